This is an optimization exercise on Yosys and OpenROAD, whose aim is small area, not a production implementation. Function was checked by simulation only, so behaviour that the tests miss may differ from the original. The runs stand in the order in which they began. Some may have run side by side, so a run need not build on the results above it, and the first need not be the original design. Some runs may be left out. An edit can pass the tests and still lose a function that they never use. Power and IR drop assume default switching activity.

`config.mk`:
```
export PLATFORM = sky130hd
export DESIGN_NAME = Greedy_snake
export DESIGN_NICKNAME = Greedy_snake
export VERILOG_FILES = /design/flow/design.v
export SDC_FILE = /design/flow/constraint.sdc
export NUM_CORES = 4
export LEC_CHECK = 0
export CAP_MARGIN = 20
export CORE_MARGIN = 2
export CORE_UTILIZATION = 40
export SLEW_MARGIN = 20
export SYNTH_MEMORY_MAX_BITS = 16384
```
`constraint.sdc`:
```
create_clock -name core_clock -period 40.0 [get_ports {clk}]
set_input_delay 8.0000 -clock core_clock [delete_from_list [all_inputs] [get_ports {clk}]]
set_output_delay 8.0000 -clock core_clock [all_outputs]
set_load 0.01 [all_outputs]
```
`run.sh`:
```
#!/bin/bash
# synth_recipe.tcl (not shown) runs the flow's synth.tcl, then flattens the netlist and writes it again
# the make line also repeats each setting of config.mk as NAME=value (left out here)
make -C /OpenROAD-flow-scripts/flow DESIGN_CONFIG=/design/flow/config.mk WORK_HOME=/design/flow/orfs CLKGATE_MAP_FILE= SYNTH_SCRIPT=/design/flow/synth_recipe.tcl finish
```
`design.v`:
```
module  smg_decoder(
        input         [ 3: 0]  hex_in                   ,
        output  reg   [ 6: 0]  hex_out 
);
always  @(*) begin
            case(hex_in)   
                4'h0: hex_out     <=      7'b100_0000;                  
                4'h1: hex_out     <=      7'b111_1001;
                4'h2: hex_out     <=      7'b010_0100;
                4'h3: hex_out     <=      7'b011_0000;
                4'h4: hex_out     <=      7'b001_1001;
                4'h5: hex_out     <=      7'b001_0010;
                4'h6: hex_out     <=      7'b000_0010;
                4'h7: hex_out     <=      7'b111_1000;
                4'h8: hex_out     <=      7'b000_0000;
                4'h9: hex_out     <=      7'b001_0000;
                4'ha: hex_out     <=      7'b000_1000;
                4'hb: hex_out     <=      7'b000_0011;
                4'hc: hex_out     <=      7'b100_0110;
                4'hd: hex_out     <=      7'b010_0001;
                4'he: hex_out     <=      7'b000_0110;
                4'hf: hex_out     <=      7'b000_1110;
                default:
                      hex_out     <=      7'b100_0000;
            endcase
end
endmodule
module  smg(
        input                   clk                     ,
        input                   rst_n                   ,
        input         [ 7: 0]   snake_length            ,
        output  wire  [ 6: 0]   HEX0                    ,
        output  wire  [ 6: 0]   HEX1                    
);
reg     [ 3: 0]                 hex_in0                         ;
reg     [ 3: 0]                 hex_in1                         ;
always  @(posedge clk or negedge rst_n) begin
        if(rst_n == 1'b0)
            {hex_in1,hex_in0}   <=      'd0;
        else 
            {hex_in1,hex_in0}   <=     snake_length;
end
smg_decoder smg_decoder_inst0(
        .hex_in                 (hex_in0                ),
        .hex_out                (HEX0                   )
);
smg_decoder smg_decoder_inst1(
        .hex_in                 (hex_in1                ),
        .hex_out                (HEX1                   )
);
endmodule
module  ir_decode(
        input                   clk                     ,
        input                   rst_n                   ,
        input                   ir_din                  ,
        output  wire  [ 7: 0]   ir_data                 ,
        output  reg             ir_dout_vld 
);
parameter   MIN_9MS     =       19'd406                     ; 
parameter   MAX_9MS     =       19'd619                     ; 
parameter   MIN_4_5MS   =       19'd191                      ; 
parameter   MAX_4_5MS   =       19'd347                     ; 
parameter   MIN_560US   =       19'd25                      ; 
parameter   MAX_560US   =       19'd44                      ; 
parameter   MIN_1690US  =       19'd94                      ; 
parameter   MAX_1690US  =       19'd112                      ; 
parameter   IDLE        =       4'b0001                         ;
parameter   CHECK_T9MS  =       4'b0010                         ;
parameter   CHECK_T4_5MS=       4'b0100                         ;
parameter   DATA_DECODE =       4'b1000                         ;
reg     [31: 0]                 ir_dout                         ; 
reg     [ 3: 0]                 state_c                         ;
reg     [ 3: 0]                 state_n                         ;
reg     [ 3: 0]                 ir_din_r                        ;
wire                            ir_l2h                          ;
wire                            ir_h2l                          ; 
reg     [18: 0]                 cnt_clk                         ; 
wire                            add_cnt_clk                     ;
wire                            end_cnt_clk                     ; 
reg     [31: 0]                 cnt_data                        ;
wire                            add_cnt_data                    ;
wire                            end_cnt_data                    ;
wire                            check_9ms_start                 ;
wire                            check_4_5ms_start               ;
wire                            data_decode_start               ;
wire                            idle_start                      ; 
wire                            check_9ms_ok                    ; 
wire                            check_4_5ms_ok                  ; 
wire                            check_560us_ok                  ; 
wire                            check_1690us_ok                 ; 
assign  ir_data     =       ir_dout[23:16];
always  @(posedge clk or negedge rst_n) begin
        if(rst_n == 1'b0)
            ir_din_r    <=      'd0;
        else
            ir_din_r    <=      {ir_din_r[2:0],ir_din}; 
end
assign  ir_h2l      =       (!ir_din_r[2]) && ir_din_r[3];
assign  ir_l2h      =       ir_din_r[2] && (!ir_din_r[3]);
always @(posedge clk or negedge rst_n)begin
    if(!rst_n)begin
        cnt_clk <= 0;
    end
    else if(add_cnt_clk)begin
        if(end_cnt_clk)
            cnt_clk <= 0;
        else
            cnt_clk <= cnt_clk + 1'b1;
    end
end
assign  add_cnt_clk     =       (state_c != IDLE);  
assign  end_cnt_clk     =       add_cnt_clk && (ir_h2l || ir_l2h);   
assign  check_9ms_ok    =       (state_c == CHECK_T9MS) && (cnt_clk >= MIN_9MS) && (cnt_clk <= MAX_9MS);   
assign  check_4_5ms_ok  =       (state_c == CHECK_T4_5MS) && (cnt_clk >= MIN_4_5MS) && (cnt_clk <= MAX_4_5MS);
assign  check_560us_ok  =       (state_c == DATA_DECODE) && (cnt_clk >= MIN_560US) && (cnt_clk <= MAX_560US);
assign  check_1690us_ok =       (state_c == DATA_DECODE) && (cnt_clk >= MIN_1690US) && (cnt_clk <= MAX_1690US);
always@(posedge clk or negedge rst_n)begin
    if(!rst_n)begin
        state_c <= IDLE;
    end
    else begin
        state_c <= state_n;
    end
end
always@(*)begin
    case(state_c)
        IDLE:begin
            if(check_9ms_start)begin  
                state_n = CHECK_T9MS;
            end
            else begin
                state_n = state_c;
            end
        end
        CHECK_T9MS:begin
            if(check_4_5ms_start)begin   
                state_n = CHECK_T4_5MS;
            end
            else if(ir_l2h && (!check_9ms_ok))begin  
                state_n = IDLE;
            end
            else begin
                state_n = state_c;   
            end
        end
        CHECK_T4_5MS:begin
            if(data_decode_start)begin 
                state_n = DATA_DECODE;
            end
            else if(ir_h2l && (!check_4_5ms_ok))begin
                state_n = IDLE;
            end
            else begin
                state_n = state_c;
            end
        end
        DATA_DECODE:begin
            if(idle_start)begin
                state_n = IDLE;
            end
            else begin
                state_n = state_c;
            end
        end
        default:begin
            state_n = IDLE;
        end
    endcase
end
assign  check_9ms_start         =       (state_c == IDLE) && ir_h2l;
assign  check_4_5ms_start       =       (state_c == CHECK_T9MS) && ir_l2h && check_9ms_ok;
assign  data_decode_start       =       (state_c == CHECK_T4_5MS) && ir_h2l && check_4_5ms_ok;
assign  idle_start              =       (state_c == DATA_DECODE) && ((ir_l2h && !check_560us_ok) || (ir_h2l && !check_560us_ok && !check_1690us_ok) || ir_dout_vld);
always @(posedge clk or negedge rst_n)begin
    if(!rst_n)begin
        cnt_data <= 0;
    end
    else if(add_cnt_data)begin
        if(end_cnt_data)
            cnt_data <= 0;
        else
            cnt_data <= cnt_data + 1;
    end
end
assign add_cnt_data = (state_c == DATA_DECODE) && ir_h2l; 
assign end_cnt_data = ((state_c == DATA_DECODE) && ((ir_l2h && !check_560us_ok) || (ir_h2l && !check_560us_ok && !check_1690us_ok))) || (add_cnt_data && (cnt_data == 32-1));   
always  @(posedge clk or negedge rst_n) begin
        if(rst_n == 1'b0)
            ir_dout_vld     <=      1'b0;
        else if(add_cnt_data && (cnt_data == 32-1))
            ir_dout_vld     <=      1'b1;
        else
            ir_dout_vld     <=      1'b0;
end
always  @(posedge clk or negedge rst_n) begin
        if(rst_n == 1'b0)
            ir_dout     <=      'd0;
        else if(add_cnt_data)
            if(check_560us_ok)
                ir_dout[cnt_data]   <=      1'b0;
            else if(check_1690us_ok)
                ir_dout[cnt_data]   <=      1'b1;
end
endmodule
module  apple_generate(
        input                   clk                     ,
        input                   rst_n                   ,
        input         [ 5: 0]   head_x                  ,
        input         [ 4: 0]   head_y                  ,
        output  reg   [ 5: 0]   apple_x                 ,
        output  reg   [ 4: 0]   apple_y                 ,
        output  reg             body_add_sig 
);
parameter   TIME_5MS        =   312                             ; 
parameter   APPLE_X_MAX     =   38                              ;
parameter   APPLE_Y_MAX     =   28                              ; 
reg     [ 5: 0]                 cnt0                            ;
wire                            add_cnt0                        ;
wire                            end_cnt0                        ;
always @(posedge clk or negedge rst_n)begin
    if(!rst_n)begin
        cnt0 <= 0;
    end
    else if(add_cnt0)begin
        if(end_cnt0)
            cnt0 <= 0;
        else
            cnt0 <= cnt0 + 1'b1;
    end
end
assign add_cnt0     =       1'b1;       
assign end_cnt0     =       add_cnt0 && cnt0== APPLE_X_MAX-1;
reg     [ 4: 0]                 cnt1                            ;
wire                            add_cnt1                        ;
wire                            end_cnt1                        ;
always @(posedge clk or negedge rst_n)begin
    if(!rst_n)begin
        cnt1 <= 0;
    end
    else if(add_cnt1)begin
        if(end_cnt1)
            cnt1 <= 0;
        else
            cnt1 <= cnt1 + 1'b1;
    end
end
assign add_cnt1     =       1'b1;       
assign end_cnt1     =       add_cnt1 && cnt1== APPLE_Y_MAX-1;
reg     [16: 0]                 cnt2                            ;
wire                            add_cnt2                        ;
wire                            end_cnt2                        ;
always @(posedge clk or negedge rst_n)begin
    if(!rst_n)begin
        cnt2 <= 0;
    end
    else if(add_cnt2)begin
        if(end_cnt2)
            cnt2 <= 0;
        else
            cnt2 <= cnt2 + 1'b1;
    end
end
assign add_cnt2     =       1'b1;       
assign end_cnt2     =       add_cnt2 && cnt2== TIME_5MS;
always  @(posedge clk or negedge rst_n)begin
    if(rst_n==1'b0)begin
        apple_x     <=      6'd10; 
        apple_y     <=      5'd13;
    end
    else if(end_cnt2 && apple_x == head_x && apple_y == head_y)begin
        apple_x     <=      cnt0;
        apple_y     <=      cnt1;
    end
end
always  @(posedge clk or negedge rst_n)begin
    if(rst_n==1'b0)begin
        body_add_sig    <=      1'b0;
    end
    else if(end_cnt2 && apple_x == head_x && apple_y == head_y)begin
        body_add_sig    <=      1'b1;
    end
    else begin
        body_add_sig    <=      1'b0;
    end
end
endmodule
module  snake_ctrl(
        input                   clk                     ,
        input                   rst_n                   ,
        input         [ 7: 0]   ir_data                 ,
        input                   ir_dout_vld             ,
        input         [ 9: 0]   pixel_x                 ,
        input         [ 9: 0]   pixel_y                 ,
        input         [ 2: 0]   game_status             ,
        input                   body_add_sig            ,
        output  reg   [ 7: 0]   snake_length            ,
        output  wire  [ 5: 0]   head_x                  ,
        output  wire  [ 4: 0]   head_y                  ,
        output  reg             hit_body                ,
        output  reg             hit_wall                ,
        output  reg   [ 1: 0]   object 
);
parameter   TIME_250MS  =       15_625                          ; 
localparam  PLAY    =           3'b010                          ;
parameter   IDLE        =       3'd0                            ; 
parameter   LETF        =       3'd1                            ;
parameter   RIGHT       =       3'd2                            ;
parameter   UP          =       3'd3                            ;
parameter   DOWN        =       3'd4                            ;
reg     [ 2: 0]                 status_c                        ;
reg     [ 2: 0]                 status_n                        ;
parameter   NONE        =       2'b00                           ;
parameter   HEAD        =       2'b01                           ;
parameter   BODY        =       2'b10                           ; 
wire    [ 5: 0]                 block_x                         ;
wire    [ 5: 0]                 block_y                         ;
reg     [22: 0]                 cnt0                            ;
wire                            add_cnt0                        ;
wire                            end_cnt0                        ;
reg     [ 5: 0]                 body_x[15: 0]                   ;
reg     [ 4: 0]                 body_y[15: 0]                   ;
reg     [15: 0]                 snake_light                     ;
reg     [ 3: 0]                 body_num                        ; 
assign  head_x      =       body_x[0];
assign  head_y      =       body_y[0];
always @(posedge clk or negedge rst_n)begin
    if(!rst_n)begin
        cnt0 <= 0;
    end
    else if(add_cnt0)begin
        if(end_cnt0)
            cnt0 <= 0;
        else
            cnt0 <= cnt0 + 1'b1;
    end
end
assign add_cnt0     =       1'b1;       
assign end_cnt0     =       add_cnt0 && cnt0 == TIME_250MS;
parameter   D_RIGHT     =       3'd0                           ;
parameter   D_LEFT      =       3'd1                           ;
parameter   D_UP        =       3'd2                           ;
parameter   D_DOWN      =       3'd3                           ;
parameter   D_NONE      =       3'd4                           ;
reg     [ 2: 0]                 direct                          ; 
always  @(posedge clk or negedge rst_n)begin
    if(rst_n==1'b0)begin
        direct  <=  D_NONE;
    end
    else if(ir_dout_vld && ir_data == 8'h07)begin
        direct  <=  D_LEFT;
    end
    else if(ir_dout_vld && ir_data == 8'h09)begin
        direct  <=  D_RIGHT;
    end
    else if(ir_dout_vld && ir_data == 8'h05)begin
        direct  <=  D_UP;
    end
    else if(ir_dout_vld && ir_data == 8'h08)begin
        direct  <=  D_DOWN;
    end
    else 
        direct  <=  D_NONE;
end
always@(posedge clk or negedge rst_n)begin
    if(!rst_n)begin
        status_c <= IDLE;
    end
    else begin
        status_c <= status_n;
    end
end
always@(*)begin
    if(game_status == PLAY)
        case(status_c)
            IDLE:begin 
                if(game_status == PLAY)
                    status_n = RIGHT;
                else
                    status_n = status_c;
            end
            RIGHT:begin
                if(direct == D_UP)begin
                    status_n = UP;
                end
                else if(direct == D_DOWN)begin
                    status_n = DOWN;
                end
                else begin
                    status_n = status_c;
                end
            end
            LETF:begin
                if(direct == D_UP)begin
                    status_n = UP;
                end
                else if(direct == D_DOWN)begin
                    status_n = DOWN;
                end
                else begin
                    status_n = status_c;
                end
            end
            UP:begin
                if(direct == D_RIGHT)begin
                    status_n = RIGHT;
                end
                else if(direct == D_LEFT)begin
                    status_n = LETF;
                end
                else begin
                    status_n = status_c;
                end
            end
            DOWN:begin
                if(direct == D_RIGHT)begin
                    status_n = RIGHT;
                end
                else if(direct == D_LEFT)begin
                    status_n = LETF;
                end
                else begin
                    status_n = status_c;
                end
            end
            default:begin
                status_n = IDLE;
            end
        endcase
    else
        status_n    =       IDLE;
end
always  @(posedge clk or negedge rst_n)begin
    if(rst_n==1'b0)begin
        hit_wall    <=      1'b0;
    end
    else if(game_status == PLAY)begin
        case(status_c)
            UP:if(body_y[0] == 5'd0)
                    hit_wall    <=      1'b1;
                else
                    hit_wall    <=      1'b0;
            DOWN:if(body_y[0] == 5'd29)
                    hit_wall    <=      1'b1;
                else
                    hit_wall    <=      1'b0;
            RIGHT:if(body_x[0] == 6'd39)
                    hit_wall    <=      1'b1;
                else
                    hit_wall    <=      1'b0;
            LETF:if(body_x[0] == 6'd0)
                    hit_wall    <=      1'b1;
                else
                    hit_wall    <=      1'b0;
            default:
                hit_wall    <=      1'b0;
        endcase
    end
    else
        hit_wall    <=      1'b0;
end
always  @(posedge clk or negedge rst_n)begin
    if(rst_n==1'b0)begin
        hit_body    <=      1'b0; 
    end
    else if((body_x[0] == body_x[ 1] && body_y[0] == body_y[ 1] && snake_light[ 1] == 1'b1)|
            (body_x[0] == body_x[ 2] && body_y[0] == body_y[ 2] && snake_light[ 2] == 1'b1)|
            (body_x[0] == body_x[ 3] && body_y[0] == body_y[ 3] && snake_light[ 3] == 1'b1)|
            (body_x[0] == body_x[ 4] && body_y[0] == body_y[ 4] && snake_light[ 4] == 1'b1)|
            (body_x[0] == body_x[ 5] && body_y[0] == body_y[ 5] && snake_light[ 5] == 1'b1)|
            (body_x[0] == body_x[ 6] && body_y[0] == body_y[ 6] && snake_light[ 6] == 1'b1)|
            (body_x[0] == body_x[ 7] && body_y[0] == body_y[ 7] && snake_light[ 7] == 1'b1)|
            (body_x[0] == body_x[ 8] && body_y[0] == body_y[ 8] && snake_light[ 8] == 1'b1)|
            (body_x[0] == body_x[ 9] && body_y[0] == body_y[ 9] && snake_light[ 9] == 1'b1)|
            (body_x[0] == body_x[10] && body_y[0] == body_y[10] && snake_light[10] == 1'b1)|
            (body_x[0] == body_x[11] && body_y[0] == body_y[11] && snake_light[11] == 1'b1)|
            (body_x[0] == body_x[12] && body_y[0] == body_y[12] && snake_light[12] == 1'b1)|
            (body_x[0] == body_x[13] && body_y[0] == body_y[13] && snake_light[13] == 1'b1)|
            (body_x[0] == body_x[14] && body_y[0] == body_y[14] && snake_light[14] == 1'b1)|
            (body_x[0] == body_x[15] && body_y[0] == body_y[15] && snake_light[15] == 1'b1)
            )begin
        hit_body    <=      1'b1;
    end
    else
        hit_body    <=      1'b0;
end
always  @(posedge clk or negedge rst_n)begin
    if(rst_n==1'b0)begin
        body_x[0]    <=      'd10;
        body_y[0]    <=      'd5;
    end
    else if(game_status == PLAY)begin
        case(status_c)
            UP:     if(end_cnt0)    
                        body_y[0]   <=  body_y[0] - 1'b1;
            DOWN:   if(end_cnt0)   
                        body_y[0]   <=  body_y[0] + 1'b1;
            RIGHT:  if(end_cnt0)
                        body_x[0]   <=  body_x[0] + 1'b1;
            LETF:   if(end_cnt0)
                        body_x[0]   <=  body_x[0] - 1'b1;            
            default:begin
                body_x[0]    <=      'd10;
                body_y[0]    <=      'd5;
            end
        endcase
    end
    else begin
        body_x[0]    <=      'd10;
        body_y[0]    <=      'd5;
    end
end
always  @(posedge clk or negedge rst_n)begin
    if(rst_n==1'b0)begin
        body_x[ 1]   <=      6'd9;
        body_y[ 1]   <=      5'd5;
        body_x[ 2]   <=      6'd8;
        body_y[ 2]   <=      5'd5;
        body_x[ 3]   <=      6'd0;
        body_y[ 3]   <=      5'd0;
        body_x[ 4]   <=      6'd0;
        body_y[ 4]   <=      5'd0;
        body_x[ 5]   <=      6'd0;
        body_y[ 5]   <=      5'd0;
        body_x[ 6]   <=      6'd0;
        body_y[ 6]   <=      5'd0;
        body_x[ 7]   <=      6'd0;
        body_y[ 7]   <=      5'd0;
        body_x[ 8]   <=      6'd0;
        body_y[ 8]   <=      5'd0;
        body_x[ 9]   <=      6'd0;
        body_y[ 9]   <=      5'd0;
        body_x[10]   <=      6'd0;
        body_y[10]   <=      5'd0;
        body_x[11]   <=      6'd0;
        body_y[11]   <=      5'd0;
        body_x[12]   <=      6'd0;
        body_y[12]   <=      5'd0;
        body_x[13]   <=      6'd0;
        body_y[13]   <=      5'd0;
        body_x[14]   <=      6'd0;
        body_y[14]   <=      5'd0;
        body_x[15]   <=      6'd0;
        body_y[15]   <=      5'd0;
    end
    else if(status_c != IDLE && end_cnt0 && game_status == PLAY)begin
        body_x[ 1]   <=      body_x[ 0];   
        body_y[ 1]   <=      body_y[ 0];
        body_x[ 2]   <=      body_x[ 1];
        body_y[ 2]   <=      body_y[ 1];
        body_x[ 3]   <=      body_x[ 2];
        body_y[ 3]   <=      body_y[ 2];
        body_x[ 4]   <=      body_x[ 3];
        body_y[ 4]   <=      body_y[ 3];
        body_x[ 5]   <=      body_x[ 4];
        body_y[ 5]   <=      body_y[ 4];
        body_x[ 6]   <=      body_x[ 5];
        body_y[ 6]   <=      body_y[ 5];
        body_x[ 7]   <=      body_x[ 6];
        body_y[ 7]   <=      body_y[ 6];
        body_x[ 8]   <=      body_x[ 7];
        body_y[ 8]   <=      body_y[ 7];
        body_x[ 9]   <=      body_x[ 8];
        body_y[ 9]   <=      body_y[ 8];
        body_x[10]   <=      body_x[ 9];
        body_y[10]   <=      body_y[ 9];
        body_x[11]   <=      body_x[10];
        body_y[11]   <=      body_y[10];
        body_x[12]   <=      body_x[11];
        body_y[12]   <=      body_y[11];
        body_x[13]   <=      body_x[12];
        body_y[13]   <=      body_y[12];
        body_x[14]   <=      body_x[13];
        body_y[14]   <=      body_y[13];
        body_x[15]   <=      body_x[14];
        body_y[15]   <=      body_y[14];
    end
    else if(game_status != PLAY)begin
        body_x[ 1]   <=      6'd9;
        body_y[ 1]   <=      5'd5;
        body_x[ 2]   <=      6'd8;
        body_y[ 2]   <=      5'd5;
        body_x[ 3]   <=      6'd0;
        body_y[ 3]   <=      5'd0;
        body_x[ 4]   <=      6'd0;
        body_y[ 4]   <=      5'd0;
        body_x[ 5]   <=      6'd0;
        body_y[ 5]   <=      5'd0;
        body_x[ 6]   <=      6'd0;
        body_y[ 6]   <=      5'd0;
        body_x[ 7]   <=      6'd0;
        body_y[ 7]   <=      5'd0;
        body_x[ 8]   <=      6'd0;
        body_y[ 8]   <=      5'd0;
        body_x[ 9]   <=      6'd0;
        body_y[ 9]   <=      5'd0;
        body_x[10]   <=      6'd0;
        body_y[10]   <=      5'd0;
        body_x[11]   <=      6'd0;
        body_y[11]   <=      5'd0;
        body_x[12]   <=      6'd0;
        body_y[12]   <=      5'd0;
        body_x[13]   <=      6'd0;
        body_y[13]   <=      5'd0;
        body_x[14]   <=      6'd0;
        body_y[14]   <=      5'd0;
        body_x[15]   <=      6'd0;
        body_y[15]   <=      5'd0;
    end
end
always  @(posedge clk or negedge rst_n)begin
    if(rst_n==1'b0)begin
        snake_light             <=  16'h0007;
    end
    else if(body_add_sig && game_status == PLAY)begin
        snake_light[body_num]   <=  1'b1;
    end
    else if(game_status != PLAY)begin
        snake_light <=  16'h0007;
    end
end
always  @(posedge clk or negedge rst_n)begin
    if(rst_n==1'b0)begin
        snake_length    <=      8'd3;
    end
    else
        case(snake_light)
            16'h0007: snake_length    <=      8'h3; 
            16'h000f: snake_length    <=      8'h4;
            16'h001f: snake_length    <=      8'h5;
            16'h003f: snake_length    <=      8'h6;
            16'h007f: snake_length    <=      8'h7;
            16'h00ff: snake_length    <=      8'h8;
            16'h01ff: snake_length    <=      8'h9;
            16'h03ff: snake_length    <=      8'h10;
            16'h07ff: snake_length    <=      8'h11;
            16'h0fff: snake_length    <=      8'h12;
            16'h1fff: snake_length    <=      8'h13;
            16'h3fff: snake_length    <=      8'h14;
            16'h7fff: snake_length    <=      8'h15;
            16'hffff: snake_length    <=      8'h16;
        default:
            snake_length    <=      8'd3;
		  endcase
end
always  @(posedge clk or negedge rst_n)begin
    if(rst_n==1'b0)begin
        body_num    <=      'd3;
    end
    else if(body_add_sig && game_status == PLAY)begin
        body_num    <=      body_num + 1'b1;
    end
    else if(game_status != PLAY)begin
        body_num    <=      'd3;
    end
end
assign  block_x    =       pixel_x[9:4];
assign  block_y    =       pixel_y[9:4];
always  @(posedge clk or negedge rst_n)begin
    if(rst_n==1'b0)begin
        object  <=  NONE;
    end
    else if(block_x == body_x[0] && block_y == body_y[0] && snake_light[0] == 1'b1)begin
        object  <=  HEAD;
    end
    else if((block_x == body_x[ 1] && block_y == body_y[ 1] && snake_light[ 1] == 1'b1)|
            (block_x == body_x[ 2] && block_y == body_y[ 2] && snake_light[ 2] == 1'b1)|
            (block_x == body_x[ 3] && block_y == body_y[ 3] && snake_light[ 3] == 1'b1)|
            (block_x == body_x[ 4] && block_y == body_y[ 4] && snake_light[ 4] == 1'b1)|
            (block_x == body_x[ 5] && block_y == body_y[ 5] && snake_light[ 5] == 1'b1)|
            (block_x == body_x[ 6] && block_y == body_y[ 6] && snake_light[ 6] == 1'b1)|
            (block_x == body_x[ 7] && block_y == body_y[ 7] && snake_light[ 7] == 1'b1)|
            (block_x == body_x[ 8] && block_y == body_y[ 8] && snake_light[ 8] == 1'b1)|
            (block_x == body_x[ 9] && block_y == body_y[ 9] && snake_light[ 9] == 1'b1)|
            (block_x == body_x[10] && block_y == body_y[10] && snake_light[10] == 1'b1)|
            (block_x == body_x[11] && block_y == body_y[11] && snake_light[11] == 1'b1)|
            (block_x == body_x[12] && block_y == body_y[12] && snake_light[12] == 1'b1)|
            (block_x == body_x[13] && block_y == body_y[13] && snake_light[13] == 1'b1)|
            (block_x == body_x[14] && block_y == body_y[14] && snake_light[14] == 1'b1)|
            (block_x == body_x[15] && block_y == body_y[15] && snake_light[15] == 1'b1)
            )begin
        object  <=  BODY;
    end
    else begin
        object  <=  NONE;
    end
end
endmodule
module  vga_play(
        input                   clk                     ,
        input                   rst_n                   ,
        input         [ 1: 0]   object                  ,
        input         [ 5: 0]   apple_x                 ,
        input         [ 4: 0]   apple_y                 ,
        output  reg   [ 9: 0]   pixel_x                 ,
        output  reg   [ 9: 0]   pixel_y                 ,
        output  reg   [ 7: 0]   play_vga_r              ,
        output  reg   [ 7: 0]   play_vga_g              ,
        output  reg   [ 7: 0]   play_vga_b              ,
        output  wire            play_hs                 ,
        output  wire            play_vs 
);
parameter   LinePeriod      =       800                         ;
parameter   H_SyncPulse     =       96                          ;
parameter   H_BackPorch     =       48                          ;
parameter   H_ActivePix     =       640                         ;
parameter   H_FrontPorch    =       16                          ;
parameter   Hde_start       =       H_SyncPulse + H_BackPorch   ; 
parameter   Hde_end         =       Hde_start + H_ActivePix     ; 
parameter   FramePeriod     =       525                         ;
parameter   V_SyncPulse     =       2                           ;
parameter   V_BackPorch     =       33                          ;
parameter   V_ActivePix     =       480                         ;
parameter   V_FrontPorch    =       10                          ;
parameter   Vde_start       =       V_SyncPulse + V_BackPorch   ; 
parameter   Vde_end         =       Vde_start + V_ActivePix     ; 
parameter   Red_Wide        =       16                          ;
parameter   NONE            =       2'b00                       ;
parameter   HEAD            =       2'b01                       ;
parameter   BODY            =       2'b10                       ;
reg                             hsync                           ;
reg                             vsync                           ;
reg     [ 9: 0]                 h_cnt                           ;
wire                            add_h_cnt                       ;
wire                            end_h_cnt                       ;
reg     [ 9: 0]                 v_cnt                           ;
wire                            add_v_cnt                       ; 
wire                            end_v_cnt                       ;
wire                            valid_area                      ; 
reg     [ 3: 0]                 snake_x                         ;
reg     [ 3: 0]                 snake_y                         ; 
wire                            wall_area                       ; 
assign  play_hs      =       hsync;
assign  play_vs      =       vsync;
always @(posedge clk or negedge rst_n)begin
    if(!rst_n)begin
        h_cnt <= 0;
    end
    else if(add_h_cnt)begin
        if(end_h_cnt)
            h_cnt <= 0;
        else
            h_cnt <= h_cnt + 1'b1;
    end
end
assign add_h_cnt     =       1'b1;
assign end_h_cnt     =       add_h_cnt && h_cnt== LinePeriod-1;
always @(posedge clk or negedge rst_n)begin 
    if(!rst_n)begin
        v_cnt <= 0;
    end
    else if(add_v_cnt)begin
        if(end_v_cnt)
            v_cnt <= 0;
        else
            v_cnt <= v_cnt + 1'b1;
    end
end
assign add_v_cnt     =       end_h_cnt;
assign end_v_cnt     =       add_v_cnt && v_cnt== FramePeriod-1;
always @(posedge clk or negedge rst_n)begin
    if(!rst_n)begin
        pixel_x <= 0;
        pixel_y <= 0;
    end
    else if(valid_area)begin
            pixel_x <= h_cnt - Hde_start + 2; 
            pixel_y <= v_cnt - Vde_start; 
    end
    else begin
        pixel_x <= 0;
        pixel_y <= 0;
    end
end
always  @(posedge clk or negedge rst_n)begin
    if(rst_n==1'b0)begin
        hsync   <=      1'b0;
    end
    else if(add_h_cnt && h_cnt == H_SyncPulse-1)begin
        hsync   <=      1'b1;
    end
    else if(end_h_cnt)begin
        hsync   <=      1'b0;
    end
end
always  @(posedge clk or negedge rst_n)begin
    if(rst_n==1'b0)begin
        vsync   <=      1'b0;
    end
    else if(add_v_cnt && v_cnt == V_SyncPulse-1)begin
        vsync   <=      1'b1;
    end
    else if(end_v_cnt)begin
        vsync   <=      1'b0;
    end
end
assign  valid_area        =   (h_cnt >= Hde_start - 1 && h_cnt < Hde_end - 1 && v_cnt >= Vde_start && v_cnt < Vde_end); 
assign  wall_area    =   (h_cnt >= Hde_start -1 && h_cnt < Hde_start - 1 + Red_Wide) || (h_cnt >= Hde_end - 1 - Red_Wide && h_cnt < Hde_end - 1) || (v_cnt >= Vde_start && v_cnt < Vde_start + Red_Wide) || (v_cnt >= Vde_end - Red_Wide && v_cnt < Vde_end);
always  @(posedge clk or negedge rst_n)begin
    if(rst_n==1'b0)begin
        play_vga_r   <=      8'h0;
        play_vga_g   <=      8'h0;
        play_vga_b   <=      8'h0;
    end
    else if(valid_area)begin
        if(wall_area)begin
            play_vga_r   <=      8'hff;
            play_vga_g   <=      8'h00;
            play_vga_b   <=      8'h00;
        end
        else if(pixel_x[9:4] == apple_x && pixel_y[9:4] == apple_y)begin 
            play_vga_r   <=      8'hff;
            play_vga_g   <=      8'hff;
            play_vga_b   <=      8'h00;
        end
        else if(object == NONE)begin
                play_vga_r   <=      8'h00;
                play_vga_g   <=      8'h00;
                play_vga_b   <=      8'h00;
            end
        else if(object == HEAD || object == BODY)begin
            case({snake_x,snake_y})
                8'b0000_0000,8'b0000_1111,8'b1111_0000,8'b1111_1111:begin
                    play_vga_r   <=      8'h00;
                    play_vga_g   <=      8'h00;
                    play_vga_b   <=      8'h00;
                end    
                default:begin
                    if(object == HEAD)begin
                        play_vga_r   <=      8'h00;
                        play_vga_g   <=      8'hff;
                        play_vga_b   <=      8'h00;
                    end
                    else begin
                        play_vga_r   <=      8'h00;
                        play_vga_g   <=      8'hff;
                        play_vga_b   <=      8'hff;
                    end
                end
            endcase
        end
    end
    else begin
        play_vga_r   <=      8'h0;
        play_vga_g   <=      8'h0;
        play_vga_b   <=      8'h0;
    end
end
always  @(posedge clk or negedge rst_n)begin
    if(rst_n==1'b0)begin
        snake_x     <=      'd0;
        snake_y     <=      'd0;
    end
    else if(valid_area)begin
        snake_x     <=      pixel_x[3:0];
        snake_y     <=      pixel_y[3:0];
    end
end
endmodule
module  start_end(
        input                   clk                     ,
        input                   rst_n                   ,
        output  reg   [ 7: 0]   vga_r                   ,
        output  reg   [ 7: 0]   vga_g                   ,
        output  reg   [ 7: 0]   vga_b                   ,
        output  wire            vga_hs                  ,
        output  wire            vga_vs                  ,
        input         [ 7: 0]   rom_data                ,
        output  reg             rom_rd_en 
);
parameter   LinePeriod      =       800                         ;
parameter   H_SyncPulse     =       96                          ;
parameter   H_BackPorch     =       48                          ;
parameter   H_ActivePix     =       640                         ;
parameter   H_FrontPorch    =       16                          ;
parameter   Hde_start       =       H_SyncPulse + H_BackPorch   ; 
parameter   Hde_end         =       Hde_start + H_ActivePix     ; 
parameter   FramePeriod     =       525                         ;
parameter   V_SyncPulse     =       2                           ;
parameter   V_BackPorch     =       33                          ;
parameter   V_ActivePix     =       480                         ;
parameter   V_FrontPorch    =       10                          ;
parameter   Vde_start       =       V_SyncPulse + V_BackPorch   ; 
parameter   Vde_end         =       Vde_start + V_ActivePix     ; 
parameter   Red_Wide        =       20                          ;
parameter   Red_Length      =       30                          ; 
reg                             hsync                           ;
reg                             vsync                           ;
reg     [ 9: 0]                 h_cnt                           ;
wire                            add_h_cnt                       ;
wire                            end_h_cnt                       ;
reg     [ 9: 0]                 v_cnt                           ;
wire                            add_v_cnt                       ; 
wire                            end_v_cnt                       ;
wire							start_area	                    ;
assign  vga_hs      =       hsync;
assign  vga_vs      =       vsync;
always @(posedge clk or negedge rst_n)begin
    if(!rst_n)begin
        h_cnt <= 0;
    end
    else if(add_h_cnt)begin
        if(end_h_cnt)
            h_cnt <= 0;
        else
            h_cnt <= h_cnt + 1'b1;
    end
end
assign add_h_cnt     =       1'b1;
assign end_h_cnt     =       add_h_cnt && h_cnt== LinePeriod-1;
always @(posedge clk or negedge rst_n)begin 
    if(!rst_n)begin
        v_cnt <= 0;
    end
    else if(add_v_cnt)begin
        if(end_v_cnt)
            v_cnt <= 0;
        else
            v_cnt <= v_cnt + 1'b1;
    end
end
assign add_v_cnt     =       end_h_cnt;
assign end_v_cnt     =       add_v_cnt && v_cnt== FramePeriod-1;
always  @(posedge clk or negedge rst_n)begin
    if(rst_n==1'b0)begin
        hsync   <=      1'b0;
    end
    else if(add_h_cnt && h_cnt == H_SyncPulse-1)begin
        hsync   <=      1'b1;
    end
    else if(end_h_cnt)begin
        hsync   <=      1'b0;
    end
end
always  @(posedge clk or negedge rst_n)begin
    if(rst_n==1'b0)begin
        vsync   <=      1'b0;
    end
    else if(add_v_cnt && v_cnt == V_SyncPulse-1)begin
        vsync   <=      1'b1;
    end
    else if(end_v_cnt)begin
        vsync   <=      1'b0;
    end
end
assign  start_area        =   (h_cnt >= Hde_start - 2 + 220 && h_cnt < Hde_start - 2 + 420 && v_cnt >= Vde_start + 140 && v_cnt < Vde_start + 340); 
always  @(posedge clk or negedge rst_n)begin
    if(rst_n==1'b0)begin
        vga_r   <=      8'h0;
        vga_g   <=      8'h0;
        vga_b   <=      8'h0;
    end
    else if(rom_rd_en)begin
        vga_r   <=      {rom_data[7:5],5'h0};
        vga_g   <=      {rom_data[4:2],5'h0};
        vga_b   <=      {rom_data[1:0],6'h0};
    end
    else begin
        vga_r   <=      8'h0;
        vga_g   <=      8'h0;
        vga_b   <=      8'h0;
    end
end
always  @(posedge clk or negedge rst_n)begin
    if(rst_n==1'b0)begin
        rom_rd_en   <=      1'b0;
    end
    else if(start_area)begin
        rom_rd_en   <=      1'b1;
    end
    else begin
        rom_rd_en   <=      1'b0;
    end
end
endmodule
module  rom_start(
        input         [ 4: 0]   row                     ,
        input         [ 4: 0]   col                     ,
        input                   clock                   ,
        output  reg   [ 7: 0]   q
);
always  @(posedge clock) begin
    case({row,col})
        10'd0: q <= 8'hFE;
        10'd1: q <= 8'hFF;
        10'd2: q <= 8'hFF;
        10'd3: q <= 8'hFF;
        10'd4: q <= 8'hFF;
        10'd5: q <= 8'hFF;
        10'd6: q <= 8'hFF;
        10'd7: q <= 8'hFF;
        10'd8: q <= 8'hFF;
        10'd9: q <= 8'hFF;
        10'd10: q <= 8'hFF;
        10'd11: q <= 8'hFF;
        10'd12: q <= 8'hFF;
        10'd13: q <= 8'hFF;
        10'd14: q <= 8'hFF;
        10'd15: q <= 8'hFF;
        10'd16: q <= 8'hFF;
        10'd17: q <= 8'hFF;
        10'd18: q <= 8'hFF;
        10'd19: q <= 8'hFF;
        10'd20: q <= 8'hFF;
        10'd21: q <= 8'hFF;
        10'd22: q <= 8'hFF;
        10'd23: q <= 8'hFF;
        10'd24: q <= 8'hF4;
        10'd32: q <= 8'hFF;
        10'd33: q <= 8'hFF;
        10'd34: q <= 8'hFF;
        10'd35: q <= 8'hFF;
        10'd36: q <= 8'hFF;
        10'd37: q <= 8'hFF;
        10'd38: q <= 8'hFF;
        10'd39: q <= 8'hFF;
        10'd40: q <= 8'hFF;
        10'd41: q <= 8'hFF;
        10'd42: q <= 8'hFF;
        10'd43: q <= 8'hFF;
        10'd44: q <= 8'hFF;
        10'd45: q <= 8'hFF;
        10'd46: q <= 8'hFF;
        10'd47: q <= 8'hFF;
        10'd48: q <= 8'hFF;
        10'd49: q <= 8'hFF;
        10'd50: q <= 8'hFF;
        10'd51: q <= 8'hFF;
        10'd52: q <= 8'hFF;
        10'd53: q <= 8'hFF;
        10'd54: q <= 8'hFF;
        10'd55: q <= 8'hFF;
        10'd56: q <= 8'hFE;
        10'd64: q <= 8'hFF;
        10'd65: q <= 8'hFF;
        10'd66: q <= 8'hFF;
        10'd67: q <= 8'hFF;
        10'd68: q <= 8'hFF;
        10'd69: q <= 8'hFF;
        10'd70: q <= 8'hFF;
        10'd71: q <= 8'h1D;
        10'd72: q <= 8'h1E;
        10'd73: q <= 8'h1E;
        10'd74: q <= 8'h1D;
        10'd75: q <= 8'h00;
        10'd76: q <= 8'h00;
        10'd77: q <= 8'hFF;
        10'd78: q <= 8'hFF;
        10'd79: q <= 8'hFF;
        10'd80: q <= 8'hFF;
        10'd81: q <= 8'hFF;
        10'd82: q <= 8'hFF;
        10'd83: q <= 8'hFF;
        10'd84: q <= 8'hFF;
        10'd85: q <= 8'hFF;
        10'd86: q <= 8'hFF;
        10'd87: q <= 8'hFF;
        10'd88: q <= 8'hFE;
        10'd96: q <= 8'hFF;
        10'd97: q <= 8'hFF;
        10'd98: q <= 8'hFF;
        10'd99: q <= 8'hFF;
        10'd100: q <= 8'hFF;
        10'd101: q <= 8'hFF;
        10'd102: q <= 8'h3D;
        10'd103: q <= 8'h10;
        10'd104: q <= 8'h20;
        10'd105: q <= 8'h1E;
        10'd106: q <= 8'h1D;
        10'd107: q <= 8'h1D;
        10'd108: q <= 8'h1C;
        10'd109: q <= 8'h0C;
        10'd110: q <= 8'h00;
        10'd111: q <= 8'hFF;
        10'd112: q <= 8'hFF;
        10'd113: q <= 8'hFF;
        10'd114: q <= 8'hFF;
        10'd115: q <= 8'hFF;
        10'd116: q <= 8'hFF;
        10'd117: q <= 8'hFF;
        10'd118: q <= 8'hFF;
        10'd119: q <= 8'hFF;
        10'd120: q <= 8'hFE;
        10'd128: q <= 8'hFF;
        10'd129: q <= 8'hFF;
        10'd130: q <= 8'hFF;
        10'd131: q <= 8'h44;
        10'd132: q <= 8'h44;
        10'd133: q <= 8'h20;
        10'd134: q <= 8'h20;
        10'd135: q <= 8'h00;
        10'd136: q <= 8'h1E;
        10'd137: q <= 8'h1D;
        10'd138: q <= 8'h1D;
        10'd139: q <= 8'h1D;
        10'd140: q <= 8'h00;
        10'd141: q <= 8'h00;
        10'd142: q <= 8'h48;
        10'd143: q <= 8'hFF;
        10'd144: q <= 8'hFF;
        10'd145: q <= 8'hFF;
        10'd146: q <= 8'hFF;
        10'd147: q <= 8'hFF;
        10'd148: q <= 8'hFF;
        10'd149: q <= 8'hFF;
        10'd150: q <= 8'hFF;
        10'd151: q <= 8'hFF;
        10'd152: q <= 8'hFE;
        10'd160: q <= 8'hFF;
        10'd161: q <= 8'hFF;
        10'd162: q <= 8'hFF;
        10'd163: q <= 8'hD1;
        10'd164: q <= 8'h44;
        10'd165: q <= 8'h44;
        10'd166: q <= 8'h20;
        10'd167: q <= 8'h00;
        10'd168: q <= 8'h00;
        10'd169: q <= 8'h00;
        10'd170: q <= 8'h00;
        10'd171: q <= 8'h00;
        10'd172: q <= 8'h00;
        10'd173: q <= 8'h00;
        10'd174: q <= 8'h00;
        10'd175: q <= 8'h00;
        10'd176: q <= 8'hFF;
        10'd177: q <= 8'hFF;
        10'd178: q <= 8'hFE;
        10'd179: q <= 8'hFE;
        10'd180: q <= 8'hFE;
        10'd181: q <= 8'hFE;
        10'd182: q <= 8'hFE;
        10'd183: q <= 8'hFE;
        10'd184: q <= 8'hFD;
        10'd192: q <= 8'hFE;
        10'd193: q <= 8'hFF;
        10'd194: q <= 8'hFF;
        10'd195: q <= 8'hFF;
        10'd196: q <= 8'h40;
        10'd197: q <= 8'h44;
        10'd198: q <= 8'h20;
        10'd199: q <= 8'h00;
        10'd200: q <= 8'h3D;
        10'd201: q <= 8'h1C;
        10'd202: q <= 8'h00;
        10'd203: q <= 8'h00;
        10'd204: q <= 8'h00;
        10'd205: q <= 8'h00;
        10'd206: q <= 8'h00;
        10'd207: q <= 8'hFF;
        10'd208: q <= 8'hFE;
        10'd209: q <= 8'hFE;
        10'd210: q <= 8'hFE;
        10'd211: q <= 8'hFD;
        10'd212: q <= 8'hFE;
        10'd213: q <= 8'hFE;
        10'd214: q <= 8'hFE;
        10'd215: q <= 8'hFE;
        10'd216: q <= 8'hFD;
        10'd224: q <= 8'hFE;
        10'd225: q <= 8'hFF;
        10'd226: q <= 8'hFF;
        10'd227: q <= 8'hFE;
        10'd228: q <= 8'h40;
        10'd229: q <= 8'h20;
        10'd230: q <= 8'h08;
        10'd231: q <= 8'h3D;
        10'd232: q <= 8'h1C;
        10'd233: q <= 8'h1C;
        10'd234: q <= 8'h3D;
        10'd235: q <= 8'h00;
        10'd236: q <= 8'h00;
        10'd237: q <= 8'h00;
        10'd238: q <= 8'h00;
        10'd239: q <= 8'hF4;
        10'd240: q <= 8'hF4;
        10'd241: q <= 8'hF0;
        10'd242: q <= 8'hF4;
        10'd243: q <= 8'hF0;
        10'd244: q <= 8'hF4;
        10'd245: q <= 8'hFD;
        10'd246: q <= 8'hFD;
        10'd247: q <= 8'hFE;
        10'd248: q <= 8'hFD;
        10'd256: q <= 8'hFE;
        10'd257: q <= 8'hFE;
        10'd258: q <= 8'hFE;
        10'd259: q <= 8'hFE;
        10'd260: q <= 8'hFE;
        10'd261: q <= 8'h5C;
        10'd262: q <= 8'h1C;
        10'd263: q <= 8'h1C;
        10'd264: q <= 8'h1C;
        10'd265: q <= 8'h1C;
        10'd266: q <= 8'h1C;
        10'd267: q <= 8'h1C;
        10'd268: q <= 8'h18;
        10'd269: q <= 8'h14;
        10'd270: q <= 8'h14;
        10'd271: q <= 8'hF4;
        10'd272: q <= 8'hF4;
        10'd273: q <= 8'hF0;
        10'd274: q <= 8'hF4;
        10'd275: q <= 8'hD9;
        10'd276: q <= 8'hF4;
        10'd277: q <= 8'hF4;
        10'd278: q <= 8'hF4;
        10'd279: q <= 8'hF4;
        10'd280: q <= 8'hF8;
        10'd288: q <= 8'hFD;
        10'd289: q <= 8'hFE;
        10'd290: q <= 8'hFE;
        10'd291: q <= 8'hFE;
        10'd292: q <= 8'hFD;
        10'd293: q <= 8'h7C;
        10'd294: q <= 8'h1C;
        10'd295: q <= 8'h1C;
        10'd296: q <= 8'h1C;
        10'd297: q <= 8'h1C;
        10'd298: q <= 8'h18;
        10'd299: q <= 8'h18;
        10'd300: q <= 8'h18;
        10'd301: q <= 8'h18;
        10'd302: q <= 8'hD4;
        10'd303: q <= 8'hF0;
        10'd304: q <= 8'hF4;
        10'd305: q <= 8'hF4;
        10'd306: q <= 8'hF4;
        10'd307: q <= 8'hFF;
        10'd308: q <= 8'hF4;
        10'd309: q <= 8'hF4;
        10'd310: q <= 8'hF4;
        10'd311: q <= 8'hF4;
        10'd312: q <= 8'hF4;
        10'd320: q <= 8'hFD;
        10'd321: q <= 8'hFD;
        10'd322: q <= 8'hFD;
        10'd323: q <= 8'hFD;
        10'd324: q <= 8'hFC;
        10'd325: q <= 8'hFC;
        10'd326: q <= 8'h14;
        10'd327: q <= 8'h1C;
        10'd328: q <= 8'h18;
        10'd329: q <= 8'h18;
        10'd330: q <= 8'h18;
        10'd331: q <= 8'h18;
        10'd332: q <= 8'h1C;
        10'd333: q <= 8'hBC;
        10'd334: q <= 8'hF4;
        10'd335: q <= 8'hFF;
        10'd336: q <= 8'hDA;
        10'd337: q <= 8'hDE;
        10'd338: q <= 8'hFF;
        10'd339: q <= 8'hFF;
        10'd340: q <= 8'hFF;
        10'd341: q <= 8'hDA;
        10'd342: q <= 8'hFF;
        10'd343: q <= 8'hF4;
        10'd344: q <= 8'hF4;
        10'd352: q <= 8'hFD;
        10'd353: q <= 8'hFD;
        10'd354: q <= 8'hFC;
        10'd355: q <= 8'hF8;
        10'd356: q <= 8'hFC;
        10'd357: q <= 8'hFF;
        10'd358: q <= 8'hF8;
        10'd359: q <= 8'h58;
        10'd360: q <= 8'h1D;
        10'd361: q <= 8'h1C;
        10'd362: q <= 8'h1C;
        10'd363: q <= 8'h1C;
        10'd364: q <= 8'hF8;
        10'd365: q <= 8'hF4;
        10'd366: q <= 8'hF4;
        10'd367: q <= 8'hFF;
        10'd368: q <= 8'hFF;
        10'd369: q <= 8'hFF;
        10'd370: q <= 8'hFF;
        10'd371: q <= 8'hFF;
        10'd372: q <= 8'hFF;
        10'd373: q <= 8'hFF;
        10'd374: q <= 8'hF4;
        10'd375: q <= 8'hF4;
        10'd376: q <= 8'hF4;
        10'd384: q <= 8'hFC;
        10'd385: q <= 8'hFC;
        10'd386: q <= 8'hFC;
        10'd387: q <= 8'hF8;
        10'd388: q <= 8'hF8;
        10'd389: q <= 8'hFF;
        10'd390: q <= 8'hF8;
        10'd391: q <= 8'hFD;
        10'd392: q <= 8'hFD;
        10'd393: q <= 8'hFD;
        10'd394: q <= 8'h18;
        10'd395: q <= 8'hFF;
        10'd396: q <= 8'hFF;
        10'd397: q <= 8'hF4;
        10'd398: q <= 8'hFF;
        10'd399: q <= 8'hFF;
        10'd400: q <= 8'hFF;
        10'd401: q <= 8'hFF;
        10'd402: q <= 8'hFF;
        10'd403: q <= 8'hFF;
        10'd404: q <= 8'hFF;
        10'd405: q <= 8'hFF;
        10'd406: q <= 8'hD5;
        10'd407: q <= 8'hF4;
        10'd408: q <= 8'hF4;
        10'd416: q <= 8'hFC;
        10'd417: q <= 8'hF8;
        10'd418: q <= 8'hFC;
        10'd419: q <= 8'hFF;
        10'd420: q <= 8'hFD;
        10'd421: q <= 8'hFF;
        10'd422: q <= 8'hF8;
        10'd423: q <= 8'hFF;
        10'd424: q <= 8'hFE;
        10'd425: q <= 8'h34;
        10'd426: q <= 8'hC4;
        10'd427: q <= 8'hF8;
        10'd428: q <= 8'hFF;
        10'd429: q <= 8'hFF;
        10'd430: q <= 8'hFF;
        10'd431: q <= 8'hFF;
        10'd432: q <= 8'hFF;
        10'd433: q <= 8'hFF;
        10'd434: q <= 8'hFF;
        10'd435: q <= 8'h6D;
        10'd436: q <= 8'hFF;
        10'd437: q <= 8'hFF;
        10'd438: q <= 8'hFF;
        10'd439: q <= 8'hD5;
        10'd440: q <= 8'hF4;
        10'd448: q <= 8'hF8;
        10'd449: q <= 8'hF8;
        10'd450: q <= 8'hF8;
        10'd451: q <= 8'hFC;
        10'd452: q <= 8'hF8;
        10'd453: q <= 8'hFC;
        10'd454: q <= 8'hFF;
        10'd455: q <= 8'hDB;
        10'd456: q <= 8'hDA;
        10'd457: q <= 8'h9E;
        10'd458: q <= 8'hFA;
        10'd459: q <= 8'hFF;
        10'd460: q <= 8'hFF;
        10'd461: q <= 8'hFF;
        10'd462: q <= 8'h6D;
        10'd463: q <= 8'hFF;
        10'd464: q <= 8'h6D;
        10'd465: q <= 8'hDF;
        10'd466: q <= 8'hFF;
        10'd467: q <= 8'hFF;
        10'd468: q <= 8'hFF;
        10'd469: q <= 8'hF4;
        10'd470: q <= 8'hF4;
        10'd471: q <= 8'hF4;
        10'd472: q <= 8'hF8;
        10'd480: q <= 8'hF8;
        10'd481: q <= 8'hF8;
        10'd482: q <= 8'hF8;
        10'd483: q <= 8'hFC;
        10'd484: q <= 8'hFC;
        10'd485: q <= 8'hFD;
        10'd486: q <= 8'hFF;
        10'd487: q <= 8'hFF;
        10'd488: q <= 8'hFF;
        10'd489: q <= 8'h18;
        10'd490: q <= 8'hFF;
        10'd491: q <= 8'hFF;
        10'd492: q <= 8'hFF;
        10'd493: q <= 8'h6D;
        10'd494: q <= 8'hFF;
        10'd495: q <= 8'hFF;
        10'd496: q <= 8'hFF;
        10'd497: q <= 8'hFF;
        10'd498: q <= 8'hFF;
        10'd499: q <= 8'hFF;
        10'd500: q <= 8'hD9;
        10'd501: q <= 8'hF5;
        10'd502: q <= 8'hF4;
        10'd503: q <= 8'hF4;
        10'd504: q <= 8'hF8;
        10'd512: q <= 8'hFC;
        10'd513: q <= 8'hFC;
        10'd514: q <= 8'hFC;
        10'd515: q <= 8'hF8;
        10'd516: q <= 8'hF8;
        10'd517: q <= 8'hFE;
        10'd518: q <= 8'hFF;
        10'd519: q <= 8'hFF;
        10'd520: q <= 8'hFE;
        10'd521: q <= 8'h1C;
        10'd522: q <= 8'hFF;
        10'd523: q <= 8'hFF;
        10'd524: q <= 8'hFF;
        10'd525: q <= 8'hDA;
        10'd526: q <= 8'hFF;
        10'd527: q <= 8'hFF;
        10'd528: q <= 8'hFF;
        10'd529: q <= 8'hFF;
        10'd530: q <= 8'hDF;
        10'd531: q <= 8'hFF;
        10'd532: q <= 8'hF4;
        10'd533: q <= 8'hF4;
        10'd534: q <= 8'hF4;
        10'd535: q <= 8'hF8;
        10'd536: q <= 8'hF8;
        10'd544: q <= 8'hFC;
        10'd545: q <= 8'hFC;
        10'd546: q <= 8'hFC;
        10'd547: q <= 8'hF8;
        10'd548: q <= 8'hFC;
        10'd549: q <= 8'hFD;
        10'd550: q <= 8'hFF;
        10'd551: q <= 8'hFF;
        10'd552: q <= 8'hDE;
        10'd553: q <= 8'hBF;
        10'd554: q <= 8'hCD;
        10'd555: q <= 8'hF4;
        10'd556: q <= 8'hFF;
        10'd557: q <= 8'hFF;
        10'd558: q <= 8'hFF;
        10'd559: q <= 8'hFF;
        10'd560: q <= 8'hDA;
        10'd561: q <= 8'hDA;
        10'd562: q <= 8'hF0;
        10'd563: q <= 8'hF4;
        10'd564: q <= 8'hD5;
        10'd565: q <= 8'hF8;
        10'd566: q <= 8'hFC;
        10'd567: q <= 8'hF4;
        10'd568: q <= 8'hF8;
        10'd576: q <= 8'hFC;
        10'd577: q <= 8'hFC;
        10'd578: q <= 8'hF8;
        10'd579: q <= 8'hF8;
        10'd580: q <= 8'hF8;
        10'd581: q <= 8'hFD;
        10'd582: q <= 8'hFD;
        10'd583: q <= 8'hFD;
        10'd584: q <= 8'hFD;
        10'd585: q <= 8'h18;
        10'd586: q <= 8'h18;
        10'd587: q <= 8'hF4;
        10'd588: q <= 8'hFF;
        10'd589: q <= 8'hD5;
        10'd590: q <= 8'hDA;
        10'd591: q <= 8'hFF;
        10'd592: q <= 8'hF8;
        10'd593: q <= 8'hFC;
        10'd594: q <= 8'hF4;
        10'd595: q <= 8'hF0;
        10'd596: q <= 8'hF0;
        10'd597: q <= 8'hF0;
        10'd598: q <= 8'hF0;
        10'd599: q <= 8'hF4;
        10'd600: q <= 8'hF4;
        10'd608: q <= 8'hF8;
        10'd609: q <= 8'hF8;
        10'd610: q <= 8'hF8;
        10'd611: q <= 8'hF8;
        10'd612: q <= 8'hF8;
        10'd613: q <= 8'hF8;
        10'd614: q <= 8'hFC;
        10'd615: q <= 8'hFC;
        10'd616: q <= 8'hFC;
        10'd617: q <= 8'h18;
        10'd618: q <= 8'h18;
        10'd619: q <= 8'hD6;
        10'd620: q <= 8'hF4;
        10'd621: q <= 8'hF4;
        10'd622: q <= 8'hF4;
        10'd623: q <= 8'hF4;
        10'd624: q <= 8'hFC;
        10'd625: q <= 8'hFC;
        10'd626: q <= 8'hFC;
        10'd627: q <= 8'hF4;
        10'd628: q <= 8'hF0;
        10'd629: q <= 8'hF0;
        10'd630: q <= 8'hF4;
        10'd631: q <= 8'hF0;
        10'd632: q <= 8'hF4;
        10'd640: q <= 8'hF8;
        10'd641: q <= 8'hF4;
        10'd642: q <= 8'hF8;
        10'd643: q <= 8'hF8;
        10'd644: q <= 8'hF8;
        10'd645: q <= 8'hF4;
        10'd646: q <= 8'hFC;
        10'd647: q <= 8'hFC;
        10'd648: q <= 8'hFC;
        10'd649: q <= 8'h18;
        10'd650: q <= 8'h18;
        10'd651: q <= 8'h1C;
        10'd652: q <= 8'h74;
        10'd653: q <= 8'hE0;
        10'd654: q <= 8'h3C;
        10'd655: q <= 8'hE0;
        10'd656: q <= 8'hF4;
        10'd657: q <= 8'hFC;
        10'd658: q <= 8'hF4;
        10'd659: q <= 8'hF4;
        10'd660: q <= 8'hF4;
        10'd661: q <= 8'hF4;
        10'd662: q <= 8'hFC;
        10'd663: q <= 8'hFC;
        10'd664: q <= 8'hF4;
        10'd672: q <= 8'hF4;
        10'd673: q <= 8'hF8;
        10'd674: q <= 8'hF8;
        10'd675: q <= 8'hF8;
        10'd676: q <= 8'hF8;
        10'd677: q <= 8'hF8;
        10'd678: q <= 8'hFC;
        10'd679: q <= 8'hFC;
        10'd680: q <= 8'hFC;
        10'd681: q <= 8'hFC;
        10'd682: q <= 8'h18;
        10'd683: q <= 8'h3C;
        10'd684: q <= 8'hBC;
        10'd685: q <= 8'hBC;
        10'd686: q <= 8'h1C;
        10'd687: q <= 8'h1C;
        10'd688: q <= 8'h1C;
        10'd689: q <= 8'h18;
        10'd690: q <= 8'hE4;
        10'd691: q <= 8'h1C;
        10'd692: q <= 8'h3C;
        10'd693: q <= 8'h9D;
        10'd694: q <= 8'h9D;
        10'd695: q <= 8'hFC;
        10'd696: q <= 8'hFC;
        10'd704: q <= 8'hF8;
        10'd705: q <= 8'hF8;
        10'd706: q <= 8'hF8;
        10'd707: q <= 8'hF8;
        10'd708: q <= 8'hF4;
        10'd709: q <= 8'hFC;
        10'd710: q <= 8'hFC;
        10'd711: q <= 8'hFC;
        10'd712: q <= 8'hFC;
        10'd713: q <= 8'hFC;
        10'd714: q <= 8'hFC;
        10'd715: q <= 8'h58;
        10'd716: q <= 8'hDC;
        10'd717: q <= 8'hDC;
        10'd718: q <= 8'hB8;
        10'd719: q <= 8'hFC;
        10'd720: q <= 8'hBC;
        10'd721: q <= 8'hFC;
        10'd722: q <= 8'h9C;
        10'd723: q <= 8'hFC;
        10'd724: q <= 8'hFC;
        10'd725: q <= 8'hF4;
        10'd726: q <= 8'hFC;
        10'd727: q <= 8'hFC;
        10'd728: q <= 8'hF8;
        10'd736: q <= 8'hF8;
        10'd737: q <= 8'hF8;
        10'd738: q <= 8'hF8;
        10'd739: q <= 8'hF4;
        10'd740: q <= 8'hF4;
        10'd741: q <= 8'hFC;
        10'd742: q <= 8'hFC;
        10'd743: q <= 8'hFC;
        10'd744: q <= 8'hFC;
        10'd745: q <= 8'hF8;
        10'd746: q <= 8'hF4;
        10'd747: q <= 8'hF8;
        10'd748: q <= 8'hF8;
        10'd749: q <= 8'hF8;
        10'd750: q <= 8'hF8;
        10'd751: q <= 8'hFC;
        10'd752: q <= 8'hFC;
        10'd753: q <= 8'hFC;
        10'd754: q <= 8'hFC;
        10'd755: q <= 8'hFC;
        10'd756: q <= 8'hFC;
        10'd757: q <= 8'hFC;
        10'd758: q <= 8'hF8;
        10'd759: q <= 8'hF8;
        10'd760: q <= 8'hF8;
        10'd768: q <= 8'hF8;
        10'd769: q <= 8'hF8;
        10'd770: q <= 8'hF8;
        10'd771: q <= 8'hF4;
        10'd772: q <= 8'hF4;
        10'd773: q <= 8'hFC;
        10'd774: q <= 8'hFC;
        10'd775: q <= 8'hFC;
        10'd776: q <= 8'hFC;
        10'd777: q <= 8'hF8;
        10'd778: q <= 8'hF4;
        10'd779: q <= 8'hF4;
        10'd780: q <= 8'hF4;
        10'd781: q <= 8'hF4;
        10'd782: q <= 8'hF4;
        10'd783: q <= 8'hFC;
        10'd784: q <= 8'hFC;
        10'd785: q <= 8'hFC;
        10'd786: q <= 8'hFC;
        10'd787: q <= 8'hFC;
        10'd788: q <= 8'hFC;
        10'd789: q <= 8'hF4;
        10'd790: q <= 8'hF4;
        10'd791: q <= 8'hF4;
        10'd792: q <= 8'hF8;
        default: q <= 8'h00;
    endcase
end
endmodule
module  rom_end(
        input         [ 4: 0]   row                     ,
        input         [ 4: 0]   col                     ,
        input                   clock                   ,
        output  reg   [ 7: 0]   q
);
always  @(posedge clock) begin
    case({row,col})
        10'd0: q <= 8'hFF;
        10'd1: q <= 8'hFF;
        10'd2: q <= 8'hFF;
        10'd3: q <= 8'hFF;
        10'd4: q <= 8'hFF;
        10'd5: q <= 8'hFF;
        10'd6: q <= 8'hFF;
        10'd7: q <= 8'hFF;
        10'd8: q <= 8'hFF;
        10'd9: q <= 8'hFF;
        10'd10: q <= 8'hFF;
        10'd11: q <= 8'hFF;
        10'd12: q <= 8'hFF;
        10'd13: q <= 8'hFF;
        10'd14: q <= 8'hFF;
        10'd15: q <= 8'hFF;
        10'd16: q <= 8'hFF;
        10'd17: q <= 8'hFF;
        10'd18: q <= 8'hFF;
        10'd19: q <= 8'hFF;
        10'd20: q <= 8'hFF;
        10'd21: q <= 8'hFF;
        10'd22: q <= 8'hFF;
        10'd23: q <= 8'hFF;
        10'd24: q <= 8'hFF;
        10'd32: q <= 8'hFF;
        10'd33: q <= 8'hFF;
        10'd34: q <= 8'hFF;
        10'd35: q <= 8'hFF;
        10'd36: q <= 8'hFF;
        10'd37: q <= 8'hFF;
        10'd38: q <= 8'hFF;
        10'd39: q <= 8'hFF;
        10'd40: q <= 8'hFF;
        10'd41: q <= 8'hFF;
        10'd42: q <= 8'hFF;
        10'd43: q <= 8'hFF;
        10'd44: q <= 8'hFB;
        10'd45: q <= 8'hFF;
        10'd46: q <= 8'hFF;
        10'd47: q <= 8'hFF;
        10'd48: q <= 8'hFF;
        10'd49: q <= 8'hFF;
        10'd50: q <= 8'hFF;
        10'd51: q <= 8'hFF;
        10'd52: q <= 8'hFF;
        10'd53: q <= 8'hFF;
        10'd54: q <= 8'hFF;
        10'd55: q <= 8'hFF;
        10'd56: q <= 8'hFF;
        10'd64: q <= 8'hFF;
        10'd65: q <= 8'hFF;
        10'd66: q <= 8'hFF;
        10'd67: q <= 8'hFF;
        10'd68: q <= 8'hFF;
        10'd69: q <= 8'hFF;
        10'd70: q <= 8'hFF;
        10'd71: q <= 8'hFF;
        10'd72: q <= 8'hFF;
        10'd73: q <= 8'hFF;
        10'd74: q <= 8'hFF;
        10'd75: q <= 8'hFF;
        10'd76: q <= 8'hFA;
        10'd77: q <= 8'hFF;
        10'd78: q <= 8'hFF;
        10'd79: q <= 8'hFF;
        10'd80: q <= 8'hFF;
        10'd81: q <= 8'hFF;
        10'd82: q <= 8'hFF;
        10'd83: q <= 8'hFF;
        10'd84: q <= 8'hFF;
        10'd85: q <= 8'hFF;
        10'd86: q <= 8'hFF;
        10'd87: q <= 8'hFF;
        10'd88: q <= 8'hFF;
        10'd96: q <= 8'hFF;
        10'd97: q <= 8'hFF;
        10'd98: q <= 8'hFF;
        10'd99: q <= 8'hFF;
        10'd100: q <= 8'hFF;
        10'd101: q <= 8'hFF;
        10'd102: q <= 8'hFF;
        10'd103: q <= 8'hFF;
        10'd104: q <= 8'hFF;
        10'd105: q <= 8'hFF;
        10'd106: q <= 8'hFF;
        10'd107: q <= 8'hFB;
        10'd108: q <= 8'hF6;
        10'd109: q <= 8'hFB;
        10'd110: q <= 8'hFB;
        10'd111: q <= 8'hFF;
        10'd112: q <= 8'hFF;
        10'd113: q <= 8'hFF;
        10'd114: q <= 8'hFF;
        10'd115: q <= 8'hFF;
        10'd116: q <= 8'hFF;
        10'd117: q <= 8'hFF;
        10'd118: q <= 8'hFF;
        10'd119: q <= 8'hFF;
        10'd120: q <= 8'hFF;
        10'd128: q <= 8'hFF;
        10'd129: q <= 8'hFF;
        10'd130: q <= 8'hFF;
        10'd131: q <= 8'hFF;
        10'd132: q <= 8'hFF;
        10'd133: q <= 8'hFF;
        10'd134: q <= 8'hFF;
        10'd135: q <= 8'hFF;
        10'd136: q <= 8'hFF;
        10'd137: q <= 8'hFB;
        10'd138: q <= 8'hFA;
        10'd139: q <= 8'hFA;
        10'd140: q <= 8'hFA;
        10'd141: q <= 8'hFA;
        10'd142: q <= 8'hFA;
        10'd143: q <= 8'hFB;
        10'd144: q <= 8'hFF;
        10'd145: q <= 8'hFF;
        10'd146: q <= 8'hFF;
        10'd147: q <= 8'hFF;
        10'd148: q <= 8'hFF;
        10'd149: q <= 8'hFF;
        10'd150: q <= 8'hFF;
        10'd151: q <= 8'hFF;
        10'd152: q <= 8'hFF;
        10'd160: q <= 8'hFF;
        10'd161: q <= 8'hFF;
        10'd162: q <= 8'hFF;
        10'd163: q <= 8'hFF;
        10'd164: q <= 8'hFF;
        10'd165: q <= 8'hFF;
        10'd166: q <= 8'hFF;
        10'd167: q <= 8'hFA;
        10'd168: q <= 8'hFA;
        10'd169: q <= 8'hF6;
        10'd170: q <= 8'hF6;
        10'd171: q <= 8'hF6;
        10'd172: q <= 8'hFA;
        10'd173: q <= 8'hFB;
        10'd174: q <= 8'hF6;
        10'd175: q <= 8'hFA;
        10'd176: q <= 8'hFB;
        10'd177: q <= 8'hFF;
        10'd178: q <= 8'hFF;
        10'd179: q <= 8'hFF;
        10'd180: q <= 8'hFF;
        10'd181: q <= 8'hFF;
        10'd182: q <= 8'hFF;
        10'd183: q <= 8'hFF;
        10'd184: q <= 8'hFF;
        10'd192: q <= 8'hFF;
        10'd193: q <= 8'hFF;
        10'd194: q <= 8'hFF;
        10'd195: q <= 8'hFF;
        10'd196: q <= 8'hFF;
        10'd197: q <= 8'hFB;
        10'd198: q <= 8'hF6;
        10'd199: q <= 8'hFB;
        10'd200: q <= 8'hFB;
        10'd201: q <= 8'hE8;
        10'd202: q <= 8'hF6;
        10'd203: q <= 8'hE8;
        10'd204: q <= 8'hF1;
        10'd205: q <= 8'hF5;
        10'd206: q <= 8'hFA;
        10'd207: q <= 8'hED;
        10'd208: q <= 8'hFB;
        10'd209: q <= 8'hF6;
        10'd210: q <= 8'hFF;
        10'd211: q <= 8'hFF;
        10'd212: q <= 8'hFF;
        10'd213: q <= 8'hFF;
        10'd214: q <= 8'hFF;
        10'd215: q <= 8'hFF;
        10'd216: q <= 8'hFF;
        10'd224: q <= 8'hFF;
        10'd225: q <= 8'hFF;
        10'd226: q <= 8'hFF;
        10'd227: q <= 8'hFF;
        10'd228: q <= 8'hFF;
        10'd229: q <= 8'hFF;
        10'd230: q <= 8'hFA;
        10'd231: q <= 8'hA8;
        10'd232: q <= 8'h40;
        10'd233: q <= 8'h80;
        10'd234: q <= 8'hC0;
        10'd235: q <= 8'hE8;
        10'd236: q <= 8'h60;
        10'd237: q <= 8'hE4;
        10'd238: q <= 8'hC0;
        10'd239: q <= 8'h60;
        10'd240: q <= 8'h60;
        10'd241: q <= 8'hCC;
        10'd242: q <= 8'hFA;
        10'd243: q <= 8'hFF;
        10'd244: q <= 8'hFF;
        10'd245: q <= 8'hFF;
        10'd246: q <= 8'hFF;
        10'd247: q <= 8'hFF;
        10'd248: q <= 8'hFF;
        10'd256: q <= 8'hFF;
        10'd257: q <= 8'h60;
        10'd258: q <= 8'h20;
        10'd259: q <= 8'h89;
        10'd260: q <= 8'h89;
        10'd261: q <= 8'h40;
        10'd262: q <= 8'h20;
        10'd263: q <= 8'h40;
        10'd264: q <= 8'h40;
        10'd265: q <= 8'h40;
        10'd266: q <= 8'h20;
        10'd267: q <= 8'h60;
        10'd268: q <= 8'h60;
        10'd269: q <= 8'h60;
        10'd270: q <= 8'h40;
        10'd271: q <= 8'h40;
        10'd272: q <= 8'h40;
        10'd273: q <= 8'h20;
        10'd274: q <= 8'h20;
        10'd275: q <= 8'h20;
        10'd276: q <= 8'h89;
        10'd277: q <= 8'h88;
        10'd278: q <= 8'h20;
        10'd279: q <= 8'h60;
        10'd280: q <= 8'hFF;
        10'd288: q <= 8'h68;
        10'd289: q <= 8'h20;
        10'd290: q <= 8'h40;
        10'd291: q <= 8'h20;
        10'd292: q <= 8'h20;
        10'd293: q <= 8'h40;
        10'd294: q <= 8'h40;
        10'd295: q <= 8'h60;
        10'd296: q <= 8'h40;
        10'd297: q <= 8'h60;
        10'd298: q <= 8'h64;
        10'd299: q <= 8'h60;
        10'd300: q <= 8'h64;
        10'd301: q <= 8'h64;
        10'd302: q <= 8'h64;
        10'd303: q <= 8'h64;
        10'd304: q <= 8'h40;
        10'd305: q <= 8'h60;
        10'd306: q <= 8'h40;
        10'd307: q <= 8'h20;
        10'd308: q <= 8'h20;
        10'd309: q <= 8'h40;
        10'd310: q <= 8'h40;
        10'd311: q <= 8'h20;
        10'd312: q <= 8'hD6;
        10'd320: q <= 8'h64;
        10'd321: q <= 8'h20;
        10'd322: q <= 8'h20;
        10'd323: q <= 8'h40;
        10'd324: q <= 8'hF9;
        10'd325: q <= 8'h40;
        10'd326: q <= 8'hF9;
        10'd327: q <= 8'h40;
        10'd328: q <= 8'hF5;
        10'd329: q <= 8'h40;
        10'd330: q <= 8'hD1;
        10'd331: q <= 8'h40;
        10'd332: q <= 8'h40;
        10'd333: q <= 8'h40;
        10'd334: q <= 8'h64;
        10'd335: q <= 8'h44;
        10'd336: q <= 8'hF9;
        10'd337: q <= 8'h40;
        10'd338: q <= 8'h40;
        10'd339: q <= 8'hF9;
        10'd340: q <= 8'h20;
        10'd341: q <= 8'h20;
        10'd342: q <= 8'h40;
        10'd343: q <= 8'h20;
        10'd344: q <= 8'hA8;
        10'd352: q <= 8'h84;
        10'd353: q <= 8'h00;
        10'd354: q <= 8'h40;
        10'd355: q <= 8'h20;
        10'd356: q <= 8'h88;
        10'd357: q <= 8'h20;
        10'd358: q <= 8'h88;
        10'd359: q <= 8'h40;
        10'd360: q <= 8'h84;
        10'd361: q <= 8'h40;
        10'd362: q <= 8'h84;
        10'd363: q <= 8'h40;
        10'd364: q <= 8'h40;
        10'd365: q <= 8'h40;
        10'd366: q <= 8'h40;
        10'd367: q <= 8'hA8;
        10'd368: q <= 8'hCD;
        10'd369: q <= 8'h40;
        10'd370: q <= 8'h20;
        10'd371: q <= 8'hA8;
        10'd372: q <= 8'h20;
        10'd373: q <= 8'h20;
        10'd374: q <= 8'h20;
        10'd375: q <= 8'h20;
        10'd376: q <= 8'hE8;
        10'd384: q <= 8'hFF;
        10'd385: q <= 8'h60;
        10'd386: q <= 8'h20;
        10'd387: q <= 8'h20;
        10'd388: q <= 8'h84;
        10'd389: q <= 8'hAD;
        10'd390: q <= 8'hD1;
        10'd391: q <= 8'h20;
        10'd392: q <= 8'h20;
        10'd393: q <= 8'h40;
        10'd394: q <= 8'h40;
        10'd395: q <= 8'h64;
        10'd396: q <= 8'h64;
        10'd397: q <= 8'h40;
        10'd398: q <= 8'h40;
        10'd399: q <= 8'h40;
        10'd400: q <= 8'h40;
        10'd401: q <= 8'h20;
        10'd402: q <= 8'h20;
        10'd403: q <= 8'h88;
        10'd404: q <= 8'h20;
        10'd405: q <= 8'h20;
        10'd406: q <= 8'h20;
        10'd407: q <= 8'h60;
        10'd408: q <= 8'hFF;
        10'd416: q <= 8'hFF;
        10'd417: q <= 8'h69;
        10'd418: q <= 8'h20;
        10'd419: q <= 8'h20;
        10'd420: q <= 8'h20;
        10'd421: q <= 8'h20;
        10'd422: q <= 8'h20;
        10'd423: q <= 8'h40;
        10'd424: q <= 8'h40;
        10'd425: q <= 8'h40;
        10'd426: q <= 8'h40;
        10'd427: q <= 8'h60;
        10'd428: q <= 8'h60;
        10'd429: q <= 8'h60;
        10'd430: q <= 8'h60;
        10'd431: q <= 8'h60;
        10'd432: q <= 8'h40;
        10'd433: q <= 8'h40;
        10'd434: q <= 8'h20;
        10'd435: q <= 8'h20;
        10'd436: q <= 8'h20;
        10'd437: q <= 8'h20;
        10'd438: q <= 8'h20;
        10'd439: q <= 8'hFF;
        10'd440: q <= 8'hFF;
        10'd448: q <= 8'hFF;
        10'd449: q <= 8'hFF;
        10'd450: q <= 8'h60;
        10'd451: q <= 8'hB2;
        10'd452: q <= 8'hFF;
        10'd453: q <= 8'hFA;
        10'd454: q <= 8'hED;
        10'd455: q <= 8'hF1;
        10'd456: q <= 8'hED;
        10'd457: q <= 8'h60;
        10'd458: q <= 8'h60;
        10'd459: q <= 8'h84;
        10'd460: q <= 8'h64;
        10'd461: q <= 8'h60;
        10'd462: q <= 8'h60;
        10'd463: q <= 8'h60;
        10'd464: q <= 8'hED;
        10'd465: q <= 8'hF1;
        10'd466: q <= 8'hC8;
        10'd467: q <= 8'hFF;
        10'd468: q <= 8'hFF;
        10'd469: q <= 8'h8D;
        10'd470: q <= 8'hA4;
        10'd471: q <= 8'hFF;
        10'd472: q <= 8'hFF;
        10'd480: q <= 8'hFF;
        10'd481: q <= 8'hFF;
        10'd482: q <= 8'hFF;
        10'd483: q <= 8'hFF;
        10'd484: q <= 8'hFF;
        10'd485: q <= 8'hFF;
        10'd486: q <= 8'hFA;
        10'd487: q <= 8'h84;
        10'd488: q <= 8'h80;
        10'd489: q <= 8'hE8;
        10'd490: q <= 8'hED;
        10'd491: q <= 8'h80;
        10'd492: q <= 8'hF5;
        10'd493: q <= 8'hC8;
        10'd494: q <= 8'hE9;
        10'd495: q <= 8'hE4;
        10'd496: q <= 8'h80;
        10'd497: q <= 8'hCD;
        10'd498: q <= 8'hFF;
        10'd499: q <= 8'hFB;
        10'd500: q <= 8'hFF;
        10'd501: q <= 8'hFF;
        10'd502: q <= 8'hFF;
        10'd503: q <= 8'hFF;
        10'd504: q <= 8'hFF;
        10'd512: q <= 8'hFF;
        10'd513: q <= 8'hFF;
        10'd514: q <= 8'hFF;
        10'd515: q <= 8'hFF;
        10'd516: q <= 8'hFF;
        10'd517: q <= 8'hFF;
        10'd518: q <= 8'hFF;
        10'd519: q <= 8'hFB;
        10'd520: q <= 8'hA8;
        10'd521: q <= 8'hE8;
        10'd522: q <= 8'hF6;
        10'd523: q <= 8'hFB;
        10'd524: q <= 8'hC8;
        10'd525: q <= 8'hFB;
        10'd526: q <= 8'hFA;
        10'd527: q <= 8'hC8;
        10'd528: q <= 8'hC8;
        10'd529: q <= 8'hFF;
        10'd530: q <= 8'hFF;
        10'd531: q <= 8'hFF;
        10'd532: q <= 8'hFF;
        10'd533: q <= 8'hFF;
        10'd534: q <= 8'hFF;
        10'd535: q <= 8'hFF;
        10'd536: q <= 8'hFF;
        10'd544: q <= 8'hFF;
        10'd545: q <= 8'hFF;
        10'd546: q <= 8'hFF;
        10'd547: q <= 8'hFF;
        10'd548: q <= 8'hFF;
        10'd549: q <= 8'hFF;
        10'd550: q <= 8'hFF;
        10'd551: q <= 8'hFA;
        10'd552: q <= 8'hFA;
        10'd553: q <= 8'hFB;
        10'd554: q <= 8'hFA;
        10'd555: q <= 8'hFB;
        10'd556: q <= 8'hFB;
        10'd557: q <= 8'hFB;
        10'd558: q <= 8'hFB;
        10'd559: q <= 8'hFF;
        10'd560: q <= 8'hFA;
        10'd561: q <= 8'hFF;
        10'd562: q <= 8'hFB;
        10'd563: q <= 8'hFB;
        10'd564: q <= 8'hFF;
        10'd565: q <= 8'hFF;
        10'd566: q <= 8'hFF;
        10'd567: q <= 8'hFF;
        10'd568: q <= 8'hFF;
        10'd576: q <= 8'hFF;
        10'd577: q <= 8'hFF;
        10'd578: q <= 8'hFF;
        10'd579: q <= 8'hFF;
        10'd580: q <= 8'hFF;
        10'd581: q <= 8'hFF;
        10'd582: q <= 8'hFF;
        10'd583: q <= 8'hFF;
        10'd584: q <= 8'hFF;
        10'd585: q <= 8'hFB;
        10'd586: q <= 8'hFA;
        10'd587: q <= 8'hFB;
        10'd588: q <= 8'hFF;
        10'd589: q <= 8'hFB;
        10'd590: q <= 8'hFA;
        10'd591: q <= 8'hFF;
        10'd592: q <= 8'hFF;
        10'd593: q <= 8'hFF;
        10'd594: q <= 8'hFF;
        10'd595: q <= 8'hFF;
        10'd596: q <= 8'hFF;
        10'd597: q <= 8'hFF;
        10'd598: q <= 8'hFF;
        10'd599: q <= 8'hFF;
        10'd600: q <= 8'hFF;
        10'd608: q <= 8'hFF;
        10'd609: q <= 8'hFF;
        10'd610: q <= 8'hFF;
        10'd611: q <= 8'hFF;
        10'd612: q <= 8'hFF;
        10'd613: q <= 8'hFF;
        10'd614: q <= 8'hFF;
        10'd615: q <= 8'hFF;
        10'd616: q <= 8'hFF;
        10'd617: q <= 8'hFF;
        10'd618: q <= 8'hFB;
        10'd619: q <= 8'hFB;
        10'd620: q <= 8'hFF;
        10'd621: q <= 8'hFF;
        10'd622: q <= 8'hFF;
        10'd623: q <= 8'hFF;
        10'd624: q <= 8'hFF;
        10'd625: q <= 8'hFF;
        10'd626: q <= 8'hFF;
        10'd627: q <= 8'hFF;
        10'd628: q <= 8'hFF;
        10'd629: q <= 8'hFF;
        10'd630: q <= 8'hFF;
        10'd631: q <= 8'hFF;
        10'd632: q <= 8'hFF;
        10'd640: q <= 8'hFF;
        10'd641: q <= 8'hFF;
        10'd642: q <= 8'hFF;
        10'd643: q <= 8'hFF;
        10'd644: q <= 8'hFF;
        10'd645: q <= 8'hFF;
        10'd646: q <= 8'hFF;
        10'd647: q <= 8'hFF;
        10'd648: q <= 8'hFF;
        10'd649: q <= 8'hFF;
        10'd650: q <= 8'hFF;
        10'd651: q <= 8'hFB;
        10'd652: q <= 8'hFF;
        10'd653: q <= 8'hFB;
        10'd654: q <= 8'hFF;
        10'd655: q <= 8'hFF;
        10'd656: q <= 8'hFF;
        10'd657: q <= 8'hFF;
        10'd658: q <= 8'hFF;
        10'd659: q <= 8'hFF;
        10'd660: q <= 8'hFF;
        10'd661: q <= 8'hFF;
        10'd662: q <= 8'hFF;
        10'd663: q <= 8'hFF;
        10'd664: q <= 8'hFF;
        10'd672: q <= 8'hFF;
        10'd673: q <= 8'hFF;
        10'd674: q <= 8'hFF;
        10'd675: q <= 8'hFF;
        10'd676: q <= 8'hFF;
        10'd677: q <= 8'hFF;
        10'd678: q <= 8'hFF;
        10'd679: q <= 8'hFF;
        10'd680: q <= 8'hFF;
        10'd681: q <= 8'hFF;
        10'd682: q <= 8'hFF;
        10'd683: q <= 8'hFF;
        10'd684: q <= 8'hFF;
        10'd685: q <= 8'hFF;
        10'd686: q <= 8'hFF;
        10'd687: q <= 8'hFF;
        10'd688: q <= 8'hFF;
        10'd689: q <= 8'hFF;
        10'd690: q <= 8'hFF;
        10'd691: q <= 8'hFF;
        10'd692: q <= 8'hFF;
        10'd693: q <= 8'hFF;
        10'd694: q <= 8'hFF;
        10'd695: q <= 8'hFF;
        10'd696: q <= 8'hFF;
        10'd704: q <= 8'hFF;
        10'd705: q <= 8'hFF;
        10'd706: q <= 8'hFF;
        10'd707: q <= 8'hFF;
        10'd708: q <= 8'hFF;
        10'd709: q <= 8'hFF;
        10'd710: q <= 8'hFF;
        10'd711: q <= 8'hFF;
        10'd712: q <= 8'hFF;
        10'd713: q <= 8'hFF;
        10'd714: q <= 8'hFF;
        10'd715: q <= 8'hFF;
        10'd716: q <= 8'hFF;
        10'd717: q <= 8'hFF;
        10'd718: q <= 8'hFF;
        10'd719: q <= 8'hFF;
        10'd720: q <= 8'hFF;
        10'd721: q <= 8'hFF;
        10'd722: q <= 8'hFF;
        10'd723: q <= 8'hFF;
        10'd724: q <= 8'hFF;
        10'd725: q <= 8'hFF;
        10'd726: q <= 8'hFF;
        10'd727: q <= 8'hFF;
        10'd728: q <= 8'hFF;
        10'd736: q <= 8'hFF;
        10'd737: q <= 8'hFF;
        10'd738: q <= 8'hFF;
        10'd739: q <= 8'hFF;
        10'd740: q <= 8'hFF;
        10'd741: q <= 8'hFF;
        10'd742: q <= 8'hFF;
        10'd743: q <= 8'hFF;
        10'd744: q <= 8'hFF;
        10'd745: q <= 8'hFF;
        10'd746: q <= 8'hFF;
        10'd747: q <= 8'hFF;
        10'd748: q <= 8'hFF;
        10'd749: q <= 8'hFF;
        10'd750: q <= 8'hFF;
        10'd751: q <= 8'hFF;
        10'd752: q <= 8'hFF;
        10'd753: q <= 8'hFF;
        10'd754: q <= 8'hFF;
        10'd755: q <= 8'hFF;
        10'd756: q <= 8'hFF;
        10'd757: q <= 8'hFF;
        10'd758: q <= 8'hFF;
        10'd759: q <= 8'hFF;
        10'd760: q <= 8'hFF;
        10'd768: q <= 8'hFF;
        10'd769: q <= 8'hFF;
        10'd770: q <= 8'hFF;
        10'd771: q <= 8'hFF;
        10'd772: q <= 8'hFF;
        10'd773: q <= 8'hFF;
        10'd774: q <= 8'hFF;
        10'd775: q <= 8'hFF;
        10'd776: q <= 8'hFF;
        10'd777: q <= 8'hFF;
        10'd778: q <= 8'hFF;
        10'd779: q <= 8'hFF;
        10'd780: q <= 8'hFF;
        10'd781: q <= 8'hFF;
        10'd782: q <= 8'hFF;
        10'd783: q <= 8'hFF;
        10'd784: q <= 8'hFF;
        10'd785: q <= 8'hFF;
        10'd786: q <= 8'hFF;
        10'd787: q <= 8'hFF;
        10'd788: q <= 8'hFF;
        10'd789: q <= 8'hFF;
        10'd790: q <= 8'hFF;
        10'd791: q <= 8'hFF;
        10'd792: q <= 8'hFF;
        default: q <= 8'h00;
    endcase
end
endmodule
module  rom_start_ctrl(
        input                   clk                     ,
        input                   rst_n                   ,
        input                   start_rd_en             ,
        output  wire  [ 7: 0]   start_data 
);
localparam  IMG_SIZE    =       200                             ;
reg     [ 7: 0]                 rom_col                         ;
reg     [ 7: 0]                 rom_row                         ;
wire                            add_rom_addr                    ;
wire                            end_rom_col                     ;
wire                            end_rom_row                     ;
always @(posedge clk or negedge rst_n)begin
    if(!rst_n)begin
        rom_col <= 0;
    end
    else if(add_rom_addr)begin
        if(end_rom_col)
            rom_col <= 0;
        else
            rom_col <= rom_col + 1'b1;
    end
end
always @(posedge clk or negedge rst_n)begin
    if(!rst_n)begin
        rom_row <= 0;
    end
    else if(end_rom_col)begin
        if(end_rom_row)
            rom_row <= 0;
        else
            rom_row <= rom_row + 1'b1;
    end
end
assign add_rom_addr      =       start_rd_en;
assign end_rom_col       =       add_rom_addr && rom_col== IMG_SIZE-1;
assign end_rom_row       =       end_rom_col && rom_row== IMG_SIZE-1;
rom_start rom_start_inst(
        .row                    (rom_row[7:3]           ),
        .col                    (rom_col[7:3]           ),
        .clock                  (clk                    ),
        .q                      (start_data               )
);
endmodule
module  rom_end_ctrl(
        input                   clk                     ,
        input                   rst_n                   ,
        input                   end_rd_en               ,
        output  wire  [ 7: 0]   end_data 
);
localparam  IMG_SIZE    =       200                             ;
reg     [ 7: 0]                 rom_col                         ;
reg     [ 7: 0]                 rom_row                         ;
wire                            add_rom_addr                    ;
wire                            end_rom_col                     ;
wire                            end_rom_row                     ;
always @(posedge clk or negedge rst_n)begin
    if(!rst_n)begin
        rom_col <= 0;
    end
    else if(add_rom_addr)begin
        if(end_rom_col)
            rom_col <= 0;
        else
            rom_col <= rom_col + 1'b1;
    end
end
always @(posedge clk or negedge rst_n)begin
    if(!rst_n)begin
        rom_row <= 0;
    end
    else if(end_rom_col)begin
        if(end_rom_row)
            rom_row <= 0;
        else
            rom_row <= rom_row + 1'b1;
    end
end
assign add_rom_addr      =       end_rd_en;
assign end_rom_col       =       add_rom_addr && rom_col== IMG_SIZE-1;
assign end_rom_row       =       end_rom_col && rom_row== IMG_SIZE-1;
rom_end rom_end_inst(
        .row                    (rom_row[7:3]           ),
        .col                    (rom_col[7:3]           ),
        .clock                  (clk                    ),
        .q                      (end_data               )
);
endmodule
module  game_ctrl(
        input                   clk                     ,
        input                   rst_n                   ,
        input         [ 7: 0]   ir_data                 ,
        input                   ir_dout_vld             ,
        input                   hit_wall                ,
        input                   hit_body                ,
        input         [ 7: 0]   play_vga_r              ,
        input         [ 7: 0]   play_vga_g              ,
        input         [ 7: 0]   play_vga_b              ,
        input                   play_hs                 ,
        input                   play_vs                 ,
        output  wire  [ 2: 0]   game_status             ,
        output  reg   [ 7: 0]   vga_r                   ,
        output  reg   [ 7: 0]   vga_g                   ,
        output  reg   [ 7: 0]   vga_b                   ,
        output  reg             vga_hs                  ,
        output  reg             vga_vs                
);
localparam  START   =           3'b001                          ;
localparam  PLAY    =           3'b010                          ;
localparam  END     =           3'b100                          ;
reg     [ 2: 0]                 status_c                        ;
reg     [ 2: 0]                 status_n                        ; 
wire    [ 7: 0]                 start_vga_r                     ; 
wire    [ 7: 0]                 start_vga_g                     ;
wire    [ 7: 0]                 start_vga_b                     ;
wire                            start_hs                        ;
wire                            start_vs                        ;
wire    [ 7: 0]                 end_vga_r                       ;
wire    [ 7: 0]                 end_vga_g                       ;
wire    [ 7: 0]                 end_vga_b                       ;
wire                            end_hs                          ;
wire                            end_vs                          ;
wire    [ 7: 0]                 start_data                      ;
wire                            start_rd_en                     ;
wire    [ 7: 0]                 end_data                        ;
wire                            end_rd_en                       ; 
assign	game_status		=		status_c;
always@(posedge clk or negedge rst_n)begin
    if(!rst_n)begin
        status_c <= START;
    end
    else begin
        status_c <= status_n;
    end
end
always@(*)begin
    case(status_c)
        START:begin
            if(ir_dout_vld && ir_data == 8'h12)begin
                status_n = PLAY;
            end
            else begin
                status_n = status_c;
            end
        end
        PLAY:begin
            if(hit_body||hit_wall)begin
                status_n = END;
            end
            else begin
                status_n = status_c;
            end
        end
        END:begin
            if(ir_dout_vld && ir_data == 8'h12)begin
                status_n = START;
            end
            else begin
                status_n = status_c;
            end
        end
        default:begin
            status_n = START;
        end
    endcase
end
always  @(posedge clk or negedge rst_n)begin
    if(!rst_n)begin
        vga_r        <=     8'h0;
        vga_g        <=     8'h0;
        vga_b        <=     8'h0;
        vga_hs       <=     1'b0;
        vga_vs       <=     1'b0;
    end
    else 
        case(status_c)
            START:begin
                vga_r        <=     start_vga_r; 
                vga_g        <=     start_vga_g; 
                vga_b        <=     start_vga_b; 
                vga_hs       <=     start_hs; 
                vga_vs       <=     start_vs; 
            end
            PLAY:begin
                vga_r        <=     play_vga_r; 
                vga_g        <=     play_vga_g; 
                vga_b        <=     play_vga_b; 
                vga_hs       <=     play_hs; 
                vga_vs       <=     play_vs; 
            end
            END:begin
                vga_r        <=     end_vga_r; 
                vga_g        <=     end_vga_g; 
                vga_b        <=     end_vga_b; 
                vga_hs       <=     end_hs; 
                vga_vs       <=     end_vs; 
            end
            default:begin
                vga_r        <=     start_vga_r; 
                vga_g        <=     start_vga_g; 
                vga_b        <=     start_vga_b; 
                vga_hs       <=     start_hs; 
                vga_vs       <=     start_vs; 
            end
        endcase
end
start_end   start_inst(
        .clk                    (clk                    ),
        .rst_n                  (rst_n                  ),
        .vga_r                  (start_vga_r            ),
        .vga_g                  (start_vga_g            ),
        .vga_b                  (start_vga_b            ),
        .vga_hs                 (start_hs               ),
        .vga_vs                 (start_vs               ),
        .rom_data               (start_data             ),
        .rom_rd_en              (start_rd_en            )
);
rom_start_ctrl  rom_start_ctrl_inst(
        .clk                    (clk                    ),
        .rst_n                  (rst_n                  ),
        .start_rd_en            (start_rd_en            ),
        .start_data             (start_data             )
);
start_end   end_inst(
        .clk                    (clk                    ),
        .rst_n                  (rst_n                  ),
        .vga_r                  (end_vga_r              ),
        .vga_g                  (end_vga_g              ),
        .vga_b                  (end_vga_b              ),
        .vga_hs                 (end_hs                 ),
        .vga_vs                 (end_vs                 ),
        .rom_data               (end_data               ),
        .rom_rd_en              (end_rd_en              )
);
rom_end_ctrl    rom_end_ctrl_inst(
        .clk                    (clk                    ),
        .rst_n                  (rst_n                  ),
        .end_rd_en              (end_rd_en              ),
        .end_data               (end_data               )
);
endmodule
module  Greedy_snake(
        input                   clk                     , 
        input                   rst_n                   , 
        input                   IRDA_RXD                ,
        output  wire            VGA_SYNC_N              ,
        output  wire            VGA_BLANK_N             ,
        output  wire            VGA_HS                  ,
        output  wire            VGA_VS                  ,
        output  wire  [ 7: 0]   VGA_R                   ,
        output  wire  [ 7: 0]   VGA_G                   ,
        output  wire  [ 7: 0]   VGA_B                   ,
        output  wire  [ 6: 0]   HEX0                    ,
        output  wire  [ 6: 0]   HEX1                    
);
wire                            clk_25m                         ;
wire                            rom_rd_en                       ;
wire    [ 7: 0]                 rom_data                        ; 
wire                            hit_wall                        ;
wire                            hit_body                        ;
wire    [ 7: 0]                 play_vga_r                      ;
wire    [ 7: 0]                 play_vga_g                      ;
wire    [ 7: 0]                 play_vga_b                      ;
wire                            play_hs                         ;
wire                            play_vs                         ;
wire    [ 1: 0]                 object                          ;
wire    [ 5: 0]                 apple_x                         ;
wire    [ 4: 0]                 apple_y                         ;
wire    [ 9: 0]                 pixel_x                         ;
wire    [ 9: 0]                 pixel_y                         ;
wire    [ 5: 0]                 head_x                          ;
wire    [ 4: 0]                 head_y                          ; 
wire    [ 2: 0]                 game_status                     ; 
wire                            body_add_sig                    ;
wire    [ 7: 0]                 ir_data                         ;
wire                            ir_dout_vld                     ;
wire    [ 7: 0]                 snake_length                    ; 
assign  clk_25m     =       clk;
assign  VGA_BLANK_N =       VGA_HS && VGA_VS;
assign  VGA_SYNC_N  =       1'b0;
game_ctrl   game_ctrl_inst(
        .clk                    (clk_25m                ),
        .rst_n                  (rst_n                  ),
        .ir_data                (ir_data                ),
        .ir_dout_vld            (ir_dout_vld            ),
        .hit_wall               (hit_wall               ),
        .hit_body               (hit_body               ),
        .game_status            (game_status            ),
        .play_vga_r             (play_vga_r             ),
        .play_vga_g             (play_vga_g             ),
        .play_vga_b             (play_vga_b             ),
        .play_hs                (play_hs                ),
        .play_vs                (play_vs                ),
        .vga_r                  (VGA_R                  ),
        .vga_g                  (VGA_G                  ),
        .vga_b                  (VGA_B                  ),
        .vga_hs                 (VGA_HS                 ),
        .vga_vs                 (VGA_VS                 )
);
vga_play    vga_play_inst(
        .clk                    (clk_25m                ),
        .rst_n                  (rst_n                  ),
        .object                 (object                 ),
        .apple_x                (apple_x                ),
        .apple_y                (apple_y                ),
        .pixel_x                (pixel_x                ),
        .pixel_y                (pixel_y                ),
        .play_vga_r             (play_vga_r             ),
        .play_vga_g             (play_vga_g             ),
        .play_vga_b             (play_vga_b             ),
        .play_hs                (play_hs                ),
        .play_vs                (play_vs                )
);
ir_decode   ir_decode_inst(
        .clk                    (clk_25m                ),
        .rst_n                  (rst_n                  ),
        .ir_din                 (IRDA_RXD               ),
        .ir_data                (ir_data                ),
        .ir_dout_vld            (ir_dout_vld            )
);
snake_ctrl  snake_ctrl_inst(
        .clk                    (clk_25m                ),
        .rst_n                  (rst_n                  ),
        .ir_data                (ir_data                ),
        .ir_dout_vld            (ir_dout_vld            ),
        .pixel_x                (pixel_x                ),
        .pixel_y                (pixel_y                ),
        .game_status            (game_status            ),
        .body_add_sig           (body_add_sig           ),
        .snake_length           (snake_length           ),
        .head_x                 (head_x                 ),
        .head_y                 (head_y                 ),
        .hit_body               (hit_body               ),
        .hit_wall               (hit_wall               ),
        .object                 (object                 )
);
apple_generate  apple_generate_inst(
        .clk                    (clk_25m                ),
        .rst_n                  (rst_n                  ),
        .head_x                 (head_x                 ),
        .head_y                 (head_y                 ),
        .apple_x                (apple_x                ),
        .apple_y                (apple_y                ),
        .body_add_sig           (body_add_sig           )
);
smg smg_inst(
        .clk                    (clk_25m                ),
        .rst_n                  (rst_n                  ),
        .snake_length           (snake_length           ),
        .HEX0                   (HEX0                   ),
        .HEX1                   (HEX1                   )
);
endmodule
```
==> results of run 1 <==
layer usage:
| metal | track usage, % | up-vias | wire, um |
|---|---|---|---|
| li1 | - | 13600 | - |
| met5 | 0 | - | 0 |
| met3 | 3.56 | 228 | 7050 |
| met2 | 33.9 | 1112 | 44200 |
| met1 | 30.9 | 14200 | 45000 |
| met4 | 7.00 | 0 | 2910 |
placed cells by master, fill, tap and decap left out, types with 18 or more instances in the layout:
master | netlist | routed
o31ai_1 | 32 | 32
mux2_2 | 28 | 28
nor3b_1 | 22 | 22
clkdlybuf4s50_1 | 0 | 39
mux2i_1 | 22 | 22
nor3_1 | 97 | 96
o221ai_1 | 22 | 22
o311ai_0 | 18 | 18
nand3_1 | 125 | 125
a211oi_1 | 30 | 30
xnor2_1 | 376 | 376
nor2b_1 | 40 | 40
ha_1 | 80 | 80
inv_1 | 94 | 94
nand2_1 | 283 | 283
nor2_1 | 362 | 359
nand4_1 | 128 | 128
o22ai_1 | 24 | 24
and3_1 | 40 | 40
a31oi_1 | 42 | 42
or3_1 | 20 | 20
nand2b_1 | 33 | 33
clkbuf_16 | 0 | 58
a22o_1 | 167 | 167
and2_1 | 34 | 34
a21oi_1 | 215 | 214
o21ai_0 | 181 | 181
dfstp_2 | 26 | 26
dfrtp_1 | 484 | 476
buf_4 | 21 | 55
xor2_1 | 165 | 165
o211ai_1 | 34 | 34
nor4_1 | 52 | 50
state kept, by name, indices dropped and copies added (netlist names), 16 cells and up, named ones only:
name / count
ir_decode_inst.cnt_data: 32
snake_ctrl_inst.body_x: 96
snake_ctrl_inst.snake_light: 16
ir_decode_inst.cnt_clk: 19
apple_generate_inst.cnt2: 17
snake_ctrl_inst.body_y: 80
snake_ctrl_inst.cnt0: 23
metrics by stage:
stage | hold slack [ps] | power [mW] | cells | area [sq um]
floorplan | 331 | 0.560 | 3887 | 34400
global route | 369 | 1.21 | 4918 | 37600
global placement | 333 | 0.574 | 4809 | 35400
detailed placement | 335 | 0.574 | 4809 | 35400
CTS | 348 | 1.19 | 4918 | 37600
finish | 346 | 1.17 | 4918 | 37600
path summary, 6_finish.rpt:
kind                                                                            from  cells past startpoint                                                        end
min                                        snake_ctrl_inst.snake_length[3]$_DFF_PN0_                      0                              smg_inst.hex_in0[3]$_DFF_PN0_
max reg2reg                game_ctrl_inst.rom_start_ctrl_inst.rom_col[3]$_DFFE_PN0P_                     10                                                       flop
max in group asynchronous                                                      rst_n                      3  game_ctrl_inst.rom_start_ctrl_inst.rom_col[5]$_DFFE_PN0P_
max                                                    smg_inst.hex_in0[1]$_DFF_PN0_                      6                                                    HEX0[0]
min reg2reg                                snake_ctrl_inst.snake_length[3]$_DFF_PN0_                      0                              smg_inst.hex_in0[3]$_DFF_PN0_
min in group asynchronous                                                      rst_n                      1                  snake_ctrl_inst.body_y[11][0]$_DFFE_PN0P_
synth_stat cells (all sizes together), types with 94 or more instances:
master and count:
inv 94, nand3 125, a21oi 215, xor2 165, dfrtp 484, a22o 167, nor2 362, nor3 99
o21ai 183, clkbuf 228, nand4 128, xnor2 376, nand2 284
power by group:
part / internal, mW / switching [mW]
sequential: 0.535 / 0.00416
combinational: 0.00636 / 0.0191
clock: 0.380 / 0.228
final cells by class:
type | count | area (sq um)
Multi-Input combinational cell | 2944 | 19600
Inverter | 99 | 372
Timing Repair Buffer | 96 | 838
Tap cell | 1144 | 1430
Clock buffer | 78 | 1650
Clock inverter | 31 | 552
Sequential cell | 526 | 13100
Fill cell | 8363 | 47600
worst max-delay path, cell delays in order (launching register included):
cell and delay [ps]:
dfrtp_1 420, inv_1 130, ha_1 250, nor2b_1 80, or3b_2 470, o21ai_0 90, clkdlybuf4s50_1 560
kinds of logic after synthesis:
logic type	after synthesis	share of synthesized area, %
buffers and inverters	417	4.88
adders and majority gates	82	3.03
other	2	0.0219
AOI/OAI and AO/OA	933	18.6
and+or+nand+nor	1328	19.5
muxes	56	1.95
xor gates and xnor gates	541	13.8
DFF	526	38.2
==> flow_summary.json, run 1 <==
{
  "cts_resized": 0,
  "clkLatencyLatePin_ps": 630,
  "drive_above_1_share_pct": 7.23,
  "grt_pass1_vias": 27900,
  "synth_seq_cells": 526,
  "slew_viol_final": 0,
  "initial_utilization_pct": 40.4,
  "grt_max_degree": 162,
  "wirelength_um": 99200,
  "ys_warn_count": 14,
  "relSlewSlack_pct": 24.6,
  "synth_edf_count": 0,
  "skew_ps": 30.1,
  "grt_usage_pct": 21.8,
  "wire_per_inst_um": 20.2,
  "synth_cell_types": 94,
  "drv_cap": 0,
  "syn_area_sq_um": 34400,
  "ys.flop_type": "dfrtp_1",
  "clockRootBuffer": "clkbuf_16",
  "syn2layout_area_growth_pct": 9.38,
  "hold_viol_final": 0,
  "fin_nets": 3810,
  "ant_nets": 0,
  "ir_drop_v": 0.0000327,
  "synth.avg_cell_area_sq_um": 8.85,
  "clkSlewWorstSetupHoldPaths_ps": 60,
  "setup_viol": 0,
  "synth_cells": 3885,
  "drc_errors": 0,
  "drt-initial-drc-count": 2946,
  "h-tree-depth": 2,
  "vias_per_cell": 5.91,
  "die-area_sq_um": 88300,
  "antenna_cells": 0,
  "arrival_ps": 2620,
  "place_ws_ps": 29590,
  "r2r_slack_ps": 35150,
  "synth_top_area_share_pct": 35.2,
  "dpl.hpwl_um": 64500,
  "ys_seq_area_share_pct": 38.2,
  "rsz0062_at_grt": "no",
  "drt_pre_antenna_iters": 6,
  "synthArstFlopShare_pct": 97.0,
  "grt_overflow": 0,
  "period_needed_ps": 10620,
  "final.setup.worst_slack_ps": 29380,
  "setup_tns_ps": 0,
  "die_h_um": 297,
  "cp.required_ps": 32000,
  "cts_tree": "yes",
  "total_leakage_power_nw": 15.4,
  "postCtsSetupRepairBufs": 0,
  "p_per_area_nw_per_um2": 31.2,
  "postCtsHoldBufs": 0,
  "fin_util_pct": 44.1,
  "io_pins": 45,
  "dieWidth_um": 297,
  "status": "no timing/DRC/antenna violations",
  "core_area_sq_um": 85100,
  "crit_path_end_kind": "primary output",
  "routabilityCongestion": 0.974,
  "cts_buffers": 58,
  "synth.largest_area_cell": "dfrtp_1",
  "io_buffers": 40,
  "fmax_ghz": 0.0942,
  "worst_slew_pin_slew_ps": 1130,
  "ys_top_cells_by_area": "dfrtp_1 (35%), xnor2_1 (9.6%), a22o_1 (4.3%), xor2_1 (4.2%), nor2_1 (4.0%)",
  "finalCritPeriodShare_pct": 26.5,
  "antenna_found_initial": 2,
  "grt_pass1_wl_um": 159000,
  "worstSetupPathType": "flop to primary output",
  "worstSetupStartpointType": "flop",
  "cp_max_fo": 5,
  "std_cell_rows": 107,
  "num_vias": 29100,
  "clkSinkCount": 526,
  "clockBufferDepth": 3,
  "hp-class": "flop to flop"
}
==> inputs of run 2 (changes only) <==
==> design.v (replaced) <==
module  rom_start(
        input         [ 4: 0]   row                     ,
        input         [ 4: 0]   col                     ,
        output  reg   [ 7: 0]   q
);
always @(*) begin
    case({row,col})
        10'd0: q = 8'hFE;
        10'd1: q = 8'hFF;
        10'd2: q = 8'hFF;
        10'd3: q = 8'hFF;
        10'd4: q = 8'hFF;
        10'd5: q = 8'hFF;
        10'd6: q = 8'hFF;
        10'd7: q = 8'hFF;
        10'd8: q = 8'hFF;
        10'd9: q = 8'hFF;
        10'd10: q = 8'hFF;
        10'd11: q = 8'hFF;
        10'd12: q = 8'hFF;
        10'd13: q = 8'hFF;
        10'd14: q = 8'hFF;
        10'd15: q = 8'hFF;
        10'd16: q = 8'hFF;
        10'd17: q = 8'hFF;
        10'd18: q = 8'hFF;
        10'd19: q = 8'hFF;
        10'd20: q = 8'hFF;
        10'd21: q = 8'hFF;
        10'd22: q = 8'hFF;
        10'd23: q = 8'hFF;
        10'd24: q = 8'hF4;
        10'd32: q = 8'hFF;
        10'd33: q = 8'hFF;
        10'd34: q = 8'hFF;
        10'd35: q = 8'hFF;
        10'd36: q = 8'hFF;
        10'd37: q = 8'hFF;
        10'd38: q = 8'hFF;
        10'd39: q = 8'hFF;
        10'd40: q = 8'hFF;
        10'd41: q = 8'hFF;
        10'd42: q = 8'hFF;
        10'd43: q = 8'hFF;
        10'd44: q = 8'hFF;
        10'd45: q = 8'hFF;
        10'd46: q = 8'hFF;
        10'd47: q = 8'hFF;
        10'd48: q = 8'hFF;
        10'd49: q = 8'hFF;
        10'd50: q = 8'hFF;
        10'd51: q = 8'hFF;
        10'd52: q = 8'hFF;
        10'd53: q = 8'hFF;
        10'd54: q = 8'hFF;
        10'd55: q = 8'hFF;
        10'd56: q = 8'hFE;
        10'd64: q = 8'hFF;
        10'd65: q = 8'hFF;
        10'd66: q = 8'hFF;
        10'd67: q = 8'hFF;
        10'd68: q = 8'hFF;
        10'd69: q = 8'hFF;
        10'd70: q = 8'hFF;
        10'd71: q = 8'h1D;
        10'd72: q = 8'h1E;
        10'd73: q = 8'h1E;
        10'd74: q = 8'h1D;
        10'd75: q = 8'h00;
        10'd76: q = 8'h00;
        10'd77: q = 8'hFF;
        10'd78: q = 8'hFF;
        10'd79: q = 8'hFF;
        10'd80: q = 8'hFF;
        10'd81: q = 8'hFF;
        10'd82: q = 8'hFF;
        10'd83: q = 8'hFF;
        10'd84: q = 8'hFF;
        10'd85: q = 8'hFF;
        10'd86: q = 8'hFF;
        10'd87: q = 8'hFF;
        10'd88: q = 8'hFE;
        10'd96: q = 8'hFF;
        10'd97: q = 8'hFF;
        10'd98: q = 8'hFF;
        10'd99: q = 8'hFF;
        10'd100: q = 8'hFF;
        10'd101: q = 8'hFF;
        10'd102: q = 8'h3D;
        10'd103: q = 8'h10;
        10'd104: q = 8'h20;
        10'd105: q = 8'h1E;
        10'd106: q = 8'h1D;
        10'd107: q = 8'h1D;
        10'd108: q = 8'h1C;
        10'd109: q = 8'h0C;
        10'd110: q = 8'h00;
        10'd111: q = 8'hFF;
        10'd112: q = 8'hFF;
        10'd113: q = 8'hFF;
        10'd114: q = 8'hFF;
        10'd115: q = 8'hFF;
        10'd116: q = 8'hFF;
        10'd117: q = 8'hFF;
        10'd118: q = 8'hFF;
        10'd119: q = 8'hFF;
        10'd120: q = 8'hFE;
        10'd128: q = 8'hFF;
        10'd129: q = 8'hFF;
        10'd130: q = 8'hFF;
        10'd131: q = 8'h44;
        10'd132: q = 8'h44;
        10'd133: q = 8'h20;
        10'd134: q = 8'h20;
        10'd135: q = 8'h00;
        10'd136: q = 8'h1E;
        10'd137: q = 8'h1D;
        10'd138: q = 8'h1D;
        10'd139: q = 8'h1D;
        10'd140: q = 8'h00;
        10'd141: q = 8'h00;
        10'd142: q = 8'h48;
        10'd143: q = 8'hFF;
        10'd144: q = 8'hFF;
        10'd145: q = 8'hFF;
        10'd146: q = 8'hFF;
        10'd147: q = 8'hFF;
        10'd148: q = 8'hFF;
        10'd149: q = 8'hFF;
        10'd150: q = 8'hFF;
        10'd151: q = 8'hFF;
        10'd152: q = 8'hFE;
        10'd160: q = 8'hFF;
        10'd161: q = 8'hFF;
        10'd162: q = 8'hFF;
        10'd163: q = 8'hD1;
        10'd164: q = 8'h44;
        10'd165: q = 8'h44;
        10'd166: q = 8'h20;
        10'd167: q = 8'h00;
        10'd168: q = 8'h00;
        10'd169: q = 8'h00;
        10'd170: q = 8'h00;
        10'd171: q = 8'h00;
        10'd172: q = 8'h00;
        10'd173: q = 8'h00;
        10'd174: q = 8'h00;
        10'd175: q = 8'h00;
        10'd176: q = 8'hFF;
        10'd177: q = 8'hFF;
        10'd178: q = 8'hFE;
        10'd179: q = 8'hFE;
        10'd180: q = 8'hFE;
        10'd181: q = 8'hFE;
        10'd182: q = 8'hFE;
        10'd183: q = 8'hFE;
        10'd184: q = 8'hFD;
        10'd192: q = 8'hFE;
        10'd193: q = 8'hFF;
        10'd194: q = 8'hFF;
        10'd195: q = 8'hFF;
        10'd196: q = 8'h40;
        10'd197: q = 8'h44;
        10'd198: q = 8'h20;
        10'd199: q = 8'h00;
        10'd200: q = 8'h3D;
        10'd201: q = 8'h1C;
        10'd202: q = 8'h00;
        10'd203: q = 8'h00;
        10'd204: q = 8'h00;
        10'd205: q = 8'h00;
        10'd206: q = 8'h00;
        10'd207: q = 8'hFF;
        10'd208: q = 8'hFE;
        10'd209: q = 8'hFE;
        10'd210: q = 8'hFE;
        10'd211: q = 8'hFD;
        10'd212: q = 8'hFE;
        10'd213: q = 8'hFE;
        10'd214: q = 8'hFE;
        10'd215: q = 8'hFE;
        10'd216: q = 8'hFD;
        10'd224: q = 8'hFE;
        10'd225: q = 8'hFF;
        10'd226: q = 8'hFF;
        10'd227: q = 8'hFE;
        10'd228: q = 8'h40;
        10'd229: q = 8'h20;
        10'd230: q = 8'h08;
        10'd231: q = 8'h3D;
        10'd232: q = 8'h1C;
        10'd233: q = 8'h1C;
        10'd234: q = 8'h3D;
        10'd235: q = 8'h00;
        10'd236: q = 8'h00;
        10'd237: q = 8'h00;
        10'd238: q = 8'h00;
        10'd239: q = 8'hF4;
        10'd240: q = 8'hF4;
        10'd241: q = 8'hF0;
        10'd242: q = 8'hF4;
        10'd243: q = 8'hF0;
        10'd244: q = 8'hF4;
        10'd245: q = 8'hFD;
        10'd246: q = 8'hFD;
        10'd247: q = 8'hFE;
        10'd248: q = 8'hFD;
        10'd256: q = 8'hFE;
        10'd257: q = 8'hFE;
        10'd258: q = 8'hFE;
        10'd259: q = 8'hFE;
        10'd260: q = 8'hFE;
        10'd261: q = 8'h5C;
        10'd262: q = 8'h1C;
        10'd263: q = 8'h1C;
        10'd264: q = 8'h1C;
        10'd265: q = 8'h1C;
        10'd266: q = 8'h1C;
        10'd267: q = 8'h1C;
        10'd268: q = 8'h18;
        10'd269: q = 8'h14;
        10'd270: q = 8'h14;
        10'd271: q = 8'hF4;
        10'd272: q = 8'hF4;
        10'd273: q = 8'hF0;
        10'd274: q = 8'hF4;
        10'd275: q = 8'hD9;
        10'd276: q = 8'hF4;
        10'd277: q = 8'hF4;
        10'd278: q = 8'hF4;
        10'd279: q = 8'hF4;
        10'd280: q = 8'hF8;
        10'd288: q = 8'hFD;
        10'd289: q = 8'hFE;
        10'd290: q = 8'hFE;
        10'd291: q = 8'hFE;
        10'd292: q = 8'hFD;
        10'd293: q = 8'h7C;
        10'd294: q = 8'h1C;
        10'd295: q = 8'h1C;
        10'd296: q = 8'h1C;
        10'd297: q = 8'h1C;
        10'd298: q = 8'h18;
        10'd299: q = 8'h18;
        10'd300: q = 8'h18;
        10'd301: q = 8'h18;
        10'd302: q = 8'hD4;
        10'd303: q = 8'hF0;
        10'd304: q = 8'hF4;
        10'd305: q = 8'hF4;
        10'd306: q = 8'hF4;
        10'd307: q = 8'hFF;
        10'd308: q = 8'hF4;
        10'd309: q = 8'hF4;
        10'd310: q = 8'hF4;
        10'd311: q = 8'hF4;
        10'd312: q = 8'hF4;
        10'd320: q = 8'hFD;
        10'd321: q = 8'hFD;
        10'd322: q = 8'hFD;
        10'd323: q = 8'hFD;
        10'd324: q = 8'hFC;
        10'd325: q = 8'hFC;
        10'd326: q = 8'h14;
        10'd327: q = 8'h1C;
        10'd328: q = 8'h18;
        10'd329: q = 8'h18;
        10'd330: q = 8'h18;
        10'd331: q = 8'h18;
        10'd332: q = 8'h1C;
        10'd333: q = 8'hBC;
        10'd334: q = 8'hF4;
        10'd335: q = 8'hFF;
        10'd336: q = 8'hDA;
        10'd337: q = 8'hDE;
        10'd338: q = 8'hFF;
        10'd339: q = 8'hFF;
        10'd340: q = 8'hFF;
        10'd341: q = 8'hDA;
        10'd342: q = 8'hFF;
        10'd343: q = 8'hF4;
        10'd344: q = 8'hF4;
        10'd352: q = 8'hFD;
        10'd353: q = 8'hFD;
        10'd354: q = 8'hFC;
        10'd355: q = 8'hF8;
        10'd356: q = 8'hFC;
        10'd357: q = 8'hFF;
        10'd358: q = 8'hF8;
        10'd359: q = 8'h58;
        10'd360: q = 8'h1D;
        10'd361: q = 8'h1C;
        10'd362: q = 8'h1C;
        10'd363: q = 8'h1C;
        10'd364: q = 8'hF8;
        10'd365: q = 8'hF4;
        10'd366: q = 8'hF4;
        10'd367: q = 8'hFF;
        10'd368: q = 8'hFF;
        10'd369: q = 8'hFF;
        10'd370: q = 8'hFF;
        10'd371: q = 8'hFF;
        10'd372: q = 8'hFF;
        10'd373: q = 8'hFF;
        10'd374: q = 8'hF4;
        10'd375: q = 8'hF4;
        10'd376: q = 8'hF4;
        10'd384: q = 8'hFC;
        10'd385: q = 8'hFC;
        10'd386: q = 8'hFC;
        10'd387: q = 8'hF8;
        10'd388: q = 8'hF8;
        10'd389: q = 8'hFF;
        10'd390: q = 8'hF8;
        10'd391: q = 8'hFD;
        10'd392: q = 8'hFD;
        10'd393: q = 8'hFD;
        10'd394: q = 8'h18;
        10'd395: q = 8'hFF;
        10'd396: q = 8'hFF;
        10'd397: q = 8'hF4;
        10'd398: q = 8'hFF;
        10'd399: q = 8'hFF;
        10'd400: q = 8'hFF;
        10'd401: q = 8'hFF;
        10'd402: q = 8'hFF;
        10'd403: q = 8'hFF;
        10'd404: q = 8'hFF;
        10'd405: q = 8'hFF;
        10'd406: q = 8'hD5;
        10'd407: q = 8'hF4;
        10'd408: q = 8'hF4;
        10'd416: q = 8'hFC;
        10'd417: q = 8'hF8;
        10'd418: q = 8'hFC;
        10'd419: q = 8'hFF;
        10'd420: q = 8'hFD;
        10'd421: q = 8'hFF;
        10'd422: q = 8'hF8;
        10'd423: q = 8'hFF;
        10'd424: q = 8'hFE;
        10'd425: q = 8'h34;
        10'd426: q = 8'hC4;
        10'd427: q = 8'hF8;
        10'd428: q = 8'hFF;
        10'd429: q = 8'hFF;
        10'd430: q = 8'hFF;
        10'd431: q = 8'hFF;
        10'd432: q = 8'hFF;
        10'd433: q = 8'hFF;
        10'd434: q = 8'hFF;
        10'd435: q = 8'h6D;
        10'd436: q = 8'hFF;
        10'd437: q = 8'hFF;
        10'd438: q = 8'hFF;
        10'd439: q = 8'hD5;
        10'd440: q = 8'hF4;
        10'd448: q = 8'hF8;
        10'd449: q = 8'hF8;
        10'd450: q = 8'hF8;
        10'd451: q = 8'hFC;
        10'd452: q = 8'hF8;
        10'd453: q = 8'hFC;
        10'd454: q = 8'hFF;
        10'd455: q = 8'hDB;
        10'd456: q = 8'hDA;
        10'd457: q = 8'h9E;
        10'd458: q = 8'hFA;
        10'd459: q = 8'hFF;
        10'd460: q = 8'hFF;
        10'd461: q = 8'hFF;
        10'd462: q = 8'h6D;
        10'd463: q = 8'hFF;
        10'd464: q = 8'h6D;
        10'd465: q = 8'hDF;
        10'd466: q = 8'hFF;
        10'd467: q = 8'hFF;
        10'd468: q = 8'hFF;
        10'd469: q = 8'hF4;
        10'd470: q = 8'hF4;
        10'd471: q = 8'hF4;
        10'd472: q = 8'hF8;
        10'd480: q = 8'hF8;
        10'd481: q = 8'hF8;
        10'd482: q = 8'hF8;
        10'd483: q = 8'hFC;
        10'd484: q = 8'hFC;
        10'd485: q = 8'hFD;
        10'd486: q = 8'hFF;
        10'd487: q = 8'hFF;
        10'd488: q = 8'hFF;
        10'd489: q = 8'h18;
        10'd490: q = 8'hFF;
        10'd491: q = 8'hFF;
        10'd492: q = 8'hFF;
        10'd493: q = 8'h6D;
        10'd494: q = 8'hFF;
        10'd495: q = 8'hFF;
        10'd496: q = 8'hFF;
        10'd497: q = 8'hFF;
        10'd498: q = 8'hFF;
        10'd499: q = 8'hFF;
        10'd500: q = 8'hD9;
        10'd501: q = 8'hF5;
        10'd502: q = 8'hF4;
        10'd503: q = 8'hF4;
        10'd504: q = 8'hF8;
        10'd512: q = 8'hFC;
        10'd513: q = 8'hFC;
        10'd514: q = 8'hFC;
        10'd515: q = 8'hF8;
        10'd516: q = 8'hF8;
        10'd517: q = 8'hFE;
        10'd518: q = 8'hFF;
        10'd519: q = 8'hFF;
        10'd520: q = 8'hFE;
        10'd521: q = 8'h1C;
        10'd522: q = 8'hFF;
        10'd523: q = 8'hFF;
        10'd524: q = 8'hFF;
        10'd525: q = 8'hDA;
        10'd526: q = 8'hFF;
        10'd527: q = 8'hFF;
        10'd528: q = 8'hFF;
        10'd529: q = 8'hFF;
        10'd530: q = 8'hDF;
        10'd531: q = 8'hFF;
        10'd532: q = 8'hF4;
        10'd533: q = 8'hF4;
        10'd534: q = 8'hF4;
        10'd535: q = 8'hF8;
        10'd536: q = 8'hF8;
        10'd544: q = 8'hFC;
        10'd545: q = 8'hFC;
        10'd546: q = 8'hFC;
        10'd547: q = 8'hF8;
        10'd548: q = 8'hFC;
        10'd549: q = 8'hFD;
        10'd550: q = 8'hFF;
        10'd551: q = 8'hFF;
        10'd552: q = 8'hDE;
        10'd553: q = 8'hBF;
        10'd554: q = 8'hCD;
        10'd555: q = 8'hF4;
        10'd556: q = 8'hFF;
        10'd557: q = 8'hFF;
        10'd558: q = 8'hFF;
        10'd559: q = 8'hFF;
        10'd560: q = 8'hDA;
        10'd561: q = 8'hDA;
        10'd562: q = 8'hF0;
        10'd563: q = 8'hF4;
        10'd564: q = 8'hD5;
        10'd565: q = 8'hF8;
        10'd566: q = 8'hFC;
        10'd567: q = 8'hF4;
        10'd568: q = 8'hF8;
        10'd576: q = 8'hFC;
        10'd577: q = 8'hFC;
        10'd578: q = 8'hF8;
        10'd579: q = 8'hF8;
        10'd580: q = 8'hF8;
        10'd581: q = 8'hFD;
        10'd582: q = 8'hFD;
        10'd583: q = 8'hFD;
        10'd584: q = 8'hFD;
        10'd585: q = 8'h18;
        10'd586: q = 8'h18;
        10'd587: q = 8'hF4;
        10'd588: q = 8'hFF;
        10'd589: q = 8'hD5;
        10'd590: q = 8'hDA;
        10'd591: q = 8'hFF;
        10'd592: q = 8'hF8;
        10'd593: q = 8'hFC;
        10'd594: q = 8'hF4;
        10'd595: q = 8'hF0;
        10'd596: q = 8'hF0;
        10'd597: q = 8'hF0;
        10'd598: q = 8'hF0;
        10'd599: q = 8'hF4;
        10'd600: q = 8'hF4;
        10'd608: q = 8'hF8;
        10'd609: q = 8'hF8;
        10'd610: q = 8'hF8;
        10'd611: q = 8'hF8;
        10'd612: q = 8'hF8;
        10'd613: q = 8'hF8;
        10'd614: q = 8'hFC;
        10'd615: q = 8'hFC;
        10'd616: q = 8'hFC;
        10'd617: q = 8'h18;
        10'd618: q = 8'h18;
        10'd619: q = 8'hD6;
        10'd620: q = 8'hF4;
        10'd621: q = 8'hF4;
        10'd622: q = 8'hF4;
        10'd623: q = 8'hF4;
        10'd624: q = 8'hFC;
        10'd625: q = 8'hFC;
        10'd626: q = 8'hFC;
        10'd627: q = 8'hF4;
        10'd628: q = 8'hF0;
        10'd629: q = 8'hF0;
        10'd630: q = 8'hF4;
        10'd631: q = 8'hF0;
        10'd632: q = 8'hF4;
        10'd640: q = 8'hF8;
        10'd641: q = 8'hF4;
        10'd642: q = 8'hF8;
        10'd643: q = 8'hF8;
        10'd644: q = 8'hF8;
        10'd645: q = 8'hF4;
        10'd646: q = 8'hFC;
        10'd647: q = 8'hFC;
        10'd648: q = 8'hFC;
        10'd649: q = 8'h18;
        10'd650: q = 8'h18;
        10'd651: q = 8'h1C;
        10'd652: q = 8'h74;
        10'd653: q = 8'hE0;
        10'd654: q = 8'h3C;
        10'd655: q = 8'hE0;
        10'd656: q = 8'hF4;
        10'd657: q = 8'hFC;
        10'd658: q = 8'hF4;
        10'd659: q = 8'hF4;
        10'd660: q = 8'hF4;
        10'd661: q = 8'hF4;
        10'd662: q = 8'hFC;
        10'd663: q = 8'hFC;
        10'd664: q = 8'hF4;
        10'd672: q = 8'hF4;
        10'd673: q = 8'hF8;
        10'd674: q = 8'hF8;
        10'd675: q = 8'hF8;
        10'd676: q = 8'hF8;
        10'd677: q = 8'hF8;
        10'd678: q = 8'hFC;
        10'd679: q = 8'hFC;
        10'd680: q = 8'hFC;
        10'd681: q = 8'hFC;
        10'd682: q = 8'h18;
        10'd683: q = 8'h3C;
        10'd684: q = 8'hBC;
        10'd685: q = 8'hBC;
        10'd686: q = 8'h1C;
        10'd687: q = 8'h1C;
        10'd688: q = 8'h1C;
        10'd689: q = 8'h18;
        10'd690: q = 8'hE4;
        10'd691: q = 8'h1C;
        10'd692: q = 8'h3C;
        10'd693: q = 8'h9D;
        10'd694: q = 8'h9D;
        10'd695: q = 8'hFC;
        10'd696: q = 8'hFC;
        10'd704: q = 8'hF8;
        10'd705: q = 8'hF8;
        10'd706: q = 8'hF8;
        10'd707: q = 8'hF8;
        10'd708: q = 8'hF4;
        10'd709: q = 8'hFC;
        10'd710: q = 8'hFC;
        10'd711: q = 8'hFC;
        10'd712: q = 8'hFC;
        10'd713: q = 8'hFC;
        10'd714: q = 8'hFC;
        10'd715: q = 8'h58;
        10'd716: q = 8'hDC;
        10'd717: q = 8'hDC;
        10'd718: q = 8'hB8;
        10'd719: q = 8'hFC;
        10'd720: q = 8'hBC;
        10'd721: q = 8'hFC;
        10'd722: q = 8'h9C;
        10'd723: q = 8'hFC;
        10'd724: q = 8'hFC;
        10'd725: q = 8'hF4;
        10'd726: q = 8'hFC;
        10'd727: q = 8'hFC;
        10'd728: q = 8'hF8;
        10'd736: q = 8'hF8;
        10'd737: q = 8'hF8;
        10'd738: q = 8'hF8;
        10'd739: q = 8'hF4;
        10'd740: q = 8'hF4;
        10'd741: q = 8'hFC;
        10'd742: q = 8'hFC;
        10'd743: q = 8'hFC;
        10'd744: q = 8'hFC;
        10'd745: q = 8'hF8;
        10'd746: q = 8'hF4;
        10'd747: q = 8'hF8;
        10'd748: q = 8'hF8;
        10'd749: q = 8'hF8;
        10'd750: q = 8'hF8;
        10'd751: q = 8'hFC;
        10'd752: q = 8'hFC;
        10'd753: q = 8'hFC;
        10'd754: q = 8'hFC;
        10'd755: q = 8'hFC;
        10'd756: q = 8'hFC;
        10'd757: q = 8'hFC;
        10'd758: q = 8'hF8;
        10'd759: q = 8'hF8;
        10'd760: q = 8'hF8;
        10'd768: q = 8'hF8;
        10'd769: q = 8'hF8;
        10'd770: q = 8'hF8;
        10'd771: q = 8'hF4;
        10'd772: q = 8'hF4;
        10'd773: q = 8'hFC;
        10'd774: q = 8'hFC;
        10'd775: q = 8'hFC;
        10'd776: q = 8'hFC;
        10'd777: q = 8'hF8;
        10'd778: q = 8'hF4;
        10'd779: q = 8'hF4;
        10'd780: q = 8'hF4;
        10'd781: q = 8'hF4;
        10'd782: q = 8'hF4;
        10'd783: q = 8'hFC;
        10'd784: q = 8'hFC;
        10'd785: q = 8'hFC;
        10'd786: q = 8'hFC;
        10'd787: q = 8'hFC;
        10'd788: q = 8'hFC;
        10'd789: q = 8'hF4;
        10'd790: q = 8'hF4;
        10'd791: q = 8'hF4;
        10'd792: q = 8'hF8;
        default: q = 8'h00;
    endcase
end
endmodule
module  rom_end(
        input         [ 4: 0]   row                     ,
        input         [ 4: 0]   col                     ,
        output  reg   [ 7: 0]   q
);
always @(*) begin
    case({row,col})
        10'd0: q = 8'hFF;
        10'd1: q = 8'hFF;
        10'd2: q = 8'hFF;
        10'd3: q = 8'hFF;
        10'd4: q = 8'hFF;
        10'd5: q = 8'hFF;
        10'd6: q = 8'hFF;
        10'd7: q = 8'hFF;
        10'd8: q = 8'hFF;
        10'd9: q = 8'hFF;
        10'd10: q = 8'hFF;
        10'd11: q = 8'hFF;
        10'd12: q = 8'hFF;
        10'd13: q = 8'hFF;
        10'd14: q = 8'hFF;
        10'd15: q = 8'hFF;
        10'd16: q = 8'hFF;
        10'd17: q = 8'hFF;
        10'd18: q = 8'hFF;
        10'd19: q = 8'hFF;
        10'd20: q = 8'hFF;
        10'd21: q = 8'hFF;
        10'd22: q = 8'hFF;
        10'd23: q = 8'hFF;
        10'd24: q = 8'hFF;
        10'd32: q = 8'hFF;
        10'd33: q = 8'hFF;
        10'd34: q = 8'hFF;
        10'd35: q = 8'hFF;
        10'd36: q = 8'hFF;
        10'd37: q = 8'hFF;
        10'd38: q = 8'hFF;
        10'd39: q = 8'hFF;
        10'd40: q = 8'hFF;
        10'd41: q = 8'hFF;
        10'd42: q = 8'hFF;
        10'd43: q = 8'hFF;
        10'd44: q = 8'hFB;
        10'd45: q = 8'hFF;
        10'd46: q = 8'hFF;
        10'd47: q = 8'hFF;
        10'd48: q = 8'hFF;
        10'd49: q = 8'hFF;
        10'd50: q = 8'hFF;
        10'd51: q = 8'hFF;
        10'd52: q = 8'hFF;
        10'd53: q = 8'hFF;
        10'd54: q = 8'hFF;
        10'd55: q = 8'hFF;
        10'd56: q = 8'hFF;
        10'd64: q = 8'hFF;
        10'd65: q = 8'hFF;
        10'd66: q = 8'hFF;
        10'd67: q = 8'hFF;
        10'd68: q = 8'hFF;
        10'd69: q = 8'hFF;
        10'd70: q = 8'hFF;
        10'd71: q = 8'hFF;
        10'd72: q = 8'hFF;
        10'd73: q = 8'hFF;
        10'd74: q = 8'hFF;
        10'd75: q = 8'hFF;
        10'd76: q = 8'hFA;
        10'd77: q = 8'hFF;
        10'd78: q = 8'hFF;
        10'd79: q = 8'hFF;
        10'd80: q = 8'hFF;
        10'd81: q = 8'hFF;
        10'd82: q = 8'hFF;
        10'd83: q = 8'hFF;
        10'd84: q = 8'hFF;
        10'd85: q = 8'hFF;
        10'd86: q = 8'hFF;
        10'd87: q = 8'hFF;
        10'd88: q = 8'hFF;
        10'd96: q = 8'hFF;
        10'd97: q = 8'hFF;
        10'd98: q = 8'hFF;
        10'd99: q = 8'hFF;
        10'd100: q = 8'hFF;
        10'd101: q = 8'hFF;
        10'd102: q = 8'hFF;
        10'd103: q = 8'hFF;
        10'd104: q = 8'hFF;
        10'd105: q = 8'hFF;
        10'd106: q = 8'hFF;
        10'd107: q = 8'hFB;
        10'd108: q = 8'hF6;
        10'd109: q = 8'hFB;
        10'd110: q = 8'hFB;
        10'd111: q = 8'hFF;
        10'd112: q = 8'hFF;
        10'd113: q = 8'hFF;
        10'd114: q = 8'hFF;
        10'd115: q = 8'hFF;
        10'd116: q = 8'hFF;
        10'd117: q = 8'hFF;
        10'd118: q = 8'hFF;
        10'd119: q = 8'hFF;
        10'd120: q = 8'hFF;
        10'd128: q = 8'hFF;
        10'd129: q = 8'hFF;
        10'd130: q = 8'hFF;
        10'd131: q = 8'hFF;
        10'd132: q = 8'hFF;
        10'd133: q = 8'hFF;
        10'd134: q = 8'hFF;
        10'd135: q = 8'hFF;
        10'd136: q = 8'hFF;
        10'd137: q = 8'hFB;
        10'd138: q = 8'hFA;
        10'd139: q = 8'hFA;
        10'd140: q = 8'hFA;
        10'd141: q = 8'hFA;
        10'd142: q = 8'hFA;
        10'd143: q = 8'hFB;
        10'd144: q = 8'hFF;
        10'd145: q = 8'hFF;
        10'd146: q = 8'hFF;
        10'd147: q = 8'hFF;
        10'd148: q = 8'hFF;
        10'd149: q = 8'hFF;
        10'd150: q = 8'hFF;
        10'd151: q = 8'hFF;
        10'd152: q = 8'hFF;
        10'd160: q = 8'hFF;
        10'd161: q = 8'hFF;
        10'd162: q = 8'hFF;
        10'd163: q = 8'hFF;
        10'd164: q = 8'hFF;
        10'd165: q = 8'hFF;
        10'd166: q = 8'hFF;
        10'd167: q = 8'hFA;
        10'd168: q = 8'hFA;
        10'd169: q = 8'hF6;
        10'd170: q = 8'hF6;
        10'd171: q = 8'hF6;
        10'd172: q = 8'hFA;
        10'd173: q = 8'hFB;
        10'd174: q = 8'hF6;
        10'd175: q = 8'hFA;
        10'd176: q = 8'hFB;
        10'd177: q = 8'hFF;
        10'd178: q = 8'hFF;
        10'd179: q = 8'hFF;
        10'd180: q = 8'hFF;
        10'd181: q = 8'hFF;
        10'd182: q = 8'hFF;
        10'd183: q = 8'hFF;
        10'd184: q = 8'hFF;
        10'd192: q = 8'hFF;
        10'd193: q = 8'hFF;
        10'd194: q = 8'hFF;
        10'd195: q = 8'hFF;
        10'd196: q = 8'hFF;
        10'd197: q = 8'hFB;
        10'd198: q = 8'hF6;
        10'd199: q = 8'hFB;
        10'd200: q = 8'hFB;
        10'd201: q = 8'hE8;
        10'd202: q = 8'hF6;
        10'd203: q = 8'hE8;
        10'd204: q = 8'hF1;
        10'd205: q = 8'hF5;
        10'd206: q = 8'hFA;
        10'd207: q = 8'hED;
        10'd208: q = 8'hFB;
        10'd209: q = 8'hF6;
        10'd210: q = 8'hFF;
        10'd211: q = 8'hFF;
        10'd212: q = 8'hFF;
        10'd213: q = 8'hFF;
        10'd214: q = 8'hFF;
        10'd215: q = 8'hFF;
        10'd216: q = 8'hFF;
        10'd224: q = 8'hFF;
        10'd225: q = 8'hFF;
        10'd226: q = 8'hFF;
        10'd227: q = 8'hFF;
        10'd228: q = 8'hFF;
        10'd229: q = 8'hFF;
        10'd230: q = 8'hFA;
        10'd231: q = 8'hA8;
        10'd232: q = 8'h40;
        10'd233: q = 8'h80;
        10'd234: q = 8'hC0;
        10'd235: q = 8'hE8;
        10'd236: q = 8'h60;
        10'd237: q = 8'hE4;
        10'd238: q = 8'hC0;
        10'd239: q = 8'h60;
        10'd240: q = 8'h60;
        10'd241: q = 8'hCC;
        10'd242: q = 8'hFA;
        10'd243: q = 8'hFF;
        10'd244: q = 8'hFF;
        10'd245: q = 8'hFF;
        10'd246: q = 8'hFF;
        10'd247: q = 8'hFF;
        10'd248: q = 8'hFF;
        10'd256: q = 8'hFF;
        10'd257: q = 8'h60;
        10'd258: q = 8'h20;
        10'd259: q = 8'h89;
        10'd260: q = 8'h89;
        10'd261: q = 8'h40;
        10'd262: q = 8'h20;
        10'd263: q = 8'h40;
        10'd264: q = 8'h40;
        10'd265: q = 8'h40;
        10'd266: q = 8'h20;
        10'd267: q = 8'h60;
        10'd268: q = 8'h60;
        10'd269: q = 8'h60;
        10'd270: q = 8'h40;
        10'd271: q = 8'h40;
        10'd272: q = 8'h40;
        10'd273: q = 8'h20;
        10'd274: q = 8'h20;
        10'd275: q = 8'h20;
        10'd276: q = 8'h89;
        10'd277: q = 8'h88;
        10'd278: q = 8'h20;
        10'd279: q = 8'h60;
        10'd280: q = 8'hFF;
        10'd288: q = 8'h68;
        10'd289: q = 8'h20;
        10'd290: q = 8'h40;
        10'd291: q = 8'h20;
        10'd292: q = 8'h20;
        10'd293: q = 8'h40;
        10'd294: q = 8'h40;
        10'd295: q = 8'h60;
        10'd296: q = 8'h40;
        10'd297: q = 8'h60;
        10'd298: q = 8'h64;
        10'd299: q = 8'h60;
        10'd300: q = 8'h64;
        10'd301: q = 8'h64;
        10'd302: q = 8'h64;
        10'd303: q = 8'h64;
        10'd304: q = 8'h40;
        10'd305: q = 8'h60;
        10'd306: q = 8'h40;
        10'd307: q = 8'h20;
        10'd308: q = 8'h20;
        10'd309: q = 8'h40;
        10'd310: q = 8'h40;
        10'd311: q = 8'h20;
        10'd312: q = 8'hD6;
        10'd320: q = 8'h64;
        10'd321: q = 8'h20;
        10'd322: q = 8'h20;
        10'd323: q = 8'h40;
        10'd324: q = 8'hF9;
        10'd325: q = 8'h40;
        10'd326: q = 8'hF9;
        10'd327: q = 8'h40;
        10'd328: q = 8'hF5;
        10'd329: q = 8'h40;
        10'd330: q = 8'hD1;
        10'd331: q = 8'h40;
        10'd332: q = 8'h40;
        10'd333: q = 8'h40;
        10'd334: q = 8'h64;
        10'd335: q = 8'h44;
        10'd336: q = 8'hF9;
        10'd337: q = 8'h40;
        10'd338: q = 8'h40;
        10'd339: q = 8'hF9;
        10'd340: q = 8'h20;
        10'd341: q = 8'h20;
        10'd342: q = 8'h40;
        10'd343: q = 8'h20;
        10'd344: q = 8'hA8;
        10'd352: q = 8'h84;
        10'd353: q = 8'h00;
        10'd354: q = 8'h40;
        10'd355: q = 8'h20;
        10'd356: q = 8'h88;
        10'd357: q = 8'h20;
        10'd358: q = 8'h88;
        10'd359: q = 8'h40;
        10'd360: q = 8'h84;
        10'd361: q = 8'h40;
        10'd362: q = 8'h84;
        10'd363: q = 8'h40;
        10'd364: q = 8'h40;
        10'd365: q = 8'h40;
        10'd366: q = 8'h40;
        10'd367: q = 8'hA8;
        10'd368: q = 8'hCD;
        10'd369: q = 8'h40;
        10'd370: q = 8'h20;
        10'd371: q = 8'hA8;
        10'd372: q = 8'h20;
        10'd373: q = 8'h20;
        10'd374: q = 8'h20;
        10'd375: q = 8'h20;
        10'd376: q = 8'hE8;
        10'd384: q = 8'hFF;
        10'd385: q = 8'h60;
        10'd386: q = 8'h20;
        10'd387: q = 8'h20;
        10'd388: q = 8'h84;
        10'd389: q = 8'hAD;
        10'd390: q = 8'hD1;
        10'd391: q = 8'h20;
        10'd392: q = 8'h20;
        10'd393: q = 8'h40;
        10'd394: q = 8'h40;
        10'd395: q = 8'h64;
        10'd396: q = 8'h64;
        10'd397: q = 8'h40;
        10'd398: q = 8'h40;
        10'd399: q = 8'h40;
        10'd400: q = 8'h40;
        10'd401: q = 8'h20;
        10'd402: q = 8'h20;
        10'd403: q = 8'h88;
        10'd404: q = 8'h20;
        10'd405: q = 8'h20;
        10'd406: q = 8'h20;
        10'd407: q = 8'h60;
        10'd408: q = 8'hFF;
        10'd416: q = 8'hFF;
        10'd417: q = 8'h69;
        10'd418: q = 8'h20;
        10'd419: q = 8'h20;
        10'd420: q = 8'h20;
        10'd421: q = 8'h20;
        10'd422: q = 8'h20;
        10'd423: q = 8'h40;
        10'd424: q = 8'h40;
        10'd425: q = 8'h40;
        10'd426: q = 8'h40;
        10'd427: q = 8'h60;
        10'd428: q = 8'h60;
        10'd429: q = 8'h60;
        10'd430: q = 8'h60;
        10'd431: q = 8'h60;
        10'd432: q = 8'h40;
        10'd433: q = 8'h40;
        10'd434: q = 8'h20;
        10'd435: q = 8'h20;
        10'd436: q = 8'h20;
        10'd437: q = 8'h20;
        10'd438: q = 8'h20;
        10'd439: q = 8'hFF;
        10'd440: q = 8'hFF;
        10'd448: q = 8'hFF;
        10'd449: q = 8'hFF;
        10'd450: q = 8'h60;
        10'd451: q = 8'hB2;
        10'd452: q = 8'hFF;
        10'd453: q = 8'hFA;
        10'd454: q = 8'hED;
        10'd455: q = 8'hF1;
        10'd456: q = 8'hED;
        10'd457: q = 8'h60;
        10'd458: q = 8'h60;
        10'd459: q = 8'h84;
        10'd460: q = 8'h64;
        10'd461: q = 8'h60;
        10'd462: q = 8'h60;
        10'd463: q = 8'h60;
        10'd464: q = 8'hED;
        10'd465: q = 8'hF1;
        10'd466: q = 8'hC8;
        10'd467: q = 8'hFF;
        10'd468: q = 8'hFF;
        10'd469: q = 8'h8D;
        10'd470: q = 8'hA4;
        10'd471: q = 8'hFF;
        10'd472: q = 8'hFF;
        10'd480: q = 8'hFF;
        10'd481: q = 8'hFF;
        10'd482: q = 8'hFF;
        10'd483: q = 8'hFF;
        10'd484: q = 8'hFF;
        10'd485: q = 8'hFF;
        10'd486: q = 8'hFA;
        10'd487: q = 8'h84;
        10'd488: q = 8'h80;
        10'd489: q = 8'hE8;
        10'd490: q = 8'hED;
        10'd491: q = 8'h80;
        10'd492: q = 8'hF5;
        10'd493: q = 8'hC8;
        10'd494: q = 8'hE9;
        10'd495: q = 8'hE4;
        10'd496: q = 8'h80;
        10'd497: q = 8'hCD;
        10'd498: q = 8'hFF;
        10'd499: q = 8'hFB;
        10'd500: q = 8'hFF;
        10'd501: q = 8'hFF;
        10'd502: q = 8'hFF;
        10'd503: q = 8'hFF;
        10'd504: q = 8'hFF;
        10'd512: q = 8'hFF;
        10'd513: q = 8'hFF;
        10'd514: q = 8'hFF;
        10'd515: q = 8'hFF;
        10'd516: q = 8'hFF;
        10'd517: q = 8'hFF;
        10'd518: q = 8'hFF;
        10'd519: q = 8'hFB;
        10'd520: q = 8'hA8;
        10'd521: q = 8'hE8;
        10'd522: q = 8'hF6;
        10'd523: q = 8'hFB;
        10'd524: q = 8'hC8;
        10'd525: q = 8'hFB;
        10'd526: q = 8'hFA;
        10'd527: q = 8'hC8;
        10'd528: q = 8'hC8;
        10'd529: q = 8'hFF;
        10'd530: q = 8'hFF;
        10'd531: q = 8'hFF;
        10'd532: q = 8'hFF;
        10'd533: q = 8'hFF;
        10'd534: q = 8'hFF;
        10'd535: q = 8'hFF;
        10'd536: q = 8'hFF;
        10'd544: q = 8'hFF;
        10'd545: q = 8'hFF;
        10'd546: q = 8'hFF;
        10'd547: q = 8'hFF;
        10'd548: q = 8'hFF;
        10'd549: q = 8'hFF;
        10'd550: q = 8'hFF;
        10'd551: q = 8'hFA;
        10'd552: q = 8'hFA;
        10'd553: q = 8'hFB;
        10'd554: q = 8'hFA;
        10'd555: q = 8'hFB;
        10'd556: q = 8'hFB;
        10'd557: q = 8'hFB;
        10'd558: q = 8'hFB;
        10'd559: q = 8'hFF;
        10'd560: q = 8'hFA;
        10'd561: q = 8'hFF;
        10'd562: q = 8'hFB;
        10'd563: q = 8'hFB;
        10'd564: q = 8'hFF;
        10'd565: q = 8'hFF;
        10'd566: q = 8'hFF;
        10'd567: q = 8'hFF;
        10'd568: q = 8'hFF;
        10'd576: q = 8'hFF;
        10'd577: q = 8'hFF;
        10'd578: q = 8'hFF;
        10'd579: q = 8'hFF;
        10'd580: q = 8'hFF;
        10'd581: q = 8'hFF;
        10'd582: q = 8'hFF;
        10'd583: q = 8'hFF;
        10'd584: q = 8'hFF;
        10'd585: q = 8'hFB;
        10'd586: q = 8'hFA;
        10'd587: q = 8'hFB;
        10'd588: q = 8'hFF;
        10'd589: q = 8'hFB;
        10'd590: q = 8'hFA;
        10'd591: q = 8'hFF;
        10'd592: q = 8'hFF;
        10'd593: q = 8'hFF;
        10'd594: q = 8'hFF;
        10'd595: q = 8'hFF;
        10'd596: q = 8'hFF;
        10'd597: q = 8'hFF;
        10'd598: q = 8'hFF;
        10'd599: q = 8'hFF;
        10'd600: q = 8'hFF;
        10'd608: q = 8'hFF;
        10'd609: q = 8'hFF;
        10'd610: q = 8'hFF;
        10'd611: q = 8'hFF;
        10'd612: q = 8'hFF;
        10'd613: q = 8'hFF;
        10'd614: q = 8'hFF;
        10'd615: q = 8'hFF;
        10'd616: q = 8'hFF;
        10'd617: q = 8'hFF;
        10'd618: q = 8'hFB;
        10'd619: q = 8'hFB;
        10'd620: q = 8'hFF;
        10'd621: q = 8'hFF;
        10'd622: q = 8'hFF;
        10'd623: q = 8'hFF;
        10'd624: q = 8'hFF;
        10'd625: q = 8'hFF;
        10'd626: q = 8'hFF;
        10'd627: q = 8'hFF;
        10'd628: q = 8'hFF;
        10'd629: q = 8'hFF;
        10'd630: q = 8'hFF;
        10'd631: q = 8'hFF;
        10'd632: q = 8'hFF;
        10'd640: q = 8'hFF;
        10'd641: q = 8'hFF;
        10'd642: q = 8'hFF;
        10'd643: q = 8'hFF;
        10'd644: q = 8'hFF;
        10'd645: q = 8'hFF;
        10'd646: q = 8'hFF;
        10'd647: q = 8'hFF;
        10'd648: q = 8'hFF;
        10'd649: q = 8'hFF;
        10'd650: q = 8'hFF;
        10'd651: q = 8'hFB;
        10'd652: q = 8'hFF;
        10'd653: q = 8'hFB;
        10'd654: q = 8'hFF;
        10'd655: q = 8'hFF;
        10'd656: q = 8'hFF;
        10'd657: q = 8'hFF;
        10'd658: q = 8'hFF;
        10'd659: q = 8'hFF;
        10'd660: q = 8'hFF;
        10'd661: q = 8'hFF;
        10'd662: q = 8'hFF;
        10'd663: q = 8'hFF;
        10'd664: q = 8'hFF;
        10'd672: q = 8'hFF;
        10'd673: q = 8'hFF;
        10'd674: q = 8'hFF;
        10'd675: q = 8'hFF;
        10'd676: q = 8'hFF;
        10'd677: q = 8'hFF;
        10'd678: q = 8'hFF;
        10'd679: q = 8'hFF;
        10'd680: q = 8'hFF;
        10'd681: q = 8'hFF;
        10'd682: q = 8'hFF;
        10'd683: q = 8'hFF;
        10'd684: q = 8'hFF;
        10'd685: q = 8'hFF;
        10'd686: q = 8'hFF;
        10'd687: q = 8'hFF;
        10'd688: q = 8'hFF;
        10'd689: q = 8'hFF;
        10'd690: q = 8'hFF;
        10'd691: q = 8'hFF;
        10'd692: q = 8'hFF;
        10'd693: q = 8'hFF;
        10'd694: q = 8'hFF;
        10'd695: q = 8'hFF;
        10'd696: q = 8'hFF;
        10'd704: q = 8'hFF;
        10'd705: q = 8'hFF;
        10'd706: q = 8'hFF;
        10'd707: q = 8'hFF;
        10'd708: q = 8'hFF;
        10'd709: q = 8'hFF;
        10'd710: q = 8'hFF;
        10'd711: q = 8'hFF;
        10'd712: q = 8'hFF;
        10'd713: q = 8'hFF;
        10'd714: q = 8'hFF;
        10'd715: q = 8'hFF;
        10'd716: q = 8'hFF;
        10'd717: q = 8'hFF;
        10'd718: q = 8'hFF;
        10'd719: q = 8'hFF;
        10'd720: q = 8'hFF;
        10'd721: q = 8'hFF;
        10'd722: q = 8'hFF;
        10'd723: q = 8'hFF;
        10'd724: q = 8'hFF;
        10'd725: q = 8'hFF;
        10'd726: q = 8'hFF;
        10'd727: q = 8'hFF;
        10'd728: q = 8'hFF;
        10'd736: q = 8'hFF;
        10'd737: q = 8'hFF;
        10'd738: q = 8'hFF;
        10'd739: q = 8'hFF;
        10'd740: q = 8'hFF;
        10'd741: q = 8'hFF;
        10'd742: q = 8'hFF;
        10'd743: q = 8'hFF;
        10'd744: q = 8'hFF;
        10'd745: q = 8'hFF;
        10'd746: q = 8'hFF;
        10'd747: q = 8'hFF;
        10'd748: q = 8'hFF;
        10'd749: q = 8'hFF;
        10'd750: q = 8'hFF;
        10'd751: q = 8'hFF;
        10'd752: q = 8'hFF;
        10'd753: q = 8'hFF;
        10'd754: q = 8'hFF;
        10'd755: q = 8'hFF;
        10'd756: q = 8'hFF;
        10'd757: q = 8'hFF;
        10'd758: q = 8'hFF;
        10'd759: q = 8'hFF;
        10'd760: q = 8'hFF;
        10'd768: q = 8'hFF;
        10'd769: q = 8'hFF;
        10'd770: q = 8'hFF;
        10'd771: q = 8'hFF;
        10'd772: q = 8'hFF;
        10'd773: q = 8'hFF;
        10'd774: q = 8'hFF;
        10'd775: q = 8'hFF;
        10'd776: q = 8'hFF;
        10'd777: q = 8'hFF;
        10'd778: q = 8'hFF;
        10'd779: q = 8'hFF;
        10'd780: q = 8'hFF;
        10'd781: q = 8'hFF;
        10'd782: q = 8'hFF;
        10'd783: q = 8'hFF;
        10'd784: q = 8'hFF;
        10'd785: q = 8'hFF;
        10'd786: q = 8'hFF;
        10'd787: q = 8'hFF;
        10'd788: q = 8'hFF;
        10'd789: q = 8'hFF;
        10'd790: q = 8'hFF;
        10'd791: q = 8'hFF;
        10'd792: q = 8'hFF;
        default: q = 8'h00;
    endcase
end
endmodule
module  Greedy_snake(
        input                   clk                     ,
        input                   rst_n                   ,
        input                   IRDA_RXD                ,
        output  wire            VGA_SYNC_N              ,
        output  wire            VGA_BLANK_N             ,
        output  wire            VGA_HS                  ,
        output  wire            VGA_VS                  ,
        output  wire  [ 7: 0]   VGA_R                   ,
        output  wire  [ 7: 0]   VGA_G                   ,
        output  wire  [ 7: 0]   VGA_B                   ,
        output  wire  [ 6: 0]   HEX0                    ,
        output  wire  [ 6: 0]   HEX1
);
reg     [ 9: 0]     h_cnt;
reg     [ 9: 0]     v_cnt;
wire                end_h = (h_cnt == 10'd799);
wire                end_v = (v_cnt == 10'd524);
always @(posedge clk or negedge rst_n) begin
    if (!rst_n)
        h_cnt <= 10'd0;
    else if (end_h)
        h_cnt <= 10'd0;
    else
        h_cnt <= h_cnt + 1'b1;
end
always @(posedge clk or negedge rst_n) begin
    if (!rst_n)
        v_cnt <= 10'd0;
    else if (end_h) begin
        if (end_v)
            v_cnt <= 10'd0;
        else
            v_cnt <= v_cnt + 1'b1;
    end
end
localparam  IR_IDLE = 2'd0, IR_C9 = 2'd1, IR_C45 = 2'd2, IR_DATA = 2'd3;
reg     [ 3: 0]     ir_din_r;
reg     [ 1: 0]     ir_st;
reg     [18: 0]     cnt_clk;
reg     [ 4: 0]     cnt_data;
reg     [ 7: 0]     ir_data;
reg                 ir_vld;
wire    ir_h2l  = !ir_din_r[2] &&  ir_din_r[3];
wire    ir_l2h  =  ir_din_r[2] && !ir_din_r[3];
wire    ir_edge = ir_din_r[2] ^ ir_din_r[3];
wire    ok_9ms    = (cnt_clk >= 19'd406) && (cnt_clk <= 19'd619);
wire    ok_4_5ms  = (cnt_clk >= 19'd191) && (cnt_clk <= 19'd347);
wire    ok_560us  = (cnt_clk >= 19'd25)  && (cnt_clk <= 19'd44);
wire    ok_1690us = (cnt_clk >= 19'd94)  && (cnt_clk <= 19'd112);
wire    in_data   = (ir_st == IR_DATA);
wire    add_data  = in_data && ir_h2l;
wire    bad_data  = in_data && ((ir_l2h && !ok_560us) || (ir_h2l && !ok_560us && !ok_1690us));
wire    last_bit  = add_data && (cnt_data == 5'd31);
always @(posedge clk or negedge rst_n) begin
    if (!rst_n)
        ir_din_r <= 4'd0;
    else
        ir_din_r <= {ir_din_r[2:0], IRDA_RXD};
end
always @(posedge clk or negedge rst_n) begin
    if (!rst_n)
        cnt_clk <= 19'd0;
    else if (ir_st != IR_IDLE) begin
        if (ir_edge)
            cnt_clk <= 19'd0;
        else
            cnt_clk <= cnt_clk + 1'b1;
    end
end
always @(posedge clk or negedge rst_n) begin
    if (!rst_n)
        ir_st <= IR_IDLE;
    else case (ir_st)
        IR_IDLE: if (ir_h2l) ir_st <= IR_C9;
        IR_C9:   if (ir_l2h) ir_st <= ok_9ms ? IR_C45 : IR_IDLE;
        IR_C45:  if (ir_h2l) ir_st <= ok_4_5ms ? IR_DATA : IR_IDLE;
        IR_DATA: if (bad_data || ir_vld) ir_st <= IR_IDLE;
    endcase
end
always @(posedge clk or negedge rst_n) begin
    if (!rst_n)
        cnt_data <= 5'd0;
    else if (add_data) begin
        if (bad_data)
            cnt_data <= 5'd0;
        else
            cnt_data <= cnt_data + 1'b1;
    end
end
always @(posedge clk or negedge rst_n) begin
    if (!rst_n)
        ir_vld <= 1'b0;
    else
        ir_vld <= last_bit;
end
always @(posedge clk or negedge rst_n) begin
    if (!rst_n)
        ir_data <= 8'd0;
    else if (add_data && cnt_data[4:3] == 2'b10 && (ok_560us || ok_1690us))
        ir_data[cnt_data[2:0]] <= !ok_560us;
end
localparam  G_START = 2'd0, G_PLAY = 2'd1, G_END = 2'd2;
reg     [ 1: 0]     game_st;
reg                 hit_wall;
reg                 hit_body;
wire                play = (game_st == G_PLAY);
wire                cmd_go = ir_vld && (ir_data == 8'h12);
always @(posedge clk or negedge rst_n) begin
    if (!rst_n)
        game_st <= G_START;
    else case (game_st)
        G_PLAY:  if (hit_body || hit_wall) game_st <= G_END;
        G_END:   if (cmd_go) game_st <= G_START;
        default: if (cmd_go) game_st <= G_PLAY;
    endcase
end
reg     [13: 0]     move_cnt;
wire                move_tick = (move_cnt == 14'd15625);
always @(posedge clk or negedge rst_n) begin
    if (!rst_n)
        move_cnt <= 14'd0;
    else if (move_tick)
        move_cnt <= 14'd0;
    else
        move_cnt <= move_cnt + 1'b1;
end
localparam  D_RIGHT = 3'd0, D_LEFT = 3'd1, D_UP = 3'd2, D_DOWN = 3'd3, D_NONE = 3'd4;
reg     [ 2: 0]     direct;
always @(posedge clk or negedge rst_n) begin
    if (!rst_n)
        direct <= D_NONE;
    else if (ir_vld && ir_data == 8'h07)
        direct <= D_LEFT;
    else if (ir_vld && ir_data == 8'h09)
        direct <= D_RIGHT;
    else if (ir_vld && ir_data == 8'h05)
        direct <= D_UP;
    else if (ir_vld && ir_data == 8'h08)
        direct <= D_DOWN;
    else
        direct <= D_NONE;
end
localparam  S_IDLE = 3'd0, S_LEFT = 3'd1, S_RIGHT = 3'd2, S_UP = 3'd3, S_DOWN = 3'd4;
reg     [ 2: 0]     sdir;
always @(posedge clk or negedge rst_n) begin
    if (!rst_n)
        sdir <= S_IDLE;
    else if (!play)
        sdir <= S_IDLE;
    else case (sdir)
        S_IDLE:         sdir <= S_RIGHT;
        S_LEFT, S_RIGHT: begin
            if (direct == D_UP)         sdir <= S_UP;
            else if (direct == D_DOWN)  sdir <= S_DOWN;
        end
        S_UP, S_DOWN: begin
            if (direct == D_RIGHT)      sdir <= S_RIGHT;
            else if (direct == D_LEFT)  sdir <= S_LEFT;
        end
        default:        sdir <= S_IDLE;
    endcase
end
reg     [ 5: 0]     body_x [0:15];
reg     [ 4: 0]     body_y [0:15];
wire    [ 5: 0]     head_x = body_x[0];
wire    [ 4: 0]     head_y = body_y[0];
wire                shift  = play && (sdir != S_IDLE) && move_tick;
reg     [ 3: 0]     grow;
reg                 body_add_sig;
wire    [15: 0]     light;
genvar gi;
generate
    for (gi = 0; gi < 16; gi = gi + 1) begin : g_light
        if (gi < 3)
            assign light[gi] = 1'b1;
        else
            assign light[gi] = (grow >= gi - 1);
    end
endgenerate
always @(posedge clk or negedge rst_n) begin
    if (!rst_n)
        grow <= 4'd1;
    else if (!play)
        grow <= 4'd1;
    else if (body_add_sig && grow != 4'd14)
        grow <= grow + 1'b1;
end
always @(posedge clk or negedge rst_n) begin
    if (!rst_n) begin
        body_x[0] <= 6'd10;
        body_y[0] <= 5'd5;
    end
    else if (play && sdir != S_IDLE) begin
        if (move_tick) case (sdir)
            S_UP:    body_y[0] <= body_y[0] - 1'b1;
            S_DOWN:  body_y[0] <= body_y[0] + 1'b1;
            S_RIGHT: body_x[0] <= body_x[0] + 1'b1;
            default: body_x[0] <= body_x[0] - 1'b1;
        endcase
    end
    else begin
        body_x[0] <= 6'd10;
        body_y[0] <= 5'd5;
    end
end
integer k;
always @(posedge clk) begin
    if (!play) begin
        body_x[1] <= 6'd9;
        body_y[1] <= 5'd5;
        body_x[2] <= 6'd8;
        body_y[2] <= 5'd5;
        for (k = 3; k < 16; k = k + 1) begin
            body_x[k] <= 6'd0;
            body_y[k] <= 5'd0;
        end
    end
    else if (shift) begin
        for (k = 1; k < 16; k = k + 1) begin
            body_x[k] <= body_x[k-1];
            body_y[k] <= body_y[k-1];
        end
    end
end
always @(posedge clk or negedge rst_n) begin
    if (!rst_n)
        hit_wall <= 1'b0;
    else
        hit_wall <= play && ((sdir == S_UP    && head_y == 5'd0)  ||
                             (sdir == S_DOWN  && head_y == 5'd29) ||
                             (sdir == S_RIGHT && head_x == 6'd39) ||
                             (sdir == S_LEFT  && head_x == 6'd0));
end
reg     [15: 1]     hit_k;
always @(*) begin
    for (k = 1; k < 16; k = k + 1)
        hit_k[k] = (head_x == body_x[k]) && (head_y == body_y[k]) && light[k];
end
always @(posedge clk or negedge rst_n) begin
    if (!rst_n)
        hit_body <= 1'b0;
    else
        hit_body <= |hit_k;
end
reg     [ 5: 0]     rnd_x;
reg     [ 4: 0]     rnd_y;
reg     [ 8: 0]     eat_cnt;
reg     [ 5: 0]     apple_x;
reg     [ 4: 0]     apple_y;
wire                eat_tick = (eat_cnt == 9'd312);
wire                eat = eat_tick && (apple_x == head_x) && (apple_y == head_y);
always @(posedge clk or negedge rst_n) begin
    if (!rst_n) begin
        rnd_x   <= 6'd0;
        rnd_y   <= 5'd0;
        eat_cnt <= 9'd0;
    end
    else begin
        rnd_x   <= (rnd_x == 6'd37)    ? 6'd0 : rnd_x + 1'b1;
        rnd_y   <= (rnd_y == 5'd27)    ? 5'd0 : rnd_y + 1'b1;
        eat_cnt <= eat_tick            ? 9'd0 : eat_cnt + 1'b1;
    end
end
always @(posedge clk or negedge rst_n) begin
    if (!rst_n) begin
        apple_x      <= 6'd10;
        apple_y      <= 5'd13;
        body_add_sig <= 1'b0;
    end
    else begin
        body_add_sig <= eat;
        if (eat) begin
            apple_x <= rnd_x;
            apple_y <= rnd_y;
        end
    end
end
wire    [ 9: 0]     pix_x = h_cnt - 10'd143;
wire    [ 9: 0]     pix_y = v_cnt - 10'd35;
wire    [ 5: 0]     blk_x = pix_x[9:4];
wire    [ 5: 0]     blk_y = pix_y[9:4];
localparam  O_NONE = 2'd0, O_HEAD = 2'd1, O_BODY = 2'd2;
reg     [ 1: 0]     object;
reg     [15: 1]     on_k;
always @(*) begin
    for (k = 1; k < 16; k = k + 1)
        on_k[k] = (blk_x == body_x[k]) && (blk_y == {1'b0, body_y[k]}) && light[k];
end
always @(posedge clk or negedge rst_n) begin
    if (!rst_n)
        object <= O_NONE;
    else if (blk_x == head_x && blk_y == {1'b0, head_y})
        object <= O_HEAD;
    else if (|on_k)
        object <= O_BODY;
    else
        object <= O_NONE;
end
wire    valid = (h_cnt >= 10'd143) && (h_cnt < 10'd783) && (v_cnt >= 10'd35) && (v_cnt < 10'd515);
wire    wall  = (h_cnt < 10'd159) || (h_cnt >= 10'd767) || (v_cnt < 10'd51) || (v_cnt >= 10'd499);
wire    apple_here = (blk_x == apple_x) && (blk_y == {1'b0, apple_y});
wire    [ 3: 0] cy = pix_y[3:0];
wire    corner = (h_cnt[3:0] == 4'd0 || h_cnt[3:0] == 4'd15) && (cy == 4'd0 || cy == 4'd15);
reg                 play_r, play_g, play_b;
always @(posedge clk or negedge rst_n) begin
    if (!rst_n) begin
        play_r <= 1'b0;
        play_g <= 1'b0;
        play_b <= 1'b0;
    end
    else begin
        play_r <= valid && (wall || apple_here);
        play_g <= valid && !wall && (apple_here || (object != O_NONE && !corner));
        play_b <= valid && !wall && !apple_here && object == O_BODY && !corner;
    end
end
wire    img_area = (h_cnt >= 10'd364) && (h_cnt < 10'd564) && (v_cnt >= 10'd175) && (v_cnt < 10'd375);
wire    [ 9: 0]     img_col = (h_cnt == 10'd364) ? 10'd0 : h_cnt - 10'd365;
wire    [ 9: 0]     img_row = v_cnt - 10'd175;
wire    [ 7: 0]     start_q;
wire    [ 7: 0]     end_q;
rom_start rom_start_inst(
        .row                    (img_row[7:3]           ),
        .col                    (img_col[7:3]           ),
        .q                      (start_q                )
);
rom_end rom_end_inst(
        .row                    (img_row[7:3]           ),
        .col                    (img_col[7:3]           ),
        .q                      (end_q                  )
);
wire    [ 7: 0]     img_q = !img_area ? 8'h00 : (game_st == G_END) ? end_q : start_q;
reg     [ 2: 0]     out_r_hi;
reg     [ 2: 0]     out_g_hi;
reg     [ 1: 0]     out_b_hi;
reg                 out_r_lo, out_g_lo, out_b_lo;
reg                 out_hs, out_vs;
reg     [ 3: 0]     len_d;
reg     [ 3: 0]     len_code;
always @(posedge clk or negedge rst_n) begin
    if (!rst_n) begin
        out_r_hi <= 3'd0;
        out_g_hi <= 3'd0;
        out_b_hi <= 2'd0;
        out_r_lo <= 1'b0;
        out_g_lo <= 1'b0;
        out_b_lo <= 1'b0;
        out_hs   <= 1'b0;
        out_vs   <= 1'b0;
    end
    else begin
        out_r_hi <= play ? {3{play_r}} : img_q[7:5];
        out_g_hi <= play ? {3{play_g}} : img_q[4:2];
        out_b_hi <= play ? {2{play_b}} : img_q[1:0];
        out_r_lo <= play && play_r;
        out_g_lo <= play && play_g;
        out_b_lo <= play && play_b;
        out_hs   <= (h_cnt >= 10'd96);
        out_vs   <= (v_cnt >= 10'd2);
    end
end
always @(posedge clk or negedge rst_n) begin
    if (!rst_n) begin
        len_d    <= 4'd1;
        len_code <= 4'd0;
    end
    else begin
        len_d    <= grow;
        len_code <= len_d;
    end
end
reg     [ 6: 0]     hex_units;
always @(*) begin
    case (len_code)
        4'd0, 4'd8:  hex_units = 7'b100_0000;    
        4'd9:        hex_units = 7'b111_1001;    
        4'd10:       hex_units = 7'b010_0100;    
        4'd1, 4'd11: hex_units = 7'b011_0000;    
        4'd2, 4'd12: hex_units = 7'b001_1001;    
        4'd3, 4'd13: hex_units = 7'b001_0010;    
        4'd4, 4'd14: hex_units = 7'b000_0010;    
        4'd5:        hex_units = 7'b111_1000;    
        4'd6:        hex_units = 7'b000_0000;    
        4'd7:        hex_units = 7'b001_0000;    
        default:     hex_units = 7'b100_0000;
    endcase
end
assign  HEX0        = hex_units;
assign  HEX1        = len_code[3] ? 7'b111_1001 : 7'b100_0000;
assign  VGA_R       = {out_r_hi, {5{out_r_lo}}};
assign  VGA_G       = {out_g_hi, {5{out_g_lo}}};
assign  VGA_B       = {out_b_hi, {6{out_b_lo}}};
assign  VGA_HS      = out_hs;
assign  VGA_VS      = out_vs;
assign  VGA_BLANK_N = out_hs && out_vs;
assign  VGA_SYNC_N  = 1'b0;
endmodule
==> run 2 against run 1 <==
  * Synthesized area fell by 25%
  * Maximum frequency rose by 2.8%
  * Sequential cell count fell by 205
==> flow_summary.json, run 2 <==
{
  "fmax_ghz": 0.0968,
  "clockRootBuffer": "clkbuf_16",
  "arrival_ps": 2330,
  "io_pins": 45,
  "io_buffers": 40,
  "clkSinkCount": 321,
  "r2r_slack_ps": 33810,
  "grt_usage_pct": 34.3,
  "die_h_um": 258,
  "dieWidth_um": 258,
  "synth_seq_cells": 321,
  "min_delay_path_depth": 0,
  "die-area_sq_um": 66700,
  "grt_overflow": 0,
  "critPathBufInv": 2,
  "wirelength_um": 117000,
  "cts_buffers": 39,
  "drv_cap": 0,
  "largest-register": "body_x",
  "postCtsHoldBufs": 0,
  "status": "no timing/DRC/antenna violations",
  "fin_nets": 3250,
  "clkSlewWorstSetupHoldPaths_ps": 60,
  "rsz0062_at_grt": "no",
  "r2r_cells": 15,
  "synthArstFlopShare_pct": 48.6,
  "largest_reg_flops": 96,
  "hold_viol_final": 0,
  "grt_pass1_vias": 25000,
  "cts_resized": 0,
  "ys_warn_count": 5,
  "hp-class": "flop to flop",
  "ys_top_cells_by_count": "nand2_1 (487), nand3_1 (265), nor2_1 (233)",
  "setup_tns_ps": 0,
  "fin_util_pct": 44.3,
  "hold_ws_ps": 350,
  "period_needed_ps": 10330,
  "syn_area_sq_um": 25800,
  "syn2layout_area_growth_pct": 9.79,
  "slowest_stage": "clkdlybuf4s50_1",
  "drc_errors": 0,
  "synth.largest_area_cell": "dfrtp_1",
  "antenna_found_initial": 7,
  "path_delay_family": "buffers and inverters",
  "drt-initial-drc-count": 3474,
  "h-tree-depth": 2,
  "grt_pass1_wl_um": 172000,
  "crit_chain": "inv_1 > ha_1 > mux2i_1 > o21ai_0 > a31o_2 > clkdlybuf4s50_1",
  "drt_pre_antenna_iters": 8,
  "worstSetupStartpointType": "flop",
  "num_vias": 26400,
  "setup_viol": 0,
  "cp_max_fo": 4,
  "slew_viol_final": 0,
  "yosysMostFrequentCell": "nand2_1",
  "crit_path_end_kind": "primary output",
  "wire_per_inst_um": 28.6,
  "critPathMaxStageDelay_ps": 520,
  "synth.avg_cell_area_sq_um": 7.86,
  "finalCritPeriodShare_pct": 25.8,
  "relSlewSlack_pct": 13.8,
  "most-common-layout-cells": "nand2_1 (485), nand3_1 (264), nor2_1 (233)",
  "synth_cells": 3289,
  "min-delay-start": "ir_din_r[0]$_DFF_PN0_",
  "holdPathEnd": "ir_din_r[1]$_DFF_PN0_",
  "worst_slew_pin_slew_ps": 1280,
  "drive_above_1_share_pct": 8.76,
  "ys_top_cells_by_area": "dfrtp_1 (14%), dfxtp_1 (13%), xnor2_1 (7.3%), nand2_1 (7.1%), xor2_1 (5.7%)",
  "skew_ps": 27.6,
  "grt_max_degree": 170,
  "core_area_sq_um": 64100,
  "synth_edf_count": 0,
  "synth_top_area_share_pct": 13.9,
  "startpoint": "len_code[1]$_DFF_PN0_",
  "ys.flop_type": "dfxtp_1",
  "dpl.hpwl_um": 77700,
  "clkLatencyLatePin_ps": 580,
  "r2r-start": "h_cnt[0]$_DFF_PN0_",
  "vias_per_cell": 6.48,
  "worstSetupPathType": "flop to primary output",
  "ys_seq_area_share_pct": 27.9,
  "layout_commonest_cell": "nand2_1",
  "cp.required_ps": 32000,
  "clockBufferDepth": 3,
  "cts_tree": "yes",
  "fillers": 6491,
  "ant_nets": 0,
  "routabilityCongestion": 1.09,
  "std_cell_rows": 93,
  "synth_cell_types": 113,
  "rr_endpoint": "out_b_hi[0]$_DFF_PN0_",
  "initial_utilization_pct": 40.3,
  "postCtsSetupRepairBufs": 0,
  "top_regs": "body_x (96), body_y (80), cnt_clk (19)"
}
[run 2: changes by cell type after synthesis, sizes merged, moves of 30 or more]
cell    delta
xnor3     +38
buf       +54
nor2b     -30
nand2    +203
a21oi     -66
nor2     -126
clkbuf    -87
dfxtp    +149
dfrtp    -340
nand3    +141
xnor2    -153
nand4     -55
a22o     -166
[run 2: per-stage QoR]
stage          setup slack, ps  area (sq um)  std cells
2_1_floorplan            30710         25900       3291
3_3_place_gp             30270         27000       4003
3_5_place_dp             30250         27000       4004
4_1_cts                  29630         28300       4074
5_1_grt                  29540         28400       4075
6_report                 29670         28400       4078
[run 2: final cells by class]
type                            instances  area [sq um]  share of cell area (%)
Multi-Input combinational cell       2608         17200                    60.7
Sequential cell                       321          7220                    25.4
Clock buffer                           60          1260                    4.45
Timing Repair Buffer                  143          1180                    4.18
Tap cell                              855          1070                    3.77
Inverter                               77           289                    1.02
Clock inverter                         10           121                   0.428
Antenna cell                            4          10.0                  0.0353
[run 2: logic make-up after synthesis]
group	after synthesis	synth area share [%]
xor+xnor	436	17.4
other cells	2	0.0291
mux	18	0.794
simple gates	1337	24.5
flops	321	27.9
compound gates	756	20.4
fa+ha+maj	57	2.82
buf+inv	362	6.14
[run 2: worst max path at each step]
stage	to	cells after the start
2_1_floorplan	HEX0[3]	4
3_3_place_gp	HEX0[3]	6
3_5_place_dp	HEX0[3]	6
4_1_cts	HEX0[3]	6
5_1_grt	HEX0[3]	6
6_report	HEX0[3]	6
[run 2: per-layer routing]
metal	vias to the layer above	track usage (%)	wire length [um]
met3	545	10.3	13000
li1	11600	-	-
met1	12600	42.6	44700
met5	-	0	32
met4	6	21.4	8770
met2	1725	52.1	50300
Power of run 2 is not shown: the default activity estimate is doubtful for this run.
==> inputs of run 3 (changes only) <==
==> design.v (replaced) <==
module  rom_start(
        input         [ 4: 0]   row                     ,
        input         [ 4: 0]   col                     ,
        output  reg   [ 7: 0]   q
);
always @(*) begin
    case({row,col})
        10'd0: q = 8'hF4;
        10'd1: q = 8'hD9;
        10'd2: q = 8'hF4;
        10'd3: q = 8'hF4;
        10'd4: q = 8'hF4;
        10'd5: q = 8'hF4;
        10'd6: q = 8'hF8;
        10'd13: q = 8'hFE;
        10'd14: q = 8'hFE;
        10'd15: q = 8'hFE;
        10'd16: q = 8'hFE;
        10'd17: q = 8'hFE;
        10'd18: q = 8'hFE;
        10'd19: q = 8'h5C;
        10'd20: q = 8'h1C;
        10'd21: q = 8'h1C;
        10'd22: q = 8'h1C;
        10'd23: q = 8'h1C;
        10'd24: q = 8'h1C;
        10'd25: q = 8'h1C;
        10'd26: q = 8'h18;
        10'd27: q = 8'h14;
        10'd28: q = 8'h14;
        10'd29: q = 8'hF4;
        10'd30: q = 8'hF4;
        10'd31: q = 8'hF0;
        10'd32: q = 8'hF4;
        10'd33: q = 8'hFF;
        10'd34: q = 8'hF4;
        10'd35: q = 8'hF4;
        10'd36: q = 8'hF4;
        10'd37: q = 8'hF4;
        10'd38: q = 8'hF4;
        10'd45: q = 8'hFD;
        10'd46: q = 8'hFD;
        10'd47: q = 8'hFE;
        10'd48: q = 8'hFE;
        10'd49: q = 8'hFE;
        10'd50: q = 8'hFD;
        10'd51: q = 8'h7C;
        10'd52: q = 8'h1C;
        10'd53: q = 8'h1C;
        10'd54: q = 8'h1C;
        10'd55: q = 8'h1C;
        10'd56: q = 8'h18;
        10'd57: q = 8'h18;
        10'd58: q = 8'h18;
        10'd59: q = 8'h18;
        10'd60: q = 8'hD4;
        10'd61: q = 8'hF0;
        10'd62: q = 8'hF4;
        10'd63: q = 8'hF4;
        10'd64: q = 8'hFF;
        10'd65: q = 8'hFF;
        10'd66: q = 8'hFF;
        10'd67: q = 8'hDA;
        10'd68: q = 8'hFF;
        10'd69: q = 8'hF4;
        10'd70: q = 8'hF4;
        10'd77: q = 8'hFD;
        10'd78: q = 8'hFD;
        10'd79: q = 8'hFD;
        10'd80: q = 8'hFD;
        10'd81: q = 8'hFD;
        10'd82: q = 8'hFC;
        10'd83: q = 8'hFC;
        10'd84: q = 8'h14;
        10'd85: q = 8'h1C;
        10'd86: q = 8'h18;
        10'd87: q = 8'h18;
        10'd88: q = 8'h18;
        10'd89: q = 8'h18;
        10'd90: q = 8'h1C;
        10'd91: q = 8'hBC;
        10'd92: q = 8'hF4;
        10'd93: q = 8'hFF;
        10'd94: q = 8'hDA;
        10'd95: q = 8'hDE;
        10'd96: q = 8'hFF;
        10'd97: q = 8'hFF;
        10'd98: q = 8'hFF;
        10'd99: q = 8'hFF;
        10'd100: q = 8'hF4;
        10'd101: q = 8'hF4;
        10'd102: q = 8'hF4;
        10'd109: q = 8'hFD;
        10'd110: q = 8'hFD;
        10'd111: q = 8'hFD;
        10'd112: q = 8'hFC;
        10'd113: q = 8'hF8;
        10'd114: q = 8'hFC;
        10'd115: q = 8'hFF;
        10'd116: q = 8'hF8;
        10'd117: q = 8'h58;
        10'd118: q = 8'h1D;
        10'd119: q = 8'h1C;
        10'd120: q = 8'h1C;
        10'd121: q = 8'h1C;
        10'd122: q = 8'hF8;
        10'd123: q = 8'hF4;
        10'd124: q = 8'hF4;
        10'd125: q = 8'hFF;
        10'd126: q = 8'hFF;
        10'd127: q = 8'hFF;
        10'd128: q = 8'hFF;
        10'd129: q = 8'hFF;
        10'd130: q = 8'hFF;
        10'd131: q = 8'hFF;
        10'd132: q = 8'hD5;
        10'd133: q = 8'hF4;
        10'd134: q = 8'hF4;
        10'd141: q = 8'hFC;
        10'd142: q = 8'hFC;
        10'd143: q = 8'hFC;
        10'd144: q = 8'hFC;
        10'd145: q = 8'hF8;
        10'd146: q = 8'hF8;
        10'd147: q = 8'hFF;
        10'd148: q = 8'hF8;
        10'd149: q = 8'hFD;
        10'd150: q = 8'hFD;
        10'd151: q = 8'hFD;
        10'd152: q = 8'h18;
        10'd153: q = 8'hFF;
        10'd154: q = 8'hFF;
        10'd155: q = 8'hF4;
        10'd156: q = 8'hFF;
        10'd157: q = 8'hFF;
        10'd158: q = 8'hFF;
        10'd159: q = 8'hFF;
        10'd160: q = 8'hFF;
        10'd161: q = 8'h6D;
        10'd162: q = 8'hFF;
        10'd163: q = 8'hFF;
        10'd164: q = 8'hFF;
        10'd165: q = 8'hD5;
        10'd166: q = 8'hF4;
        10'd173: q = 8'hFC;
        10'd174: q = 8'hFC;
        10'd175: q = 8'hF8;
        10'd176: q = 8'hFC;
        10'd177: q = 8'hFF;
        10'd178: q = 8'hFD;
        10'd179: q = 8'hFF;
        10'd180: q = 8'hF8;
        10'd181: q = 8'hFF;
        10'd182: q = 8'hFE;
        10'd183: q = 8'h34;
        10'd184: q = 8'hC4;
        10'd185: q = 8'hF8;
        10'd186: q = 8'hFF;
        10'd187: q = 8'hFF;
        10'd188: q = 8'hFF;
        10'd189: q = 8'hFF;
        10'd190: q = 8'hFF;
        10'd191: q = 8'hFF;
        10'd192: q = 8'hFF;
        10'd193: q = 8'hFF;
        10'd194: q = 8'hFF;
        10'd195: q = 8'hF4;
        10'd196: q = 8'hF4;
        10'd197: q = 8'hF4;
        10'd198: q = 8'hF8;
        10'd205: q = 8'hF8;
        10'd206: q = 8'hF8;
        10'd207: q = 8'hF8;
        10'd208: q = 8'hF8;
        10'd209: q = 8'hFC;
        10'd210: q = 8'hF8;
        10'd211: q = 8'hFC;
        10'd212: q = 8'hFF;
        10'd213: q = 8'hDB;
        10'd214: q = 8'hDA;
        10'd215: q = 8'h9E;
        10'd216: q = 8'hFA;
        10'd217: q = 8'hFF;
        10'd218: q = 8'hFF;
        10'd219: q = 8'hFF;
        10'd220: q = 8'h6D;
        10'd221: q = 8'hFF;
        10'd222: q = 8'h6D;
        10'd223: q = 8'hDF;
        10'd224: q = 8'hFF;
        10'd225: q = 8'hFF;
        10'd226: q = 8'hD9;
        10'd227: q = 8'hF5;
        10'd228: q = 8'hF4;
        10'd229: q = 8'hF4;
        10'd230: q = 8'hF8;
        10'd237: q = 8'hF8;
        10'd238: q = 8'hF8;
        10'd239: q = 8'hF8;
        10'd240: q = 8'hF8;
        10'd241: q = 8'hFC;
        10'd242: q = 8'hFC;
        10'd243: q = 8'hFD;
        10'd244: q = 8'hFF;
        10'd245: q = 8'hFF;
        10'd246: q = 8'hFF;
        10'd247: q = 8'h18;
        10'd248: q = 8'hFF;
        10'd249: q = 8'hFF;
        10'd250: q = 8'hFF;
        10'd251: q = 8'h6D;
        10'd252: q = 8'hFF;
        10'd253: q = 8'hFF;
        10'd254: q = 8'hFF;
        10'd255: q = 8'hFF;
        10'd256: q = 8'hDF;
        10'd257: q = 8'hFF;
        10'd258: q = 8'hF4;
        10'd259: q = 8'hF4;
        10'd260: q = 8'hF4;
        10'd261: q = 8'hF8;
        10'd262: q = 8'hF8;
        10'd269: q = 8'hFC;
        10'd270: q = 8'hFC;
        10'd271: q = 8'hFC;
        10'd272: q = 8'hFC;
        10'd273: q = 8'hF8;
        10'd274: q = 8'hF8;
        10'd275: q = 8'hFE;
        10'd276: q = 8'hFF;
        10'd277: q = 8'hFF;
        10'd278: q = 8'hFE;
        10'd279: q = 8'h1C;
        10'd280: q = 8'hFF;
        10'd281: q = 8'hFF;
        10'd282: q = 8'hFF;
        10'd283: q = 8'hDA;
        10'd284: q = 8'hFF;
        10'd285: q = 8'hFF;
        10'd286: q = 8'hFF;
        10'd287: q = 8'hFF;
        10'd288: q = 8'hF0;
        10'd289: q = 8'hF4;
        10'd290: q = 8'hD5;
        10'd291: q = 8'hF8;
        10'd292: q = 8'hFC;
        10'd293: q = 8'hF4;
        10'd294: q = 8'hF8;
        10'd301: q = 8'hFC;
        10'd302: q = 8'hFC;
        10'd303: q = 8'hFC;
        10'd304: q = 8'hFC;
        10'd305: q = 8'hF8;
        10'd306: q = 8'hFC;
        10'd307: q = 8'hFD;
        10'd308: q = 8'hFF;
        10'd309: q = 8'hFF;
        10'd310: q = 8'hDE;
        10'd311: q = 8'hBF;
        10'd312: q = 8'hCD;
        10'd313: q = 8'hF4;
        10'd314: q = 8'hFF;
        10'd315: q = 8'hFF;
        10'd316: q = 8'hFF;
        10'd317: q = 8'hFF;
        10'd318: q = 8'hDA;
        10'd319: q = 8'hDA;
        10'd320: q = 8'hF4;
        10'd321: q = 8'hF0;
        10'd322: q = 8'hF0;
        10'd323: q = 8'hF0;
        10'd324: q = 8'hF0;
        10'd325: q = 8'hF4;
        10'd326: q = 8'hF4;
        10'd333: q = 8'hFC;
        10'd334: q = 8'hFC;
        10'd335: q = 8'hFC;
        10'd336: q = 8'hF8;
        10'd337: q = 8'hF8;
        10'd338: q = 8'hF8;
        10'd339: q = 8'hFD;
        10'd340: q = 8'hFD;
        10'd341: q = 8'hFD;
        10'd342: q = 8'hFD;
        10'd343: q = 8'h18;
        10'd344: q = 8'h18;
        10'd345: q = 8'hF4;
        10'd346: q = 8'hFF;
        10'd347: q = 8'hD5;
        10'd348: q = 8'hDA;
        10'd349: q = 8'hFF;
        10'd350: q = 8'hF8;
        10'd351: q = 8'hFC;
        10'd352: q = 8'hFC;
        10'd353: q = 8'hF4;
        10'd354: q = 8'hF0;
        10'd355: q = 8'hF0;
        10'd356: q = 8'hF4;
        10'd357: q = 8'hF0;
        10'd358: q = 8'hF4;
        10'd365: q = 8'hF8;
        10'd366: q = 8'hF8;
        10'd367: q = 8'hF8;
        10'd368: q = 8'hF8;
        10'd369: q = 8'hF8;
        10'd370: q = 8'hF8;
        10'd371: q = 8'hF8;
        10'd372: q = 8'hFC;
        10'd373: q = 8'hFC;
        10'd374: q = 8'hFC;
        10'd375: q = 8'h18;
        10'd376: q = 8'h18;
        10'd377: q = 8'hD6;
        10'd378: q = 8'hF4;
        10'd379: q = 8'hF4;
        10'd380: q = 8'hF4;
        10'd381: q = 8'hF4;
        10'd382: q = 8'hFC;
        10'd383: q = 8'hFC;
        10'd384: q = 8'hF4;
        10'd385: q = 8'hF4;
        10'd386: q = 8'hF4;
        10'd387: q = 8'hF4;
        10'd388: q = 8'hFC;
        10'd389: q = 8'hFC;
        10'd390: q = 8'hF4;
        10'd397: q = 8'hF8;
        10'd398: q = 8'hF8;
        10'd399: q = 8'hF4;
        10'd400: q = 8'hF8;
        10'd401: q = 8'hF8;
        10'd402: q = 8'hF8;
        10'd403: q = 8'hF4;
        10'd404: q = 8'hFC;
        10'd405: q = 8'hFC;
        10'd406: q = 8'hFC;
        10'd407: q = 8'h18;
        10'd408: q = 8'h18;
        10'd409: q = 8'h1C;
        10'd410: q = 8'h74;
        10'd411: q = 8'hE0;
        10'd412: q = 8'h3C;
        10'd413: q = 8'hE0;
        10'd414: q = 8'hF4;
        10'd415: q = 8'hFC;
        10'd416: q = 8'hE4;
        10'd417: q = 8'h1C;
        10'd418: q = 8'h3C;
        10'd419: q = 8'h9D;
        10'd420: q = 8'h9D;
        10'd421: q = 8'hFC;
        10'd422: q = 8'hFC;
        10'd429: q = 8'hF4;
        10'd430: q = 8'hF4;
        10'd431: q = 8'hF8;
        10'd432: q = 8'hF8;
        10'd433: q = 8'hF8;
        10'd434: q = 8'hF8;
        10'd435: q = 8'hF8;
        10'd436: q = 8'hFC;
        10'd437: q = 8'hFC;
        10'd438: q = 8'hFC;
        10'd439: q = 8'hFC;
        10'd440: q = 8'h18;
        10'd441: q = 8'h3C;
        10'd442: q = 8'hBC;
        10'd443: q = 8'hBC;
        10'd444: q = 8'h1C;
        10'd445: q = 8'h1C;
        10'd446: q = 8'h1C;
        10'd447: q = 8'h18;
        10'd448: q = 8'h9C;
        10'd449: q = 8'hFC;
        10'd450: q = 8'hFC;
        10'd451: q = 8'hF4;
        10'd452: q = 8'hFC;
        10'd453: q = 8'hFC;
        10'd454: q = 8'hF8;
        10'd461: q = 8'hF8;
        10'd462: q = 8'hF8;
        10'd463: q = 8'hF8;
        10'd464: q = 8'hF8;
        10'd465: q = 8'hF8;
        10'd466: q = 8'hF4;
        10'd467: q = 8'hFC;
        10'd468: q = 8'hFC;
        10'd469: q = 8'hFC;
        10'd470: q = 8'hFC;
        10'd471: q = 8'hFC;
        10'd472: q = 8'hFC;
        10'd473: q = 8'h58;
        10'd474: q = 8'hDC;
        10'd475: q = 8'hDC;
        10'd476: q = 8'hB8;
        10'd477: q = 8'hFC;
        10'd478: q = 8'hBC;
        10'd479: q = 8'hFC;
        10'd480: q = 8'hFC;
        10'd481: q = 8'hFC;
        10'd482: q = 8'hFC;
        10'd483: q = 8'hFC;
        10'd484: q = 8'hF8;
        10'd485: q = 8'hF8;
        10'd486: q = 8'hF8;
        10'd493: q = 8'hF8;
        10'd494: q = 8'hF8;
        10'd495: q = 8'hF8;
        10'd496: q = 8'hF8;
        10'd497: q = 8'hF4;
        10'd498: q = 8'hF4;
        10'd499: q = 8'hFC;
        10'd500: q = 8'hFC;
        10'd501: q = 8'hFC;
        10'd502: q = 8'hFC;
        10'd503: q = 8'hF8;
        10'd504: q = 8'hF4;
        10'd505: q = 8'hF8;
        10'd506: q = 8'hF8;
        10'd507: q = 8'hF8;
        10'd508: q = 8'hF8;
        10'd509: q = 8'hFC;
        10'd510: q = 8'hFC;
        10'd511: q = 8'hFC;
        10'd512: q = 8'hFC;
        10'd513: q = 8'hFC;
        10'd514: q = 8'hFC;
        10'd515: q = 8'hF4;
        10'd516: q = 8'hF4;
        10'd517: q = 8'hF4;
        10'd518: q = 8'hF8;
        10'd525: q = 8'hF8;
        10'd526: q = 8'hF8;
        10'd527: q = 8'hF8;
        10'd528: q = 8'hF8;
        10'd529: q = 8'hF4;
        10'd530: q = 8'hF4;
        10'd531: q = 8'hFC;
        10'd532: q = 8'hFC;
        10'd533: q = 8'hFC;
        10'd534: q = 8'hFC;
        10'd535: q = 8'hF8;
        10'd536: q = 8'hF4;
        10'd537: q = 8'hF4;
        10'd538: q = 8'hF4;
        10'd539: q = 8'hF4;
        10'd540: q = 8'hF4;
        10'd541: q = 8'hFC;
        10'd542: q = 8'hFC;
        10'd543: q = 8'hFC;
        10'd768: q = 8'hFF;
        10'd769: q = 8'hFF;
        10'd770: q = 8'hFF;
        10'd771: q = 8'hFF;
        10'd772: q = 8'hFF;
        10'd773: q = 8'hFF;
        10'd774: q = 8'hF4;
        10'd781: q = 8'hFE;
        10'd782: q = 8'hFE;
        10'd783: q = 8'hFF;
        10'd784: q = 8'hFF;
        10'd785: q = 8'hFF;
        10'd786: q = 8'hFF;
        10'd787: q = 8'hFF;
        10'd788: q = 8'hFF;
        10'd789: q = 8'hFF;
        10'd790: q = 8'hFF;
        10'd791: q = 8'hFF;
        10'd792: q = 8'hFF;
        10'd793: q = 8'hFF;
        10'd794: q = 8'hFF;
        10'd795: q = 8'hFF;
        10'd796: q = 8'hFF;
        10'd797: q = 8'hFF;
        10'd798: q = 8'hFF;
        10'd799: q = 8'hFF;
        10'd800: q = 8'hFF;
        10'd801: q = 8'hFF;
        10'd802: q = 8'hFF;
        10'd803: q = 8'hFF;
        10'd804: q = 8'hFF;
        10'd805: q = 8'hFF;
        10'd806: q = 8'hFE;
        10'd813: q = 8'hFF;
        10'd814: q = 8'hFF;
        10'd815: q = 8'hFF;
        10'd816: q = 8'hFF;
        10'd817: q = 8'hFF;
        10'd818: q = 8'hFF;
        10'd819: q = 8'hFF;
        10'd820: q = 8'hFF;
        10'd821: q = 8'hFF;
        10'd822: q = 8'hFF;
        10'd823: q = 8'hFF;
        10'd824: q = 8'hFF;
        10'd825: q = 8'hFF;
        10'd826: q = 8'hFF;
        10'd827: q = 8'hFF;
        10'd828: q = 8'hFF;
        10'd829: q = 8'hFF;
        10'd830: q = 8'hFF;
        10'd831: q = 8'hFF;
        10'd832: q = 8'hFF;
        10'd833: q = 8'hFF;
        10'd834: q = 8'hFF;
        10'd835: q = 8'hFF;
        10'd836: q = 8'hFF;
        10'd837: q = 8'hFF;
        10'd838: q = 8'hFE;
        10'd845: q = 8'hFF;
        10'd846: q = 8'hFF;
        10'd847: q = 8'hFF;
        10'd848: q = 8'hFF;
        10'd849: q = 8'hFF;
        10'd850: q = 8'hFF;
        10'd851: q = 8'hFF;
        10'd852: q = 8'hFF;
        10'd853: q = 8'h1D;
        10'd854: q = 8'h1E;
        10'd855: q = 8'h1E;
        10'd856: q = 8'h1D;
        10'd857: q = 8'h00;
        10'd858: q = 8'h00;
        10'd859: q = 8'hFF;
        10'd860: q = 8'hFF;
        10'd861: q = 8'hFF;
        10'd862: q = 8'hFF;
        10'd863: q = 8'hFF;
        10'd864: q = 8'hFF;
        10'd865: q = 8'hFF;
        10'd866: q = 8'hFF;
        10'd867: q = 8'hFF;
        10'd868: q = 8'hFF;
        10'd869: q = 8'hFF;
        10'd870: q = 8'hFE;
        10'd877: q = 8'hFF;
        10'd878: q = 8'hFF;
        10'd879: q = 8'hFF;
        10'd880: q = 8'hFF;
        10'd881: q = 8'hFF;
        10'd882: q = 8'hFF;
        10'd883: q = 8'hFF;
        10'd884: q = 8'h3D;
        10'd885: q = 8'h10;
        10'd886: q = 8'h20;
        10'd887: q = 8'h1E;
        10'd888: q = 8'h1D;
        10'd889: q = 8'h1D;
        10'd890: q = 8'h1C;
        10'd891: q = 8'h0C;
        10'd892: q = 8'h00;
        10'd893: q = 8'hFF;
        10'd894: q = 8'hFF;
        10'd895: q = 8'hFF;
        10'd896: q = 8'hFF;
        10'd897: q = 8'hFF;
        10'd898: q = 8'hFF;
        10'd899: q = 8'hFF;
        10'd900: q = 8'hFF;
        10'd901: q = 8'hFF;
        10'd902: q = 8'hFE;
        10'd909: q = 8'hFF;
        10'd910: q = 8'hFF;
        10'd911: q = 8'hFF;
        10'd912: q = 8'hFF;
        10'd913: q = 8'h44;
        10'd914: q = 8'h44;
        10'd915: q = 8'h20;
        10'd916: q = 8'h20;
        10'd917: q = 8'h00;
        10'd918: q = 8'h1E;
        10'd919: q = 8'h1D;
        10'd920: q = 8'h1D;
        10'd921: q = 8'h1D;
        10'd922: q = 8'h00;
        10'd923: q = 8'h00;
        10'd924: q = 8'h48;
        10'd925: q = 8'hFF;
        10'd926: q = 8'hFF;
        10'd927: q = 8'hFF;
        10'd928: q = 8'hFE;
        10'd929: q = 8'hFE;
        10'd930: q = 8'hFE;
        10'd931: q = 8'hFE;
        10'd932: q = 8'hFE;
        10'd933: q = 8'hFE;
        10'd934: q = 8'hFD;
        10'd941: q = 8'hFF;
        10'd942: q = 8'hFF;
        10'd943: q = 8'hFF;
        10'd944: q = 8'hFF;
        10'd945: q = 8'hD1;
        10'd946: q = 8'h44;
        10'd947: q = 8'h44;
        10'd948: q = 8'h20;
        10'd949: q = 8'h00;
        10'd950: q = 8'h00;
        10'd951: q = 8'h00;
        10'd952: q = 8'h00;
        10'd953: q = 8'h00;
        10'd954: q = 8'h00;
        10'd955: q = 8'h00;
        10'd956: q = 8'h00;
        10'd957: q = 8'h00;
        10'd958: q = 8'hFF;
        10'd959: q = 8'hFF;
        10'd960: q = 8'hFE;
        10'd961: q = 8'hFD;
        10'd962: q = 8'hFE;
        10'd963: q = 8'hFE;
        10'd964: q = 8'hFE;
        10'd965: q = 8'hFE;
        10'd966: q = 8'hFD;
        10'd973: q = 8'hFE;
        10'd974: q = 8'hFE;
        10'd975: q = 8'hFF;
        10'd976: q = 8'hFF;
        10'd977: q = 8'hFF;
        10'd978: q = 8'h40;
        10'd979: q = 8'h44;
        10'd980: q = 8'h20;
        10'd981: q = 8'h00;
        10'd982: q = 8'h3D;
        10'd983: q = 8'h1C;
        10'd984: q = 8'h00;
        10'd985: q = 8'h00;
        10'd986: q = 8'h00;
        10'd987: q = 8'h00;
        10'd988: q = 8'h00;
        10'd989: q = 8'hFF;
        10'd990: q = 8'hFE;
        10'd991: q = 8'hFE;
        10'd992: q = 8'hF4;
        10'd993: q = 8'hF0;
        10'd994: q = 8'hF4;
        10'd995: q = 8'hFD;
        10'd996: q = 8'hFD;
        10'd997: q = 8'hFE;
        10'd998: q = 8'hFD;
        10'd1005: q = 8'hFE;
        10'd1006: q = 8'hFE;
        10'd1007: q = 8'hFF;
        10'd1008: q = 8'hFF;
        10'd1009: q = 8'hFE;
        10'd1010: q = 8'h40;
        10'd1011: q = 8'h20;
        10'd1012: q = 8'h08;
        10'd1013: q = 8'h3D;
        10'd1014: q = 8'h1C;
        10'd1015: q = 8'h1C;
        10'd1016: q = 8'h3D;
        10'd1017: q = 8'h00;
        10'd1018: q = 8'h00;
        10'd1019: q = 8'h00;
        10'd1020: q = 8'h00;
        10'd1021: q = 8'hF4;
        10'd1022: q = 8'hF4;
        10'd1023: q = 8'hF0;
        default: q = 8'h00;
    endcase
end
endmodule
module  rom_end(
        input         [ 4: 0]   row                     ,
        input         [ 4: 0]   col                     ,
        output  reg   [ 7: 0]   q
);
always @(*) begin
    case({row,col})
        10'd0: q = 8'h20;
        10'd1: q = 8'h20;
        10'd2: q = 8'h89;
        10'd3: q = 8'h88;
        10'd4: q = 8'h20;
        10'd5: q = 8'h60;
        10'd6: q = 8'hFF;
        10'd13: q = 8'hFF;
        10'd14: q = 8'hFF;
        10'd15: q = 8'h60;
        10'd16: q = 8'h20;
        10'd17: q = 8'h89;
        10'd18: q = 8'h89;
        10'd19: q = 8'h40;
        10'd20: q = 8'h20;
        10'd21: q = 8'h40;
        10'd22: q = 8'h40;
        10'd23: q = 8'h40;
        10'd24: q = 8'h20;
        10'd25: q = 8'h60;
        10'd26: q = 8'h60;
        10'd27: q = 8'h60;
        10'd28: q = 8'h40;
        10'd29: q = 8'h40;
        10'd30: q = 8'h40;
        10'd31: q = 8'h20;
        10'd32: q = 8'h40;
        10'd33: q = 8'h20;
        10'd34: q = 8'h20;
        10'd35: q = 8'h40;
        10'd36: q = 8'h40;
        10'd37: q = 8'h20;
        10'd38: q = 8'hD6;
        10'd45: q = 8'h68;
        10'd46: q = 8'h68;
        10'd47: q = 8'h20;
        10'd48: q = 8'h40;
        10'd49: q = 8'h20;
        10'd50: q = 8'h20;
        10'd51: q = 8'h40;
        10'd52: q = 8'h40;
        10'd53: q = 8'h60;
        10'd54: q = 8'h40;
        10'd55: q = 8'h60;
        10'd56: q = 8'h64;
        10'd57: q = 8'h60;
        10'd58: q = 8'h64;
        10'd59: q = 8'h64;
        10'd60: q = 8'h64;
        10'd61: q = 8'h64;
        10'd62: q = 8'h40;
        10'd63: q = 8'h60;
        10'd64: q = 8'h40;
        10'd65: q = 8'hF9;
        10'd66: q = 8'h20;
        10'd67: q = 8'h20;
        10'd68: q = 8'h40;
        10'd69: q = 8'h20;
        10'd70: q = 8'hA8;
        10'd77: q = 8'h64;
        10'd78: q = 8'h64;
        10'd79: q = 8'h20;
        10'd80: q = 8'h20;
        10'd81: q = 8'h40;
        10'd82: q = 8'hF9;
        10'd83: q = 8'h40;
        10'd84: q = 8'hF9;
        10'd85: q = 8'h40;
        10'd86: q = 8'hF5;
        10'd87: q = 8'h40;
        10'd88: q = 8'hD1;
        10'd89: q = 8'h40;
        10'd90: q = 8'h40;
        10'd91: q = 8'h40;
        10'd92: q = 8'h64;
        10'd93: q = 8'h44;
        10'd94: q = 8'hF9;
        10'd95: q = 8'h40;
        10'd96: q = 8'h20;
        10'd97: q = 8'hA8;
        10'd98: q = 8'h20;
        10'd99: q = 8'h20;
        10'd100: q = 8'h20;
        10'd101: q = 8'h20;
        10'd102: q = 8'hE8;
        10'd109: q = 8'h84;
        10'd110: q = 8'h84;
        10'd111: q = 8'h00;
        10'd112: q = 8'h40;
        10'd113: q = 8'h20;
        10'd114: q = 8'h88;
        10'd115: q = 8'h20;
        10'd116: q = 8'h88;
        10'd117: q = 8'h40;
        10'd118: q = 8'h84;
        10'd119: q = 8'h40;
        10'd120: q = 8'h84;
        10'd121: q = 8'h40;
        10'd122: q = 8'h40;
        10'd123: q = 8'h40;
        10'd124: q = 8'h40;
        10'd125: q = 8'hA8;
        10'd126: q = 8'hCD;
        10'd127: q = 8'h40;
        10'd128: q = 8'h20;
        10'd129: q = 8'h88;
        10'd130: q = 8'h20;
        10'd131: q = 8'h20;
        10'd132: q = 8'h20;
        10'd133: q = 8'h60;
        10'd134: q = 8'hFF;
        10'd141: q = 8'hFF;
        10'd142: q = 8'hFF;
        10'd143: q = 8'h60;
        10'd144: q = 8'h20;
        10'd145: q = 8'h20;
        10'd146: q = 8'h84;
        10'd147: q = 8'hAD;
        10'd148: q = 8'hD1;
        10'd149: q = 8'h20;
        10'd150: q = 8'h20;
        10'd151: q = 8'h40;
        10'd152: q = 8'h40;
        10'd153: q = 8'h64;
        10'd154: q = 8'h64;
        10'd155: q = 8'h40;
        10'd156: q = 8'h40;
        10'd157: q = 8'h40;
        10'd158: q = 8'h40;
        10'd159: q = 8'h20;
        10'd160: q = 8'h20;
        10'd161: q = 8'h20;
        10'd162: q = 8'h20;
        10'd163: q = 8'h20;
        10'd164: q = 8'h20;
        10'd165: q = 8'hFF;
        10'd166: q = 8'hFF;
        10'd173: q = 8'hFF;
        10'd174: q = 8'hFF;
        10'd175: q = 8'h69;
        10'd176: q = 8'h20;
        10'd177: q = 8'h20;
        10'd178: q = 8'h20;
        10'd179: q = 8'h20;
        10'd180: q = 8'h20;
        10'd181: q = 8'h40;
        10'd182: q = 8'h40;
        10'd183: q = 8'h40;
        10'd184: q = 8'h40;
        10'd185: q = 8'h60;
        10'd186: q = 8'h60;
        10'd187: q = 8'h60;
        10'd188: q = 8'h60;
        10'd189: q = 8'h60;
        10'd190: q = 8'h40;
        10'd191: q = 8'h40;
        10'd192: q = 8'hC8;
        10'd193: q = 8'hFF;
        10'd194: q = 8'hFF;
        10'd195: q = 8'h8D;
        10'd196: q = 8'hA4;
        10'd197: q = 8'hFF;
        10'd198: q = 8'hFF;
        10'd205: q = 8'hFF;
        10'd206: q = 8'hFF;
        10'd207: q = 8'hFF;
        10'd208: q = 8'h60;
        10'd209: q = 8'hB2;
        10'd210: q = 8'hFF;
        10'd211: q = 8'hFA;
        10'd212: q = 8'hED;
        10'd213: q = 8'hF1;
        10'd214: q = 8'hED;
        10'd215: q = 8'h60;
        10'd216: q = 8'h60;
        10'd217: q = 8'h84;
        10'd218: q = 8'h64;
        10'd219: q = 8'h60;
        10'd220: q = 8'h60;
        10'd221: q = 8'h60;
        10'd222: q = 8'hED;
        10'd223: q = 8'hF1;
        10'd224: q = 8'hFF;
        10'd225: q = 8'hFB;
        10'd226: q = 8'hFF;
        10'd227: q = 8'hFF;
        10'd228: q = 8'hFF;
        10'd229: q = 8'hFF;
        10'd230: q = 8'hFF;
        10'd237: q = 8'hFF;
        10'd238: q = 8'hFF;
        10'd239: q = 8'hFF;
        10'd240: q = 8'hFF;
        10'd241: q = 8'hFF;
        10'd242: q = 8'hFF;
        10'd243: q = 8'hFF;
        10'd244: q = 8'hFA;
        10'd245: q = 8'h84;
        10'd246: q = 8'h80;
        10'd247: q = 8'hE8;
        10'd248: q = 8'hED;
        10'd249: q = 8'h80;
        10'd250: q = 8'hF5;
        10'd251: q = 8'hC8;
        10'd252: q = 8'hE9;
        10'd253: q = 8'hE4;
        10'd254: q = 8'h80;
        10'd255: q = 8'hCD;
        10'd256: q = 8'hFF;
        10'd257: q = 8'hFF;
        10'd258: q = 8'hFF;
        10'd259: q = 8'hFF;
        10'd260: q = 8'hFF;
        10'd261: q = 8'hFF;
        10'd262: q = 8'hFF;
        10'd269: q = 8'hFF;
        10'd270: q = 8'hFF;
        10'd271: q = 8'hFF;
        10'd272: q = 8'hFF;
        10'd273: q = 8'hFF;
        10'd274: q = 8'hFF;
        10'd275: q = 8'hFF;
        10'd276: q = 8'hFF;
        10'd277: q = 8'hFB;
        10'd278: q = 8'hA8;
        10'd279: q = 8'hE8;
        10'd280: q = 8'hF6;
        10'd281: q = 8'hFB;
        10'd282: q = 8'hC8;
        10'd283: q = 8'hFB;
        10'd284: q = 8'hFA;
        10'd285: q = 8'hC8;
        10'd286: q = 8'hC8;
        10'd287: q = 8'hFF;
        10'd288: q = 8'hFB;
        10'd289: q = 8'hFB;
        10'd290: q = 8'hFF;
        10'd291: q = 8'hFF;
        10'd292: q = 8'hFF;
        10'd293: q = 8'hFF;
        10'd294: q = 8'hFF;
        10'd301: q = 8'hFF;
        10'd302: q = 8'hFF;
        10'd303: q = 8'hFF;
        10'd304: q = 8'hFF;
        10'd305: q = 8'hFF;
        10'd306: q = 8'hFF;
        10'd307: q = 8'hFF;
        10'd308: q = 8'hFF;
        10'd309: q = 8'hFA;
        10'd310: q = 8'hFA;
        10'd311: q = 8'hFB;
        10'd312: q = 8'hFA;
        10'd313: q = 8'hFB;
        10'd314: q = 8'hFB;
        10'd315: q = 8'hFB;
        10'd316: q = 8'hFB;
        10'd317: q = 8'hFF;
        10'd318: q = 8'hFA;
        10'd319: q = 8'hFF;
        10'd320: q = 8'hFF;
        10'd321: q = 8'hFF;
        10'd322: q = 8'hFF;
        10'd323: q = 8'hFF;
        10'd324: q = 8'hFF;
        10'd325: q = 8'hFF;
        10'd326: q = 8'hFF;
        10'd333: q = 8'hFF;
        10'd334: q = 8'hFF;
        10'd335: q = 8'hFF;
        10'd336: q = 8'hFF;
        10'd337: q = 8'hFF;
        10'd338: q = 8'hFF;
        10'd339: q = 8'hFF;
        10'd340: q = 8'hFF;
        10'd341: q = 8'hFF;
        10'd342: q = 8'hFF;
        10'd343: q = 8'hFB;
        10'd344: q = 8'hFA;
        10'd345: q = 8'hFB;
        10'd346: q = 8'hFF;
        10'd347: q = 8'hFB;
        10'd348: q = 8'hFA;
        10'd349: q = 8'hFF;
        10'd350: q = 8'hFF;
        10'd351: q = 8'hFF;
        10'd352: q = 8'hFF;
        10'd353: q = 8'hFF;
        10'd354: q = 8'hFF;
        10'd355: q = 8'hFF;
        10'd356: q = 8'hFF;
        10'd357: q = 8'hFF;
        10'd358: q = 8'hFF;
        10'd365: q = 8'hFF;
        10'd366: q = 8'hFF;
        10'd367: q = 8'hFF;
        10'd368: q = 8'hFF;
        10'd369: q = 8'hFF;
        10'd370: q = 8'hFF;
        10'd371: q = 8'hFF;
        10'd372: q = 8'hFF;
        10'd373: q = 8'hFF;
        10'd374: q = 8'hFF;
        10'd375: q = 8'hFF;
        10'd376: q = 8'hFB;
        10'd377: q = 8'hFB;
        10'd378: q = 8'hFF;
        10'd379: q = 8'hFF;
        10'd380: q = 8'hFF;
        10'd381: q = 8'hFF;
        10'd382: q = 8'hFF;
        10'd383: q = 8'hFF;
        10'd384: q = 8'hFF;
        10'd385: q = 8'hFF;
        10'd386: q = 8'hFF;
        10'd387: q = 8'hFF;
        10'd388: q = 8'hFF;
        10'd389: q = 8'hFF;
        10'd390: q = 8'hFF;
        10'd397: q = 8'hFF;
        10'd398: q = 8'hFF;
        10'd399: q = 8'hFF;
        10'd400: q = 8'hFF;
        10'd401: q = 8'hFF;
        10'd402: q = 8'hFF;
        10'd403: q = 8'hFF;
        10'd404: q = 8'hFF;
        10'd405: q = 8'hFF;
        10'd406: q = 8'hFF;
        10'd407: q = 8'hFF;
        10'd408: q = 8'hFF;
        10'd409: q = 8'hFB;
        10'd410: q = 8'hFF;
        10'd411: q = 8'hFB;
        10'd412: q = 8'hFF;
        10'd413: q = 8'hFF;
        10'd414: q = 8'hFF;
        10'd415: q = 8'hFF;
        10'd416: q = 8'hFF;
        10'd417: q = 8'hFF;
        10'd418: q = 8'hFF;
        10'd419: q = 8'hFF;
        10'd420: q = 8'hFF;
        10'd421: q = 8'hFF;
        10'd422: q = 8'hFF;
        10'd429: q = 8'hFF;
        10'd430: q = 8'hFF;
        10'd431: q = 8'hFF;
        10'd432: q = 8'hFF;
        10'd433: q = 8'hFF;
        10'd434: q = 8'hFF;
        10'd435: q = 8'hFF;
        10'd436: q = 8'hFF;
        10'd437: q = 8'hFF;
        10'd438: q = 8'hFF;
        10'd439: q = 8'hFF;
        10'd440: q = 8'hFF;
        10'd441: q = 8'hFF;
        10'd442: q = 8'hFF;
        10'd443: q = 8'hFF;
        10'd444: q = 8'hFF;
        10'd445: q = 8'hFF;
        10'd446: q = 8'hFF;
        10'd447: q = 8'hFF;
        10'd448: q = 8'hFF;
        10'd449: q = 8'hFF;
        10'd450: q = 8'hFF;
        10'd451: q = 8'hFF;
        10'd452: q = 8'hFF;
        10'd453: q = 8'hFF;
        10'd454: q = 8'hFF;
        10'd461: q = 8'hFF;
        10'd462: q = 8'hFF;
        10'd463: q = 8'hFF;
        10'd464: q = 8'hFF;
        10'd465: q = 8'hFF;
        10'd466: q = 8'hFF;
        10'd467: q = 8'hFF;
        10'd468: q = 8'hFF;
        10'd469: q = 8'hFF;
        10'd470: q = 8'hFF;
        10'd471: q = 8'hFF;
        10'd472: q = 8'hFF;
        10'd473: q = 8'hFF;
        10'd474: q = 8'hFF;
        10'd475: q = 8'hFF;
        10'd476: q = 8'hFF;
        10'd477: q = 8'hFF;
        10'd478: q = 8'hFF;
        10'd479: q = 8'hFF;
        10'd480: q = 8'hFF;
        10'd481: q = 8'hFF;
        10'd482: q = 8'hFF;
        10'd483: q = 8'hFF;
        10'd484: q = 8'hFF;
        10'd485: q = 8'hFF;
        10'd486: q = 8'hFF;
        10'd493: q = 8'hFF;
        10'd494: q = 8'hFF;
        10'd495: q = 8'hFF;
        10'd496: q = 8'hFF;
        10'd497: q = 8'hFF;
        10'd498: q = 8'hFF;
        10'd499: q = 8'hFF;
        10'd500: q = 8'hFF;
        10'd501: q = 8'hFF;
        10'd502: q = 8'hFF;
        10'd503: q = 8'hFF;
        10'd504: q = 8'hFF;
        10'd505: q = 8'hFF;
        10'd506: q = 8'hFF;
        10'd507: q = 8'hFF;
        10'd508: q = 8'hFF;
        10'd509: q = 8'hFF;
        10'd510: q = 8'hFF;
        10'd511: q = 8'hFF;
        10'd512: q = 8'hFF;
        10'd513: q = 8'hFF;
        10'd514: q = 8'hFF;
        10'd515: q = 8'hFF;
        10'd516: q = 8'hFF;
        10'd517: q = 8'hFF;
        10'd518: q = 8'hFF;
        10'd525: q = 8'hFF;
        10'd526: q = 8'hFF;
        10'd527: q = 8'hFF;
        10'd528: q = 8'hFF;
        10'd529: q = 8'hFF;
        10'd530: q = 8'hFF;
        10'd531: q = 8'hFF;
        10'd532: q = 8'hFF;
        10'd533: q = 8'hFF;
        10'd534: q = 8'hFF;
        10'd535: q = 8'hFF;
        10'd536: q = 8'hFF;
        10'd537: q = 8'hFF;
        10'd538: q = 8'hFF;
        10'd539: q = 8'hFF;
        10'd540: q = 8'hFF;
        10'd541: q = 8'hFF;
        10'd542: q = 8'hFF;
        10'd543: q = 8'hFF;
        10'd768: q = 8'hFF;
        10'd769: q = 8'hFF;
        10'd770: q = 8'hFF;
        10'd771: q = 8'hFF;
        10'd772: q = 8'hFF;
        10'd773: q = 8'hFF;
        10'd774: q = 8'hFF;
        10'd781: q = 8'hFF;
        10'd782: q = 8'hFF;
        10'd783: q = 8'hFF;
        10'd784: q = 8'hFF;
        10'd785: q = 8'hFF;
        10'd786: q = 8'hFF;
        10'd787: q = 8'hFF;
        10'd788: q = 8'hFF;
        10'd789: q = 8'hFF;
        10'd790: q = 8'hFF;
        10'd791: q = 8'hFF;
        10'd792: q = 8'hFF;
        10'd793: q = 8'hFF;
        10'd794: q = 8'hFF;
        10'd795: q = 8'hFF;
        10'd796: q = 8'hFF;
        10'd797: q = 8'hFF;
        10'd798: q = 8'hFF;
        10'd799: q = 8'hFF;
        10'd800: q = 8'hFF;
        10'd801: q = 8'hFF;
        10'd802: q = 8'hFF;
        10'd803: q = 8'hFF;
        10'd804: q = 8'hFF;
        10'd805: q = 8'hFF;
        10'd806: q = 8'hFF;
        10'd813: q = 8'hFF;
        10'd814: q = 8'hFF;
        10'd815: q = 8'hFF;
        10'd816: q = 8'hFF;
        10'd817: q = 8'hFF;
        10'd818: q = 8'hFF;
        10'd819: q = 8'hFF;
        10'd820: q = 8'hFF;
        10'd821: q = 8'hFF;
        10'd822: q = 8'hFF;
        10'd823: q = 8'hFF;
        10'd824: q = 8'hFF;
        10'd825: q = 8'hFF;
        10'd826: q = 8'hFB;
        10'd827: q = 8'hFF;
        10'd828: q = 8'hFF;
        10'd829: q = 8'hFF;
        10'd830: q = 8'hFF;
        10'd831: q = 8'hFF;
        10'd832: q = 8'hFF;
        10'd833: q = 8'hFF;
        10'd834: q = 8'hFF;
        10'd835: q = 8'hFF;
        10'd836: q = 8'hFF;
        10'd837: q = 8'hFF;
        10'd838: q = 8'hFF;
        10'd845: q = 8'hFF;
        10'd846: q = 8'hFF;
        10'd847: q = 8'hFF;
        10'd848: q = 8'hFF;
        10'd849: q = 8'hFF;
        10'd850: q = 8'hFF;
        10'd851: q = 8'hFF;
        10'd852: q = 8'hFF;
        10'd853: q = 8'hFF;
        10'd854: q = 8'hFF;
        10'd855: q = 8'hFF;
        10'd856: q = 8'hFF;
        10'd857: q = 8'hFF;
        10'd858: q = 8'hFA;
        10'd859: q = 8'hFF;
        10'd860: q = 8'hFF;
        10'd861: q = 8'hFF;
        10'd862: q = 8'hFF;
        10'd863: q = 8'hFF;
        10'd864: q = 8'hFF;
        10'd865: q = 8'hFF;
        10'd866: q = 8'hFF;
        10'd867: q = 8'hFF;
        10'd868: q = 8'hFF;
        10'd869: q = 8'hFF;
        10'd870: q = 8'hFF;
        10'd877: q = 8'hFF;
        10'd878: q = 8'hFF;
        10'd879: q = 8'hFF;
        10'd880: q = 8'hFF;
        10'd881: q = 8'hFF;
        10'd882: q = 8'hFF;
        10'd883: q = 8'hFF;
        10'd884: q = 8'hFF;
        10'd885: q = 8'hFF;
        10'd886: q = 8'hFF;
        10'd887: q = 8'hFF;
        10'd888: q = 8'hFF;
        10'd889: q = 8'hFB;
        10'd890: q = 8'hF6;
        10'd891: q = 8'hFB;
        10'd892: q = 8'hFB;
        10'd893: q = 8'hFF;
        10'd894: q = 8'hFF;
        10'd895: q = 8'hFF;
        10'd896: q = 8'hFF;
        10'd897: q = 8'hFF;
        10'd898: q = 8'hFF;
        10'd899: q = 8'hFF;
        10'd900: q = 8'hFF;
        10'd901: q = 8'hFF;
        10'd902: q = 8'hFF;
        10'd909: q = 8'hFF;
        10'd910: q = 8'hFF;
        10'd911: q = 8'hFF;
        10'd912: q = 8'hFF;
        10'd913: q = 8'hFF;
        10'd914: q = 8'hFF;
        10'd915: q = 8'hFF;
        10'd916: q = 8'hFF;
        10'd917: q = 8'hFF;
        10'd918: q = 8'hFF;
        10'd919: q = 8'hFB;
        10'd920: q = 8'hFA;
        10'd921: q = 8'hFA;
        10'd922: q = 8'hFA;
        10'd923: q = 8'hFA;
        10'd924: q = 8'hFA;
        10'd925: q = 8'hFB;
        10'd926: q = 8'hFF;
        10'd927: q = 8'hFF;
        10'd928: q = 8'hFF;
        10'd929: q = 8'hFF;
        10'd930: q = 8'hFF;
        10'd931: q = 8'hFF;
        10'd932: q = 8'hFF;
        10'd933: q = 8'hFF;
        10'd934: q = 8'hFF;
        10'd941: q = 8'hFF;
        10'd942: q = 8'hFF;
        10'd943: q = 8'hFF;
        10'd944: q = 8'hFF;
        10'd945: q = 8'hFF;
        10'd946: q = 8'hFF;
        10'd947: q = 8'hFF;
        10'd948: q = 8'hFF;
        10'd949: q = 8'hFA;
        10'd950: q = 8'hFA;
        10'd951: q = 8'hF6;
        10'd952: q = 8'hF6;
        10'd953: q = 8'hF6;
        10'd954: q = 8'hFA;
        10'd955: q = 8'hFB;
        10'd956: q = 8'hF6;
        10'd957: q = 8'hFA;
        10'd958: q = 8'hFB;
        10'd959: q = 8'hFF;
        10'd960: q = 8'hFF;
        10'd961: q = 8'hFF;
        10'd962: q = 8'hFF;
        10'd963: q = 8'hFF;
        10'd964: q = 8'hFF;
        10'd965: q = 8'hFF;
        10'd966: q = 8'hFF;
        10'd973: q = 8'hFF;
        10'd974: q = 8'hFF;
        10'd975: q = 8'hFF;
        10'd976: q = 8'hFF;
        10'd977: q = 8'hFF;
        10'd978: q = 8'hFF;
        10'd979: q = 8'hFB;
        10'd980: q = 8'hF6;
        10'd981: q = 8'hFB;
        10'd982: q = 8'hFB;
        10'd983: q = 8'hE8;
        10'd984: q = 8'hF6;
        10'd985: q = 8'hE8;
        10'd986: q = 8'hF1;
        10'd987: q = 8'hF5;
        10'd988: q = 8'hFA;
        10'd989: q = 8'hED;
        10'd990: q = 8'hFB;
        10'd991: q = 8'hF6;
        10'd992: q = 8'hFA;
        10'd993: q = 8'hFF;
        10'd994: q = 8'hFF;
        10'd995: q = 8'hFF;
        10'd996: q = 8'hFF;
        10'd997: q = 8'hFF;
        10'd998: q = 8'hFF;
        10'd1005: q = 8'hFF;
        10'd1006: q = 8'hFF;
        10'd1007: q = 8'hFF;
        10'd1008: q = 8'hFF;
        10'd1009: q = 8'hFF;
        10'd1010: q = 8'hFF;
        10'd1011: q = 8'hFF;
        10'd1012: q = 8'hFA;
        10'd1013: q = 8'hA8;
        10'd1014: q = 8'h40;
        10'd1015: q = 8'h80;
        10'd1016: q = 8'hC0;
        10'd1017: q = 8'hE8;
        10'd1018: q = 8'h60;
        10'd1019: q = 8'hE4;
        10'd1020: q = 8'hC0;
        10'd1021: q = 8'h60;
        10'd1022: q = 8'h60;
        10'd1023: q = 8'hCC;
        default: q = 8'h00;
    endcase
end
endmodule
module  Greedy_snake(
        input                   clk                     ,
        input                   rst_n                   ,
        input                   IRDA_RXD                ,
        output  wire            VGA_SYNC_N              ,
        output  wire            VGA_BLANK_N             ,
        output  wire            VGA_HS                  ,
        output  wire            VGA_VS                  ,
        output  wire  [ 7: 0]   VGA_R                   ,
        output  wire  [ 7: 0]   VGA_G                   ,
        output  wire  [ 7: 0]   VGA_B                   ,
        output  wire  [ 6: 0]   HEX0                    ,
        output  wire  [ 6: 0]   HEX1
);
reg     [ 9: 0]     hc;
reg     [ 9: 0]     vc;
wire                end_h = (hc == 10'd800);
wire                end_v = (vc == 10'd537);
always @(posedge clk or negedge rst_n) begin
    if (!rst_n)
        hc <= 10'd1;
    else if (end_h)
        hc <= 10'd1;
    else
        hc <= hc + 1'b1;
end
always @(posedge clk or negedge rst_n) begin
    if (!rst_n)
        vc <= 10'd13;
    else if (end_h) begin
        if (end_v)
            vc <= 10'd13;
        else
            vc <= vc + 1'b1;
    end
end
localparam  IR_IDLE = 2'd0, IR_C9 = 2'd1, IR_C45 = 2'd2, IR_DATA = 2'd3;
reg     [ 3: 0]     ir_din_r;
reg     [ 1: 0]     ir_st;
reg     [18: 0]     cnt_clk;
reg     [ 4: 0]     cnt_data;
reg     [ 7: 0]     ir_data;
reg                 ir_vld;
wire    ir_h2l  = !ir_din_r[2] &&  ir_din_r[3];
wire    ir_l2h  =  ir_din_r[2] && !ir_din_r[3];
wire    ir_edge = ir_din_r[2] ^ ir_din_r[3];
wire    ok_9ms    = (cnt_clk >= 19'd406) && (cnt_clk <= 19'd619);
wire    ok_4_5ms  = (cnt_clk >= 19'd191) && (cnt_clk <= 19'd347);
wire    ok_560us  = (cnt_clk >= 19'd25)  && (cnt_clk <= 19'd44);
wire    ok_1690us = (cnt_clk >= 19'd94)  && (cnt_clk <= 19'd112);
wire    in_data   = (ir_st == IR_DATA);
wire    add_data  = in_data && ir_h2l;
wire    bad_data  = in_data && ((ir_l2h && !ok_560us) || (ir_h2l && !ok_560us && !ok_1690us));
wire    last_bit  = add_data && (cnt_data == 5'd31);
always @(posedge clk or negedge rst_n) begin
    if (!rst_n)
        ir_din_r <= 4'd0;
    else
        ir_din_r <= {ir_din_r[2:0], IRDA_RXD};
end
always @(posedge clk or negedge rst_n) begin
    if (!rst_n)
        cnt_clk <= 19'd0;
    else if (ir_st != IR_IDLE) begin
        if (ir_edge)
            cnt_clk <= 19'd0;
        else
            cnt_clk <= cnt_clk + 1'b1;
    end
end
always @(posedge clk or negedge rst_n) begin
    if (!rst_n)
        ir_st <= IR_IDLE;
    else case (ir_st)
        IR_IDLE: if (ir_h2l) ir_st <= IR_C9;
        IR_C9:   if (ir_l2h) ir_st <= ok_9ms ? IR_C45 : IR_IDLE;
        IR_C45:  if (ir_h2l) ir_st <= ok_4_5ms ? IR_DATA : IR_IDLE;
        IR_DATA: if (bad_data || ir_vld) ir_st <= IR_IDLE;
    endcase
end
always @(posedge clk or negedge rst_n) begin
    if (!rst_n)
        cnt_data <= 5'd0;
    else if (add_data) begin
        if (bad_data)
            cnt_data <= 5'd0;
        else
            cnt_data <= cnt_data + 1'b1;
    end
end
always @(posedge clk or negedge rst_n) begin
    if (!rst_n)
        ir_vld <= 1'b0;
    else
        ir_vld <= last_bit;
end
always @(posedge clk) begin
    if (add_data && cnt_data[4:3] == 2'b10 && (ok_560us || ok_1690us))
        ir_data[cnt_data[2:0]] <= !ok_560us;
end
localparam  G_START = 2'd0, G_PLAY = 2'd1, G_END = 2'd2;
reg     [ 1: 0]     game_st;
reg                 hit_wall;
reg                 hit_body;
wire                play = (game_st == G_PLAY);
wire                cmd_go = ir_vld && (ir_data == 8'h12);
always @(posedge clk or negedge rst_n) begin
    if (!rst_n)
        game_st <= G_START;
    else case (game_st)
        G_PLAY:  if (hit_body || hit_wall) game_st <= G_END;
        G_END:   if (cmd_go) game_st <= G_START;
        default: if (cmd_go) game_st <= G_PLAY;
    endcase
end
reg     [13: 0]     move_cnt;
wire                move_tick = (move_cnt == 14'd15625);
always @(posedge clk or negedge rst_n) begin
    if (!rst_n)
        move_cnt <= 14'd0;
    else if (move_tick)
        move_cnt <= 14'd0;
    else
        move_cnt <= move_cnt + 1'b1;
end
localparam  D_RIGHT = 3'd0, D_LEFT = 3'd1, D_UP = 3'd2, D_DOWN = 3'd3, D_NONE = 3'd4;
reg     [ 2: 0]     direct;
always @(posedge clk) begin
    if (ir_vld && ir_data == 8'h07)
        direct <= D_LEFT;
    else if (ir_vld && ir_data == 8'h09)
        direct <= D_RIGHT;
    else if (ir_vld && ir_data == 8'h05)
        direct <= D_UP;
    else if (ir_vld && ir_data == 8'h08)
        direct <= D_DOWN;
    else
        direct <= D_NONE;
end
localparam  S_IDLE = 3'd0, S_LEFT = 3'd1, S_RIGHT = 3'd2, S_UP = 3'd3, S_DOWN = 3'd4;
reg     [ 2: 0]     sdir;
always @(posedge clk) begin
    if (!play)
        sdir <= S_IDLE;
    else case (sdir)
        S_IDLE:         sdir <= S_RIGHT;
        S_LEFT, S_RIGHT: begin
            if (direct == D_UP)         sdir <= S_UP;
            else if (direct == D_DOWN)  sdir <= S_DOWN;
        end
        S_UP, S_DOWN: begin
            if (direct == D_RIGHT)      sdir <= S_RIGHT;
            else if (direct == D_LEFT)  sdir <= S_LEFT;
        end
        default:        sdir <= S_IDLE;
    endcase
end
localparam  [ 5: 0] HOME_X = 6'd19;      
localparam  [ 4: 0] HOME_Y = 5'd8;       
reg     [ 5: 0]     head_x;
reg     [ 4: 0]     head_y;
always @(posedge clk) begin
    if (play && sdir != S_IDLE) begin
        if (move_tick) case (sdir)
            S_UP:    head_y <= head_y - 1'b1;
            S_DOWN:  head_y <= head_y + 1'b1;
            S_RIGHT: head_x <= head_x + 1'b1;
            default: head_x <= head_x - 1'b1;
        endcase
    end
    else begin
        head_x <= HOME_X;
        head_y <= HOME_Y;
    end
end
wire                shift    = play && (sdir != S_IDLE) && move_tick;
wire                body_en  = shift || !play;
reg     [ 1: 0]     dcode [1:15];
reg     [ 3: 0]     moves;           
integer k;
always @(posedge clk) begin
    if (body_en) begin
        if (!play)
            dcode[1] <= 2'b00;
        else case (sdir)
            S_RIGHT: dcode[1] <= 2'b00;
            S_LEFT:  dcode[1] <= 2'b01;
            S_DOWN:  dcode[1] <= 2'b10;
            default: dcode[1] <= 2'b11;      
        endcase
        for (k = 2; k < 16; k = k + 1)
            dcode[k] <= dcode[k-1];
    end
end
always @(posedge clk) begin
    if (!play)
        moves <= 4'd0;
    else if (shift && moves != 4'd13)
        moves <= moves + 1'b1;
end
wire    signed [ 4: 0]  sx [0:15];
wire    signed [ 4: 0]  sy [0:15];
assign sx[0] = 5'sd0;
assign sy[0] = 5'sd0;
function [4:0] unit_step(input [4:0] a, input en, input up);
    integer i;
    reg t;
    begin
        t = en;
        for (i = 0; i < 5; i = i + 1) begin
            unit_step[i] = a[i] ^ t;
            t = t && (up ? a[i] : !a[i]);
        end
    end
endfunction
genvar gi;
generate
    for (gi = 1; gi < 16; gi = gi + 1) begin : g_off
        localparam integer W = (gi < 2) ? 2 : (gi < 4) ? 3 : (gi < 8) ? 4 : 5;
        wire [ 4: 0] nx = unit_step(sx[gi-1], !dcode[gi][1], dcode[gi][0]);
        wire [ 4: 0] ny = unit_step(sy[gi-1],  dcode[gi][1], dcode[gi][0]);
        assign sx[gi] = {{(6-W){nx[W-1]}}, nx[W-2:0]};
        assign sy[gi] = {{(6-W){ny[W-1]}}, ny[W-2:0]};
    end
endgenerate
wire    [15: 0]     origin;
generate
    for (gi = 0; gi < 16; gi = gi + 1) begin : g_origin
        if (gi < 3)
            assign origin[gi] = 1'b0;
        else
            assign origin[gi] = (moves <= gi - 3);
    end
endgenerate
reg     [ 3: 0]     grow;
reg                 body_add_sig;
wire    [15: 0]     light;
generate
    for (gi = 0; gi < 16; gi = gi + 1) begin : g_light
        if (gi < 3)
            assign light[gi] = 1'b1;
        else
            assign light[gi] = (grow >= gi - 1);
    end
endgenerate
always @(posedge clk or negedge rst_n) begin
    if (!rst_n)
        grow <= 4'd1;
    else if (!play)
        grow <= 4'd1;
    else if (body_add_sig && grow != 4'd14)
        grow <= grow + 1'b1;
end
always @(posedge clk) begin
    hit_wall <= play && ((sdir == S_UP    && head_y == 5'd3)  ||      
                             (sdir == S_DOWN  && head_y == 5'd0)  ||      
                             (sdir == S_RIGHT && head_x == 6'd48) ||      
                             (sdir == S_LEFT  && head_x == 6'd9));        
end
wire                head_origin = (head_x == 6'd9) && (head_y == 5'd3);
reg     [15: 1]     hit_k;
always @(*) begin
    for (k = 1; k < 16; k = k + 1)
        hit_k[k] = light[k] && (origin[k] ? head_origin : (sx[k] == 5'sd0 && sy[k] == 5'sd0));
end
always @(posedge clk) begin
    hit_body <= |hit_k;
end
reg     [ 5: 0]     rnd_x;       
reg     [ 4: 0]     rnd_y;       
reg     [ 8: 0]     eat_cnt;
reg     [ 5: 0]     apple_x;
reg     [ 4: 0]     apple_y;
wire                eat_tick = (eat_cnt == 9'd312);
wire                eat = eat_tick && (apple_x == head_x) && (apple_y == head_y);
always @(posedge clk or negedge rst_n) begin
    if (!rst_n) begin
        rnd_x   <= 6'd9;
        rnd_y   <= 5'd3;
        eat_cnt <= 9'd0;
    end
    else begin
        rnd_x   <= (rnd_x == 6'd46)    ? 6'd9 : rnd_x + 1'b1;
        rnd_y   <= (rnd_y == 5'd30)    ? 5'd3 : rnd_y + 1'b1;
        eat_cnt <= eat_tick            ? 9'd0 : eat_cnt + 1'b1;
    end
end
always @(posedge clk) begin
    body_add_sig <= eat;
end
always @(posedge clk or negedge rst_n) begin
    if (!rst_n) begin
        apple_x      <= 6'd19;       
        apple_y      <= 5'd16;
    end
    else begin
        if (eat) begin
            apple_x <= rnd_x;
            apple_y <= rnd_y;
        end
    end
end
wire    [ 5: 0]     blk_x = hc[9:4];
wire    [ 4: 0]     blk_y = vc[8:4];
localparam  O_NONE = 2'd0, O_HEAD = 2'd1, O_BODY = 2'd2;
wire    [ 5: 0]     rel_x = blk_x - head_x;
wire    [ 4: 0]     rel_y = blk_y - head_y;
reg     [ 1: 0]     object;
reg     [15: 1]     on_k;
always @(*) begin
    for (k = 1; k < 16; k = k + 1)
        on_k[k] = light[k] && !origin[k] &&
                  (rel_x == {sx[k][4], sx[k]}) && (rel_y == sy[k]);
end
always @(posedge clk) begin
    if (rel_x == 6'd0 && rel_y == 5'd0)
        object <= O_HEAD;
    else if (|on_k)
        object <= O_BODY;
    else
        object <= O_NONE;
end
wire    valid = (hc >= 10'd144) && (hc < 10'd784) && (vc >= 10'd48) && (vc < 10'd528);
wire    wall  = (hc < 10'd160) || (hc >= 10'd768) || (vc < 10'd64) || (vc >= 10'd512);
wire    apple_here = (blk_x == apple_x) && (blk_y == apple_y);
wire    corner = (hc[3:1] == 3'd0) && (vc[3:0] == 4'd0 || vc[3:0] == 4'd15);
reg                 play_r, play_g, play_b;
always @(posedge clk) begin
    play_r <= valid && (wall || apple_here);
    play_g <= valid && !wall && (apple_here || (object != O_NONE && !corner));
    play_b <= valid && !wall && !apple_here && object == O_BODY && !corner;
end
wire    img_area = (hc >= 10'd365) && (hc < 10'd565) && (vc >= 10'd188) && (vc < 10'd388);
wire    [ 4: 0]     img_col = hc[7:3] + (hc[2:1] == 2'b11);
wire    [ 4: 0]     img_row = vc[7:3] + vc[2];
wire    [ 7: 0]     start_q;
wire    [ 7: 0]     end_q;
rom_start rom_start_inst(
        .row                    (img_row                ),
        .col                    (img_col                ),
        .q                      (start_q                )
);
rom_end rom_end_inst(
        .row                    (img_row                ),
        .col                    (img_col                ),
        .q                      (end_q                  )
);
wire    [ 7: 0]     img_q = !img_area ? 8'h00 : (game_st == G_END) ? end_q : start_q;
reg     [ 2: 0]     out_r_hi;
reg     [ 2: 0]     out_g_hi;
reg     [ 1: 0]     out_b_hi;
reg                 out_r_lo, out_g_lo, out_b_lo;
reg                 out_hs, out_vs;
reg     [ 3: 0]     len_d;
reg     [ 3: 0]     len_code;
always @(posedge clk or negedge rst_n) begin
    if (!rst_n) begin
        out_r_hi <= 3'd0;
        out_g_hi <= 3'd0;
        out_b_hi <= 2'd0;
        out_r_lo <= 1'b0;
        out_g_lo <= 1'b0;
        out_b_lo <= 1'b0;
        out_hs   <= 1'b0;
        out_vs   <= 1'b0;
    end
    else begin
        out_r_hi <= play ? {3{play_r}} : img_q[7:5];
        out_g_hi <= play ? {3{play_g}} : img_q[4:2];
        out_b_hi <= play ? {2{play_b}} : img_q[1:0];
        out_r_lo <= play && play_r;
        out_g_lo <= play && play_g;
        out_b_lo <= play && play_b;
        out_hs   <= (hc >= 10'd97);
        out_vs   <= (vc >= 10'd15);
    end
end
always @(posedge clk or negedge rst_n) begin
    if (!rst_n) begin
        len_d    <= 4'd1;
        len_code <= 4'd0;
    end
    else begin
        len_d    <= grow;
        len_code <= len_d;
    end
end
reg     [ 6: 0]     hex_units;
always @(*) begin
    case (len_code)
        4'd0, 4'd8:  hex_units = 7'b100_0000;    
        4'd9:        hex_units = 7'b111_1001;    
        4'd10:       hex_units = 7'b010_0100;    
        4'd1, 4'd11: hex_units = 7'b011_0000;    
        4'd2, 4'd12: hex_units = 7'b001_1001;    
        4'd3, 4'd13: hex_units = 7'b001_0010;    
        4'd4, 4'd14: hex_units = 7'b000_0010;    
        4'd5:        hex_units = 7'b111_1000;    
        4'd6:        hex_units = 7'b000_0000;    
        4'd7:        hex_units = 7'b001_0000;    
        default:     hex_units = 7'b100_0000;
    endcase
end
assign  HEX0        = hex_units;
assign  HEX1        = len_code[3] ? 7'b111_1001 : 7'b100_0000;
assign  VGA_R       = {out_r_hi, {5{out_r_lo}}};
assign  VGA_G       = {out_g_hi, {5{out_g_lo}}};
assign  VGA_B       = {out_b_hi, {6{out_b_lo}}};
assign  VGA_HS      = out_hs;
assign  VGA_VS      = out_vs;
assign  VGA_BLANK_N = out_hs && out_vs;
assign  VGA_SYNC_N  = 1'b0;
endmodule
==> flow/run.sh (new file) <==
#!/bin/bash
# Own layout flow: the standard flow (standard.sh), with
#  - clock tree synthesis without dummy loads, with larger sink clusters;
#  - the smallest buffer on the ports.
# Each ORFS step writes its full log under orfs/logs/; make's own output goes
# to make_synth.log and make_finish.log here.
set -euo pipefail
W=$PWD
rm -rf "$W/scripts_mod"
cp -r "$FLOW_HOME/scripts" "$W/scripts_mod"
cp "$W/flow/abc_area.script" "$W/scripts_mod/abc_area.script"
export SCRIPTS_DIR="$W/scripts_mod"
export CTS_ARGS="-sink_clustering_enable -repair_clock_nets -dont_use_dummy_load -sink_clustering_size 16 -sink_clustering_max_diameter 60 -buf_list {sky130_fd_sc_hd__clkbuf_8 sky130_fd_sc_hd__clkbuf_16}"
export BUFFER_PORTS_ARGS="-inputs -outputs -buffer_cell sky130_fd_sc_hd__buf_1"
bash standard.sh synth > "$W/make_synth.log" 2>&1
bash standard.sh > "$W/make_finish.log" 2>&1
==> flow/abc_area.script (new file) <==
strash
&get -n
&deepsyn -T 120
&put
dch -f
map -a
topo
==> standard.sh (new file) <==
#!/bin/bash
# synth_recipe.tcl (not shown) runs the flow's synth.tcl, then flattens the netlist and writes it again
# the make line also repeats each setting of config.mk as NAME=value (left out here)
make -C /OpenROAD-flow-scripts/flow DESIGN_CONFIG=/design/flow/config.mk WORK_HOME=/design/flow/orfs CLKGATE_MAP_FILE= SYNTH_SCRIPT=/design/flow/synth_recipe.tcl "${@:-finish}"
--- a/config.mk
+++ b/config.mk
@@ -7,2 +7,3 @@
 export LEC_CHECK = 0
+export ABC_AREA = 1
 export CAP_MARGIN = 20
@@ -10,2 +11,3 @@
 export CORE_UTILIZATION = 40
+export GPL_TIMING_DRIVEN = 0
 export SLEW_MARGIN = 20
removed: run.sh
==> run 3 against run 2 <==
  * Still clean on timing, DRC and antenna
  * Wire length is 26% lower
  * Die area is 30% lower
  * Cell count is 17% lower
  * Sequential share of layout area is 0.90 points lower
  * Sequential cell count is 131 lower
  * Setup slack better by 370 ps
  * Via count is 21% lower
  * Clock-buffer cell count is 43 lower
  * Largest cell class unchanged
==> flow_summary.json, run 3 <==
{
  "arrival_ps": 1960,
  "h-tree-depth": 4,
  "wl_met1_um": 33000,
  "ir_drop_v": 0.0000215,
  "fillers": 4668,
  "hold_viol_final": 0,
  "min-delay-start": "len_d[2]$_DFF_PN0_",
  "finalCritPeriodShare_pct": 24.9,
  "top_layer_used": "met5",
  "clockRootBuffer": "clkbuf_16",
  "crit_path_end_kind": "primary output",
  "drv_cap": 0,
  "clockBufferDepth": 2,
  "synthArstFlopShare_pct": 64.7,
  "io_pins": 45,
  "placedCellCount": 3381,
  "ys_seq_area_share_pct": 26.7,
  "yosysMostFrequentCell": "nor2_1",
  "top_regs": "dcode (30), cnt_clk (19), move_cnt (14)",
  "synth_edf_count": 38,
  "slew_viol_final": 0,
  "worstSetupStartpointType": "flop",
  "pwr-share-seq_pct": 56.1,
  "grt_usage_pct": 36.6,
  "clkPwrFrac_pct": 39.9,
  "cp_max_fo": 9,
  "grt_max_degree": 36,
  "core_area_sq_um": 44300,
  "drt-initial-drc-count": 2328,
  "cp.required_ps": 32000,
  "largest-register": "dcode",
  "hp-class": "flop to flop",
  "die-area_sq_um": 46800,
  "ys_warn_count": 4,
  "min_delay_path_depth": 0,
  "grt_overflow": 0,
  "die_h_um": 216,
  "grt_pass1_wl_um": 127000,
  "setup_tns_ps": 0,
  "setup_viol": 0,
  "r2r-start": "dcode[1][1]$_SDFFCE_PN0P_",
  "fmax_ghz": 0.100,
  "stdcell_count": 3399,
  "total_leakage_power_nw": 7.43,
  "clkSinkCount": 190,
  "ys_top_cells_by_count": "nor2_1 (471), clkinv_1 (436), nand2_1 (388)",
  "synth_seq_cells": 190,
  "largest_reg_flops": 30,
  "skew_ps": 24.6,
  "synth.avg_cell_area_sq_um": 6.59,
  "p_int_mw": 0.276,
  "dpl.hpwl_um": 66100,
  "synth.largest_area_cell": "dfrtp_1",
  "r2r_slack_ps": 31310,
  "drt_pre_antenna_iters": 9,
  "synth_top_area_share_pct": 15.1,
  "worst_slew_pin_slew_ps": 1300,
  "cts_tree": "yes",
  "holdPathEnd": "len_code[2]$_DFF_PN0_",
  "synth_cells": 2735,
  "period_needed_ps": 9960,
  "std_cell_rows": 77,
  "switching_share_pct": 22.9,
  "vias_per_cell": 6.16,
  "clkLatencyLatePin_ps": 490,
  "worstSetupPathType": "flop to primary output",
  "wire_per_inst_um": 25.3,
  "postCtsHoldBufs": 0,
  "multi_input_area_sq_um": 11500,
  "fin_nets": 2903,
  "p_sw_mw": 0.0821,
  "drive_above_1_share_pct": 4.60,
  "postCtsSetupRepairBufs": 0,
  "wl_met3_um": 8180,
  "comb_power_share_pct": 4.1,
  "rsz0062_at_grt": "no",
  "most-common-layout-cells": "nor2_1 (457), clkinv_1 (434), nand2_1 (385)",
  "clkSlewWorstSetupHoldPaths_ps": 70,
  "routabilityCongestion": 1.09,
  "relSlewSlack_pct": 12.8,
  "p_per_area_nw_per_um2": 18.3,
  "initial_utilization_pct": 40.7,
  "cts_buffers": 17,
  "drc_errors": 0,
  "syn_area_sq_um": 18000,
  "ys.flop_type": "dfrtp_1",
  "layout_commonest_cell": "nor2_1",
  "grt_pass1_vias": 20100,
  "rr_endpoint": "object[1]$_SDFF_PP0_",
  "status": "no timing/DRC/antenna violations",
  "wirelength_um": 85900,
  "num_vias": 20900,
  "cts_resized": 0,
  "ys_top_cells_by_area": "dfrtp_1 (15%), nor2_1 (9.8%), clkinv_1 (9.1%), nand2_1 (8.1%), edfxtp_1 (6.3%)",
  "antenna_found_initial": 1,
  "ant_nets": 0,
  "dieWidth_um": 216,
  "io_buffers": 40,
  "synth_cell_types": 52,
  "syn2layout_area_growth_pct": 8.81,
  "wl_met2_um": 37800,
  "antenna_cells": 0,
  "area.sequential_sq_um": 4820,
  "r2r_cells": 45
}
[run 3: cell types whose count changed after synthesis, moves of 133 or more]
cell      before  now
xnor2_1      214   35
nand3_1      265  132
clkinv_1       1  436
nor2_1       233  471
dfxtp_1      165   29
clkbuf_1     141    0
[run 3: kinds of logic (layout without fill, tap and decap cells)]
group	after synthesis	count (layout)	synth area share [%]
xor+xnor	118	118	5.73
flops	190	190	26.7
mux	1	1	0.0624
other cells	2	4	0.0416
compound gates	676	676	22.7
buf+inv	460	530	10.1
simple gates	1197	1197	28.2
fa+ha+maj	91	91	6.48
[run 3: metrics by stage]
stage          setup slack (ps)  cell area (sq um)  utilization, %  power [mW]  hold WS, ps
5_1_grt                   29880              19600            44.3       0.373          356
3_5_place_dp              30560              19200            43.3       0.219          337
2_1_floorplan             30860              18000               -       0.213          331
3_3_place_gp              25230              18900            42.7       0.218          334
4_1_cts                   30000              19600            44.2       0.363          354
6_report                  30040              19600            44.3       0.359          351
[run 3: power groups by stage]
| stage | clock, mW | sequential, mW | combinational (mW) |
|---|---|---|---|
| after floorplan | 0 | 0.204 | 0.00856 |
| after global placement | 0 | 0.205 | 0.0133 |
| after detailed placement | 0 | 0.205 | 0.0145 |
| after CTS | 0.148 | 0.201 | 0.0146 |
| after global routing | 0.155 | 0.201 | 0.0166 |
| final | 0.143 | 0.201 | 0.0146 |
[run 3: final cells by class]
| cell class | count | area share, % |
|---|---|---|
| Multi-Input combinational cell | 2087 | 58.5 |
| Sequential cell | 190 | 24.6 |
| Inverter | 436 | 8.35 |
| Tap cell | 592 | 3.78 |
| Clock buffer | 17 | 2.17 |
| Timing Repair Buffer | 53 | 1.77 |
| Buffer | 24 | 0.918 |
[run 3: how the worst max path moves through the flow]
stage | from | cells after the start | slack (ps) | to
global placement | rst_n | 1 | 25230 | out_g_hi[0]$_DFF_PN0_
global route | len_code[3]$_DFF_PN0_ | 6 | 29880 | HEX0[4]
CTS | len_code[3]$_DFF_PN0_ | 6 | 30000 | HEX0[4]
detailed placement | len_code[3]$_DFF_PN0_ | 6 | 30560 | HEX0[4]
finish | len_code[3]$_DFF_PN0_ | 6 | 30040 | HEX0[4]
floorplan | len_code[3]$_DFF_PN0_ | 4 | 30860 | HEX0[4]
[run 3: critical path, cell delays in order (launching register included)]
cell      delay, ps
dfrtp_1         500
clkinv_1        200
nor2_1          300
nor2_1           70
a211oi_1        200
a21oi_1          70
buf_1           140
[run 3: layer usage]
layer	global-route usage (%)	vias to the layer above
li1	-	9561
met2	57.6	1199
met1	44.0	9808
met3	9.19	377
met4	25.1	2
met5	0	-
==> inputs of run 4 (changes only) <==
--- a/flow/run.sh
+++ b/flow/run.sh
@@ -12,3 +12,3 @@
 export SCRIPTS_DIR="$W/scripts_mod"
-export CTS_ARGS="-sink_clustering_enable -repair_clock_nets -dont_use_dummy_load -sink_clustering_size 16 -sink_clustering_max_diameter 60 -buf_list {sky130_fd_sc_hd__clkbuf_8 sky130_fd_sc_hd__clkbuf_16}"
+export CTS_ARGS="-sink_clustering_enable -repair_clock_nets -dont_use_dummy_load -sink_clustering_size 12 -sink_clustering_max_diameter 50 -buf_list {sky130_fd_sc_hd__clkbuf_4 sky130_fd_sc_hd__clkbuf_8}"
 export BUFFER_PORTS_ARGS="-inputs -outputs -buffer_cell sky130_fd_sc_hd__buf_1"
==> run 4 against run 3 <==
  * Maximum frequency fell by 0.75%
  * Critical path type unchanged
  * Register-to-register slack barely moved
  * Still clean
  * Utilization fell by 0.44 points
==> flow_summary.json, run 4 <==
{
  "clkLatencyLatePin_ps": 560,
  "ys_warn_count": 4,
  "status": "no timing/DRC/antenna violations",
  "clkSinkCount": 190,
  "vias_per_cell": 6.17,
  "ant_nets": 0,
  "ys.flop_type": "dfrtp_1",
  "die-area_sq_um": 46800,
  "initial_utilization_pct": 40.7,
  "synth_top_area_share_pct": 15.1,
  "synth_edf_count": 38,
  "period_needed_ps": 10040,
  "cts_tree": "yes",
  "r2r_slack_ps": 31310,
  "largest_reg_flops": 30,
  "routabilityCongestion": 1.09,
  "clkSlewWorstSetupHoldPaths_ps": 100,
  "skew_ps": 38.0,
  "postCtsSetupRepairBufs": 0,
  "p_per_area_nw_per_um2": 16.3,
  "dpl.hpwl_um": 66100,
  "place_ws_ps": 30560,
  "worst_slew_pin_slew_ps": 1230,
  "grt_usage_pct": 36.5,
  "fin_nets": 2902,
  "clockRootBuffer": "clkbuf_8",
  "worstSetupStartpointType": "flop",
  "cp_max_fo": 9,
  "wirelength_um": 85900,
  "drc_errors": 0,
  "top_regs": "dcode (30), cnt_clk (19), move_cnt (14)",
  "grt_pass1_vias": 20100,
  "min-delay-start": "ir_din_r[1]$_DFF_PN0_",
  "cts_buffers": 17,
  "r2r-start": "dcode[1][1]$_SDFFCE_PN0P_",
  "most-common-layout-cells": "nor2_1 (457), clkinv_1 (434), nand2_1 (385)",
  "ys_top_cells_by_count": "nor2_1 (471), clkinv_1 (436), nand2_1 (388)",
  "postCtsHoldBufs": 0,
  "largest-register": "dcode",
  "holdPathEnd": "ir_din_r[2]$_DFF_PN0_",
  "r2r_cells": 45,
  "rsz0062_at_grt": "no",
  "hold_viol_final": 0,
  "hold_ws_ps": 357,
  "fin_util_pct": 43.8,
  "synth.largest_area_cell": "dfrtp_1",
  "die_h_um": 216,
  "drive_above_1_share_pct": 4.56,
  "finalCritPeriodShare_pct": 25.1,
  "drt_pre_antenna_iters": 8,
  "total_leakage_power_nw": 7.34,
  "min_delay_path_depth": 0,
  "crit_path_end_kind": "primary output",
  "syn2layout_area_growth_pct": 7.72,
  "hp-class": "flop to flop",
  "rr_endpoint": "object[1]$_SDFF_PP0_",
  "drv_cap": 0,
  "arrival_ps": 2040,
  "setup_viol": 0,
  "synth_seq_cells": 190,
  "ir_drop_v": 0.0000207,
  "cts_resized": 0,
  "yosysMostFrequentCell": "nor2_1",
  "grt_overflow": 0,
  "grt_max_degree": 36,
  "h-tree-depth": 4,
  "wire_per_inst_um": 25.3,
  "relSlewSlack_pct": 17.8,
  "core_area_sq_um": 44300,
  "dieWidth_um": 216,
  "ys_seq_area_share_pct": 26.7,
  "cp.required_ps": 32000,
  "worstSetupPathType": "flop to primary output",
  "io_pins": 45,
  "num_vias": 21000,
  "clockBufferDepth": 2,
  "synth_cells": 2735,
  "synthArstFlopShare_pct": 64.7,
  "drt-initial-drc-count": 2437,
  "fmax_ghz": 0.0996,
  "setup_tns_ps": 0,
  "synth_cell_types": 52,
  "ys_top_cells_by_area": "dfrtp_1 (15%), nor2_1 (9.8%), clkinv_1 (9.1%), nand2_1 (8.1%), edfxtp_1 (6.3%)",
  "syn_area_sq_um": 18000,
  "synth.avg_cell_area_sq_um": 6.59,
  "std_cell_rows": 77,
  "layout_commonest_cell": "nor2_1",
  "slew_viol_final": 0,
  "io_buffers": 40,
  "startpoint": "len_code[3]$_DFF_PN0_",
  "antenna_found_initial": 2,
  "grt_pass1_wl_um": 126000,
  "final.setup.worst_slack_ps": 29960
}
-- run 4: cell counts after synthesis --
No cell type changed its count.
-- run 4: metrics by stage --
stage          std cells  cell area, sq um  power (mW)
2_1_floorplan       2737             18000       0.213
3_3_place_gp        3369             18900       0.218
3_5_place_dp        3381             19200       0.219
4_1_cts             3398             19400       0.321
5_1_grt             3398             19400       0.331
6_report            3399             19400       0.317
-- run 4: metal layers --
layer  vias to the layer above  track usage, %  wire length (um)
met2                      1175            57.0             37800
met4                         2            26.2              6960
met3                       410            9.15              8270
li1                       9562               -                 -
met5                         -               0                13
met1                      9831            43.7             32800
-- run 4: how the worst max path moves through the flow --
stage	depth (start not counted)	slack, ps	to
after global placement	1	25230	out_g_hi[0]$_DFF_PN0_
final	6	29960	HEX0[4]
after CTS	6	29910	HEX0[4]
after detailed placement	6	30560	HEX0[4]
after global routing	6	29790	HEX0[4]
after floorplan	4	30860	HEX0[4]
-- run 4: final cells by class --
type | count | area, sq um
fillers | 4692 | 24900
multi-input cells | 2087 | 11500
flip-flops and latches | 190 | 4820
inverters | 436 | 1640
well taps | 592 | 741
repair buffers | 52 | 340
clock buffers | 17 | 234
plain buffers | 24 | 180
diodes | 1 | 2.50
-- run 4: report_power, final --
| group | switching (mW) | internal [mW] | total (mW) |
|---|---|---|---|
| Combinational | 0.0102 | 0.00441 | 0.0146 |
| Sequential | 0.00264 | 0.198 | 0.201 |
| Clock | 0.0640 | 0.0375 | 0.101 |
-- run 4: kinds of logic (layout without fill, tap and decap cells) --
family / count (synthesis) / count (layout) / share of synthesized area [%]
fa+ha+maj: 91 / 91 / 6.48
other cells: 2 / 5 / 0.0416
compound gates: 676 / 676 / 22.7
mux: 1 / 1 / 0.0624
xor+xnor: 118 / 118 / 5.73
buf+inv: 460 / 529 / 10.1
flops: 190 / 190 / 26.7
simple gates: 1197 / 1197 / 28.2
-- run 4: worst max-delay path, cell delays in order, from the launching register on --
cell and delay (ps):
dfrtp_1 510, clkinv_1 200, nor2_1 300, nor2_1 70
a211oi_1 200, a21oi_1 80, buf_1 140
--- run 5: outline of the changes from run 4 ---
design.v: 1735 -> 1638 lines; modules unchanged: 0
  img_rom: new, 1234 lines, shown in part
  Greedy_snake: edited, 413 -> 404 lines
  removed: rom_start, rom_end
==> module img_rom as of run 5, first 41 of 1234 lines <==
module img_rom(
        input         [ 9: 0]   hc                      ,
        input         [ 9: 0]   vc                      ,
        input                   is_end                  ,
        output        [ 7: 0]   img_q
);
  wire hc_0 = hc[0];
  wire hc_1 = hc[1];
  wire hc_2 = hc[2];
  wire hc_3 = hc[3];
  wire hc_4 = hc[4];
  wire hc_5 = hc[5];
  wire hc_6 = hc[6];
  wire hc_7 = hc[7];
  wire hc_8 = hc[8];
  wire hc_9 = hc[9];
  wire vc_0 = vc[0];
  wire vc_1 = vc[1];
  wire vc_2 = vc[2];
  wire vc_3 = vc[3];
  wire vc_4 = vc[4];
  wire vc_5 = vc[5];
  wire vc_6 = vc[6];
  wire vc_7 = vc[7];
  wire vc_8 = vc[8];
  wire vc_9 = vc[9];
  wire img_q_0, img_q_1, img_q_2, img_q_3, img_q_4, img_q_5, img_q_6, img_q_7;
  wire new_n30, new_n31, new_n32, new_n33, new_n34, new_n35, new_n36,
    new_n37, new_n38, new_n39, new_n40, new_n41, new_n42, new_n43, new_n44,
    new_n45, new_n46, new_n47, new_n48, new_n49, new_n50, new_n51, new_n52,
    new_n53, new_n54, new_n55, new_n56, new_n57, new_n58, new_n59, new_n60,
    new_n61, new_n62, new_n63, new_n64, new_n65, new_n66, new_n67, new_n68,
    new_n69, new_n70, new_n71, new_n72, new_n73, new_n74, new_n75, new_n76,
    new_n77, new_n78, new_n79, new_n80, new_n81, new_n82, new_n83, new_n84,
    new_n85, new_n86, new_n87, new_n88, new_n89, new_n90, new_n91, new_n92,
    new_n93, new_n94, new_n95, new_n96, new_n97, new_n98, new_n99,
    new_n100, new_n101, new_n102, new_n103, new_n104, new_n105, new_n106,
    new_n107, new_n108, new_n109, new_n110, new_n111, new_n112, new_n113,
    new_n114, new_n115, new_n116, new_n117, new_n118, new_n119, new_n120,
    new_n121, new_n122, new_n123, new_n124, new_n125, new_n126, new_n127,
    new_n128, new_n129, new_n130, new_n131, new_n132, new_n133, new_n134,
==> module Greedy_snake, changes in run 5 <==
@@ -116,3 +116,3 @@
 reg     [13: 0]     move_cnt;
-wire                move_tick = (move_cnt == 14'd15625);
+wire                move_tick = (move_cnt == 14'd12053);
 always @(posedge clk or negedge rst_n) begin
@@ -123,3 +123,3 @@
     else
-        move_cnt <= move_cnt + 1'b1;
+        move_cnt <= {move_cnt[12:0], ~(move_cnt[13] ^ move_cnt[12] ^ move_cnt[11] ^ move_cnt[1])};
 end
@@ -273,3 +273,3 @@
 reg     [ 4: 0]     apple_y;
-wire                eat_tick = (eat_cnt == 9'd312);
+wire                eat_tick = (eat_cnt == 9'd333);
 wire                eat = eat_tick && (apple_x == head_x) && (apple_y == head_y);
@@ -284,3 +284,3 @@
         rnd_y   <= (rnd_y == 5'd30)    ? 5'd3 : rnd_y + 1'b1;
-        eat_cnt <= eat_tick            ? 9'd0 : eat_cnt + 1'b1;
+        eat_cnt <= eat_tick            ? 9'd0 : {eat_cnt[7:0], ~(eat_cnt[8] ^ eat_cnt[4])};
     end
@@ -332,18 +332,9 @@
 end
-wire    img_area = (hc >= 10'd365) && (hc < 10'd565) && (vc >= 10'd188) && (vc < 10'd388);
-wire    [ 4: 0]     img_col = hc[7:3] + (hc[2:1] == 2'b11);
-wire    [ 4: 0]     img_row = vc[7:3] + vc[2];
-wire    [ 7: 0]     start_q;
-wire    [ 7: 0]     end_q;
-rom_start rom_start_inst(
-        .row                    (img_row                ),
-        .col                    (img_col                ),
-        .q                      (start_q                )
+wire    [ 7: 0]     img_q;       
+img_rom img_rom_inst(
+        .hc                     (hc                     ),
+        .vc                     (vc                     ),
+        .is_end                 (game_st == G_END       ),
+        .img_q                  (img_q                  )
 );
-rom_end rom_end_inst(
-        .row                    (img_row                ),
-        .col                    (img_col                ),
-        .q                      (end_q                  )
-);
-wire    [ 7: 0]     img_q = !img_area ? 8'h00 : (game_st == G_END) ? end_q : start_q;
 reg     [ 2: 0]     out_r_hi;
==> flow/abc_area.script (replaced) <==
strash
&get -n
&deepsyn -T 300
&dch -f
&nf -p -R 1000 -F 16 -A 8 -C 32
&put
topo
==> run 5 against run 4 <==
  * Sequential power about the same
  * Largest power group unchanged
  * Global-route usage decreased by 4.0 points
  * Sequential share of layout area increased by 2.8 points
  * Die area decreased by 10%
==> flow_summary.json, run 5 <==
{
  "min-delay-start": "len_d[2]$_DFF_PN0_",
  "vias_per_cell": 6.39,
  "syn_area_sq_um": 16200,
  "drive_above_1_share_pct": 3.84,
  "fin_nets": 2199,
  "placedCellCount": 2620,
  "top_regs": "dcode (30), cnt_clk (19), move_cnt (14)",
  "yosysMostFrequentCell": "nand2_1",
  "synth_cells": 2043,
  "ant_nets": 0,
  "total_power_mw": 0.315,
  "synth_compound_area_share_pct": 23.5,
  "worstSetupStartpointType": "flop",
  "critPathMaxStageDelay_ps": 490,
  "largest_reg_flops": 30,
  "arrival_ps": 1990,
  "cp_max_fo": 5,
  "ys_top_cells_by_area": "dfrtp_1 (17%), edfxtp_1 (7.0%), ha_1 (6.0%), nand2_1 (5.7%), a21oi_1 (5.4%)",
  "dpl.hpwl_um": 50500,
  "layout_commonest_cell": "nand2_1",
  "fillers": 4085,
  "core_area_sq_um": 39800,
  "worst_slew_pin_slew_ps": 1200,
  "ys_warn_count": 2,
  "drv_cap": 0,
  "hp-class": "flop to flop",
  "cts_buffers": 17,
  "io_pins": 45,
  "clkLatencyLatePin_ps": 550,
  "place_ws_ps": 30600,
  "skew_ps": 30.3,
  "relSlewSlack_pct": 19.8,
  "setup_viol": 0,
  "fmax_ghz": 0.100,
  "synth.largest_area_cell": "dfrtp_1",
  "clkSlewWorstSetupHoldPaths_ps": 80,
  "largest-register": "dcode",
  "antenna_found_initial": 0,
  "stdcell_count": 2638,
  "cts_resized": 0,
  "die_h_um": 205,
  "cts_tree": "yes",
  "grt_pass1_wl_um": 101000,
  "io_buffers": 40,
  "wire_per_inst_um": 25.5,
  "syn2layout_area_growth_pct": 8.01,
  "hold_ws_ps": 354,
  "die-area_sq_um": 42100,
  "r2r_slack_ps": 30690,
  "ir_drop_v": 0.0000217,
  "synth_top_family_by_area": "simple AND/OR/NAND/NOR gates",
  "h-tree-depth": 4,
  "grt_pass1_vias": 16100,
  "grt_usage_pct": 32.5,
  "ys.flop_type": "dfrtp_1",
  "synth_cell_types": 75,
  "drt_pre_antenna_iters": 7,
  "synth_top_area_share_pct": 16.8,
  "postCtsHoldBufs": 0,
  "p_per_area_nw_per_um2": 18.0,
  "routabilityCongestion": 1.05,
  "crit_path_end_kind": "primary output",
  "r2r-start": "dcode[1][1]$_SDFFCE_PN0P_",
  "rsz0062_at_grt": "no",
  "period_needed_ps": 9990,
  "wirelength_um": 67300,
  "worstSetupPathType": "flop to primary output",
  "total_leakage_power_nw": 6.66,
  "num_vias": 16900,
  "postCtsSetupRepairBufs": 0,
  "ys_top_cells_by_count": "nand2_1 (245), nor2_1 (215), a21oi_1 (176)",
  "dieWidth_um": 205,
  "synth-xor-area-share_pct": 9.30,
  "slew_viol_final": 0,
  "status": "no timing/DRC/antenna violations",
  "yosys.area_share.simple_pct": 25.2,
  "initial_utilization_pct": 40.7,
  "hold_viol_final": 0,
  "drc_errors": 0,
  "synth_edf_count": 38,
  "finalCritPeriodShare_pct": 25.0,
  "final.setup.worst_slack_ps": 30010,
  "synthArstFlopShare_pct": 64.7,
  "slowest_stage": "mux4_2",
  "grt_overflow": 0,
  "setup_tns_ps": 0,
  "most-common-layout-cells": "nand2_1 (245), nor2_1 (212), a21oi_1 (175)",
  "clockRootBuffer": "clkbuf_8",
  "cp.required_ps": 32000,
  "grt_max_degree": 30,
  "startpoint": "len_code[0]$_DFF_PN0_",
  "synthMuxAreaShare_pct": 2.36,
  "synth.avg_cell_area_sq_um": 7.93,
  "crit_chain": "clkinv_1 > ha_1 > mux4_2 > buf_1",
  "std_cell_rows": 73,
  "clockBufferDepth": 2,
  "synth_fa_ha_area_share_pct": 6.58,
  "clkSinkCount": 190,
  "ys_seq_area_share_pct": 29.7,
  "synth_seq_cells": 190,
  "drt-initial-drc-count": 1856
}
## run 5: cell types whose count changed in the layout (fill, tap and decap cells not counted), sizes merged, moves of 25 or more
cell | before | now
a21oi | 213 | 176
and2 | 4 | 29
nand3 | 132 | 73
nor2b | 0 | 40
nand2b | 0 | 45
clkinv | 436 | 84
nor2 | 471 | 215
o21ai | 195 | 136
nand2 | 388 | 245
o22ai | 41 | 16
xnor2 | 35 | 90
nor3 | 100 | 65
## run 5: per-layer routing
layer	share of wire (%)	vias up	GRT usage [%]
li1	-	7682	-
met1	42	8152	41.2
met2	45	794	51.7
met3	7.6	229	6.75
met4	5.7	0	17.9
met5	0	-	0
## run 5: metrics by stage
step                      util [%]  instance area, sq um
final                         43.9                 17500
after floorplan                  -                 16200
after global routing          43.9                 17500
after detailed placement      43.3                 17300
after global placement        42.7                 17000
after CTS                     43.9                 17500
## run 5: worst max-delay path: cells and delay by family, from the launching register on
family | cells | cell delay, ps
adders and majority gates | 1 | 270
buffers and inverters | 2 | 270
muxes | 1 | 490
DFF | 1 | 420
## run 5: final timing paths
kind | endpoint | cells after the start
setup reg to reg | object[1]$_SDFF_PP0_ | 23
setup / recovery | HEX0[6] | 4
hold / removal | len_code[2]$_DFF_PN0_ | 0
max in group asynchronous | grow[0]$_DFFE_PN1P_ | 4
min in group asynchronous | cnt_clk[13]$_DFFE_PN0N_ | 1
hold reg to reg | len_code[2]$_DFF_PN0_ | 0
## run 5: kinds of logic (layout without fill, tap and decap cells)
kind of cell               Yosys count  count (layout)
xor gates and xnor gates           172             172
AOI/OAI and AO/OA                  594             594
muxes                               35              35
buffers and inverters              117             184
and+or+nand+nor                    850             850
adders and majority gates           83              83
DFF                                190             190
other                                2               5
## run 5: power breakdown
part	internal, mW	switching [mW]	leakage, nW
Clock	0.0375	0.0653	0.122
Combinational	0.00399	0.00703	4.31
Sequential	0.198	0.00299	2.22
## run 5: cell type report
class	count	area [sq um]	share of cell area (%)
antenna	1	2.50	0.0143
buffer	33	214	1.22
clock buffer	17	234	1.34
inverter	84	315	1.80
multi-input combinational	1738	10900	62.4
sequential	190	4820	27.6
tap	525	657	3.75
timing repair buffer	50	334	1.91
==> inputs of run 6 (changes only) <==
--- a/config.mk
+++ b/config.mk
@@ -8,3 +8,3 @@
 export ABC_AREA = 1
-export CAP_MARGIN = 20
+export CAP_MARGIN = 10
 export CORE_MARGIN = 2
@@ -12,3 +12,3 @@
 export GPL_TIMING_DRIVEN = 0
-export SLEW_MARGIN = 20
+export SLEW_MARGIN = 10
 export SYNTH_MEMORY_MAX_BITS = 16384
==> run 6 against run 5 <==
  * Highest routed layer unchanged
  * Critical endpoint unchanged
  * Still clean on timing, DRC and antenna
  * Synthesized area unchanged
  * Critical path depth unchanged
  * Critical path type unchanged
  * Worst hold slack worse by 1.1 ps
  * Cell count unchanged
  * Synthesized cell count unchanged
  * Wire length down 0.73%
==> flow_summary.json, run 6 <==
{
  "critPathMaxStageDelay_ps": 490,
  "fillers": 4096,
  "die-area_sq_um": 42100,
  "hp-class": "flop to flop",
  "clkSinkCount": 190,
  "ys_top_cells_by_area": "dfrtp_1 (17%), edfxtp_1 (7.0%), ha_1 (6.0%), nand2_1 (5.7%), a21oi_1 (5.4%)",
  "yosysMostFrequentCell": "nand2_1",
  "wire_per_inst_um": 25.3,
  "fin_nets": 2199,
  "status": "no timing/DRC/antenna violations",
  "synth-xor-area-share_pct": 9.30,
  "setup_tns_ps": 0,
  "grt_pass1_wl_um": 101000,
  "h-tree-depth": 4,
  "io_buffers": 40,
  "drc_errors": 0,
  "ys_top_cells_by_count": "nand2_1 (245), nor2_1 (215), a21oi_1 (176)",
  "fmax_ghz": 0.100,
  "worstSetupPathType": "flop to primary output",
  "synth_top_family_by_area": "simple AND/OR/NAND/NOR gates",
  "die_h_um": 205,
  "syn2layout_area_growth_pct": 7.68,
  "worstSetupStartpointType": "flop",
  "synthArstFlopShare_pct": 64.7,
  "cts_buffers": 17,
  "worst_slew_pin_slew_ps": 1340,
  "postCtsHoldBufs": 0,
  "io_pins": 45,
  "grt_max_degree": 38,
  "clkLatencyLatePin_ps": 540,
  "synth_compound_area_share_pct": 23.5,
  "dpl.hpwl_um": 50400,
  "grt_pass1_vias": 16100,
  "arrival_ps": 1970,
  "cp.required_ps": 32000,
  "cp_max_fo": 5,
  "drive_above_1_share_pct": 3.50,
  "vias_per_cell": 6.32,
  "postCtsSetupRepairBufs": 0,
  "synth.largest_area_cell": "dfrtp_1",
  "slowest_stage": "mux4_2",
  "synth_cell_types": 75,
  "ant_nets": 0,
  "yosys.area_share.simple_pct": 25.2,
  "crit_path_end_kind": "primary output",
  "synth.avg_cell_area_sq_um": 7.93,
  "synth_cells": 2043,
  "ys_seq_area_share_pct": 29.7,
  "grt_overflow": 0,
  "syn_area_sq_um": 16200,
  "finalCritPeriodShare_pct": 24.9,
  "cts_resized": 0,
  "synth_edf_count": 38,
  "crit_chain": "clkinv_1 > ha_1 > mux4_2 > buf_1",
  "num_vias": 16700,
  "setup_viol": 0,
  "relSlewSlack_pct": 10.9,
  "dieWidth_um": 205,
  "top_regs": "dcode (30), cnt_clk (19), move_cnt (14)",
  "largest-register": "dcode",
  "drv_cap": 0,
  "rsz0062_at_grt": "no",
  "antenna_found_initial": 1,
  "cts_tree": "yes",
  "core_area_sq_um": 39800,
  "ys_warn_count": 2,
  "period_needed_ps": 9970,
  "clockRootBuffer": "clkbuf_8",
  "routabilityCongestion": 1.05,
  "most-common-layout-cells": "nand2_1 (245), nor2_1 (213), a21oi_1 (175)",
  "synth_seq_cells": 190,
  "postPlaceCellArea_sq_um": 17200,
  "clkSlewWorstSetupHoldPaths_ps": 80,
  "hold_viol_final": 0,
  "drt_pre_antenna_iters": 8,
  "initial_utilization_pct": 40.7,
  "clockBufferDepth": 2,
  "layout_commonest_cell": "nand2_1",
  "grt_usage_pct": 32.2,
  "largest_reg_flops": 30,
  "drt-initial-drc-count": 1991,
  "synth_fa_ha_area_share_pct": 6.58,
  "ys.flop_type": "dfrtp_1",
  "std_cell_rows": 73,
  "final_area_sq_um": 17400,
  "slew_viol_final": 0,
  "synthMuxAreaShare_pct": 2.36,
  "synth_top_area_share_pct": 16.8,
  "skew_ps": 27.7,
  "wirelength_um": 66800
}
==> run 6: final timing paths <==
| path | to | slack [ps] | depth (start not counted) | start |
|---|---|---|---|---|
| setup / recovery | HEX0[6] | 30030 | 4 | len_code[1]$_DFF_PN0_ |
| min in group asynchronous | cnt_clk[4]$_DFFE_PN0N_ | 7540 | 1 | rst_n |
| max in group asynchronous | grow[0]$_DFFE_PN1P_ | 31470 | 3 | rst_n |
| hold reg to reg | len_code[1]$_DFF_PN0_ | 350 | 0 | len_d[1]$_DFF_PN0_ |
| hold / removal | len_code[1]$_DFF_PN0_ | 350 | 0 | len_d[1]$_DFF_PN0_ |
| setup reg to reg | object[1]$_SDFF_PP0_ | 30690 | 23 | dcode[1][1]$_SDFFCE_PN0P_ |
==> run 6: logic make-up after synthesis <==
kind of cell               after synthesis
buffers and inverters                  117
other                                    2
xor gates and xnor gates               172
AOI/OAI and AO/OA                      594
adders and majority gates               83
and+or+nand+nor                        850
DFF                                    190
muxes                                   35
==> run 6: per-layer routing <==
layer	part of all wire [%]	track usage, %	wire length, um
met1	42	40.8	27900
met2	45	50.7	29900
met3	7.6	6.67	5060
met4	6.0	18.5	4020
met5	0	0	0
==> run 6: layout make-up <==
| class | count | area, sq um | area share (%) |
|---|---|---|---|
| Antenna cell | 1 | 2.50 | 0.0143 |
| Buffer | 33 | 214 | 1.23 |
| Clock buffer | 17 | 234 | 1.34 |
| Inverter | 84 | 315 | 1.81 |
| Multi-Input combinational cell | 1738 | 10900 | 62.4 |
| Sequential cell | 190 | 4820 | 27.6 |
| Tap cell | 525 | 657 | 3.76 |
| Timing Repair Buffer | 50 | 313 | 1.79 |
==> run 6: through the flow <==
stage / instances / util, % / hold slack (ps) / setup slack, ps
2_1_floorplan: 2045 / - / 331 / 30790
6_report: 2638 / 43.8 / 353 / 30030
3_5_place_dp: 2620 / 43.2 / 337 / 30620
3_3_place_gp: 2610 / 42.7 / 333 / 25260
4_1_cts: 2637 / 43.8 / 356 / 29990
5_1_grt: 2637 / 43.8 / 372 / 29780
==> run 6: worst max-delay path, delay by kind of cell (launching register included) <==
kind                     cells  cell delay [ps]
adder cells (fa/ha/maj)      1              270
flip-flops                   1              390
multiplexers                 1              490
buffers and inverters        2              290
Power of run 6 is not shown: the default activity estimate is doubtful for this run.
==> inputs of run 7 (changes only) <==
--- a/design.v
+++ b/design.v
@@ -1360,14 +1360,18 @@
 localparam  D_RIGHT = 3'd0, D_LEFT = 3'd1, D_UP = 3'd2, D_DOWN = 3'd3, D_NONE = 3'd4;
-reg     [ 2: 0]     direct;
+reg                 ir_vld_d;
 always @(posedge clk) begin
-    if (ir_vld && ir_data == 8'h07)
-        direct <= D_LEFT;
-    else if (ir_vld && ir_data == 8'h09)
-        direct <= D_RIGHT;
-    else if (ir_vld && ir_data == 8'h05)
-        direct <= D_UP;
-    else if (ir_vld && ir_data == 8'h08)
-        direct <= D_DOWN;
+    ir_vld_d <= ir_vld;
+end
+reg     [ 2: 0]     direct;
+always @(*) begin
+    if (ir_vld_d && ir_data == 8'h07)
+        direct = D_LEFT;
+    else if (ir_vld_d && ir_data == 8'h09)
+        direct = D_RIGHT;
+    else if (ir_vld_d && ir_data == 8'h05)
+        direct = D_UP;
+    else if (ir_vld_d && ir_data == 8'h08)
+        direct = D_DOWN;
     else
-        direct <= D_NONE;
+        direct = D_NONE;
 end
==> flow/abc_area.script (replaced) <==
strash
&get -n
&deepsyn -T 600
&dch -f
&nf -p -R 1000 -F 16 -A 8 -C 32
&put
topo
--- a/config.mk
+++ b/config.mk
@@ -10,3 +10,3 @@
 export CORE_MARGIN = 2
-export CORE_UTILIZATION = 40
+export CORE_UTILIZATION = 50
 export GPL_TIMING_DRIVEN = 0
==> run 7 against run 6 <==
  * Via count is 1.5% higher
  * First-iteration DRC count up 12%
  * Worst hold slack lost 2.1 ps
  * Highest routed layer is now met5
==> flow_summary.json, run 7 <==
{
  "status": "no timing/DRC/antenna violations",
  "most-common-layout-cells": "nand2_1 (234), nor2_1 (225), a21oi_1 (181)",
  "clockRootBuffer": "clkbuf_8",
  "final.setup.worst_slack_ps": 30160,
  "stdcell_count": 2512,
  "fmax_ghz": 0.102,
  "ir_drop_v": 0.0000334,
  "fillers": 3043,
  "arrival_ps": 1840,
  "io_pins": 45,
  "crit_path_end_kind": "primary output",
  "clkLatencyLatePin_ps": 480,
  "synth.avg_cell_area_sq_um": 7.85,
  "ys.flop_type": "dfrtp_1",
  "skew_ps": 33.2,
  "io_buffers": 40,
  "clkSlewWorstSetupHoldPaths_ps": 80,
  "syn2layout_area_growth_pct": 7.16,
  "synth_compound_area_share_pct": 24.2,
  "ys_top_cells_by_area": "dfrtp_1 (17%), edfxtp_1 (7.1%), ha_1 (6.1%), a21oi_1 (5.7%), nand2_1 (5.5%)",
  "cp_max_fo": 5,
  "ys_top_cells_by_count": "nand2_1 (234), nor2_1 (225), a21oi_1 (182)",
  "hp-class": "flop to flop",
  "synth-xor-area-share_pct": 9.00,
  "place_ws_ps": 30640,
  "setup_viol": 0,
  "yosysMostFrequentCell": "nand2_1",
  "synth_top_family_by_area": "simple AND/OR/NAND/NOR gates",
  "setup_tns_ps": 0,
  "total_leakage_power_nw": 6.44,
  "hold_ws_ps": 350,
  "layout_commonest_cell": "nand2_1",
  "synth.largest_area_cell": "dfrtp_1",
  "ant_nets": 0,
  "clockBufferDepth": 2,
  "placedCellCount": 2491,
  "die_h_um": 183,
  "wire_per_inst_um": 23.9,
  "drv_cap": 0,
  "dpl.hpwl_um": 44100,
  "slowest_stage": "dfrtp_1",
  "clkSinkCount": 188,
  "initial_utilization_pct": 50.7,
  "worstSetupPathType": "flop to primary output",
  "fin_nets": 2194,
  "antenna_found_initial": 2,
  "synthMuxAreaShare_pct": 1.57,
  "worst_slew_pin_slew_ps": 1390,
  "yosys.area_share.simple_pct": 25.2,
  "grt_max_degree": 43,
  "synth_seq_cells": 188,
  "core_area_sq_um": 31500,
  "hold_viol_final": 0,
  "cts_buffers": 17,
  "std_cell_rows": 65,
  "top_regs": "dcode (30), cnt_clk (19), move_cnt (14)",
  "drt-initial-drc-count": 2239,
  "drive_above_1_share_pct": 3.70,
  "grt_pass1_wl_um": 92500,
  "fin_util_pct": 54.3,
  "ys_seq_area_share_pct": 29.9,
  "worstSetupStartpointType": "flop",
  "cts_resized": 0,
  "synth_cells": 2034,
  "largest-register": "dcode",
  "critPathMaxStageDelay_ps": 430,
  "syn_area_sq_um": 16000,
  "postCtsSetupRepairBufs": 0,
  "synth_edf_count": 38,
  "synth_fa_ha_area_share_pct": 6.74,
  "relSlewSlack_pct": 7.14,
  "p_per_area_nw_per_um2": 18.2,
  "dieWidth_um": 183,
  "vias_per_cell": 6.74,
  "crit_chain": "clkinv_1 > ha_1 > clkinv_1 > o21ai_0 > a21oi_1 > a211oi_1 > buf_1",
  "routabilityCongestion": 1.15,
  "die-area_sq_um": 33400,
  "synthArstFlopShare_pct": 65.4,
  "grt_overflow": 0,
  "synth_top_area_share_pct": 17.1,
  "slew_viol_final": 0,
  "finalCritPeriodShare_pct": 24.6,
  "num_vias": 16900,
  "cts_tree": "yes",
  "grt_usage_pct": 36.1,
  "postPlaceCellArea_sq_um": 16900,
  "cpMostUsedCell": "clkinv_1",
  "grt_pass1_vias": 16200,
  "wirelength_um": 60100,
  "cp.required_ps": 32000,
  "largest_reg_flops": 30,
  "period_needed_ps": 9840,
  "drc_errors": 0,
  "h-tree-depth": 4,
  "final_area_sq_um": 17100,
  "total_power_mw": 0.311,
  "postCtsHoldBufs": 0,
  "ys_warn_count": 2,
  "drt_pre_antenna_iters": 9,
  "rsz0062_at_grt": "no",
  "synth_cell_types": 72
}
-- run 7: cell families (layout without fill, tap and decap cells) --
logic type      Yosys count  in the layout
simple gates            842            842
compound gates          613            613
flops                   188            188
xor+xnor                164            164
buf+inv                 117            188
fa+ha+maj                84             84
mux                      24             24
other cells               2              7
-- run 7: critical path: cells and delay by family, from the launching register on --
family | cells | cell delay [ps]
AOI/OAI and AO/OA | 3 | 400
adders and majority gates | 1 | 190
buffers and inverters | 3 | 350
DFF | 1 | 430
-- run 7: power breakdown --
part           switching [mW]  leakage (nW)  internal [mW]
Combinational         0.00732          4.11        0.00424
Sequential            0.00436          2.21          0.196
Clock                  0.0608         0.122         0.0377
Total                  0.0724          6.44          0.238
-- run 7: worst paths after layout --
| check | from | end | slack [ps] | cells after the start |
|---|---|---|---|---|
| worst max-delay path | len_code[1]$_DFF_PN0_ | HEX0[6] | 30160 | 7 |
| worst min-delay path | ir_din_r[1]$_DFF_PN0_ | ir_din_r[2]$_DFF_PN0_ | 350 | 0 |
| worst max register to register | hc[4]$_DFF_PN0_ | out_b_hi[1]$_DFF_PN0_ | 31060 | 18 |
| worst min register to register | ir_din_r[1]$_DFF_PN0_ | ir_din_r[2]$_DFF_PN0_ | 350 | 0 |
| max in group asynchronous | rst_n | len_d[0]$_DFF_PN1_ | 31510 | 3 |
| min in group asynchronous | rst_n | cnt_clk[16]$_DFFE_PN0N_ | 7540 | 1 |
-- run 7: final cells by class --
class	count	area (sq um)	share of cell area (%)
Inverter	84	315	1.84
Sequential cell	188	4780	27.9
Multi-Input combinational cell	1731	10700	62.5
Timing Repair Buffer	54	354	2.07
Tap cell	402	503	2.94
Buffer	33	214	1.25
Clock buffer	17	234	1.37
Antenna cell	3	7.51	0.0439
-- run 7: metal layers --
metal / global-route usage, % / vias to the layer above / share of wire [%]
met5: 0.444 / - / 0.070
met4: 18.1 / 2 / 5.9
met3: 11.3 / 311 / 11
met2: 57.1 / 1009 / 44
met1: 44.5 / 7985 / 39
li1: - / 7630 / -
==> run 8: too many edits to list; what changed since run 7 <==
design.v: 1642 -> 1537 lines; modules unchanged: 1
  img_rom: edited, 1234 -> 1129 lines, shown in part
==> module img_rom, changes in run 8, first 25 of 2113 lines <==
@@ -78,11 +78,11 @@
     new_n387, new_n388, new_n389, new_n390, new_n391, new_n392, new_n393,
-    new_n394, new_n396, new_n397, new_n398, new_n399, new_n400, new_n401,
-    new_n402, new_n403, new_n404, new_n405, new_n406, new_n407, new_n408,
-    new_n409, new_n410, new_n411, new_n412, new_n413, new_n414, new_n415,
-    new_n416, new_n417, new_n418, new_n419, new_n420, new_n421, new_n422,
-    new_n423, new_n424, new_n425, new_n426, new_n427, new_n428, new_n429,
-    new_n430, new_n431, new_n432, new_n433, new_n434, new_n435, new_n436,
-    new_n437, new_n438, new_n439, new_n440, new_n441, new_n442, new_n443,
-    new_n444, new_n445, new_n446, new_n447, new_n448, new_n449, new_n450,
-    new_n451, new_n452, new_n453, new_n454, new_n455, new_n456, new_n457,
+    new_n394, new_n395, new_n396, new_n397, new_n398, new_n399, new_n400,
+    new_n401, new_n402, new_n403, new_n404, new_n405, new_n406, new_n407,
+    new_n408, new_n409, new_n410, new_n411, new_n412, new_n413, new_n414,
+    new_n415, new_n416, new_n417, new_n418, new_n419, new_n420, new_n421,
+    new_n422, new_n423, new_n424, new_n425, new_n426, new_n427, new_n428,
+    new_n429, new_n430, new_n431, new_n432, new_n433, new_n434, new_n435,
+    new_n436, new_n437, new_n438, new_n439, new_n440, new_n441, new_n442,
+    new_n443, new_n444, new_n445, new_n446, new_n447, new_n448, new_n449,
+    new_n450, new_n451, new_n453, new_n454, new_n455, new_n456, new_n457,
     new_n458, new_n459, new_n460, new_n461, new_n462, new_n463, new_n464,
@@ -95,11 +95,11 @@
     new_n507, new_n508, new_n509, new_n510, new_n511, new_n512, new_n513,
-    new_n514, new_n515, new_n516, new_n518, new_n519, new_n520, new_n521,
-    new_n522, new_n523, new_n524, new_n525, new_n526, new_n527, new_n528,
==> flow/abc_area.script (replaced) <==
strash
&get -n
&deepsyn -T 900
&dch -f
&nf -p -R 1000 -F 16 -A 8 -C 32
&put
topo
==> run 8 against run 7 <==
  * Die area fell by 2.6%
  * Largest cell class unchanged
  * Power rose by 0.89%
  * Setup slack got worse by 1600 ps
  * Critical path depth rose by 23
  * Sequential power barely moved
  * Maximum frequency fell by 14%
  * First-iteration DRC count fell by 20%
  * Synthesized area fell by 2.7%
  * Critical path type is now flop to flop
  * Sequential share of layout area rose by 0.92 points
  * Largest power group unchanged
  * Still clean on timing, DRC and antenna
==> flow_summary.json, run 8 <==
{
  "clkLatencyLatePin_ps": 490,
  "status": "no timing/DRC/antenna violations",
  "r2r_slack_ps": 28580,
  "yosysMostFrequentCell": "nand2_1",
  "hp-class": "flop to flop",
  "synth.avg_cell_area_sq_um": 7.94,
  "dpl.hpwl_um": 44000,
  "std_cell_rows": 64,
  "die-area_sq_um": 32500,
  "r2r-start": "hc[5]$_DFF_PN0_",
  "slowest_stage": "a21oi_1",
  "grt_overflow": 0,
  "slew_viol_final": 0,
  "die_h_um": 180,
  "rsz0062_at_grt": "no",
  "clkSinkCount": 188,
  "most-common-layout-cells": "nand2_1 (216), nor2_1 (211), a21oi_1 (178)",
  "grt_pass1_vias": 15600,
  "grt_max_degree": 37,
  "startpoint": "hc[5]$_DFF_PN0_",
  "largest_reg_flops": 30,
  "h-tree-depth": 4,
  "num_vias": 16500,
  "cp.required_ps": 40340,
  "synth.largest_area_cell": "dfrtp_1",
  "p_per_area_nw_per_um2": 18.9,
  "total_power_mw": 0.313,
  "ys_top_cells_by_area": "dfrtp_1 (18%), edfxtp_1 (7.3%), ha_1 (6.3%), a21oi_1 (5.8%), nand2_1 (5.2%)",
  "hold_viol_final": 0,
  "synth_seq_cells": 188,
  "drc_errors": 0,
  "layout_commonest_cell": "nand2_1",
  "synth_cell_types": 72,
  "grt_pass1_wl_um": 91800,
  "r2r_cells": 30,
  "ir_drop_v": 0.0000304,
  "cp_max_fo": 33,
  "postCtsHoldBufs": 0,
  "switching_share_pct": 23.9,
  "crit_path_end_kind": "flop",
  "dieWidth_um": 180,
  "initial_utilization_pct": 50.8,
  "worstSetupStartpointType": "flop",
  "ant_nets": 0,
  "postCtsSetupRepairBufs": 0,
  "ys_warn_count": 2,
  "grt_usage_pct": 36.3,
  "pwr-share-seq_pct": 64.0,
  "drv_cap": 0,
  "place_ws_ps": 29410,
  "drt_pre_antenna_iters": 8,
  "worst_slew_pin_slew_ps": 1370,
  "drt-initial-drc-count": 1800,
  "io_pins": 45,
  "critPathMaxStageDelay_ps": 1160,
  "cpMostUsedCell": "nand2_1",
  "clkPwrFrac_pct": 31.9,
  "wirelength_um": 59700,
  "syn2layout_area_growth_pct": 6.61,
  "synthArstFlopShare_pct": 65.4,
  "setup_tns_ps": 0,
  "clockRootBuffer": "clkbuf_8",
  "arrival_ps": 11770,
  "core_area_sq_um": 30600,
  "antenna_cells": 0,
  "synth_top_area_share_pct": 17.6,
  "antenna_found_initial": 0,
  "fin_nets": 2111,
  "io_buffers": 40,
  "relSlewSlack_pct": 8.49,
  "top_regs": "dcode (30), cnt_clk (19), move_cnt (14)",
  "crit_end": "out_g_hi[2]$_DFF_PN0_",
  "largest-register": "dcode",
  "cts_buffers": 17,
  "cts_resized": 0,
  "skew_ps": 44.8,
  "syn_area_sq_um": 15500,
  "ys.flop_type": "dfrtp_1",
  "cts_tree": "yes",
  "p_int_mw": 0.238,
  "synth_cells": 1956,
  "wire_per_inst_um": 24.7,
  "synth_edf_count": 38,
  "worstSetupPathType": "flop to flop",
  "ys_top_cells_by_count": "nand2_1 (217), nor2_1 (211), a21oi_1 (179)",
  "rr_endpoint": "out_g_hi[2]$_DFF_PN0_",
  "period_needed_ps": 11420,
  "clockBufferDepth": 2,
  "vias_per_cell": 6.81,
  "final.setup.worst_slack_ps": 28580,
  "clkSlewWorstSetupHoldPaths_ps": 90,
  "drive_above_1_share_pct": 3.51,
  "setup_viol": 0,
  "total_leakage_power_nw": 6.31,
  "fmax_ghz": 0.0875,
  "p_sw_mw": 0.0750,
  "comb_power_share_pct": 4.1,
  "ys_seq_area_share_pct": 30.8,
  "finalCritPeriodShare_pct": 28.6,
  "routabilityCongestion": 1.05
}
==> run 8: cell types whose count changed in the layout (fill, tap and decap cells not counted), sizes merged, moves of 7 or more <==
cell,previous run,this run
o21ai,160,129
xnor2,100,76
nand2,234,217
nor2,225,211
and2,31,22
mux2,8,16
mux2i,16,8
nor3,76,83
==> run 8: layer usage <==
metal / global-route usage (%) / up-vias / share of wire [%]
met5: 0 / - / 0
li1: - / 7363 / -
met3: 8.81 / 289 / 9.4
met1: 44.8 / 7841 / 38
met2: 58.7 / 976 / 46
met4: 19.7 / 0 / 6.6
==> run 8: cell type report <==
type	count	area, sq um
buffer	33	214
clock buffer	17	234
fill	2875	14000
inverter	89	334
multi-input combinational	1648	10200
sequential	188	4780
tap	396	495
timing repair buffer	49	272
==> run 8: worst min-delay path by stage <==
stage / start / to / slack [ps] / depth (start not counted)
after floorplan: ir_din_r[0]$_DFF_PN0_ / ir_din_r[1]$_DFF_PN0_ / 330 / 0
after global placement: ir_din_r[1]$_DFF_PN0_ / ir_din_r[2]$_DFF_PN0_ / 330 / 0
after detailed placement: len_d[1]$_DFF_PN0_ / len_code[1]$_DFF_PN0_ / 340 / 0
after CTS: len_d[2]$_DFF_PN0_ / len_code[2]$_DFF_PN0_ / 360 / 0
after global routing: len_d[2]$_DFF_PN0_ / len_code[2]$_DFF_PN0_ / 360 / 0
final: len_d[2]$_DFF_PN0_ / len_code[2]$_DFF_PN0_ / 360 / 0
==> run 8: worst max-delay path, delay by kind of cell (launching register included) <==
kind	cells	cell delay, ps
flops	1	890
buf+inv	4	1600
fa+ha+maj	1	1070
simple gates	13	3220
compound gates	12	4480
==> run 8: logic make-up after synthesis <==
kind of cell	share of synthesized area, %
other	0.0484
flip-flops	30.8
buffers and inverters	3.53
adder cells (fa/ha/maj)	6.80
XOR/XNOR	8.12
AND/OR/NAND/NOR	25.1
AO/OA/AOI/OAI	24.0
multiplexers	1.68
==> run 8: metrics by stage <==
stage | instances | util [%] | hold slack (ps) | instance area [sq um]
floorplan | 1958 | - | 331 | 15500
global placement | 2394 | 52.9 | 333 | 16200
detailed placement | 2402 | 53.3 | 337 | 16300
CTS | 2419 | 54.1 | 361 | 16600
global route | 2420 | 54.1 | 362 | 16600
finish | 2420 | 54.1 | 359 | 16600
==> run 8: power groups by stage <==
| stage | registers (mW) | clock network, mW | logic [mW] |
|---|---|---|---|
| CTS | 0.200 | 0.103 | 0.0129 |
| global placement | 0.204 | 0 | 0.0119 |
| detailed placement | 0.204 | 0 | 0.0128 |
| floorplan | 0.203 | 0 | 0.00775 |
| global route | 0.201 | 0.109 | 0.0146 |
| finish | 0.201 | 0.100 | 0.0127 |
==> inputs of run 9 (changes only) <==
--- a/design.v
+++ b/design.v
@@ -1 +1,1195 @@
+module body_cmp(
+        input         [29: 0]   dcode                   ,
+        input         [ 3: 0]   moves                   ,
+        input         [ 3: 0]   grow                    ,
+        input         [ 5: 0]   rel_x                   ,
+        input         [ 4: 0]   rel_y                   ,
+        input                   head_origin             ,
+        output                  any_on                  ,
+        output                  any_hit
+);
+  wire dcode_0 = dcode[0];
+  wire dcode_1 = dcode[1];
+  wire dcode_2 = dcode[2];
+  wire dcode_3 = dcode[3];
+  wire dcode_4 = dcode[4];
+  wire dcode_5 = dcode[5];
+  wire dcode_6 = dcode[6];
+  wire dcode_7 = dcode[7];
+  wire dcode_8 = dcode[8];
+  wire dcode_9 = dcode[9];
+  wire dcode_10 = dcode[10];
+  wire dcode_11 = dcode[11];
+  wire dcode_12 = dcode[12];
+  wire dcode_13 = dcode[13];
+  wire dcode_14 = dcode[14];
+  wire dcode_15 = dcode[15];
+  wire dcode_16 = dcode[16];
+  wire dcode_17 = dcode[17];
+  wire dcode_18 = dcode[18];
+  wire dcode_19 = dcode[19];
+  wire dcode_20 = dcode[20];
+  wire dcode_21 = dcode[21];
+  wire dcode_22 = dcode[22];
+  wire dcode_23 = dcode[23];
+  wire dcode_24 = dcode[24];
+  wire dcode_25 = dcode[25];
+  wire dcode_26 = dcode[26];
+  wire dcode_27 = dcode[27];
+  wire dcode_28 = dcode[28];
+  wire dcode_29 = dcode[29];
+  wire moves_0 = moves[0];
+  wire moves_1 = moves[1];
+  wire moves_2 = moves[2];
+  wire moves_3 = moves[3];
+  wire grow_0 = grow[0];
+  wire grow_1 = grow[1];
+  wire grow_2 = grow[2];
+  wire grow_3 = grow[3];
+  wire rel_x_0 = rel_x[0];
+  wire rel_x_1 = rel_x[1];
+  wire rel_x_2 = rel_x[2];
+  wire rel_x_3 = rel_x[3];
+  wire rel_x_4 = rel_x[4];
+  wire rel_x_5 = rel_x[5];
+  wire rel_y_0 = rel_y[0];
+  wire rel_y_1 = rel_y[1];
+  wire rel_y_2 = rel_y[2];
+  wire rel_y_3 = rel_y[3];
+  wire rel_y_4 = rel_y[4];
+  wire new_n53, new_n54, new_n55, new_n56, new_n57, new_n58, new_n59,
+    new_n60, new_n61, new_n62, new_n63, new_n64, new_n65, new_n66, new_n67,
+    new_n68, new_n69, new_n70, new_n71, new_n72, new_n73, new_n74, new_n75,
+    new_n76, new_n77, new_n78, new_n79, new_n80, new_n81, new_n82, new_n83,
+    new_n84, new_n85, new_n86, new_n87, new_n88, new_n89, new_n90, new_n91,
+    new_n92, new_n93, new_n94, new_n95, new_n96, new_n97, new_n98, new_n99,
+    new_n100, new_n101, new_n102, new_n103, new_n104, new_n105, new_n106,
+    new_n107, new_n108, new_n109, new_n110, new_n111, new_n112, new_n113,
+    new_n114, new_n115, new_n116, new_n117, new_n118, new_n119, new_n120,
+    new_n121, new_n122, new_n123, new_n124, new_n125, new_n126, new_n127,
+    new_n128, new_n129, new_n130, new_n131, new_n132, new_n133, new_n134,
+    new_n135, new_n136, new_n137, new_n138, new_n139, new_n140, new_n141,
+    new_n142, new_n143, new_n144, new_n145, new_n146, new_n147, new_n148,
+    new_n149, new_n150, new_n151, new_n152, new_n153, new_n154, new_n155,
+    new_n156, new_n157, new_n158, new_n159, new_n160, new_n161, new_n162,
+    new_n163, new_n164, new_n165, new_n166, new_n167, new_n168, new_n169,
+    new_n170, new_n171, new_n172, new_n173, new_n174, new_n175, new_n176,
+    new_n177, new_n178, new_n179, new_n180, new_n181, new_n182, new_n183,
+    new_n184, new_n185, new_n186, new_n187, new_n188, new_n189, new_n190,
+    new_n191, new_n192, new_n193, new_n194, new_n195, new_n196, new_n197,
+    new_n198, new_n199, new_n200, new_n201, new_n202, new_n203, new_n204,
+    new_n205, new_n206, new_n207, new_n208, new_n209, new_n210, new_n211,
+    new_n212, new_n213, new_n214, new_n215, new_n216, new_n217, new_n218,
+    new_n219, new_n220, new_n221, new_n222, new_n223, new_n224, new_n225,
+    new_n226, new_n227, new_n228, new_n229, new_n230, new_n231, new_n232,
+    new_n233, new_n234, new_n235, new_n236, new_n237, new_n238, new_n239,
+    new_n240, new_n241, new_n242, new_n243, new_n244, new_n245, new_n246,
+    new_n247, new_n248, new_n249, new_n250, new_n251, new_n252, new_n253,
+    new_n254, new_n255, new_n256, new_n257, new_n258, new_n259, new_n260,
+    new_n261, new_n262, new_n263, new_n264, new_n265, new_n266, new_n267,
+    new_n268, new_n269, new_n270, new_n271, new_n272, new_n273, new_n274,
+    new_n275, new_n276, new_n277, new_n278, new_n279, new_n280, new_n281,
+    new_n282, new_n283, new_n284, new_n285, new_n286, new_n287, new_n288,
+    new_n289, new_n290, new_n291, new_n292, new_n293, new_n294, new_n295,
+    new_n296, new_n297, new_n298, new_n299, new_n300, new_n301, new_n302,
+    new_n303, new_n304, new_n305, new_n306, new_n307, new_n308, new_n309,
+    new_n310, new_n311, new_n312, new_n313, new_n314, new_n315, new_n316,
+    new_n317, new_n318, new_n319, new_n320, new_n321, new_n322, new_n323,
+    new_n324, new_n325, new_n326, new_n327, new_n328, new_n329, new_n330,
+    new_n331, new_n332, new_n333, new_n334, new_n335, new_n336, new_n337,
+    new_n338, new_n339, new_n340, new_n341, new_n342, new_n343, new_n344,
+    new_n345, new_n346, new_n347, new_n348, new_n349, new_n350, new_n351,
+    new_n352, new_n353, new_n354, new_n355, new_n356, new_n357, new_n358,
+    new_n359, new_n360, new_n361, new_n362, new_n363, new_n364, new_n365,
+    new_n366, new_n367, new_n368, new_n369, new_n370, new_n371, new_n372,
+    new_n373, new_n374, new_n375, new_n376, new_n377, new_n378, new_n379,
+    new_n380, new_n381, new_n382, new_n383, new_n384, new_n385, new_n386,
+    new_n387, new_n388, new_n389, new_n390, new_n391, new_n392, new_n393,
+    new_n394, new_n395, new_n396, new_n397, new_n398, new_n399, new_n400,
+    new_n401, new_n402, new_n403, new_n404, new_n405, new_n406, new_n407,
+    new_n408, new_n409, new_n410, new_n411, new_n412, new_n413, new_n414,
+    new_n415, new_n416, new_n417, new_n418, new_n419, new_n420, new_n421,
+    new_n422, new_n423, new_n424, new_n425, new_n426, new_n427, new_n428,
+    new_n429, new_n430, new_n431, new_n432, new_n433, new_n434, new_n435,
+    new_n436, new_n437, new_n438, new_n439, new_n440, new_n441, new_n442,
+    new_n443, new_n444, new_n445, new_n446, new_n447, new_n448, new_n449,
+    new_n450, new_n451, new_n452, new_n453, new_n454, new_n455, new_n456,
+    new_n457, new_n458, new_n459, new_n460, new_n461, new_n462, new_n463,
+    new_n464, new_n465, new_n466, new_n467, new_n468, new_n469, new_n470,
+    new_n471, new_n472, new_n473, new_n474, new_n475, new_n476, new_n477,
+    new_n478, new_n479, new_n480, new_n481, new_n482, new_n483, new_n484,
+    new_n485, new_n486, new_n487, new_n488, new_n489, new_n490, new_n491,
+    new_n492, new_n493, new_n494, new_n495, new_n496, new_n497, new_n498,
+    new_n499, new_n500, new_n501, new_n502, new_n503, new_n504, new_n505,
+    new_n506, new_n507, new_n508, new_n509, new_n510, new_n511, new_n512,
+    new_n513, new_n514, new_n515, new_n516, new_n517, new_n518, new_n519,
+    new_n520, new_n521, new_n522, new_n523, new_n524, new_n525, new_n526,
+    new_n527, new_n528, new_n529, new_n530, new_n531, new_n532, new_n533,
+    new_n534, new_n535, new_n536, new_n537, new_n538, new_n539, new_n540,
+    new_n541, new_n542, new_n543, new_n544, new_n545, new_n546, new_n547,
+    new_n548, new_n549, new_n550, new_n551, new_n552, new_n553, new_n554,
+    new_n555, new_n556, new_n557, new_n558, new_n559, new_n560, new_n561,
+    new_n562, new_n563, new_n564, new_n565, new_n566, new_n567, new_n568,
+    new_n569, new_n570, new_n571, new_n572, new_n573, new_n574, new_n575,
+    new_n576, new_n577, new_n578, new_n579, new_n580, new_n581, new_n582,
+    new_n583, new_n584, new_n585, new_n586, new_n587, new_n588, new_n589,
+    new_n590, new_n591, new_n592, new_n593, new_n594, new_n595, new_n596,
+    new_n597, new_n598, new_n599, new_n600, new_n601, new_n602, new_n603,
+    new_n604, new_n605, new_n606, new_n607, new_n608, new_n609, new_n610,
+    new_n611, new_n612, new_n613, new_n614, new_n615, new_n616, new_n617,
+    new_n618, new_n619, new_n620, new_n621, new_n622, new_n623, new_n624,
+    new_n625, new_n626, new_n627, new_n628, new_n629, new_n630, new_n631,
+    new_n632, new_n633, new_n634, new_n635, new_n636, new_n637, new_n638,
+    new_n639, new_n640, new_n641, new_n642, new_n643, new_n644, new_n645,
+    new_n646, new_n647, new_n648, new_n649, new_n650, new_n651, new_n652,
+    new_n653, new_n654, new_n655, new_n656, new_n657, new_n658, new_n659,
+    new_n660, new_n661, new_n662, new_n663, new_n664, new_n665, new_n666,
+    new_n667, new_n668, new_n669, new_n670, new_n671, new_n672, new_n673,
+    new_n674, new_n675, new_n676, new_n677, new_n678, new_n679, new_n680,
+    new_n681, new_n682, new_n683, new_n684, new_n685, new_n686, new_n687,
+    new_n688, new_n689, new_n690, new_n691, new_n692, new_n693, new_n694,
+    new_n695, new_n696, new_n697, new_n698, new_n699, new_n700, new_n701,
+    new_n702, new_n703, new_n704, new_n705, new_n706, new_n707, new_n708,
+    new_n709, new_n710, new_n711, new_n712, new_n713, new_n714, new_n715,
+    new_n716, new_n717, new_n718, new_n719, new_n720, new_n721, new_n722,
+    new_n723, new_n724, new_n725, new_n726, new_n727, new_n728, new_n729,
+    new_n730, new_n731, new_n732, new_n733, new_n734, new_n735, new_n736,
+    new_n737, new_n738, new_n739, new_n740, new_n741, new_n742, new_n743,
+    new_n744, new_n745, new_n746, new_n747, new_n748, new_n749, new_n750,
+    new_n751, new_n752, new_n753, new_n754, new_n755, new_n756, new_n757,
+    new_n758, new_n759, new_n760, new_n761, new_n762, new_n763, new_n764,
+    new_n765, new_n766, new_n767, new_n768, new_n769, new_n770, new_n771,
+    new_n772, new_n773, new_n774, new_n775, new_n776, new_n777, new_n778,
+    new_n779, new_n780, new_n781, new_n782, new_n783, new_n784, new_n785,
+    new_n786, new_n787, new_n788, new_n789, new_n790, new_n791, new_n792,
+    new_n793, new_n794, new_n795, new_n796, new_n797, new_n798, new_n799,
+    new_n800, new_n801, new_n802, new_n803, new_n804, new_n805, new_n806,
+    new_n807, new_n808, new_n809, new_n810, new_n811, new_n812, new_n813,
+    new_n814, new_n815, new_n816, new_n817, new_n818, new_n819, new_n820,
+    new_n821, new_n822, new_n823, new_n824, new_n825, new_n826, new_n827,
+    new_n828, new_n829, new_n830, new_n831, new_n832, new_n833, new_n834,
+    new_n835, new_n836, new_n837, new_n838, new_n839, new_n840, new_n841,
+    new_n842, new_n843, new_n844, new_n845, new_n846, new_n847, new_n848,
+    new_n849, new_n850, new_n851, new_n852, new_n853, new_n854, new_n855,
+    new_n856, new_n857, new_n858, new_n859, new_n860, new_n861, new_n862,
+    new_n863, new_n864, new_n865, new_n866, new_n867, new_n868, new_n869,
+    new_n870, new_n871, new_n872, new_n873, new_n874, new_n875, new_n876,
+    new_n877, new_n878, new_n879, new_n880, new_n881, new_n882, new_n883,
+    new_n884, new_n885, new_n886, new_n887, new_n888, new_n889, new_n890,
+    new_n891, new_n892, new_n893, new_n894, new_n895, new_n896, new_n897,
+    new_n898, new_n899, new_n900, new_n901, new_n902, new_n903, new_n904,
+    new_n905, new_n906, new_n907, new_n908, new_n909, new_n910, new_n911,
+    new_n912, new_n913, new_n914, new_n915, new_n916, new_n917, new_n918,
+    new_n919, new_n920, new_n921, new_n922, new_n923, new_n924, new_n925,
+    new_n926, new_n927, new_n928, new_n929, new_n930, new_n931, new_n932,
+    new_n933, new_n934, new_n935, new_n936, new_n937, new_n938, new_n939,
+    new_n940, new_n941, new_n942, new_n943, new_n944, new_n945, new_n946,
+    new_n947, new_n948, new_n949, new_n950, new_n951, new_n952, new_n953,
+    new_n954, new_n955, new_n956, new_n957, new_n958, new_n959, new_n960,
+    new_n961, new_n962, new_n963, new_n964, new_n965, new_n966, new_n967,
+    new_n968, new_n969, new_n970, new_n971, new_n972, new_n973, new_n975,
+    new_n976, new_n977, new_n978, new_n979, new_n980, new_n981, new_n982,
+    new_n983, new_n984, new_n985, new_n986, new_n987, new_n988, new_n989,
+    new_n990, new_n991, new_n992, new_n993, new_n994, new_n995, new_n996,
+    new_n997, new_n998, new_n999, new_n1000, new_n1001, new_n1002,
+    new_n1003, new_n1004, new_n1005, new_n1006, new_n1007, new_n1008,
+    new_n1009, new_n1010, new_n1011, new_n1012, new_n1013, new_n1014,
+    new_n1015, new_n1016, new_n1017, new_n1018, new_n1019, new_n1020,
+    new_n1021, new_n1022, new_n1023, new_n1024, new_n1025, new_n1026,
+    new_n1027, new_n1028, new_n1029, new_n1030, new_n1031, new_n1032,
+    new_n1033, new_n1034, new_n1035, new_n1036, new_n1037, new_n1038,
+    new_n1039, new_n1040, new_n1041, new_n1042, new_n1043;
+  assign new_n53 = ~dcode_1  & ~dcode_3 ;
+  assign new_n54 = dcode_1  & dcode_3 ;
+  assign new_n55 = ~new_n53 & ~new_n54;
+  assign new_n56 = ~dcode_5  & ~new_n55;
+  assign new_n57 = dcode_5  & new_n55;
+  assign new_n58 = ~new_n56 & ~new_n57;
+  assign new_n59 = dcode_7  & ~new_n58;
+  assign new_n60 = ~dcode_7  & new_n58;
+  assign new_n61 = ~new_n59 & ~new_n60;
+  assign new_n62 = dcode_9  & ~new_n61;
+  assign new_n63 = ~dcode_9  & new_n61;
+  assign new_n64 = ~new_n62 & ~new_n63;
+  assign new_n65 = ~dcode_11  & ~new_n64;
+  assign new_n66 = dcode_11  & new_n64;
+  assign new_n67 = ~new_n65 & ~new_n66;
+  assign new_n68 = dcode_13  & new_n67;
+  assign new_n69 = ~dcode_13  & ~new_n67;
+  assign new_n70 = ~new_n68 & ~new_n69;
+  assign new_n71 = dcode_15  & ~new_n70;
+  assign new_n72 = ~dcode_15  & new_n70;
+  assign new_n73 = ~new_n71 & ~new_n72;
+  assign new_n74 = ~dcode_17  & dcode_19 ;
+  assign new_n75 = dcode_17  & ~dcode_19 ;
+  assign new_n76 = ~new_n74 & ~new_n75;
+  assign new_n77 = ~new_n73 & new_n76;
+  assign new_n78 = new_n73 & ~new_n76;
+  assign new_n79 = ~new_n77 & ~new_n78;
+  assign new_n80 = ~dcode_21  & new_n79;
+  assign new_n81 = dcode_21  & ~new_n79;
+  assign new_n82 = ~new_n80 & ~new_n81;
+  assign new_n83 = dcode_23  & ~new_n82;
+  assign new_n84 = ~dcode_22  & new_n83;
+  assign new_n85 = ~dcode_0  & ~dcode_1 ;
+  assign new_n86 = dcode_1  & ~new_n58;
+  assign new_n87 = ~new_n85 & ~new_n86;
+  assign new_n88 = ~dcode_0  & ~new_n87;
+  assign new_n89 = dcode_0  & ~new_n86;
+  assign new_n90 = ~new_n88 & ~new_n89;
+  assign new_n91 = dcode_2  & dcode_3 ;
+  assign new_n92 = dcode_4  & dcode_5 ;
+  assign new_n93 = ~new_n91 & new_n92;
+  assign new_n94 = ~dcode_3  & ~dcode_5 ;
+  assign new_n95 = ~new_n91 & ~new_n94;
+  assign new_n96 = ~new_n92 & ~new_n95;
+  assign new_n97 = ~new_n93 & ~new_n96;
+  assign new_n98 = new_n90 & ~new_n97;
+  assign new_n99 = ~new_n90 & new_n97;
+  assign new_n100 = ~new_n98 & ~new_n99;
+  assign new_n101 = dcode_6  & new_n58;
+  assign new_n102 = ~dcode_6  & ~new_n58;
+  assign new_n103 = ~new_n101 & ~new_n102;
+  assign new_n104 = dcode_7  & ~new_n103;
+  assign new_n105 = new_n100 & new_n104;
+  assign new_n106 = ~new_n100 & ~new_n104;
+  assign new_n107 = ~new_n105 & ~new_n106;
+  assign new_n108 = dcode_10  & dcode_11 ;
+  assign new_n109 = ~new_n65 & ~new_n108;
+  assign new_n110 = ~dcode_8  & dcode_9 ;
+  assign new_n111 = ~new_n63 & ~new_n110;
+  assign new_n112 = ~new_n109 & new_n111;
+  assign new_n113 = new_n109 & ~new_n111;
+  assign new_n114 = ~new_n112 & ~new_n113;
+  assign new_n115 = new_n107 & new_n114;
+  assign new_n116 = ~new_n107 & ~new_n114;
+  assign new_n117 = ~new_n115 & ~new_n116;
+  assign new_n118 = dcode_14  & ~new_n67;
+  assign new_n119 = ~dcode_14  & new_n67;
+  assign new_n120 = ~dcode_13  & dcode_15 ;
+  assign new_n121 = ~new_n119 & new_n120;
+  assign new_n122 = ~new_n118 & new_n121;
+  assign new_n123 = ~dcode_15  & ~new_n67;
+  assign new_n124 = ~dcode_14  & dcode_15 ;
+  assign new_n125 = ~new_n123 & ~new_n124;
+  assign new_n126 = dcode_12  & dcode_13 ;
+  assign new_n127 = new_n125 & new_n126;
+  assign new_n128 = ~new_n122 & ~new_n127;
+  assign new_n129 = ~dcode_12  & dcode_13 ;
+  assign new_n130 = ~new_n125 & new_n129;
+  assign new_n131 = new_n128 & ~new_n130;
+  assign new_n132 = new_n117 & new_n131;
+  assign new_n133 = ~new_n117 & ~new_n131;
+  assign new_n134 = ~new_n132 & ~new_n133;
+  assign new_n135 = ~dcode_18  & dcode_19 ;
+  assign new_n136 = new_n78 & new_n135;
+  assign new_n137 = ~dcode_19  & new_n73;
+  assign new_n138 = ~new_n135 & ~new_n137;
+  assign new_n139 = ~dcode_16  & dcode_17 ;
+  assign new_n140 = ~new_n138 & new_n139;
+  assign new_n141 = ~new_n136 & ~new_n140;
+  assign new_n142 = dcode_18  & new_n74;
+  assign new_n143 = ~new_n73 & new_n142;
+  assign new_n144 = dcode_16  & dcode_17 ;
+  assign new_n145 = new_n138 & new_n144;
+  assign new_n146 = ~new_n143 & ~new_n145;
+  assign new_n147 = new_n141 & new_n146;
+  assign new_n148 = ~new_n134 & new_n147;
+  assign new_n149 = new_n134 & ~new_n147;
+  assign new_n150 = ~new_n148 & ~new_n149;
+  assign new_n151 = dcode_22  & dcode_23 ;
+  assign new_n152 = ~dcode_23  & ~new_n79;
+  assign new_n153 = ~new_n151 & ~new_n152;
+  assign new_n154 = dcode_20  & ~new_n153;
+  assign new_n155 = ~dcode_20  & new_n153;
+  assign new_n156 = dcode_21  & ~new_n155;
+  assign new_n157 = ~new_n154 & new_n156;
+  assign new_n158 = new_n82 & new_n151;
+  assign new_n159 = ~dcode_21  & ~new_n158;
+  assign new_n160 = ~new_n84 & new_n159;
+  assign new_n161 = ~new_n157 & ~new_n160;
+  assign new_n162 = new_n150 & new_n161;
+  assign new_n163 = ~new_n150 & ~new_n161;
+  assign new_n164 = ~new_n162 & ~new_n163;
+  assign new_n165 = ~new_n84 & ~new_n164;
+  assign new_n166 = ~new_n158 & new_n164;
+  assign new_n167 = ~new_n165 & ~new_n166;
+  assign new_n168 = ~new_n107 & new_n112;
+  assign new_n169 = new_n107 & new_n113;
+  assign new_n170 = ~new_n168 & ~new_n169;
+  assign new_n171 = ~dcode_4  & dcode_5 ;
+  assign new_n172 = ~dcode_2  & dcode_3 ;
+  assign new_n173 = ~new_n94 & ~new_n172;
+  assign new_n174 = ~new_n171 & new_n173;
+  assign new_n175 = dcode_7  & new_n101;
+  assign new_n176 = ~new_n100 & new_n175;
+  assign new_n177 = new_n174 & new_n176;
+  assign new_n178 = ~dcode_0  & dcode_1 ;
+  assign new_n179 = new_n100 & ~new_n178;
+  assign new_n180 = ~new_n174 & ~new_n179;
+  assign new_n181 = ~new_n176 & new_n180;
+  assign new_n182 = ~new_n58 & new_n105;
+  assign new_n183 = ~new_n181 & ~new_n182;
+  assign new_n184 = ~new_n177 & new_n183;
+  assign new_n185 = new_n170 & new_n184;
+  assign new_n186 = ~new_n170 & ~new_n184;
+  assign new_n187 = ~new_n185 & ~new_n186;
+  assign new_n188 = new_n125 & ~new_n128;
+  assign new_n189 = ~new_n132 & ~new_n188;
+  assign new_n190 = ~new_n187 & new_n189;
+  assign new_n191 = new_n187 & ~new_n189;
+  assign new_n192 = ~new_n190 & ~new_n191;
+  assign new_n193 = new_n141 & ~new_n148;
+  assign new_n194 = new_n192 & ~new_n193;
+  assign new_n195 = ~new_n192 & new_n193;
+  assign new_n196 = ~new_n194 & ~new_n195;
+  assign new_n197 = ~dcode_20  & new_n79;
+  assign new_n198 = new_n150 & ~new_n197;
+  assign new_n199 = dcode_20  & ~new_n79;
+  assign new_n200 = ~new_n150 & ~new_n199;
+  assign new_n201 = dcode_21  & ~new_n200;
+  assign new_n202 = ~new_n198 & new_n201;
+  assign new_n203 = new_n196 & new_n202;
+  assign new_n204 = ~new_n196 & ~new_n202;
+  assign new_n205 = ~new_n203 & ~new_n204;
+  assign new_n206 = rel_y_2  & ~new_n205;
+  assign new_n207 = ~rel_y_2  & new_n205;
+  assign new_n208 = ~new_n206 & ~new_n207;
+  assign new_n209 = ~new_n167 & new_n208;
+  assign new_n210 = new_n167 & ~new_n208;
+  assign new_n211 = ~new_n209 & ~new_n210;
+  assign new_n212 = ~dcode_23  & new_n82;
+  assign new_n213 = ~new_n83 & ~new_n212;
+  assign new_n214 = dcode_24  & ~new_n213;
+  assign new_n215 = new_n164 & ~new_n214;
+  assign new_n216 = ~dcode_24  & new_n213;
+  assign new_n217 = ~new_n164 & ~new_n216;
+  assign new_n218 = ~new_n215 & ~new_n217;
+  assign new_n219 = dcode_25  & new_n218;
+  assign new_n220 = new_n211 & new_n219;
+  assign new_n221 = ~new_n84 & ~new_n166;
+  assign new_n222 = ~new_n205 & new_n221;
+  assign new_n223 = new_n205 & ~new_n221;
+  assign new_n224 = ~rel_y_2  & ~new_n223;
+  assign new_n225 = ~new_n222 & ~new_n224;
+  assign new_n226 = ~new_n168 & ~new_n177;
+  assign new_n227 = ~new_n185 & new_n226;
+  assign new_n228 = ~rel_y_3  & ~new_n227;
+  assign new_n229 = rel_y_3  & new_n227;
+  assign new_n230 = ~new_n228 & ~new_n229;
+  assign new_n231 = ~new_n190 & ~new_n194;
+  assign new_n232 = dcode_20  & ~new_n196;
+  assign new_n233 = ~dcode_20  & new_n196;
+  assign new_n234 = ~new_n232 & ~new_n233;
+  assign new_n235 = new_n202 & ~new_n234;
+  assign new_n236 = new_n231 & ~new_n235;
+  assign new_n237 = ~new_n231 & new_n235;
+  assign new_n238 = ~new_n236 & ~new_n237;
+  assign new_n239 = ~new_n230 & new_n238;
+  assign new_n240 = new_n230 & ~new_n238;
+  assign new_n241 = ~new_n239 & ~new_n240;
+  assign new_n242 = new_n225 & new_n241;
+  assign new_n243 = ~new_n225 & ~new_n241;
+  assign new_n244 = ~new_n242 & ~new_n243;
+  assign new_n245 = new_n220 & new_n244;
+  assign new_n246 = ~new_n220 & ~new_n244;
+  assign new_n247 = ~new_n245 & ~new_n246;
+  assign new_n248 = ~dcode_25  & ~new_n213;
+  assign new_n249 = dcode_25  & new_n213;
+  assign new_n250 = ~new_n248 & ~new_n249;
+  assign new_n251 = dcode_28  & new_n250;
+  assign new_n252 = ~dcode_28  & ~new_n250;
+  assign new_n253 = ~new_n251 & ~new_n252;
+  assign new_n254 = dcode_27  & dcode_29 ;
+  assign new_n255 = ~new_n253 & new_n254;
+  assign new_n256 = dcode_24  & dcode_25 ;
+  assign new_n257 = ~new_n248 & ~new_n256;
+  assign new_n258 = new_n164 & new_n257;
+  assign new_n259 = ~new_n164 & ~new_n257;
+  assign new_n260 = ~new_n258 & ~new_n259;
+  assign new_n261 = rel_y_1  & ~new_n134;
+  assign new_n262 = ~rel_y_1  & new_n134;
+  assign new_n263 = ~new_n261 & ~new_n262;
+  assign new_n264 = new_n147 & new_n263;
+  assign new_n265 = ~new_n147 & ~new_n263;
+  assign new_n266 = ~new_n264 & ~new_n265;
+  assign new_n267 = new_n161 & new_n266;
+  assign new_n268 = ~new_n161 & ~new_n266;
+  assign new_n269 = ~new_n267 & ~new_n268;
+  assign new_n270 = ~new_n260 & ~new_n269;
+  assign new_n271 = new_n211 & ~new_n270;
+  assign new_n272 = ~new_n211 & new_n270;
+  assign new_n273 = ~new_n271 & ~new_n272;
+  assign new_n274 = new_n255 & new_n273;
+  assign new_n275 = ~new_n214 & ~new_n216;
+  assign new_n276 = ~dcode_25  & ~new_n275;
+  assign new_n277 = ~dcode_22  & ~dcode_23 ;
+  assign new_n278 = ~new_n83 & ~new_n277;
+  assign new_n279 = dcode_20  & ~dcode_21 ;
+  assign new_n280 = ~new_n81 & ~new_n279;
+  assign new_n281 = ~new_n278 & new_n280;
+  assign new_n282 = new_n278 & ~new_n280;
+  assign new_n283 = ~new_n281 & ~new_n282;
+  assign new_n284 = dcode_8  & ~dcode_9 ;
+  assign new_n285 = ~new_n62 & ~new_n284;
+  assign new_n286 = dcode_10  & new_n285;
+  assign new_n287 = ~dcode_10  & ~new_n285;
+  assign new_n288 = ~dcode_11  & ~new_n287;
+  assign new_n289 = ~new_n286 & new_n288;
+  assign new_n290 = dcode_8  & ~new_n61;
+  assign new_n291 = ~dcode_8  & new_n61;
+  assign new_n292 = ~new_n290 & ~new_n291;
+  assign new_n293 = ~dcode_9  & dcode_11 ;
+  assign new_n294 = ~new_n292 & new_n293;
+  assign new_n295 = ~new_n289 & ~new_n294;
+  assign new_n296 = ~dcode_7  & new_n103;
+  assign new_n297 = ~dcode_2  & ~dcode_3 ;
+  assign new_n298 = ~dcode_4  & ~dcode_5 ;
+  assign new_n299 = new_n297 & new_n298;
+  assign new_n300 = dcode_3  & dcode_5 ;
+  assign new_n301 = ~new_n297 & ~new_n298;
+  assign new_n302 = ~new_n300 & new_n301;
+  assign new_n303 = ~new_n299 & ~new_n302;
+  assign new_n304 = new_n87 & ~new_n303;
+  assign new_n305 = ~new_n87 & new_n303;
+  assign new_n306 = ~new_n304 & ~new_n305;
+  assign new_n307 = rel_x_1  & new_n306;
+  assign new_n308 = ~rel_x_1  & ~new_n306;
+  assign new_n309 = ~new_n307 & ~new_n308;
+  assign new_n310 = new_n296 & ~new_n309;
+  assign new_n311 = ~new_n296 & new_n309;
+  assign new_n312 = ~new_n310 & ~new_n311;
+  assign new_n313 = new_n295 & new_n312;
+  assign new_n314 = ~new_n295 & ~new_n312;
+  assign new_n315 = ~new_n313 & ~new_n314;
+  assign new_n316 = dcode_14  & ~dcode_15 ;
+  assign new_n317 = new_n68 & new_n316;
+  assign new_n318 = dcode_15  & new_n67;
+  assign new_n319 = ~new_n316 & ~new_n318;
+  assign new_n320 = dcode_12  & ~dcode_13 ;
+  assign new_n321 = ~new_n319 & new_n320;
+  assign new_n322 = ~new_n317 & ~new_n321;
+  assign new_n323 = dcode_13  & ~dcode_14 ;
+  assign new_n324 = new_n123 & new_n323;
+  assign new_n325 = ~dcode_12  & ~dcode_13 ;
+  assign new_n326 = new_n319 & new_n325;
+  assign new_n327 = ~new_n324 & ~new_n326;
+  assign new_n328 = new_n322 & new_n327;
+  assign new_n329 = ~new_n315 & new_n328;
+  assign new_n330 = new_n315 & ~new_n328;
+  assign new_n331 = ~new_n329 & ~new_n330;
+  assign new_n332 = ~dcode_16  & ~dcode_17 ;
+  assign new_n333 = dcode_17  & new_n73;
+  assign new_n334 = ~new_n332 & ~new_n333;
+  assign new_n335 = dcode_19  & new_n79;
+  assign new_n336 = dcode_18  & ~dcode_19 ;
+  assign new_n337 = ~new_n335 & ~new_n336;
+  assign new_n338 = ~new_n334 & new_n337;
+  assign new_n339 = new_n334 & ~new_n337;
+  assign new_n340 = ~new_n338 & ~new_n339;
+  assign new_n341 = new_n331 & new_n340;
+  assign new_n342 = ~new_n331 & ~new_n340;
+  assign new_n343 = ~new_n341 & ~new_n342;
+  assign new_n344 = new_n283 & new_n343;
+  assign new_n345 = ~new_n283 & ~new_n343;
+  assign new_n346 = ~new_n344 & ~new_n345;
+  assign new_n347 = new_n276 & ~new_n346;
+  assign new_n348 = ~new_n276 & new_n346;
+  assign new_n349 = ~new_n347 & ~new_n348;
+  assign new_n350 = dcode_26  & ~dcode_28 ;
+  assign new_n351 = ~dcode_26  & dcode_28 ;
+  assign new_n352 = ~new_n350 & ~new_n351;
+  assign new_n353 = new_n349 & new_n352;
+  assign new_n354 = ~new_n349 & ~new_n352;
+  assign new_n355 = ~new_n353 & ~new_n354;
+  assign new_n356 = dcode_25  & ~new_n275;
+  assign new_n357 = new_n269 & ~new_n356;
+  assign new_n358 = ~new_n269 & new_n356;
+  assign new_n359 = ~new_n357 & ~new_n358;
+  assign new_n360 = ~new_n355 & new_n359;
+  assign new_n361 = rel_x_0  & ~rel_y_0 ;
+  assign new_n362 = ~dcode_26  & new_n250;
+  assign new_n363 = ~new_n361 & ~new_n362;
+  assign new_n364 = ~rel_x_0  & rel_y_0 ;
+  assign new_n365 = dcode_26  & ~new_n250;
+  assign new_n366 = ~new_n364 & ~new_n365;
+  assign new_n367 = ~new_n363 & ~new_n366;
+  assign new_n368 = ~dcode_29  & ~new_n367;
+  assign new_n369 = new_n359 & ~new_n368;
+  assign new_n370 = new_n355 & ~new_n369;
+  assign new_n371 = ~dcode_27  & ~new_n367;
+  assign new_n372 = ~new_n349 & new_n371;
+  assign new_n373 = new_n250 & ~new_n361;
+  assign new_n374 = ~new_n250 & ~new_n364;
+  assign new_n375 = ~new_n373 & ~new_n374;
+  assign new_n376 = ~dcode_27  & ~dcode_29 ;
+  assign new_n377 = ~new_n254 & ~new_n376;
+  assign new_n378 = ~new_n375 & ~new_n377;
+  assign new_n379 = moves_3  & grow_3 ;
+  assign new_n380 = grow_2  & new_n379;
+  assign new_n381 = moves_2  & new_n380;
+  assign new_n382 = ~moves_0  & ~moves_1 ;
+  assign new_n383 = grow_1  & ~new_n382;
+  assign new_n384 = new_n381 & new_n383;
+  assign new_n385 = ~new_n378 & new_n384;
+  assign new_n386 = ~new_n372 & new_n385;
+  assign new_n387 = ~new_n370 & new_n386;
+  assign new_n388 = ~new_n360 & new_n387;
+  assign new_n389 = new_n296 & ~new_n306;
+  assign new_n390 = ~new_n296 & new_n306;
+  assign new_n391 = ~new_n389 & ~new_n390;
+  assign new_n392 = new_n295 & new_n391;
+  assign new_n393 = ~new_n295 & ~new_n391;
+  assign new_n394 = ~new_n392 & ~new_n393;
+  assign new_n395 = new_n328 & ~new_n394;
+  assign new_n396 = ~new_n328 & new_n394;
+  assign new_n397 = ~new_n395 & ~new_n396;
+  assign new_n398 = new_n340 & ~new_n397;
+  assign new_n399 = ~new_n340 & new_n397;
+  assign new_n400 = ~new_n398 & ~new_n399;
+  assign new_n401 = ~new_n283 & ~new_n400;
+  assign new_n402 = new_n283 & new_n400;
+  assign new_n403 = ~new_n401 & ~new_n402;
+  assign new_n404 = ~dcode_24  & ~dcode_25 ;
+  assign new_n405 = ~new_n249 & ~new_n404;
+  assign new_n406 = new_n403 & ~new_n405;
+  assign new_n407 = ~new_n403 & new_n405;
+  assign new_n408 = ~new_n406 & ~new_n407;
+  assign new_n409 = dcode_27  & ~new_n253;
+  assign new_n410 = new_n408 & ~new_n409;
+  assign new_n411 = ~dcode_27  & new_n253;
+  assign new_n412 = ~new_n408 & ~new_n411;
+  assign new_n413 = ~dcode_29  & ~new_n412;
+  assign new_n414 = ~new_n410 & new_n413;
+  assign new_n415 = ~dcode_26  & ~dcode_27 ;
+  assign new_n416 = dcode_27  & new_n250;
+  assign new_n417 = ~new_n415 & ~new_n416;
+  assign new_n418 = ~new_n407 & ~new_n417;
+  assign new_n419 = ~new_n406 & ~new_n418;
+  assign new_n420 = ~new_n281 & ~new_n402;
+  assign new_n421 = dcode_10  & new_n65;
+  assign new_n422 = new_n394 & new_n421;
+  assign new_n423 = ~dcode_10  & ~dcode_11 ;
+  assign new_n424 = new_n64 & new_n423;
+  assign new_n425 = ~new_n394 & new_n424;
+  assign new_n426 = ~new_n422 & ~new_n425;
+  assign new_n427 = dcode_6  & new_n389;
+  assign new_n428 = new_n302 & new_n427;
+  assign new_n429 = ~new_n299 & ~new_n305;
+  assign new_n430 = ~new_n427 & ~new_n429;
+  assign new_n431 = ~dcode_6  & new_n60;
+  assign new_n432 = new_n306 & new_n431;
+  assign new_n433 = ~new_n430 & ~new_n432;
+  assign new_n434 = ~new_n428 & new_n433;
+  assign new_n435 = ~dcode_9  & new_n290;
+  assign new_n436 = new_n391 & new_n435;
+  assign new_n437 = ~dcode_8  & new_n63;
+  assign new_n438 = ~new_n391 & new_n437;
+  assign new_n439 = ~new_n436 & ~new_n438;
+  assign new_n440 = new_n434 & new_n439;
+  assign new_n441 = ~new_n434 & ~new_n439;
+  assign new_n442 = ~new_n440 & ~new_n441;
+  assign new_n443 = ~rel_x_2  & ~new_n442;
+  assign new_n444 = rel_x_2  & new_n442;
+  assign new_n445 = ~new_n443 & ~new_n444;
+  assign new_n446 = ~new_n426 & ~new_n445;
+  assign new_n447 = new_n426 & new_n445;
+  assign new_n448 = ~new_n446 & ~new_n447;
+  assign new_n449 = new_n322 & ~new_n394;
+  assign new_n450 = new_n327 & new_n394;
+  assign new_n451 = ~new_n449 & ~new_n450;
+  assign new_n452 = ~new_n448 & new_n451;
+  assign new_n453 = new_n448 & ~new_n451;
+  assign new_n454 = ~new_n452 & ~new_n453;
+  assign new_n455 = new_n338 & new_n397;
+  assign new_n456 = new_n339 & ~new_n397;
+  assign new_n457 = ~new_n455 & ~new_n456;
+  assign new_n458 = ~new_n454 & ~new_n457;
+  assign new_n459 = new_n454 & new_n457;
+  assign new_n460 = ~new_n458 & ~new_n459;
+  assign new_n461 = new_n420 & new_n460;
+  assign new_n462 = ~new_n420 & ~new_n460;
+  assign new_n463 = ~new_n461 & ~new_n462;
+  assign new_n464 = new_n419 & ~new_n463;
+  assign new_n465 = ~new_n419 & new_n463;
+  assign new_n466 = ~new_n464 & ~new_n465;
+  assign new_n467 = ~new_n414 & ~new_n466;
+  assign new_n468 = dcode_27  & ~new_n359;
+  assign new_n469 = ~dcode_29  & ~new_n468;
+  assign new_n470 = ~new_n349 & ~new_n468;
+  assign new_n471 = ~dcode_26  & ~new_n250;
+  assign new_n472 = new_n361 & new_n471;
+  assign new_n473 = dcode_26  & new_n364;
+  assign new_n474 = new_n250 & new_n473;
+  assign new_n475 = ~new_n472 & ~new_n474;
+  assign new_n476 = ~new_n470 & new_n475;
+  assign new_n477 = ~new_n469 & new_n476;
+  assign new_n478 = ~new_n467 & ~new_n477;
+  assign new_n479 = new_n388 & new_n478;
+  assign new_n480 = ~new_n274 & new_n479;
+  assign new_n481 = ~new_n426 & ~new_n442;
+  assign new_n482 = new_n426 & new_n442;
+  assign new_n483 = ~new_n481 & ~new_n482;
+  assign new_n484 = ~new_n394 & ~new_n483;
+  assign new_n485 = ~new_n428 & new_n484;
+  assign new_n486 = ~new_n433 & new_n451;
+  assign new_n487 = new_n433 & ~new_n451;
+  assign new_n488 = ~new_n486 & ~new_n487;
+  assign new_n489 = new_n394 & new_n488;
+  assign new_n490 = new_n483 & ~new_n488;
+  assign new_n491 = ~new_n489 & ~new_n490;
+  assign new_n492 = ~new_n485 & new_n491;
+  assign new_n493 = ~rel_x_3  & ~new_n492;
+  assign new_n494 = rel_x_3  & new_n492;
+  assign new_n495 = ~new_n493 & ~new_n494;
+  assign new_n496 = ~new_n451 & ~new_n483;
+  assign new_n497 = new_n451 & new_n483;
+  assign new_n498 = ~new_n496 & ~new_n497;
+  assign new_n499 = new_n457 & ~new_n498;
+  assign new_n500 = ~new_n455 & ~new_n499;
+  assign new_n501 = ~new_n457 & new_n498;
+  assign new_n502 = ~new_n499 & ~new_n501;
+  assign new_n503 = new_n420 & ~new_n502;
+  assign new_n504 = ~new_n420 & new_n502;
+  assign new_n505 = ~new_n503 & ~new_n504;
+  assign new_n506 = ~new_n460 & ~new_n505;
+  assign new_n507 = new_n500 & ~new_n506;
+  assign new_n508 = ~new_n500 & new_n506;
+  assign new_n509 = ~new_n507 & ~new_n508;
+  assign new_n510 = new_n495 & new_n509;
+  assign new_n511 = ~new_n495 & ~new_n509;
+  assign new_n512 = ~new_n510 & ~new_n511;
+  assign new_n513 = ~dcode_28  & new_n465;
+  assign new_n514 = dcode_28  & new_n464;
+  assign new_n515 = ~new_n513 & ~new_n514;
+  assign new_n516 = ~new_n466 & new_n515;
+  assign new_n517 = new_n414 & ~new_n516;
+  assign new_n518 = ~new_n512 & new_n517;
+  assign new_n519 = ~new_n255 & ~new_n273;
+  assign new_n520 = ~new_n518 & ~new_n519;
+  assign new_n521 = new_n480 & new_n520;
+  assign new_n522 = ~new_n247 & new_n521;
+  assign new_n523 = ~new_n79 & ~new_n400;
+  assign new_n524 = new_n79 & new_n400;
+  assign new_n525 = ~new_n523 & ~new_n524;
+  assign new_n526 = new_n343 & ~new_n525;
+  assign new_n527 = new_n460 & new_n526;
+  assign new_n528 = new_n266 & ~new_n343;
+  assign new_n529 = ~new_n197 & ~new_n199;
+  assign new_n530 = new_n528 & ~new_n529;
+  assign new_n531 = ~new_n528 & new_n529;
+  assign new_n532 = dcode_21  & new_n343;
+  assign new_n533 = ~new_n82 & ~new_n361;
+  assign new_n534 = ~grow_1  & ~grow_2 ;
+  assign new_n535 = ~moves_1  & ~moves_2 ;
+  assign new_n536 = ~moves_0  & new_n535;
+  assign new_n537 = ~new_n534 & ~new_n536;
+  assign new_n538 = new_n82 & ~new_n364;
+  assign new_n539 = new_n537 & ~new_n538;
+  assign new_n540 = ~new_n533 & new_n539;
+  assign new_n541 = ~new_n532 & new_n540;
+  assign new_n542 = ~new_n531 & new_n541;
+  assign new_n543 = ~new_n530 & new_n542;
+  assign new_n544 = ~new_n527 & new_n543;
+  assign new_n545 = new_n208 & new_n544;
+  assign new_n546 = rel_y_2  & new_n196;
+  assign new_n547 = ~rel_y_2  & ~new_n196;
+  assign new_n548 = ~new_n546 & ~new_n547;
+  assign new_n549 = ~rel_x_0  & ~rel_y_0 ;
+  assign new_n550 = new_n79 & ~new_n549;
+  assign new_n551 = rel_x_0  & rel_y_0 ;
+  assign new_n552 = ~new_n79 & ~new_n551;
+  assign new_n553 = ~grow_0  & ~grow_1 ;
+  assign new_n554 = ~grow_2  & new_n553;
+  assign new_n555 = ~new_n552 & ~new_n554;
+  assign new_n556 = ~new_n550 & new_n555;
+  assign new_n557 = new_n528 & new_n556;
+  assign new_n558 = ~new_n548 & new_n557;
+  assign new_n559 = ~new_n545 & ~new_n558;
+  assign new_n560 = ~new_n460 & ~new_n526;
+  assign new_n561 = ~dcode_21  & ~new_n266;
+  assign new_n562 = new_n379 & ~new_n561;
+  assign new_n563 = ~new_n560 & new_n562;
+  assign new_n564 = ~new_n559 & new_n563;
+  assign new_n565 = ~new_n362 & ~new_n365;
+  assign new_n566 = new_n470 & new_n565;
+  assign new_n567 = ~new_n470 & ~new_n565;
+  assign new_n568 = dcode_27  & new_n349;
+  assign new_n569 = ~dcode_27  & new_n359;
+  assign new_n570 = ~dcode_27  & ~new_n250;
+  assign new_n571 = ~new_n416 & ~new_n570;
+  assign new_n572 = ~new_n551 & ~new_n571;
+  assign new_n573 = new_n381 & ~new_n553;
+  assign new_n574 = ~new_n549 & new_n571;
+  assign new_n575 = new_n573 & ~new_n574;
+  assign new_n576 = ~new_n572 & new_n575;
+  assign new_n577 = ~new_n569 & new_n576;
+  assign new_n578 = ~new_n568 & new_n577;
+  assign new_n579 = ~new_n567 & new_n578;
+  assign new_n580 = ~new_n566 & new_n579;
+  assign new_n581 = moves_0  & moves_1 ;
+  assign new_n582 = ~moves_2  & ~new_n581;
+  assign new_n583 = new_n380 & ~new_n582;
+  assign new_n584 = new_n375 & new_n583;
+  assign new_n585 = ~new_n349 & new_n584;
+  assign new_n586 = ~new_n359 & new_n585;
+  assign new_n587 = ~new_n213 & ~new_n551;
+  assign new_n588 = new_n213 & ~new_n549;
+  assign new_n589 = grow_0  & grow_1 ;
+  assign new_n590 = ~grow_2  & ~new_n589;
+  assign new_n591 = new_n379 & ~new_n535;
+  assign new_n592 = ~new_n590 & new_n591;
+  assign new_n593 = ~new_n588 & new_n592;
+  assign new_n594 = ~new_n587 & new_n593;
+  assign new_n595 = new_n269 & new_n594;
+  assign new_n596 = new_n346 & new_n595;
+  assign new_n597 = ~new_n586 & ~new_n596;
+  assign new_n598 = ~new_n580 & new_n597;
+  assign new_n599 = ~rel_x_1  & ~new_n406;
+  assign new_n600 = ~new_n407 & ~new_n599;
+  assign new_n601 = ~new_n463 & ~new_n600;
+  assign new_n602 = new_n463 & new_n600;
+  assign new_n603 = ~new_n601 & ~new_n602;
+  assign new_n604 = new_n273 & new_n603;
+  assign new_n605 = ~new_n598 & new_n604;
+  assign new_n606 = ~new_n564 & ~new_n605;
+  assign new_n607 = ~new_n244 & ~new_n512;
+  assign new_n608 = ~new_n606 & new_n607;
+  assign new_n609 = ~new_n522 & ~new_n608;
+  assign new_n610 = ~new_n133 & ~new_n188;
+  assign new_n611 = ~new_n117 & new_n125;
+  assign new_n612 = ~new_n610 & ~new_n611;
+  assign new_n613 = ~dcode_16  & new_n73;
+  assign new_n614 = new_n134 & ~new_n613;
+  assign new_n615 = dcode_16  & ~new_n73;
+  assign new_n616 = ~new_n134 & ~new_n615;
+  assign new_n617 = ~new_n614 & ~new_n616;
+  assign new_n618 = dcode_17  & new_n617;
+  assign new_n619 = ~new_n612 & new_n618;
+  assign new_n620 = new_n612 & ~new_n618;
+  assign new_n621 = ~new_n619 & ~new_n620;
+  assign new_n622 = ~new_n192 & ~new_n621;
+  assign new_n623 = new_n227 & ~new_n622;
+  assign new_n624 = new_n190 & ~new_n621;
+  assign new_n625 = ~new_n623 & ~new_n624;
+  assign new_n626 = rel_y_4  & ~new_n625;
+  assign new_n627 = ~rel_y_4  & new_n625;
+  assign new_n628 = ~new_n626 & ~new_n627;
+  assign new_n629 = new_n230 & ~new_n622;
+  assign new_n630 = ~new_n230 & new_n622;
+  assign new_n631 = ~new_n629 & ~new_n630;
+  assign new_n632 = new_n227 & new_n238;
+  assign new_n633 = ~new_n227 & ~new_n238;
+  assign new_n634 = ~new_n632 & ~new_n633;
+  assign new_n635 = ~new_n631 & new_n634;
+  assign new_n636 = ~new_n628 & new_n635;
+  assign new_n637 = rel_x_4  & rel_x_5 ;
+  assign new_n638 = rel_x_3  & new_n637;
+  assign new_n639 = ~rel_x_4  & ~rel_x_5 ;
+  assign new_n640 = ~rel_x_3  & new_n639;
+  assign new_n641 = ~new_n638 & ~new_n640;
+  assign new_n642 = new_n279 & new_n523;
+  assign new_n643 = ~dcode_20  & new_n80;
+  assign new_n644 = new_n400 & new_n643;
+  assign new_n645 = ~new_n502 & ~new_n644;
+  assign new_n646 = ~new_n642 & ~new_n645;
+  assign new_n647 = new_n500 & ~new_n646;
+  assign new_n648 = ~new_n500 & new_n646;
+  assign new_n649 = ~new_n647 & ~new_n648;
+  assign new_n650 = new_n492 & new_n649;
+  assign new_n651 = ~new_n492 & ~new_n649;
+  assign new_n652 = ~new_n650 & ~new_n651;
+  assign new_n653 = new_n641 & new_n652;
+  assign new_n654 = ~dcode_17  & new_n615;
+  assign new_n655 = ~new_n397 & new_n654;
+  assign new_n656 = ~new_n498 & ~new_n655;
+  assign new_n657 = new_n73 & new_n397;
+  assign new_n658 = new_n332 & new_n657;
+  assign new_n659 = ~new_n656 & ~new_n658;
+  assign new_n660 = ~new_n492 & ~new_n659;
+  assign new_n661 = ~new_n433 & new_n492;
+  assign new_n662 = ~new_n660 & ~new_n661;
+  assign new_n663 = new_n637 & ~new_n662;
+  assign new_n664 = new_n639 & new_n662;
+  assign new_n665 = ~new_n663 & ~new_n664;
+  assign new_n666 = ~new_n652 & new_n665;
+  assign new_n667 = ~new_n653 & ~new_n666;
+  assign new_n668 = ~new_n636 & new_n667;
+  assign new_n669 = new_n512 & new_n515;
+  assign new_n670 = new_n628 & ~new_n635;
+  assign new_n671 = ~new_n669 & ~new_n670;
+  assign new_n672 = new_n668 & new_n671;
+  assign new_n673 = ~new_n609 & new_n672;
+  assign new_n674 = ~grow_2  & ~grow_3 ;
+  assign new_n675 = ~moves_2  & ~moves_3 ;
+  assign new_n676 = ~new_n674 & ~new_n675;
+  assign new_n677 = ~rel_y_2  & ~new_n184;
+  assign new_n678 = rel_y_2  & new_n184;
+  assign new_n679 = ~new_n677 & ~new_n678;
+  assign new_n680 = ~new_n170 & ~new_n679;
+  assign new_n681 = new_n170 & new_n679;
+  assign new_n682 = ~new_n680 & ~new_n681;
+  assign new_n683 = ~dcode_12  & ~new_n67;
+  assign new_n684 = new_n394 & ~new_n683;
+  assign new_n685 = dcode_12  & new_n67;
+  assign new_n686 = ~new_n394 & ~new_n685;
+  assign new_n687 = ~dcode_13  & ~new_n686;
+  assign new_n688 = ~new_n684 & new_n687;
+  assign new_n689 = new_n394 & new_n483;
+  assign new_n690 = ~new_n433 & ~new_n484;
+  assign new_n691 = ~new_n689 & ~new_n690;
+  assign new_n692 = ~new_n640 & new_n691;
+  assign new_n693 = ~new_n638 & ~new_n691;
+  assign new_n694 = ~new_n448 & ~new_n693;
+  assign new_n695 = ~new_n692 & new_n694;
+  assign new_n696 = new_n688 & ~new_n695;
+  assign new_n697 = rel_y_1  & new_n117;
+  assign new_n698 = ~rel_y_1  & ~new_n117;
+  assign new_n699 = ~new_n697 & ~new_n698;
+  assign new_n700 = ~new_n117 & ~new_n685;
+  assign new_n701 = new_n117 & ~new_n683;
+  assign new_n702 = dcode_13  & ~new_n701;
+  assign new_n703 = ~new_n700 & new_n702;
+  assign new_n704 = new_n699 & ~new_n703;
+  assign new_n705 = ~new_n696 & ~new_n704;
+  assign new_n706 = ~new_n682 & ~new_n705;
+  assign new_n707 = ~new_n433 & ~new_n689;
+  assign new_n708 = ~new_n485 & ~new_n707;
+  assign new_n709 = ~new_n640 & new_n708;
+  assign new_n710 = ~new_n638 & ~new_n708;
+  assign new_n711 = new_n448 & ~new_n710;
+  assign new_n712 = ~new_n709 & new_n711;
+  assign new_n713 = ~new_n688 & ~new_n712;
+  assign new_n714 = ~new_n117 & new_n683;
+  assign new_n715 = new_n682 & ~new_n714;
+  assign new_n716 = new_n364 & ~new_n715;
+  assign new_n717 = ~new_n70 & ~new_n682;
+  assign new_n718 = dcode_12  & new_n68;
+  assign new_n719 = new_n117 & new_n718;
+  assign new_n720 = ~new_n717 & ~new_n719;
+  assign new_n721 = ~new_n716 & new_n720;
+  assign new_n722 = rel_y_3  & rel_y_4 ;
+  assign new_n723 = dcode_13  & new_n714;
+  assign new_n724 = ~new_n187 & new_n723;
+  assign new_n725 = ~new_n227 & ~new_n724;
+  assign new_n726 = new_n187 & new_n719;
+  assign new_n727 = ~new_n725 & ~new_n726;
+  assign new_n728 = ~new_n722 & new_n727;
+  assign new_n729 = ~rel_y_3  & ~rel_y_4 ;
+  assign new_n730 = ~new_n727 & ~new_n729;
+  assign new_n731 = ~new_n683 & ~new_n685;
+  assign new_n732 = ~new_n699 & ~new_n731;
+  assign new_n733 = ~new_n315 & ~new_n732;
+  assign new_n734 = ~dcode_13  & ~new_n315;
+  assign new_n735 = new_n732 & ~new_n734;
+  assign new_n736 = ~new_n70 & ~new_n361;
+  assign new_n737 = ~grow_1  & ~grow_3 ;
+  assign new_n738 = ~moves_3  & new_n382;
+  assign new_n739 = ~new_n737 & ~new_n738;
+  assign new_n740 = ~new_n736 & new_n739;
+  assign new_n741 = ~new_n735 & new_n740;
+  assign new_n742 = ~new_n733 & new_n741;
+  assign new_n743 = ~new_n730 & new_n742;
+  assign new_n744 = ~new_n728 & new_n743;
+  assign new_n745 = ~new_n721 & new_n744;
+  assign new_n746 = ~new_n713 & new_n745;
+  assign new_n747 = ~new_n706 & new_n746;
+  assign new_n748 = new_n67 & ~new_n551;
+  assign new_n749 = ~new_n67 & ~new_n549;
+  assign new_n750 = ~new_n722 & ~new_n729;
+  assign new_n751 = ~grow_3  & new_n553;
+  assign new_n752 = ~new_n750 & ~new_n751;
+  assign new_n753 = ~new_n749 & new_n752;
+  assign new_n754 = ~new_n748 & new_n753;
+  assign new_n755 = new_n315 & new_n754;
+  assign new_n756 = ~new_n699 & new_n755;
+  assign new_n757 = ~new_n230 & new_n756;
+  assign new_n758 = ~new_n682 & new_n757;
+  assign new_n759 = new_n712 & new_n758;
+  assign new_n760 = new_n433 & ~new_n639;
+  assign new_n761 = new_n498 & ~new_n760;
+  assign new_n762 = ~new_n495 & new_n761;
+  assign new_n763 = ~new_n498 & ~new_n641;
+  assign new_n764 = new_n495 & new_n763;
+  assign new_n765 = ~new_n762 & ~new_n764;
+  assign new_n766 = ~new_n612 & ~new_n682;
+  assign new_n767 = new_n612 & new_n682;
+  assign new_n768 = ~new_n766 & ~new_n767;
+  assign new_n769 = rel_y_0  & ~new_n73;
+  assign new_n770 = ~rel_y_0  & new_n73;
+  assign new_n771 = ~new_n769 & ~new_n770;
+  assign new_n772 = ~new_n768 & ~new_n771;
+  assign new_n773 = ~new_n263 & new_n331;
+  assign new_n774 = rel_y_3  & new_n177;
+  assign new_n775 = ~new_n750 & ~new_n774;
+  assign new_n776 = new_n750 & new_n774;
+  assign new_n777 = ~new_n775 & ~new_n776;
+  assign new_n778 = ~new_n433 & new_n641;
+  assign new_n779 = ~new_n361 & ~new_n364;
+  assign new_n780 = ~moves_1  & ~moves_3 ;
+  assign new_n781 = ~grow_3  & ~new_n589;
+  assign new_n782 = ~new_n780 & ~new_n781;
+  assign new_n783 = new_n779 & new_n782;
+  assign new_n784 = ~new_n778 & new_n783;
+  assign new_n785 = ~new_n777 & new_n784;
+  assign new_n786 = new_n773 & new_n785;
+  assign new_n787 = ~new_n454 & new_n786;
+  assign new_n788 = ~new_n192 & new_n612;
+  assign new_n789 = new_n230 & ~new_n788;
+  assign new_n790 = ~new_n230 & new_n788;
+  assign new_n791 = ~new_n789 & ~new_n790;
+  assign new_n792 = new_n787 & new_n791;
+  assign new_n793 = new_n772 & new_n792;
+  assign new_n794 = ~new_n765 & new_n793;
+  assign new_n795 = ~new_n759 & ~new_n794;
+  assign new_n796 = ~new_n747 & new_n795;
+  assign new_n797 = new_n676 & ~new_n796;
+  assign new_n798 = new_n495 & new_n659;
+  assign new_n799 = ~new_n495 & ~new_n659;
+  assign new_n800 = ~new_n613 & ~new_n615;
+  assign new_n801 = new_n773 & ~new_n800;
+  assign new_n802 = ~new_n773 & new_n800;
+  assign new_n803 = ~rel_x_0  & new_n73;
+  assign new_n804 = rel_x_0  & ~new_n73;
+  assign new_n805 = dcode_17  & ~new_n804;
+  assign new_n806 = ~new_n803 & new_n805;
+  assign new_n807 = moves_2  & new_n581;
+  assign new_n808 = ~moves_3  & ~new_n807;
+  assign new_n809 = grow_3  & ~new_n779;
+  assign new_n810 = ~new_n808 & new_n809;
+  assign new_n811 = ~new_n806 & new_n810;
+  assign new_n812 = ~new_n802 & new_n811;
+  assign new_n813 = ~new_n801 & new_n812;
+  assign new_n814 = ~new_n655 & ~new_n658;
+  assign new_n815 = ~new_n454 & ~new_n814;
+  assign new_n816 = new_n454 & new_n814;
+  assign new_n817 = ~new_n815 & ~new_n816;
+  assign new_n818 = new_n813 & new_n817;
+  assign new_n819 = ~new_n799 & new_n818;
+  assign new_n820 = ~new_n798 & new_n819;
+  assign new_n821 = ~new_n263 & new_n772;
+  assign new_n822 = ~new_n617 & ~new_n768;
+  assign new_n823 = new_n617 & new_n768;
+  assign new_n824 = ~new_n822 & ~new_n823;
+  assign new_n825 = dcode_17  & new_n331;
+  assign new_n826 = ~new_n824 & new_n825;
+  assign new_n827 = ~new_n821 & ~new_n826;
+  assign new_n828 = new_n631 & ~new_n827;
+  assign new_n829 = new_n820 & new_n828;
+  assign new_n830 = ~new_n665 & new_n829;
+  assign new_n831 = ~new_n628 & new_n830;
+  assign new_n832 = rel_y_1  & new_n100;
+  assign new_n833 = ~rel_y_1  & ~new_n100;
+  assign new_n834 = ~new_n832 & ~new_n833;
+  assign new_n835 = new_n103 & ~new_n834;
+  assign new_n836 = ~new_n103 & new_n834;
+  assign new_n837 = ~rel_y_0  & ~new_n58;
+  assign new_n838 = rel_y_0  & new_n58;
+  assign new_n839 = ~new_n837 & ~new_n838;
+  assign new_n840 = dcode_7  & new_n839;
+  assign new_n841 = ~new_n836 & new_n840;
+  assign new_n842 = ~new_n835 & new_n841;
+  assign new_n843 = new_n834 & ~new_n839;
+  assign new_n844 = ~dcode_7  & new_n843;
+  assign new_n845 = dcode_9  & ~new_n779;
+  assign new_n846 = ~new_n312 & new_n845;
+  assign new_n847 = ~new_n844 & ~new_n846;
+  assign new_n848 = ~new_n842 & new_n847;
+  assign new_n849 = ~new_n183 & ~new_n722;
+  assign new_n850 = new_n183 & ~new_n729;
+  assign new_n851 = ~new_n849 & ~new_n850;
+  assign new_n852 = new_n679 & new_n851;
+  assign new_n853 = ~rel_x_2  & new_n640;
+  assign new_n854 = new_n434 & new_n853;
+  assign new_n855 = ~new_n433 & new_n638;
+  assign new_n856 = new_n428 & new_n640;
+  assign new_n857 = ~new_n855 & ~new_n856;
+  assign new_n858 = rel_x_2  & ~new_n857;
+  assign new_n859 = ~new_n854 & ~new_n858;
+  assign new_n860 = ~moves_3  & new_n535;
+  assign new_n861 = ~new_n589 & new_n674;
+  assign new_n862 = ~new_n860 & ~new_n861;
+  assign new_n863 = new_n779 & new_n862;
+  assign new_n864 = ~new_n312 & new_n863;
+  assign new_n865 = ~new_n859 & new_n864;
+  assign new_n866 = new_n852 & new_n865;
+  assign new_n867 = dcode_8  & new_n729;
+  assign new_n868 = ~dcode_8  & new_n722;
+  assign new_n869 = new_n100 & new_n868;
+  assign new_n870 = ~new_n867 & ~new_n869;
+  assign new_n871 = new_n107 & ~new_n291;
+  assign new_n872 = ~new_n107 & ~new_n290;
+  assign new_n873 = dcode_9  & ~new_n872;
+  assign new_n874 = ~new_n871 & new_n873;
+  assign new_n875 = ~new_n870 & new_n874;
+  assign new_n876 = ~new_n852 & ~new_n875;
+  assign new_n877 = new_n679 & new_n874;
+  assign new_n878 = dcode_8  & new_n309;
+  assign new_n879 = ~dcode_8  & ~new_n309;
+  assign new_n880 = ~new_n878 & ~new_n879;
+  assign new_n881 = ~dcode_6  & ~new_n834;
+  assign new_n882 = dcode_6  & new_n834;
+  assign new_n883 = ~new_n881 & ~new_n882;
+  assign new_n884 = new_n880 & new_n883;
+  assign new_n885 = ~new_n880 & ~new_n883;
+  assign new_n886 = ~new_n64 & ~new_n361;
+  assign new_n887 = ~new_n581 & new_n675;
+  assign new_n888 = ~new_n674 & ~new_n887;
+  assign new_n889 = new_n64 & ~new_n364;
+  assign new_n890 = new_n888 & ~new_n889;
+  assign new_n891 = ~new_n886 & new_n890;
+  assign new_n892 = ~new_n885 & new_n891;
+  assign new_n893 = ~new_n884 & new_n892;
+  assign new_n894 = ~new_n428 & ~new_n436;
+  assign new_n895 = ~new_n440 & new_n894;
+  assign new_n896 = ~new_n638 & new_n895;
+  assign new_n897 = ~new_n640 & ~new_n895;
+  assign new_n898 = ~new_n896 & ~new_n897;
+  assign new_n899 = new_n893 & new_n898;
+  assign new_n900 = ~new_n445 & new_n899;
+  assign new_n901 = ~new_n877 & new_n900;
+  assign new_n902 = ~new_n876 & new_n901;
+  assign new_n903 = ~new_n866 & ~new_n902;
+  assign new_n904 = ~new_n848 & ~new_n903;
+  assign new_n905 = ~rel_y_2  & new_n729;
+  assign new_n906 = ~new_n180 & ~new_n905;
+  assign new_n907 = new_n429 & ~new_n853;
+  assign new_n908 = rel_x_2  & new_n638;
+  assign new_n909 = ~new_n429 & ~new_n908;
+  assign new_n910 = ~new_n537 & ~new_n739;
+  assign new_n911 = ~new_n888 & new_n910;
+  assign new_n912 = ~new_n779 & ~new_n911;
+  assign new_n913 = ~new_n909 & new_n912;
+  assign new_n914 = ~new_n907 & new_n913;
+  assign new_n915 = new_n309 & new_n914;
+  assign new_n916 = ~new_n906 & new_n915;
+  assign new_n917 = rel_y_2  & new_n722;
+  assign new_n918 = new_n180 & ~new_n917;
+  assign new_n919 = new_n843 & ~new_n918;
+  assign new_n920 = new_n916 & new_n919;
+  assign new_n921 = ~dcode_0  & dcode_3 ;
+  assign new_n922 = rel_x_0  & new_n921;
+  assign new_n923 = ~new_n297 & ~new_n922;
+  assign new_n924 = rel_x_1  & new_n908;
+  assign new_n925 = ~new_n923 & new_n924;
+  assign new_n926 = ~rel_x_1  & new_n853;
+  assign new_n927 = new_n923 & new_n926;
+  assign new_n928 = dcode_0  & ~dcode_3 ;
+  assign new_n929 = ~rel_x_0  & new_n928;
+  assign new_n930 = new_n853 & new_n929;
+  assign new_n931 = ~new_n927 & ~new_n930;
+  assign new_n932 = ~new_n925 & new_n931;
+  assign new_n933 = dcode_0  & dcode_2 ;
+  assign new_n934 = ~dcode_0  & ~dcode_2 ;
+  assign new_n935 = ~new_n933 & ~new_n934;
+  assign new_n936 = ~rel_x_1  & ~new_n935;
+  assign new_n937 = rel_x_1  & new_n935;
+  assign new_n938 = ~new_n936 & ~new_n937;
+  assign new_n939 = ~rel_y_1  & ~new_n938;
+  assign new_n940 = ~new_n55 & new_n549;
+  assign new_n941 = ~new_n939 & new_n940;
+  assign new_n942 = ~rel_y_1  & new_n938;
+  assign new_n943 = new_n55 & new_n551;
+  assign new_n944 = ~new_n942 & new_n943;
+  assign new_n945 = ~new_n941 & ~new_n944;
+  assign new_n946 = rel_y_1  & ~new_n91;
+  assign new_n947 = new_n905 & ~new_n946;
+  assign new_n948 = dcode_0  & dcode_1 ;
+  assign new_n949 = ~new_n53 & ~new_n91;
+  assign new_n950 = ~new_n948 & new_n949;
+  assign new_n951 = ~new_n947 & ~new_n950;
+  assign new_n952 = ~new_n945 & ~new_n951;
+  assign new_n953 = ~new_n932 & new_n952;
+  assign new_n954 = ~dcode_1  & new_n361;
+  assign new_n955 = ~rel_y_1  & new_n364;
+  assign new_n956 = new_n948 & new_n955;
+  assign new_n957 = ~new_n954 & ~new_n956;
+  assign new_n958 = new_n905 & ~new_n957;
+  assign new_n959 = rel_y_1  & new_n178;
+  assign new_n960 = new_n364 & new_n959;
+  assign new_n961 = ~new_n958 & ~new_n960;
+  assign new_n962 = ~new_n85 & ~new_n926;
+  assign new_n963 = new_n85 & ~new_n924;
+  assign new_n964 = ~new_n962 & ~new_n963;
+  assign new_n965 = ~new_n961 & new_n964;
+  assign new_n966 = ~new_n953 & ~new_n965;
+  assign new_n967 = rel_y_1  & ~new_n948;
+  assign new_n968 = ~new_n917 & new_n967;
+  assign new_n969 = ~new_n966 & ~new_n968;
+  assign new_n970 = ~new_n920 & ~new_n969;
+  assign new_n971 = ~new_n904 & new_n970;
+  assign new_n972 = ~new_n831 & new_n971;
+  assign new_n973 = ~new_n797 & new_n972;
+  assign any_on = new_n673 | ~new_n973;
+  assign new_n975 = ~dcode_26  & ~new_n260;
+  assign new_n976 = new_n408 & new_n975;
+  assign new_n977 = ~new_n362 & ~new_n408;
+  assign new_n978 = new_n260 & ~new_n471;
+  assign new_n979 = new_n571 & new_n573;
+  assign new_n980 = ~new_n978 & new_n979;
+  assign new_n981 = ~new_n977 & new_n980;
+  assign new_n982 = ~new_n976 & new_n981;
+  assign new_n983 = new_n213 & new_n592;
+  assign new_n984 = new_n164 & new_n983;
+  assign new_n985 = ~new_n403 & new_n984;
+  assign new_n986 = ~new_n982 & ~new_n985;
+  assign new_n987 = ~new_n218 & new_n221;
+  assign new_n988 = ~new_n205 & new_n987;
+  assign new_n989 = new_n205 & ~new_n987;
+  assign new_n990 = new_n403 & new_n415;
+  assign new_n991 = new_n505 & ~new_n990;
+  assign new_n992 = ~new_n505 & new_n990;
+  assign new_n993 = ~new_n991 & ~new_n992;
+  assign new_n994 = ~new_n989 & new_n993;
+  assign new_n995 = ~new_n988 & new_n994;
+  assign new_n996 = ~new_n986 & new_n995;
+  assign new_n997 = new_n379 & ~new_n554;
+  assign new_n998 = new_n150 & new_n997;
+  assign new_n999 = new_n502 & new_n998;
+  assign new_n1000 = ~new_n196 & new_n524;
+  assign new_n1001 = new_n999 & new_n1000;
+  assign new_n1002 = new_n676 & new_n782;
+  assign new_n1003 = new_n134 & new_n1002;
+  assign new_n1004 = new_n657 & new_n1003;
+  assign new_n1005 = ~new_n192 & new_n1004;
+  assign new_n1006 = new_n498 & new_n1005;
+  assign new_n1007 = ~new_n1001 & ~new_n1006;
+  assign new_n1008 = ~new_n996 & new_n1007;
+  assign new_n1009 = new_n634 & new_n652;
+  assign new_n1010 = ~new_n1008 & new_n1009;
+  assign new_n1011 = new_n676 & ~new_n751;
+  assign new_n1012 = ~new_n67 & new_n1011;
+  assign new_n1013 = ~new_n117 & new_n1012;
+  assign new_n1014 = ~new_n187 & new_n1013;
+  assign new_n1015 = new_n689 & new_n1014;
+  assign new_n1016 = dcode_4  & new_n933;
+  assign new_n1017 = ~dcode_4  & new_n934;
+  assign new_n1018 = ~new_n1016 & ~new_n1017;
+  assign new_n1019 = new_n862 & new_n1018;
+  assign new_n1020 = new_n61 & new_n1019;
+  assign new_n1021 = ~new_n391 & new_n1020;
+  assign new_n1022 = new_n107 & new_n1021;
+  assign new_n1023 = ~new_n55 & new_n935;
+  assign new_n1024 = new_n553 & new_n581;
+  assign new_n1025 = ~moves_3  & grow_3 ;
+  assign new_n1026 = ~moves_2  & grow_2 ;
+  assign new_n1027 = ~new_n1025 & ~new_n1026;
+  assign new_n1028 = ~new_n1024 & ~new_n1027;
+  assign new_n1029 = moves_2  & ~grow_2 ;
+  assign new_n1030 = moves_2  & grow_3 ;
+  assign new_n1031 = grow_0  & ~new_n1030;
+  assign new_n1032 = moves_0  & ~new_n1031;
+  assign new_n1033 = ~moves_1  & grow_1 ;
+  assign new_n1034 = ~new_n1032 & new_n1033;
+  assign new_n1035 = ~new_n1025 & ~new_n1034;
+  assign new_n1036 = ~new_n1029 & ~new_n1035;
+  assign new_n1037 = ~new_n1028 & ~new_n1036;
+  assign new_n1038 = moves_3  & ~grow_3 ;
+  assign new_n1039 = head_origin & ~new_n1038;
+  assign new_n1040 = ~new_n1037 & new_n1039;
+  assign new_n1041 = ~new_n1023 & ~new_n1040;
+  assign new_n1042 = ~new_n1022 & new_n1041;
+  assign new_n1043 = ~new_n1015 & new_n1042;
+  assign any_hit = new_n1010 | ~new_n1043;
+endmodule
 module img_rom(
@@ -1333,47 +2527,4 @@
 end
-wire    signed [ 4: 0]  sx [0:15];
-wire    signed [ 4: 0]  sy [0:15];
-assign sx[0] = 5'sd0;
-assign sy[0] = 5'sd0;
-function [4:0] unit_step(input [4:0] a, input en, input up);
-    integer i;
-    reg t;
-    begin
-        t = en;
-        for (i = 0; i < 5; i = i + 1) begin
-            unit_step[i] = a[i] ^ t;
-            t = t && (up ? a[i] : !a[i]);
-        end
-    end
-endfunction
-genvar gi;
-generate
-    for (gi = 1; gi < 16; gi = gi + 1) begin : g_off
-        localparam integer W = (gi < 2) ? 2 : (gi < 4) ? 3 : (gi < 8) ? 4 : 5;
-        wire [ 4: 0] nx = unit_step(sx[gi-1], !dcode[gi][1], dcode[gi][0]);
-        wire [ 4: 0] ny = unit_step(sy[gi-1],  dcode[gi][1], dcode[gi][0]);
-        assign sx[gi] = {{(6-W){nx[W-1]}}, nx[W-2:0]};
-        assign sy[gi] = {{(6-W){ny[W-1]}}, ny[W-2:0]};
-    end
-endgenerate
-wire    [15: 0]     origin;
-generate
-    for (gi = 0; gi < 16; gi = gi + 1) begin : g_origin
-        if (gi < 3)
-            assign origin[gi] = 1'b0;
-        else
-            assign origin[gi] = (moves <= gi - 3);
-    end
-endgenerate
 reg     [ 3: 0]     grow;
 reg                 body_add_sig;
-wire    [15: 0]     light;
-generate
-    for (gi = 0; gi < 16; gi = gi + 1) begin : g_light
-        if (gi < 3)
-            assign light[gi] = 1'b1;
-        else
-            assign light[gi] = (grow >= gi - 1);
-    end
-endgenerate
 always @(posedge clk or negedge rst_n) begin
@@ -1392,11 +2543,2 @@
 end
-wire                head_origin = (head_x == 6'd9) && (head_y == 5'd3);
-reg     [15: 1]     hit_k;
-always @(*) begin
-    for (k = 1; k < 16; k = k + 1)
-        hit_k[k] = light[k] && (origin[k] ? head_origin : (sx[k] == 5'sd0 && sy[k] == 5'sd0));
-end
-always @(posedge clk) begin
-    hit_body <= |hit_k;
-end
 reg     [ 5: 0]     rnd_x;       
@@ -1437,12 +2579,28 @@
 wire    [ 4: 0]     blk_y = vc[8:4];
-localparam  O_NONE = 2'd0, O_HEAD = 2'd1, O_BODY = 2'd2;
+wire                head_origin = (head_x == 6'd9) && (head_y == 5'd3);
 wire    [ 5: 0]     rel_x = blk_x - head_x;
 wire    [ 4: 0]     rel_y = blk_y - head_y;
-reg     [ 1: 0]     object;
-reg     [15: 1]     on_k;
-always @(*) begin
-    for (k = 1; k < 16; k = k + 1)
-        on_k[k] = light[k] && !origin[k] &&
-                  (rel_x == {sx[k][4], sx[k]}) && (rel_y == sy[k]);
+wire                any_on, any_hit;
+wire    [29: 0]     dcode_flat;
+genvar gi;
+generate
+    for (gi = 1; gi < 16; gi = gi + 1) begin : g_dflat
+        assign dcode_flat[2*gi-1:2*gi-2] = dcode[gi];
+    end
+endgenerate
+body_cmp body_cmp_inst(
+        .dcode                  (dcode_flat             ),
+        .moves                  (moves                  ),
+        .grow                   (grow                   ),
+        .rel_x                  (rel_x                  ),
+        .rel_y                  (rel_y                  ),
+        .head_origin            (head_origin            ),
+        .any_on                 (any_on                 ),
+        .any_hit                (any_hit                )
+);
+always @(posedge clk) begin
+    hit_body <= any_hit;
 end
+localparam  O_NONE = 2'd0, O_HEAD = 2'd1, O_BODY = 2'd2;
+reg     [ 1: 0]     object;
 always @(posedge clk) begin
@@ -1450,3 +2608,3 @@
         object <= O_HEAD;
-    else if (|on_k)
+    else if (any_on)
         object <= O_BODY;
==> run 9 against run 8 <==
  * First-iteration DRC count is 6.4% higher
  * Clock skew is 11 ps lower
  * Still clean
  * Largest power group unchanged
  * Synthesized area is 1.8% higher
  * Sequential cell count stayed put
  * Design area is 1.8% higher
  * Sequential power hardly changed
==> flow_summary.json, run 9 <==
{
  "status": "no timing/DRC/antenna violations",
  "ant_nets": 0,
  "io_pins": 45,
  "p_sw_mw": 0.0762,
  "rr_endpoint": "out_b_hi[1]$_DFF_PN0_",
  "critPathMaxStageDelay_ps": 1060,
  "wirelength_um": 59000,
  "grt-busiest-layer": "met2",
  "synth_compound_area_share_pct": 23.3,
  "ys_top_cells_by_area": "dfrtp_1 (17%), ha_1 (10%), edfxtp_1 (7.2%), a21oi_1 (5.8%), nor2_1 (4.8%)",
  "comb_power_share_pct": 3.7,
  "synth_edf_count": 38,
  "cts_resized": 0,
  "routabilityCongestion": 1.10,
  "dpl.hpwl_um": 43300,
  "cpMostUsedCell": "a21oi_1",
  "drt-initial-drc-count": 1916,
  "fmax_ghz": 0.0792,
  "r2r_slack_ps": 27380,
  "num_vias": 16300,
  "synth_top_family_by_area": "compound AO/OA/AOI/OAI gates",
  "yosys.area_share.simple_pct": 21.4,
  "period_needed_ps": 12620,
  "postCtsHoldBufs": 0,
  "total_power_mw": 0.314,
  "ys_top_cells_by_count": "nor2_1 (204), nand2_1 (194), a21oi_1 (182)",
  "postCtsSetupRepairBufs": 0,
  "grt_use_met2_pct": 57.9,
  "crit_path_end_kind": "flop",
  "clockRootBuffer": "clkbuf_8",
  "setup_tns_ps": 0,
  "grt_overflow": 0,
  "r2r_cells": 26,
  "ys_warn_count": 2,
  "drc_errors": 0,
  "holdPathEnd": "ir_din_r[2]$_DFF_PN0_",
  "worstSetupStartpointType": "flop",
  "ir_drop_v": 0.0000199,
  "cp_max_fo": 14,
  "fin_util_pct": 53.8,
  "grt_max_degree": 38,
  "relSlewSlack_pct": 14.1,
  "top_regs": "dcode (30), cnt_clk (19), move_cnt (14)",
  "arrival_ps": 13000,
  "drv_cap": 0,
  "skew_ps": 33.6,
  "layout_commonest_cell": "nor2_1",
  "min_delay_path_depth": 0,
  "initial_utilization_pct": 50.5,
  "most-common-layout-cells": "nor2_1 (204), nand2_1 (193), a21oi_1 (181)",
  "stdcell_count": 2427,
  "pwr-share-seq_pct": 63.8,
  "largest_reg_flops": 30,
  "grt_use_met3_pct": 7.26,
  "ys_seq_area_share_pct": 30.2,
  "core_area_sq_um": 31300,
  "slowest_stage": "o21ai_0",
  "syn_area_sq_um": 15800,
  "grt_pass1_vias": 15600,
  "synth.largest_area_cell": "dfrtp_1",
  "p_int_mw": 0.238,
  "synth-xor-area-share_pct": 7.15,
  "antenna_found_initial": 0,
  "wire_per_inst_um": 24.3,
  "grt_util_met1_pct": 45.0,
  "syn2layout_area_growth_pct": 6.68,
  "hp-class": "flop to flop",
  "drive_above_1_share_pct": 3.56,
  "grt_pass1_wl_um": 91100,
  "clkLatencyLatePin_ps": 520,
  "synth_fa_ha_area_share_pct": 11.3,
  "hold_viol_final": 0,
  "cts_buffers": 17,
  "worst_slew_pin_slew_ps": 1280,
  "worstSetupPathType": "flop to flop",
  "dieWidth_um": 182,
  "finalCritPeriodShare_pct": 31.6,
  "cp.required_ps": 40370,
  "synth.avg_cell_area_sq_um": 8.07,
  "h-tree-depth": 4,
  "clkSlewWorstSetupHoldPaths_ps": 90,
  "fin_nets": 2168,
  "yosysMostFrequentCell": "nor2_1",
  "clkSinkCount": 188,
  "largest-register": "dcode",
  "postPlaceCellArea_sq_um": 16600,
  "antenna_cells": 0,
  "r2r-start": "hc[4]$_DFF_PN0_",
  "cts_tree": "yes",
  "placedCellCount": 2410,
  "die-area_sq_um": 33000,
  "min-delay-start": "ir_din_r[1]$_DFF_PN0_",
  "startpoint": "hc[4]$_DFF_PN0_",
  "io_buffers": 40,
  "setup_viol": 0,
  "synth_cells": 1958,
  "total_leakage_power_nw": 6.64,
  "final_area_sq_um": 16900,
  "rsz0062_at_grt": "no",
  "synthArstFlopShare_pct": 65.4,
  "grt_usage_pct": 36.0,
  "std_cell_rows": 65,
  "clkPwrFrac_pct": 32.5,
  "p_per_area_nw_per_um2": 18.6,
  "synth_top_area_share_pct": 17.3,
  "synthMuxAreaShare_pct": 2.05,
  "synth_cell_types": 70,
  "slew_viol_final": 0,
  "synth_seq_cells": 188,
  "die_h_um": 182,
  "drt_pre_antenna_iters": 8,
  "vias_per_cell": 6.70,
  "switching_share_pct": 24.3,
  "clockBufferDepth": 2,
  "ys.flop_type": "dfrtp_1"
}
-- run 9: cell count changes in the layout (fill, tap and decap cells not counted), sizes merged, moves of 10 or more --
| cell | before | now |
|---|---|---|
| clkinv | 89 | 132 |
| ha | 78 | 132 |
| mux2i | 8 | 20 |
| nand2 | 217 | 194 |
| nand2b | 43 | 18 |
| nor2b | 39 | 21 |
| nor3 | 83 | 62 |
| o2111ai | 7 | 17 |
| o211ai | 15 | 25 |
| o21ai | 129 | 139 |
| xor2 | 68 | 51 |
-- run 9: worst max path at each step --
stage                       endpoint  slack, ps
2_1_floorplan                HEX0[3]      30930
3_3_place_gp   out_r_hi[0]$_DFF_PN0_      25490
3_5_place_dp   out_b_hi[1]$_DFF_PN0_      28900
4_1_cts        out_b_hi[1]$_DFF_PN0_      28850
5_1_grt        out_b_hi[1]$_DFF_PN0_      27820
6_report       out_b_hi[1]$_DFF_PN0_      27380
-- run 9: worst max-delay path: cells and delay by family, from the launching register on --
| family | cells | cell delay, ps |
|---|---|---|
| AOI/OAI and AO/OA | 15 | 6330 |
| buffers and inverters | 3 | 1560 |
| and+or+nand+nor | 7 | 3470 |
| muxes | 1 | 370 |
| DFF | 1 | 760 |
-- run 9: cell type report --
cell class | instances | area (sq um)
well taps | 402 | 503
inverters | 132 | 495
fillers | 2983 | 14500
multi-input cells | 1607 | 10400
repair buffers | 48 | 280
flip-flops and latches | 188 | 4780
clock buffers | 17 | 234
plain buffers | 33 | 214
-- run 9: logic make-up after synthesis --
group	count (synthesis)
muxes	31
buffers and inverters	165
xor gates and xnor gates	129
adders and majority gates	139
AOI/OAI and AO/OA	586
and+or+nand+nor	718
DFF	188
other	2
-- run 9: power by group through the flow --
| stage | Combinational (mW) | Sequential (mW) | Clock, mW |
|---|---|---|---|
| after global routing | 0.0138 | 0.201 | 0.111 |
| after CTS | 0.0120 | 0.200 | 0.105 |
| final | 0.0117 | 0.200 | 0.102 |
| after detailed placement | 0.0120 | 0.204 | 0 |
| after floorplan | 0.00707 | 0.203 | 0 |
| after global placement | 0.0110 | 0.204 | 0 |
-- run 9: metrics by stage --
stage	hold WS, ps	worst slack, ps
finish	365	27380
CTS	367	28850
detailed placement	338	28900
floorplan	331	30930
global route	376	27820
global placement	332	25490
-- run 9: per-layer routing --
layer  share of wire [%]  wire length [um]  vias to the layer above
li1                    -                 -                     7303
met1                  39             23100                     7653
met2                  44             26200                      995
met3                 9.3              5480                      310
met4                 7.1              4200                        0
met5                   0                 0                        -
==> inputs of run 10 (changes only) <==
==> flow/abc_area.script (replaced) <==
strash
&get -n
&deepsyn -T 1500
&dch -f
&nf -p -R 1000 -F 16 -A 8 -C 32
&put
topo
==> run 10 against run 9 <==
  * Clock-buffer cell count stayed put
  * Largest power group unchanged
  * Still clean on timing, DRC and antenna
  * Sequential share of layout area is the same
  * Largest cell class unchanged
  * Sequential cell count did not move
  * Sequential power barely moved
  * Cell count unchanged
  * Worst hold slack stayed put
  * Register-to-register slack is essentially flat
==> flow_summary.json, run 10 <==
{
  "status": "no timing/DRC/antenna violations",
  "hold_ws_ps": 365,
  "fin_util_pct": 53.8,
  "grt_usage_pct": 36.0,
  "switching_share_pct": 24.3,
  "synth_top_family_by_area": "compound AO/OA/AOI/OAI gates",
  "pwr-share-seq_pct": 63.8,
  "relSlewSlack_pct": 14.1,
  "largest-register": "dcode",
  "total_leakage_power_nw": 6.64,
  "area.sequential_sq_um": 4780,
  "crit_path_end_kind": "flop",
  "fmax_ghz": 0.0792,
  "synth-xor-area-share_pct": 7.15,
  "ir_drop_v": 0.0000199,
  "cp.required_ps": 40370,
  "hold_viol_final": 0,
  "largest_reg_flops": 30,
  "antenna_cells": 0,
  "clockBufferDepth": 2,
  "cts_tree": "yes",
  "multi_input_area_sq_um": 10400,
  "ys_seq_area_share_pct": 30.2,
  "worstSetupStartpointType": "flop",
  "synth.avg_cell_area_sq_um": 8.07,
  "num_vias": 16300,
  "grt_pass1_vias": 15600,
  "p_int_mw": 0.238,
  "io_pins": 45,
  "synthMuxAreaShare_pct": 2.05,
  "worstSetupPathType": "flop to flop",
  "dpl.hpwl_um": 43300,
  "synth_top_area_share_pct": 17.3,
  "yosys.area_share.simple_pct": 21.4,
  "top_regs": "dcode (30), cnt_clk (19), move_cnt (14)",
  "cp_max_fo": 14,
  "drv_cap": 0,
  "ys_top_cells_by_count": "nor2_1 (204), nand2_1 (194), a21oi_1 (182)",
  "io_buffers": 40,
  "place_ws_ps": 28900,
  "wire_per_inst_um": 24.3,
  "fin_nets": 2168,
  "cpMostUsedCell": "a21oi_1",
  "slowest_stage": "o21ai_0",
  "most-common-layout-cells": "nor2_1 (204), nand2_1 (193), a21oi_1 (181)",
  "fillers": 2983,
  "setup_viol": 0,
  "arrival_ps": 13000,
  "ys_top_cells_by_area": "dfrtp_1 (17%), ha_1 (10%), edfxtp_1 (7.2%), a21oi_1 (5.8%), nor2_1 (4.8%)",
  "finalCritPeriodShare_pct": 31.6,
  "grt_max_degree": 38,
  "synth_fa_ha_area_share_pct": 11.3,
  "synth_seq_cells": 188,
  "ys_warn_count": 2,
  "clockRootBuffer": "clkbuf_8",
  "ys.flop_type": "dfrtp_1",
  "hp-class": "flop to flop",
  "syn2layout_area_growth_pct": 6.68,
  "setup_tns_ps": 0,
  "postCtsHoldBufs": 0,
  "die-area_sq_um": 33000,
  "slew_viol_final": 0,
  "wirelength_um": 59000,
  "total_power_mw": 0.314,
  "layout_commonest_cell": "nor2_1",
  "p_per_area_nw_per_um2": 18.6,
  "initial_utilization_pct": 50.5,
  "core_area_sq_um": 31300,
  "clkLatencyLatePin_ps": 520,
  "synth.largest_area_cell": "dfrtp_1",
  "drive_above_1_share_pct": 3.56,
  "cts_buffers": 17,
  "routabilityCongestion": 1.10,
  "drt-initial-drc-count": 1916,
  "rsz0062_at_grt": "no",
  "clkSlewWorstSetupHoldPaths_ps": 90,
  "period_needed_ps": 12620,
  "drt_pre_antenna_iters": 8,
  "skew_ps": 33.6,
  "drc_errors": 0,
  "cts_resized": 0,
  "yosysMostFrequentCell": "nor2_1",
  "ant_nets": 0,
  "std_cell_rows": 65,
  "clkSinkCount": 188,
  "dieWidth_um": 182,
  "synth_edf_count": 38,
  "synth_compound_area_share_pct": 23.3,
  "worst_slew_pin_slew_ps": 1280,
  "synth_cells": 1958,
  "vias_per_cell": 6.70,
  "synthArstFlopShare_pct": 65.4,
  "synth_cell_types": 70,
  "antenna_found_initial": 0,
  "comb_power_share_pct": 3.7,
  "die_h_um": 182,
  "p_sw_mw": 0.0762,
  "syn_area_sq_um": 15800,
  "postCtsSetupRepairBufs": 0,
  "clkPwrFrac_pct": 32.5,
  "final.setup.worst_slack_ps": 27380,
  "grt_overflow": 0,
  "critPathMaxStageDelay_ps": 1060,
  "h-tree-depth": 4,
  "grt_pass1_wl_um": 91100
}
run 10: cell counts in the layout (fill, tap and decap cells not counted):
No cell type changed its count.
run 10: layout make-up:
type | instances | share of cell area [%]
Sequential cell | 188 | 28.4
Multi-Input combinational cell | 1607 | 61.4
Clock buffer | 17 | 1.39
Tap cell | 402 | 2.98
Inverter | 132 | 2.94
Timing Repair Buffer | 48 | 1.66
Buffer | 33 | 1.27
run 10: layer usage:
metal / GRT usage, % / up-vias / share of wire, %
met5: 0 / - / 0
li1: - / 7303 / -
met1: 45.0 / 7653 / 39
met3: 7.26 / 310 / 9.3
met4: 20.8 / 0 / 7.1
met2: 57.9 / 995 / 44
run 10: cell families after synthesis:
logic type	count (synthesis)
buffers and inverters	165
DFF	188
adders and majority gates	139
muxes	31
xor gates and xnor gates	129
AOI/OAI and AO/OA	586
and+or+nand+nor	718
other	2
run 10: metrics by stage:
| stage | cells | cell area, sq um |
|---|---|---|
| after global placement | 2402 | 16500 |
| after global routing | 2427 | 16900 |
| after CTS | 2427 | 16900 |
| after detailed placement | 2410 | 16600 |
| after floorplan | 1960 | 15800 |
| final | 2427 | 16900 |
run 10: worst paths after layout:
| kind | startpoint | to | slack (ps) | cells after the start |
|---|---|---|---|---|
| setup reg to reg | hc[4]$_DFF_PN0_ | out_b_hi[1]$_DFF_PN0_ | 27380 | 26 |
| min in group asynchronous | rst_n | cnt_clk[11]$_DFFE_PN0N_ | 7480 | 1 |
| hold / removal | ir_din_r[1]$_DFF_PN0_ | ir_din_r[2]$_DFF_PN0_ | 370 | 0 |
| setup / recovery | hc[4]$_DFF_PN0_ | out_b_hi[1]$_DFF_PN0_ | 27380 | 26 |
| max in group asynchronous | rst_n | apple_x[1]$_DFFE_PN1P_ | 31630 | 3 |
| hold reg to reg | ir_din_r[1]$_DFF_PN0_ | ir_din_r[2]$_DFF_PN0_ | 370 | 0 |
run 10: worst max-delay path: cells and delay by family (launching register included):
family	cells	cell delay, ps
simple gates	7	3470
mux	1	370
compound gates	15	6330
flops	1	760
buf+inv	3	1560
run 10: power groups by stage:
| stage | Combinational (mW) | Clock (mW) | Sequential, mW |
|---|---|---|---|
| 6_report | 0.0117 | 0.102 | 0.200 |
| 5_1_grt | 0.0138 | 0.111 | 0.201 |
| 4_1_cts | 0.0120 | 0.105 | 0.200 |
| 3_3_place_gp | 0.0110 | 0 | 0.204 |
| 3_5_place_dp | 0.0120 | 0 | 0.204 |
| 2_1_floorplan | 0.00707 | 0 | 0.203 |
==> inputs of run 11 (changes only) <==
==> design.v: back to that of run 8 <==
==> flow/abc_area.script (replaced) <==
strash
&get -n
&deepsyn -T 1200
&dch -f
&nf -p -R 1000 -F 16 -A 8 -C 32
&put
topo
==> run 11 against run 10 <==
  * Critical path depth is 4 higher
  * Power is 0.28% lower
  * Synthesized area is 1.7% lower
  * Combinational power is 9% higher
  * Worst hold slack worse by 6.6 ps
  * Global-route usage is 0.37 points higher
  * Clock-buffer cell count stayed put
  * Via count is 1.3% higher
  * Sequential power hardly changed
  * Cell count is 0.29% lower
==> flow_summary.json, run 11 <==
{
  "status": "no timing/DRC/antenna violations",
  "slew_viol_final": 0,
  "drt-initial-drc-count": 1800,
  "comb_power_share_pct": 4.1,
  "crit_end": "out_g_hi[2]$_DFF_PN0_",
  "drc_errors": 0,
  "ant_nets": 0,
  "skew_ps": 44.8,
  "h-tree-depth": 4,
  "layout_commonest_cell": "nand2_1",
  "yosys.area_share.simple_pct": 25.1,
  "postCtsSetupRepairBufs": 0,
  "grt_usage_pct": 36.3,
  "cts_tree": "yes",
  "ys.flop_type": "dfrtp_1",
  "fin_nets": 2111,
  "largest-register": "dcode",
  "p_sw_mw": 0.0750,
  "die-area_sq_um": 32500,
  "hold_viol_final": 0,
  "r2r-start": "hc[5]$_DFF_PN0_",
  "ys_top_cells_by_area": "dfrtp_1 (18%), edfxtp_1 (7.3%), ha_1 (6.3%), a21oi_1 (5.8%), nand2_1 (5.2%)",
  "cp.required_ps": 40340,
  "clockBufferDepth": 2,
  "synth.largest_area_cell": "dfrtp_1",
  "fmax_ghz": 0.0875,
  "grt_pass1_wl_um": 91800,
  "clkSinkCount": 188,
  "cts_buffers": 17,
  "synth_seq_cells": 188,
  "routabilityCongestion": 1.05,
  "synth-xor-area-share_pct": 8.12,
  "r2r_cells": 30,
  "yosysMostFrequentCell": "nand2_1",
  "synth_cells": 1956,
  "worstSetupStartpointType": "flop",
  "synth_cell_types": 72,
  "period_needed_ps": 11420,
  "postPlaceCellArea_sq_um": 16300,
  "relSlewSlack_pct": 8.49,
  "path_delay_family": "compound AO/OA/AOI/OAI gates",
  "synth_top_area_share_pct": 17.6,
  "antenna_found_initial": 0,
  "finalCritPeriodShare_pct": 28.6,
  "clkPwrFrac_pct": 31.9,
  "cts_resized": 0,
  "total_leakage_power_nw": 6.31,
  "drt_pre_antenna_iters": 8,
  "syn2layout_area_growth_pct": 6.61,
  "worst_slew_pin_slew_ps": 1370,
  "postCtsHoldBufs": 0,
  "arrival_ps": 11770,
  "p_int_mw": 0.238,
  "num_vias": 16500,
  "synth_top_family_by_area": "simple AND/OR/NAND/NOR gates",
  "hp-class": "flop to flop",
  "dieWidth_um": 180,
  "synth_compound_area_share_pct": 24.0,
  "r2r_slack_ps": 28580,
  "vias_per_cell": 6.81,
  "top_regs": "dcode (30), cnt_clk (19), move_cnt (14)",
  "p_per_area_nw_per_um2": 18.9,
  "synthArstFlopShare_pct": 65.4,
  "syn_area_sq_um": 15500,
  "grt_overflow": 0,
  "path_depth": 30,
  "synth.avg_cell_area_sq_um": 7.94,
  "most-common-layout-cells": "nand2_1 (216), nor2_1 (211), a21oi_1 (178)",
  "synth_fa_ha_area_share_pct": 6.80,
  "largest_reg_flops": 30,
  "ys_warn_count": 2,
  "dpl.hpwl_um": 44000,
  "pwr-share-seq_pct": 64.0,
  "wirelength_um": 59700,
  "antenna_cells": 0,
  "critPathMaxStageDelay_ps": 1160,
  "drv_cap": 0,
  "startpoint": "hc[5]$_DFF_PN0_",
  "core_area_sq_um": 30600,
  "rr_endpoint": "out_g_hi[2]$_DFF_PN0_",
  "rsz0062_at_grt": "no",
  "drive_above_1_share_pct": 3.51,
  "io_buffers": 40,
  "cp_max_fo": 33,
  "die_h_um": 180,
  "setup_tns_ps": 0,
  "critPathBufInv": 4,
  "switching_share_pct": 23.9,
  "ys_top_cells_by_count": "nand2_1 (217), nor2_1 (211), a21oi_1 (179)",
  "ir_drop_v": 0.0000304,
  "slowest_stage": "a21oi_1",
  "crit_path_end_kind": "flop",
  "synth_edf_count": 38,
  "worstSetupPathType": "flop to flop",
  "std_cell_rows": 64,
  "setup_viol": 0,
  "cpMostUsedCell": "nand2_1",
  "clkLatencyLatePin_ps": 490,
  "initial_utilization_pct": 50.8,
  "synthMuxAreaShare_pct": 1.68,
  "ys_seq_area_share_pct": 30.8,
  "grt_max_degree": 37,
  "clockRootBuffer": "clkbuf_8",
  "grt_pass1_vias": 15600,
  "wire_per_inst_um": 24.7,
  "final_area_sq_um": 16600,
  "clkSlewWorstSetupHoldPaths_ps": 90,
  "io_pins": 45
}
[run 11: cell types whose count changed after synthesis, sizes merged, moves of 12 or more]
cell,delta
xor2,+17
mux2i,-12
nand2b,+25
ha,-54
nor3,+21
nor2b,+18
clkinv,-43
nand2,+23
[run 11: logic make-up after synthesis]
kind of cell | count (synthesis)
xor gates and xnor gates | 144
DFF | 188
muxes | 24
and+or+nand+nor | 810
other | 2
AOI/OAI and AO/OA | 584
adders and majority gates | 82
buffers and inverters | 122
[run 11: layout make-up]
class,instances,area (sq um)
plain buffers,33,214
well taps,396,495
clock buffers,17,234
repair buffers,49,272
inverters,89,334
fillers,2875,14000
multi-input cells,1648,10200
flip-flops and latches,188,4780
[run 11: how the worst min path moves through the flow]
stage / start / end / slack (ps) / cells past startpoint
3_5_place_dp: len_d[1]$_DFF_PN0_ / len_code[1]$_DFF_PN0_ / 340 / 0
4_1_cts: len_d[2]$_DFF_PN0_ / len_code[2]$_DFF_PN0_ / 360 / 0
5_1_grt: len_d[2]$_DFF_PN0_ / len_code[2]$_DFF_PN0_ / 360 / 0
6_report: len_d[2]$_DFF_PN0_ / len_code[2]$_DFF_PN0_ / 360 / 0
2_1_floorplan: ir_din_r[0]$_DFF_PN0_ / ir_din_r[1]$_DFF_PN0_ / 330 / 0
3_3_place_gp: ir_din_r[1]$_DFF_PN0_ / ir_din_r[2]$_DFF_PN0_ / 330 / 0
[run 11: stage by stage]
step                std cells  hold WS (ps)  setup slack, ps  utilization [%]  total power [mW]
floorplan                1958           331            30730                -             0.211
global placement         2394           333            25390             52.9             0.216
detailed placement       2402           337            29410             53.3             0.217
CTS                      2419           361            29380             54.1             0.316
global route             2420           362            28670             54.1             0.325
finish                   2420           359            28580             54.1             0.313
[run 11: power by group through the flow]
stage / registers (mW) / clock network (mW) / logic (mW)
finish: 0.201 / 0.100 / 0.0127
global route: 0.201 / 0.109 / 0.0146
CTS: 0.200 / 0.103 / 0.0129
detailed placement: 0.204 / 0 / 0.0128
global placement: 0.204 / 0 / 0.0119
floorplan: 0.203 / 0 / 0.00775
[run 11: layer usage]
metal	up-vias	share of wire [%]	track usage [%]	wire length, um
met5	-	0	0	0
met4	0	6.6	19.7	3930
met3	289	9.4	8.81	5610
li1	7363	-	-	-
met1	7841	38	44.8	23000
met2	976	46	58.7	27200

[separate check: timing with driven ports]
Ports are ideal in the flow. The routed layouts listed here were re-timed in OpenROAD. Step 1, drivers: a clkbuf_16 drives clk and a buf_2 each remaining input, both assumed. Step 2 also shifts input and output timing later by t, the mid clock arrival at the registers, as if the neighbouring blocks saw the same clock. Three values: ideal ports, drivers, drivers and shift; two values: the first two.
run	shift t [ns]	setup slack, ns	hold slack, ns	worst setup path at the end
run 1	0.671	29.382 / 29.324 / 29.749	0.346 / 0.346 / 0.346	input, reset recovery
run 2	0.635	29.671 / 29.605 / 30.239	0.350 / 0.350 / 0.350	register to output
run 3	0.527	30.039 / 29.984 / 30.511	0.351 / 0.351 / 0.351	register to output
run 4	0.596	29.965 / 29.905 / 30.501	0.357 / 0.357 / 0.357	register to output
run 5	0.593	30.014 / 29.960 / 30.552	0.354 / 0.354 / 0.354	register to output
run 6	0.579	30.028 / 29.979 / 30.557	0.353 / 0.353 / 0.353	register to output
run 7	0.519	30.163 / 30.110 / 30.629	0.350 / 0.350 / 0.350	register to output
run 8	0.519	28.577 / 28.577 / 28.577	0.359 / 0.359 / 0.359	register to register
run 9	0.545	27.379 / 27.379 / 27.379	0.365 / 0.365 / 0.365	register to register
run 10	0.545	27.379 / 27.379 / 27.379	0.365 / 0.365 / 0.365	register to register
run 11	0.519	28.577 / 28.577 / 28.577	0.359 / 0.359 / 0.359	register to register
After both steps setup and hold are still met in every run listed. The worst setup slack also covers recovery checks on asynchronous resets.
